This is an optimization exercise on Yosys and OpenROAD, whose aim is small area, a short achievable clock period and few clock cycles per item, not a production implementation.
At most, simulation tests tie the RTL to the original design; equivalence was not proved.
Runs are listed by start time; runs that overlapped did not see each other's results, and the first one shown may already differ from the original design.
The series may have gaps, and a smaller design here may also do less where the tests do not look.
Only the layout flow was run in runs 2, 3, 5 to 13, 21, 29, 30, 41 and 42; the RTL was not checked for function there.
Power is estimated from default activity; no workload was simulated.

## design/flow/config.mk

```make
export PLATFORM = sky130hd
export DESIGN_NAME = cordic_multiply
export DESIGN_NICKNAME = cordic_multiply
export VERILOG_FILES = /design/flow/design.v
export SDC_FILE = /design/flow/constraint.sdc
export NUM_CORES = 4
export LEC_CHECK = 0
export CAP_MARGIN = 20
export CORE_MARGIN = 2
export CORE_UTILIZATION = 40
export SLEW_MARGIN = 20
```

## design/flow/constraint.sdc

```tcl
create_clock -name core_clock -period 7.0 [get_ports {clk}]
set_input_delay 1.4000 -clock core_clock [delete_from_list [all_inputs] [get_ports {clk}]]
set_output_delay 1.4000 -clock core_clock [all_outputs]
set_load 0.01 [all_outputs]
```

## design/flow/design.v

```verilog
module cordic_multiply #(
    parameter WL = 16,
    parameter FL = 14,
    parameter N_ITER = 15
)(
    input  wire                 clk,
    input  wire                 rst_n,
    input  wire                 start,
    input  wire signed [WL-1:0] in1,
    input  wire signed [WL-1:0] in2,
    output reg  signed [WL-1:0] out,
    output reg                  done
);
    wire [14:0] dir = {~in2[15], in2[14:1]};    
    wire signed [16:0] x = {in1[15], in1};
    reg  signed [16:0] y;
    integer k;
    always @(*) begin
        y = 17'sd0;
        for (k = 0; k < 15; k = k + 1)
            if (dir[14-k]) y = y + (x >>> k);
            else           y = y - (x >>> k);
    end
    always @(posedge clk)
        out <= y[16:1];
    always @(posedge clk or negedge rst_n)
        if (!rst_n) done <= 1'b0;
        else        done <= start;
endmodule
```

## design/flow/run.sh

```bash
#!/bin/bash
# synth_recipe.tcl (not shown) runs the flow's synth.tcl, then flattens the netlist and writes it again
# the make line also repeats each setting of config.mk as NAME=value (left out here)
make -C /OpenROAD-flow-scripts/flow DESIGN_CONFIG=/design/flow/config.mk WORK_HOME=/design/flow/orfs CLKGATE_MAP_FILE= SYNTH_SCRIPT=/design/flow/synth_recipe.tcl finish
```

==> run summary, run 1 <==
largest area contributor in the netlist ha_1; ANT cells 0; Worst-path clk slew 0.06 ns; share of cells above drive strength 1 42.3%; Critical Path AT 14.43 ns; Max Fclk 69.9 MHz; crit path time final 14.30 ns; Ports 52; Crit path max-delay family adder cells; number of flops mapped to enable cells by yosys 0; met1 Use GR 35.8%; Total GRT Usage 26.6%; CTS HTree Levels 1; worst min path class input pin to async pin; Area Overhead vs Synth 60.3%; GP Congestion 0.914; FILL cells 2,609; Max Cap Viol 0; synth unique cells 76; largest net degree at the start of global routing 41; Die ar. 0.0336 mm²; synthesized flop and latch total 17; type of destination of the critical path flip-flop; share of the synthesized area in the top cell type 25.5%; synthesized area 0.0129 mm²; Slew @ Worst Pin 0.623 ns; Post-CTS Hold Buffers 0; Root Buffer Master clkbuf_16; final WL 47,600 µm; Vias/cell 5.43; cell mode on critical path ha_1; Detailed Routing Iterations Pass 1 5; Worst Path Required 7.13 ns; WL/cell 17.2 µm; global-route wire length before repair 72,800 µm; Hold Fails Final Rpt 0; fin crit share 204%; dpl cell area 0.0181 mm²; mean post-synth cell area 7.45 µm²; Syn. warnings 1; Core ar. 0.0316 mm²; Nets 2,671; GR Util met3 2.22%; Num CTS Buffers 3; asr flop ratio synth 5.88%; clk buf depth 2; leading cell types by total area after synthesis ha_1 25%, xnor2_1 20%, a21oi_1 8.8%; CP peak stage delay 0.43 ns; main flop type after synthesis dfxtp_1; Slowest cell on crit path or4_4; # setup viols final 16; TritonCTS clock tree yes; Port Buffers 50; post-route cell area 0.0206 mm²; Detail Route Antenna Nets 0; Rel. slew slack 58.5%; DP HPWL 36,500 µm; number of DRC markers in iteration 0 918; initial antenna violation count 1; Clock Sinks 17; total number of vias 15,000; WP buf/inv 9; Final Worst Setup Slack -7.30 ns; RSZ-0062 raised after global routing true; run status finished with violations; synthesized instance count 1,729; SO Viols setup timing; critical path launch point type input pin; post-synthesis sequential area ratio 2.68%; Slew Viols, Final 0; Hold Slack 1.30 ns; die height 183 µm; die width 183 µm; initial core utilization 40.7%; met2 GRT Util 46.0%; critical path class input pin to flip-flop; floorplan row count 65; Post-route DRC 0; Top Usage Layer GRT met2; GR Overflow Total 0; Crit Path Max Fanout 5; vias in the first global route 14,800
cell usage after synthesis, drive strengths merged (4+ instances only):
master / instances
clkbuf: 31
a211oi: 14
mux2: 14
and3: 19
a311oi: 4
inv: 127
clkinv: 6
xnor2: 295
nand3: 33
a211o: 6
nor2: 143
o311ai: 5
fa: 14
o211ai: 4
or4: 4
a31oi: 34
buf: 14
nand2b: 7
o21ai: 63
nor2b: 14
or3: 5
dfxtp: 16
o21bai: 53
or2: 8
a31o: 9
a21o: 40
a311o: 5
a2111o: 6
o21a: 13
ha: 262
and2: 10
nand2: 73
a21boi: 4
nor4: 4
o31a: 6
a21oi: 228
xor2: 39
nor3: 26
nand4: 6
a2111oi: 7
o22ai: 6
o31ai: 21
registers in the layout (all words and copies together) (netlist names):
| register | cells |
|---|---|
| done | 1 |
| out | 16 |
cell type report:
type / count / area (µm²) / share of cell area (%)
inverter: 133 / 517 / 2.50
sequential: 17 / 345 / 1.67
tap: 402 / 503 / 2.44
timing repair buffer: 671 / 5260 / 25.5
multi-input combinational: 1534 / 13900 / 67.5
clock buffer: 4 / 78.8 / 0.382
cells in the final DEF (no fill, tap or decap), types with 9 or more instances in the layout:
master,Yosys,final
a21o_1,39,39
a21oi_1,226,142
a21oi_2,2,77
a21oi_4,0,9
a31o_2,9,9
a31oi_1,34,30
and3_1,18,18
buf_4,1,598
buf_6,0,22
clkdlybuf4s50_1,0,41
dfxtp_1,16,16
fa_2,0,10
ha_1,262,203
ha_2,0,20
ha_4,0,39
inv_1,124,111
inv_2,3,11
mux2_2,14,13
nand2_1,73,68
nand3_1,33,27
nor2_1,143,123
nor2_2,0,19
nor2b_1,14,12
nor3_1,26,18
o21a_1,13,12
o21ai_0,62,40
o21ai_1,1,16
o21bai_1,53,44
o31ai_1,20,9
xnor2_1,295,250
xnor2_2,0,37
xor2_1,39,34
layer usage:
metal / share of wire [%] / up-vias
met5: 0.027 / -
met4: 2.0 / 2
met3: 4.9 / 77
met2: 48 / 371
met1: 45 / 7105
li1: - / 7445
through the flow:
step | instances | setup TNS, ns | setup slack, ns | utilization (%)
2_1_floorplan | 1729 | -61.22 | -6.58 | -
3_3_place_gp | 2670 | -86.94 | -7.81 | 57.2
3_5_place_dp | 2670 | -89.60 | -8.11 | 57.2
4_1_cts | 2735 | -76.43 | -7.07 | 62.2
5_1_grt | 2761 | -85.04 | -7.90 | 65.2
6_report | 2761 | -78.03 | -7.30 | 65.2
cell families after synthesis:
family	synth area share, %
xor+xnor	23.4
buf+inv	5.26
compound gates	26.6
mux	1.46
simple gates	12.9
flops	2.68
fa+ha+maj	27.6
worst max path at each step:
stage / from / endpoint / slack, ns / cells after the start
after floorplan: in1[1] / out[15]$_DFF_P_ / -6.58 / 71
after global placement: in1[1] / out[15]$_DFF_P_ / -7.81 / 72
after detailed placement: in1[2] / out[15]$_DFF_P_ / -8.11 / 69
after CTS: in1[1] / out[15]$_DFF_P_ / -7.07 / 71
after global routing: in1[1] / out[15]$_DFF_P_ / -7.90 / 75
final: in1[1] / out[15]$_DFF_P_ / -7.30 / 73
what timing repair did:
| action | in CTS | in global routing |
|---|---|---|
| pin swaps | 169 | 110 |
| gates resized for setup | 231 | 126 |
| endpoints found under the setup margin | 16 | 16 |
| buffers inserted | 61 | 26 |
Testbench counts, summed over its fixed seeds: cycles 1,608, items 1,600.
Power of run 1 is not shown: default switching activity piles up to over one toggle a cycle in this logic, so the estimate is an artifact.
==> inputs of run 2 (changes only) <==
==> design/flow/design.v (replaced) <==
module cordic_multiply #(
    parameter WL = 16,
    parameter FL = 14,
    parameter N_ITER = 15
)(
    input  wire                 clk,
    input  wire                 rst_n,
    input  wire                 start,
    input  wire signed [WL-1:0] in1,
    input  wire signed [WL-1:0] in2,
    output reg  signed [WL-1:0] out,
    output reg                  done
);
    wire w1 = in2[15] & ~in1[0];
    wire w2 = in2[15] & ~in1[1];
    wire w3 = in2[15] & ~in1[2];
    wire w4 = in2[15] & ~in1[3];
    wire w5 = in2[15] & ~in1[4];
    wire w6 = in2[15] & ~in1[5];
    wire w7 = in2[15] & ~in1[6];
    wire w8 = in2[15] & ~in1[7];
    wire w9 = in2[15] & ~in1[8];
    wire w10 = in2[15] & ~in1[9];
    wire w11 = in2[15] & ~in1[10];
    wire w12 = in2[15] & ~in1[11];
    wire w13 = in2[15] & ~in1[12];
    wire w14 = in2[15] & ~in1[13];
    wire w15 = in2[15] & ~in1[14];
    wire w16 = in2[15] & ~in1[15];
    wire w17 = in2[14] & in1[1];
    wire w18 = in2[14] & in1[2];
    wire w19 = in2[14] & in1[3];
    wire w20 = in2[14] & in1[4];
    wire w21 = in2[14] & in1[5];
    wire w22 = in2[14] & in1[6];
    wire w23 = in2[14] & in1[7];
    wire w24 = in2[14] & in1[8];
    wire w25 = in2[14] & in1[9];
    wire w26 = in2[14] & in1[10];
    wire w27 = in2[14] & in1[11];
    wire w28 = in2[14] & in1[12];
    wire w29 = in2[14] & in1[13];
    wire w30 = in2[14] & in1[14];
    wire w31 = in2[14] & in1[15];
    wire w32 = in2[13] & in1[2];
    wire w33 = in2[13] & in1[3];
    wire w34 = in2[13] & in1[4];
    wire w35 = in2[13] & in1[5];
    wire w36 = in2[13] & in1[6];
    wire w37 = in2[13] & in1[7];
    wire w38 = in2[13] & in1[8];
    wire w39 = in2[13] & in1[9];
    wire w40 = in2[13] & in1[10];
    wire w41 = in2[13] & in1[11];
    wire w42 = in2[13] & in1[12];
    wire w43 = in2[13] & in1[13];
    wire w44 = in2[13] & in1[14];
    wire w45 = in2[13] & in1[15];
    wire w46 = in2[12] & in1[3];
    wire w47 = in2[12] & in1[4];
    wire w48 = in2[12] & in1[5];
    wire w49 = in2[12] & in1[6];
    wire w50 = in2[12] & in1[7];
    wire w51 = in2[12] & in1[8];
    wire w52 = in2[12] & in1[9];
    wire w53 = in2[12] & in1[10];
    wire w54 = in2[12] & in1[11];
    wire w55 = in2[12] & in1[12];
    wire w56 = in2[12] & in1[13];
    wire w57 = in2[12] & in1[14];
    wire w58 = in2[12] & in1[15];
    wire w59 = in2[11] & in1[4];
    wire w60 = in2[11] & in1[5];
    wire w61 = in2[11] & in1[6];
    wire w62 = in2[11] & in1[7];
    wire w63 = in2[11] & in1[8];
    wire w64 = in2[11] & in1[9];
    wire w65 = in2[11] & in1[10];
    wire w66 = in2[11] & in1[11];
    wire w67 = in2[11] & in1[12];
    wire w68 = in2[11] & in1[13];
    wire w69 = in2[11] & in1[14];
    wire w70 = in2[11] & in1[15];
    wire w71 = in2[10] & in1[5];
    wire w72 = in2[10] & in1[6];
    wire w73 = in2[10] & in1[7];
    wire w74 = in2[10] & in1[8];
    wire w75 = in2[10] & in1[9];
    wire w76 = in2[10] & in1[10];
    wire w77 = in2[10] & in1[11];
    wire w78 = in2[10] & in1[12];
    wire w79 = in2[10] & in1[13];
    wire w80 = in2[10] & in1[14];
    wire w81 = in2[10] & in1[15];
    wire w82 = in2[9] & in1[6];
    wire w83 = in2[9] & in1[7];
    wire w84 = in2[9] & in1[8];
    wire w85 = in2[9] & in1[9];
    wire w86 = in2[9] & in1[10];
    wire w87 = in2[9] & in1[11];
    wire w88 = in2[9] & in1[12];
    wire w89 = in2[9] & in1[13];
    wire w90 = in2[9] & in1[14];
    wire w91 = in2[9] & in1[15];
    wire w92 = in2[8] & in1[7];
    wire w93 = in2[8] & in1[8];
    wire w94 = in2[8] & in1[9];
    wire w95 = in2[8] & in1[10];
    wire w96 = in2[8] & in1[11];
    wire w97 = in2[8] & in1[12];
    wire w98 = in2[8] & in1[13];
    wire w99 = in2[8] & in1[14];
    wire w100 = in2[8] & in1[15];
    wire w101 = in2[7] & in1[8];
    wire w102 = in2[7] & in1[9];
    wire w103 = in2[7] & in1[10];
    wire w104 = in2[7] & in1[11];
    wire w105 = in2[7] & in1[12];
    wire w106 = in2[7] & in1[13];
    wire w107 = in2[7] & in1[14];
    wire w108 = in2[7] & in1[15];
    wire w109 = in2[6] & in1[9];
    wire w110 = in2[6] & in1[10];
    wire w111 = in2[6] & in1[11];
    wire w112 = in2[6] & in1[12];
    wire w113 = in2[6] & in1[13];
    wire w114 = in2[6] & in1[14];
    wire w115 = in2[6] & in1[15];
    wire w116 = in2[5] & in1[10];
    wire w117 = in2[5] & in1[11];
    wire w118 = in2[5] & in1[12];
    wire w119 = in2[5] & in1[13];
    wire w120 = in2[5] & in1[14];
    wire w121 = in2[5] & in1[15];
    wire w122 = in2[4] & in1[11];
    wire w123 = in2[4] & in1[12];
    wire w124 = in2[4] & in1[13];
    wire w125 = in2[4] & in1[14];
    wire w126 = in2[4] & in1[15];
    wire w127 = in2[3] & in1[12];
    wire w128 = in2[3] & in1[13];
    wire w129 = in2[3] & in1[14];
    wire w130 = in2[3] & in1[15];
    wire w131 = in2[2] & in1[13];
    wire w132 = in2[2] & in1[14];
    wire w133 = in2[2] & in1[15];
    wire w134 = in2[1] & in1[14];
    wire w135 = in2[1] & in1[15];
    wire s136 = in1[0] ^ in1[1] ^ in1[2];
    wire c136 = (in1[0] & in1[1]) | (in1[0] & in1[2]) | (in1[1] & in1[2]);
    wire s137 = ~in1[15] ^ in2[15] ^ 1'b1;
    wire c137 = (~in1[15] & in2[15]) | (~in1[15] & 1'b1) | (in2[15] & 1'b1);
    wire s138 = w1 ^ w17 ^ w32;
    wire c138 = (w1 & w17) | (w1 & w32) | (w17 & w32);
    wire s139 = w46 ^ w59 ^ w71;
    wire c139 = (w46 & w59) | (w46 & w71) | (w59 & w71);
    wire s140 = w2 ^ w18 ^ w33;
    wire c140 = (w2 & w18) | (w2 & w33) | (w18 & w33);
    wire s141 = w47 ^ w60 ^ w72;
    wire c141 = (w47 & w60) | (w47 & w72) | (w60 & w72);
    wire s142 = w83 ^ w93;
    wire c142 = w83 & w93;
    wire s143 = w3 ^ w19 ^ w34;
    wire c143 = (w3 & w19) | (w3 & w34) | (w19 & w34);
    wire s144 = w48 ^ w61 ^ w73;
    wire c144 = (w48 & w61) | (w48 & w73) | (w61 & w73);
    wire s145 = w4 ^ w20 ^ w35;
    wire c145 = (w4 & w20) | (w4 & w35) | (w20 & w35);
    wire s146 = in1[3] ^ in1[4] ^ in1[5];
    wire c146 = (in1[3] & in1[4]) | (in1[3] & in1[5]) | (in1[4] & in1[5]);
    wire s147 = in1[6] ^ in1[7] ^ in1[8];
    wire c147 = (in1[6] & in1[7]) | (in1[6] & in1[8]) | (in1[7] & in1[8]);
    wire s148 = w82 ^ w92 ^ w101;
    wire c148 = (w82 & w92) | (w82 & w101) | (w92 & w101);
    wire s149 = w109 ^ w116 ^ w122;
    wire c149 = (w109 & w116) | (w109 & w122) | (w116 & w122);
    wire s150 = w127 ^ w131 ^ w134;
    wire c150 = (w127 & w131) | (w127 & w134) | (w131 & w134);
    wire s151 = w102 ^ w110 ^ w117;
    wire c151 = (w102 & w110) | (w102 & w117) | (w110 & w117);
    wire s152 = w123 ^ w128 ^ w132;
    wire c152 = (w123 & w128) | (w123 & w132) | (w128 & w132);
    wire s153 = ~w135 ^ c137 ^ s142;
    wire c153 = (~w135 & c137) | (~w135 & s142) | (c137 & s142);
    wire s154 = s140 ^ s141;
    wire c154 = s140 & s141;
    wire s155 = w84 ^ w94 ^ w103;
    wire c155 = (w84 & w94) | (w84 & w103) | (w94 & w103);
    wire s156 = w111 ^ w118 ^ w124;
    wire c156 = (w111 & w118) | (w111 & w124) | (w118 & w124);
    wire s157 = w129 ^ ~w133 ^ c142;
    wire c157 = (w129 & ~w133) | (w129 & c142) | (~w133 & c142);
    wire s158 = s143 ^ s144 ^ c140;
    wire c158 = (s143 & s144) | (s143 & c140) | (s144 & c140);
    wire s159 = w49 ^ w62 ^ w74;
    wire c159 = (w49 & w62) | (w49 & w74) | (w62 & w74);
    wire s160 = w85 ^ w95 ^ w104;
    wire c160 = (w85 & w95) | (w85 & w104) | (w95 & w104);
    wire s161 = w112 ^ w119 ^ w125;
    wire c161 = (w112 & w119) | (w112 & w125) | (w119 & w125);
    wire s162 = ~w130 ^ s145 ^ c143;
    wire c162 = (~w130 & s145) | (~w130 & c143) | (s145 & c143);
    wire s163 = w5 ^ w21 ^ w36;
    wire c163 = (w5 & w21) | (w5 & w36) | (w21 & w36);
    wire s164 = w50 ^ w63 ^ w75;
    wire c164 = (w50 & w63) | (w50 & w75) | (w63 & w75);
    wire s165 = w86 ^ w96 ^ w105;
    wire c165 = (w86 & w96) | (w86 & w105) | (w96 & w105);
    wire s166 = w113 ^ w120 ^ ~w126;
    wire c166 = (w113 & w120) | (w113 & ~w126) | (w120 & ~w126);
    wire s167 = w6 ^ w22 ^ w37;
    wire c167 = (w6 & w22) | (w6 & w37) | (w22 & w37);
    wire s168 = w51 ^ w64 ^ w76;
    wire c168 = (w51 & w64) | (w51 & w76) | (w64 & w76);
    wire s169 = w87 ^ w97 ^ w106;
    wire c169 = (w87 & w97) | (w87 & w106) | (w97 & w106);
    wire s170 = w7 ^ w23 ^ w38;
    wire c170 = (w7 & w23) | (w7 & w38) | (w23 & w38);
    wire s171 = w52 ^ w65 ^ w77;
    wire c171 = (w52 & w65) | (w52 & w77) | (w65 & w77);
    wire s172 = w8 ^ w24 ^ w39;
    wire c172 = (w8 & w24) | (w8 & w39) | (w24 & w39);
    wire s173 = in1[9] ^ in1[10] ^ in1[11];
    wire c173 = (in1[9] & in1[10]) | (in1[9] & in1[11]) | (in1[10] & in1[11]);
    wire s174 = in1[12] ^ in1[13];
    wire c174 = in1[12] & in1[13];
    wire s175 = s137 ^ c136 ^ c146;
    wire c175 = (s137 & c136) | (s137 & c146) | (c136 & c146);
    wire s176 = c147 ^ s138 ^ s139;
    wire c176 = (c147 & s138) | (c147 & s139) | (s138 & s139);
    wire s177 = s148 ^ s149;
    wire c177 = s148 & s149;
    wire s178 = c138 ^ c139 ^ s151;
    wire c178 = (c138 & c139) | (c138 & s151) | (c139 & s151);
    wire s179 = s152 ^ c148 ^ c149;
    wire c179 = (s152 & c148) | (s152 & c149) | (c148 & c149);
    wire s180 = c150 ^ s153 ^ s154;
    wire c180 = (c150 & s153) | (c150 & s154) | (s153 & s154);
    wire s181 = c141 ^ s155 ^ s156;
    wire c181 = (c141 & s155) | (c141 & s156) | (s155 & s156);
    wire s182 = c151 ^ c152 ^ s157;
    wire c182 = (c151 & c152) | (c151 & s157) | (c152 & s157);
    wire s183 = c153 ^ c154 ^ s158;
    wire c183 = (c153 & c154) | (c153 & s158) | (c154 & s158);
    wire s184 = c144 ^ s159 ^ s160;
    wire c184 = (c144 & s159) | (c144 & s160) | (s159 & s160);
    wire s185 = s161 ^ c155 ^ c156;
    wire c185 = (s161 & c155) | (s161 & c156) | (c155 & c156);
    wire s186 = c157 ^ s162 ^ c158;
    wire c186 = (c157 & s162) | (c157 & c158) | (s162 & c158);
    wire s187 = c145 ^ s163 ^ s164;
    wire c187 = (c145 & s163) | (c145 & s164) | (s163 & s164);
    wire s188 = s165 ^ s166 ^ c159;
    wire c188 = (s165 & s166) | (s165 & c159) | (s166 & c159);
    wire s189 = c160 ^ c161 ^ c162;
    wire c189 = (c160 & c161) | (c160 & c162) | (c161 & c162);
    wire s190 = w114 ^ ~w121 ^ s167;
    wire c190 = (w114 & ~w121) | (w114 & s167) | (~w121 & s167);
    wire s191 = s168 ^ s169 ^ c163;
    wire c191 = (s168 & s169) | (s168 & c163) | (s169 & c163);
    wire s192 = c164 ^ c165 ^ c166;
    wire c192 = (c164 & c165) | (c164 & c166) | (c165 & c166);
    wire s193 = w88 ^ w98 ^ w107;
    wire c193 = (w88 & w98) | (w88 & w107) | (w98 & w107);
    wire s194 = ~w115 ^ s170 ^ s171;
    wire c194 = (~w115 & s170) | (~w115 & s171) | (s170 & s171);
    wire s195 = c167 ^ c168 ^ c169;
    wire c195 = (c167 & c168) | (c167 & c169) | (c168 & c169);
    wire s196 = w53 ^ w66 ^ w78;
    wire c196 = (w53 & w66) | (w53 & w78) | (w66 & w78);
    wire s197 = w89 ^ w99 ^ ~w108;
    wire c197 = (w89 & w99) | (w89 & ~w108) | (w99 & ~w108);
    wire s198 = s172 ^ c170 ^ c171;
    wire c198 = (s172 & c170) | (s172 & c171) | (c170 & c171);
    wire s199 = w9 ^ w25 ^ w40;
    wire c199 = (w9 & w25) | (w9 & w40) | (w25 & w40);
    wire s200 = w54 ^ w67 ^ w79;
    wire c200 = (w54 & w67) | (w54 & w79) | (w67 & w79);
    wire s201 = w90 ^ ~w100 ^ c172;
    wire c201 = (w90 & ~w100) | (w90 & c172) | (~w100 & c172);
    wire s202 = w10 ^ w26 ^ w41;
    wire c202 = (w10 & w26) | (w10 & w41) | (w26 & w41);
    wire s203 = w55 ^ w68 ^ w80;
    wire c203 = (w55 & w68) | (w55 & w80) | (w68 & w80);
    wire s204 = w11 ^ w27 ^ w42;
    wire c204 = (w11 & w27) | (w11 & w42) | (w27 & w42);
    wire s205 = in1[14] ^ s174 ^ s136;
    wire c205 = (in1[14] & s174) | (in1[14] & s136) | (s174 & s136);
    wire s206 = c174 ^ c173 ^ s150;
    wire c206 = (c174 & c173) | (c174 & s150) | (c173 & s150);
    wire s207 = s175 ^ s177;
    wire c207 = s175 & s177;
    wire s208 = c175 ^ c177 ^ s178;
    wire c208 = (c175 & c177) | (c175 & s178) | (c177 & s178);
    wire s209 = s179 ^ c176 ^ s180;
    wire c209 = (s179 & c176) | (s179 & s180) | (c176 & s180);
    wire s210 = s181 ^ c178 ^ c179;
    wire c210 = (s181 & c178) | (s181 & c179) | (c178 & c179);
    wire s211 = s182 ^ c180 ^ s183;
    wire c211 = (s182 & c180) | (s182 & s183) | (c180 & s183);
    wire s212 = s184 ^ s185 ^ c181;
    wire c212 = (s184 & s185) | (s184 & c181) | (s185 & c181);
    wire s213 = c182 ^ s186 ^ c183;
    wire c213 = (c182 & s186) | (c182 & c183) | (s186 & c183);
    wire s214 = s187 ^ s188 ^ c184;
    wire c214 = (s187 & s188) | (s187 & c184) | (s188 & c184);
    wire s215 = c185 ^ s189 ^ c186;
    wire c215 = (c185 & s189) | (c185 & c186) | (s189 & c186);
    wire s216 = s190 ^ s191 ^ s192;
    wire c216 = (s190 & s191) | (s190 & s192) | (s191 & s192);
    wire s217 = c187 ^ c188 ^ c189;
    wire c217 = (c187 & c188) | (c187 & c189) | (c188 & c189);
    wire s218 = s193 ^ s194 ^ s195;
    wire c218 = (s193 & s194) | (s193 & s195) | (s194 & s195);
    wire s219 = c190 ^ c191 ^ c192;
    wire c219 = (c190 & c191) | (c190 & c192) | (c191 & c192);
    wire s220 = s196 ^ s197 ^ c193;
    wire c220 = (s196 & s197) | (s196 & c193) | (s197 & c193);
    wire s221 = s198 ^ c194 ^ c195;
    wire c221 = (s198 & c194) | (s198 & c195) | (c194 & c195);
    wire s222 = s199 ^ s200 ^ c196;
    wire c222 = (s199 & s200) | (s199 & c196) | (s200 & c196);
    wire s223 = c197 ^ s201 ^ c198;
    wire c223 = (c197 & s201) | (c197 & c198) | (s201 & c198);
    wire s224 = ~w91 ^ s202 ^ s203;
    wire c224 = (~w91 & s202) | (~w91 & s203) | (s202 & s203);
    wire s225 = c199 ^ c200 ^ c201;
    wire c225 = (c199 & c200) | (c199 & c201) | (c200 & c201);
    wire s226 = w56 ^ w69 ^ ~w81;
    wire c226 = (w56 & w69) | (w56 & ~w81) | (w69 & ~w81);
    wire s227 = s204 ^ c202 ^ c203;
    wire c227 = (s204 & c202) | (s204 & c203) | (c202 & c203);
    wire s228 = w12 ^ w28 ^ w43;
    wire c228 = (w12 & w28) | (w12 & w43) | (w28 & w43);
    wire s229 = w57 ^ ~w70 ^ c204;
    wire c229 = (w57 & ~w70) | (w57 & c204) | (~w70 & c204);
    wire s230 = w13 ^ w29 ^ w44;
    wire c230 = (w13 & w29) | (w13 & w44) | (w29 & w44);
    wire s231 = s146 ^ s147;
    wire c231 = s146 & s147;
    wire s232 = c205 ^ s176 ^ s206;
    wire c232 = (c205 & s176) | (c205 & s206) | (s176 & s206);
    wire s233 = c206 ^ c207 ^ s208;
    wire c233 = (c206 & c207) | (c206 & s208) | (c207 & s208);
    wire s234 = s210 ^ c208 ^ c209;
    wire c234 = (s210 & c208) | (s210 & c209) | (c208 & c209);
    wire s235 = s212 ^ c210 ^ s213;
    wire c235 = (s212 & c210) | (s212 & s213) | (c210 & s213);
    wire s236 = s214 ^ c212 ^ s215;
    wire c236 = (s214 & c212) | (s214 & s215) | (c212 & s215);
    wire s237 = s216 ^ c214 ^ s217;
    wire c237 = (s216 & c214) | (s216 & s217) | (c214 & s217);
    wire s238 = s218 ^ s219 ^ c216;
    wire c238 = (s218 & s219) | (s218 & c216) | (s219 & c216);
    wire s239 = s220 ^ s221 ^ c218;
    wire c239 = (s220 & s221) | (s220 & c218) | (s221 & c218);
    wire s240 = s222 ^ c220 ^ s223;
    wire c240 = (s222 & c220) | (s222 & s223) | (c220 & s223);
    wire s241 = s224 ^ c222 ^ s225;
    wire c241 = (s224 & c222) | (s224 & s225) | (c222 & s225);
    wire s242 = s226 ^ s227 ^ c224;
    wire c242 = (s226 & s227) | (s226 & c224) | (s227 & c224);
    wire s243 = s228 ^ c226 ^ s229;
    wire c243 = (s228 & c226) | (s228 & s229) | (c226 & s229);
    wire s244 = ~w58 ^ s230 ^ c228;
    wire c244 = (~w58 & s230) | (~w58 & c228) | (s230 & c228);
    wire s245 = w14 ^ w30 ^ ~w45;
    wire c245 = (w14 & w30) | (w14 & ~w45) | (w30 & ~w45);
    wire s246 = s173 ^ s231;
    wire c246 = s173 & s231;
    wire s247 = c231 ^ s207 ^ s232;
    wire c247 = (c231 & s207) | (c231 & s232) | (s207 & s232);
    wire s248 = c232 ^ s209 ^ s233;
    wire c248 = (c232 & s209) | (c232 & s233) | (s209 & s233);
    wire s249 = s211 ^ c233 ^ s234;
    wire c249 = (s211 & c233) | (s211 & s234) | (c233 & s234);
    wire s250 = c211 ^ c234 ^ s235;
    wire c250 = (c211 & c234) | (c211 & s235) | (c234 & s235);
    wire s251 = c213 ^ s236 ^ c235;
    wire c251 = (c213 & s236) | (c213 & c235) | (s236 & c235);
    wire s252 = c215 ^ s237 ^ c236;
    wire c252 = (c215 & s237) | (c215 & c236) | (s237 & c236);
    wire s253 = c217 ^ s238 ^ c237;
    wire c253 = (c217 & s238) | (c217 & c237) | (s238 & c237);
    wire s254 = c219 ^ s239 ^ c238;
    wire c254 = (c219 & s239) | (c219 & c238) | (s239 & c238);
    wire s255 = c221 ^ s240 ^ c239;
    wire c255 = (c221 & s240) | (c221 & c239) | (s240 & c239);
    wire s256 = c223 ^ s241 ^ c240;
    wire c256 = (c223 & s241) | (c223 & c240) | (s241 & c240);
    wire s257 = c225 ^ s242 ^ c241;
    wire c257 = (c225 & s242) | (c225 & c241) | (s242 & c241);
    wire s258 = c227 ^ s243 ^ c242;
    wire c258 = (c227 & s243) | (c227 & c242) | (s243 & c242);
    wire s259 = c229 ^ s244 ^ c243;
    wire c259 = (c229 & s244) | (c229 & c243) | (s244 & c243);
    wire s260 = c230 ^ s245 ^ c244;
    wire c260 = (c230 & s245) | (c230 & c244) | (s245 & c244);
    wire s261 = w15 ^ ~w31 ^ c245;
    wire c261 = (w15 & ~w31) | (w15 & c245) | (~w31 & c245);
    wire s262 = 1'b1 ^ w16;
    wire c262 = 1'b1 & w16;
    wire [16:0] ya = {s262, s261, s260, s259, s258, s257, s256, s255, s254, s253, s252, s251, s250, s249, s248, s247, s205};
    wire [16:0] yb = {c261, c260, c259, c258, c257, c256, c255, c254, c253, c252, c251, c250, c249, c248, c247, c246, s246};
    wire [16:0] y = ya + yb;
    always @(posedge clk)
        out <= y[16:1];
    always @(posedge clk or negedge rst_n)
        if (!rst_n) done <= 1'b0;
        else        done <= start;
endmodule
==> run 2 against run 1 <==
- the run now finishes clean
- fmax is 120% higher
- global-route usage is 6.9 points lower
- setup slack better by 7.8 ns
- worst hold slack hardly changed
- area after synthesis is 62% lower
- flip-flop and latch count stayed put
==> run summary, run 2 <==
Slew Viols, Final 0 (unchanged); Max Cap Viol 0 (unchanged); synth unique cells 41 (-46%); Synth Area in XOR/XNOR 2.52% (-21 points); number of DRC markers in iteration 0 188 (-80%); Ports 52 (unchanged); CP peak stage delay 0.59 ns (+0.16 ns); Port Buffers 50 (unchanged); crit path time final 6.48 ns (-7.82 ns); GR Util met3 1.96% (-0.26 points); Critical Path AT 6.61 ns (-7.82 ns); RSZ-0062 raised after global routing false; # setup viols final 0 (-16); Hold Fails Final Rpt 0 (unchanged); Register Area 345 µm² (unchanged); Worst Path Required 7.13 ns (about the same); leading cell types by total area after synthesis fa_1 49%, and2_1 11%, inv_1 10%; initial core utilization 40.7% (about the same); number of flops mapped to enable cells by yosys 0 (unchanged); critical path class input pin to flip-flop; FILL cells 1,141 (-56%); area share of fa/ha/maj cells after synthesis 55.1% (+27 points); met2 GRT Util 33.8% (-12 points); Slowest cell on crit path fa_1; die width 114 µm (-38%); commonest non-fill, non-tap cell in the layout inv_1; largest area contributor in the netlist fa_1; type of destination of the critical path flip-flop; largest net degree at the start of global routing 15 (-63%); Root Buffer Master clkbuf_16; Area Overhead vs Synth 17.6%; global-route wire length before repair 19,800 µm (-73%); initial antenna violation count 0 (-1); GP Congestion 0.890 (-2.6%); floorplan row count 40 (-38%); multiplexer area fraction after synthesis 0% (-1.5 points); Clock Sinks 17 (unchanged); mean post-synth cell area 9.28 µm² (+25%); Crit Path Max Fanout 7 (+2); Num CTS Buffers 3 (unchanged); Detail Route Antenna Nets 0 (unchanged); Worst-path clk slew 0.05 ns (about the same); fin crit share 92.6% (-110 points); synthesized instance count 525 (-70%); Slew @ Worst Pin 0.472 ns (-0.151 ns); Vias/cell 4.88 (-10%); area of the multi-input gates 0.00397 mm² (-72%); Top Usage Layer GRT met2; share of cells above drive strength 1 5.47% (-37 points); Post-route DRC 0 (unchanged); number of flip-flops in the largest register 16 (unchanged); GR Overflow Total 0 (unchanged); asr flop ratio synth 5.88% (unchanged); commonest non-fill, non-tap cells in the layout 134 x inv_1, 119 x fa_1, 86 x and2_1; Nets 764 (-71%); critical path launch point type input pin; top-count cell post-synth inv_1; Max Fclk 154 MHz (+120%); synthesized flop and latch total 17 (unchanged); run status timing/DRC/antenna clean; Post-CTS Setup Inserts 0 (-100%); Compound-Gate Fraction of Synth Area 6.32% (-20 points); Detailed Routing Iterations Pass 1 4 (-1); top flop regs out (16), done (1); post-synthesis sequential area ratio 7.09% (+4.4 points); Core ar. 0.0120 mm² (-62%); CTS HTree Levels 1 (unchanged); cell mode on critical path fa_1; post-CTS sizing 0 (-100%); share of the synthesized area in the top cell type 48.9% (+23 points); Synth Area in Simple Gates 17.5% (+4.6 points); WL/cell 16.3 µm (-5.3%); worst min path class input pin to async pin; TritonCTS clock tree yes; Post-CTS Hold Buffers 0 (unchanged); vias in the first global route 3,852 (-74%); met1 Use GR 27.1% (-8.7 points); die height 114 µm (-38%); Rel. slew slack 68.4% (+9.9 points); synthesized area 0.00487 mm² (-62%); total number of vias 3,572 (-76%); final WL 12,000 µm (-75%); Largest Register out; Critical Path, Cell by Cell clkdlybuf4s50_1 -> and2_1 -> fa_1 -> fa_1 -> fa_1 -> inv_1 -> fa_1 -> inv_1 -> fa_1 -> fa_1 -> ha_1 -> and3_1 -> and3_1 -> a21oi_1 -> o21ai_1 -> xor2_1; clk buf depth 2 (unchanged); ANT cells 0 (unchanged); combinational family with the most area after synthesis adder cells; DP HPWL 10,400 µm (-72%); Die ar. 0.0131 mm² (-61%); Syn. warnings 1 (unchanged); Total GRT Usage 19.7% (-6.9 points); commonest cells in the netlist 134 x inv_1, 119 x fa_1, 86 x and2_1; setup TNS 0 ns (+78.03 ns); main flop type after synthesis dfxtp_1
-- run 2: cell count changes after synthesis, moves of 33 or more --
cell      delta
xor2_1      -34
nor2_1     -129
xnor2_1    -286
and2_1      +78
o21bai_1    -52
o21ai_0     -60
a21o_1      -34
a21oi_1    -211
nand2_1     -33
ha_1       -238
fa_1       +105
-- run 2: critical path: cells and delay by family --
family	cells	cell delay [ns]
buffers and inverters	3	0.65
and+or+nand+nor	3	0.65
adders and majority gates	7	3.42
xor gates and xnor gates	1	0.15
AOI/OAI and AO/OA	2	0.33
-- run 2: final timing paths --
kind | start | endpoint | slack [ns] | cells past startpoint
max | in2[13] | out[14]$_DFF_P_ | 0.52 | 16
min | rst_n | done$_DFF_PN0_ | 1.30 | 1
max in group asynchronous | rst_n | done$_DFF_PN0_ | 5.60 | 1
min in group core_clock | start | done$_DFF_PN0_ | 1.59 | 1
-- run 2: cells by family (layout without fill, tap and decap cells) --
group | Yosys count | after routing
adder cells (fa/ha/maj) | 143 | 143
buffers and inverters | 148 | 208
AO/OA/AOI/OAI | 45 | 45
AND/OR/NAND/NOR | 158 | 158
XOR/XNOR | 14 | 14
flip-flops | 17 | 17
-- run 2: area by class of cell --
class / count / share of cell area, %
Timing Repair Buffer: 70 / 11.4
Clock buffer: 3 / 1.31
Tap cell: 147 / 3.21
Multi-Input combinational cell: 360 / 69.2
Inverter: 134 / 8.78
Sequential cell: 17 / 6.03
Clock inverter: 1 / 0.0874
-- run 2: stage by stage --
stage / util [%] / cell area (µm²) / setup WS, ns / hold WS (ns) / std cells
after floorplan: - / 4870 / 0.954 / 1.10 / 525
after global placement: 47.2 / 5650 / 0.285 / 1.55 / 728
after detailed placement: 47.2 / 5650 / 0.261 / 1.55 / 728
after CTS: 47.9 / 5730 / 0.480 / 1.29 / 732
after global routing: 47.9 / 5730 / 0.262 / 1.30 / 732
final: 47.9 / 5730 / 0.520 / 1.30 / 732
-- run 2: routing by layer --
metal | vias up | part of all wire [%]
li1 | 1652 | -
met1 | 1786 | 44
met4 | 0 | 2.4
met5 | - | 0
met2 | 116 | 49
met3 | 18 | 5.3
Power of run 2 is not shown: the default activity estimate is doubtful for this run.
==> inputs of run 3 (changes only) <==
==> design/flow/design.v (replaced) <==
module cordic_multiply #(
    parameter WL = 16,
    parameter FL = 14,
    parameter N_ITER = 15
)(
    input  wire                 clk,
    input  wire                 rst_n,
    input  wire                 start,
    input  wire signed [WL-1:0] in1,
    input  wire signed [WL-1:0] in2,
    output reg  signed [WL-1:0] out,
    output reg                  done
);
    wire p1 = ~(in1[0]);
    wire p2 = ~(in1[1]);
    wire p3 = ~(in1[2]);
    wire p4 = ~(in1[3]);
    wire p5 = ~(in1[4]);
    wire p6 = ~(in1[5]);
    wire p7 = ~(in1[6]);
    wire p8 = ~(in1[7]);
    wire p9 = ~(in1[8]);
    wire p10 = ~(in1[9]);
    wire p11 = ~(in1[10]);
    wire p12 = ~(in1[11]);
    wire p13 = ~(in1[12]);
    wire p14 = ~(in1[13]);
    wire p15 = ~(in1[14]);
    wire p16 = ~(~(in1[15]));
    wire p17 = ~(in2[15] & ~in1[0]);
    wire p18 = ~(in2[15]);
    wire p19 = ~(in2[14] & in1[1]);
    wire p20 = ~(in2[13] & in1[2]);
    wire p21 = ~(in2[12] & in1[3]);
    wire p22 = ~(in2[11] & in1[4]);
    wire p23 = ~(in2[10] & in1[5]);
    wire p24 = ~(in2[9] & in1[6]);
    wire p25 = ~(in2[8] & in1[7]);
    wire p26 = ~(in2[7] & in1[8]);
    wire p27 = ~(in2[6] & in1[9]);
    wire p28 = ~(in2[5] & in1[10]);
    wire p29 = ~(in2[4] & in1[11]);
    wire p30 = ~(in2[3] & in1[12]);
    wire p31 = ~(in2[2] & in1[13]);
    wire p32 = ~(~(in2[1] & in1[14]));
    wire p33 = ~(in2[15] & ~in1[1]);
    wire p34 = ~(in2[14] & in1[2]);
    wire p35 = ~(in2[13] & in1[3]);
    wire p36 = ~(in2[12] & in1[4]);
    wire p37 = ~(in2[11] & in1[5]);
    wire p38 = ~(in2[10] & in1[6]);
    wire p39 = ~(in2[9] & in1[7]);
    wire p40 = ~(in2[8] & in1[8]);
    wire p41 = ~(in2[7] & in1[9]);
    wire p42 = ~(in2[6] & in1[10]);
    wire p43 = ~(in2[5] & in1[11]);
    wire p44 = ~(in2[4] & in1[12]);
    wire p45 = ~(in2[3] & in1[13]);
    wire p46 = ~(in2[2] & in1[14]);
    wire p47 = ~(~(in2[1] & in1[15]));
    wire p48 = ~(in2[1] & in1[14]);
    wire p49 = ~(in2[15] & ~in1[2]);
    wire p50 = ~(in2[14] & in1[3]);
    wire p51 = ~(in2[13] & in1[4]);
    wire p52 = ~(in2[12] & in1[5]);
    wire p53 = ~(in2[11] & in1[6]);
    wire p54 = ~(in2[10] & in1[7]);
    wire p55 = ~(in2[9] & in1[8]);
    wire p56 = ~(in2[8] & in1[9]);
    wire p57 = ~(in2[7] & in1[10]);
    wire p58 = ~(in2[6] & in1[11]);
    wire p59 = ~(in2[5] & in1[12]);
    wire p60 = ~(in2[4] & in1[13]);
    wire p61 = ~(in2[3] & in1[14]);
    wire p62 = ~(~(in2[2] & in1[15]));
    wire p63 = ~(in2[15] & ~in1[3]);
    wire p64 = ~(in2[14] & in1[4]);
    wire p65 = ~(in2[13] & in1[5]);
    wire p66 = ~(in2[12] & in1[6]);
    wire p67 = ~(in2[11] & in1[7]);
    wire p68 = ~(in2[10] & in1[8]);
    wire p69 = ~(in2[9] & in1[9]);
    wire p70 = ~(in2[8] & in1[10]);
    wire p71 = ~(in2[7] & in1[11]);
    wire p72 = ~(in2[6] & in1[12]);
    wire p73 = ~(in2[5] & in1[13]);
    wire p74 = ~(in2[4] & in1[14]);
    wire p75 = ~(~(in2[3] & in1[15]));
    wire p76 = ~(in2[15] & ~in1[4]);
    wire p77 = ~(in2[14] & in1[5]);
    wire p78 = ~(in2[13] & in1[6]);
    wire p79 = ~(in2[12] & in1[7]);
    wire p80 = ~(in2[11] & in1[8]);
    wire p81 = ~(in2[10] & in1[9]);
    wire p82 = ~(in2[9] & in1[10]);
    wire p83 = ~(in2[8] & in1[11]);
    wire p84 = ~(in2[7] & in1[12]);
    wire p85 = ~(in2[6] & in1[13]);
    wire p86 = ~(in2[5] & in1[14]);
    wire p87 = ~(~(in2[4] & in1[15]));
    wire p88 = ~(in2[15] & ~in1[5]);
    wire p89 = ~(in2[14] & in1[6]);
    wire p90 = ~(in2[13] & in1[7]);
    wire p91 = ~(in2[12] & in1[8]);
    wire p92 = ~(in2[11] & in1[9]);
    wire p93 = ~(in2[10] & in1[10]);
    wire p94 = ~(in2[9] & in1[11]);
    wire p95 = ~(in2[8] & in1[12]);
    wire p96 = ~(in2[7] & in1[13]);
    wire p97 = ~(in2[6] & in1[14]);
    wire p98 = ~(~(in2[5] & in1[15]));
    wire p99 = ~(in2[15] & ~in1[6]);
    wire p100 = ~(in2[14] & in1[7]);
    wire p101 = ~(in2[13] & in1[8]);
    wire p102 = ~(in2[12] & in1[9]);
    wire p103 = ~(in2[11] & in1[10]);
    wire p104 = ~(in2[10] & in1[11]);
    wire p105 = ~(in2[9] & in1[12]);
    wire p106 = ~(in2[8] & in1[13]);
    wire p107 = ~(in2[7] & in1[14]);
    wire p108 = ~(~(in2[6] & in1[15]));
    wire p109 = ~(in2[15] & ~in1[7]);
    wire p110 = ~(in2[14] & in1[8]);
    wire p111 = ~(in2[13] & in1[9]);
    wire p112 = ~(in2[12] & in1[10]);
    wire p113 = ~(in2[11] & in1[11]);
    wire p114 = ~(in2[10] & in1[12]);
    wire p115 = ~(in2[9] & in1[13]);
    wire p116 = ~(in2[8] & in1[14]);
    wire p117 = ~(~(in2[7] & in1[15]));
    wire p118 = ~(in2[15] & ~in1[8]);
    wire p119 = ~(in2[14] & in1[9]);
    wire p120 = ~(in2[13] & in1[10]);
    wire p121 = ~(in2[12] & in1[11]);
    wire p122 = ~(in2[11] & in1[12]);
    wire p123 = ~(in2[10] & in1[13]);
    wire p124 = ~(in2[9] & in1[14]);
    wire p125 = ~(~(in2[8] & in1[15]));
    wire p126 = ~(in2[15] & ~in1[9]);
    wire p127 = ~(in2[14] & in1[10]);
    wire p128 = ~(in2[13] & in1[11]);
    wire p129 = ~(in2[12] & in1[12]);
    wire p130 = ~(in2[11] & in1[13]);
    wire p131 = ~(in2[10] & in1[14]);
    wire p132 = ~(~(in2[9] & in1[15]));
    wire p133 = ~(in2[15] & ~in1[10]);
    wire p134 = ~(in2[14] & in1[11]);
    wire p135 = ~(in2[13] & in1[12]);
    wire p136 = ~(in2[12] & in1[13]);
    wire p137 = ~(in2[11] & in1[14]);
    wire p138 = ~(~(in2[10] & in1[15]));
    wire p139 = ~(in2[15] & ~in1[11]);
    wire p140 = ~(in2[14] & in1[12]);
    wire p141 = ~(in2[13] & in1[13]);
    wire p142 = ~(in2[12] & in1[14]);
    wire p143 = ~(~(in2[11] & in1[15]));
    wire p144 = ~(in2[15] & ~in1[12]);
    wire p145 = ~(in2[14] & in1[13]);
    wire p146 = ~(in2[13] & in1[14]);
    wire p147 = ~(~(in2[12] & in1[15]));
    wire p148 = ~(in2[15] & ~in1[13]);
    wire p149 = ~(in2[14] & in1[14]);
    wire p150 = ~(~(in2[13] & in1[15]));
    wire p151 = ~(in2[15] & ~in1[14]);
    wire p152 = ~(~(in2[14] & in1[15]));
    wire p153 = ~(in2[15] & ~in1[15]);
    wire p154 = ~(1'b1);
    wire s155, c156;
    cm_fa us155 (.a(p1), .b(p2), .ci(p3), .s(s155), .co(c156));
    wire s157, c158;
    cm_fa us157 (.a(p16), .b(p17), .ci(p18), .s(s157), .co(c158));
    wire s159, c160;
    cm_fa us159 (.a(p19), .b(p20), .ci(p21), .s(s159), .co(c160));
    wire s161, c162;
    cm_han us161 (.a(p22), .b(p23), .s(s161), .co(c162));
    wire s163, c164;
    cm_fa us163 (.a(p33), .b(p34), .ci(p35), .s(s163), .co(c164));
    wire s165, c166;
    cm_fa us165 (.a(p36), .b(p37), .ci(p38), .s(s165), .co(c166));
    wire s167, c168;
    cm_fa us167 (.a(p39), .b(p40), .ci(p41), .s(s167), .co(c168));
    wire s169, c170;
    cm_fa us169 (.a(p49), .b(p50), .ci(p51), .s(s169), .co(c170));
    wire s171, c172;
    cm_fa us171 (.a(p52), .b(p53), .ci(p54), .s(s171), .co(c172));
    wire s173, c174;
    cm_fa us173 (.a(p63), .b(p64), .ci(p65), .s(s173), .co(c174));
    wire s175, c176;
    cm_fa us175 (.a(p4), .b(p5), .ci(p6), .s(s175), .co(c176));
    wire s177, c178;
    cm_fa us177 (.a(p7), .b(p8), .ci(p9), .s(s177), .co(c178));
    wire s179, c180;
    cm_fa us179 (.a(p24), .b(p25), .ci(p26), .s(s179), .co(c180));
    wire s181, c182;
    cm_fa us181 (.a(p27), .b(p28), .ci(p29), .s(s181), .co(c182));
    wire s183, c184;
    cm_fa us183 (.a(p30), .b(p31), .ci(p32), .s(s183), .co(c184));
    wire s185, c186;
    cm_fa us185 (.a(p42), .b(p43), .ci(p44), .s(s185), .co(c186));
    wire s187, c188;
    cm_fa us187 (.a(p45), .b(p46), .ci(p47), .s(s187), .co(c188));
    wire s189, c190;
    cm_fa us189 (.a(p48), .b(c162), .ci(s163), .s(s189), .co(c190));
    wire s191, c192;
    cm_han us191 (.a(s165), .b(s167), .s(s191), .co(c192));
    wire s193, c194;
    cm_fa us193 (.a(p55), .b(p56), .ci(p57), .s(s193), .co(c194));
    wire s195, c196;
    cm_fa us195 (.a(p58), .b(p59), .ci(p60), .s(s195), .co(c196));
    wire s197, c198;
    cm_fa us197 (.a(p61), .b(p62), .ci(s169), .s(s197), .co(c198));
    wire s199, c200;
    cm_fa us199 (.a(s171), .b(c164), .ci(c166), .s(s199), .co(c200));
    wire s201, c202;
    cm_fa us201 (.a(p66), .b(p67), .ci(p68), .s(s201), .co(c202));
    wire s203, c204;
    cm_fa us203 (.a(p69), .b(p70), .ci(p71), .s(s203), .co(c204));
    wire s205, c206;
    cm_fa us205 (.a(p72), .b(p73), .ci(p74), .s(s205), .co(c206));
    wire s207, c208;
    cm_fa us207 (.a(p75), .b(s173), .ci(c170), .s(s207), .co(c208));
    wire s209, c210;
    cm_fa us209 (.a(p76), .b(p77), .ci(p78), .s(s209), .co(c210));
    wire s211, c212;
    cm_fa us211 (.a(p79), .b(p80), .ci(p81), .s(s211), .co(c212));
    wire s213, c214;
    cm_fa us213 (.a(p82), .b(p83), .ci(p84), .s(s213), .co(c214));
    wire s215, c216;
    cm_fa us215 (.a(p85), .b(p86), .ci(p87), .s(s215), .co(c216));
    wire s217, c218;
    cm_fa us217 (.a(p88), .b(p89), .ci(p90), .s(s217), .co(c218));
    wire s219, c220;
    cm_fa us219 (.a(p91), .b(p92), .ci(p93), .s(s219), .co(c220));
    wire s221, c222;
    cm_fa us221 (.a(p94), .b(p95), .ci(p96), .s(s221), .co(c222));
    wire s223, c224;
    cm_fa us223 (.a(p99), .b(p100), .ci(p101), .s(s223), .co(c224));
    wire s225, c226;
    cm_fa us225 (.a(p102), .b(p103), .ci(p104), .s(s225), .co(c226));
    wire s227, c228;
    cm_fa us227 (.a(p109), .b(p110), .ci(p111), .s(s227), .co(c228));
    wire s229, c230;
    cm_fa us229 (.a(p10), .b(p11), .ci(p12), .s(s229), .co(c230));
    wire s231, c232;
    cm_han us231 (.a(p13), .b(p14), .s(s231), .co(c232));
    wire s233, c234;
    cm_fa us233 (.a(c156), .b(c176), .ci(c178), .s(s233), .co(c234));
    wire s235, c236;
    cm_fa us235 (.a(s161), .b(s157), .ci(s159), .s(s235), .co(c236));
    wire s237, c238;
    cm_han us237 (.a(s179), .b(s181), .s(s237), .co(c238));
    wire s239, c240;
    cm_fa us239 (.a(c158), .b(c160), .ci(s185), .s(s239), .co(c240));
    wire s241, c242;
    cm_fa us241 (.a(s187), .b(c180), .ci(c182), .s(s241), .co(c242));
    wire s243, c244;
    cm_fa us243 (.a(c184), .b(s191), .ci(s189), .s(s243), .co(c244));
    wire s245, c246;
    cm_fa us245 (.a(c168), .b(s193), .ci(s195), .s(s245), .co(c246));
    wire s247, c248;
    cm_fa us247 (.a(c186), .b(c188), .ci(c192), .s(s247), .co(c248));
    wire s249, c250;
    cm_fa us249 (.a(s197), .b(s199), .ci(c190), .s(s249), .co(c250));
    wire s251, c252;
    cm_fa us251 (.a(c172), .b(s201), .ci(s203), .s(s251), .co(c252));
    wire s253, c254;
    cm_fa us253 (.a(s205), .b(c194), .ci(c196), .s(s253), .co(c254));
    wire s255, c256;
    cm_fa us255 (.a(s207), .b(c198), .ci(c200), .s(s255), .co(c256));
    wire s257, c258;
    cm_fa us257 (.a(c174), .b(s209), .ci(s211), .s(s257), .co(c258));
    wire s259, c260;
    cm_fa us259 (.a(s213), .b(s215), .ci(c202), .s(s259), .co(c260));
    wire s261, c262;
    cm_fa us261 (.a(c204), .b(c206), .ci(c208), .s(s261), .co(c262));
    wire s263, c264;
    cm_fa us263 (.a(p97), .b(p98), .ci(s217), .s(s263), .co(c264));
    wire s265, c266;
    cm_fa us265 (.a(s219), .b(s221), .ci(c210), .s(s265), .co(c266));
    wire s267, c268;
    cm_fa us267 (.a(c212), .b(c214), .ci(c216), .s(s267), .co(c268));
    wire s269, c270;
    cm_fa us269 (.a(p105), .b(p106), .ci(p107), .s(s269), .co(c270));
    wire s271, c272;
    cm_fa us271 (.a(p108), .b(s223), .ci(s225), .s(s271), .co(c272));
    wire s273, c274;
    cm_fa us273 (.a(c218), .b(c220), .ci(c222), .s(s273), .co(c274));
    wire s275, c276;
    cm_fa us275 (.a(p112), .b(p113), .ci(p114), .s(s275), .co(c276));
    wire s277, c278;
    cm_fa us277 (.a(p115), .b(p116), .ci(p117), .s(s277), .co(c278));
    wire s279, c280;
    cm_fa us279 (.a(s227), .b(c224), .ci(c226), .s(s279), .co(c280));
    wire s281, c282;
    cm_fa us281 (.a(p118), .b(p119), .ci(p120), .s(s281), .co(c282));
    wire s283, c284;
    cm_fa us283 (.a(p121), .b(p122), .ci(p123), .s(s283), .co(c284));
    wire s285, c286;
    cm_fa us285 (.a(p124), .b(p125), .ci(c228), .s(s285), .co(c286));
    wire s287, c288;
    cm_fa us287 (.a(p126), .b(p127), .ci(p128), .s(s287), .co(c288));
    wire s289, c290;
    cm_fa us289 (.a(p129), .b(p130), .ci(p131), .s(s289), .co(c290));
    wire s291, c292;
    cm_fa us291 (.a(p133), .b(p134), .ci(p135), .s(s291), .co(c292));
    wire s293, c294;
    cm_fa us293 (.a(p15), .b(s231), .ci(s155), .s(s293), .co(c294));
    wire s295, c296;
    cm_fa us295 (.a(c232), .b(c230), .ci(s183), .s(s295), .co(c296));
    wire s297, c298;
    cm_han us297 (.a(s233), .b(s237), .s(s297), .co(c298));
    wire s299, c300;
    cm_fa us299 (.a(c234), .b(c238), .ci(s239), .s(s299), .co(c300));
    wire s301, c302;
    cm_fa us301 (.a(s241), .b(c236), .ci(s243), .s(s301), .co(c302));
    wire s303, c304;
    cm_fa us303 (.a(s245), .b(c240), .ci(c242), .s(s303), .co(c304));
    wire s305, c306;
    cm_fa us305 (.a(s247), .b(s249), .ci(c244), .s(s305), .co(c306));
    wire s307, c308;
    cm_fa us307 (.a(s251), .b(s253), .ci(c246), .s(s307), .co(c308));
    wire s309, c310;
    cm_fa us309 (.a(c248), .b(s255), .ci(c250), .s(s309), .co(c310));
    wire s311, c312;
    cm_fa us311 (.a(s257), .b(s259), .ci(c252), .s(s311), .co(c312));
    wire s313, c314;
    cm_fa us313 (.a(c254), .b(s261), .ci(c256), .s(s313), .co(c314));
    wire s315, c316;
    cm_fa us315 (.a(s263), .b(s265), .ci(s267), .s(s315), .co(c316));
    wire s317, c318;
    cm_fa us317 (.a(c258), .b(c260), .ci(c262), .s(s317), .co(c318));
    wire s319, c320;
    cm_fa us319 (.a(s269), .b(s271), .ci(s273), .s(s319), .co(c320));
    wire s321, c322;
    cm_fa us321 (.a(c264), .b(c266), .ci(c268), .s(s321), .co(c322));
    wire s323, c324;
    cm_fa us323 (.a(s275), .b(s277), .ci(c270), .s(s323), .co(c324));
    wire s325, c326;
    cm_fa us325 (.a(s279), .b(c272), .ci(c274), .s(s325), .co(c326));
    wire s327, c328;
    cm_fa us327 (.a(s281), .b(s283), .ci(c276), .s(s327), .co(c328));
    wire s329, c330;
    cm_fa us329 (.a(c278), .b(s285), .ci(c280), .s(s329), .co(c330));
    wire s331, c332;
    cm_fa us331 (.a(p132), .b(s287), .ci(s289), .s(s331), .co(c332));
    wire s333, c334;
    cm_fa us333 (.a(c282), .b(c284), .ci(c286), .s(s333), .co(c334));
    wire s335, c336;
    cm_fa us335 (.a(p136), .b(p137), .ci(p138), .s(s335), .co(c336));
    wire s337, c338;
    cm_fa us337 (.a(s291), .b(c288), .ci(c290), .s(s337), .co(c338));
    wire s339, c340;
    cm_fa us339 (.a(p139), .b(p140), .ci(p141), .s(s339), .co(c340));
    wire s341, c342;
    cm_fa us341 (.a(p142), .b(p143), .ci(c292), .s(s341), .co(c342));
    wire s343, c344;
    cm_fa us343 (.a(p144), .b(p145), .ci(p146), .s(s343), .co(c344));
    wire s345, c346;
    cm_han us345 (.a(s175), .b(s177), .s(s345), .co(c346));
    wire s347, c348;
    cm_fa us347 (.a(c294), .b(s235), .ci(s295), .s(s347), .co(c348));
    wire s349, c350;
    cm_fa us349 (.a(c296), .b(c298), .ci(s299), .s(s349), .co(c350));
    wire s351, c352;
    cm_fa us351 (.a(s303), .b(c300), .ci(s305), .s(s351), .co(c352));
    wire s353, c354;
    cm_fa us353 (.a(s307), .b(c304), .ci(s309), .s(s353), .co(c354));
    wire s355, c356;
    cm_fa us355 (.a(s311), .b(c308), .ci(s313), .s(s355), .co(c356));
    wire s357, c358;
    cm_fa us357 (.a(s315), .b(c312), .ci(s317), .s(s357), .co(c358));
    wire s359, c360;
    cm_fa us359 (.a(s319), .b(s321), .ci(c316), .s(s359), .co(c360));
    wire s361, c362;
    cm_fa us361 (.a(s323), .b(s325), .ci(c320), .s(s361), .co(c362));
    wire s363, c364;
    cm_fa us363 (.a(s327), .b(c324), .ci(s329), .s(s363), .co(c364));
    wire s365, c366;
    cm_fa us365 (.a(s331), .b(c328), .ci(s333), .s(s365), .co(c366));
    wire s367, c368;
    cm_fa us367 (.a(s335), .b(s337), .ci(c332), .s(s367), .co(c368));
    wire s369, c370;
    cm_fa us369 (.a(s339), .b(c336), .ci(s341), .s(s369), .co(c370));
    wire s371, c372;
    cm_fa us371 (.a(p147), .b(s343), .ci(c340), .s(s371), .co(c372));
    wire s373, c374;
    cm_fa us373 (.a(p148), .b(p149), .ci(p150), .s(s373), .co(c374));
    wire s375, c376;
    cm_han us375 (.a(s229), .b(s345), .s(s375), .co(c376));
    wire s377, c378;
    cm_fa us377 (.a(c346), .b(s297), .ci(s347), .s(s377), .co(c378));
    wire s379, c380;
    cm_fa us379 (.a(c348), .b(s301), .ci(s349), .s(s379), .co(c380));
    wire s381, c382;
    cm_fa us381 (.a(c302), .b(c350), .ci(s351), .s(s381), .co(c382));
    wire s383, c384;
    cm_fa us383 (.a(c306), .b(s353), .ci(c352), .s(s383), .co(c384));
    wire s385, c386;
    cm_fa us385 (.a(c310), .b(s355), .ci(c354), .s(s385), .co(c386));
    wire s387, c388;
    cm_fa us387 (.a(c314), .b(s357), .ci(c356), .s(s387), .co(c388));
    wire s389, c390;
    cm_fa us389 (.a(c318), .b(s359), .ci(c358), .s(s389), .co(c390));
    wire s391, c392;
    cm_fa us391 (.a(c322), .b(s361), .ci(c360), .s(s391), .co(c392));
    wire s393, c394;
    cm_fa us393 (.a(c326), .b(s363), .ci(c362), .s(s393), .co(c394));
    wire s395, c396;
    cm_fa us395 (.a(c330), .b(s365), .ci(c364), .s(s395), .co(c396));
    wire s397, c398;
    cm_fa us397 (.a(c334), .b(s367), .ci(c366), .s(s397), .co(c398));
    wire s399, c400;
    cm_fa us399 (.a(c338), .b(s369), .ci(c368), .s(s399), .co(c400));
    wire s401, c402;
    cm_fa us401 (.a(c342), .b(s371), .ci(c370), .s(s401), .co(c402));
    wire s403, c404;
    cm_fa us403 (.a(c344), .b(s373), .ci(c372), .s(s403), .co(c404));
    wire s405, c406;
    cm_fa us405 (.a(p151), .b(p152), .ci(c374), .s(s405), .co(c406));
    wire s407, c408;
    cm_han us407 (.a(p153), .b(p154), .s(s407), .co(c408));
    wire [16:0] ya = {s407, s405, s403, s401, s399, s397, s395, s393, s391, s389, s387, s385, s383, s381, s379, s377, s293};
    wire [16:0] yb = {c406, c404, c402, c400, c398, c396, c394, c392, c390, c388, c386, c384, c382, c380, c378, c376, s375};
    wire [16:0] yn = ya + yb + 17'd1;
    wire [16:0] y = ~yn;
    always @(posedge clk)
        out <= y[16:1];
    always @(posedge clk or negedge rst_n)
        if (!rst_n) done <= 1'b0;
        else        done <= start;
endmodule
module cm_han (
    input  wire a,
    input  wire b,
    output wire s,
    output wire co
);
    assign s  = ~(a ^ b);
    assign co = a | b;
endmodule
module cm_fa (
    input  wire a,
    input  wire b,
    input  wire ci,
    output wire s,
    output wire co
);
    assign s  = a ^ b ^ ci;
    assign co = (a & b) | (a & ci) | (b & ci);
endmodule
--- a/design/flow/config.mk
+++ b/design/flow/config.mk
@@ -8,4 +8,7 @@
 export CAP_MARGIN = 20
 export CORE_MARGIN = 2
 export CORE_UTILIZATION = 40
+export CTS_BUF_LIST = sky130_fd_sc_hd__clkbuf_4
 export SLEW_MARGIN = 20
+export SYNTH_HIERARCHICAL = 1
+export SYNTH_MINIMUM_KEEP_SIZE = 0
==> run 3 against run 2 <==
- sequential share of layout area rose by 0.66 points
- still clean
- setup slack got worse by 0.031 ns
- global-route usage up 0.65 points
- critical path depth down 1
- count of clock-buffer cells in the layout increased by 1
- cell area down 9.8%
- core utilization hardly changed
- non-clock buffer count decreased by 3
- final cell count decreased by 12%
- first-iteration DRC count down 31%
- flip-flop and latch count unchanged
==> run summary, run 3 <==
Critical Path AT 6.69 ns (+0.08 ns); Post-CTS Setup Inserts 0 (unchanged); initial core utilization 40.6% (-0.077 points); total number of vias 3,200 (-10%); Post-CTS Hold Buffers 0 (unchanged); dpl cell area 0.00513 mm² (-9.1%); largest net degree at the start of global routing 18 (+3); Max Fclk 154 MHz (-0.48%); worst min path class input pin to async pin; Rel. slew slack 66.1% (-2.3 points); Detail Route Antenna Nets 0 (unchanged); Detailed Routing Iterations Pass 1 5 (+1); initial antenna violation count 0 (unchanged); Vias/cell 4.97 (+1.8%); final WL 10,600 µm (-12%); setup TNS 0 ns (unchanged); commonest non-fill, non-tap cell in the layout nand2_1; fin crit share 93.0% (+0.44 points); Crit Path Max Fanout 17 (+10); CTS HTree Levels 1 (unchanged); DP HPWL 9290 µm (-11%); Ports 52 (unchanged); synthesized area 0.00439 mm² (-9.9%); Die ar. 0.0118 mm² (-9.6%); Syn. warnings 7 (+6); GP Congestion 0.860 (-3.4%); type of destination of the critical path flip-flop; critical path launch point type input pin; Clock Sinks 17 (unchanged); Largest Register out; Max Cap Viol 0 (unchanged); die height 109 µm (-4.9%); clk buf depth 2 (unchanged); Finished Layout Cells 644 (-12%); run status timing/DRC/antenna clean; Nets 683 (-11%); Root Buffer Master clkbuf_4; GR Overflow Total 0 (unchanged); floorplan row count 38 (-5.0%); post-route cell area 0.00516 mm² (-9.8%); ANT cells 0 (unchanged); top flop regs out (16), done (1); number of flip-flops in the largest register 16 (unchanged); Slew Viols, Final 0 (unchanged); commonest non-fill, non-tap cells in the layout 130 x nand2_1, 120 x fa_1, 56 x inv_1; crit path time final 6.51 ns (+0.0311 ns); Area Overhead vs Synth 17.7%; # setup viols final 0 (unchanged); Slew @ Worst Pin 0.507 ns (+0.0346 ns); global-route wire length before repair 18,300 µm (-7.3%); post-CTS sizing 0 (unchanged); critical path class input pin to flip-flop; number of DRC markers in iteration 0 130 (-31%); Cells after DPL 640 (-12%); vias in the first global route 3,632 (-5.7%); Worst-path clk slew 0.09 ns (+0.04 ns); share of cells above drive strength 1 5.36% (-0.11 points); Worst Path Required 7.17 ns (+0.04 ns); TritonCTS clock tree yes; Hold Fails Final Rpt 0 (unchanged); Total GRT Usage 20.3% (+0.65 points); Post-route DRC 0 (unchanged); mean post-synth cell area 9.73 µm² (+4.8%); Num CTS Buffers 3 (unchanged); RSZ-0062 raised after global routing false; die width 109 µm (-4.9%); Core ar. 0.0108 mm² (-9.8%); Port Buffers 50 (unchanged); WL/cell 16.4 µm (+0.51%); synthesized instance count 451 (-14%)
## run 3: changes by cell type in the layout (fill, tap and decap cells not counted), moves of 4 or more
cell      before  now
and2_1        86   14
buf_4         20   16
o21ai_1        6    0
clkbuf_4       0    4
nor2_1        14    4
a21o_1         5    1
o21ai_0        2    6
inv_1        134   56
nand2_1       40  130
## run 3: through the flow
stage          util [%]  setup slack (ns)  hold WS, ns
4_1_cts            47.9             0.471         1.23
5_1_grt            47.9             0.242         1.22
3_5_place_dp       47.6             0.167         1.55
3_3_place_gp       47.6             0.173         1.55
2_1_floorplan         -             0.747         1.10
6_report           47.9             0.489         1.24
## run 3: area by class of cell
cell class                      count  area, µm²
Fill cell                        1021       5630
Multi-Input combinational cell    360       3760
Timing Repair Buffer               67        641
Sequential cell                    17        345
Inverter                           56        210
Tap cell                          140        175
Clock buffer                        4       30.0
## run 3: worst max-delay path, cell delays in order
cell	delay, ns
clkdlybuf4s50_1	0.51
buf_12	0.15
nand2_1	0.09
fa_1	0.56
fa_1	0.44
fa_1	0.52
fa_1	0.54
fa_1	0.44
fa_1	0.41
ha_1	0.40
and4_4	0.23
a21boi_4	0.15
o31ai_1	0.47
o211ai_1	0.21
xnor2_1	0.17
## run 3: worst max-delay path by stage
stage,to,slack [ns],from
after detailed placement,out[15]$_DFF_P_,0.17,in2[15]
final,out[15]$_DFF_P_,0.49,in2[15]
after CTS,out[15]$_DFF_P_,0.47,in2[15]
after global placement,out[15]$_DFF_P_,0.17,in2[15]
after floorplan,out[9]$_DFF_P_,0.75,in2[14]
after global routing,out[15]$_DFF_P_,0.24,in2[15]
## run 3: metal layers
layer  global-route usage, %  wire, µm
met1                    28.4      4770
met2                    34.5      5240
met3                    2.57       360
met4                    3.66       199
met5                       0         0
Power of run 3 is not shown: the default activity estimate is doubtful for this run.
==> inputs of run 4 (changes only) <==
--- a/design/flow/design.v
+++ b/design/flow/design.v
@@ -172,7 +172,7 @@
     wire s159, c160;
     cm_fa us159 (.a(p19), .b(p20), .ci(p21), .s(s159), .co(c160));
     wire s161, c162;
-    cm_han us161 (.a(p22), .b(p23), .s(s161), .co(c162));
+    cm_fa us161 (.a(p22), .b(p23), .ci(p24), .s(s161), .co(c162));
     wire s163, c164;
     cm_fa us163 (.a(p33), .b(p34), .ci(p35), .s(s163), .co(c164));
     wire s165, c166;
@@ -190,19 +190,19 @@
     wire s177, c178;
     cm_fa us177 (.a(p7), .b(p8), .ci(p9), .s(s177), .co(c178));
     wire s179, c180;
-    cm_fa us179 (.a(p24), .b(p25), .ci(p26), .s(s179), .co(c180));
+    cm_fa us179 (.a(p25), .b(p26), .ci(p27), .s(s179), .co(c180));
     wire s181, c182;
-    cm_fa us181 (.a(p27), .b(p28), .ci(p29), .s(s181), .co(c182));
+    cm_fa us181 (.a(p28), .b(p29), .ci(p30), .s(s181), .co(c182));
     wire s183, c184;
-    cm_fa us183 (.a(p30), .b(p31), .ci(p32), .s(s183), .co(c184));
+    cm_fa us183 (.a(p31), .b(p32), .ci(c156), .s(s183), .co(c184));
     wire s185, c186;
     cm_fa us185 (.a(p42), .b(p43), .ci(p44), .s(s185), .co(c186));
     wire s187, c188;
     cm_fa us187 (.a(p45), .b(p46), .ci(p47), .s(s187), .co(c188));
     wire s189, c190;
-    cm_fa us189 (.a(p48), .b(c162), .ci(s163), .s(s189), .co(c190));
+    cm_fa us189 (.a(p48), .b(s163), .ci(s165), .s(s189), .co(c190));
     wire s191, c192;
-    cm_han us191 (.a(s165), .b(s167), .s(s191), .co(c192));
+    cm_fa us191 (.a(s167), .b(c158), .ci(c160), .s(s191), .co(c192));
     wire s193, c194;
     cm_fa us193 (.a(p55), .b(p56), .ci(p57), .s(s193), .co(c194));
     wire s195, c196;
@@ -242,185 +242,177 @@
     wire s229, c230;
     cm_fa us229 (.a(p10), .b(p11), .ci(p12), .s(s229), .co(c230));
     wire s231, c232;
-    cm_han us231 (.a(p13), .b(p14), .s(s231), .co(c232));
+    cm_fa us231 (.a(p13), .b(p14), .ci(p15), .s(s231), .co(c232));
     wire s233, c234;
-    cm_fa us233 (.a(c156), .b(c176), .ci(c178), .s(s233), .co(c234));
+    cm_fa us233 (.a(c176), .b(c178), .ci(s157), .s(s233), .co(c234));
     wire s235, c236;
-    cm_fa us235 (.a(s161), .b(s157), .ci(s159), .s(s235), .co(c236));
+    cm_fa us235 (.a(s159), .b(s161), .ci(s179), .s(s235), .co(c236));
     wire s237, c238;
-    cm_han us237 (.a(s179), .b(s181), .s(s237), .co(c238));
+    cm_fa us237 (.a(c162), .b(s185), .ci(s187), .s(s237), .co(c238));
     wire s239, c240;
-    cm_fa us239 (.a(c158), .b(c160), .ci(s185), .s(s239), .co(c240));
+    cm_fa us239 (.a(c180), .b(c182), .ci(c184), .s(s239), .co(c240));
     wire s241, c242;
-    cm_fa us241 (.a(s187), .b(c180), .ci(c182), .s(s241), .co(c242));
+    cm_fa us241 (.a(c168), .b(s193), .ci(s195), .s(s241), .co(c242));
     wire s243, c244;
-    cm_fa us243 (.a(c184), .b(s191), .ci(s189), .s(s243), .co(c244));
+    cm_fa us243 (.a(c186), .b(c188), .ci(s197), .s(s243), .co(c244));
     wire s245, c246;
-    cm_fa us245 (.a(c168), .b(s193), .ci(s195), .s(s245), .co(c246));
+    cm_fa us245 (.a(s199), .b(c190), .ci(c192), .s(s245), .co(c246));
     wire s247, c248;
-    cm_fa us247 (.a(c186), .b(c188), .ci(c192), .s(s247), .co(c248));
+    cm_fa us247 (.a(c172), .b(s201), .ci(s203), .s(s247), .co(c248));
     wire s249, c250;
-    cm_fa us249 (.a(s197), .b(s199), .ci(c190), .s(s249), .co(c250));
+    cm_fa us249 (.a(s205), .b(c194), .ci(c196), .s(s249), .co(c250));
     wire s251, c252;
-    cm_fa us251 (.a(c172), .b(s201), .ci(s203), .s(s251), .co(c252));
+    cm_fa us251 (.a(s207), .b(c198), .ci(c200), .s(s251), .co(c252));
     wire s253, c254;
-    cm_fa us253 (.a(s205), .b(c194), .ci(c196), .s(s253), .co(c254));
+    cm_fa us253 (.a(c174), .b(s209), .ci(s211), .s(s253), .co(c254));
     wire s255, c256;
-    cm_fa us255 (.a(s207), .b(c198), .ci(c200), .s(s255), .co(c256));
+    cm_fa us255 (.a(s213), .b(s215), .ci(c202), .s(s255), .co(c256));
     wire s257, c258;
-    cm_fa us257 (.a(c174), .b(s209), .ci(s211), .s(s257), .co(c258));
+    cm_fa us257 (.a(c204), .b(c206), .ci(c208), .s(s257), .co(c258));
     wire s259, c260;
-    cm_fa us259 (.a(s213), .b(s215), .ci(c202), .s(s259), .co(c260));
+    cm_fa us259 (.a(p97), .b(p98), .ci(s217), .s(s259), .co(c260));
     wire s261, c262;
-    cm_fa us261 (.a(c204), .b(c206), .ci(c208), .s(s261), .co(c262));
+    cm_fa us261 (.a(s219), .b(s221), .ci(c210), .s(s261), .co(c262));
     wire s263, c264;
-    cm_fa us263 (.a(p97), .b(p98), .ci(s217), .s(s263), .co(c264));
+    cm_fa us263 (.a(c212), .b(c214), .ci(c216), .s(s263), .co(c264));
     wire s265, c266;
-    cm_fa us265 (.a(s219), .b(s221), .ci(c210), .s(s265), .co(c266));
+    cm_fa us265 (.a(p105), .b(p106), .ci(p107), .s(s265), .co(c266));
     wire s267, c268;
-    cm_fa us267 (.a(c212), .b(c214), .ci(c216), .s(s267), .co(c268));
+    cm_fa us267 (.a(p108), .b(s223), .ci(s225), .s(s267), .co(c268));
     wire s269, c270;
-    cm_fa us269 (.a(p105), .b(p106), .ci(p107), .s(s269), .co(c270));
+    cm_fa us269 (.a(c218), .b(c220), .ci(c222), .s(s269), .co(c270));
     wire s271, c272;
-    cm_fa us271 (.a(p108), .b(s223), .ci(s225), .s(s271), .co(c272));
+    cm_fa us271 (.a(p112), .b(p113), .ci(p114), .s(s271), .co(c272));
     wire s273, c274;
-    cm_fa us273 (.a(c218), .b(c220), .ci(c222), .s(s273), .co(c274));
+    cm_fa us273 (.a(p115), .b(p116), .ci(p117), .s(s273), .co(c274));
     wire s275, c276;
-    cm_fa us275 (.a(p112), .b(p113), .ci(p114), .s(s275), .co(c276));
+    cm_fa us275 (.a(s227), .b(c224), .ci(c226), .s(s275), .co(c276));
     wire s277, c278;
-    cm_fa us277 (.a(p115), .b(p116), .ci(p117), .s(s277), .co(c278));
+    cm_fa us277 (.a(p118), .b(p119), .ci(p120), .s(s277), .co(c278));
     wire s279, c280;
-    cm_fa us279 (.a(s227), .b(c224), .ci(c226), .s(s279), .co(c280));
+    cm_fa us279 (.a(p121), .b(p122), .ci(p123), .s(s279), .co(c280));
     wire s281, c282;
-    cm_fa us281 (.a(p118), .b(p119), .ci(p120), .s(s281), .co(c282));
+    cm_fa us281 (.a(p124), .b(p125), .ci(c228), .s(s281), .co(c282));
     wire s283, c284;
-    cm_fa us283 (.a(p121), .b(p122), .ci(p123), .s(s283), .co(c284));
+    cm_fa us283 (.a(p126), .b(p127), .ci(p128), .s(s283), .co(c284));
     wire s285, c286;
-    cm_fa us285 (.a(p124), .b(p125), .ci(c228), .s(s285), .co(c286));
+    cm_fa us285 (.a(p129), .b(p130), .ci(p131), .s(s285), .co(c286));
     wire s287, c288;
-    cm_fa us287 (.a(p126), .b(p127), .ci(p128), .s(s287), .co(c288));
+    cm_fa us287 (.a(p133), .b(p134), .ci(p135), .s(s287), .co(c288));
     wire s289, c290;
-    cm_fa us289 (.a(p129), .b(p130), .ci(p131), .s(s289), .co(c290));
+    cm_fa us289 (.a(s155), .b(s175), .ci(s177), .s(s289), .co(c290));
     wire s291, c292;
-    cm_fa us291 (.a(p133), .b(p134), .ci(p135), .s(s291), .co(c292));
+    cm_fa us291 (.a(c230), .b(c232), .ci(s181), .s(s291), .co(c292));
     wire s293, c294;
-    cm_fa us293 (.a(p15), .b(s231), .ci(s155), .s(s293), .co(c294));
+    cm_fa us293 (.a(s183), .b(s233), .ci(s235), .s(s293), .co(c294));
     wire s295, c296;
-    cm_fa us295 (.a(c232), .b(c230), .ci(s183), .s(s295), .co(c296));
+    cm_fa us295 (.a(s189), .b(s191), .ci(s237), .s(s295), .co(c296));
     wire s297, c298;
-    cm_han us297 (.a(s233), .b(s237), .s(s297), .co(c298));
+    cm_fa us297 (.a(c234), .b(c236), .ci(s239), .s(s297), .co(c298));
     wire s299, c300;
-    cm_fa us299 (.a(c234), .b(c238), .ci(s239), .s(s299), .co(c300));
+    cm_fa us299 (.a(s241), .b(c238), .ci(c240), .s(s299), .co(c300));
     wire s301, c302;
-    cm_fa us301 (.a(s241), .b(c236), .ci(s243), .s(s301), .co(c302));
+    cm_han us301 (.a(s243), .b(s245), .s(s301), .co(c302));
     wire s303, c304;
-    cm_fa us303 (.a(s245), .b(c240), .ci(c242), .s(s303), .co(c304));
+    cm_fa us303 (.a(s247), .b(s249), .ci(c242), .s(s303), .co(c304));
     wire s305, c306;
-    cm_fa us305 (.a(s247), .b(s249), .ci(c244), .s(s305), .co(c306));
+    cm_fa us305 (.a(s251), .b(c244), .ci(c246), .s(s305), .co(c306));
     wire s307, c308;
-    cm_fa us307 (.a(s251), .b(s253), .ci(c246), .s(s307), .co(c308));
+    cm_fa us307 (.a(s253), .b(s255), .ci(c248), .s(s307), .co(c308));
     wire s309, c310;
-    cm_fa us309 (.a(c248), .b(s255), .ci(c250), .s(s309), .co(c310));
+    cm_fa us309 (.a(c250), .b(s257), .ci(c252), .s(s309), .co(c310));
     wire s311, c312;
-    cm_fa us311 (.a(s257), .b(s259), .ci(c252), .s(s311), .co(c312));
+    cm_fa us311 (.a(s259), .b(s261), .ci(s263), .s(s311), .co(c312));
     wire s313, c314;
-    cm_fa us313 (.a(c254), .b(s261), .ci(c256), .s(s313), .co(c314));
+    cm_fa us313 (.a(c254), .b(c256), .ci(c258), .s(s313), .co(c314));
     wire s315, c316;
-    cm_fa us315 (.a(s263), .b(s265), .ci(s267), .s(s315), .co(c316));
+    cm_fa us315 (.a(s265), .b(s267), .ci(s269), .s(s315), .co(c316));
     wire s317, c318;
-    cm_fa us317 (.a(c258), .b(c260), .ci(c262), .s(s317), .co(c318));
+    cm_fa us317 (.a(c260), .b(c262), .ci(c264), .s(s317), .co(c318));
     wire s319, c320;
-    cm_fa us319 (.a(s269), .b(s271), .ci(s273), .s(s319), .co(c320));
+    cm_fa us319 (.a(s271), .b(s273), .ci(c266), .s(s319), .co(c320));
     wire s321, c322;
-    cm_fa us321 (.a(c264), .b(c266), .ci(c268), .s(s321), .co(c322));
+    cm_fa us321 (.a(s275), .b(c268), .ci(c270), .s(s321), .co(c322));
     wire s323, c324;
-    cm_fa us323 (.a(s275), .b(s277), .ci(c270), .s(s323), .co(c324));
+    cm_fa us323 (.a(s277), .b(s279), .ci(c272), .s(s323), .co(c324));
     wire s325, c326;
-    cm_fa us325 (.a(s279), .b(c272), .ci(c274), .s(s325), .co(c326));
+    cm_fa us325 (.a(c274), .b(s281), .ci(c276), .s(s325), .co(c326));
     wire s327, c328;
-    cm_fa us327 (.a(s281), .b(s283), .ci(c276), .s(s327), .co(c328));
+    cm_fa us327 (.a(p132), .b(s283), .ci(s285), .s(s327), .co(c328));
     wire s329, c330;
-    cm_fa us329 (.a(c278), .b(s285), .ci(c280), .s(s329), .co(c330));
+    cm_fa us329 (.a(c278), .b(c280), .ci(c282), .s(s329), .co(c330));
     wire s331, c332;
-    cm_fa us331 (.a(p132), .b(s287), .ci(s289), .s(s331), .co(c332));
+    cm_fa us331 (.a(p136), .b(p137), .ci(p138), .s(s331), .co(c332));
     wire s333, c334;
-    cm_fa us333 (.a(c282), .b(c284), .ci(c286), .s(s333), .co(c334));
+    cm_fa us333 (.a(s287), .b(c284), .ci(c286), .s(s333), .co(c334));
     wire s335, c336;
-    cm_fa us335 (.a(p136), .b(p137), .ci(p138), .s(s335), .co(c336));
+    cm_fa us335 (.a(p139), .b(p140), .ci(p141), .s(s335), .co(c336));
     wire s337, c338;
-    cm_fa us337 (.a(s291), .b(c288), .ci(c290), .s(s337), .co(c338));
+    cm_fa us337 (.a(p142), .b(p143), .ci(c288), .s(s337), .co(c338));
     wire s339, c340;
-    cm_fa us339 (.a(p139), .b(p140), .ci(p141), .s(s339), .co(c340));
+    cm_fa us339 (.a(p144), .b(p145), .ci(p146), .s(s339), .co(c340));
     wire s341, c342;
-    cm_fa us341 (.a(p142), .b(p143), .ci(c292), .s(s341), .co(c342));
+    cm_fa us341 (.a(c292), .b(s295), .ci(c294), .s(s341), .co(c342));
     wire s343, c344;
-    cm_fa us343 (.a(p144), .b(p145), .ci(p146), .s(s343), .co(c344));
+    cm_fa us343 (.a(c296), .b(s299), .ci(c298), .s(s343), .co(c344));
     wire s345, c346;
-    cm_han us345 (.a(s175), .b(s177), .s(s345), .co(c346));
+    cm_fa us345 (.a(s303), .b(c300), .ci(c302), .s(s345), .co(c346));
     wire s347, c348;
-    cm_fa us347 (.a(c294), .b(s235), .ci(s295), .s(s347), .co(c348));
+    cm_fa us347 (.a(s307), .b(c304), .ci(s309), .s(s347), .co(c348));
     wire s349, c350;
-    cm_fa us349 (.a(c296), .b(c298), .ci(s299), .s(s349), .co(c350));
+    cm_fa us349 (.a(s311), .b(c308), .ci(s313), .s(s349), .co(c350));
     wire s351, c352;
-    cm_fa us351 (.a(s303), .b(c300), .ci(s305), .s(s351), .co(c352));
+    cm_fa us351 (.a(s315), .b(s317), .ci(c312), .s(s351), .co(c352));
     wire s353, c354;
-    cm_fa us353 (.a(s307), .b(c304), .ci(s309), .s(s353), .co(c354));
+    cm_fa us353 (.a(s319), .b(s321), .ci(c316), .s(s353), .co(c354));
     wire s355, c356;
-    cm_fa us355 (.a(s311), .b(c308), .ci(s313), .s(s355), .co(c356));
+    cm_fa us355 (.a(s323), .b(c320), .ci(s325), .s(s355), .co(c356));
     wire s357, c358;
-    cm_fa us357 (.a(s315), .b(c312), .ci(s317), .s(s357), .co(c358));
+    cm_fa us357 (.a(s327), .b(c324), .ci(s329), .s(s357), .co(c358));
     wire s359, c360;
-    cm_fa us359 (.a(s319), .b(s321), .ci(c316), .s(s359), .co(c360));
+    cm_fa us359 (.a(s331), .b(s333), .ci(c328), .s(s359), .co(c360));
     wire s361, c362;
-    cm_fa us361 (.a(s323), .b(s325), .ci(c320), .s(s361), .co(c362));
+    cm_fa us361 (.a(s335), .b(c332), .ci(s337), .s(s361), .co(c362));
     wire s363, c364;
-    cm_fa us363 (.a(s327), .b(c324), .ci(s329), .s(s363), .co(c364));
+    cm_fa us363 (.a(p147), .b(s339), .ci(c336), .s(s363), .co(c364));
     wire s365, c366;
-    cm_fa us365 (.a(s331), .b(c328), .ci(s333), .s(s365), .co(c366));
+    cm_fa us365 (.a(p148), .b(p149), .ci(p150), .s(s365), .co(c366));
     wire s367, c368;
-    cm_fa us367 (.a(s335), .b(s337), .ci(c332), .s(s367), .co(c368));
+    cm_fa us367 (.a(s229), .b(s231), .ci(s289), .s(s367), .co(c368));
     wire s369, c370;
-    cm_fa us369 (.a(s339), .b(c336), .ci(s341), .s(s369), .co(c370));
+    cm_fa us369 (.a(c290), .b(s291), .ci(s293), .s(s369), .co(c370));
     wire s371, c372;
-    cm_fa us371 (.a(p147), .b(s343), .ci(c340), .s(s371), .co(c372));
+    cm_han us371 (.a(s297), .b(s341), .s(s371), .co(c372));
     wire s373, c374;
-    cm_fa us373 (.a(p148), .b(p149), .ci(p150), .s(s373), .co(c374));
+    cm_fa us373 (.a(s301), .b(c342), .ci(s343), .s(s373), .co(c374));
     wire s375, c376;
-    cm_han us375 (.a(s229), .b(s345), .s(s375), .co(c376));
+    cm_fa us375 (.a(s305), .b(c344), .ci(s345), .s(s375), .co(c376));
     wire s377, c378;
-    cm_fa us377 (.a(c346), .b(s297), .ci(s347), .s(s377), .co(c378));
+    cm_fa us377 (.a(c306), .b(c346), .ci(s347), .s(s377), .co(c378));
     wire s379, c380;
-    cm_fa us379 (.a(c348), .b(s301), .ci(s349), .s(s379), .co(c380));
+    cm_fa us379 (.a(c310), .b(s349), .ci(c348), .s(s379), .co(c380));
     wire s381, c382;
-    cm_fa us381 (.a(c302), .b(c350), .ci(s351), .s(s381), .co(c382));
+    cm_fa us381 (.a(c314), .b(s351), .ci(c350), .s(s381), .co(c382));
     wire s383, c384;
-    cm_fa us383 (.a(c306), .b(s353), .ci(c352), .s(s383), .co(c384));
+    cm_fa us383 (.a(c318), .b(s353), .ci(c352), .s(s383), .co(c384));
     wire s385, c386;
-    cm_fa us385 (.a(c310), .b(s355), .ci(c354), .s(s385), .co(c386));
+    cm_fa us385 (.a(c322), .b(s355), .ci(c354), .s(s385), .co(c386));
     wire s387, c388;
-    cm_fa us387 (.a(c314), .b(s357), .ci(c356), .s(s387), .co(c388));
+    cm_fa us387 (.a(c326), .b(s357), .ci(c356), .s(s387), .co(c388));
     wire s389, c390;
-    cm_fa us389 (.a(c318), .b(s359), .ci(c358), .s(s389), .co(c390));
+    cm_fa us389 (.a(c330), .b(s359), .ci(c358), .s(s389), .co(c390));
     wire s391, c392;
-    cm_fa us391 (.a(c322), .b(s361), .ci(c360), .s(s391), .co(c392));
+    cm_fa us391 (.a(c334), .b(s361), .ci(c360), .s(s391), .co(c392));
     wire s393, c394;
-    cm_fa us393 (.a(c326), .b(s363), .ci(c362), .s(s393), .co(c394));
+    cm_fa us393 (.a(c338), .b(s363), .ci(c362), .s(s393), .co(c394));
     wire s395, c396;
-    cm_fa us395 (.a(c330), .b(s365), .ci(c364), .s(s395), .co(c396));
+    cm_fa us395 (.a(c340), .b(s365), .ci(c364), .s(s395), .co(c396));
     wire s397, c398;
-    cm_fa us397 (.a(c334), .b(s367), .ci(c366), .s(s397), .co(c398));
+    cm_fa us397 (.a(p151), .b(p152), .ci(c366), .s(s397), .co(c398));
     wire s399, c400;
-    cm_fa us399 (.a(c338), .b(s369), .ci(c368), .s(s399), .co(c400));
-    wire s401, c402;
-    cm_fa us401 (.a(c342), .b(s371), .ci(c370), .s(s401), .co(c402));
-    wire s403, c404;
-    cm_fa us403 (.a(c344), .b(s373), .ci(c372), .s(s403), .co(c404));
-    wire s405, c406;
-    cm_fa us405 (.a(p151), .b(p152), .ci(c374), .s(s405), .co(c406));
-    wire s407, c408;
-    cm_han us407 (.a(p153), .b(p154), .s(s407), .co(c408));
-    wire [16:0] ya = {s407, s405, s403, s401, s399, s397, s395, s393, s391, s389, s387, s385, s383, s381, s379, s377, s293};
-    wire [16:0] yb = {c406, c404, c402, c400, c398, c396, c394, c392, c390, c388, c386, c384, c382, c380, c378, c376, s375};
+    cm_han us399 (.a(p153), .b(p154), .s(s399), .co(c400));
+    wire [16:0] ya = {s399, s397, s395, s393, s391, s389, s387, s385, s383, s381, s379, s377, s375, s373, s371, s369, s367};
+    wire [16:0] yb = {c398, c396, c394, c392, c390, c388, c386, c384, c382, c380, c378, c376, c374, c372, c370, c368, 1'b1};
     wire [16:0] yn = ya + yb + 17'd1;
     wire [16:0] y = ~yn;
     always @(posedge clk)
==> design/flow/flow/run.sh (new file) <==
#!/bin/bash
# Layout flow: the standard flow (standard.sh, unchanged synthesis and
# steps), except that the port buffers are the platform's smallest buffer
# (buf_1) instead of the default pick; repair_design still resizes them where
# a load needs it.  The full output goes to standard.log in this folder.
set -euo pipefail
export BUFFER_PORTS_ARGS="-buffer_cell sky130_fd_sc_hd__buf_1"
bash standard.sh > standard.log 2>&1
==> design/flow/standard.sh (new file) <==
#!/bin/bash
# synth_recipe.tcl (not shown) runs the flow's synth.tcl, then flattens the netlist and writes it again
# the make line also repeats each setting of config.mk as NAME=value (left out here)
make -C /OpenROAD-flow-scripts/flow DESIGN_CONFIG=/design/flow/config.mk WORK_HOME=/design/flow/orfs CLKGATE_MAP_FILE= SYNTH_SCRIPT=/design/flow/synth_recipe.tcl "${@:-finish}"
removed: design/flow/run.sh
==> run 4 against run 3 <==
- routed wire length decreased by 5.2%
- sequential share of layout area grew 0.62 points
- still clean
- global-route usage decreased by 1.6 points
==> run summary, run 4 <==
DP HPWL 9030 µm (-2.8%); post-CTS sizing 0 (unchanged); Detail Route Antenna Nets 0 (unchanged); Register Area 345 µm² (unchanged); WL/cell 16.4 µm (-0.36%); Final Worst Setup Slack 0.845 ns (+0.356 ns); number of DRC markers in iteration 0 144 (+11%); Slowest cell on crit path fa_1; die height 108 µm (-0.68%); Placement Setup Slack 0.520 ns (+0.353 ns); Area Overhead vs Synth 9.23%; RSZ-0062 raised after global routing false; die width 108 µm (-0.68%); Largest Register out; synthesized area 0.00433 mm² (-1.4%); initial core utilization 41.5% (+0.88 points); GP Congestion 0.849 (-1.3%); Critical Path, Cell by Cell buf_1 -> nand2_1 -> fa_1 -> fa_1 -> fa_1 -> fa_1 -> fa_1 -> fa_1 -> ha_1 -> a21o_1 -> a221oi_2 -> o22ai_2 -> a221oi_2 -> xor2_1; Total GRT Usage 18.7% (-1.6 points); critical path launch point type input pin; Num CTS Buffers 3 (unchanged); Core ar. 0.0104 mm² (-3.5%); setup TNS 0 ns (unchanged); share of cells above drive strength 1 4.82% (-0.54 points); worst min path class input pin to async pin; GR Overflow Total 0 (unchanged); Syn. warnings 7 (unchanged); mean post-synth cell area 10.0 µm² (+3.2%); largest net degree at the start of global routing 13 (-5); Vias/cell 5.15 (+3.6%); type of destination of the critical path flip-flop; WP buf/inv 1 (-1); commonest non-fill, non-tap cells in the layout 128 x nand2_1, 121 x fa_1, 50 x buf_1; Max Fclk 162 MHz (+5.8%); crit path time final 6.15 ns (-0.356 ns); Detailed Routing Iterations Pass 1 5 (unchanged); run status timing/DRC/antenna clean; cell mode on critical path fa_1; global-route wire length before repair 16,700 µm (-8.9%); Post-CTS Setup Inserts 0 (unchanged); Critical Path AT 6.38 ns (-0.31 ns); ANT cells 0 (unchanged); FILL cells 1,036 (+1.5%); Slew @ Worst Pin 0.602 ns (+0.0952 ns); area of the multi-input gates 0.00376 mm² (about the same); Nets 653 (-4.4%); # setup viols final 0 (unchanged); TritonCTS clock tree yes; CTS HTree Levels 1 (unchanged); Max Cap Viol 0 (unchanged); Worst Path Required 7.22 ns (+0.05 ns); Rel. slew slack 59.9% (-6.2 points); Post-CTS Hold Buffers 0 (unchanged); Root Buffer Master clkbuf_4; clk buf depth 2 (unchanged); top flop regs out (16), done (1); total number of vias 3,156 (-1.4%); Ports 52 (unchanged); Port Buffers 50 (unchanged); Post-route DRC 0 (unchanged); initial antenna violation count 0 (unchanged); commonest non-fill, non-tap cell in the layout nand2_1; floorplan row count 37 (-2.6%); synthesized instance count 431 (-4.4%); CP peak stage delay 0.58 ns (+0.02 ns); number of cells on the critical path 14 (-1); Crit path max-delay family adder cells; Finished Layout Cells 613 (-4.8%); Worst-path clk slew 0.10 ns (about the same); final WL 10,000 µm (-5.2%); Slew Viols, Final 0 (unchanged); Crit Path Max Fanout 6 (-11); vias in the first global route 3,373 (-7.1%); Clock Sinks 17 (unchanged); number of flip-flops in the largest register 16 (unchanged); Die ar. 0.0117 mm² (-1.3%); Cells after DPL 609 (-4.8%); fin crit share 87.9% (-5.1 points); Hold Fails Final Rpt 0 (unchanged); critical path class input pin to flip-flop
[run 4: cell type report]
cell class,instances,share of cell area [%]
clock buffers,4,0.636
inverters,35,2.78
multi-input cells,358,79.6
flip-flops and latches,17,7.31
well taps,136,3.60
repair buffers,63,6.04
[run 4: final timing paths]
path                         start               to  slack [ns]
max                        in2[15]  out[14]$_DFF_P_        0.85
min                          rst_n   done$_DFF_PN0_        0.86
max in group asynchronous    rst_n   done$_DFF_PN0_        6.04
min in group core_clock      start   done$_DFF_PN0_        1.21
[run 4: stage by stage]
stage / util (%) / cell area [µm²] / hold WS, ns
floorplan: - / 4330 / 1.10
global placement: 45.1 / 4690 / 1.16
detailed placement: 45.1 / 4690 / 1.17
CTS: 45.4 / 4720 / 0.851
global route: 45.4 / 4720 / 0.840
finish: 45.4 / 4720 / 0.863
[run 4: per-layer routing]
metal  wire length, µm  vias to the layer above  GRT usage [%]
li1                  -                     1430              -
met1              4360                     1636           26.0
met2              4920                       76           31.1
met3               527                       14           2.95
met4               221                        0           4.03
met5                 0                        -              0
Testbench counts for the RTL of run 4, summed over its fixed seeds: cycles 1,608, items 1,600.
Power of run 4 is not shown: the default activity estimate is doubtful for this run.
==> inputs of run 5 (changes only) <==
--- a/design/flow/design.v
+++ b/design/flow/design.v
@@ -8,9 +8,10 @@
     input  wire                 start,
     input  wire signed [WL-1:0] in1,
     input  wire signed [WL-1:0] in2,
-    output reg  signed [WL-1:0] out,
+    output wire signed [WL-1:0] out,
     output reg                  done
 );
+    reg  [16:0] ya_r, yb_r;
     wire p1 = ~(in1[0]);
     wire p2 = ~(in1[1]);
     wire p3 = ~(in1[2]);
@@ -413,10 +414,12 @@
     cm_han us399 (.a(p153), .b(p154), .s(s399), .co(c400));
     wire [16:0] ya = {s399, s397, s395, s393, s391, s389, s387, s385, s383, s381, s379, s377, s375, s373, s371, s369, s367};
     wire [16:0] yb = {c398, c396, c394, c392, c390, c388, c386, c384, c382, c380, c378, c376, c374, c372, c370, c368, 1'b1};
-    wire [16:0] yn = ya + yb + 17'd1;
-    wire [16:0] y = ~yn;
-    always @(posedge clk)
-        out <= y[16:1];
+    always @(posedge clk) begin
+        ya_r <= ya;
+        yb_r <= yb;
+    end
+    wire [16:0] yn = ya_r + yb_r + 17'd1;
+    assign out = ~yn[16:1];
     always @(posedge clk or negedge rst_n)
         if (!rst_n) done <= 1'b0;
         else        done <= start;
==> run 5 against run 4 <==
- die area grew 7.1%
- critical path depth decreased by 6
- final cell count grew 2.4%
- routed wire length is 9.0% higher
- still clean
- first-iteration DRC count shrank 10%
- critical path type unchanged
- highest routed layer unchanged
- flip-flop and latch count is 16 higher
- via count rose by 1.5%
- global-route usage down 0.072 points
==> run summary, run 5 <==
clk buf depth 2 (unchanged); vias in the first global route 3,607 (+6.9%); Post-route DRC 0 (unchanged); global-route wire length before repair 18,300 µm (+9.5%); Vias/cell 5.10 (-0.97%); Worst Path Required 7.20 ns (-0.02 ns); critical path class input pin to flip-flop; largest net degree at the start of global routing 18 (+5); Crit Path Max Fanout 15 (+9); top flop regs ya_r (16), yb_r (16), done (1); Detailed Routing Iterations Pass 1 4 (-1); Slew @ Worst Pin 0.867 ns (+0.265 ns); Util after Layout 44.1% (-1.3 points); dpl cell area 0.00493 mm² (+5.1%); total number of vias 3,202 (+1.5%); Total GRT Usage 18.6% (-0.072 points); run status timing/DRC/antenna clean; Detail Route Antenna Nets 0 (unchanged); WL/cell 17.4 µm (+6.4%); GR Overflow Total 0 (unchanged); ANT cells 0 (unchanged); Clock Sinks 33 (+16); PD cells 402 mW/mm²; setup TNS 0 ns (unchanged); CTS HTree Levels 2 (+1); post-CTS sizing 0 (unchanged); synthesized area 0.00465 mm² (+7.4%); TritonCTS clock tree yes; Hold Fails Final Rpt 0 (unchanged); fin crit share 69.5% (-18 points); Worst-path clk slew 0.09 ns (about the same); Slew Viols, Final 0 (unchanged); Max Fclk 206 MHz (+27%); crit path time final 4.86 ns (-1.29 ns); Root Buffer Master clkbuf_4; Post-CTS Hold Buffers 0 (unchanged); Syn. warnings 7 (unchanged); Core ar. 0.0114 mm² (+9.2%); Die ar. 0.0125 mm² (+7.1%); share of cells above drive strength 1 2.89% (-1.9 points); commonest non-fill, non-tap cell in the layout nand2_1; GR Util met3 1.20% (-1.8 points); DP HPWL 8990 µm (-0.41%); # setup viols final 0 (unchanged); Port Buffers 50 (unchanged); Ports 52 (unchanged); Post-CTS Setup Inserts 0 (unchanged); type of destination of the critical path flip-flop; critical path launch point type input pin; synthesized instance count 447 (+3.7%); post-route cell area 0.00501 mm² (+6.1%); floorplan row count 39 (+5.4%); met2 GRT Util 30.1% (-0.99 points); Area Overhead vs Synth 7.89%; mean post-synth cell area 10.4 µm² (+3.6%); initial core utilization 40.9% (-0.66 points); Rel. slew slack 42.2% (-18 points); met1 Use GR 27.2% (+1.2 points); Num CTS Buffers 5 (+2); final WL 10,900 µm (+9.0%); RSZ-0062 raised after global routing false; GP Congestion 0.849 (about the same); Hold Slack 0.823 ns (-0.0405 ns); worst min path class input pin to async pin; die height 112 µm (+3.5%); Finished Layout Cells 628 (+2.4%); Max Cap Viol 0 (unchanged); Top Usage Layer GRT met2; die width 112 µm (+3.5%); commonest non-fill, non-tap cells in the layout 128 x nand2_1, 121 x fa_1, 50 x buf_1; Cells after DPL 620 (+1.8%); Nets 659 (+0.92%); Leak 1.95 nW; Critical Path AT 5.06 ns (-1.32 ns); initial antenna violation count 0 (unchanged); peak supply drop 0.355 mV; number of DRC markers in iteration 0 129 (-10%)
## run 5: changes by cell type in the layout (fill, tap and decap cells not counted)
cell       before  now
buf_4          13    1
bufinv_16       0    1
clkinv_1        0    1
dfxtp_1        16   32
clkbuf_4        4    6
## run 5: path summary, 6_finish.rpt
check | slack [ns] | from | depth (start not counted) | end
setup / recovery | 2.14 | in2[14] | 8 | ya_r[5]$_DFF_P_
hold / removal | 0.82 | rst_n | 1 | done$_DFF_PN0_
max in group asynchronous | 6.08 | rst_n | 1 | done$_DFF_PN0_
min in group core_clock | 1.17 | start | 1 | done$_DFF_PN0_
## run 5: metrics by stage
stage | total power, mW | setup WS (ns)
after floorplan | 1.43 | 2.36
after CTS | 2.03 | 2.13
final | 2.01 | 2.14
after detailed placement | 1.89 | 1.77
after global placement | 1.85 | 1.82
after global routing | 2.24 | 2.02
## run 5: worst max-delay path: stages
cell,delay [ns]
buf_1,0.57
nand2_1,0.16
fa_1,0.59
fa_1,0.45
fa_1,0.45
fa_1,0.46
fa_1,0.55
fa_1,0.42
## run 5: layout make-up
cell class,instances,area [µm²]
Fill cell,1119,6360
Multi-Input combinational cell,358,3760
Sequential cell,33,666
Timing Repair Buffer,51,195
Tap cell,143,179
Inverter,35,131
Clock buffer,6,45.0
Clock inverter,2,33.8
## run 5: routing by layer
| layer | wire length, µm | vias up |
|---|---|---|
| li1 | - | 1456 |
| met1 | 4900 | 1615 |
| met2 | 5170 | 123 |
| met3 | 728 | 8 |
| met4 | 133 | 0 |
| met5 | 0 | - |
## run 5: where the power goes
group	total, mW	internal [mW]	switching, mW
logic	1.56	0.667	0.894
clock network	0.134	0.0782	0.0555
registers	0.318	0.288	0.0303
total	2.01	1.03	0.979
==> inputs of run 6 (changes only) <==
--- a/design/flow/flow/run.sh
+++ b/design/flow/flow/run.sh
@@ -4,5 +4,5 @@
 # (buf_1) instead of the default pick; repair_design still resizes them where
 # a load needs it.  The full output goes to standard.log in this folder.
 set -euo pipefail
-export BUFFER_PORTS_ARGS="-buffer_cell sky130_fd_sc_hd__buf_1"
+export BUFFER_PORTS_ARGS="-buffer_cell sky130_fd_sc_hd__buf_2"
 bash standard.sh > standard.log 2>&1
==> run 6 against run 5 <==
- core utilization rose by 0.48 points
- clock power is 3% higher
- power rose by 2.4%
- global-route usage increased by 0.37 points
- first-iteration DRC count is 85% higher
- via count up 1.5%
- critical path type unchanged
- cell area up 1.1%
- highest routed layer unchanged
- still clean
- worst hold slack better by 0.0010 ns
- count of clock-buffer cells in the layout unchanged
==> run summary, run 6 <==
WL/cell 17.8 µm (+2.4%); initial core utilization 40.9% (unchanged); total number of vias 3,249 (+1.5%); CTS HTree Levels 2 (unchanged); Post-CTS Setup Inserts 0 (unchanged); total power 2.06 mW (+2.4%); Util after Layout 44.6% (+0.48 points); fin crit share 65.1% (-4.4 points); share of cells above drive strength 1 13.0% (+10 points); Critical Path AT 4.76 ns (-0.30 ns); peak supply drop 0.320 mV (-9.7%); commonest non-fill, non-tap cells in the layout 128 x nand2_1, 121 x fa_1, 50 x buf_2; critical path launch point type input pin; Root Buffer Master clkbuf_4; Worst Path Required 7.21 ns (about the same); Core ar. 0.0114 mm² (unchanged); clk buf depth 2 (unchanged); dpl cell area 0.00499 mm² (+1.1%); vias in the first global route 3,612 (+0.14%); synthesized area 0.00465 mm² (unchanged); Nets 658 (-0.15%); largest net degree at the start of global routing 18 (unchanged); Post-CTS Hold Buffers 0 (unchanged); die height 112 µm (unchanged); Placement Setup Slack 2.09 ns (+0.319 ns); Hold Fails Final Rpt 0 (unchanged); post-route cell area 0.00507 mm² (+1.1%); Final Worst Setup Slack 2.45 ns (+0.308 ns); Total GRT Usage 19.0% (+0.37 points); Area Overhead vs Synth 9.08%; Leak 2.09 nW (+6.8%); crit path time final 4.55 ns (-0.308 ns); setup TNS 0 ns (unchanged); DP HPWL 9080 µm (+0.91%); TritonCTS clock tree yes; GP Congestion 0.859 (+1.1%); GR Overflow Total 0 (unchanged); critical path class input pin to flip-flop; RSZ-0062 raised after global routing false; Hold Slack 0.824 ns (+0.00105 ns); Max Cap Viol 0 (unchanged); Clock Sinks 33 (unchanged); Post-route DRC 0 (unchanged); # setup viols final 0 (unchanged); Worst-path clk slew 0.09 ns (about the same); Port Buffers 50 (unchanged); type of destination of the critical path flip-flop; Cells after DPL 619 (-0.16%); Detail Route Antenna Nets 0 (unchanged); Slew Viols, Final 0 (unchanged); post-CTS sizing 0 (unchanged); number of DRC markers in iteration 0 239 (+85%); Die ar. 0.0125 mm² (unchanged); worst min path class input pin to async pin; mean post-synth cell area 10.4 µm² (unchanged); top flop regs ya_r (16), yb_r (16), done (1); PD cells 407 mW/mm² (+1.3%); global-route wire length before repair 18,600 µm (+1.9%); Syn. warnings 7 (unchanged); commonest non-fill, non-tap cell in the layout nand2_1; Vias/cell 5.18 (+1.6%); run status timing/DRC/antenna clean; initial antenna violation count 0 (unchanged); final WL 11,200 µm (+2.2%); synthesized instance count 447 (unchanged); Num CTS Buffers 5 (unchanged); ANT cells 0 (unchanged); Detailed Routing Iterations Pass 1 4 (unchanged); Crit Path Max Fanout 17 (+2); floorplan row count 39 (unchanged); Max Fclk 220 MHz (+6.8%); die width 112 µm (unchanged); Ports 52 (unchanged); Finished Layout Cells 627 (-0.16%)
==> run 6: worst max-delay path, stage by stage <==
cell and delay (ns):
buf_2 0.29, nand2_1 0.14, fa_1 0.59, fa_1 0.46
fa_1 0.45, fa_1 0.45, fa_1 0.55, fa_1 0.43
==> run 6: worst paths after layout <==
check	cells past startpoint	start	slack [ns]	endpoint
max in group asynchronous	1	rst_n	6.09	done$_DFF_PN0_
worst min-delay path	1	rst_n	0.82	done$_DFF_PN0_
worst max-delay path	8	in2[15]	2.45	ya_r[5]$_DFF_P_
min in group core_clock	1	start	1.17	done$_DFF_PN0_
==> run 6: area by class of cell <==
| type | instances | area [µm²] |
|---|---|---|
| Clock buffer | 6 | 45.0 |
| Clock inverter | 2 | 33.8 |
| Fill cell | 1094 | 6300 |
| Inverter | 35 | 131 |
| Multi-Input combinational cell | 358 | 3760 |
| Sequential cell | 33 | 666 |
| Tap cell | 143 | 179 |
| Timing Repair Buffer | 50 | 250 |
==> run 6: where the power goes <==
group	leakage (nW)	total [mW]	internal (mW)	switching [mW]
registers	0.281	0.321	0.288	0.0328
logic	1.76	1.60	0.713	0.890
clock network	0.0433	0.138	0.0782	0.0599
==> run 6: per-layer routing <==
layer | up-vias | wire length [µm] | global-route usage [%]
li1 | 1460 | - | -
met2 | 123 | 5300 | 30.9
met5 | - | 0 | 0
met3 | 15 | 672 | 3.10
met1 | 1651 | 5030 | 26.6
met4 | 0 | 162 | 5.27
==> inputs of run 7 (changes only) <==
--- a/design/flow/flow/run.sh
+++ b/design/flow/flow/run.sh
@@ -4,5 +4,5 @@
 # (buf_1) instead of the default pick; repair_design still resizes them where
 # a load needs it.  The full output goes to standard.log in this folder.
 set -euo pipefail
-export BUFFER_PORTS_ARGS="-buffer_cell sky130_fd_sc_hd__buf_2"
+export BUFFER_PORTS_ARGS="-buffer_cell sky130_fd_sc_hd__buf_1"
 bash standard.sh > standard.log 2>&1
--- a/design/flow/config.mk
+++ b/design/flow/config.mk
@@ -9,6 +9,7 @@
 export CORE_MARGIN = 2
 export CORE_UTILIZATION = 40
 export CTS_BUF_LIST = sky130_fd_sc_hd__clkbuf_4
+export SETUP_SLACK_MARGIN = 2.5
 export SLEW_MARGIN = 20
 export SYNTH_HIERARCHICAL = 1
 export SYNTH_MINIMUM_KEEP_SIZE = 0
==> run 7 against run 6 <==
- synthesized cell count is the same
- first-iteration DRC count shrank 14%
- via count shrank 0.15%
==> run summary, run 7 <==
mean post-synth cell area 10.4 µm² (unchanged); commonest non-fill, non-tap cell in the layout nand2_1; Detailed Routing Iterations Pass 1 4 (unchanged); Hold Slack 0.823 ns (-0.000679 ns); worst min path class input pin to async pin; initial antenna violation count 0 (unchanged); critical path launch point type input pin; total number of vias 3,244 (-0.15%); Root Buffer Master clkbuf_4; Worst Path Required 7.21 ns (about the same); global-route wire length before repair 18,600 µm (-0.26%); Detail Route Antenna Nets 0 (unchanged); type of destination of the critical path flip-flop; peak supply drop 0.302 mV (-5.6%); number of DRC markers in iteration 0 206 (-14%); Port Buffers 50 (unchanged); synthesized instance count 447 (unchanged); Area Overhead vs Synth 8.30%; Post-CTS Hold Buffers 0 (unchanged); total power 2.01 mW (-2.4%); Die ar. 0.0125 mm² (unchanged); GR Overflow Total 0 (unchanged); die width 112 µm (unchanged); GP Congestion 0.849 (-1.1%); WL/cell 17.6 µm (-1.3%); ANT cells 0 (unchanged); Nets 658 (unchanged); Vias/cell 5.17 (-0.15%); Clock Sinks 33 (unchanged); Ports 52 (unchanged); share of cells above drive strength 1 5.17% (-7.9 points); Max Fclk 225 MHz (+2.4%); CTS HTree Levels 2 (unchanged); floorplan row count 39 (unchanged); critical path class input pin to flip-flop; Worst-path clk slew 0.09 ns (about the same); RSZ-0062 raised after global routing true; PD cells 400 mW/mm² (-1.7%); Crit Path Max Fanout 5 (-12); Post-CTS Setup Inserts 0 (unchanged); Rel. slew slack 63.5%; Hold Fails Final Rpt 0 (unchanged); Setup crit start in1[4]; Post-route DRC 0 (unchanged); # setup viols final 0 (unchanged); commonest non-fill, non-tap cells in the layout 128 x nand2_1, 121 x fa_1, 38 x buf_1; FILL cells 1,112 (+1.6%); TritonCTS clock tree yes; initial core utilization 40.9% (unchanged); synthesized area 0.00465 mm² (unchanged); final WL 11,000 µm (-1.3%); Critical Path AT 4.65 ns (-0.11 ns); largest net degree at the start of global routing 18 (unchanged); setup TNS 0 ns (unchanged); Core ar. 0.0114 mm² (unchanged); Total GRT Usage 18.9% (-0.072 points); fin crit share 63.5% (-1.5 points); run status timing/DRC/antenna clean; Num CTS Buffers 5 (unchanged); vias in the first global route 3,606 (-0.17%); clk buf depth 2 (unchanged); die height 112 µm (unchanged); top flop regs ya_r (16), yb_r (16), done (1); Max Cap Viol 0 (unchanged); Syn. warnings 7 (unchanged); DP HPWL 9010 µm (-0.77%); Slew Viols, Final 0 (unchanged); Slew @ Worst Pin 0.548 ns; crit path time final 4.45 ns (-0.106 ns); Leak 1.98 nW (-4.9%)
run 7: where the power goes:
part / total [mW] / leakage, nW / internal (mW) / switching (mW)
logic: 1.56 / 1.66 / 0.667 / 0.893
clock network: 0.135 / 0.0433 / 0.0782 / 0.0568
registers: 0.317 / 0.281 / 0.288 / 0.0293
run 7: what timing repair did:
item / in CTS / in global routing
endpoints found under the hold margin: 0 / 0
pin swaps: 0 / 0
gates resized for setup: 11 / 4
endpoints found under the setup margin: 10 / 6
run 7: final cells by class:
type | count | area, µm² | area share (%)
clock inverters | 2 | 33.8 | 0.671
clock buffers | 6 | 45.0 | 0.895
multi-input cells | 358 | 3760 | 74.8
inverters | 35 | 131 | 2.61
repair buffers | 50 | 214 | 4.25
well taps | 143 | 179 | 3.56
flip-flops and latches | 33 | 666 | 13.2
run 7: per-stage QoR:
stage	utilization, %	cell area, µm²	worst slack [ns]	cells
floorplan	-	4650	2.47	447
global placement	43.3	4930	1.85	619
detailed placement	43.3	4930	1.76	619
CTS	44.2	5020	2.48	627
global route	44.3	5030	2.47	627
finish	44.3	5030	2.55	627
run 7: path summary, 6_finish.rpt:
path / endpoint / slack (ns) / cells past startpoint
setup / recovery: ya_r[5]$_DFF_P_ / 2.55 / 8
hold / removal: done$_DFF_PN0_ / 0.82 / 1
max in group asynchronous: done$_DFF_PN0_ / 6.08 / 1
min in group core_clock: done$_DFF_PN0_ / 1.17 / 1
run 7: critical path, stage by stage:
cell	delay [ns]
buf_1	0.27
nand2_1	0.13
fa_1	0.53
fa_1	0.44
fa_1	0.45
fa_1	0.46
fa_1	0.54
fa_1	0.42
run 7: layer usage:
layer	vias to the layer above	wire length, µm	part of all wire [%]	global-route usage, %
met5	-	0	0	0
met4	0	138	1.3	5.27
met3	13	669	6.1	2.67
met2	101	5190	47	30.6
met1	1671	5020	46	27.0
li1	1459	-	-	-
==> inputs of run 8 (changes only) <==
--- a/design/flow/config.mk
+++ b/design/flow/config.mk
@@ -7,9 +7,8 @@
 export LEC_CHECK = 0
 export CAP_MARGIN = 20
 export CORE_MARGIN = 2
-export CORE_UTILIZATION = 40
+export CORE_UTILIZATION = 65
 export CTS_BUF_LIST = sky130_fd_sc_hd__clkbuf_4
-export SETUP_SLACK_MARGIN = 2.5
 export SLEW_MARGIN = 20
 export SYNTH_HIERARCHICAL = 1
 export SYNTH_MINIMUM_KEEP_SIZE = 0
==> run 8 against run 7 <==
- die area down 37%
- combinational power about the same
- area after synthesis unchanged
- fmax down 9.1%
- power down 0.17%
- setup slack worse by 0.44 ns
- count of clock-buffer cells in the layout unchanged
- clock power about the same
==> run summary, run 8 <==
Clock Sinks 33 (unchanged); Slowest cell on crit path fa_1; share of cells above drive strength 1 2.69% (-2.5 points); # setup viols final 0 (unchanged); TritonCTS clock tree yes; met2 GRT Util 49.8% (+19 points); synthesized instance count 447 (unchanged); critical path class input pin to flip-flop; Post-route DRC 0 (unchanged); RSZ-0062 raised after global routing false; post-CTS sizing 0 (-11); Ports 52 (unchanged); ANT cells 0 (unchanged); Num CTS Buffers 5 (unchanged); Detailed Routing Iterations Pass 1 4 (unchanged); synthesized area 0.00465 mm² (unchanged); GR Overflow Total 0 (unchanged); Top Usage Layer GRT met2; mean post-synth cell area 10.4 µm² (unchanged); Max Fclk 204 MHz (-9.1%); Crit path max-delay family adder cells; number of DRC markers in iteration 0 131 (-36%); Max Cap Viol 0 (unchanged); type of destination of the critical path flip-flop; PD cells 406 mW/mm² (+1.5%); Syn. warnings 7 (unchanged); clk buf depth 2 (unchanged); Critical Path AT 5.08 ns (+0.43 ns); Hold Fails Final Rpt 0 (unchanged); Crit Path Max Fanout 17 (+12); Worst Path Required 7.19 ns (-0.02 ns); WL/cell 17.7 µm (+0.94%); dpl cell area 0.00487 mm² (-1.2%); run status timing/DRC/antenna clean; CTS HTree Levels 2 (unchanged); Nets 658 (unchanged); initial antenna violation count 0 (unchanged); Worst-path clk slew 0.10 ns (about the same); Gate power share 77.3% (-0.2 points); top flop regs ya_r (16), yb_r (16), done (1); Slew Viols, Final 0 (unchanged); die width 88.5 µm (-21%); internal power 1.04 mW (+0.16%); critical path launch point type input pin; post-route cell area 0.00495 mm² (-1.7%); CP peak stage delay 0.62 ns (+0.08 ns); WP buf/inv 1 (unchanged); setup TNS 0 ns (unchanged); Slew @ Worst Pin 0.841 ns (+0.293 ns); peak supply drop 0.178 mV (-41%); GR Util met3 3.64% (+0.97 points); total number of vias 3,230 (-0.43%); commonest non-fill, non-tap cell in the layout nand2_1; largest net degree at the start of global routing 18 (unchanged); Post-CTS Hold Buffers 0 (unchanged); Die ar. 0.00784 mm² (-37%); Critical Path, Cell by Cell buf_1 -> nand2_1 -> fa_1 -> fa_1 -> fa_1 -> fa_1 -> fa_1 -> fa_1; Rel. slew slack 43.9% (-20 points); Vias/cell 5.57 (+7.6%); Total GRT Usage 29.3% (+10 points); global-route wire length before repair 16,800 µm (-9.7%); P_sw 0.974 mW (-0.52%); met1 Use GR 40.3% (+13 points); die height 88.5 µm (-21%); worst min path class input pin to async pin; DP HPWL 8230 µm (-8.7%); commonest non-fill, non-tap cells in the layout 128 x nand2_1, 121 x fa_1, 50 x buf_1; initial core utilization 67.6% (+27 points); cell mode on critical path fa_1; floorplan row count 30 (-23%); vias in the first global route 3,461 (-4.0%); total power 2.01 mW (-0.17%); Leak 1.95 nW (-1.8%); final WL 10,300 µm (-6.6%); Detail Route Antenna Nets 0 (unchanged); GP Congestion 0.911 (+7.2%); sequential share of power 15.9% (about the same); fin crit share 69.9% (+6.3 points); Root Buffer Master clkbuf_4; crit path time final 4.89 ns (+0.443 ns); Sw Ratio 48.5% (-0.17 points); Clk pwr share 6.8% (about the same); Port Buffers 50 (unchanged); Post-CTS Setup Inserts 0 (unchanged); Core ar. 0.00687 mm² (-40%); Area Overhead vs Synth 6.46%
==> run 8: cell type report <==
cell class / count / area [µm²]
Clock buffer: 6 / 45.0
Clock inverter: 2 / 33.8
Fill cell: 550 / 1920
Inverter: 35 / 131
Multi-Input combinational cell: 358 / 3760
Sequential cell: 33 / 666
Tap cell: 96 / 120
Timing Repair Buffer: 50 / 188
==> run 8: worst max path at each step <==
stage	from	endpoint	slack, ns	cells after the start
4_1_cts	in2[15]	ya_r[5]$_DFF_P_	2.13	8
5_1_grt	in2[15]	ya_r[5]$_DFF_P_	1.98	8
3_5_place_dp	in2[15]	ya_r[5]$_DFF_P_	1.79	8
3_3_place_gp	in2[15]	ya_r[5]$_DFF_P_	1.84	8
6_report	in2[15]	ya_r[5]$_DFF_P_	2.11	8
2_1_floorplan	in2[14]	ya_r[5]$_DFF_P_	2.36	8
==> run 8: per-stage QoR <==
step / util, % / instances / hold WS (ns) / worst slack [ns]
2_1_floorplan: - / 447 / 1.10 / 2.36
5_1_grt: 72.0 / 580 / 0.802 / 1.98
3_5_place_dp: 70.9 / 572 / 1.17 / 1.79
3_3_place_gp: 70.9 / 572 / 1.16 / 1.84
4_1_cts: 72.0 / 580 / 0.804 / 2.13
6_report: 72.0 / 580 / 0.814 / 2.11
==> run 8: power by group through the flow <==
stage	logic, mW	registers [mW]	clock network, mW
global placement	1.49	0.321	0
finish	1.55	0.319	0.137
detailed placement	1.55	0.324	0
global route	1.77	0.327	0.147
CTS	1.57	0.320	0.141
floorplan	1.11	0.314	0
==> run 8: metal layers <==
layer	share of wire, %	wire [µm]
met5	0	0
met4	2.1	213
met3	7.0	720
met2	49	5050
met1	42	4300
==> inputs of run 9 (changes only) <==
--- a/design/flow/config.mk
+++ b/design/flow/config.mk
@@ -7,8 +7,9 @@
 export LEC_CHECK = 0
 export CAP_MARGIN = 20
 export CORE_MARGIN = 2
-export CORE_UTILIZATION = 65
+export CORE_UTILIZATION = 40
 export CTS_BUF_LIST = sky130_fd_sc_hd__clkbuf_4
+export SETUP_SLACK_MARGIN = 4.0
 export SLEW_MARGIN = 20
 export SYNTH_HIERARCHICAL = 1
 export SYNTH_MINIMUM_KEEP_SIZE = 0
==> run 9 against run 8 <==
- final cell count is 13% higher
- largest cell class unchanged
- core utilization shrank 19 points
- critical path type unchanged
- die area grew 59%
==> run summary, run 9 <==
run status timing/DRC/antenna clean; Util after Layout 53.1% (-19 points); Max Fclk 239 MHz (+17%); Critical Path AT 4.39 ns (-0.69 ns); global-route wire length before repair 19,300 µm (+15%); commonest non-fill, non-tap cells in the layout 102 x nand2_1, 66 x fa_1, 55 x fa_2; Ports 52 (unchanged); type of destination of the critical path flip-flop; Setup crit start in1[4]; Slowest cell on crit path fa_1; commonest non-fill, non-tap cell in the layout nand2_1; total power 2.49 mW (+24%); Syn. warnings 7 (unchanged); GR Overflow Total 0 (unchanged); initial antenna violation count 0 (unchanged); critical path class input pin to flip-flop; vias in the first global route 3,853 (+11%); Core ar. 0.0114 mm² (+66%); worst min path class input pin to async pin; Hold Fails Final Rpt 0 (unchanged); Vias/cell 5.14 (-7.7%); WL/cell 17.8 µm (+0.47%); Cells after DPL 620 (+8.4%); floorplan row count 39 (+30%); TritonCTS clock tree yes; Post-route DRC 0 (unchanged); setup TNS 0 ns (unchanged); Leak 2.36 nW (+21%); number of DRC markers in iteration 0 212 (+62%); WP buf/inv 3 (+2); Crit path max-delay family adder cells; Port Buffers 50 (unchanged); Critical Path, Cell by Cell buf_8 -> buf_6 -> inv_1 -> nand2_1 -> fa_2 -> fa_1 -> fa_2 -> fa_1 -> fa_1; Total GRT Usage 19.7% (-9.7 points); Slew Viols, Final 0 (unchanged); crit path time final 4.19 ns (-0.699 ns); final WL 11,700 µm (+14%); die width 112 µm (+26%); initial core utilization 40.9% (-27 points); Worst Path Required 7.20 ns (about the same); PD cells 414 mW/mm² (+1.8%); Die ar. 0.0125 mm² (+59%); critical path launch point type input pin; RSZ-0062 raised after global routing true; GP Congestion 0.829 (-9.0%); CTS HTree Levels 2 (unchanged); Area Overhead vs Synth 29.8%; synthesized area 0.00465 mm² (unchanged); die height 112 µm (+26%); CP peak stage delay 0.60 ns (-0.02 ns); Detailed Routing Iterations Pass 1 4 (unchanged); ANT cells 0 (unchanged); Nets 689 (+4.7%); cell mode on critical path fa_1; fin crit share 59.9% (-10 points); synthesized instance count 447 (unchanged); Worst-path clk slew 0.09 ns (about the same); peak supply drop 0.427 mV (+140%); share of cells above drive strength 1 40.8% (+38 points); Clock Sinks 33 (unchanged); top flop regs ya_r (16), yb_r (16), done (1); # setup viols final 0 (unchanged); Crit Path Max Fanout 4 (-13); mean post-synth cell area 10.4 µm² (unchanged); DP HPWL 9140 µm (+11%); Num CTS Buffers 5 (unchanged); Detail Route Antenna Nets 0 (unchanged); Max Cap Viol 0 (unchanged); Root Buffer Master clkbuf_4; Finished Layout Cells 658 (+13%); total number of vias 3,381 (+4.7%); clk buf depth 2 (unchanged); largest net degree at the start of global routing 18 (unchanged)
==> run 9: metal layers <==
metal | track usage, % | wire, µm | vias to the layer above
met1 | 28.0 | 5290 | 1730
met2 | 32.1 | 5700 | 112
met5 | 0 | 0 | -
met4 | 6.01 | 209 | 0
met3 | 2.01 | 525 | 16
li1 | - | - | 1523
==> run 9: worst max-delay path by stage <==
stage	slack (ns)	endpoint	depth (start not counted)
after global routing	2.75	ya_r[5]$_DFF_P_	9
after global placement	1.92	ya_r[6]$_DFF_P_	8
after floorplan	2.64	ya_r[5]$_DFF_P_	8
after CTS	2.75	ya_r[5]$_DFF_P_	9
after detailed placement	1.85	ya_r[6]$_DFF_P_	8
final	2.81	ya_r[5]$_DFF_P_	9
==> run 9: layout make-up <==
class / instances / area [µm²]
fill: 1016 / 5340
clock buffer: 6 / 45.0
tap: 143 / 179
sequential: 33 / 671
multi-input combinational: 358 / 4230
inverter: 35 / 141
timing repair buffer: 81 / 756
clock inverter: 2 / 10.0
==> run 9: repair_timing <==
item / CTS / global route
buffers inserted: 22 / 8
hold endpoints to repair: 0 / 0
pin swaps: 40 / 39
hold buffers: 0 / 0
resized for setup: 156 / 55
setup endpoints to repair: 42 / 42
==> run 9: metrics by stage <==
step	hold WS [ns]	cell area (µm²)	setup WS, ns
after floorplan	1.10	5080	2.64
after global placement	1.16	5140	1.92
after detailed placement	1.16	5140	1.85
after CTS	0.809	5780	2.75
after global routing	0.807	6030	2.75
final	0.827	6030	2.81
==> run 9: report_power, final <==
group          internal (mW)  switching (mW)  leakage [nW]
registers              0.291          0.0420         0.281
logic                   1.01            1.05          2.04
clock network         0.0421          0.0561        0.0354
==> inputs of run 10 (changes only) <==
--- a/design/flow/config.mk
+++ b/design/flow/config.mk
@@ -9,7 +9,7 @@
 export CORE_MARGIN = 2
 export CORE_UTILIZATION = 40
 export CTS_BUF_LIST = sky130_fd_sc_hd__clkbuf_4
-export SETUP_SLACK_MARGIN = 4.0
+export SETUP_SLACK_MARGIN = 3.0
 export SLEW_MARGIN = 20
 export SYNTH_HIERARCHICAL = 1
 export SYNTH_MINIMUM_KEEP_SIZE = 0
==> run 10 against run 9 <==
- clock power is 37% higher
- critical path depth stayed put
- combinational power shrank 17%
- synthesized cell count is the same
- sequential power shrank 4%
- area after synthesis did not move
- largest cell class unchanged
- cell area down 8.2%
- final cell count shrank 2.0%
- power shrank 13%
- still clean on timing, DRC and antenna
==> run summary, run 10 <==
Leak 2.18 nW (-7.7%); initial core utilization 40.9% (unchanged); total number of vias 3,270 (-3.3%); Area Overhead vs Synth 19.2%; peak supply drop 0.330 mV (-23%); Worst-path clk slew 0.09 ns (about the same); PD cells 393 mW/mm² (-4.9%); Port Buffers 50 (unchanged); Hold Slack 0.825 ns (-0.00273 ns); CTS HTree Levels 2 (unchanged); commonest non-fill, non-tap cell in the layout nand2_1; commonest non-fill, non-tap cells in the layout 116 x nand2_1, 90 x fa_1, 31 x fa_2; GP Congestion 0.862 (+4.0%); critical path launch point type input pin; initial antenna violation count 0 (unchanged); number of DRC markers in iteration 0 222 (+4.7%); Slew Viols, Final 0 (unchanged); FILL cells 1,075 (+5.8%); critical path class input pin to flip-flop; fin crit share 59.7% (-0.18 points); vias in the first global route 3,680 (-4.5%); Hold Fails Final Rpt 0 (unchanged); Clock Sinks 33 (unchanged); RSZ-0062 raised after global routing true; die height 112 µm (unchanged); WL/cell 17.6 µm (-1.1%); Critical Path AT 4.38 ns (about the same); mean post-synth cell area 10.4 µm² (unchanged); ANT cells 0 (unchanged); global-route wire length before repair 18,700 µm (-3.0%); clk buf depth 2 (unchanged); GR Overflow Total 0 (unchanged); Ports 52 (unchanged); Syn. warnings 7 (unchanged); Die ar. 0.0125 mm² (unchanged); Post-route DRC 0 (unchanged); setup TNS 0 ns (unchanged); Worst Path Required 7.20 ns (about the same); Core ar. 0.0114 mm² (unchanged); final WL 11,400 µm (-3.1%); dpl cell area 0.00500 mm² (-2.8%); Post-CTS Hold Buffers 0 (unchanged); floorplan row count 39 (unchanged); share of cells above drive strength 1 22.7% (-18 points); Total GRT Usage 19.3% (-0.41 points); synthesized instance count 447 (unchanged); worst min path class input pin to async pin; Detailed Routing Iterations Pass 1 4 (unchanged); Nets 676 (-1.9%); Root Buffer Master clkbuf_4; Crit Path Max Fanout 3 (-1); Vias/cell 5.07 (-1.3%); run status timing/DRC/antenna clean; Max Cap Viol 0 (unchanged); die width 112 µm (unchanged); Max Fclk 239 MHz (+0.30%); TritonCTS clock tree yes; type of destination of the critical path flip-flop; largest net degree at the start of global routing 17 (-1); Detail Route Antenna Nets 0 (unchanged); synthesized area 0.00465 mm² (unchanged); # setup viols final 0 (unchanged); top flop regs ya_r (16), yb_r (16), done (1); crit path time final 4.18 ns (-0.0126 ns); DP HPWL 9200 µm (+0.56%); Num CTS Buffers 5 (unchanged); post-route cell area 0.00554 mm² (-8.2%)
run 10: area by class of cell:
cell class                      instances  area, µm²  area share, %
Clock inverter                          2       33.8          0.610
Clock buffer                            6       45.0          0.813
Inverter                               35        134           2.42
Multi-Input combinational cell        358       3950           71.2
Tap cell                              143        179           3.23
Timing Repair Buffer                   68        533           9.62
Sequential cell                        33        668           12.1
run 10: per-layer routing:
| metal | track usage (%) | part of all wire [%] | up-vias |
|---|---|---|---|
| met5 | 0 | 0 | - |
| met4 | 6.17 | 1.5 | 0 |
| met3 | 2.01 | 5.5 | 10 |
| met2 | 31.9 | 50 | 102 |
| met1 | 26.8 | 43 | 1668 |
| li1 | - | - | 1490 |
run 10: through the flow:
stage | total power, mW | cells | worst slack (ns) | util, %
after floorplan | 1.45 | 447 | 2.64 | -
after detailed placement | 1.91 | 619 | 1.84 | 44.0
after global placement | 1.86 | 619 | 1.89 | 44.0
final | 2.18 | 645 | 2.82 | 48.7
after global routing | 2.42 | 645 | 2.80 | 48.7
after CTS | 2.13 | 641 | 2.81 | 47.7
run 10: worst max path at each step:
stage / to / cells past startpoint / slack (ns) / from
detailed placement: ya_r[5]$_DFF_P_ / 8 / 1.84 / in2[15]
floorplan: ya_r[5]$_DFF_P_ / 8 / 2.64 / in2[15]
CTS: ya_r[5]$_DFF_P_ / 9 / 2.81 / in1[3]
global route: ya_r[5]$_DFF_P_ / 9 / 2.80 / in1[3]
finish: ya_r[5]$_DFF_P_ / 9 / 2.82 / in1[3]
global placement: ya_r[5]$_DFF_P_ / 8 / 1.89 / in2[15]
run 10: worst max-delay path: stages:
cell and delay (ns):
buf_8 0.11, inv_4 0.04, nand2_2 0.04, fa_1 0.48
fa_2 0.37, fa_1 0.52, fa_1 0.44, fa_2 0.56
fa_2 0.43
run 10: timing repair:
action                                 CTS  global route
gates resized for setup                 96            24
buffers inserted                        14             4
endpoints found under the hold margin    0             0
pin swaps                               20            16
setup endpoints to repair               23            18
run 10: power breakdown:
group | internal (mW) | switching (mW)
Clock | 0.0782 | 0.0565
Combinational | 0.770 | 0.954
Sequential | 0.289 | 0.0303
==> inputs of run 11 (changes only) <==
--- a/design/flow/design.v
+++ b/design/flow/design.v
@@ -11,7 +11,8 @@
     output wire signed [WL-1:0] out,
     output reg                  done
 );
-    reg  [16:0] ya_r, yb_r;
+    reg  [15:1] ya_r, yb_r;
+    reg         c0_r, p16_r;
     wire p1 = ~(in1[0]);
     wire p2 = ~(in1[1]);
     wire p3 = ~(in1[2]);
@@ -313,7 +314,7 @@
     wire s299, c300;
     cm_fa us299 (.a(s241), .b(c238), .ci(c240), .s(s299), .co(c300));
     wire s301, c302;
-    cm_han us301 (.a(s243), .b(s245), .s(s301), .co(c302));
+    cm_fa us301 (.a(s243), .b(s245), .ci(1'b1), .s(s301), .co(c302));
     wire s303, c304;
     cm_fa us303 (.a(s247), .b(s249), .ci(c242), .s(s303), .co(c304));
     wire s305, c306;
@@ -383,7 +384,7 @@
     wire s369, c370;
     cm_fa us369 (.a(c290), .b(s291), .ci(s293), .s(s369), .co(c370));
     wire s371, c372;
-    cm_han us371 (.a(s297), .b(s341), .s(s371), .co(c372));
+    cm_fa us371 (.a(s297), .b(s341), .ci(1'b1), .s(s371), .co(c372));
     wire s373, c374;
     cm_fa us373 (.a(s301), .b(c342), .ci(s343), .s(s373), .co(c374));
     wire s375, c376;
@@ -411,15 +412,19 @@
     wire s397, c398;
     cm_fa us397 (.a(p151), .b(p152), .ci(c366), .s(s397), .co(c398));
     wire s399, c400;
-    cm_han us399 (.a(p153), .b(p154), .s(s399), .co(c400));
+    cm_fa us399 (.a(p153), .b(p154), .ci(1'b1), .s(s399), .co(c400));
     wire [16:0] ya = {s399, s397, s395, s393, s391, s389, s387, s385, s383, s381, s379, s377, s375, s373, s371, s369, s367};
     wire [16:0] yb = {c398, c396, c394, c392, c390, c388, c386, c384, c382, c380, c378, c376, c374, c372, c370, c368, 1'b1};
+    wire        cy0 = ya[0] | yb[0];        
+    wire        sx16 = ~(ya[16] ^ yb[16]);  
     always @(posedge clk) begin
-        ya_r <= ya;
-        yb_r <= yb;
+        ya_r  <= ya[15:1];
+        yb_r  <= yb[15:1];
+        c0_r  <= cy0;
+        p16_r <= sx16;
     end
-    wire [16:0] yn = ya_r + yb_r + 17'd1;
-    assign out = ~yn[16:1];
+    wire [16:0] sum = {p16_r, ya_r, 1'b1} + {1'b1, yb_r, c0_r};
+    assign out = ~sum[16:1];
     always @(posedge clk or negedge rst_n)
         if (!rst_n) done <= 1'b0;
         else        done <= start;
--- a/design/flow/flow/run.sh
+++ b/design/flow/flow/run.sh
@@ -4,5 +4,5 @@
 # (buf_1) instead of the default pick; repair_design still resizes them where
 # a load needs it.  The full output goes to standard.log in this folder.
 set -euo pipefail
-export BUFFER_PORTS_ARGS="-buffer_cell sky130_fd_sc_hd__buf_1"
+export BUFFER_PORTS_ARGS="-buffer_cell sky130_fd_sc_hd__buf_2"
 bash standard.sh > standard.log 2>&1
--- a/design/flow/config.mk
+++ b/design/flow/config.mk
@@ -9,7 +9,7 @@
 export CORE_MARGIN = 2
 export CORE_UTILIZATION = 40
 export CTS_BUF_LIST = sky130_fd_sc_hd__clkbuf_4
-export SETUP_SLACK_MARGIN = 3.0
+export SETUP_SLACK_MARGIN = 2.5
 export SLEW_MARGIN = 20
 export SYNTH_HIERARCHICAL = 1
 export SYNTH_MINIMUM_KEEP_SIZE = 0
==> run 11 against run 10 <==
- still clean on timing, DRC and antenna
- power down 4.1%
- sequential power down 1%
- area after synthesis is 0.46% lower
- count of clock-buffer cells in the layout is 1 higher
- global-route usage fell by 0.38 points
- flip-flop and latch count shrank 1
- routed wire length down 3.7%
- critical path type unchanged
- largest cell class unchanged
- largest power group unchanged
==> run summary, run 11 <==
setup TNS 0 ns (unchanged); synthesized instance count 436 (-2.5%); Max Cap Viol 0 (unchanged); Slew Viols, Final 0 (unchanged); dpl cell area 0.00498 mm² (-0.45%); Port Buffers 50 (unchanged); leading cell types by total area after synthesis fa_1 54%, dfxtp_1 13%, nand2_1 10%; TritonCTS clock tree yes; fin crit share 63.1% (+3.4 points); Vias/cell 5.21 (+2.7%); largest net degree at the start of global routing 18 (+1); run status timing/DRC/antenna clean; die height 112 µm (-0.22%); Worst-path clk slew 0.09 ns (about the same); # setup viols final 0 (unchanged); Detail Route Antenna Nets 0 (unchanged); vias in the first global route 3,568 (-3.0%); initial antenna violation count 0 (unchanged); Num CTS Buffers 5 (unchanged); FILL cells 1,109 (+3.2%); Slowest cell on crit path fa_1; worst min path class input pin to async pin; Root Buffer Master clkbuf_4; Total GRT Usage 18.9% (-0.38 points); mean post-synth cell area 10.6 µm² (+2.1%); commonest cells in the netlist 128 x nand2_1, 124 x fa_1, 31 x dfxtp_1; CTS HTree Levels 2 (unchanged); post-route cell area 0.00504 mm² (-9.0%); Post-CTS Setup Inserts 0 (-14); total power 2.09 mW (-4.1%); top-count cell post-synth nand2_1; Hold Fails Final Rpt 0 (unchanged); die width 112 µm (-0.22%); commonest non-fill, non-tap cell in the layout nand2_1; cell mode on critical path fa_1; total number of vias 3,212 (-1.8%); GR Overflow Total 0 (unchanged); WL/cell 17.8 µm (+0.72%); Die ar. 0.0124 mm² (-0.45%); DP HPWL 9090 µm (-1.1%); Detailed Routing Iterations Pass 1 5 (+1); Crit Path Max Fanout 17 (+14); CP peak stage delay 0.58 ns (+0.02 ns); Crit path max-delay family adder cells; top flop regs ya_r (15), yb_r (15); Ports 52 (unchanged); WP buf/inv 1 (-1); Nets 648 (-4.1%); GP Congestion 0.819 (-5.0%); synthesized flop and latch total 32; Clock Sinks 32 (-3.0%); Worst Path Required 7.20 ns (about the same); Leak 2.03 nW (-6.7%); PD cells 414 mW/mm² (+5.4%); number of flops mapped to enable cells by yosys 0; main flop type after synthesis dfxtp_1; synthesized area 0.00462 mm² (-0.46%); final WL 11,000 µm (-3.7%); global-route wire length before repair 18,300 µm (-2.2%); type of destination of the critical path flip-flop; post-synthesis sequential area ratio 14.0%; Area Overhead vs Synth 9.01%; RSZ-0062 raised after global routing false; floorplan row count 39 (unchanged); largest area contributor in the netlist fa_1; ANT cells 0 (unchanged); asr flop ratio synth 3.13%; synth unique cells 39; Core ar. 0.0114 mm² (unchanged); Critical Path AT 4.62 ns (+0.24 ns); clk buf depth 2 (unchanged); critical path class input pin to flip-flop; commonest non-fill, non-tap cells in the layout 128 x nand2_1, 121 x fa_1, 47 x buf_2; Max Fclk 227 MHz (-5.3%); share of the synthesized area in the top cell type 53.7%; crit path time final 4.41 ns (+0.235 ns); initial core utilization 40.7% (-0.19 points); peak supply drop 0.341 mV (+3.3%); Critical Path, Cell by Cell clkbuf_4 -> nand2_1 -> fa_1 -> fa_1 -> fa_2 -> fa_1 -> fa_1 -> fa_1; Syn. warnings 7 (unchanged); Post-CTS Hold Buffers 0 (unchanged); number of DRC markers in iteration 0 249 (+12%); critical path launch point type input pin; Post-route DRC 0 (unchanged); share of cells above drive strength 1 14.1% (-8.6 points)
==> run 11: worst max-delay path by stage <==
stage	cells after the start	slack, ns	start	to
3_3_place_gp	8	2.22	in2[15]	ya_r[6]$_DFF_P_
3_5_place_dp	8	2.18	in2[15]	ya_r[5]$_DFF_P_
5_1_grt	9	2.51	in1[3]	ya_r[5]$_DFF_P_
6_report	8	2.59	in2[15]	ya_r[5]$_DFF_P_
4_1_cts	8	2.54	in2[15]	ya_r[4]$_DFF_P_
2_1_floorplan	8	2.49	in2[15]	ya_r[4]$_DFF_P_
==> run 11: layout make-up <==
class                           count  area [µm²]  share of cell area, %
Multi-Input combinational cell    363        3820                   75.8
Sequential cell                    32         646                   12.8
Timing Repair Buffer               50         258                   5.11
Tap cell                          143         179                   3.55
Inverter                           21        78.8                   1.56
Clock buffer                        7        52.6                   1.04
Clock inverter                      1        5.00                 0.0993
==> run 11: power breakdown <==
part / switching, mW / internal, mW
Sequential: 0.0314 / 0.284
Combinational: 0.932 / 0.741
Clock: 0.0539 / 0.0468
Total: 1.02 / 1.07
==> run 11: layer usage <==
layer / part of all wire [%] / vias up / track usage, %
li1: - / 1430 / -
met1: 47 / 1653 / 28.1
met5: 0 / - / 0
met4: 1.5 / 0 / 5.19
met2: 46 / 116 / 29.3
met3: 5.0 / 13 / 2.61
==> run 11: through the flow <==
stage | utilization, % | setup WS (ns) | hold WS [ns] | instances
floorplan | - | 2.49 | 1.10 | 438
global placement | 43.8 | 2.22 | 1.17 | 609
detailed placement | 43.8 | 2.18 | 1.17 | 609
CTS | 44.3 | 2.54 | 0.807 | 617
global route | 44.3 | 2.51 | 0.796 | 617
finish | 44.3 | 2.59 | 0.833 | 617
==> run 11: kinds of logic (layout without fill, tap and decap cells) <==
family / Yosys count / count (layout) / synth area share, %
and+or+nand+nor: 165 / 165 / 15.0
AOI/OAI and AO/OA: 40 / 40 / 6.55
xor gates and xnor gates: 14 / 14 / 2.65
DFF: 32 / 32 / 14.0
buffers and inverters: 43 / 79 / 3.71
other: 2 / 4 / 0.162
adders and majority gates: 140 / 140 / 58.0
==> run 11: per-module statistics from Yosys (local to each module, per instance) <==
| module | flops+latches | copies in the design |
|---|---|---|
| cordic_multiply | 32 | 1 |
| cm_fa | 0 | 123 |
==> run 11: repair_timing <==
item	in CTS	in global routing
endpoints found under the setup margin	0	5
endpoints found under the hold margin	0	0
resized for setup	0	3
==> inputs of run 12 (changes only) <==
--- a/design/flow/flow/run.sh
+++ b/design/flow/flow/run.sh
@@ -4,5 +4,5 @@
 # (buf_1) instead of the default pick; repair_design still resizes them where
 # a load needs it.  The full output goes to standard.log in this folder.
 set -euo pipefail
-export BUFFER_PORTS_ARGS="-buffer_cell sky130_fd_sc_hd__buf_2"
+export BUFFER_PORTS_ARGS="-buffer_cell sky130_fd_sc_hd__buf_1"
 bash standard.sh > standard.log 2>&1
==> run 12 against run 11 <==
- final cell count unchanged
- largest power group unchanged
- area after synthesis unchanged
- sequential share of layout area up 0.13 points
- flip-flop and latch count unchanged
- routed wire length up 0.10%
- synthesized cell count unchanged
- worst hold slack worse by 0.011 ns
- die area unchanged
- critical path type unchanged
- fmax down 0.56%
==> run summary, run 12 <==
commonest non-fill, non-tap cell in the layout nand2_1; worst min path class input pin to async pin; commonest non-fill, non-tap cells in the layout 128 x nand2_1, 121 x fa_1, 33 x buf_1; dpl cell area 0.00491 mm² (-1.3%); final WL 11,000 µm (+0.10%); Gate power share 79.9% (-0.2 points); ANT cells 0 (unchanged); Nets 648 (unchanged); Crit Path Max Fanout 15 (-2); post-synthesis sequential area ratio 14.0% (unchanged); Final Worst Setup Slack 2.56 ns (-0.0248 ns); vias in the first global route 3,574 (+0.17%); Area Overhead vs Synth 7.95%; share of cells above drive strength 1 6.75% (-7.4 points); critical path launch point type input pin; number of DRC markers in iteration 0 286 (+15%); Slew Viols, Final 0 (unchanged); GP Congestion 0.829 (+1.2%); main flop type after synthesis dfxtp_1; initial core utilization 40.7% (unchanged); Total GRT Usage 18.8% (-0.022 points); Max Cap Viol 0 (unchanged); CTS HTree Levels 2 (unchanged); asr flop ratio synth 3.13% (unchanged); Port Buffers 50 (unchanged); Placement Setup Slack 1.87 ns (-0.310 ns); Detail Route Antenna Nets 0 (unchanged); DP HPWL 9030 µm (-0.75%); Worst-path clk slew 0.09 ns (about the same); # setup viols final 0 (unchanged); setup TNS 0 ns (unchanged); Vias/cell 5.25 (+0.84%); sequential share of power 15.5% (+0.4 points); TritonCTS clock tree yes; Detailed Routing Iterations Pass 1 4 (-1); Hold Fails Final Rpt 0 (unchanged); clk buf depth 2 (unchanged); share of the synthesized area in the top cell type 53.7% (unchanged); GR Overflow Total 0 (unchanged); PD cells 406 mW/mm² (-2.1%); Hold Slack 0.822 ns (-0.0111 ns); synthesized area 0.00462 mm² (unchanged); global-route wire length before repair 18,600 µm (+1.4%); Post-route DRC 0 (unchanged); Clk pwr share 4.7% (about the same); synthesized instance count 436 (unchanged); floorplan row count 39 (unchanged); top-count cell post-synth nand2_1; Syn. warnings 7 (unchanged); Max Fclk 225 MHz (-0.56%); Die ar. 0.0124 mm² (unchanged); number of flops mapped to enable cells by yosys 0 (unchanged); Leak 1.94 nW (-4.7%); run status timing/DRC/antenna clean; Num CTS Buffers 5 (unchanged); Core ar. 0.0114 mm² (unchanged); post-route cell area 0.00499 mm² (-0.97%); total number of vias 3,239 (+0.84%); Clock Sinks 32 (unchanged); fin crit share 63.4% (+0.35 points); Ports 52 (unchanged); WL/cell 17.8 µm (+0.10%); initial antenna violation count 0 (unchanged); Critical Path AT 4.63 ns (about the same); commonest cells in the netlist 128 x nand2_1, 124 x fa_1, 31 x dfxtp_1; Sw Ratio 49.9% (+1.2 points); P_sw 1.01 mW (-0.62%); synth unique cells 39 (unchanged); type of destination of the critical path flip-flop; Root Buffer Master clkbuf_4; die height 112 µm (unchanged); peak supply drop 0.330 mV (-3.2%); mean post-synth cell area 10.6 µm² (unchanged); largest net degree at the start of global routing 18 (unchanged); crit path time final 4.44 ns (+0.0248 ns); leading cell types by total area after synthesis fa_1 54%, dfxtp_1 13%, nand2_1 10%; top flop regs ya_r (15), yb_r (15); critical path class input pin to flip-flop; RSZ-0062 raised after global routing false; internal power 1.01 mW (-5.4%); die width 112 µm (unchanged); Worst Path Required 7.19 ns (about the same); Setup crit start in2[14]; largest area contributor in the netlist fa_1; synthesized flop and latch total 32 (unchanged)
## run 12: changes by cell type in the layout (fill, tap and decap cells not counted)
| cell | previous run | this run |
|---|---|---|
| clkinv_1 | 0 | 2 |
| clkbuf_4 | 10 | 8 |
| clkinv_2 | 1 | 0 |
| clkbuf_2 | 0 | 5 |
| buf_2 | 47 | 10 |
| buf_1 | 0 | 33 |
## run 12: Yosys stat by module, one instance, submodules excluded
module	cells	flip-flops and latches
cm_fa	1	0
cordic_multiply	313	32
## run 12: timing repair
item                       CTS  global route
resized for setup           12             7
setup endpoints to repair   10             8
buffers inserted             0             0
hold buffers                 0             0
## run 12: power by group through the flow
stage / Combinational [mW] / Clock [mW] / Sequential (mW)
after floorplan: 1.15 / 0 / 0.310
after global placement: 1.57 / 0 / 0.319
after detailed placement: 1.61 / 0 / 0.319
after CTS: 1.62 / 0.100 / 0.315
after global routing: 1.82 / 0.104 / 0.323
final: 1.62 / 0.0943 / 0.314
## run 12: routing by layer
layer	wire [µm]	global-route usage [%]	vias up
li1	-	-	1424
met1	5050	28.0	1655
met2	5030	28.8	141
met3	667	2.99	19
met4	217	5.68	0
met5	0	0	-
## run 12: path summary, 6_finish.rpt
path	end
min in group core_clock	done$_DFF_PN0_
max	ya_r[4]$_DFF_P_
min	done$_DFF_PN0_
max in group asynchronous	done$_DFF_PN0_
## run 12: layout make-up
class	instances	area, µm²
inverter	21	78.8
sequential	32	646
clock buffer	6	45.0
fill	1113	6380
tap	143	179
timing repair buffer	50	214
multi-input combinational	363	3820
clock inverter	2	7.51
## run 12: logic make-up (layout without fill, tap and decap cells)
family                     after synthesis  after routing  share of synthesized area, %
buffers and inverters                   43             79                          3.71
other                                    2              4                         0.162
adders and majority gates              140            140                          58.0
and+or+nand+nor                        165            165                          15.0
AOI/OAI and AO/OA                       40             40                          6.55
DFF                                     32             32                          14.0
xor gates and xnor gates                14             14                          2.65
## run 12: worst max-delay path, stage by stage
cell and delay (ns):
buf_2 0.28, nand2_1 0.12, fa_1 0.55, fa_1 0.44, fa_1 0.51, fa_2 0.40, fa_1 0.50, fa_1 0.43
## run 12: stage by stage
stage / util (%) / cells / power [mW]
2_1_floorplan: - / 438 / 1.46
3_3_place_gp: 43.2 / 609 / 1.89
3_5_place_dp: 43.2 / 609 / 1.93
4_1_cts: 43.8 / 617 / 2.03
5_1_grt: 43.9 / 617 / 2.25
6_report: 43.9 / 617 / 2.02
==> inputs of run 13 (changes only) <==
--- a/design/flow/config.mk
+++ b/design/flow/config.mk
@@ -9,7 +9,7 @@
 export CORE_MARGIN = 2
 export CORE_UTILIZATION = 40
 export CTS_BUF_LIST = sky130_fd_sc_hd__clkbuf_4
-export SETUP_SLACK_MARGIN = 2.5
+export SETUP_SLACK_MARGIN = 2.8
 export SLEW_MARGIN = 20
 export SYNTH_HIERARCHICAL = 1
 export SYNTH_MINIMUM_KEEP_SIZE = 0
==> run 13 against run 12 <==
- core utilization rose by 2.3 points
- sequential power barely moved
- final cell count rose by 1.9%
- non-clock buffer count up 11
- combinational power is essentially flat
- fmax rose by 3.7%
- global-route usage is 0.15 points higher
- count of clock-buffer cells in the layout down 1
- critical path type unchanged
==> run summary, run 13 <==
Die ar. 0.0124 mm² (unchanged); peak supply drop 0.311 mV (-5.9%); GP Congestion 0.867 (+4.6%); commonest non-fill, non-tap cell in the layout nand2_1; Port Buffers 50 (unchanged); dpl cell area 0.00494 mm² (+0.46%); internal power 1.06 mW (+4.6%); vias in the first global route 3,603 (+0.81%); Slew Viols, Final 0 (unchanged); synthesized flop and latch total 32 (unchanged); Critical Path, Cell by Cell buf_4 -> nand2_1 -> fa_1 -> fa_2 -> fa_1 -> fa_2 -> fa_1 -> fa_1; Hold Fails Final Rpt 0 (unchanged); setup TNS 0 ns (unchanged); Crit Path Max Fanout 8 (-7); Syn. warnings 7 (unchanged); post-synthesis sequential area ratio 14.0% (unchanged); total number of vias 3,239 (unchanged); synthesized area 0.00462 mm² (unchanged); # setup viols final 0 (unchanged); top flop regs ya_r (15), yb_r (15); type of destination of the critical path flip-flop; run status timing/DRC/antenna clean; Worst Path Required 7.21 ns (+0.02 ns); Leak 2.06 nW (+6.3%); Max Fclk 234 MHz (+3.7%); sequential share of power 15.2% (-0.3 points); Core ar. 0.0114 mm² (unchanged); Detailed Routing Iterations Pass 1 4 (unchanged); critical path launch point type input pin; WL/cell 17.9 µm (+0.52%); synthesized instance count 436 (unchanged); Critical Path AT 4.49 ns (-0.14 ns); Area Overhead vs Synth 13.7%; floorplan row count 39 (unchanged); share of the synthesized area in the top cell type 53.7% (unchanged); Total GRT Usage 19.0% (+0.15 points); final WL 11,200 µm (+2.5%); Ports 52 (unchanged); Worst-path clk slew 0.10 ns (about the same); Util after Layout 46.3% (+2.3 points); initial core utilization 40.7% (unchanged); RSZ-0062 raised after global routing true; mean post-synth cell area 10.6 µm² (unchanged); Post-route DRC 0 (unchanged); Max Cap Viol 0 (unchanged); post-route cell area 0.00526 mm² (+5.3%); Clk pwr share 6.3% (+1.6 points); commonest cells in the netlist 128 x nand2_1, 124 x fa_1, 31 x dfxtp_1; number of DRC markers in iteration 0 238 (-17%); Nets 659 (+1.7%); cell mode on critical path fa_1; initial antenna violation count 1 (+1); PD cells 394 mW/mm² (-2.9%); Root Buffer Master clkbuf_4; Vias/cell 5.15 (-1.9%); number of flops mapped to enable cells by yosys 0 (unchanged); global-route wire length before repair 18,500 µm (-0.55%); main flop type after synthesis dfxtp_1; largest area contributor in the netlist fa_1; die width 112 µm (unchanged); worst min path class input pin to async pin; leading cell types by total area after synthesis fa_1 54%, dfxtp_1 13%, nand2_1 10%; commonest non-fill, non-tap cells in the layout 124 x nand2_1, 113 x fa_1, 31 x dfxtp_1; largest net degree at the start of global routing 17 (-1); P_sw 1.01 mW (about the same); critical path class input pin to flip-flop; synth unique cells 39 (unchanged); Clock Sinks 32 (unchanged); DP HPWL 9140 µm (+1.2%); share of cells above drive strength 1 13.0% (+6.2 points); top-count cell post-synth nand2_1; fin crit share 61.2% (-2.3 points); Sw Ratio 48.8% (-1.1 points); CTS HTree Levels 2 (unchanged); crit path time final 4.28 ns (-0.158 ns); Num CTS Buffers 5 (unchanged); clk buf depth 2 (unchanged); die height 112 µm (unchanged); Gate power share 78.5% (-1.4 points); TritonCTS clock tree yes; GR Overflow Total 0 (unchanged); asr flop ratio synth 3.13% (unchanged); CP peak stage delay 0.56 ns (about the same); Slowest cell on crit path fa_2; Detail Route Antenna Nets 0 (unchanged)
## run 13: cell counts after synthesis
Identical to the previous run, type by type.
## run 13: final cells by class
| class | count | area (µm²) |
|---|---|---|
| Antenna cell | 1 | 2.50 |
| Multi-Input combinational cell | 363 | 3860 |
| Fill cell | 1069 | 6110 |
| Sequential cell | 32 | 646 |
| Clock buffer | 5 | 37.5 |
| Inverter | 21 | 81.3 |
| Timing Repair Buffer | 61 | 413 |
| Clock inverter | 3 | 37.5 |
| Tap cell | 143 | 179 |
## run 13: metrics by stage
| stage | hold WS (ns) | total power [mW] | worst slack (ns) | cells |
|---|---|---|---|---|
| 2_1_floorplan | 1.10 | 1.46 | 2.60 | 438 |
| 3_3_place_gp | 1.16 | 1.90 | 1.76 | 609 |
| 3_5_place_dp | 1.17 | 1.93 | 1.70 | 609 |
| 4_1_cts | 0.813 | 2.09 | 2.70 | 628 |
| 5_1_grt | 0.814 | 2.31 | 2.68 | 629 |
| 6_report | 0.830 | 2.07 | 2.72 | 629 |
## run 13: worst paths after layout
check                       start         endpoint  slack, ns  depth (start not counted)
max in group asynchronous   rst_n   done$_DFF_PN0_       6.07                          1
worst min-delay path        rst_n   done$_DFF_PN0_       0.83                          1
min in group core_clock     start   done$_DFF_PN0_       1.18                          1
worst max-delay path       in1[7]  ya_r[4]$_DFF_P_       2.72                          8
## run 13: power by group through the flow
stage / sequential, mW / combinational, mW / clock [mW]
after global routing: 0.326 / 1.84 / 0.145
after global placement: 0.319 / 1.59 / 0
after CTS: 0.317 / 1.63 / 0.134
after detailed placement: 0.321 / 1.61 / 0
final: 0.315 / 1.63 / 0.130
after floorplan: 0.310 / 1.15 / 0
## run 13: cell families after synthesis
kind of cell / synth area share, %
adders and majority gates: 58.0
AOI/OAI and AO/OA: 6.55
other: 0.162
and+or+nand+nor: 15.0
xor gates and xnor gates: 2.65
buffers and inverters: 3.71
DFF: 14.0
## run 13: modules after synthesis (local to each module, per instance)
module           cells inside  copies in the design  flip-flops and latches  area (µm²)
cordic_multiply           313                     1                      32        2160
cm_fa                       1                   123                       0        20.0
## run 13: critical path: cells and delay by family
kind,cells,cell delay (ns)
adders and majority gates,6,2.86
buffers and inverters,1,0.15
and+or+nand+nor,1,0.09
## run 13: timing repair
item,4_1_cts,5_1_grt
setup buffers,11,0
endpoints found under the hold margin,0,0
hold buffers,0,0
resized for setup,68,8
endpoints found under the setup margin,19,5
pin swaps,10,3
## run 13: layer usage
metal | vias to the layer above | GRT usage, % | share of wire, %
met4 | 0 | 6.58 | 2.3
met2 | 128 | 31.6 | 48
met1 | 1639 | 26.6 | 43
li1 | 1456 | - | -
met5 | - | 0 | 0
met3 | 16 | 1.52 | 5.9
==> run 14: too many edits to list; what changed since run 13 <==
design/flow/design.v: 450 -> 450 lines; modules unchanged: 2
  cordic_multiply: edited, 431 -> 431 lines, shown in part
==> module cordic_multiply, changes in run 14, first 35 of 376 lines <==
@@ -170,251 +170,251 @@
     wire s155, c156;
     cm_fa us155 (.a(p1), .b(p2), .ci(p3), .s(s155), .co(c156));
     wire s157, c158;
-    cm_fa us157 (.a(p16), .b(p17), .ci(p18), .s(s157), .co(c158));
+    cm_fa us157 (.a(p4), .b(p5), .ci(p6), .s(s157), .co(c158));
     wire s159, c160;
-    cm_fa us159 (.a(p19), .b(p20), .ci(p21), .s(s159), .co(c160));
+    cm_fa us159 (.a(p7), .b(p8), .ci(p9), .s(s159), .co(c160));
     wire s161, c162;
-    cm_fa us161 (.a(p22), .b(p23), .ci(p24), .s(s161), .co(c162));
+    cm_fa us161 (.a(p10), .b(p11), .ci(p12), .s(s161), .co(c162));
     wire s163, c164;
-    cm_fa us163 (.a(p33), .b(p34), .ci(p35), .s(s163), .co(c164));
+    cm_fa us163 (.a(p13), .b(p14), .ci(p15), .s(s163), .co(c164));
     wire s165, c166;
-    cm_fa us165 (.a(p36), .b(p37), .ci(p38), .s(s165), .co(c166));
+    cm_fa us165 (.a(s155), .b(s157), .ci(s159), .s(s165), .co(c166));
     wire s167, c168;
-    cm_fa us167 (.a(p39), .b(p40), .ci(p41), .s(s167), .co(c168));
+    cm_fa us167 (.a(s161), .b(s163), .ci(s165), .s(s167), .co(c168));
     wire s169, c170;
-    cm_fa us169 (.a(p49), .b(p50), .ci(p51), .s(s169), .co(c170));
+    cm_fa us169 (.a(p16), .b(p17), .ci(p18), .s(s169), .co(c170));
     wire s171, c172;
-    cm_fa us171 (.a(p52), .b(p53), .ci(p54), .s(s171), .co(c172));
+    cm_fa us171 (.a(p19), .b(p20), .ci(p21), .s(s171), .co(c172));
     wire s173, c174;
-    cm_fa us173 (.a(p63), .b(p64), .ci(p65), .s(s173), .co(c174));
+    cm_fa us173 (.a(p22), .b(p23), .ci(p24), .s(s173), .co(c174));
     wire s175, c176;
-    cm_fa us175 (.a(p4), .b(p5), .ci(p6), .s(s175), .co(c176));
+    cm_fa us175 (.a(p25), .b(p26), .ci(p27), .s(s175), .co(c176));
     wire s177, c178;
-    cm_fa us177 (.a(p7), .b(p8), .ci(p9), .s(s177), .co(c178));
--- a/design/flow/config.mk
+++ b/design/flow/config.mk
@@ -9,7 +9,7 @@
 export CORE_MARGIN = 2
 export CORE_UTILIZATION = 40
 export CTS_BUF_LIST = sky130_fd_sc_hd__clkbuf_4
-export SETUP_SLACK_MARGIN = 2.8
+export SETUP_SLACK_MARGIN = 2.5
 export SLEW_MARGIN = 20
 export SYNTH_HIERARCHICAL = 1
 export SYNTH_MINIMUM_KEEP_SIZE = 0
==> run 14 against run 13 <==
- largest power group unchanged
- cell area down 7.3%
- critical endpoint is now yb_r[6]$_DFF_P_
- first-iteration DRC count down 22%
- worst hold slack better by 0.0024 ns
- final cell count down 3.8%
- core utilization down 1.5 points
- synthesized cell count down 3.4%
- non-clock buffer count down 7
- via count down 2.0%
- fmax down 2.9%
- critical path type unchanged
==> run summary, run 14 <==
asr flop ratio synth 3.33% (+0.21 points); share of the synthesized area in the top cell type 55.1% (+1.4 points); Ports 52 (unchanged); Area Overhead vs Synth 9.13%; number of DRC markers in iteration 0 186 (-22%); peak supply drop 0.368 mV (+18%); GR Overflow Total 0 (unchanged); Clk pwr share 5.1% (-1.2 points); TritonCTS clock tree yes; CP peak stage delay 0.51 ns (-0.05 ns); Post-CTS Setup Inserts 0 (-11); die width 110 µm (-1.6%); critical path launch point type input pin; Compound-Gate Fraction of Synth Area 5.29% (-1.3 points); multiplexer area fraction after synthesis 0.224% (+0.22 points); type of destination of the critical path flip-flop; Post-route DRC 0 (unchanged); top flop regs ya_r (15), yb_r (13); setup TNS 0 ns (unchanged); final WL 11,200 µm (-0.53%); Port Buffers 50 (unchanged); Largest Register ya_r; area share of fa/ha/maj cells after synthesis 59.0% (+1.0 points); crit path time final 4.41 ns (+0.127 ns); post-synthesis sequential area ratio 13.6% (-0.41 points); top-count cell post-synth nand2_1; Critical Path, Cell by Cell buf_1 -> buf_4 -> nand2_1 -> fa_1 -> fa_1 -> fa_1 -> fa_1 -> fa_1 -> fa_1; Root Buffer Master clkbuf_4; RSZ-0062 raised after global routing false; P_sw 0.931 mW (-7.8%); synth unique cells 41 (+5.1%); Sw Ratio 50.1% (+1.3 points); commonest cells in the netlist 125 x nand2_1, 123 x fa_1, 29 x dfxtp_1; Detailed Routing Iterations Pass 1 5 (+1); Synth Area in Simple Gates 16.5% (+1.5 points); Critical Path AT 4.58 ns (+0.09 ns); internal power 0.927 mW (-13%); synthesized area 0.00447 mm² (-3.4%); PD cells 381 mW/mm² (-3.3%); Crit Path Max Fanout 13 (+5); Max Cap Viol 0 (unchanged); die height 110 µm (-1.6%); FILL cells 1,026 (-4.0%); Worst Path Required 7.17 ns (-0.04 ns); number of flops mapped to enable cells by yosys 0 (unchanged); cell mode on critical path fa_1; Max Fclk 227 MHz (-2.9%); WL/cell 18.5 µm (+3.4%); synthesized flop and latch total 30 (-6.3%); # setup viols final 0 (unchanged); Core ar. 0.0109 mm² (-4.2%); commonest non-fill, non-tap cell in the layout nand2_1; Gate power share 78.9% (+0.4 points); Slowest cell on crit path fa_1; Nets 636 (-3.5%); Clock Sinks 30 (-6.3%); Slew Viols, Final 0 (unchanged); Total GRT Usage 20.5% (+1.5 points); Die ar. 0.0120 mm² (-3.3%); CTS HTree Levels 2 (unchanged); mean post-synth cell area 10.6 µm² (about the same); total power 1.86 mW (-10%); ANT cells 0 (-1); Detail Route Antenna Nets 0 (unchanged); number of flip-flops in the largest register 15; critical path class input pin to flip-flop; share of cells above drive strength 1 6.88% (-6.1 points); run status timing/DRC/antenna clean; Syn. warnings 7 (unchanged); GP Congestion 0.878 (+1.2%); vias in the first global route 3,529 (-2.1%); fin crit share 63.0% (+1.8 points); combinational family with the most area after synthesis adder cells; global-route wire length before repair 18,400 µm (-0.45%); Crit path max-delay family adder cells; main flop type after synthesis dfxtp_1; Num CTS Buffers 5 (unchanged); clk buf depth 2 (unchanged); Synth Area in XOR/XNOR 1.96% (-0.69 points); DP HPWL 9020 µm (-1.3%); largest net degree at the start of global routing 18 (+1); WP buf/inv 2 (+1); total number of vias 3,175 (-2.0%); Worst-path clk slew 0.09 ns (about the same); worst min path class input pin to async pin; sequential share of power 16.0% (+0.8 points); floorplan row count 38 (-2.6%); commonest non-fill, non-tap cells in the layout 125 x nand2_1, 122 x fa_1, 34 x buf_1; largest area contributor in the netlist fa_1; Vias/cell 5.25 (+1.9%); initial antenna violation count 0 (-1); synthesized instance count 421 (-3.4%); Register Area 606 µm² (-6.2%); initial core utilization 41.0% (+0.36 points); area of the multi-input gates 0.00371 mm² (-3.8%); Leak 1.88 nW (-8.7%); leading cell types by total area after synthesis fa_1 55%, dfxtp_1 13%, nand2_1 11%; Hold Fails Final Rpt 0 (unchanged)
[run 14: per-stage QoR]
step | utilization [%] | hold slack (ns) | std cells | setup WS (ns) | area, µm²
after floorplan | - | 1.10 | 421 | 2.50 | 4500
after global placement | 44.0 | 1.16 | 597 | 1.95 | 4800
after detailed placement | 44.0 | 1.17 | 597 | 1.91 | 4800
after CTS | 44.7 | 0.815 | 605 | 2.51 | 4860
after global routing | 44.8 | 0.806 | 605 | 2.50 | 4880
final | 44.8 | 0.832 | 605 | 2.59 | 4880
[run 14: per-layer routing]
| layer | GRT usage (%) | up-vias | share of wire [%] |
|---|---|---|---|
| li1 | - | 1405 | - |
| met1 | 27.9 | 1631 | 44 |
| met2 | 34.4 | 115 | 48 |
| met3 | 2.73 | 24 | 5.5 |
| met4 | 5.97 | 0 | 2.6 |
| met5 | 0 | - | 0 |
[run 14: worst paths after layout]
| kind | from | end | slack, ns | cells past startpoint |
|---|---|---|---|---|
| hold / removal | rst_n | done$_DFF_PN0_ | 0.83 | 1 |
| max in group asynchronous | rst_n | done$_DFF_PN0_ | 6.07 | 1 |
| setup / recovery | in2[12] | yb_r[6]$_DFF_P_ | 2.59 | 9 |
| min in group core_clock | start | done$_DFF_PN0_ | 1.19 | 1 |
[run 14: kinds of logic after synthesis]
logic type / after synthesis
adders and majority gates: 137
AOI/OAI and AO/OA: 34
DFF: 30
buffers and inverters: 40
and+or+nand+nor: 168
muxes: 1
other: 1
xor gates and xnor gates: 10
[run 14: area by class of cell]
cell class,instances,area share [%]
inverters,22,1.69
clock buffers,6,0.924
well taps,140,3.59
repair buffers,54,5.00
clock inverters,2,0.180
multi-input cells,351,76.2
flip-flops and latches,30,12.4
[run 14: per-module statistics from Yosys (local to each module, per instance)]
module           cells inside  copies in the design
cm_fa                       1                   123
cordic_multiply           298                     1
[run 14: repair_timing]
item                                    4_1_cts  5_1_grt
gates resized for setup                      11        7
endpoints found under the setup margin       10       10
hold buffers                                  0        0
[run 14: power groups by stage]
stage                     combinational [mW]  clock, mW  sequential, mW
final                                   1.46     0.0950           0.298
after floorplan                         1.01          0           0.293
after detailed placement                1.46          0           0.302
after global placement                  1.43          0           0.300
after CTS                               1.46     0.0992           0.299
after global routing                    1.66      0.105           0.306
Testbench counts for the RTL of run 14, summed over its fixed seeds: cycles 1,608, items 1,600.
==> inputs of run 15 (changes only) <==
==> design/flow/flow/run.sh (replaced) <==
#!/bin/bash
# Layout flow: the standard flow (standard.sh, unchanged synthesis and
# steps), except that
#  - the port buffers are the platform's smallest buffer (buf_1) instead of
#    the default pick; repair_design still resizes them where a load needs it;
#  - clock tree synthesis clusters all sinks under one leaf level and adds no
#    dummy loads.
# The full output goes to standard.log in this folder.
set -euo pipefail
export BUFFER_PORTS_ARGS="-buffer_cell sky130_fd_sc_hd__buf_1"
export CTS_ARGS="-sink_clustering_enable -repair_clock_nets -buf_list sky130_fd_sc_hd__clkbuf_4 -sink_clustering_size 16 -dont_use_dummy_load"
bash standard.sh > standard.log 2>&1
==> run 15 against run 14 <==
- still clean on timing, DRC and antenna
- die area is the same
- flip-flop and latch count stayed put
- combinational power barely moved
- final cell count decreased by 0.50%
- core utilization shrank 0.15 points
- critical path depth unchanged
- clock power fell by 15%
- non-clock buffer count unchanged
==> run summary, run 15 <==
run status timing/DRC/antenna clean; largest area contributor in the netlist fa_1; TritonCTS clock tree yes; number of DRC markers in iteration 0 195 (+4.8%); internal power 0.918 mW (-0.93%); WP buf/inv 2 (unchanged); Post-route DRC 0 (unchanged); setup TNS 0 ns (unchanged); top flop regs ya_r (15), yb_r (13); vias in the first global route 3,527 (-0.057%); Slew Viols, Final 0 (unchanged); Final Worst Setup Slack 2.55 ns (-0.0371 ns); GR Overflow Total 0 (unchanged); Sw Ratio 50.2% (about the same); post-synthesis sequential area ratio 13.6% (unchanged); Crit Path Max Fanout 13 (unchanged); Die ar. 0.0120 mm² (unchanged); Leak 1.87 nW (-0.54%); Worst-path clk slew 0.08 ns (about the same); Area Overhead vs Synth 8.77%; Post-CTS Setup Inserts 0 (unchanged); CTS HTree Levels 2 (unchanged); cell mode on critical path fa_1; die width 110 µm (unchanged); Post-CTS Hold Buffers 0 (unchanged); commonest cells in the netlist 125 x nand2_1, 123 x fa_1, 29 x dfxtp_1; synthesized flop and latch total 30 (unchanged); Critical Path AT 4.61 ns (+0.03 ns); P_sw 0.924 mW (-0.78%); PD cells 379 mW/mm² (-0.53%); sequential share of power 16.2% (+0.2 points); Clock Sinks 30 (unchanged); type of destination of the critical path flip-flop; fin crit share 63.5% (+0.53 points); GP Congestion 0.878 (unchanged); Largest Register ya_r; leading cell types by total area after synthesis fa_1 55%, dfxtp_1 13%, nand2_1 11%; critical path launch point type input pin; Critical Path, Cell by Cell buf_1 -> buf_4 -> nand2_1 -> fa_1 -> fa_1 -> fa_1 -> fa_1 -> fa_1 -> fa_1; initial antenna violation count 0 (unchanged); top-count cell post-synth nand2_1; synth unique cells 41 (unchanged); asr flop ratio synth 3.33% (unchanged); Slowest cell on crit path fa_1; number of flip-flops in the largest register 15 (unchanged); RSZ-0062 raised after global routing true; synthesized instance count 421 (unchanged); peak supply drop 0.366 mV (-0.36%); Placement Setup Slack 1.91 ns (unchanged); global-route wire length before repair 18,300 µm (-0.30%); share of the synthesized area in the top cell type 55.1% (unchanged); Hold Fails Final Rpt 0 (unchanged); Ports 52 (unchanged); Detail Route Antenna Nets 0 (unchanged); critical path class input pin to flip-flop; Gate power share 79.5% (+0.6 points); clk buf depth 2 (unchanged); Vias/cell 5.28 (+0.62%); Root Buffer Master clkbuf_4; Nets 636 (unchanged); Total GRT Usage 20.4% (-0.079 points); number of flops mapped to enable cells by yosys 0 (unchanged); largest net degree at the start of global routing 18 (unchanged); CP peak stage delay 0.54 ns (+0.03 ns); commonest non-fill, non-tap cell in the layout nand2_1; Clk pwr share 4.4% (-0.7 points); Max Cap Viol 0 (unchanged); final WL 11,100 µm (-0.68%); main flop type after synthesis dfxtp_1; Num CTS Buffers 5 (unchanged); Detailed Routing Iterations Pass 1 4 (-1); Crit path max-delay family adder cells; total number of vias 3,179 (+0.13%); synthesized area 0.00447 mm² (unchanged); ANT cells 0 (unchanged); Syn. warnings 7 (unchanged); crit path time final 4.45 ns (+0.0371 ns); die height 110 µm (unchanged); share of cells above drive strength 1 6.49% (-0.39 points); initial core utilization 41.0% (unchanged); commonest non-fill, non-tap cells in the layout 125 x nand2_1, 122 x fa_1, 34 x buf_1; Worst Path Required 7.17 ns (about the same); mean post-synth cell area 10.6 µm² (unchanged); # setup viols final 0 (unchanged); Port Buffers 50 (unchanged); floorplan row count 38 (unchanged); DP HPWL 9020 µm (unchanged); Core ar. 0.0109 mm² (unchanged); Max Fclk 225 MHz (-0.84%); worst min path class input pin to async pin; WL/cell 18.4 µm (-0.19%)
run 15: cell types whose count changed in the layout (fill, tap and decap cells not counted):
cell / change
clkinv_2: -1
clkinv_1: -1
clkbuf_4: -1
run 15: layout make-up:
class / count / area (µm²)
clock buffer: 5 / 37.5
fill: 1027 / 6030
inverter: 22 / 82.6
multi-input combinational: 351 / 3710
sequential: 30 / 606
tap: 140 / 175
timing repair buffer: 54 / 244
run 15: metal layers:
metal	GRT usage (%)	wire length [µm]	vias to the layer above
li1	-	-	1400
met1	27.9	4980	1634
met2	34.1	5300	121
met3	2.73	542	24
met4	5.97	279	0
met5	0	0	-
run 15: per-module statistics from Yosys, one instance, submodules excluded:
module           copies in the design  flops+latches  cell area (µm²)
cm_fa                             123              0             20.0
cordic_multiply                     1             30             2010
run 15: final timing paths:
path,slack [ns],start,end,cells after the start
max,2.55,in2[12],yb_r[5]$_DFF_P_,9
min,0.84,rst_n,done$_DFF_PN0_,1
max in group asynchronous,6.06,rst_n,done$_DFF_PN0_,1
min in group core_clock,1.19,start,done$_DFF_PN0_,1
run 15: cells by family (layout without fill, tap and decap cells):
logic type               after synthesis  after routing  synth area share (%)
XOR/XNOR                              10             10                  1.96
buffers and inverters                 40             81                  3.36
flip-flops                            30             30                  13.6
multiplexers                           1              1                 0.224
other                                  1              1                0.0839
AO/OA/AOI/OAI                         34             34                  5.29
adder cells (fa/ha/maj)              137            137                  59.0
AND/OR/NAND/NOR                      168            168                  16.5
run 15: repair_timing:
action,in CTS,in global routing
pin swaps,0,0
setup endpoints to repair,10,10
gates resized for setup,11,7
run 15: power groups by stage:
stage	registers [mW]	logic, mW	clock network, mW
after detailed placement	0.302	1.46	0
after CTS	0.298	1.46	0.0855
after global routing	0.306	1.66	0.0918
after floorplan	0.293	1.01	0
final	0.298	1.46	0.0807
after global placement	0.300	1.43	0
run 15: stage by stage:
step                util, %  instances  hold slack (ns)  area [µm²]  power (mW)
floorplan                 -        421             1.10        4500        1.31
finish                 44.6        602            0.839        4860        1.84
CTS                    44.5        602            0.822        4850        1.85
global route           44.6        602            0.815        4860        2.06
detailed placement     44.0        597             1.17        4800        1.76
global placement       44.0        597             1.16        4800        1.73
==> inputs of run 16 (changes only) <==
--- a/design/flow/design.v
+++ b/design/flow/design.v
@@ -13,6 +13,7 @@
 );
     reg  [15:1] ya_r, yb_r;
     reg         c0_r, p16_r;
+    reg  [8:3] yc_r;
     wire p1 = ~(in1[0]);
     wire p2 = ~(in1[1]);
     wire p3 = ~(in1[2]);
@@ -254,167 +255,155 @@
     wire s239, c240;
     cm_fa us239 (.a(s233), .b(s235), .ci(c214), .s(s239), .co(c240));
     wire s241, c242;
-    cm_fa us241 (.a(s237), .b(c216), .ci(s239), .s(s241), .co(c242));
+    cm_fa us241 (.a(p63), .b(p64), .ci(p65), .s(s241), .co(c242));
     wire s243, c244;
-    cm_fa us243 (.a(p63), .b(p64), .ci(p65), .s(s243), .co(c244));
+    cm_fa us243 (.a(p66), .b(p67), .ci(p68), .s(s243), .co(c244));
     wire s245, c246;
-    cm_fa us245 (.a(p66), .b(p67), .ci(p68), .s(s245), .co(c246));
+    cm_fa us245 (.a(p69), .b(p70), .ci(p71), .s(s245), .co(c246));
     wire s247, c248;
-    cm_fa us247 (.a(p69), .b(p70), .ci(p71), .s(s247), .co(c248));
+    cm_fa us247 (.a(p72), .b(p73), .ci(p74), .s(s247), .co(c248));
     wire s249, c250;
-    cm_fa us249 (.a(p72), .b(p73), .ci(p74), .s(s249), .co(c250));
+    cm_fa us249 (.a(p75), .b(c218), .ci(c220), .s(s249), .co(c250));
     wire s251, c252;
-    cm_fa us251 (.a(p75), .b(c218), .ci(c220), .s(s251), .co(c252));
+    cm_fa us251 (.a(c222), .b(c224), .ci(s241), .s(s251), .co(c252));
     wire s253, c254;
-    cm_fa us253 (.a(c222), .b(c224), .ci(s243), .s(s253), .co(c254));
+    cm_fa us253 (.a(s243), .b(s245), .ci(s247), .s(s253), .co(c254));
     wire s255, c256;
-    cm_fa us255 (.a(s245), .b(s247), .ci(s249), .s(s255), .co(c256));
+    cm_fa us255 (.a(c226), .b(c228), .ci(c230), .s(s255), .co(c256));
     wire s257, c258;
-    cm_fa us257 (.a(c226), .b(c228), .ci(c230), .s(s257), .co(c258));
+    cm_fa us257 (.a(s249), .b(s251), .ci(s253), .s(s257), .co(c258));
     wire s259, c260;
-    cm_fa us259 (.a(s251), .b(s253), .ci(s255), .s(s259), .co(c260));
+    cm_fa us259 (.a(c232), .b(c234), .ci(s255), .s(s259), .co(c260));
     wire s261, c262;
-    cm_fa us261 (.a(c232), .b(c234), .ci(s257), .s(s261), .co(c262));
+    cm_fa us261 (.a(s257), .b(c236), .ci(c238), .s(s261), .co(c262));
     wire s263, c264;
-    cm_fa us263 (.a(c236), .b(s259), .ci(c238), .s(s263), .co(c264));
+    cm_fa us263 (.a(p76), .b(p77), .ci(p78), .s(s263), .co(c264));
     wire s265, c266;
-    cm_fa us265 (.a(s261), .b(c240), .ci(s263), .s(s265), .co(c266));
+    cm_fa us265 (.a(p79), .b(p80), .ci(p81), .s(s265), .co(c266));
     wire s267, c268;
-    cm_fa us267 (.a(p76), .b(p77), .ci(p78), .s(s267), .co(c268));
+    cm_fa us267 (.a(p82), .b(p83), .ci(p84), .s(s267), .co(c268));
     wire s269, c270;
-    cm_fa us269 (.a(p79), .b(p80), .ci(p81), .s(s269), .co(c270));
+    cm_fa us269 (.a(p85), .b(p86), .ci(p87), .s(s269), .co(c270));
     wire s271, c272;
-    cm_fa us271 (.a(p82), .b(p83), .ci(p84), .s(s271), .co(c272));
+    cm_fa us271 (.a(c242), .b(c244), .ci(c246), .s(s271), .co(c272));
     wire s273, c274;
-    cm_fa us273 (.a(p85), .b(p86), .ci(p87), .s(s273), .co(c274));
+    cm_fa us273 (.a(c248), .b(s263), .ci(s265), .s(s273), .co(c274));
     wire s275, c276;
-    cm_fa us275 (.a(c244), .b(c246), .ci(c248), .s(s275), .co(c276));
+    cm_fa us275 (.a(s267), .b(s269), .ci(c250), .s(s275), .co(c276));
     wire s277, c278;
-    cm_fa us277 (.a(c250), .b(s267), .ci(s269), .s(s277), .co(c278));
+    cm_fa us277 (.a(c252), .b(c254), .ci(s271), .s(s277), .co(c278));
     wire s279, c280;
-    cm_fa us279 (.a(s271), .b(s273), .ci(c252), .s(s279), .co(c280));
+    cm_fa us279 (.a(s273), .b(c256), .ci(s275), .s(s279), .co(c280));
     wire s281, c282;
-    cm_fa us281 (.a(c254), .b(c256), .ci(s275), .s(s281), .co(c282));
+    cm_fa us281 (.a(c258), .b(s277), .ci(c260), .s(s281), .co(c282));
     wire s283, c284;
-    cm_fa us283 (.a(s277), .b(c258), .ci(s279), .s(s283), .co(c284));
+    cm_fa us283 (.a(p88), .b(p89), .ci(p90), .s(s283), .co(c284));
     wire s285, c286;
-    cm_fa us285 (.a(c260), .b(s281), .ci(c262), .s(s285), .co(c286));
+    cm_fa us285 (.a(p91), .b(p92), .ci(p93), .s(s285), .co(c286));
     wire s287, c288;
-    cm_fa us287 (.a(s283), .b(c264), .ci(s285), .s(s287), .co(c288));
+    cm_fa us287 (.a(p94), .b(p95), .ci(p96), .s(s287), .co(c288));
     wire s289, c290;
-    cm_fa us289 (.a(p88), .b(p89), .ci(p90), .s(s289), .co(c290));
+    cm_fa us289 (.a(p97), .b(p98), .ci(c264), .s(s289), .co(c290));
     wire s291, c292;
-    cm_fa us291 (.a(p91), .b(p92), .ci(p93), .s(s291), .co(c292));
+    cm_fa us291 (.a(c266), .b(c268), .ci(c270), .s(s291), .co(c292));
     wire s293, c294;
-    cm_fa us293 (.a(p94), .b(p95), .ci(p96), .s(s293), .co(c294));
+    cm_fa us293 (.a(s283), .b(s285), .ci(s287), .s(s293), .co(c294));
     wire s295, c296;
-    cm_fa us295 (.a(p97), .b(p98), .ci(c268), .s(s295), .co(c296));
+    cm_fa us295 (.a(c272), .b(c274), .ci(s289), .s(s295), .co(c296));
     wire s297, c298;
-    cm_fa us297 (.a(c270), .b(c272), .ci(c274), .s(s297), .co(c298));
+    cm_fa us297 (.a(s291), .b(s293), .ci(c276), .s(s297), .co(c298));
     wire s299, c300;
-    cm_fa us299 (.a(s289), .b(s291), .ci(s293), .s(s299), .co(c300));
+    cm_fa us299 (.a(c278), .b(s295), .ci(c280), .s(s299), .co(c300));
     wire s301, c302;
-    cm_fa us301 (.a(c276), .b(c278), .ci(s295), .s(s301), .co(c302));
+    cm_fa us301 (.a(p99), .b(p100), .ci(p101), .s(s301), .co(c302));
     wire s303, c304;
-    cm_fa us303 (.a(s297), .b(s299), .ci(c280), .s(s303), .co(c304));
+    cm_fa us303 (.a(p102), .b(p103), .ci(p104), .s(s303), .co(c304));
     wire s305, c306;
-    cm_fa us305 (.a(c282), .b(s301), .ci(c284), .s(s305), .co(c306));
+    cm_fa us305 (.a(p105), .b(p106), .ci(p107), .s(s305), .co(c306));
     wire s307, c308;
-    cm_fa us307 (.a(s303), .b(c286), .ci(s305), .s(s307), .co(c308));
+    cm_fa us307 (.a(p108), .b(c284), .ci(c286), .s(s307), .co(c308));
     wire s309, c310;
-    cm_fa us309 (.a(p99), .b(p100), .ci(p101), .s(s309), .co(c310));
+    cm_fa us309 (.a(c288), .b(s301), .ci(s303), .s(s309), .co(c310));
     wire s311, c312;
-    cm_fa us311 (.a(p102), .b(p103), .ci(p104), .s(s311), .co(c312));
+    cm_fa us311 (.a(s305), .b(c290), .ci(c292), .s(s311), .co(c312));
     wire s313, c314;
-    cm_fa us313 (.a(p105), .b(p106), .ci(p107), .s(s313), .co(c314));
+    cm_fa us313 (.a(c294), .b(s307), .ci(s309), .s(s313), .co(c314));
     wire s315, c316;
-    cm_fa us315 (.a(p108), .b(c290), .ci(c292), .s(s315), .co(c316));
+    cm_fa us315 (.a(c296), .b(s311), .ci(s313), .s(s315), .co(c316));
     wire s317, c318;
-    cm_fa us317 (.a(c294), .b(s309), .ci(s311), .s(s317), .co(c318));
+    cm_fa us317 (.a(p109), .b(p110), .ci(p111), .s(s317), .co(c318));
     wire s319, c320;
-    cm_fa us319 (.a(s313), .b(c296), .ci(c298), .s(s319), .co(c320));
+    cm_fa us319 (.a(p112), .b(p113), .ci(p114), .s(s319), .co(c320));
     wire s321, c322;
-    cm_fa us321 (.a(c300), .b(s315), .ci(s317), .s(s321), .co(c322));
+    cm_fa us321 (.a(p115), .b(p116), .ci(p117), .s(s321), .co(c322));
     wire s323, c324;
-    cm_fa us323 (.a(c302), .b(s319), .ci(s321), .s(s323), .co(c324));
+    cm_fa us323 (.a(c302), .b(c304), .ci(c306), .s(s323), .co(c324));
     wire s325, c326;
-    cm_fa us325 (.a(c304), .b(s323), .ci(c306), .s(s325), .co(c326));
+    cm_fa us325 (.a(s317), .b(s319), .ci(s321), .s(s325), .co(c326));
     wire s327, c328;
-    cm_fa us327 (.a(p109), .b(p110), .ci(p111), .s(s327), .co(c328));
+    cm_fa us327 (.a(c308), .b(c310), .ci(s323), .s(s327), .co(c328));
     wire s329, c330;
-    cm_fa us329 (.a(p112), .b(p113), .ci(p114), .s(s329), .co(c330));
+    cm_fa us329 (.a(s325), .b(c312), .ci(c314), .s(s329), .co(c330));
     wire s331, c332;
-    cm_fa us331 (.a(p115), .b(p116), .ci(p117), .s(s331), .co(c332));
+    cm_fa us331 (.a(p118), .b(p119), .ci(p120), .s(s331), .co(c332));
     wire s333, c334;
-    cm_fa us333 (.a(c310), .b(c312), .ci(c314), .s(s333), .co(c334));
+    cm_fa us333 (.a(p121), .b(p122), .ci(p123), .s(s333), .co(c334));
     wire s335, c336;
-    cm_fa us335 (.a(s327), .b(s329), .ci(s331), .s(s335), .co(c336));
+    cm_fa us335 (.a(p124), .b(p125), .ci(c318), .s(s335), .co(c336));
     wire s337, c338;
-    cm_fa us337 (.a(c316), .b(c318), .ci(s333), .s(s337), .co(c338));
+    cm_fa us337 (.a(c320), .b(c322), .ci(s331), .s(s337), .co(c338));
     wire s339, c340;
-    cm_fa us339 (.a(s335), .b(c320), .ci(c322), .s(s339), .co(c340));
+    cm_fa us339 (.a(s333), .b(c324), .ci(c326), .s(s339), .co(c340));
     wire s341, c342;
-    cm_fa us341 (.a(s337), .b(c324), .ci(s339), .s(s341), .co(c342));
+    cm_fa us341 (.a(s335), .b(s337), .ci(c328), .s(s341), .co(c342));
     wire s343, c344;
-    cm_fa us343 (.a(p118), .b(p119), .ci(p120), .s(s343), .co(c344));
+    cm_fa us343 (.a(s339), .b(c330), .ci(s341), .s(s343), .co(c344));
     wire s345, c346;
-    cm_fa us345 (.a(p121), .b(p122), .ci(p123), .s(s345), .co(c346));
+    cm_fa us345 (.a(p126), .b(p127), .ci(p128), .s(s345), .co(c346));
     wire s347, c348;
-    cm_fa us347 (.a(p124), .b(p125), .ci(c328), .s(s347), .co(c348));
+    cm_fa us347 (.a(p129), .b(p130), .ci(p131), .s(s347), .co(c348));
     wire s349, c350;
-    cm_fa us349 (.a(c330), .b(c332), .ci(s343), .s(s349), .co(c350));
+    cm_fa us349 (.a(p132), .b(c332), .ci(c334), .s(s349), .co(c350));
     wire s351, c352;
-    cm_fa us351 (.a(s345), .b(c334), .ci(c336), .s(s351), .co(c352));
+    cm_fa us351 (.a(s345), .b(s347), .ci(c336), .s(s351), .co(c352));
     wire s353, c354;
-    cm_fa us353 (.a(s347), .b(s349), .ci(c338), .s(s353), .co(c354));
+    cm_fa us353 (.a(c338), .b(s349), .ci(c340), .s(s353), .co(c354));
     wire s355, c356;
-    cm_fa us355 (.a(s351), .b(c340), .ci(s353), .s(s355), .co(c356));
+    cm_fa us355 (.a(s351), .b(c342), .ci(s353), .s(s355), .co(c356));
     wire s357, c358;
-    cm_fa us357 (.a(p126), .b(p127), .ci(p128), .s(s357), .co(c358));
+    cm_fa us357 (.a(p133), .b(p134), .ci(p135), .s(s357), .co(c358));
     wire s359, c360;
-    cm_fa us359 (.a(p129), .b(p130), .ci(p131), .s(s359), .co(c360));
+    cm_fa us359 (.a(p136), .b(p137), .ci(p138), .s(s359), .co(c360));
     wire s361, c362;
-    cm_fa us361 (.a(p132), .b(c344), .ci(c346), .s(s361), .co(c362));
+    cm_fa us361 (.a(c346), .b(c348), .ci(s357), .s(s361), .co(c362));
     wire s363, c364;
-    cm_fa us363 (.a(s357), .b(s359), .ci(c348), .s(s363), .co(c364));
+    cm_fa us363 (.a(s359), .b(c350), .ci(s361), .s(s363), .co(c364));
     wire s365, c366;
-    cm_fa us365 (.a(c350), .b(s361), .ci(c352), .s(s365), .co(c366));
+    cm_fa us365 (.a(c352), .b(s363), .ci(c354), .s(s365), .co(c366));
     wire s367, c368;
-    cm_fa us367 (.a(s363), .b(c354), .ci(s365), .s(s367), .co(c368));
+    cm_fa us367 (.a(p139), .b(p140), .ci(p141), .s(s367), .co(c368));
     wire s369, c370;
-    cm_fa us369 (.a(p133), .b(p134), .ci(p135), .s(s369), .co(c370));
+    cm_fa us369 (.a(p142), .b(p143), .ci(c358), .s(s369), .co(c370));
     wire s371, c372;
-    cm_fa us371 (.a(p136), .b(p137), .ci(p138), .s(s371), .co(c372));
+    cm_fa us371 (.a(c360), .b(s367), .ci(c362), .s(s371), .co(c372));
     wire s373, c374;
-    cm_fa us373 (.a(c358), .b(c360), .ci(s369), .s(s373), .co(c374));
+    cm_fa us373 (.a(s369), .b(c364), .ci(s371), .s(s373), .co(c374));
     wire s375, c376;
-    cm_fa us375 (.a(s371), .b(c362), .ci(s373), .s(s375), .co(c376));
+    cm_fa us375 (.a(p144), .b(p145), .ci(p146), .s(s375), .co(c376));
     wire s377, c378;
-    cm_fa us377 (.a(c364), .b(s375), .ci(c366), .s(s377), .co(c378));
+    cm_fa us377 (.a(p147), .b(c368), .ci(s375), .s(s377), .co(c378));
     wire s379, c380;
-    cm_fa us379 (.a(p139), .b(p140), .ci(p141), .s(s379), .co(c380));
+    cm_fa us379 (.a(c370), .b(s377), .ci(c372), .s(s379), .co(c380));
     wire s381, c382;
-    cm_fa us381 (.a(p142), .b(p143), .ci(c370), .s(s381), .co(c382));
+    cm_fa us381 (.a(p148), .b(p149), .ci(p150), .s(s381), .co(c382));
     wire s383, c384;
-    cm_fa us383 (.a(c372), .b(s379), .ci(c374), .s(s383), .co(c384));
+    cm_fa us383 (.a(c376), .b(s381), .ci(c378), .s(s383), .co(c384));
     wire s385, c386;
-    cm_fa us385 (.a(s381), .b(c376), .ci(s383), .s(s385), .co(c386));
+    cm_fa us385 (.a(p151), .b(p152), .ci(c382), .s(s385), .co(c386));
     wire s387, c388;
-    cm_fa us387 (.a(p144), .b(p145), .ci(p146), .s(s387), .co(c388));
-    wire s389, c390;
-    cm_fa us389 (.a(p147), .b(c380), .ci(s387), .s(s389), .co(c390));
-    wire s391, c392;
-    cm_fa us391 (.a(c382), .b(s389), .ci(c384), .s(s391), .co(c392));
-    wire s393, c394;
-    cm_fa us393 (.a(p148), .b(p149), .ci(p150), .s(s393), .co(c394));
-    wire s395, c396;
-    cm_fa us395 (.a(c388), .b(s393), .ci(c390), .s(s395), .co(c396));
-    wire s397, c398;
-    cm_fa us397 (.a(p151), .b(p152), .ci(c394), .s(s397), .co(c398));
-    wire s399, c400;
-    cm_fa us399 (.a(p153), .b(p154), .ci(c398), .s(s399), .co(c400));
-    wire [16:0] ya = {s399, c396, c392, c386, c378, c368, c356, c342, c326, c308, c288, c266, c242, s241, s215, s187, s167};
-    wire [16:0] yb = {1'b1, s397, s395, s391, s385, s377, s367, s355, s341, s325, s307, s287, s265, 1'b1, 1'b1, s189, 1'b1};
+    cm_fa us387 (.a(p153), .b(p154), .ci(c386), .s(s387), .co(c388));
+    wire [16:0] ya = {s387, c384, c380, c374, c366, c356, c344, s343, s327, c298, s297, s279, s259, s237, s215, s187, s167};
+    wire [16:0] yb = {1'b1, s385, s383, s379, s373, s365, s355, 1'b1, c316, c300, c282, c262, c240, c216, 1'b1, s189, 1'b1};
     wire        cy0 = ya[0] | yb[0];        
     wire        sx16 = ~(ya[16] ^ yb[16]);  
     always @(posedge clk) begin
@@ -423,7 +412,46 @@
         c0_r  <= cy0;
         p16_r <= sx16;
     end
-    wire [16:0] sum = {p16_r, ya_r, 1'b1} + {1'b1, yb_r, c0_r};
+    always @(posedge clk)
+        yc_r <= {s329, s315, s299, s281, s261, s239};
+    wire [15:1] ya2, yb2;
+    wire yk9;
+    wire yk8;
+    wire yk7;
+    wire yk6;
+    wire yk5;
+    wire yk4;
+    cm_fa ur3 (.a(ya_r[3]), .b(yb_r[3]), .ci(yc_r[3]), .s(ya2[3]), .co(yk4));
+    cm_fa ur4 (.a(ya_r[4]), .b(yb_r[4]), .ci(yc_r[4]), .s(ya2[4]), .co(yk5));
+    cm_fa ur5 (.a(ya_r[5]), .b(yb_r[5]), .ci(yc_r[5]), .s(ya2[5]), .co(yk6));
+    cm_fa ur6 (.a(ya_r[6]), .b(yb_r[6]), .ci(yc_r[6]), .s(ya2[6]), .co(yk7));
+    cm_fa ur7 (.a(ya_r[7]), .b(yb_r[7]), .ci(yc_r[7]), .s(ya2[7]), .co(yk8));
+    cm_fa ur8 (.a(ya_r[8]), .b(yb_r[8]), .ci(yc_r[8]), .s(ya2[8]), .co(yk9));
+    assign ya2[1] = ya_r[1];
+    assign yb2[1] = yb_r[1];
+    assign ya2[2] = ya_r[2];
+    assign yb2[2] = yb_r[2];
+    assign yb2[3] = 1'b1;
+    assign yb2[4] = yk4;
+    assign yb2[5] = yk5;
+    assign yb2[6] = yk6;
+    assign yb2[7] = yk7;
+    assign yb2[8] = yk8;
+    assign ya2[9] = ya_r[9];
+    assign yb2[9] = yk9;
+    assign ya2[10] = ya_r[10];
+    assign yb2[10] = yb_r[10];
+    assign ya2[11] = ya_r[11];
+    assign yb2[11] = yb_r[11];
+    assign ya2[12] = ya_r[12];
+    assign yb2[12] = yb_r[12];
+    assign ya2[13] = ya_r[13];
+    assign yb2[13] = yb_r[13];
+    assign ya2[14] = ya_r[14];
+    assign yb2[14] = yb_r[14];
+    assign ya2[15] = ya_r[15];
+    assign yb2[15] = yb_r[15];
+    wire [16:0] sum = {p16_r, ya2, 1'b1} + {1'b1, yb2, c0_r};
     assign out = ~sum[16:1];
     always @(posedge clk or negedge rst_n)
         if (!rst_n) done <= 1'b0;
==> design/flow/flow/run.sh (replaced) <==
#!/bin/bash
# Layout flow: the standard flow (standard.sh, unchanged synthesis and
# steps), except that the port buffers are the platform's smallest buffer
# (buf_1) instead of the default pick; repair_design still resizes them where
# a load needs it.  The full output goes to standard.log in this folder.
set -euo pipefail
export BUFFER_PORTS_ARGS="-buffer_cell sky130_fd_sc_hd__buf_1"
bash standard.sh > standard.log 2>&1
==> run 16 against run 15 <==
- global-route usage down 1.5 points
- critical path depth down 2
- via count down 0.91%
- critical path type unchanged
- synthesized cell count up 2.6%
- core utilization down 0.57 points
==> run summary, run 16 <==
top flop regs ya_r (15), yb_r (13), yc_r (6); Max Cap Viol 0 (unchanged); Post-route DRC 0 (unchanged); cell mode on critical path fa_1; synth unique cells 39 (-4.9%); global-route wire length before repair 18,100 µm (-1.2%); post-synthesis sequential area ratio 15.8% (+2.2 points); commonest non-fill, non-tap cells in the layout 127 x nand2_1, 123 x fa_1, 50 x buf_1; post-CTS sizing 0 (-11); number of flops mapped to enable cells by yosys 0 (unchanged); critical path class input pin to flip-flop; CP peak stage delay 0.65 ns (+0.11 ns); Vias/cell 5.11 (-3.2%); die width 111 µm (+1.4%); Detail Route Antenna Nets 0 (unchanged); TritonCTS clock tree yes; Die ar. 0.0124 mm² (+2.8%); Util after Layout 44.1% (-0.57 points); Worst-path clk slew 0.10 ns (+0.02 ns); mean post-synth cell area 10.6 µm² (+0.29%); initial antenna violation count 0 (unchanged); CTS HTree Levels 2 (unchanged); asr flop ratio synth 2.78% (-0.56 points); Nets 644 (+1.3%); Post-CTS Hold Buffers 0 (unchanged); commonest cells in the netlist 127 x nand2_1, 123 x fa_1, 35 x dfxtp_1; floorplan row count 39 (+2.6%); largest net degree at the start of global routing 18 (unchanged); Finished Layout Cells 616 (+2.3%); post-route cell area 0.00499 mm² (+2.7%); number of flip-flops in the largest register 15 (unchanged); die height 111 µm (+1.4%); crit path time final 4.40 ns (-0.0479 ns); type of destination of the critical path flip-flop; DP HPWL 9130 µm (+1.3%); share of the synthesized area in the top cell type 53.6% (-1.6 points); Num CTS Buffers 5 (unchanged); Max Fclk 227 MHz (+1.1%); Clock Sinks 36 (+20%); synthesized instance count 432 (+2.6%); synthesized flop and latch total 36 (+20%); Ports 52 (unchanged); Post-CTS Setup Inserts 0 (unchanged); Port Buffers 50 (unchanged); Critical Path AT 4.62 ns (about the same); worst min path class input pin to async pin; setup TNS 0 ns (unchanged); final WL 11,300 µm (+1.5%); Area Overhead vs Synth 8.49%; Largest Register ya_r; clk buf depth 2 (unchanged); Critical Path, Cell by Cell buf_1 -> nand2_1 -> fa_1 -> fa_1 -> fa_1 -> fa_1 -> fa_1; RSZ-0062 raised after global routing false; initial core utilization 40.6% (-0.42 points); critical path launch point type input pin; vias in the first global route 3,426 (-2.9%); GP Congestion 0.862 (-1.9%); top-count cell post-synth nand2_1; synthesized area 0.00460 mm² (+2.9%); Slew @ Worst Pin 0.886 ns; WL/cell 18.3 µm (-0.81%); Worst Path Required 7.22 ns (+0.05 ns); routed metal-1 wire length 5110 µm (+2.5%); run status timing/DRC/antenna clean; # setup viols final 0 (unchanged); Crit Path Max Fanout 15 (+2); Total GRT Usage 18.9% (-1.5 points); main flop type after synthesis dfxtp_1; Slew Viols, Final 0 (unchanged); Cells after DPL 608 (+1.8%); met2 routed WL 5350 µm (+0.98%); dpl cell area 0.00491 mm² (+2.3%); Core ar. 0.0113 mm² (+4.0%); share of cells above drive strength 1 2.96% (-3.5 points); total number of vias 3,150 (-0.91%); number of DRC markers in iteration 0 247 (+27%); largest area contributor in the netlist fa_1; Max Used Layer met4; met3 WL post-DR 686 µm (+27%); commonest non-fill, non-tap cell in the layout nand2_1; Syn. warnings 7 (unchanged); GR Overflow Total 0 (unchanged); Rel. slew slack 40.9%; Slowest cell on crit path buf_1; ANT cells 0 (unchanged); Root Buffer Master clkbuf_4; Hold Fails Final Rpt 0 (unchanged); Detailed Routing Iterations Pass 1 5 (+1); fin crit share 62.8% (-0.68 points); leading cell types by total area after synthesis fa_1 54%, dfxtp_1 15%, nand2_1 10%
-- run 16: changes by cell type after synthesis, sizes merged, moves of 2 or more --
cell   change
nor2       +2
dfxtp      +6
a21o       -2
nand2      +2
a21oi      +2
-- run 16: cell families (layout without fill, tap and decap cells) --
| kind of cell | count (synthesis) | in the layout | synth area share, % |
|---|---|---|---|
| simple gates | 170 | 170 | 15.9 |
| fa+ha+maj | 137 | 137 | 57.4 |
| buf+inv | 42 | 83 | 3.43 |
| compound gates | 36 | 36 | 5.58 |
| flops | 36 | 36 | 15.8 |
| xor+xnor | 10 | 10 | 1.90 |
| other cells | 1 | 1 | 0.0816 |
-- run 16: routing by layer --
metal / up-vias / global-route usage [%]
li1: 1422 / -
met1: 1597 / 26.8
met2: 121 / 31.1
met3: 10 / 2.52
met4: 0 / 4.77
met5: - / 0
-- run 16: final timing paths --
check | startpoint | end | slack, ns
worst min-delay path | rst_n | done$_DFF_PN0_ | 0.80
max in group asynchronous | rst_n | done$_DFF_PN0_ | 6.10
min in group core_clock | start | done$_DFF_PN0_ | 1.17
worst max-delay path | in2[14] | ya_r[2]$_DFF_P_ | 2.60
-- run 16: metrics by stage --
stage               hold WS (ns)  setup WS (ns)
CTS                        0.782           2.61
detailed placement          1.17           2.23
finish                     0.805           2.60
floorplan                   1.10           2.63
global placement            1.16           2.27
global route               0.783           2.50
-- run 16: per-module statistics from Yosys, one instance, submodules excluded --
module	times used	flops+latches
cm_fa	123	0
cordic_multiply	1	36
-- run 16: area by class of cell --
| type | count | area [µm²] |
|---|---|---|
| Clock buffer | 6 | 45.0 |
| Clock inverter | 2 | 35.0 |
| Fill cell | 1098 | 6330 |
| Inverter | 23 | 86.3 |
| Multi-Input combinational cell | 354 | 3710 |
| Sequential cell | 36 | 726 |
| Tap cell | 143 | 179 |
| Timing Repair Buffer | 52 | 203 |
-- run 16: worst max-delay path: cells and delay by family --
family                   cells  cell delay (ns)
adder cells (fa/ha/maj)      5             2.39
buffers and inverters        1             0.65
AND/OR/NAND/NOR              1             0.18
Testbench counts for the RTL of run 16, summed over its fixed seeds: cycles 1,608, items 1,600.
Power of run 16 is not shown: the default activity estimate is doubtful for this run.
==> inputs of run 17 (changes only) <==
--- a/design/flow/config.mk
+++ b/design/flow/config.mk
@@ -9,7 +9,7 @@
 export CORE_MARGIN = 2
 export CORE_UTILIZATION = 40
 export CTS_BUF_LIST = sky130_fd_sc_hd__clkbuf_4
-export SETUP_SLACK_MARGIN = 2.5
+export SETUP_SLACK_MARGIN = 2.8
 export SLEW_MARGIN = 20
 export SYNTH_HIERARCHICAL = 1
 export SYNTH_MINIMUM_KEEP_SIZE = 0
==> run 17 against run 16 <==
- routed wire length down 0.16%
- final cell count fell by 0.16%
- cell area grew 0.10%
- worst hold slack better by 0.0049 ns
- global-route usage is 0.62 points higher
- area after synthesis unchanged
- die area is the same
- via count increased by 2.0%
==> run summary, run 17 <==
run status timing/DRC/antenna clean; floorplan row count 39 (unchanged); share of the synthesized area in the top cell type 53.6% (unchanged); asr flop ratio synth 2.78% (unchanged); vias in the first global route 3,586 (+4.7%); Clock Sinks 36 (unchanged); # setup viols final 0 (unchanged); Post-CTS Setup Inserts 0 (unchanged); synthesized area 0.00460 mm² (unchanged); Detail Route Antenna Nets 0 (unchanged); die height 111 µm (unchanged); Post-CTS Hold Buffers 0 (unchanged); critical path class input pin to flip-flop; area share of fa/ha/maj cells after synthesis 57.4% (unchanged); FILL cells 1,095 (-0.27%); Synth Area in Simple Gates 15.9% (unchanged); top-count cell post-synth nand2_1; ANT cells 0 (unchanged); GR Overflow Total 0 (unchanged); clk buf depth 2 (unchanged); Root Buffer Master clkbuf_4; Largest Register ya_r; Worst Path Required 7.19 ns (-0.03 ns); cell mode on critical path fa_1; commonest non-fill, non-tap cell in the layout nand2_1; initial core utilization 40.6% (unchanged); area of the multi-input gates 0.00373 mm² (+0.44%); synthesized flop and latch total 36 (unchanged); Max Cap Viol 0 (unchanged); crit path time final 4.16 ns (-0.236 ns); fin crit share 59.4% (-3.4 points); synthesized instance count 432 (unchanged); largest net degree at the start of global routing 18 (unchanged); Synth Area in XOR/XNOR 1.90% (unchanged); top flop regs ya_r (15), yb_r (13), yc_r (6); Port Buffers 50 (unchanged); Vias/cell 5.22 (+2.1%); main flop type after synthesis dfxtp_1; Crit path max-delay family adder cells; Die ar. 0.0124 mm² (unchanged); Max Fclk 240 MHz (+5.7%); largest area contributor in the netlist fa_1; Hold Fails Final Rpt 0 (unchanged); Core ar. 0.0113 mm² (unchanged); synth unique cells 39 (unchanged); Post-route DRC 0 (unchanged); Slew @ Worst Pin 0.614 ns (-0.273 ns); Worst-path clk slew 0.11 ns (about the same); die width 111 µm (unchanged); Num CTS Buffers 5 (unchanged); mean post-synth cell area 10.6 µm² (unchanged); final WL 11,200 µm (-0.16%); setup TNS 0 ns (unchanged); DP HPWL 9140 µm (about the same); multiplexer area fraction after synthesis 0% (unchanged); CP peak stage delay 0.51 ns (-0.14 ns); CTS HTree Levels 2 (unchanged); number of DRC markers in iteration 0 250 (+1.2%); combinational family with the most area after synthesis adder cells; number of flops mapped to enable cells by yosys 0 (unchanged); Util after Layout 44.1% (+0.044 points); number of flip-flops in the largest register 15 (unchanged); Critical Path AT 4.36 ns (-0.26 ns); GP Congestion 0.869 (+0.87%); Crit Path Max Fanout 10 (-5); Nets 643 (-0.16%); Compound-Gate Fraction of Synth Area 5.58% (unchanged); Ports 52 (unchanged); TritonCTS clock tree yes; Slew Viols, Final 0 (unchanged); commonest non-fill, non-tap cells in the layout 127 x nand2_1, 123 x fa_1, 36 x buf_1; Total GRT Usage 19.5% (+0.62 points); initial antenna violation count 0 (unchanged); share of cells above drive strength 1 6.14% (+3.2 points); RSZ-0062 raised after global routing true; Syn. warnings 7 (unchanged); WL/cell 18.3 µm (about the same); Rel. slew slack 59.1% (+18 points); Critical Path, Cell by Cell buf_1 -> nand2_1 -> fa_1 -> fa_1 -> fa_1 -> fa_1 -> fa_1; post-synthesis sequential area ratio 15.8% (unchanged); Register Area 726 µm² (unchanged); total number of vias 3,212 (+2.0%); type of destination of the critical path flip-flop; WP buf/inv 1 (unchanged); critical path launch point type input pin; Area Overhead vs Synth 8.60%; leading cell types by total area after synthesis fa_1 54%, dfxtp_1 15%, nand2_1 10%; Detailed Routing Iterations Pass 1 4 (-1); global-route wire length before repair 18,900 µm (+4.3%); worst min path class input pin to async pin; commonest cells in the netlist 127 x nand2_1, 123 x fa_1, 35 x dfxtp_1; Slowest cell on crit path fa_1
==> run 17: worst paths after layout <==
path,depth (start not counted),endpoint,from,slack (ns)
worst min-delay path,1,done$_DFF_PN0_,rst_n,0.81
worst max-delay path,7,ya_r[9]$_DFF_P_,in2[9],2.84
max in group asynchronous,1,done$_DFF_PN0_,rst_n,6.10
min in group core_clock,1,done$_DFF_PN0_,start,1.17
==> run 17: stage by stage <==
step,instance area (µm²),hold WS [ns],instances,worst slack [ns]
after global placement,4900,1.16,607,2.29
after floorplan,4600,1.10,432,2.82
after CTS,4980,0.787,615,2.82
after global routing,4990,0.789,615,2.75
final,4990,0.809,615,2.84
after detailed placement,4900,1.16,607,2.27
==> run 17: final cells by class <==
type	count	area share, %
Multi-Input combinational cell	354	74.7
Sequential cell	36	14.5
Timing Repair Buffer	51	4.38
Tap cell	143	3.58
Inverter	23	1.73
Clock buffer	6	0.902
Clock inverter	2	0.150
==> run 17: timing repair <==
item                       CTS  global route
pin swaps                    0             2
cloned                       0             0
resized for setup           11            10
setup endpoints to repair   18            14
==> run 17: kinds of logic (layout without fill, tap and decap cells) <==
family	Yosys count	after routing
AND/OR/NAND/NOR	170	170
adder cells (fa/ha/maj)	137	137
buffers and inverters	42	82
AO/OA/AOI/OAI	36	36
flip-flops	36	36
XOR/XNOR	10	10
other	1	1
==> run 17: Yosys stat by module, one instance, submodules excluded <==
module | times used | area [µm²] | flops+latches | cells
cordic_multiply | 1 | 2140 | 36 | 309
cm_fa | 123 | 20.0 | 0 | 1
==> run 17: metal layers <==
metal  vias to the layer above  share of wire [%]  global-route usage (%)  wire length, µm
met1                      1641                 47                    28.9             5270
li1                       1418                  -                       -                -
met5                         -                  0                       0                0
met3                        20                5.8                    1.69              650
met2                       133                 45                    31.0             5080
met4                         0                2.2                    5.68              243
Power of run 17 is not shown: the default activity estimate is doubtful for this run.
==> inputs of run 18 (changes only) <==
--- a/design/flow/config.mk
+++ b/design/flow/config.mk
@@ -9,7 +9,7 @@
 export CORE_MARGIN = 2
 export CORE_UTILIZATION = 40
 export CTS_BUF_LIST = sky130_fd_sc_hd__clkbuf_4
-export SETUP_SLACK_MARGIN = 2.8
+export SETUP_SLACK_MARGIN = 3.5
 export SLEW_MARGIN = 20
 export SYNTH_HIERARCHICAL = 1
 export SYNTH_MINIMUM_KEEP_SIZE = 0
==> run 18 against run 17 <==
- flip-flop and latch count did not move
- worst hold slack improved by 0.0022 ns
- critical path type is now flip-flop to primary output
- die area did not move
- via count rose by 4.9%
- fmax rose by 6.0%
- non-clock buffer count rose by 25
- final cell count rose by 4.1%
- sequential share of layout area fell by 1.9 points
- synthesized cell count did not move
- routed wire length rose by 9.2%
- global-route usage rose by 1.4 points
- core utilization rose by 7.0 points
==> run summary, run 18 <==
WP buf/inv 1 (unchanged); vias in the first global route 3,753 (+4.7%); Critical Path, Cell by Cell fa_2 -> ha_4 -> a21o_1 -> a221o_1 -> a311oi_2 -> o21bai_1 -> xnor2_1 -> buf_2; post-synthesis sequential area ratio 15.8% (unchanged); commonest non-fill, non-tap cell in the layout nand2_1; Critical Path AT 2.52 ns (-1.84 ns); CTS HTree Levels 2 (unchanged); floorplan row count 39 (unchanged); Clock Sinks 36 (unchanged); Detail Route Antenna Nets 0 (unchanged); Port Buffers 50 (unchanged); Synth Area in XOR/XNOR 1.90% (unchanged); Synth Area in Simple Gates 15.9% (unchanged); FILL cells 1,012 (-7.6%); mean post-synth cell area 10.6 µm² (unchanged); Root Buffer Master clkbuf_4; number of flops mapped to enable cells by yosys 0 (unchanged); area of the multi-input gates 0.00415 mm² (+11%); Hold Fails Final Rpt 0 (unchanged); initial core utilization 40.6% (unchanged); Max Cap Viol 0 (unchanged); final WL 12,300 µm (+9.2%); main flop type after synthesis dfxtp_1; multiplexer area fraction after synthesis 0% (unchanged); Area Overhead vs Synth 25.8%; combinational family with the most area after synthesis adder cells; initial antenna violation count 0 (unchanged); Final Worst Setup Slack 3.08 ns (+0.237 ns); Placement Setup Slack 2.27 ns (+0.00801 ns); setup TNS 0 ns (unchanged); top-count cell post-synth nand2_1; Worst-path clk slew 0.10 ns (about the same); asr flop ratio synth 2.78% (unchanged); critical path launch point type flip-flop; worst min path class input pin to async pin; number of DRC markers in iteration 0 241 (-3.6%); share of the synthesized area in the top cell type 53.6% (unchanged); synth unique cells 39 (unchanged); Worst Path Required 5.60 ns (-1.59 ns); leading cell types by total area after synthesis fa_1 54%, dfxtp_1 15%, nand2_1 10%; synthesized area 0.00460 mm² (unchanged); crit path time final 3.92 ns (-0.237 ns); die width 111 µm (unchanged); Core ar. 0.0113 mm² (unchanged); share of cells above drive strength 1 37.6% (+31 points); Compound-Gate Fraction of Synth Area 5.58% (unchanged); commonest cells in the netlist 127 x nand2_1, 123 x fa_1, 35 x dfxtp_1; Syn. warnings 7 (unchanged); Slew Viols, Final 0 (unchanged); GP Congestion 0.840 (-3.3%); largest net degree at the start of global routing 18 (unchanged); Vias/cell 5.27 (+0.82%); clk buf depth 2 (unchanged); area share of fa/ha/maj cells after synthesis 57.4% (unchanged); RSZ-0062 raised after global routing true; Largest Register ya_r; DP HPWL 9380 µm (+2.6%); Register Area 732 µm² (+0.86%); die height 111 µm (unchanged); Cells after DPL 609 (+0.33%); Die ar. 0.0124 mm² (unchanged); ANT cells 0 (unchanged); total number of vias 3,370 (+4.9%); largest area contributor in the netlist fa_1; TritonCTS clock tree yes; # setup viols final 0 (unchanged); synthesized instance count 432 (unchanged); Slowest cell on crit path fa_2; CP peak stage delay 0.48 ns (-0.03 ns); Total GRT Usage 20.9% (+1.4 points); global-route wire length before repair 20,100 µm (+6.6%); Post-route DRC 0 (unchanged); number of flip-flops in the largest register 15 (unchanged); Crit Path Max Fanout 3 (-7); Nets 668 (+3.9%); run status timing/DRC/antenna clean; critical path class flip-flop to primary output; top flop regs ya_r (15), yb_r (13), yc_r (6); fin crit share 56.1% (-3.4 points); Ports 52 (unchanged); WL/cell 19.2 µm (+5.0%); Finished Layout Cells 640 (+4.1%); synthesized flop and latch total 36 (unchanged); GR Overflow Total 0 (unchanged); type of destination of the critical path primary output; Max Fclk 255 MHz (+6.0%); Detailed Routing Iterations Pass 1 4 (unchanged); commonest non-fill, non-tap cells in the layout 113 x nand2_1, 70 x fa_2, 53 x fa_1; Crit path max-delay family compound AO/OA/AOI/OAI gates; Num CTS Buffers 5 (unchanged)
-- run 18: cell types whose count changed in the layout (fill, tap and decap cells not counted), sizes merged --
cell,previous run,this run
clkbuf,11,8
buf,45,74
clkdlybuf4s15,1,0
-- run 18: worst paths after layout --
path                                  from             end  slack, ns  cells after the start
setup / recovery           yb_r[8]$_DFF_P_         out[13]       3.08                      8
min in group core_clock              start  done$_DFF_PN0_       1.17                      1
max in group asynchronous            rst_n  done$_DFF_PN0_       6.09                      1
hold / removal                       rst_n  done$_DFF_PN0_       0.81                      1
-- run 18: logic make-up after synthesis --
family | Yosys count
xor gates and xnor gates | 10
DFF | 36
and+or+nand+nor | 170
buffers and inverters | 42
AOI/OAI and AO/OA | 36
other | 1
adders and majority gates | 137
-- run 18: Yosys stat by module (local to each module, per instance) --
module | flip-flops and latches | cells inside
cordic_multiply | 36 | 309
cm_fa | 0 | 1
-- run 18: through the flow --
step	hold WS [ns]	area [µm²]	utilization, %
after global placement	1.16	5050	44.6
after CTS	0.798	5620	49.6
after global routing	0.796	5780	51.1
after detailed placement	1.17	5050	44.6
after floorplan	1.10	4870	-
final	0.812	5780	51.1
-- run 18: metal layers --
layer | GRT usage [%] | up-vias | routed length, µm
li1 | - | 1481 | -
met1 | 29.8 | 1741 | 5340
met2 | 35.2 | 134 | 6020
met3 | 0.984 | 14 | 767
met4 | 5.84 | 0 | 160
met5 | 0 | - | 0
-- run 18: what timing repair did --
item,CTS,global route
pin swaps,43,20
endpoints found under the hold margin,0,0
buffers inserted,17,6
setup endpoints to repair,41,30
resized for setup,137,39
hold buffers,0,0
cloned,0,0
-- run 18: layout make-up --
class | count | share of cell area [%]
clock inverters | 2 | 0.130
inverters | 23 | 1.58
flip-flops and latches | 36 | 12.7
multi-input cells | 354 | 71.7
clock buffers | 6 | 0.779
repair buffers | 76 | 10.1
well taps | 143 | 3.09
Power of run 18 is not shown: the default activity estimate is doubtful for this run.
==> inputs of run 19 (changes only) <==
--- a/design/flow/config.mk
+++ b/design/flow/config.mk
@@ -9,7 +9,7 @@
 export CORE_MARGIN = 2
 export CORE_UTILIZATION = 40
 export CTS_BUF_LIST = sky130_fd_sc_hd__clkbuf_4
-export SETUP_SLACK_MARGIN = 3.5
+export SETUP_SLACK_MARGIN = 3.3
 export SLEW_MARGIN = 20
 export SYNTH_HIERARCHICAL = 1
 export SYNTH_MINIMUM_KEEP_SIZE = 0
==> run 19 against run 18 <==
- still clean
- worst hold slack got worse by 0.0046 ns
- first-iteration DRC count fell by 27%
- flip-flop and latch count unchanged
- area after synthesis is the same
- die area did not move
- setup slack worse by 0.051 ns
- critical path depth is the same
- count of clock-buffer cells in the layout down 1
==> run summary, run 19 <==
leading cell types by total area after synthesis fa_1 54%, dfxtp_1 15%, nand2_1 10%; largest net degree at the start of global routing 18 (unchanged); initial core utilization 40.6% (unchanged); Die ar. 0.0124 mm² (unchanged); Total GRT Usage 19.7% (-1.2 points); final WL 11,600 µm (-5.8%); CP peak stage delay 0.50 ns (+0.02 ns); critical path class flip-flop to primary output; Core ar. 0.0113 mm² (unchanged); fin crit share 56.8% (+0.74 points); number of DRC markers in iteration 0 175 (-27%); post-synthesis sequential area ratio 15.8% (unchanged); Clock Sinks 36 (unchanged); met2 routed WL 5430 µm (-9.8%); commonest cells in the netlist 127 x nand2_1, 123 x fa_1, 35 x dfxtp_1; routed metal-1 wire length 5160 µm (-3.4%); total number of vias 3,291 (-2.3%); number of flip-flops in the largest register 15 (unchanged); Crit Path Max Fanout 3 (unchanged); synth unique cells 39 (unchanged); Worst Path Required 5.60 ns (about the same); Detailed Routing Iterations Pass 1 4 (unchanged); type of destination of the critical path primary output; mean post-synth cell area 10.6 µm² (unchanged); Worst-path clk slew 0.10 ns (about the same); Num CTS Buffers 5 (unchanged); WL/cell 18.3 µm (-4.7%); die height 111 µm (unchanged); Slowest cell on crit path fa_2; Largest Register ya_r; commonest non-fill, non-tap cell in the layout nand2_1; CTS HTree Levels 2 (unchanged); Max Cap Viol 0 (unchanged); TritonCTS clock tree yes; initial antenna violation count 0 (unchanged); clk buf depth 2 (unchanged); share of the synthesized area in the top cell type 53.6% (unchanged); top flop regs ya_r (15), yb_r (13), yc_r (6); synthesized instance count 432 (unchanged); Post-route DRC 0 (unchanged); Syn. warnings 7 (unchanged); worst min path class input pin to async pin; GR Overflow Total 0 (unchanged); Area Overhead vs Synth 20.4%; vias in the first global route 3,686 (-1.8%); setup TNS 0 ns (unchanged); run status timing/DRC/antenna clean; Root Buffer Master clkbuf_4; Slew Viols, Final 0 (unchanged); # setup viols final 0 (unchanged); Critical Path, Cell by Cell fa_2 -> ha_4 -> a21o_1 -> a221o_1 -> a311oi_2 -> o21bai_1 -> xnor2_1 -> buf_2; Max Fclk 252 MHz (-1.3%); Max Used Layer met4; Nets 660 (-1.2%); number of flops mapped to enable cells by yosys 0 (unchanged); die width 111 µm (unchanged); Ports 52 (unchanged); Hold Fails Final Rpt 0 (unchanged); synthesized area 0.00460 mm² (unchanged); GP Congestion 0.868 (+3.3%); Finished Layout Cells 632 (-1.3%); global-route wire length before repair 19,000 µm (-5.8%); critical path launch point type flip-flop; Cells after DPL 608 (-0.16%); commonest non-fill, non-tap cells in the layout 124 x nand2_1, 78 x fa_1, 45 x fa_2; top-count cell post-synth nand2_1; floorplan row count 39 (unchanged); DP HPWL 9100 µm (-3.0%); synthesized flop and latch total 36 (unchanged); ANT cells 0 (unchanged); largest area contributor in the netlist fa_1; Vias/cell 5.21 (-1.1%); RSZ-0062 raised after global routing true; met3 WL post-DR 788 µm (+2.7%); Critical Path AT 2.58 ns (+0.06 ns); Port Buffers 50 (unchanged); asr flop ratio synth 2.78% (unchanged); Detail Route Antenna Nets 0 (unchanged); main flop type after synthesis dfxtp_1; share of cells above drive strength 1 27.4% (-10 points); crit path time final 3.98 ns (+0.0514 ns)
## run 19: changes by cell type in the layout (fill, tap and decap cells not counted), sizes merged
cell,change
clkbuf,-2
inv,+1
buf,-7
clkinv,-1
clkinvlp,+1
## run 19: final cells by class
cell class,instances,area [µm²]
flip-flops and latches,36,729
multi-input cells,354,4000
clock inverters,3,21.3
repair buffers,68,483
clock buffers,5,37.5
fillers,1032,5790
inverters,23,86.3
well taps,143,179
## run 19: final timing paths
check                           startpoint        endpoint  slack [ns]  depth (start not counted)
max in group asynchronous            rst_n  done$_DFF_PN0_        6.10                          1
min in group core_clock              start  done$_DFF_PN0_        1.17                          1
setup / recovery           yb_r[8]$_DFF_P_         out[13]        3.02                          8
hold / removal                       rst_n  done$_DFF_PN0_        0.81                          1
## run 19: cells by family (layout without fill, tap and decap cells)
logic type | after synthesis | after routing | synth area share (%)
compound gates | 36 | 36 | 5.58
xor+xnor | 10 | 10 | 1.90
fa+ha+maj | 137 | 137 | 57.4
buf+inv | 42 | 99 | 3.43
flops | 36 | 36 | 15.8
other cells | 1 | 1 | 0.0816
simple gates | 170 | 170 | 15.9
## run 19: modules after synthesis (local to each module, per instance)
module / flip-flops and latches / times used / cells inside
cm_fa: 0 / 123 / 1
cordic_multiply: 36 / 1 / 309
## run 19: repair_timing
action | in CTS | in global routing
endpoints found under the setup margin | 36 | 13
buffers inserted | 11 | 5
hold buffers | 0 | 0
resized for setup | 100 | 17
pin swaps | 23 | 8
## run 19: through the flow
step                hold WS [ns]  area (µm²)  worst slack, ns  utilization, %
CTS                        0.794        5460             3.01            48.3
detailed placement          1.16        5000             2.31            44.2
finish                     0.807        5540             3.02            48.9
global route               0.794        5540             2.89            48.9
global placement            1.16        5000             2.34            44.2
floorplan                   1.10        4790             3.01               -
## run 19: critical path, delay by kind of cell (launching register included)
kind | cells | cell delay, ns
flops | 1 | 0.34
buf+inv | 1 | 0.15
xor+xnor | 1 | 0.15
compound gates | 4 | 0.92
fa+ha+maj | 2 | 0.69
## run 19: metal layers
layer / up-vias / track usage [%]
li1: 1458 / -
met5: - / 0
met4: 0 / 4.77
met1: 1675 / 28.3
met3: 17 / 2.46
met2: 141 / 32.3
Power of run 19 is not shown: the default activity estimate is doubtful for this run.
==> inputs of run 20 (changes only) <==
--- a/design/flow/config.mk
+++ b/design/flow/config.mk
@@ -9,7 +9,7 @@
 export CORE_MARGIN = 2
 export CORE_UTILIZATION = 40
 export CTS_BUF_LIST = sky130_fd_sc_hd__clkbuf_4
-export SETUP_SLACK_MARGIN = 3.3
+export SETUP_SLACK_MARGIN = 3.1
 export SLEW_MARGIN = 20
 export SYNTH_HIERARCHICAL = 1
 export SYNTH_MINIMUM_KEEP_SIZE = 0
==> run 20 against run 19 <==
- critical path type unchanged
- routed wire length is 0.39% lower
- fmax up 1.2%
- non-clock buffer count decreased by 7
- setup slack better by 0.049 ns
- sequential share of layout area up 0.63 points
- cell area decreased by 4.7%
- final cell count is 1.1% lower
- synthesized cell count unchanged
==> run summary, run 20 <==
critical path class flip-flop to primary output; post-synthesis sequential area ratio 15.8% (unchanged); Vias/cell 5.27 (+1.2%); met1 Use GR 28.3% (about the same); synthesized instance count 432 (unchanged); GR Util met3 1.97% (-0.49 points); met2 GRT Util 31.9% (-0.37 points); commonest cells in the netlist 127 x nand2_1, 123 x fa_1, 35 x dfxtp_1; commonest non-fill, non-tap cell in the layout nand2_1; Num CTS Buffers 5 (unchanged); Max Fclk 255 MHz (+1.2%); WP buf/inv 1 (unchanged); largest area contributor in the netlist fa_1; CP peak stage delay 0.48 ns (-0.02 ns); Max Cap Viol 0 (unchanged); asr flop ratio synth 2.78% (unchanged); GP Congestion 0.852 (-1.8%); critical path launch point type flip-flop; Post-route DRC 0 (unchanged); Critical Path End out[13]; Largest Register ya_r; Nets 653 (-1.1%); Critical Path, Cell by Cell fa_1 -> ha_2 -> nor4b_4 -> o21bai_2 -> a311oi_2 -> o21bai_1 -> xnor2_1 -> buf_2; run status timing/DRC/antenna clean; GR Overflow Total 0 (unchanged); type of destination of the critical path primary output; Crit path max-delay family adder cells; vias in the first global route 3,693 (+0.19%); setup TNS 0 ns (unchanged); clk buf depth 2 (unchanged); initial core utilization 40.6% (unchanged); Slowest cell on crit path fa_1; Slew Viols, Final 0 (unchanged); final WL 11,500 µm (-0.39%); RSZ-0062 raised after global routing true; synthesized flop and latch total 36 (unchanged); share of cells above drive strength 1 18.5% (-8.9 points); Total GRT Usage 19.5% (-0.20 points); number of flops mapped to enable cells by yosys 0 (unchanged); number of flip-flops in the largest register 15 (unchanged); Area Overhead vs Synth 14.7%; CTS HTree Levels 2 (unchanged); Top Usage Layer GRT met2; main flop type after synthesis dfxtp_1; Hold Fails Final Rpt 0 (unchanged); total number of vias 3,293 (+0.061%); ANT cells 0 (unchanged); top-count cell post-synth nand2_1; Detailed Routing Iterations Pass 1 4 (unchanged); Root Buffer Master clkbuf_4; die width 111 µm (unchanged); Crit Path Max Fanout 3 (unchanged); number of DRC markers in iteration 0 176 (+0.57%); top flop regs ya_r (15), yb_r (13), yc_r (6); Port Buffers 50 (unchanged); Die ar. 0.0124 mm² (unchanged); Core ar. 0.0113 mm² (unchanged); fin crit share 56.1% (-0.70 points); DP HPWL 9160 µm (+0.68%); Critical Path AT 2.53 ns (-0.05 ns); synthesized area 0.00460 mm² (unchanged); global-route wire length before repair 19,000 µm (+0.22%); # setup viols final 0 (unchanged); synth unique cells 39 (unchanged); Worst Path Required 5.60 ns (about the same); share of the synthesized area in the top cell type 53.6% (unchanged); largest net degree at the start of global routing 18 (unchanged); crit path time final 3.93 ns (-0.0491 ns); WL/cell 18.4 µm (+0.73%); commonest non-fill, non-tap cells in the layout 126 x nand2_1, 102 x fa_1, 33 x dfxtp_1; Setup crit start ya_r[4]$_DFF_P_; die height 111 µm (unchanged); floorplan row count 39 (unchanged); number of cells on the critical path 8 (unchanged); Ports 52 (unchanged); Worst-path clk slew 0.11 ns (about the same); initial antenna violation count 0 (unchanged); Syn. warnings 7 (unchanged); TritonCTS clock tree yes; Detail Route Antenna Nets 0 (unchanged); worst min path class input pin to async pin; Clock Sinks 36 (unchanged); mean post-synth cell area 10.6 µm² (unchanged); leading cell types by total area after synthesis fa_1 54%, dfxtp_1 15%, nand2_1 10%
## run 20: cell counts after synthesis
No cell type changed its count.
## run 20: final cells by class
type                            instances  area (µm²)
Fill cell                            1076        6050
Clock inverter                          2        7.51
Clock buffer                            6        45.0
Tap cell                              143         179
Inverter                               23        86.3
Multi-Input combinational cell        354        3890
Sequential cell                        36         728
Timing Repair Buffer                   61         334
## run 20: what timing repair did
action                                  CTS  global route
hold buffers                              0             0
resized for setup                        48            24
endpoints found under the setup margin   28            20
setup buffers                             6             4
pin swaps                                10             4
## run 20: kinds of logic after synthesis
| family | after synthesis | synth area share (%) |
|---|---|---|
| other | 1 | 0.0816 |
| DFF | 36 | 15.8 |
| xor gates and xnor gates | 10 | 1.90 |
| buffers and inverters | 42 | 3.43 |
| AOI/OAI and AO/OA | 36 | 5.58 |
| and+or+nand+nor | 170 | 15.9 |
| adders and majority gates | 137 | 57.4 |
## run 20: worst min-delay path by stage
stage | to | slack [ns] | cells past startpoint
3_3_place_gp | done$_DFF_PN0_ | 1.16 | 1
3_5_place_dp | done$_DFF_PN0_ | 1.16 | 1
4_1_cts | done$_DFF_PN0_ | 0.78 | 1
6_report | done$_DFF_PN0_ | 0.81 | 1
5_1_grt | done$_DFF_PN0_ | 0.78 | 1
2_1_floorplan | done$_DFF_PN0_ | 1.10 | 0
## run 20: through the flow
step	util, %	hold WS, ns	worst slack (ns)	cells	cell area (µm²)
2_1_floorplan	-	1.10	3.01	432	4710
3_3_place_gp	43.7	1.16	2.33	607	4950
3_5_place_dp	43.7	1.16	2.30	607	4950
4_1_cts	45.6	0.777	3.02	621	5160
5_1_grt	46.6	0.780	2.91	625	5270
6_report	46.6	0.806	3.07	625	5270
## run 20: Yosys stat by module, one instance, submodules excluded
module / cell area, µm² / cells inside
cm_fa: 20.0 / 1
cordic_multiply: 2140 / 309
## run 20: layer usage
metal  vias up  wire (µm)
li1       1444          -
met1      1699       5190
met2       134       5400
met3        16        740
met4         0        189
met5         -          0
Power of run 20 is not shown: the default activity estimate is doubtful for this run.
==> inputs of run 21 (changes only) <==
--- a/design/flow/design.v
+++ b/design/flow/design.v
@@ -13,7 +13,7 @@
 );
     reg  [15:1] ya_r, yb_r;
     reg         c0_r, p16_r;
-    reg  [8:3] yc_r;
+    reg  [8:2] yc_r;
     wire p1 = ~(in1[0]);
     wire p2 = ~(in1[1]);
     wire p3 = ~(in1[2]);
@@ -229,181 +229,179 @@
     wire s213, c214;
     cm_fa us213 (.a(c188), .b(s207), .ci(s209), .s(s213), .co(c214));
     wire s215, c216;
-    cm_fa us215 (.a(s211), .b(c190), .ci(s213), .s(s215), .co(c216));
+    cm_fa us215 (.a(p49), .b(p50), .ci(p51), .s(s215), .co(c216));
     wire s217, c218;
-    cm_fa us217 (.a(p49), .b(p50), .ci(p51), .s(s217), .co(c218));
+    cm_fa us217 (.a(p52), .b(p53), .ci(p54), .s(s217), .co(c218));
     wire s219, c220;
-    cm_fa us219 (.a(p52), .b(p53), .ci(p54), .s(s219), .co(c220));
+    cm_fa us219 (.a(p55), .b(p56), .ci(p57), .s(s219), .co(c220));
     wire s221, c222;
-    cm_fa us221 (.a(p55), .b(p56), .ci(p57), .s(s221), .co(c222));
+    cm_fa us221 (.a(p58), .b(p59), .ci(p60), .s(s221), .co(c222));
     wire s223, c224;
-    cm_fa us223 (.a(p58), .b(p59), .ci(p60), .s(s223), .co(c224));
+    cm_fa us223 (.a(p61), .b(p62), .ci(c192), .s(s223), .co(c224));
     wire s225, c226;
-    cm_fa us225 (.a(p61), .b(p62), .ci(c192), .s(s225), .co(c226));
+    cm_fa us225 (.a(c194), .b(c196), .ci(c198), .s(s225), .co(c226));
     wire s227, c228;
-    cm_fa us227 (.a(c194), .b(c196), .ci(c198), .s(s227), .co(c228));
+    cm_fa us227 (.a(c200), .b(s215), .ci(s217), .s(s227), .co(c228));
     wire s229, c230;
-    cm_fa us229 (.a(c200), .b(s217), .ci(s219), .s(s229), .co(c230));
+    cm_fa us229 (.a(s219), .b(s221), .ci(c202), .s(s229), .co(c230));
     wire s231, c232;
-    cm_fa us231 (.a(s221), .b(s223), .ci(c202), .s(s231), .co(c232));
+    cm_fa us231 (.a(c204), .b(c206), .ci(s223), .s(s231), .co(c232));
     wire s233, c234;
-    cm_fa us233 (.a(c204), .b(c206), .ci(s225), .s(s233), .co(c234));
+    cm_fa us233 (.a(s225), .b(s227), .ci(c208), .s(s233), .co(c234));
     wire s235, c236;
-    cm_fa us235 (.a(s227), .b(s229), .ci(c208), .s(s235), .co(c236));
+    cm_fa us235 (.a(c210), .b(s229), .ci(c212), .s(s235), .co(c236));
     wire s237, c238;
-    cm_fa us237 (.a(c210), .b(s231), .ci(c212), .s(s237), .co(c238));
+    cm_fa us237 (.a(s231), .b(s233), .ci(c214), .s(s237), .co(c238));
     wire s239, c240;
-    cm_fa us239 (.a(s233), .b(s235), .ci(c214), .s(s239), .co(c240));
+    cm_fa us239 (.a(p63), .b(p64), .ci(p65), .s(s239), .co(c240));
     wire s241, c242;
-    cm_fa us241 (.a(p63), .b(p64), .ci(p65), .s(s241), .co(c242));
+    cm_fa us241 (.a(p66), .b(p67), .ci(p68), .s(s241), .co(c242));
     wire s243, c244;
-    cm_fa us243 (.a(p66), .b(p67), .ci(p68), .s(s243), .co(c244));
+    cm_fa us243 (.a(p69), .b(p70), .ci(p71), .s(s243), .co(c244));
     wire s245, c246;
-    cm_fa us245 (.a(p69), .b(p70), .ci(p71), .s(s245), .co(c246));
+    cm_fa us245 (.a(p72), .b(p73), .ci(p74), .s(s245), .co(c246));
     wire s247, c248;
-    cm_fa us247 (.a(p72), .b(p73), .ci(p74), .s(s247), .co(c248));
+    cm_fa us247 (.a(p75), .b(c216), .ci(c218), .s(s247), .co(c248));
     wire s249, c250;
-    cm_fa us249 (.a(p75), .b(c218), .ci(c220), .s(s249), .co(c250));
+    cm_fa us249 (.a(c220), .b(c222), .ci(s239), .s(s249), .co(c250));
     wire s251, c252;
-    cm_fa us251 (.a(c222), .b(c224), .ci(s241), .s(s251), .co(c252));
+    cm_fa us251 (.a(s241), .b(s243), .ci(s245), .s(s251), .co(c252));
     wire s253, c254;
-    cm_fa us253 (.a(s243), .b(s245), .ci(s247), .s(s253), .co(c254));
+    cm_fa us253 (.a(c224), .b(c226), .ci(c228), .s(s253), .co(c254));
     wire s255, c256;
-    cm_fa us255 (.a(c226), .b(c228), .ci(c230), .s(s255), .co(c256));
+    cm_fa us255 (.a(s247), .b(s249), .ci(s251), .s(s255), .co(c256));
     wire s257, c258;
-    cm_fa us257 (.a(s249), .b(s251), .ci(s253), .s(s257), .co(c258));
+    cm_fa us257 (.a(c230), .b(c232), .ci(s253), .s(s257), .co(c258));
     wire s259, c260;
-    cm_fa us259 (.a(c232), .b(c234), .ci(s255), .s(s259), .co(c260));
+    cm_fa us259 (.a(s255), .b(c234), .ci(c236), .s(s259), .co(c260));
     wire s261, c262;
-    cm_fa us261 (.a(s257), .b(c236), .ci(c238), .s(s261), .co(c262));
+    cm_fa us261 (.a(p76), .b(p77), .ci(p78), .s(s261), .co(c262));
     wire s263, c264;
-    cm_fa us263 (.a(p76), .b(p77), .ci(p78), .s(s263), .co(c264));
+    cm_fa us263 (.a(p79), .b(p80), .ci(p81), .s(s263), .co(c264));
     wire s265, c266;
-    cm_fa us265 (.a(p79), .b(p80), .ci(p81), .s(s265), .co(c266));
+    cm_fa us265 (.a(p82), .b(p83), .ci(p84), .s(s265), .co(c266));
     wire s267, c268;
-    cm_fa us267 (.a(p82), .b(p83), .ci(p84), .s(s267), .co(c268));
+    cm_fa us267 (.a(p85), .b(p86), .ci(p87), .s(s267), .co(c268));
     wire s269, c270;
-    cm_fa us269 (.a(p85), .b(p86), .ci(p87), .s(s269), .co(c270));
+    cm_fa us269 (.a(c240), .b(c242), .ci(c244), .s(s269), .co(c270));
     wire s271, c272;
-    cm_fa us271 (.a(c242), .b(c244), .ci(c246), .s(s271), .co(c272));
+    cm_fa us271 (.a(c246), .b(s261), .ci(s263), .s(s271), .co(c272));
     wire s273, c274;
-    cm_fa us273 (.a(c248), .b(s263), .ci(s265), .s(s273), .co(c274));
+    cm_fa us273 (.a(s265), .b(s267), .ci(c248), .s(s273), .co(c274));
     wire s275, c276;
-    cm_fa us275 (.a(s267), .b(s269), .ci(c250), .s(s275), .co(c276));
+    cm_fa us275 (.a(c250), .b(c252), .ci(s269), .s(s275), .co(c276));
     wire s277, c278;
-    cm_fa us277 (.a(c252), .b(c254), .ci(s271), .s(s277), .co(c278));
+    cm_fa us277 (.a(s271), .b(c254), .ci(s273), .s(s277), .co(c278));
     wire s279, c280;
-    cm_fa us279 (.a(s273), .b(c256), .ci(s275), .s(s279), .co(c280));
+    cm_fa us279 (.a(c256), .b(s275), .ci(c258), .s(s279), .co(c280));
     wire s281, c282;
-    cm_fa us281 (.a(c258), .b(s277), .ci(c260), .s(s281), .co(c282));
+    cm_fa us281 (.a(p88), .b(p89), .ci(p90), .s(s281), .co(c282));
     wire s283, c284;
-    cm_fa us283 (.a(p88), .b(p89), .ci(p90), .s(s283), .co(c284));
+    cm_fa us283 (.a(p91), .b(p92), .ci(p93), .s(s283), .co(c284));
     wire s285, c286;
-    cm_fa us285 (.a(p91), .b(p92), .ci(p93), .s(s285), .co(c286));
+    cm_fa us285 (.a(p94), .b(p95), .ci(p96), .s(s285), .co(c286));
     wire s287, c288;
-    cm_fa us287 (.a(p94), .b(p95), .ci(p96), .s(s287), .co(c288));
+    cm_fa us287 (.a(p97), .b(p98), .ci(c262), .s(s287), .co(c288));
     wire s289, c290;
-    cm_fa us289 (.a(p97), .b(p98), .ci(c264), .s(s289), .co(c290));
+    cm_fa us289 (.a(c264), .b(c266), .ci(c268), .s(s289), .co(c290));
     wire s291, c292;
-    cm_fa us291 (.a(c266), .b(c268), .ci(c270), .s(s291), .co(c292));
+    cm_fa us291 (.a(s281), .b(s283), .ci(s285), .s(s291), .co(c292));
     wire s293, c294;
-    cm_fa us293 (.a(s283), .b(s285), .ci(s287), .s(s293), .co(c294));
+    cm_fa us293 (.a(c270), .b(c272), .ci(s287), .s(s293), .co(c294));
     wire s295, c296;
-    cm_fa us295 (.a(c272), .b(c274), .ci(s289), .s(s295), .co(c296));
+    cm_fa us295 (.a(s289), .b(s291), .ci(c274), .s(s295), .co(c296));
     wire s297, c298;
-    cm_fa us297 (.a(s291), .b(s293), .ci(c276), .s(s297), .co(c298));
+    cm_fa us297 (.a(c276), .b(s293), .ci(c278), .s(s297), .co(c298));
     wire s299, c300;
-    cm_fa us299 (.a(c278), .b(s295), .ci(c280), .s(s299), .co(c300));
+    cm_fa us299 (.a(p99), .b(p100), .ci(p101), .s(s299), .co(c300));
     wire s301, c302;
-    cm_fa us301 (.a(p99), .b(p100), .ci(p101), .s(s301), .co(c302));
+    cm_fa us301 (.a(p102), .b(p103), .ci(p104), .s(s301), .co(c302));
     wire s303, c304;
-    cm_fa us303 (.a(p102), .b(p103), .ci(p104), .s(s303), .co(c304));
+    cm_fa us303 (.a(p105), .b(p106), .ci(p107), .s(s303), .co(c304));
     wire s305, c306;
-    cm_fa us305 (.a(p105), .b(p106), .ci(p107), .s(s305), .co(c306));
+    cm_fa us305 (.a(p108), .b(c282), .ci(c284), .s(s305), .co(c306));
     wire s307, c308;
-    cm_fa us307 (.a(p108), .b(c284), .ci(c286), .s(s307), .co(c308));
+    cm_fa us307 (.a(c286), .b(s299), .ci(s301), .s(s307), .co(c308));
     wire s309, c310;
-    cm_fa us309 (.a(c288), .b(s301), .ci(s303), .s(s309), .co(c310));
+    cm_fa us309 (.a(s303), .b(c288), .ci(c290), .s(s309), .co(c310));
     wire s311, c312;
-    cm_fa us311 (.a(s305), .b(c290), .ci(c292), .s(s311), .co(c312));
+    cm_fa us311 (.a(c292), .b(s305), .ci(s307), .s(s311), .co(c312));
     wire s313, c314;
-    cm_fa us313 (.a(c294), .b(s307), .ci(s309), .s(s313), .co(c314));
+    cm_fa us313 (.a(c294), .b(s309), .ci(s311), .s(s313), .co(c314));
     wire s315, c316;
-    cm_fa us315 (.a(c296), .b(s311), .ci(s313), .s(s315), .co(c316));
+    cm_fa us315 (.a(p109), .b(p110), .ci(p111), .s(s315), .co(c316));
     wire s317, c318;
-    cm_fa us317 (.a(p109), .b(p110), .ci(p111), .s(s317), .co(c318));
+    cm_fa us317 (.a(p112), .b(p113), .ci(p114), .s(s317), .co(c318));
     wire s319, c320;
-    cm_fa us319 (.a(p112), .b(p113), .ci(p114), .s(s319), .co(c320));
+    cm_fa us319 (.a(p115), .b(p116), .ci(p117), .s(s319), .co(c320));
     wire s321, c322;
-    cm_fa us321 (.a(p115), .b(p116), .ci(p117), .s(s321), .co(c322));
+    cm_fa us321 (.a(c300), .b(c302), .ci(c304), .s(s321), .co(c322));
     wire s323, c324;
-    cm_fa us323 (.a(c302), .b(c304), .ci(c306), .s(s323), .co(c324));
+    cm_fa us323 (.a(s315), .b(s317), .ci(s319), .s(s323), .co(c324));
     wire s325, c326;
-    cm_fa us325 (.a(s317), .b(s319), .ci(s321), .s(s325), .co(c326));
+    cm_fa us325 (.a(c306), .b(c308), .ci(s321), .s(s325), .co(c326));
     wire s327, c328;
-    cm_fa us327 (.a(c308), .b(c310), .ci(s323), .s(s327), .co(c328));
+    cm_fa us327 (.a(s323), .b(c310), .ci(c312), .s(s327), .co(c328));
     wire s329, c330;
-    cm_fa us329 (.a(s325), .b(c312), .ci(c314), .s(s329), .co(c330));
+    cm_fa us329 (.a(p118), .b(p119), .ci(p120), .s(s329), .co(c330));
     wire s331, c332;
-    cm_fa us331 (.a(p118), .b(p119), .ci(p120), .s(s331), .co(c332));
+    cm_fa us331 (.a(p121), .b(p122), .ci(p123), .s(s331), .co(c332));
     wire s333, c334;
-    cm_fa us333 (.a(p121), .b(p122), .ci(p123), .s(s333), .co(c334));
+    cm_fa us333 (.a(p124), .b(p125), .ci(c316), .s(s333), .co(c334));
     wire s335, c336;
-    cm_fa us335 (.a(p124), .b(p125), .ci(c318), .s(s335), .co(c336));
+    cm_fa us335 (.a(c318), .b(c320), .ci(s329), .s(s335), .co(c336));
     wire s337, c338;
-    cm_fa us337 (.a(c320), .b(c322), .ci(s331), .s(s337), .co(c338));
+    cm_fa us337 (.a(s331), .b(c322), .ci(c324), .s(s337), .co(c338));
     wire s339, c340;
-    cm_fa us339 (.a(s333), .b(c324), .ci(c326), .s(s339), .co(c340));
+    cm_fa us339 (.a(s333), .b(s335), .ci(c326), .s(s339), .co(c340));
     wire s341, c342;
-    cm_fa us341 (.a(s335), .b(s337), .ci(c328), .s(s341), .co(c342));
+    cm_fa us341 (.a(s337), .b(c328), .ci(s339), .s(s341), .co(c342));
     wire s343, c344;
-    cm_fa us343 (.a(s339), .b(c330), .ci(s341), .s(s343), .co(c344));
+    cm_fa us343 (.a(p126), .b(p127), .ci(p128), .s(s343), .co(c344));
     wire s345, c346;
-    cm_fa us345 (.a(p126), .b(p127), .ci(p128), .s(s345), .co(c346));
+    cm_fa us345 (.a(p129), .b(p130), .ci(p131), .s(s345), .co(c346));
     wire s347, c348;
-    cm_fa us347 (.a(p129), .b(p130), .ci(p131), .s(s347), .co(c348));
+    cm_fa us347 (.a(p132), .b(c330), .ci(c332), .s(s347), .co(c348));
     wire s349, c350;
-    cm_fa us349 (.a(p132), .b(c332), .ci(c334), .s(s349), .co(c350));
+    cm_fa us349 (.a(s343), .b(s345), .ci(c334), .s(s349), .co(c350));
     wire s351, c352;
-    cm_fa us351 (.a(s345), .b(s347), .ci(c336), .s(s351), .co(c352));
+    cm_fa us351 (.a(c336), .b(s347), .ci(c338), .s(s351), .co(c352));
     wire s353, c354;
-    cm_fa us353 (.a(c338), .b(s349), .ci(c340), .s(s353), .co(c354));
+    cm_fa us353 (.a(s349), .b(c340), .ci(s351), .s(s353), .co(c354));
     wire s355, c356;
-    cm_fa us355 (.a(s351), .b(c342), .ci(s353), .s(s355), .co(c356));
+    cm_fa us355 (.a(p133), .b(p134), .ci(p135), .s(s355), .co(c356));
     wire s357, c358;
-    cm_fa us357 (.a(p133), .b(p134), .ci(p135), .s(s357), .co(c358));
+    cm_fa us357 (.a(p136), .b(p137), .ci(p138), .s(s357), .co(c358));
     wire s359, c360;
-    cm_fa us359 (.a(p136), .b(p137), .ci(p138), .s(s359), .co(c360));
+    cm_fa us359 (.a(c344), .b(c346), .ci(s355), .s(s359), .co(c360));
     wire s361, c362;
-    cm_fa us361 (.a(c346), .b(c348), .ci(s357), .s(s361), .co(c362));
+    cm_fa us361 (.a(s357), .b(c348), .ci(s359), .s(s361), .co(c362));
     wire s363, c364;
-    cm_fa us363 (.a(s359), .b(c350), .ci(s361), .s(s363), .co(c364));
+    cm_fa us363 (.a(c350), .b(s361), .ci(c352), .s(s363), .co(c364));
     wire s365, c366;
-    cm_fa us365 (.a(c352), .b(s363), .ci(c354), .s(s365), .co(c366));
+    cm_fa us365 (.a(p139), .b(p140), .ci(p141), .s(s365), .co(c366));
     wire s367, c368;
-    cm_fa us367 (.a(p139), .b(p140), .ci(p141), .s(s367), .co(c368));
+    cm_fa us367 (.a(p142), .b(p143), .ci(c356), .s(s367), .co(c368));
     wire s369, c370;
-    cm_fa us369 (.a(p142), .b(p143), .ci(c358), .s(s369), .co(c370));
+    cm_fa us369 (.a(c358), .b(s365), .ci(c360), .s(s369), .co(c370));
     wire s371, c372;
-    cm_fa us371 (.a(c360), .b(s367), .ci(c362), .s(s371), .co(c372));
+    cm_fa us371 (.a(s367), .b(c362), .ci(s369), .s(s371), .co(c372));
     wire s373, c374;
-    cm_fa us373 (.a(s369), .b(c364), .ci(s371), .s(s373), .co(c374));
+    cm_fa us373 (.a(p144), .b(p145), .ci(p146), .s(s373), .co(c374));
     wire s375, c376;
-    cm_fa us375 (.a(p144), .b(p145), .ci(p146), .s(s375), .co(c376));
+    cm_fa us375 (.a(p147), .b(c366), .ci(s373), .s(s375), .co(c376));
     wire s377, c378;
-    cm_fa us377 (.a(p147), .b(c368), .ci(s375), .s(s377), .co(c378));
+    cm_fa us377 (.a(c368), .b(s375), .ci(c370), .s(s377), .co(c378));
     wire s379, c380;
-    cm_fa us379 (.a(c370), .b(s377), .ci(c372), .s(s379), .co(c380));
+    cm_fa us379 (.a(p148), .b(p149), .ci(p150), .s(s379), .co(c380));
     wire s381, c382;
-    cm_fa us381 (.a(p148), .b(p149), .ci(p150), .s(s381), .co(c382));
+    cm_fa us381 (.a(c374), .b(s379), .ci(c376), .s(s381), .co(c382));
     wire s383, c384;
-    cm_fa us383 (.a(c376), .b(s381), .ci(c378), .s(s383), .co(c384));
+    cm_fa us383 (.a(p151), .b(p152), .ci(c380), .s(s383), .co(c384));
     wire s385, c386;
-    cm_fa us385 (.a(p151), .b(p152), .ci(c382), .s(s385), .co(c386));
-    wire s387, c388;
-    cm_fa us387 (.a(p153), .b(p154), .ci(c386), .s(s387), .co(c388));
-    wire [16:0] ya = {s387, c384, c380, c374, c366, c356, c344, s343, s327, c298, s297, s279, s259, s237, s215, s187, s167};
-    wire [16:0] yb = {1'b1, s385, s383, s379, s373, s365, s355, 1'b1, c316, c300, c282, c262, c240, c216, 1'b1, s189, 1'b1};
+    cm_fa us385 (.a(p153), .b(p154), .ci(c384), .s(s385), .co(c386));
+    wire [16:0] ya = {s385, c382, c378, c372, c364, c354, c342, s341, s325, c296, s295, s277, s257, s235, s211, s187, s167};
+    wire [16:0] yb = {1'b1, s383, s381, s377, s371, s363, s353, 1'b1, c314, c298, c280, c260, c238, s237, c190, s189, 1'b1};
     wire        cy0 = ya[0] | yb[0];        
     wire        sx16 = ~(ya[16] ^ yb[16]);  
     always @(posedge clk) begin
@@ -413,32 +411,40 @@
         p16_r <= sx16;
     end
     always @(posedge clk)
-        yc_r <= {s329, s315, s299, s281, s261, s239};
+        yc_r <= {s327, s313, s297, s279, s259, 1'b1, s213};
+    wire ys2_0, yk3_2;
+    cm_fa urys2_0 (.a(ya_r[2]), .b(yb_r[2]), .ci(yc_r[2]), .s(ys2_0), .co(yk3_2));
+    wire ys3_0, yk4_3;
+    cm_fa urys3_0 (.a(ya_r[3]), .b(yb_r[3]), .ci(yk3_2), .s(ys3_0), .co(yk4_3));
+    wire ys4_1, yk5_3;
+    cm_fa urys4_1 (.a(ya_r[4]), .b(yb_r[4]), .ci(yc_r[4]), .s(ys4_1), .co(yk5_3));
+    wire ys5_1, yk6_3;
+    cm_fa urys5_1 (.a(ya_r[5]), .b(yb_r[5]), .ci(yc_r[5]), .s(ys5_1), .co(yk6_3));
+    wire ys6_1, yk7_3;
+    cm_fa urys6_1 (.a(ya_r[6]), .b(yb_r[6]), .ci(yc_r[6]), .s(ys6_1), .co(yk7_3));
+    wire ys7_1, yk8_3;
+    cm_fa urys7_1 (.a(ya_r[7]), .b(yb_r[7]), .ci(yc_r[7]), .s(ys7_1), .co(yk8_3));
+    wire ys8_1, yk9_1;
+    cm_fa urys8_1 (.a(ya_r[8]), .b(yb_r[8]), .ci(yc_r[8]), .s(ys8_1), .co(yk9_1));
     wire [15:1] ya2, yb2;
-    wire yk9;
-    wire yk8;
-    wire yk7;
-    wire yk6;
-    wire yk5;
-    wire yk4;
-    cm_fa ur3 (.a(ya_r[3]), .b(yb_r[3]), .ci(yc_r[3]), .s(ya2[3]), .co(yk4));
-    cm_fa ur4 (.a(ya_r[4]), .b(yb_r[4]), .ci(yc_r[4]), .s(ya2[4]), .co(yk5));
-    cm_fa ur5 (.a(ya_r[5]), .b(yb_r[5]), .ci(yc_r[5]), .s(ya2[5]), .co(yk6));
-    cm_fa ur6 (.a(ya_r[6]), .b(yb_r[6]), .ci(yc_r[6]), .s(ya2[6]), .co(yk7));
-    cm_fa ur7 (.a(ya_r[7]), .b(yb_r[7]), .ci(yc_r[7]), .s(ya2[7]), .co(yk8));
-    cm_fa ur8 (.a(ya_r[8]), .b(yb_r[8]), .ci(yc_r[8]), .s(ya2[8]), .co(yk9));
     assign ya2[1] = ya_r[1];
     assign yb2[1] = yb_r[1];
-    assign ya2[2] = ya_r[2];
-    assign yb2[2] = yb_r[2];
+    assign ya2[2] = ys2_0;
+    assign yb2[2] = 1'b1;
+    assign ya2[3] = ys3_0;
     assign yb2[3] = 1'b1;
-    assign yb2[4] = yk4;
-    assign yb2[5] = yk5;
-    assign yb2[6] = yk6;
-    assign yb2[7] = yk7;
-    assign yb2[8] = yk8;
+    assign ya2[4] = yk4_3;
+    assign yb2[4] = ys4_1;
+    assign ya2[5] = yk5_3;
+    assign yb2[5] = ys5_1;
+    assign ya2[6] = yk6_3;
+    assign yb2[6] = ys6_1;
+    assign ya2[7] = yk7_3;
+    assign yb2[7] = ys7_1;
+    assign ya2[8] = yk8_3;
+    assign yb2[8] = ys8_1;
     assign ya2[9] = ya_r[9];
-    assign yb2[9] = yk9;
+    assign yb2[9] = yk9_1;
     assign ya2[10] = ya_r[10];
     assign yb2[10] = yb_r[10];
     assign ya2[11] = ya_r[11];
==> run 21 against run 20 <==
- global-route usage decreased by 0.46 points
- setup slack got worse by 0.16 ns
- non-clock buffer count decreased by 3
- still clean on timing, DRC and antenna
==> run summary, run 21 <==
commonest non-fill, non-tap cells in the layout 124 x nand2_1, 102 x fa_1, 35 x dfxtp_1; top-count cell post-synth nand2_1; Clock Sinks 37 (+2.8%); synthesized flop and latch total 37 (+2.8%); FILL cells 1,081 (+0.46%); share of cells above drive strength 1 17.0% (-1.4 points); vias in the first global route 3,633 (-1.6%); asr flop ratio synth 2.70% (-0.075 points); RSZ-0062 raised after global routing true; global-route wire length before repair 18,600 µm (-2.1%); Ports 52 (unchanged); Detail Route Antenna Nets 0 (unchanged); number of DRC markers in iteration 0 175 (-0.57%); Syn. warnings 7 (unchanged); Critical Path AT 2.68 ns (+0.15 ns); TritonCTS clock tree yes; largest area contributor in the netlist fa_1; top flop regs ya_r (15), yb_r (14), yc_r (6); Critical Path End out[15]; number of flops mapped to enable cells by yosys 0 (unchanged); Post-route DRC 0 (unchanged); Hold Fails Final Rpt 0 (unchanged); Max Fclk 245 MHz (-3.9%); leading cell types by total area after synthesis fa_1 53%, dfxtp_1 16%, nand2_1 10%; Vias/cell 5.19 (-1.4%); crit path time final 4.08 ns (+0.157 ns); total number of vias 3,215 (-2.4%); CTS HTree Levels 2 (unchanged); dpl cell area 0.00496 mm² (+0.28%); Root Buffer Master clkbuf_4; Slew Viols, Final 0 (unchanged); Total GRT Usage 19.1% (-0.46 points); Worst-path clk slew 0.11 ns (about the same); synthesized instance count 428 (-0.93%); post-route cell area 0.00525 mm² (-0.45%); Post-CTS Hold Buffers 0 (unchanged); commonest non-fill, non-tap cell in the layout nand2_1; Setup crit start yc_r[2]$_DFF_P_; floorplan row count 39 (unchanged); ANT cells 0 (unchanged); Core ar. 0.0113 mm² (unchanged); initial antenna violation count 0 (unchanged); Register Area 747 µm² (+2.6%); GR Overflow Total 0 (unchanged); commonest cells in the netlist 125 x nand2_1, 123 x fa_1, 36 x dfxtp_1; die height 111 µm (+0.11%); critical path class flip-flop to primary output; type of destination of the critical path primary output; mean post-synth cell area 10.8 µm² (+1.2%); initial core utilization 40.7% (+0.088 points); run status timing/DRC/antenna clean; WL/cell 18.2 µm (-1.2%); largest net degree at the start of global routing 18 (unchanged); Num CTS Buffers 5 (unchanged); area of the multi-input gates 0.00385 mm² (-1.0%); Detailed Routing Iterations Pass 1 5 (+1); Port Buffers 50 (unchanged); number of flip-flops in the largest register 15 (unchanged); final WL 11,300 µm (-2.2%); main flop type after synthesis dfxtp_1; # setup viols final 0 (unchanged); fin crit share 58.4% (+2.2 points); die width 111 µm (+0.11%); Die ar. 0.0124 mm² (+0.22%); Nets 647 (-0.92%); Max Cap Viol 0 (unchanged); share of the synthesized area in the top cell type 53.4% (-0.12 points); Crit Path Max Fanout 4 (+1); Largest Register ya_r; GP Congestion 0.854 (+0.25%); Area Overhead vs Synth 13.9%; synthesized area 0.00461 mm² (+0.22%); Worst Path Required 5.60 ns (about the same); synth unique cells 41 (+5.1%); setup TNS 0 ns (unchanged); clk buf depth 2 (unchanged); Finished Layout Cells 619 (-0.96%); DP HPWL 9170 µm (about the same); worst min path class input pin to async pin; critical path launch point type flip-flop; post-synthesis sequential area ratio 16.2% (+0.40 points); Cells after DPL 604 (-0.49%)
-- run 21: cell count changes after synthesis, sizes merged, moves of 2 or more --
| cell | previous run | this run |
|---|---|---|
| a21o | 2 | 4 |
| a21oi | 11 | 9 |
| nand2 | 127 | 125 |
| nor2 | 6 | 4 |
-- run 21: layer usage --
layer	wire length (µm)	GRT usage (%)	vias to the layer above
met4	229	5.93	0
met3	594	1.74	18
met1	5260	28.0	1646
li1	-	-	1428
met2	5190	30.4	123
met5	0	0	-
-- run 21: cells by family after synthesis --
| family | share of synthesized area [%] |
|---|---|
| AND/OR/NAND/NOR | 16.0 |
| other | 0.0814 |
| AO/OA/AOI/OAI | 5.13 |
| adder cells (fa/ha/maj) | 57.2 |
| buffers and inverters | 3.26 |
| multiplexers | 0.217 |
| flip-flops | 16.2 |
| XOR/XNOR | 1.90 |
-- run 21: final cells by class --
type,instances,area share [%]
Clock inverter,2,0.644
Inverter,22,1.57
Timing Repair Buffer,58,5.86
Tap cell,143,3.41
Multi-Input combinational cell,351,73.4
Sequential cell,37,14.2
Clock buffer,6,0.858
-- run 21: worst max-delay path, cell delays in order, from the launching register on --
cell	delay, ns
dfxtp_2	0.34
fa_2	0.39
fa_2	0.39
ha_4	0.31
o21ai_2	0.07
o21ai_2	0.23
nand4_1	0.15
a211o_1	0.28
nand3_1	0.07
buf_2	0.13
-- run 21: what timing repair did --
| action | in CTS | in global routing |
|---|---|---|
| gates resized for setup | 47 | 12 |
| endpoints found under the hold margin | 0 | 0 |
| setup buffers | 6 | 1 |
| pin swaps | 13 | 3 |
| endpoints found under the setup margin | 31 | 20 |
-- run 21: metrics by stage --
stage	setup WS [ns]	hold WS, ns	util [%]
after floorplan	3.02	1.10	-
after global placement	2.34	1.16	43.9
after detailed placement	2.33	1.16	43.9
after CTS	2.88	0.781	46.0
after global routing	2.79	0.782	46.4
final	2.92	0.798	46.4
-- run 21: Yosys stat by module, one instance, submodules excluded --
module,cells inside,copies in the design,flip-flops and latches,area (µm²)
cm_fa,1,123,0,20.0
cordic_multiply,305,1,37,2150
-- run 21: worst min path at each step --
stage,from,end,slack [ns],cells after the start
6_report,rst_n,done$_DFF_PN0_,0.80,1
5_1_grt,rst_n,done$_DFF_PN0_,0.78,1
4_1_cts,rst_n,done$_DFF_PN0_,0.78,1
3_5_place_dp,rst_n,done$_DFF_PN0_,1.16,1
3_3_place_gp,rst_n,done$_DFF_PN0_,1.16,1
2_1_floorplan,rst_n,done$_DFF_PN0_,1.10,0
Power of run 21 is not shown: the default activity estimate is doubtful for this run.
==> inputs of run 22 (changes only) <==
==> design/flow/design.v: back to that of run 16 <==
--- a/design/flow/config.mk
+++ b/design/flow/config.mk
@@ -9,7 +9,7 @@
 export CORE_MARGIN = 2
 export CORE_UTILIZATION = 40
 export CTS_BUF_LIST = sky130_fd_sc_hd__clkbuf_4
-export SETUP_SLACK_MARGIN = 3.1
+export SETUP_SLACK_MARGIN = 3.2
 export SLEW_MARGIN = 20
 export SYNTH_HIERARCHICAL = 1
 export SYNTH_MINIMUM_KEEP_SIZE = 0
==> run 22 against run 21 <==
- setup slack improved by 0.13 ns
- via count rose by 2.7%
- non-clock buffer count rose by 5
- flip-flop and latch count fell by 1
- area after synthesis fell by 0.22%
- fmax rose by 3.2%
- synthesized cell count rose by 0.93%
- cell area rose by 3.5%
- core utilization rose by 1.6 points
- first-iteration DRC count rose by 12%
- count of clock-buffer cells in the layout rose by 1
- sequential share of layout area fell by 0.80 points
- largest cell class unchanged
- highest routed layer unchanged
==> run summary, run 22 <==
run status timing/DRC/antenna clean; Nets 655 (+1.2%); Slew Viols, Final 0 (unchanged); CP peak stage delay 0.49 ns (+0.10 ns); Root Buffer Master clkbuf_4; GR Overflow Total 0 (unchanged); die height 111 µm (-0.11%); Detail Route Antenna Nets 0 (unchanged); Vias/cell 5.26 (+1.4%); Critical Path AT 2.56 ns (-0.12 ns); WL/cell 18.7 µm (+2.6%); floorplan row count 39 (unchanged); post-route cell area 0.00543 mm² (+3.5%); global-route wire length before repair 19,200 µm (+3.2%); number of DRC markers in iteration 0 196 (+12%); clk buf depth 2 (unchanged); Die ar. 0.0124 mm² (-0.22%); share of the synthesized area in the top cell type 53.6% (+0.12 points); Max Fclk 253 MHz (+3.2%); final WL 11,700 µm (+3.9%); CTS HTree Levels 2 (unchanged); dpl cell area 0.00499 mm² (+0.48%); Crit Path Max Fanout 3 (-1); TritonCTS clock tree yes; RSZ-0062 raised after global routing true; Total GRT Usage 19.8% (+0.74 points); FILL cells 1,051 (-2.8%); vias in the first global route 3,656 (+0.63%); Num CTS Buffers 5 (unchanged); initial core utilization 40.6% (-0.088 points); Syn. warnings 7 (unchanged); commonest non-fill, non-tap cells in the layout 124 x nand2_1, 83 x fa_1, 40 x fa_2; Port Buffers 50 (unchanged); Register Area 729 µm² (-2.3%); crit path time final 3.96 ns (-0.127 ns); Worst Path Required 5.60 ns (about the same); initial antenna violation count 0 (unchanged); die width 111 µm (-0.11%); Area Overhead vs Synth 18.1%; main flop type after synthesis dfxtp_1; type of destination of the critical path primary output; WP buf/inv 1 (unchanged); top-count cell post-synth nand2_1; synthesized instance count 432 (+0.93%); critical path class flip-flop to primary output; commonest non-fill, non-tap cell in the layout nand2_1; number of flip-flops in the largest register 15 (unchanged); Largest Register ya_r; number of flops mapped to enable cells by yosys 0 (unchanged); asr flop ratio synth 2.78% (+0.075 points); DP HPWL 9180 µm (+0.13%); Crit path max-delay family compound AO/OA/AOI/OAI gates; Detailed Routing Iterations Pass 1 4 (-1); Slowest cell on crit path fa_2; Core ar. 0.0113 mm² (unchanged); Hold Fails Final Rpt 0 (unchanged); total number of vias 3,301 (+2.7%); post-synthesis sequential area ratio 15.8% (-0.40 points); GP Congestion 0.864 (+1.1%); fin crit share 56.5% (-1.8 points); area of the multi-input gates 0.00398 mm² (+3.1%); worst min path class input pin to async pin; Critical Path, Cell by Cell fa_2 -> ha_4 -> a21o_1 -> a221o_1 -> a311oi_2 -> o21bai_1 -> xnor2_1 -> buf_2; Setup crit start yb_r[8]$_DFF_P_; largest net degree at the start of global routing 18 (unchanged); synthesized flop and latch total 36 (-2.7%); Max Cap Viol 0 (unchanged); Ports 52 (unchanged); largest area contributor in the netlist fa_1; # setup viols final 0 (unchanged); synth unique cells 39 (-4.9%); mean post-synth cell area 10.6 µm² (-1.1%); share of cells above drive strength 1 25.0% (+8.0 points); critical path launch point type flip-flop; ANT cells 0 (unchanged); Post-route DRC 0 (unchanged); leading cell types by total area after synthesis fa_1 54%, dfxtp_1 15%, nand2_1 10%; Worst-path clk slew 0.11 ns (about the same); Clock Sinks 36 (-2.7%); commonest cells in the netlist 127 x nand2_1, 123 x fa_1, 35 x dfxtp_1; setup TNS 0 ns (unchanged); top flop regs ya_r (15), yb_r (13), yc_r (6); synthesized area 0.00460 mm² (-0.22%)
[run 22: modules after synthesis, one instance, submodules excluded]
module	times used	cell area [µm²]	flops+latches	cells inside
cm_fa	123	20.0	0	1
cordic_multiply	1	2140	36	309
[run 22: metal layers]
layer / part of all wire [%] / up-vias / global-route usage (%) / wire, µm
met4: 0.87 / 0 / 4.12 / 102
li1: - / 1450 / - / -
met2: 48 / 144 / 32.9 / 5670
met1: 45 / 1695 / 28.3 / 5270
met5: 0 / - / 0 / 0
met3: 5.8 / 12 / 2.30 / 680
[run 22: area by class of cell]
class	instances	area share [%]
well taps	143	3.29
multi-input cells	354	73.2
flip-flops and latches	36	13.4
repair buffers	63	7.46
inverters	23	1.59
clock inverters	1	0.0921
clock buffers	7	0.967
[run 22: worst max-delay path by stage]
stage	to	slack (ns)	cells after the start
after floorplan	ya_r[2]$_DFF_P_	3.01	8
after global placement	yb_r[10]$_DFF_P_	2.34	7
after detailed placement	yb_r[10]$_DFF_P_	2.34	7
after CTS	out[13]	2.99	8
after global routing	out[13]	2.94	8
final	out[13]	3.04	8
[run 22: cell families (layout without fill, tap and decap cells)]
logic type	after synthesis	after routing	synth area share [%]
simple gates	170	170	15.9
fa+ha+maj	137	137	57.4
buf+inv	42	94	3.43
compound gates	36	36	5.58
flops	36	36	15.8
xor+xnor	10	10	1.90
other cells	1	1	0.0816
[run 22: repair_timing]
| item | in CTS | in global routing |
|---|---|---|
| pin swaps | 17 | 22 |
| cloned | 0 | 0 |
| hold buffers | 0 | 0 |
| gates resized for setup | 65 | 32 |
| setup endpoints to repair | 34 | 15 |
| buffers inserted | 10 | 1 |
[run 22: stage by stage]
| stage | hold slack [ns] | utilization, % | setup slack [ns] | std cells |
|---|---|---|---|---|
| 2_1_floorplan | 1.10 | - | 3.01 | 432 |
| 3_5_place_dp | 1.17 | 44.1 | 2.34 | 608 |
| 6_report | 0.804 | 48.0 | 3.04 | 627 |
| 4_1_cts | 0.786 | 46.9 | 2.99 | 626 |
| 3_3_place_gp | 1.16 | 44.1 | 2.34 | 608 |
| 5_1_grt | 0.784 | 48.0 | 2.94 | 627 |
Testbench counts for the RTL of run 22, summed over its fixed seeds: cycles 1,608, items 1,600.
Power of run 22 is not shown: the default activity estimate is doubtful for this run.
==> inputs of run 23 (changes only) <==
--- a/design/flow/config.mk
+++ b/design/flow/config.mk
@@ -9,7 +9,7 @@
 export CORE_MARGIN = 2
 export CORE_UTILIZATION = 40
 export CTS_BUF_LIST = sky130_fd_sc_hd__clkbuf_4
-export SETUP_SLACK_MARGIN = 3.2
+export SETUP_SLACK_MARGIN = 2.85
 export SLEW_MARGIN = 20
 export SYNTH_HIERARCHICAL = 1
 export SYNTH_MINIMUM_KEEP_SIZE = 0
==> run 23 against run 22 <==
- routed wire length down 4.8%
- worst hold slack better by 0.0017 ns
- critical path depth down 1
- cell area down 7.0%
- critical path type is now input pin to flip-flop
==> run summary, run 23 <==
TritonCTS clock tree yes; Hold Fails Final Rpt 0 (unchanged); Hold Slack 0.806 ns (+0.00174 ns); ANT cells 0 (unchanged); commonest non-fill, non-tap cell in the layout nand2_1; clk buf depth 2 (unchanged); floorplan row count 39 (unchanged); synth unique cells 39 (unchanged); number of flops mapped to enable cells by yosys 0 (unchanged); leading cell types by total area after synthesis fa_1 54%, dfxtp_1 15%, nand2_1 10%; GP Congestion 0.859 (-0.60%); Critical Path AT 4.30 ns (+1.74 ns); Post-CTS Setup Inserts 0 (-10); fin crit share 58.2% (+1.7 points); CP peak stage delay 0.52 ns (+0.03 ns); Crit path max-delay family adder cells; type of destination of the critical path flip-flop; initial antenna violation count 0 (unchanged); Slew @ Worst Pin 0.513 ns; GR Overflow Total 0 (unchanged); Clock Sinks 36 (unchanged); Port Buffers 50 (unchanged); Core ar. 0.0113 mm² (unchanged); Post-CTS Hold Buffers 0 (unchanged); CTS HTree Levels 2 (unchanged); critical path launch point type input pin; run status timing/DRC/antenna clean; cell mode on critical path fa_1; initial core utilization 40.6% (unchanged); critical path class input pin to flip-flop; worst min path class input pin to async pin; Largest Register ya_r; main flop type after synthesis dfxtp_1; asr flop ratio synth 2.78% (unchanged); total number of vias 3,246 (-1.7%); final WL 11,200 µm (-4.8%); die width 111 µm (unchanged); Crit Path Max Fanout 9 (+6); global-route wire length before repair 18,400 µm (-4.3%); Rel. slew slack 65.8%; Max Cap Viol 0 (unchanged); Slowest cell on crit path fa_1; largest area contributor in the netlist fa_1; Worst-path clk slew 0.11 ns (about the same); Nets 643 (-1.8%); Slew Viols, Final 0 (unchanged); Total GRT Usage 18.9% (-0.86 points); synthesized area 0.00460 mm² (unchanged); WP buf/inv 1 (unchanged); die height 111 µm (unchanged); Worst Path Required 7.22 ns (+1.62 ns); Ports 52 (unchanged); number of DRC markers in iteration 0 149 (-24%); mean post-synth cell area 10.6 µm² (unchanged); crit path time final 4.08 ns (+0.118 ns); share of cells above drive strength 1 7.84% (-17 points); area of the multi-input gates 0.00376 mm² (-5.3%); synthesized flop and latch total 36 (unchanged); setup TNS 0 ns (unchanged); # setup viols final 0 (unchanged); Detailed Routing Iterations Pass 1 4 (unchanged); top flop regs ya_r (15), yb_r (13), yc_r (6); Die ar. 0.0124 mm² (unchanged); share of the synthesized area in the top cell type 53.6% (unchanged); Root Buffer Master clkbuf_4; Detail Route Antenna Nets 0 (unchanged); Num CTS Buffers 5 (unchanged); commonest cells in the netlist 127 x nand2_1, 123 x fa_1, 35 x dfxtp_1; Max Fclk 245 MHz (-2.9%); WL/cell 18.1 µm (-2.9%); DP HPWL 9060 µm (-1.3%); RSZ-0062 raised after global routing false; top-count cell post-synth nand2_1; Syn. warnings 7 (unchanged); synthesized instance count 432 (unchanged); FILL cells 1,106 (+5.2%); number of flip-flops in the largest register 15 (unchanged); Critical Path, Cell by Cell buf_1 -> nand2_1 -> fa_1 -> fa_1 -> fa_1 -> fa_1 -> fa_1; commonest non-fill, non-tap cells in the layout 127 x nand2_1, 122 x fa_1, 34 x buf_1, 34 x dfxtp_1, 23 x inv_1; largest net degree at the start of global routing 18 (unchanged); Area Overhead vs Synth 9.88%; vias in the first global route 3,582 (-2.0%); Vias/cell 5.28 (+0.25%); post-synthesis sequential area ratio 15.8% (unchanged); Register Area 727 µm² (-0.34%); Post-route DRC 0 (unchanged)
==> run 23: final timing paths <==
check / startpoint / to / slack, ns / cells past startpoint
setup / recovery: in2[8] / ya_r[2]$_DFF_P_ / 2.92 / 7
hold / removal: rst_n / done$_DFF_PN0_ / 0.81 / 1
max in group asynchronous: rst_n / done$_DFF_PN0_ / 6.10 / 1
min in group core_clock: start / done$_DFF_PN0_ / 1.16 / 1
==> run 23: logic make-up (layout without fill, tap and decap cells) <==
group | Yosys count | in the layout | share of synthesized area, %
XOR/XNOR | 10 | 10 | 1.90
buffers and inverters | 42 | 82 | 3.43
adder cells (fa/ha/maj) | 137 | 137 | 57.4
flip-flops | 36 | 36 | 15.8
other | 1 | 1 | 0.0816
AND/OR/NAND/NOR | 170 | 170 | 15.9
AO/OA/AOI/OAI | 36 | 36 | 5.58
==> run 23: what timing repair did <==
item	CTS	global route
pin swaps	1	2
setup endpoints to repair	19	13
resized for setup	15	16
==> run 23: final cells by class <==
class                           instances  share of cell area [%]
Clock inverter                          2                   0.693
Clock buffer                            6                   0.892
Timing Repair Buffer                   51                    4.26
Tap cell                              143                    3.54
Sequential cell                        36                    14.4
Inverter                               23                    1.71
Multi-Input combinational cell        354                    74.5
==> run 23: layer usage <==
metal | track usage, % | part of all wire (%) | vias to the layer above
met5 | 0 | 0 | -
met4 | 5.51 | 2.1 | 0
met3 | 4.21 | 9.5 | 16
met2 | 29.6 | 45 | 153
met1 | 26.8 | 43 | 1659
li1 | - | - | 1418
==> run 23: through the flow <==
step                      instances  area (µm²)  utilization [%]  worst slack [ns]
final                           615        5050             44.6              2.92
after global routing            615        5050             44.6              2.86
after CTS                       615        5010             44.3              2.84
after detailed placement        607        4900             43.3              2.19
after global placement          607        4900             43.3              2.27
after floorplan                 432        4610                -              2.85
==> run 23: Yosys stat by module, one instance, submodules excluded <==
module | times used | area, µm² | cells inside
cordic_multiply | 1 | 2140 | 309
cm_fa | 123 | 20.0 | 1
Power of run 23 is not shown: the default activity estimate is doubtful for this run.
==> inputs of run 24 (changes only) <==
--- a/design/flow/config.mk
+++ b/design/flow/config.mk
@@ -9,7 +9,7 @@
 export CORE_MARGIN = 2
 export CORE_UTILIZATION = 40
 export CTS_BUF_LIST = sky130_fd_sc_hd__clkbuf_4
-export SETUP_SLACK_MARGIN = 2.85
+export SETUP_SLACK_MARGIN = 3.0
 export SLEW_MARGIN = 20
 export SYNTH_HIERARCHICAL = 1
 export SYNTH_MINIMUM_KEEP_SIZE = 0
==> run 24 against run 23 <==
- flip-flop and latch count unchanged
- die area unchanged
- still clean
- critical endpoint is now out[15]
- first-iteration DRC count increased by 46%
- largest cell class unchanged
==> run summary, run 24 <==
run status timing/DRC/antenna clean; total number of vias 3,294 (+1.5%); mean post-synth cell area 10.6 µm² (unchanged); crit path time final 4.03 ns (-0.0501 ns); DP HPWL 9010 µm (-0.49%); number of flip-flops in the largest register 15 (unchanged); top flop regs ya_r (15), yb_r (13), yc_r (6); ANT cells 0 (unchanged); synth unique cells 39 (unchanged); fin crit share 57.5% (-0.72 points); leading cell types by total area after synthesis fa_1 54%, dfxtp_1 15%, nand2_1 10%; Root Buffer Master clkbuf_4; synthesized flop and latch total 36 (unchanged); Register Area 728 µm² (+0.17%); FILL cells 1,091 (-1.4%); global-route wire length before repair 18,400 µm (about the same); Clock Sinks 36 (unchanged); WL/cell 18.3 µm (+1.1%); Detail Route Antenna Nets 0 (unchanged); share of cells above drive strength 1 15.1% (+7.2 points); die width 111 µm (unchanged); critical path launch point type flip-flop; initial antenna violation count 0 (unchanged); synthesized area 0.00460 mm² (unchanged); floorplan row count 39 (unchanged); type of destination of the critical path primary output; share of the synthesized area in the top cell type 53.6% (unchanged); commonest cells in the netlist 127 x nand2_1, 123 x fa_1, 35 x dfxtp_1; Port Buffers 50 (unchanged); post-synthesis sequential area ratio 15.8% (unchanged); largest net degree at the start of global routing 18 (unchanged); final WL 11,400 µm (+2.1%); commonest non-fill, non-tap cell in the layout nand2_1; Max Fclk 248 MHz (+1.2%); top-count cell post-synth nand2_1; Crit Path Max Fanout 3 (-6); Nets 649 (+0.93%); CTS HTree Levels 2 (unchanged); Die ar. 0.0124 mm² (unchanged); initial core utilization 40.6% (unchanged); Core ar. 0.0113 mm² (unchanged); Max Cap Viol 0 (unchanged); Vias/cell 5.30 (+0.50%); # setup viols final 0 (unchanged); GR Overflow Total 0 (unchanged); number of DRC markers in iteration 0 217 (+46%); die height 111 µm (unchanged); Area Overhead vs Synth 12.9%; Num CTS Buffers 5 (unchanged); Post-CTS Hold Buffers 0 (unchanged); worst min path class input pin to async pin; Largest Register ya_r; Post-route DRC 0 (unchanged); number of flops mapped to enable cells by yosys 0 (unchanged); vias in the first global route 3,557 (-0.70%); Hold Fails Final Rpt 0 (unchanged); Worst-path clk slew 0.10 ns (about the same); synthesized instance count 432 (unchanged); TritonCTS clock tree yes; area of the multi-input gates 0.00387 mm² (+2.8%); critical path class flip-flop to primary output; Ports 52 (unchanged); main flop type after synthesis dfxtp_1; Total GRT Usage 18.9% (-0.050 points); GP Congestion 0.869 (+1.2%); RSZ-0062 raised after global routing true; Detailed Routing Iterations Pass 1 4 (unchanged); asr flop ratio synth 2.78% (unchanged); largest area contributor in the netlist fa_1; setup TNS 0 ns (unchanged); Slew Viols, Final 0 (unchanged); commonest non-fill, non-tap cells in the layout 125 x nand2_1, 111 x fa_1, 33 x dfxtp_1; Syn. warnings 7 (unchanged); Critical Path AT 2.63 ns (-1.67 ns); clk buf depth 2 (unchanged); Worst Path Required 5.60 ns (-1.62 ns)
## run 24: routing by layer
layer	GRT usage [%]	vias up	share of wire, %
met5	0	-	0
met4	5.93	0	2.1
met3	1.69	19	4.3
met2	30.0	117	46
met1	27.7	1718	47
li1	-	1440	-
## run 24: area by class of cell
cell class                      instances  share of cell area (%)
Multi-Input combinational cell        354                    74.5
Inverter                               23                    1.66
Clock inverter                          1                  0.0964
Timing Repair Buffer                   57                    5.21
Sequential cell                        36                    14.0
Clock buffer                            7                    1.01
Tap cell                              143                    3.45
## run 24: worst max-delay path: stages (launching register included)
cell and delay (ns):
dfxtp_2 0.33, fa_2 0.41, ha_4 0.24, a21o_1 0.20, a221o_1 0.36, a21oi_2 0.20
buf_4 0.14, a211o_1 0.15, o311ai_4 0.11, buf_2 0.16
## run 24: cell families after synthesis
| family | share of synthesized area, % |
|---|---|
| buffers and inverters | 3.43 |
| AO/OA/AOI/OAI | 5.58 |
| AND/OR/NAND/NOR | 15.9 |
| flip-flops | 15.8 |
| XOR/XNOR | 1.90 |
| other | 0.0816 |
| adder cells (fa/ha/maj) | 57.4 |
## run 24: metrics by stage
stage / util [%] / std cells / setup slack [ns] / cell area (µm²) / hold WS (ns)
after floorplan: - / 432 / 2.97 / 4660 / 1.10
after global placement: 43.5 / 607 / 2.33 / 4930 / 1.16
after detailed placement: 43.5 / 607 / 2.32 / 4930 / 1.17
after CTS: 44.8 / 616 / 2.98 / 5070 / 0.790
after global routing: 45.9 / 621 / 2.90 / 5190 / 0.785
final: 45.9 / 621 / 2.97 / 5190 / 0.811
## run 24: timing repair
action / 4_1_cts / 5_1_grt
setup endpoints to repair: 21 / 16
pin swaps: 3 / 12
buffers inserted: 1 / 5
resized for setup: 31 / 22
## run 24: final timing paths
path | from | to | slack [ns]
min in group core_clock | start | done$_DFF_PN0_ | 1.18
worst max-delay path | ya_r[8]$_DFF_P_ | out[15] | 2.97
worst min-delay path | rst_n | done$_DFF_PN0_ | 0.81
max in group asynchronous | rst_n | done$_DFF_PN0_ | 6.09
## run 24: per-module statistics from Yosys, one instance, submodules excluded
module / cells / flip-flops and latches / times used / cell area [µm²]
cm_fa: 1 / 0 / 123 / 20.0
cordic_multiply: 309 / 36 / 1 / 2140
Power of run 24 is not shown: the default activity estimate is doubtful for this run.
==> inputs of run 25 (changes only) <==
--- a/design/flow/config.mk
+++ b/design/flow/config.mk
@@ -7,9 +7,9 @@
 export LEC_CHECK = 0
 export CAP_MARGIN = 20
 export CORE_MARGIN = 2
-export CORE_UTILIZATION = 40
+export CORE_UTILIZATION = 50
 export CTS_BUF_LIST = sky130_fd_sc_hd__clkbuf_4
-export SETUP_SLACK_MARGIN = 3.0
+export SETUP_SLACK_MARGIN = 2.9
 export SLEW_MARGIN = 20
 export SYNTH_HIERARCHICAL = 1
 export SYNTH_MINIMUM_KEEP_SIZE = 0
==> run 25 against run 24 <==
- die area fell by 19%
- global-route usage grew 5.8 points
- highest routed layer unchanged
- cell area decreased by 3.1%
- count of clock-buffer cells in the layout decreased by 1
- first-iteration DRC count shrank 50%
- largest cell class unchanged
- fmax grew 0.10%
- non-clock buffer count is 5 lower
==> run summary, run 25 <==
Slew Viols, Final 0 (unchanged); commonest non-fill, non-tap cells in the layout 127 x nand2_1, 117 x fa_1, 35 x dfxtp_1; Syn. warnings 7 (unchanged); final WL 11,000 µm (-3.3%); Detailed Routing Iterations Pass 1 4 (unchanged); Register Area 726 µm² (-0.34%); combinational family with the most area after synthesis adder cells; critical path class input pin to flip-flop; Vias/cell 5.48 (+3.2%); synth unique cells 39 (unchanged); die width 99.9 µm (-10%); type of destination of the critical path flip-flop; Synth Area in Simple Gates 15.9% (unchanged); multiplexer area fraction after synthesis 0% (unchanged); Core ar. 0.00881 mm² (-22%); setup TNS 0 ns (unchanged); Port Buffers 50 (unchanged); Critical Path AT 4.24 ns (+1.61 ns); share of cells above drive strength 1 10.4% (-4.7 points); share of the synthesized area in the top cell type 53.6% (unchanged); global-route wire length before repair 18,800 µm (+2.3%); asr flop ratio synth 2.78% (unchanged); Die ar. 0.00998 mm² (-19%); crit path time final 4.02 ns (-0.00420 ns); Final Worst Setup Slack 2.98 ns (+0.00420 ns); largest net degree at the start of global routing 18 (unchanged); Worst Path Required 7.22 ns (+1.62 ns); ANT cells 0 (unchanged); RSZ-0062 raised after global routing true; area share of fa/ha/maj cells after synthesis 57.4% (unchanged); largest area contributor in the netlist fa_1; synthesized instance count 432 (unchanged); main flop type after synthesis dfxtp_1; critical path launch point type input pin; GP Congestion 0.895 (+2.9%); WL/cell 19.0 µm (+3.6%); initial core utilization 52.2% (+12 points); GR Overflow Total 0 (unchanged); synthesized area 0.00460 mm² (unchanged); die height 99.9 µm (-10%); area of the multi-input gates 0.00381 mm² (-1.6%); Compound-Gate Fraction of Synth Area 5.58% (unchanged); Area Overhead vs Synth 9.42%; Worst-path clk slew 0.10 ns (about the same); FILL cells 783 (-28%); leading cell types by total area after synthesis fa_1 54%, dfxtp_1 15%, nand2_1 10%; Setup crit start in1[6]; run status timing/DRC/antenna clean; mean post-synth cell area 10.6 µm² (unchanged); TritonCTS clock tree yes; Num CTS Buffers 5 (unchanged); post-synthesis sequential area ratio 15.8% (unchanged); Hold Fails Final Rpt 0 (unchanged); DP HPWL 8920 µm (-1.0%); number of flip-flops in the largest register 15 (unchanged); Max Cap Viol 0 (unchanged); Detail Route Antenna Nets 0 (unchanged); # setup viols final 0 (unchanged); initial antenna violation count 0 (unchanged); clk buf depth 2 (unchanged); number of DRC markers in iteration 0 109 (-50%); Total GRT Usage 24.7% (+5.8 points); Largest Register ya_r; top-count cell post-synth nand2_1; Root Buffer Master clkbuf_4; synthesized flop and latch total 36 (unchanged); commonest cells in the netlist 127 x nand2_1, 123 x fa_1, 35 x dfxtp_1; floorplan row count 34 (-13%); commonest non-fill, non-tap cell in the layout nand2_1; Synth Area in XOR/XNOR 1.90% (unchanged); Ports 52 (unchanged); top flop regs ya_r (15), yb_r (13), yc_r (6); Max Fclk 249 MHz (+0.10%); fin crit share 57.5% (-0.060 points); worst min path class input pin to async pin; Nets 644 (-0.77%); total number of vias 3,176 (-3.6%); Clock Sinks 36 (unchanged); CTS HTree Levels 2 (unchanged); Post-route DRC 0 (unchanged); Placement Setup Slack 2.30 ns (-0.0265 ns); vias in the first global route 3,592 (+0.98%); Crit Path Max Fanout 7 (+4); number of flops mapped to enable cells by yosys 0 (unchanged)
==> run 25: layout make-up <==
cell class,count,share of cell area [%]
Multi-Input combinational cell,354,75.7
Timing Repair Buffer,52,4.53
Clock inverter,1,0.0995
Tap cell,108,2.69
Clock buffer,6,0.895
Sequential cell,36,14.4
Inverter,23,1.72
==> run 25: layer usage <==
layer  part of all wire (%)  GRT usage, %  wire, µm
met3                    7.7          5.22       850
met5                      0             0         0
met4                    1.0          5.69       113
met2                     47          39.3      5140
met1                     45          35.5      4910
==> run 25: Yosys stat by module, one instance, submodules excluded <==
| module | cells | flip-flops and latches | cell area [µm²] |
|---|---|---|---|
| cordic_multiply | 309 | 36 | 2140 |
| cm_fa | 1 | 0 | 20.0 |
==> run 25: worst max path at each step <==
stage,end,slack [ns],cells past startpoint
detailed placement,ya_r[2]$_DFF_P_,2.30,7
global route,out[14],2.88,8
CTS,ya_r[2]$_DFF_P_,2.89,7
floorplan,ya_r[2]$_DFF_P_,2.91,7
global placement,ya_r[9]$_DFF_P_,2.26,7
finish,ya_r[2]$_DFF_P_,2.98,7
==> run 25: cells by family after synthesis <==
group / Yosys count
AOI/OAI and AO/OA: 36
DFF: 36
and+or+nand+nor: 170
adders and majority gates: 137
other: 1
buffers and inverters: 42
xor gates and xnor gates: 10
==> run 25: repair_timing <==
| item | 4_1_cts | 5_1_grt |
|---|---|---|
| resized for setup | 19 | 19 |
| setup buffers | 0 | 1 |
| hold buffers | 0 | 0 |
| endpoints found under the setup margin | 19 | 17 |
| pin swaps | 0 | 5 |
==> run 25: per-stage QoR <==
stage / utilization [%] / area [µm²] / instances / hold slack [ns]
after floorplan: - / 4640 / 432 / 1.10
after global routing: 57.1 / 5030 / 580 / 0.794
after global placement: 55.3 / 4870 / 572 / 1.16
after detailed placement: 55.3 / 4870 / 572 / 1.18
after CTS: 56.3 / 4960 / 579 / 0.808
final: 57.1 / 5030 / 580 / 0.821
==> run 25: critical path, cell delays in order <==
cell and delay (ns):
buf_1 0.30, inv_1 0.15, fa_1 0.52, fa_1 0.41, fa_1 0.49, fa_1 0.57, fa_1 0.40
Power of run 25 is not shown: the default activity estimate is doubtful for this run.
==> inputs of run 26 (changes only) <==
--- a/design/flow/config.mk
+++ b/design/flow/config.mk
@@ -7,8 +7,8 @@
 export LEC_CHECK = 0
 export CAP_MARGIN = 20
 export CORE_MARGIN = 2
-export CORE_UTILIZATION = 50
-export CTS_BUF_LIST = sky130_fd_sc_hd__clkbuf_4
+export CORE_UTILIZATION = 40
+export CTS_BUF_LIST = sky130_fd_sc_hd__clkbuf_8
 export SETUP_SLACK_MARGIN = 2.9
 export SLEW_MARGIN = 20
 export SYNTH_HIERARCHICAL = 1
==> run 26 against run 25 <==
- still clean
- worst hold slack improved by 0.043 ns
- flip-flop and latch count did not move
- fmax fell by 0.39%
- critical endpoint is now out[13]
==> run summary, run 26 <==
Root Buffer Master clkbuf_8; Crit path max-delay family compound AO/OA/AOI/OAI gates; largest net degree at the start of global routing 18 (unchanged); setup TNS 0 ns (unchanged); initial antenna violation count 0 (unchanged); Max Used Layer met4; synthesized instance count 432 (unchanged); Synth Area in XOR/XNOR 1.90% (unchanged); Critical Path AT 2.64 ns (-1.60 ns); floorplan row count 39 (+15%); Hold Fails Final Rpt 0 (unchanged); Max Cap Viol 0 (unchanged); run status timing/DRC/antenna clean; CTS HTree Levels 2 (unchanged); Util after Layout 44.9% (-12 points); post-route cell area 0.00509 mm² (+1.1%); Cells after DPL 607 (+6.1%); dpl cell area 0.00491 mm² (+0.90%); Leak 1.94 nW; FILL cells 1,108 (+42%); PD cells 475 mW/mm²; ANT cells 0 (unchanged); commonest cells in the netlist 127 x nand2_1, 123 x fa_1, 35 x dfxtp_1; commonest non-fill, non-tap cells in the layout 127 x nand2_1, 117 x fa_1, 35 x dfxtp_1; GP Congestion 0.855 (-4.5%); Worst-path clk slew 0.07 ns (-0.03 ns); Compound-Gate Fraction of Synth Area 5.58% (unchanged); Max Fclk 248 MHz (-0.39%); combinational family with the most area after synthesis adder cells; largest area contributor in the netlist fa_1; synthesized flop and latch total 36 (unchanged); met3 WL post-DR 700 µm (-18%); synth unique cells 39 (unchanged); crit path time final 4.04 ns (+0.0159 ns); WL/cell 18.5 µm (-2.5%); asr flop ratio synth 2.78% (unchanged); vias in the first global route 3,704 (+3.1%); clk buf depth 2 (unchanged); Post-CTS Hold Buffers 0 (unchanged); Num CTS Buffers 5 (unchanged); commonest non-fill, non-tap cell in the layout nand2_1; CP peak stage delay 0.48 ns (-0.09 ns); area share of fa/ha/maj cells after synthesis 57.4% (unchanged); leading cell types by total area after synthesis fa_1 54%, dfxtp_1 15%, nand2_1 10%; Post-CTS Setup Inserts 0 (unchanged); number of flops mapped to enable cells by yosys 0 (unchanged); share of cells above drive strength 1 8.69% (-1.7 points); Syn. warnings 7 (unchanged); number of flip-flops in the largest register 15 (unchanged); initial core utilization 40.6% (-12 points); multiplexer area fraction after synthesis 0% (unchanged); Register Area 726 µm² (unchanged); top flop regs ya_r (15), yb_r (13), yc_r (6); met2 routed WL 5420 µm (+5.5%); GR Overflow Total 0 (unchanged); Worst Path Required 5.60 ns (-1.62 ns); die width 111 µm (+11%); area of the multi-input gates 0.00376 mm² (-1.2%); Total GRT Usage 19.5% (-5.3 points); critical path class flip-flop to primary output; Clock Sinks 36 (unchanged); Finished Layout Cells 615 (+6.0%); Nets 643 (-0.16%); critical path launch point type flip-flop; Synth Area in Simple Gates 15.9% (unchanged); fin crit share 57.7% (+0.23 points); Placement Setup Slack 2.28 ns (-0.0174 ns); # setup viols final 0 (unchanged); Critical Path, Cell by Cell fa_1 -> ha_1 -> o21ai_0 -> o21bai_2 -> a311oi_2 -> o21bai_1 -> xnor2_1 -> clkbuf_2; worst min path class input pin to async pin; routed metal-1 wire length 5100 µm (+3.9%); Crit Path Max Fanout 3 (-4); post-synthesis sequential area ratio 15.8% (unchanged); peak supply drop 0.711 mV; Slowest cell on crit path fa_1; Ports 52 (unchanged); RSZ-0062 raised after global routing true; Core ar. 0.0113 mm² (+29%); final WL 11,400 µm (+3.4%); Die ar. 0.0124 mm² (+24%); mean post-synth cell area 10.6 µm² (unchanged); global-route wire length before repair 18,900 µm (+0.77%); Port Buffers 50 (unchanged); DP HPWL 9250 µm (+3.7%); synthesized area 0.00460 mm² (unchanged); main flop type after synthesis dfxtp_1; Hold Slack 0.864 ns (+0.0431 ns); type of destination of the critical path primary output; Detail Route Antenna Nets 0 (unchanged); Slew Viols, Final 0 (unchanged); Final Worst Setup Slack 2.96 ns (-0.0159 ns); Area Overhead vs Synth 10.6%; total number of vias 3,215 (+1.2%); die height 111 µm (+11%); Detailed Routing Iterations Pass 1 4 (unchanged); Post-route DRC 0 (unchanged); top-count cell post-synth nand2_1; total power 2.42 mW; number of DRC markers in iteration 0 214 (+96%); share of the synthesized area in the top cell type 53.6% (unchanged); TritonCTS clock tree yes; WP buf/inv 1 (-1); Vias/cell 5.23 (-4.5%); Largest Register ya_r
run 26: modules after synthesis (local to each module, per instance):
module           copies in the design  flops+latches  cells  cell area [µm²]
cm_fa                             123              0      1             20.0
cordic_multiply                     1             36    309             2140
run 26: logic make-up after synthesis:
family          after synthesis
simple gates                170
xor+xnor                     10
flops                        36
compound gates               36
other cells                   1
buf+inv                      42
fa+ha+maj                   137
run 26: worst paths after layout:
| path | slack, ns | startpoint | endpoint | depth (start not counted) |
|---|---|---|---|---|
| max | 2.96 | ya_r[4]$_DFF_P_ | out[13] | 8 |
| min | 0.86 | rst_n | done$_DFF_PN0_ | 1 |
| max in group asynchronous | 6.04 | rst_n | done$_DFF_PN0_ | 1 |
| min in group core_clock | 1.21 | start | done$_DFF_PN0_ | 1 |
run 26: cell type report:
type,count,area share (%)
Timing Repair Buffer,51,4.45
Inverter,23,1.70
Multi-Input combinational cell,354,74.0
Clock inverter,3,0.762
Sequential cell,36,14.3
Tap cell,143,3.52
Clock buffer,5,1.35
run 26: repair_timing:
item                                    CTS  global route
gates resized for setup                  22            10
endpoints found under the hold margin     0             0
endpoints found under the setup margin   19            14
pin swaps                                 1             1
run 26: report_power, final:
part,switching [mW],internal (mW),total (mW)
Combinational,1.10,0.788,1.89
Sequential,0.0451,0.312,0.357
Clock,0.0683,0.104,0.172
run 26: routing by layer:
metal,up-vias,GRT usage [%]
li1,1419,-
met1,1651,27.7
met2,132,31.6
met3,13,2.41
met4,0,5.76
met5,-,0
==> inputs of run 27 (changes only) <==
--- a/design/flow/config.mk
+++ b/design/flow/config.mk
@@ -8,7 +8,7 @@
 export CAP_MARGIN = 20
 export CORE_MARGIN = 2
 export CORE_UTILIZATION = 40
-export CTS_BUF_LIST = sky130_fd_sc_hd__clkbuf_8
+export CTS_BUF_LIST = sky130_fd_sc_hd__clkbuf_4
 export SETUP_SLACK_MARGIN = 2.9
 export SLEW_MARGIN = 20
 export SYNTH_HIERARCHICAL = 1
==> run 27 against run 26 <==
- still clean on timing, DRC and antenna
- setup slack improved by 0.046 ns
- fmax increased by 1.1%
- flip-flop and latch count unchanged
- count of clock-buffer cells in the layout up 1
- via count grew 1.3%
- critical path type is now input pin to flip-flop
==> run summary, run 27 <==
Slew Viols, Final 0 (unchanged); Detailed Routing Iterations Pass 1 5 (+1); GR Overflow Total 0 (unchanged); type of destination of the critical path flip-flop; mean post-synth cell area 10.6 µm² (unchanged); TritonCTS clock tree yes; critical path launch point type input pin; initial core utilization 40.6% (unchanged); WL/cell 18.5 µm (about the same); largest area contributor in the netlist fa_1; Root Buffer Master clkbuf_4; fin crit share 57.0% (-0.65 points); Num CTS Buffers 5 (unchanged); synthesized flop and latch total 36 (unchanged); # setup viols final 0 (unchanged); DP HPWL 9250 µm (unchanged); met2 routed WL 5390 µm (-0.63%); commonest cells in the netlist 127 x nand2_1, 123 x fa_1, 35 x dfxtp_1; Area Overhead vs Synth 11.0%; floorplan row count 39 (unchanged); Max Fclk 250 MHz (+1.1%); die width 111 µm (unchanged); Register Area 729 µm² (+0.52%); GP Congestion 0.855 (unchanged); share of the synthesized area in the top cell type 53.6% (unchanged); critical path class input pin to flip-flop; top flop regs ya_r (15), yb_r (13), yc_r (6); Core ar. 0.0113 mm² (unchanged); number of flops mapped to enable cells by yosys 0 (unchanged); synthesized area 0.00460 mm² (unchanged); Placement Setup Slack 2.28 ns (unchanged); ANT cells 0 (unchanged); FILL cells 1,112 (+0.36%); clk buf depth 2 (unchanged); Crit Path Max Fanout 14 (+11); synth unique cells 39 (unchanged); run status timing/DRC/antenna clean; final WL 11,400 µm (+0.32%); area of the multi-input gates 0.00379 mm² (+0.83%); commonest non-fill, non-tap cells in the layout 127 x nand2_1, 117 x fa_1, 32 x dfxtp_1; Worst-path clk slew 0.11 ns (+0.04 ns); Vias/cell 5.28 (+0.95%); post-synthesis sequential area ratio 15.8% (unchanged); Max Cap Viol 0 (unchanged); largest net degree at the start of global routing 18 (unchanged); Total GRT Usage 19.5% (+0.059 points); met3 WL post-DR 658 µm (-6.0%); top-count cell post-synth nand2_1; Post-CTS Hold Buffers 0 (unchanged); Worst Path Required 7.20 ns (+1.60 ns); dpl cell area 0.00491 mm² (unchanged); global-route wire length before repair 18,900 µm (unchanged); worst min path class input pin to async pin; Max Used Layer met4; vias in the first global route 3,712 (+0.22%); asr flop ratio synth 2.78% (unchanged); die height 111 µm (unchanged); Util after Layout 45.1% (+0.15 points); synthesized instance count 432 (unchanged); crit path time final 3.99 ns (-0.0458 ns); Ports 52 (unchanged); share of cells above drive strength 1 11.2% (+2.5 points); number of DRC markers in iteration 0 180 (-16%); Port Buffers 50 (unchanged); routed metal-1 wire length 5150 µm (+0.92%); total number of vias 3,256 (+1.3%); Clock Sinks 36 (unchanged); initial antenna violation count 0 (unchanged); Post-route DRC 0 (unchanged); number of flip-flops in the largest register 15 (unchanged); CTS HTree Levels 2 (unchanged); Hold Fails Final Rpt 0 (unchanged); Critical Path AT 4.19 ns (+1.55 ns); main flop type after synthesis dfxtp_1; leading cell types by total area after synthesis fa_1 54%, dfxtp_1 15%, nand2_1 10%; Die ar. 0.0124 mm² (unchanged); Nets 645 (+0.31%); RSZ-0062 raised after global routing true; setup TNS 0 ns (unchanged); Detail Route Antenna Nets 0 (unchanged); Final Worst Setup Slack 3.01 ns (+0.0458 ns); Syn. warnings 7 (unchanged); post-route cell area 0.00510 mm² (+0.34%); commonest non-fill, non-tap cell in the layout nand2_1; Largest Register ya_r
## run 27: what timing repair did
action	CTS	global route
endpoints found under the hold margin	0	0
setup endpoints to repair	20	14
gates resized for setup	21	20
pin swaps	2	3
buffers inserted	0	2
## run 27: layout make-up
type                       count  share of cell area [%]
clock buffer                   6                   0.882
inverter                      23                    1.69
timing repair buffer          53                    4.63
tap                          143                    3.50
multi-input combinational    354                    74.3
clock inverter                 2                   0.686
sequential                    36                    14.3
## run 27: per-layer routing
metal  vias to the layer above  GRT usage, %
li1                       1425             -
met1                      1668          27.6
met2                       147          31.7
met3                        16          2.08
met4                         0          6.75
met5                         -             0
## run 27: kinds of logic after synthesis
family                   synth area share (%)
AND/OR/NAND/NOR                          15.9
adder cells (fa/ha/maj)                  57.4
XOR/XNOR                                 1.90
other                                  0.0816
AO/OA/AOI/OAI                            5.58
buffers and inverters                    3.43
flip-flops                               15.8
## run 27: through the flow
| step | hold slack [ns] | cells |
|---|---|---|
| final | 0.798 | 617 |
| after detailed placement | 1.16 | 607 |
| after floorplan | 1.10 | 432 |
| after global routing | 0.784 | 617 |
| after global placement | 1.16 | 607 |
| after CTS | 0.784 | 615 |
## run 27: critical path, stage by stage
cell and delay [ns]:
buf_2 0.31, nand2_1 0.13, fa_1 0.51, fa_1 0.46
fa_1 0.39, fa_1 0.54, fa_1 0.45
## run 27: modules after synthesis, one instance, submodules excluded
module,flops+latches,cells inside
cordic_multiply,36,309
cm_fa,0,1
## run 27: worst max-delay path by stage
| stage | from | end | slack, ns | cells past startpoint |
|---|---|---|---|---|
| global placement | in2[15] | ya_r[9]$_DFF_P_ | 2.32 | 7 |
| global route | ya_r[4]$_DFF_P_ | out[13] | 2.86 | 8 |
| detailed placement | in2[15] | yc_r[6]$_DFF_P_ | 2.28 | 7 |
| finish | in2[13] | yb_r[10]$_DFF_P_ | 3.01 | 7 |
| floorplan | in1[8] | ya_r[2]$_DFF_P_ | 2.91 | 7 |
| CTS | ya_r[8]$_DFF_P_ | out[13] | 2.89 | 8 |
Power of run 27 is not shown: the default activity estimate is doubtful for this run.
==> inputs of run 28 (changes only) <==
--- a/design/flow/config.mk
+++ b/design/flow/config.mk
@@ -5,11 +5,11 @@
 export SDC_FILE = /design/flow/constraint.sdc
 export NUM_CORES = 4
 export LEC_CHECK = 0
-export CAP_MARGIN = 20
+export CAP_MARGIN = 0
 export CORE_MARGIN = 2
 export CORE_UTILIZATION = 40
 export CTS_BUF_LIST = sky130_fd_sc_hd__clkbuf_4
 export SETUP_SLACK_MARGIN = 2.9
-export SLEW_MARGIN = 20
+export SLEW_MARGIN = 0
 export SYNTH_HIERARCHICAL = 1
 export SYNTH_MINIMUM_KEEP_SIZE = 0
==> run 28 against run 27 <==
- still clean on timing, DRC and antenna
- die area unchanged
- flip-flop and latch count unchanged
- area after synthesis unchanged
- non-clock buffer count unchanged
- critical path depth unchanged
- setup slack unchanged
- count of clock-buffer cells in the layout unchanged
==> run summary, run 28 <==
largest net degree at the start of global routing 18 (unchanged); Syn. warnings 7 (unchanged); CP peak stage delay 0.54 ns (about the same); Max Fclk 250 MHz (unchanged); synthesized area 0.00460 mm² (unchanged); asr flop ratio synth 2.78% (unchanged); top flop regs ya_r (15), yb_r (13), yc_r (6); run status timing/DRC/antenna clean; post-synthesis sequential area ratio 15.8% (unchanged); Nets 645 (unchanged); vias in the first global route 3,712 (unchanged); Critical Path, Cell by Cell buf_2 -> nand2_1 -> fa_1 -> fa_1 -> fa_1 -> fa_1 -> fa_1; Crit Path Max Fanout 14 (unchanged); synth unique cells 39 (unchanged); Setup crit start in2[13]; floorplan row count 39 (unchanged); Largest Register ya_r; largest area contributor in the netlist fa_1; Post-CTS Hold Buffers 0 (unchanged); Post-route DRC 0 (unchanged); Root Buffer Master clkbuf_4; commonest non-fill, non-tap cells in the layout 127 x nand2_1, 117 x fa_1, 32 x dfxtp_1; crit path time final 3.99 ns (unchanged); worst min path class input pin to async pin; WL/cell 18.5 µm (unchanged); RSZ-0062 raised after global routing true; Finished Layout Cells 617 (unchanged); die width 111 µm (unchanged); Slowest cell on crit path fa_1; type of destination of the critical path flip-flop; Worst-path clk slew 0.11 ns (about the same); Worst Path Required 7.20 ns (about the same); GP Congestion 0.855 (unchanged); ANT cells 0 (unchanged); Die ar. 0.0124 mm² (unchanged); final WL 11,400 µm (unchanged); initial antenna violation count 0 (unchanged); main flop type after synthesis dfxtp_1; number of DRC markers in iteration 0 180 (unchanged); Detail Route Antenna Nets 0 (unchanged); CTS HTree Levels 2 (unchanged); Detailed Routing Iterations Pass 1 5 (unchanged); Total GRT Usage 19.5% (unchanged); Final Worst Setup Slack 3.01 ns (unchanged); share of the synthesized area in the top cell type 53.6% (unchanged); global-route wire length before repair 18,900 µm (unchanged); commonest non-fill, non-tap cell in the layout nand2_1; Critical Path End yb_r[10]$_DFF_P_; Clock Sinks 36 (unchanged); synthesized flop and latch total 36 (unchanged); FILL cells 1,112 (unchanged); TritonCTS clock tree yes; share of cells above drive strength 1 11.2% (unchanged); synthesized instance count 432 (unchanged); Num CTS Buffers 5 (unchanged); Cells after DPL 607 (unchanged); Vias/cell 5.28 (unchanged); total number of vias 3,256 (unchanged); top-count cell post-synth nand2_1; fin crit share 57.0% (unchanged); commonest cells in the netlist 127 x nand2_1, 123 x fa_1, 35 x dfxtp_1; number of flops mapped to enable cells by yosys 0 (unchanged); Port Buffers 50 (unchanged); Critical Path AT 4.19 ns (about the same); Hold Fails Final Rpt 0 (unchanged); clk buf depth 2 (unchanged); number of flip-flops in the largest register 15 (unchanged); die height 111 µm (unchanged); cell mode on critical path fa_1; critical path launch point type input pin; DP HPWL 9250 µm (unchanged); Area Overhead vs Synth 11.0% (unchanged); setup TNS 0 ns (unchanged); GR Overflow Total 0 (unchanged); initial core utilization 40.6% (unchanged); Core ar. 0.0113 mm² (unchanged); leading cell types by total area after synthesis fa_1 54%, dfxtp_1 15%, nand2_1 10%; Placement Setup Slack 2.28 ns (unchanged); Slew Viols, Final 0 (unchanged); Ports 52 (unchanged); critical path class input pin to flip-flop; Max Cap Viol 0 (unchanged); # setup viols final 0 (unchanged); mean post-synth cell area 10.6 µm² (unchanged)
[run 28: cell counts after synthesis]
No cell type changed its count.
[run 28: worst min-delay path by stage]
stage,endpoint,slack (ns),cells after the start
4_1_cts,done$_DFF_PN0_,0.78,1
3_5_place_dp,done$_DFF_PN0_,1.16,1
5_1_grt,done$_DFF_PN0_,0.78,1
2_1_floorplan,done$_DFF_PN0_,1.10,0
3_3_place_gp,done$_DFF_PN0_,1.16,1
6_report,done$_DFF_PN0_,0.80,1
[run 28: modules after synthesis (local to each module, per instance)]
module / area [µm²] / cells inside
cm_fa: 20.0 / 1
cordic_multiply: 2140 / 309
[run 28: final cells by class]
cell class                 instances  area, µm²  area share [%]
sequential                        36        729            14.3
clock buffer                       6       45.0           0.882
tap                              143        179            3.50
inverter                          23       86.3            1.69
timing repair buffer              53        236            4.63
clock inverter                     2       35.0           0.686
multi-input combinational        354       3790            74.3
[run 28: worst max-delay path: cells and delay by family]
family / cells / cell delay [ns]
buffers and inverters: 1 / 0.31
AND/OR/NAND/NOR: 1 / 0.13
adder cells (fa/ha/maj): 5 / 2.35
[run 28: routing by layer]
| layer | track usage (%) | vias up | part of all wire, % |
|---|---|---|---|
| li1 | - | 1425 | - |
| met1 | 27.6 | 1668 | 45 |
| met2 | 31.7 | 147 | 47 |
| met3 | 2.08 | 16 | 5.8 |
| met4 | 6.75 | 0 | 2.0 |
| met5 | 0 | - | 0 |
[run 28: per-stage QoR]
stage | utilization (%) | hold WS [ns] | cell area [µm²]
finish | 45.1 | 0.798 | 5100
global route | 45.1 | 0.784 | 5100
CTS | 44.5 | 0.784 | 5040
detailed placement | 43.4 | 1.16 | 4910
global placement | 43.4 | 1.16 | 4910
floorplan | - | 1.10 | 4640
[run 28: kinds of logic (layout without fill, tap and decap cells)]
kind of cell / Yosys count / after routing / synth area share, %
and+or+nand+nor: 170 / 170 / 15.9
adders and majority gates: 137 / 137 / 57.4
buffers and inverters: 42 / 84 / 3.43
AOI/OAI and AO/OA: 36 / 36 / 5.58
DFF: 36 / 36 / 15.8
xor gates and xnor gates: 10 / 10 / 1.90
other: 1 / 1 / 0.0816
[run 28: repair_timing]
item	CTS	global route
buffers inserted	0	2
endpoints found under the hold margin	0	0
resized for setup	21	20
pin swaps	2	3
endpoints found under the setup margin	20	14
Power of run 28 is not shown: the default activity estimate is doubtful for this run.
--- run 29: outline of the changes from run 28 ---
design/flow/design.v: 478 -> 484 lines; modules unchanged: 2
  cordic_multiply: edited, 459 -> 465 lines, shown in part
==> module cordic_multiply, changes in run 29, first 40 of 351 lines <==
@@ -13,7 +13,7 @@
 );
     reg  [15:1] ya_r, yb_r;
     reg         c0_r, p16_r;
-    reg  [8:3] yc_r;
+    reg  [10:2] yc_r;
     wire p1 = ~(in1[0]);
     wire p2 = ~(in1[1]);
     wire p3 = ~(in1[2]);
@@ -229,181 +229,175 @@
     wire s213, c214;
     cm_fa us213 (.a(c188), .b(s207), .ci(s209), .s(s213), .co(c214));
     wire s215, c216;
-    cm_fa us215 (.a(s211), .b(c190), .ci(s213), .s(s215), .co(c216));
+    cm_fa us215 (.a(p49), .b(p50), .ci(p51), .s(s215), .co(c216));
     wire s217, c218;
-    cm_fa us217 (.a(p49), .b(p50), .ci(p51), .s(s217), .co(c218));
+    cm_fa us217 (.a(p52), .b(p53), .ci(p54), .s(s217), .co(c218));
     wire s219, c220;
-    cm_fa us219 (.a(p52), .b(p53), .ci(p54), .s(s219), .co(c220));
+    cm_fa us219 (.a(p55), .b(p56), .ci(p57), .s(s219), .co(c220));
     wire s221, c222;
-    cm_fa us221 (.a(p55), .b(p56), .ci(p57), .s(s221), .co(c222));
+    cm_fa us221 (.a(p58), .b(p59), .ci(p60), .s(s221), .co(c222));
     wire s223, c224;
-    cm_fa us223 (.a(p58), .b(p59), .ci(p60), .s(s223), .co(c224));
+    cm_fa us223 (.a(p61), .b(p62), .ci(c192), .s(s223), .co(c224));
     wire s225, c226;
-    cm_fa us225 (.a(p61), .b(p62), .ci(c192), .s(s225), .co(c226));
+    cm_fa us225 (.a(c194), .b(c196), .ci(c198), .s(s225), .co(c226));
     wire s227, c228;
-    cm_fa us227 (.a(c194), .b(c196), .ci(c198), .s(s227), .co(c228));
+    cm_fa us227 (.a(c200), .b(s215), .ci(s217), .s(s227), .co(c228));
     wire s229, c230;
-    cm_fa us229 (.a(c200), .b(s217), .ci(s219), .s(s229), .co(c230));
+    cm_fa us229 (.a(s219), .b(s221), .ci(c202), .s(s229), .co(c230));
     wire s231, c232;
-    cm_fa us231 (.a(s221), .b(s223), .ci(c202), .s(s231), .co(c232));
+    cm_fa us231 (.a(c204), .b(c206), .ci(s223), .s(s231), .co(c232));
     wire s233, c234;
==> design/flow/config.mk (replaced) <==
export PLATFORM = sky130hd
export DESIGN_NAME = cordic_multiply
export DESIGN_NICKNAME = cordic_multiply
export VERILOG_FILES = /design/flow/design.v
export SDC_FILE = /design/flow/constraint.sdc
export NUM_CORES = 4
export LEC_CHECK = 0
export CAP_MARGIN = 20
export CORE_MARGIN = 2
export CORE_UTILIZATION = 40
export CTS_BUF_LIST = sky130_fd_sc_hd__clkbuf_4
export SETUP_SLACK_MARGIN = 3.1
export SLEW_MARGIN = 20
export SYNTH_HIERARCHICAL = 1
export SYNTH_MINIMUM_KEEP_SIZE = 0
==> run 29 against run 28 <==
- routed wire length is 4.5% higher
- flip-flop and latch count grew 3
- via count is 1.5% higher
- setup slack worse by 0.18 ns
- non-clock buffer count up 11
- first-iteration DRC count shrank 19%
- critical path type is now flip-flop to primary output
- largest cell class unchanged
- highest routed layer unchanged
==> run summary, run 29 <==
combinational family with the most area after synthesis adder cells; Worst-path clk slew 0.11 ns (about the same); Synth Area in Simple Gates 15.9% (about the same); setup TNS 0 ns (unchanged); worst min path class input pin to async pin; die width 112 µm (+0.53%); CP peak stage delay 0.61 ns (+0.07 ns); largest net degree at the start of global routing 18 (unchanged); Synth Area in XOR/XNOR 1.88% (-0.021 points); share of the synthesized area in the top cell type 53.0% (-0.58 points); floorplan row count 39 (unchanged); largest area contributor in the netlist fa_1; Core ar. 0.0114 mm² (+0.43%); synth unique cells 41 (+5.1%); Detailed Routing Iterations Pass 1 4 (-1); area share of fa/ha/maj cells after synthesis 56.7% (-0.62 points); number of DRC markers in iteration 0 146 (-19%); number of flip-flops in the largest register 15 (unchanged); Nets 655 (+1.6%); Detail Route Antenna Nets 0 (unchanged); vias in the first global route 3,721 (+0.24%); Max Fclk 240 MHz (-4.3%); share of cells above drive strength 1 20.0% (+8.9 points); RSZ-0062 raised after global routing true; Critical Path, Cell by Cell fa_2 -> ha_4 -> a21o_1 -> a221o_1 -> a311oi_2 -> o21bai_1 -> xnor2_1 -> buf_2; die height 112 µm (+0.53%); # setup viols final 0 (unchanged); GP Congestion 0.871 (+1.9%); Hold Fails Final Rpt 0 (unchanged); clk buf depth 2 (unchanged); mean post-synth cell area 10.8 µm² (+1.6%); final WL 11,900 µm (+4.5%); leading cell types by total area after synthesis fa_1 53%, dfxtp_1 16%, nand2_1 10%; Max Used Layer met4; top flop regs ya_r (15), yb_r (14), yc_r (8); Crit Path Max Fanout 3 (-11); Critical Path AT 2.77 ns (-1.42 ns); total number of vias 3,304 (+1.5%); commonest cells in the netlist 125 x nand2_1, 123 x fa_1, 38 x dfxtp_1; routed metal-1 wire length 4900 µm (-4.9%); met3 WL post-DR 957 µm (+45%); top-count cell post-synth nand2_1; multiplexer area fraction after synthesis 0.215% (+0.22 points); main flop type after synthesis dfxtp_1; Slew Viols, Final 0 (unchanged); type of destination of the critical path primary output; synthesized area 0.00465 mm² (+1.1%); synthesized instance count 430 (-0.46%); commonest non-fill, non-tap cells in the layout 125 x nand2_1, 105 x fa_1, 35 x dfxtp_1; critical path launch point type flip-flop; GR Overflow Total 0 (unchanged); Clock Sinks 39 (+8.3%); number of flops mapped to enable cells by yosys 0 (unchanged); met2 routed WL 5840 µm (+8.3%); Compound-Gate Fraction of Synth Area 5.09% (-0.49 points); initial core utilization 40.9% (+0.27 points); Post-route DRC 0 (unchanged); critical path class flip-flop to primary output; Die ar. 0.0125 mm² (+1.1%); DP HPWL 9350 µm (+1.1%); fin crit share 59.6% (+2.6 points); crit path time final 4.17 ns (+0.179 ns); asr flop ratio synth 2.56% (-0.21 points); Max Cap Viol 0 (unchanged); Worst Path Required 5.60 ns (-1.60 ns); Root Buffer Master clkbuf_4; Ports 52 (unchanged); WL/cell 19.0 µm (+2.7%); TritonCTS clock tree yes; Syn. warnings 7 (unchanged); commonest non-fill, non-tap cell in the layout nand2_1; Area Overhead vs Synth 16.5%; Total GRT Usage 19.8% (+0.29 points); Slowest cell on crit path fa_2; CTS HTree Levels 2 (unchanged); post-synthesis sequential area ratio 16.9% (+1.1 points); Port Buffers 50 (unchanged); synthesized flop and latch total 39 (+8.3%); run status timing/DRC/antenna clean; Vias/cell 5.26 (-0.30%); Num CTS Buffers 5 (unchanged); Largest Register ya_r; initial antenna violation count 1 (+1); global-route wire length before repair 19,200 µm (+1.3%); Post-CTS Hold Buffers 0 (unchanged)
-- run 29: cell count changes after synthesis, sizes merged, moves of 2 or more --
cell,change
nor2,-2
a21oi,-2
nand2,-2
a21o,+2
dfxtp,+3
-- run 29: repair_timing --
action,in CTS,in global routing
pin swaps,28,14
setup buffers,9,3
setup endpoints to repair,24,15
gates resized for setup,57,22
-- run 29: per-layer routing --
metal	up-vias	GRT usage (%)
met1	1673	27.4
li1	1450	-
met5	-	0
met2	157	33.0
met4	0	6.09
met3	24	2.45
-- run 29: metrics by stage --
| step | setup slack (ns) | utilization [%] | hold slack, ns | std cells | instance area, µm² |
|---|---|---|---|---|---|
| floorplan | 3.12 | - | 1.10 | 430 | 4740 |
| global placement | 2.42 | 44.0 | 1.16 | 607 | 5000 |
| detailed placement | 2.36 | 44.0 | 1.16 | 607 | 5000 |
| CTS | 2.81 | 46.8 | 0.780 | 624 | 5320 |
| global route | 2.68 | 47.6 | 0.778 | 628 | 5420 |
| finish | 2.83 | 47.6 | 0.789 | 628 | 5420 |
-- run 29: logic make-up (layout without fill, tap and decap cells) --
family,count (synthesis),in the layout
adders and majority gates,137,137
other,1,2
DFF,39,39
xor gates and xnor gates,10,10
and+or+nand+nor,168,168
muxes,1,1
buffers and inverters,40,94
AOI/OAI and AO/OA,34,34
-- run 29: modules after synthesis, one instance, submodules excluded --
module	times used	cell area (µm²)
cordic_multiply	1	2190
cm_fa	123	20.0
-- run 29: layout make-up --
type | instances | area, µm²
antenna | 1 | 2.50
clock buffer | 5 | 37.5
clock inverter | 3 | 38.8
fill | 1062 | 5950
inverter | 22 | 82.6
multi-input combinational | 351 | 3930
sequential | 39 | 790
tap | 143 | 179
timing repair buffer | 64 | 360
-- run 29: critical path: cells and delay by family, from the launching register on --
family,cells,cell delay [ns]
buf+inv,1,0.15
flops,1,0.34
fa+ha+maj,2,0.83
xor+xnor,1,0.15
compound gates,4,0.97
-- run 29: path summary, 6_finish.rpt --
kind / endpoint / depth (start not counted) / from
worst min-delay path: done$_DFF_PN0_ / 1 / rst_n
max in group asynchronous: done$_DFF_PN0_ / 1 / rst_n
min in group core_clock: done$_DFF_PN0_ / 1 / start
worst max-delay path: out[13] / 8 / yc_r[9]$_DFF_P_
Power of run 29 is not shown: the default activity estimate is doubtful for this run.
==> inputs of run 30 (changes only) <==
--- a/design/flow/config.mk
+++ b/design/flow/config.mk
@@ -9,7 +9,7 @@
 export CORE_MARGIN = 2
 export CORE_UTILIZATION = 40
 export CTS_BUF_LIST = sky130_fd_sc_hd__clkbuf_4
-export SETUP_SLACK_MARGIN = 3.1
+export SETUP_SLACK_MARGIN = 2.9
 export SLEW_MARGIN = 20
 export SYNTH_HIERARCHICAL = 1
 export SYNTH_MINIMUM_KEEP_SIZE = 0
==> run 30 against run 29 <==
- final cell count decreased by 0.96%
- fmax increased by 1.0%
- count of clock-buffer cells in the layout unchanged
- non-clock buffer count decreased by 5
- global-route usage decreased by 0.43 points
- core utilization decreased by 1.2 points
- area after synthesis unchanged
- setup slack improved by 0.043 ns
- largest cell class unchanged
- via count decreased by 1.5%
- first-iteration DRC count increased by 14%
- cell area decreased by 2.6%
==> run summary, run 30 <==
run status timing/DRC/antenna clean; Rel. slew slack 66.3%; vias in the first global route 3,691 (-0.81%); Vias/cell 5.23 (-0.50%); worst min path class input pin to async pin; Max Fclk 242 MHz (+1.0%); main flop type after synthesis dfxtp_1; critical path class flip-flop to primary output; Post-CTS Hold Buffers 0 (unchanged); Critical Path End out[15]; top flop regs ya_r (15), yb_r (14), yc_r (8); Core ar. 0.0114 mm² (unchanged); Max Cap Viol 0 (unchanged); Largest Register ya_r; Num CTS Buffers 5 (unchanged); Die ar. 0.0125 mm² (unchanged); synthesized instance count 430 (unchanged); Hold Fails Final Rpt 0 (unchanged); Port Buffers 50 (unchanged); Area Overhead vs Synth 13.5%; asr flop ratio synth 2.56% (unchanged); Crit Path Max Fanout 4 (+1); initial core utilization 40.9% (unchanged); die width 112 µm (unchanged); Setup crit start yc_r[2]$_DFF_P_; share of the synthesized area in the top cell type 53.0% (unchanged); setup TNS 0 ns (unchanged); # setup viols final 0 (unchanged); Util after Layout 46.4% (-1.2 points); commonest non-fill, non-tap cells in the layout 125 x nand2_1, 120 x fa_1, 35 x dfxtp_1; GP Congestion 0.890 (+2.2%); ANT cells 0 (-1); commonest non-fill, non-tap cell in the layout nand2_1; Nets 650 (-0.76%); total number of vias 3,256 (-1.5%); commonest cells in the netlist 125 x nand2_1, 123 x fa_1, 38 x dfxtp_1; RSZ-0062 raised after global routing true; number of flops mapped to enable cells by yosys 0 (unchanged); TritonCTS clock tree yes; DP HPWL 9240 µm (-1.2%); CP peak stage delay 0.60 ns (about the same); largest net degree at the start of global routing 18 (unchanged); Critical Path AT 2.73 ns (-0.04 ns); Slowest cell on crit path fa_2; final WL 11,500 µm (-3.7%); initial antenna violation count 0 (-1); largest area contributor in the netlist fa_1; Critical Path, Cell by Cell fa_2 -> fa_2 -> nor4b_4 -> buf_4 -> o21ai_4 -> nand4_1 -> a211o_1 -> nand3_1 -> buf_2; CTS HTree Levels 2 (unchanged); Worst-path clk slew 0.11 ns (about the same); Detailed Routing Iterations Pass 1 4 (unchanged); GR Overflow Total 0 (unchanged); global-route wire length before repair 18,900 µm (-1.7%); synthesized area 0.00465 mm² (unchanged); mean post-synth cell area 10.8 µm² (unchanged); die height 112 µm (unchanged); number of DRC markers in iteration 0 167 (+14%); leading cell types by total area after synthesis fa_1 53%, dfxtp_1 16%, nand2_1 10%; Clock Sinks 39 (unchanged); Root Buffer Master clkbuf_4; synth unique cells 41 (unchanged); number of flip-flops in the largest register 15 (unchanged); top-count cell post-synth nand2_1; type of destination of the critical path primary output; synthesized flop and latch total 39 (unchanged); floorplan row count 39 (unchanged); clk buf depth 2 (unchanged); cell mode on critical path fa_2; Worst Path Required 5.60 ns (about the same); Total GRT Usage 19.4% (-0.43 points); crit path time final 4.13 ns (-0.0426 ns); Slew Viols, Final 0 (unchanged); Hold Slack 0.806 ns (+0.0171 ns); post-synthesis sequential area ratio 16.9% (unchanged); Post-route DRC 0 (unchanged); fin crit share 59.0% (-0.61 points); FILL cells 1,083 (+2.0%); Syn. warnings 7 (unchanged); WL/cell 18.5 µm (-2.7%); Ports 52 (unchanged); Detail Route Antenna Nets 0 (unchanged); Slew @ Worst Pin 0.506 ns; share of cells above drive strength 1 12.7% (-7.3 points); critical path launch point type flip-flop
==> run 30: cell counts after synthesis <==
No cell type changed its count.
==> run 30: through the flow <==
stage          std cells  setup slack [ns]  cell area, µm²
2_1_floorplan        430              2.91            4650
5_1_grt              622              2.73            5280
4_1_cts              619              2.84            5210
6_report             622              2.87            5280
3_5_place_dp         605              2.30            4950
3_3_place_gp         605              2.35            4950
==> run 30: worst min path at each step <==
stage / start / end
after detailed placement: rst_n / done$_DFF_PN0_
after global routing: rst_n / done$_DFF_PN0_
after global placement: rst_n / done$_DFF_PN0_
after CTS: rst_n / done$_DFF_PN0_
after floorplan: rst_n / done$_DFF_PN0_
final: rst_n / done$_DFF_PN0_
==> run 30: worst max-delay path: cells and delay by family (launching register included) <==
family	cells	cell delay, ns
buf+inv	2	0.27
flops	1	0.34
fa+ha+maj	2	1.00
simple gates	3	0.30
compound gates	2	0.48
==> run 30: Yosys stat by module, one instance, submodules excluded <==
module,times used,flip-flops and latches,area [µm²],cells
cordic_multiply,1,39,2190,307
cm_fa,123,0,20.0,1
==> run 30: kinds of logic after synthesis <==
logic type      share of synthesized area [%]
buf+inv                                  3.23
xor+xnor                                 1.88
fa+ha+maj                                56.7
mux                                     0.215
compound gates                           5.09
flops                                    16.9
simple gates                             15.9
other cells                            0.0807
==> run 30: cell type report <==
cell class	count	area, µm²	share of cell area (%)
clock buffers	5	37.5	0.711
clock inverters	3	38.8	0.735
inverters	22	82.6	1.56
multi-input cells	351	3860	73.2
flip-flops and latches	39	790	15.0
well taps	143	179	3.39
repair buffers	59	287	5.43
==> run 30: timing repair <==
item,in CTS,in global routing
setup buffers,6,3
gates resized for setup,38,14
pin swaps,13,14
setup endpoints to repair,19,14
gates cloned,0,0
==> run 30: routing by layer <==
layer | track usage [%] | vias up | routed length (µm)
met4 | 5.19 | 0 | 189
met5 | 0 | - | 0
met1 | 26.7 | 1678 | 5090
li1 | - | 1436 | -
met2 | 33.0 | 127 | 5540
met3 | 2.23 | 15 | 676
Power of run 30 is not shown: the default activity estimate is doubtful for this run.
==> inputs of run 31 (changes only) <==
==> design/flow/design.v: back to that of run 16 <==
--- a/design/flow/config.mk
+++ b/design/flow/config.mk
@@ -9,6 +9,7 @@
 export CORE_MARGIN = 2
 export CORE_UTILIZATION = 40
 export CTS_BUF_LIST = sky130_fd_sc_hd__clkbuf_4
+export PLACE_DENSITY = 0.65
 export SETUP_SLACK_MARGIN = 2.9
 export SLEW_MARGIN = 20
 export SYNTH_HIERARCHICAL = 1
==> run 31 against run 30 <==
- cell area down 3.6%
- via count is 1.4% higher
- area after synthesis fell by 1.1%
- flip-flop and latch count is 3 lower
- non-clock buffer count shrank 8
- count of clock-buffer cells in the layout unchanged
- final cell count down 1.1%
- first-iteration DRC count increased by 17%
- routed wire length grew 0.25%
==> run summary, run 31 <==
run status timing/DRC/antenna clean; Setup crit start in1[6]; final WL 11,500 µm (+0.25%); top flop regs ya_r (15), yb_r (13), yc_r (6); Worst Path Required 7.23 ns (+1.63 ns); Post-route DRC 0 (unchanged); largest net degree at the start of global routing 18 (unchanged); mean post-synth cell area 10.6 µm² (-1.5%); Hold Fails Final Rpt 0 (unchanged); die height 111 µm (-0.52%); Port Buffers 50 (unchanged); Clock Sinks 36 (-7.7%); Crit Path Max Fanout 7 (+3); crit path time final 4.05 ns (-0.0803 ns); Nets 643 (-1.1%); number of flops mapped to enable cells by yosys 0 (unchanged); synthesized area 0.00460 mm² (-1.1%); share of the synthesized area in the top cell type 53.6% (+0.58 points); main flop type after synthesis dfxtp_1; TritonCTS clock tree yes; initial core utilization 40.6% (-0.27 points); Max Fclk 247 MHz (+2.0%); Critical Path AT 4.28 ns (+1.55 ns); type of destination of the critical path flip-flop; Root Buffer Master clkbuf_4; number of DRC markers in iteration 0 196 (+17%); vias in the first global route 3,659 (-0.87%); GP Congestion 0.897 (+0.83%); global-route wire length before repair 19,100 µm (+1.2%); Finished Layout Cells 615 (-1.1%); Area Overhead vs Synth 10.7%; Slew Viols, Final 0 (unchanged); share of cells above drive strength 1 10.4% (-2.4 points); CTS HTree Levels 2 (unchanged); synthesized instance count 432 (+0.47%); asr flop ratio synth 2.78% (+0.21 points); synth unique cells 39 (-4.9%); # setup viols final 0 (unchanged); DP HPWL 8990 µm (-2.7%); fin crit share 57.8% (-1.1 points); synthesized flop and latch total 36 (-7.7%); Core ar. 0.0113 mm² (-0.43%); Syn. warnings 7 (unchanged); Total GRT Usage 19.5% (+0.15 points); Die ar. 0.0124 mm² (-1.0%); Largest Register ya_r; setup TNS 0 ns (unchanged); Worst-path clk slew 0.11 ns (about the same); clk buf depth 2 (unchanged); Rel. slew slack 64.7% (-1.5 points); die width 111 µm (-0.52%); Slew @ Worst Pin 0.529 ns (+0.0230 ns); Vias/cell 5.37 (+2.6%); WL/cell 18.8 µm (+1.4%); Critical Path End ya_r[2]$_DFF_P_; Detail Route Antenna Nets 0 (unchanged); largest area contributor in the netlist fa_1; top-count cell post-synth nand2_1; Detailed Routing Iterations Pass 1 5 (+1); commonest non-fill, non-tap cell in the layout nand2_1; number of flip-flops in the largest register 15 (unchanged); ANT cells 0 (unchanged); post-synthesis sequential area ratio 15.8% (-1.1 points); total number of vias 3,303 (+1.4%); critical path launch point type input pin; Ports 52 (unchanged); worst min path class input pin to async pin; floorplan row count 39 (unchanged); critical path class input pin to flip-flop; Cells after DPL 606 (+0.17%); initial antenna violation count 0 (unchanged); commonest cells in the netlist 127 x nand2_1, 123 x fa_1, 35 x dfxtp_1; GR Overflow Total 0 (unchanged); commonest non-fill, non-tap cells in the layout 127 x nand2_1, 117 x fa_1, 35 x dfxtp_1; Max Cap Viol 0 (unchanged); Num CTS Buffers 5 (unchanged); RSZ-0062 raised after global routing true; leading cell types by total area after synthesis fa_1 54%, dfxtp_1 15%, nand2_1 10%; Post-CTS Hold Buffers 0 (unchanged)
run 31: cell types whose count changed after synthesis, sizes merged, moves of 2 or more:
cell,change
dfxtp,-3
a21o,-2
a21oi,+2
nand2,+2
nor2,+2
run 31: cells by family after synthesis:
kind of cell / synth area share, %
other: 0.0816
adder cells (fa/ha/maj): 57.4
AO/OA/AOI/OAI: 5.58
flip-flops: 15.8
buffers and inverters: 3.43
AND/OR/NAND/NOR: 15.9
XOR/XNOR: 1.90
run 31: worst max-delay path, cell delays in order:
cell and delay [ns]:
buf_1 0.33, inv_1 0.15, fa_1 0.56, fa_1 0.41, fa_1 0.46, fa_1 0.57, fa_1 0.41
run 31: area by class of cell:
type / instances / area, µm²
Timing Repair Buffer: 51 / 224
Inverter: 23 / 86.3
Clock buffer: 5 / 37.5
Multi-Input combinational cell: 354 / 3790
Clock inverter: 3 / 42.5
Sequential cell: 36 / 726
Fill cell: 1097 / 6230
Tap cell: 143 / 179
run 31: per-stage QoR:
stage | setup slack, ns | cell area [µm²] | util (%) | hold WS [ns]
3_3_place_gp | 2.31 | 4910 | 43.3 | 1.16
2_1_floorplan | 2.91 | 4640 | - | 1.10
4_1_cts | 2.90 | 5060 | 44.7 | 0.758
6_report | 2.95 | 5090 | 45.0 | 0.790
5_1_grt | 2.85 | 5090 | 45.0 | 0.750
3_5_place_dp | 2.29 | 4910 | 43.3 | 1.16
run 31: per-module statistics from Yosys, one instance, submodules excluded:
module / flip-flops and latches / area, µm²
cm_fa: 0 / 20.0
cordic_multiply: 36 / 2140
run 31: per-layer routing:
metal	vias up	wire length [µm]	global-route usage, %
met4	0	98	4.36
met2	142	5580	32.5
met1	1730	5030	27.5
met3	8	828	2.73
met5	-	0	0
li1	1423	-	-
run 31: timing repair:
action / 4_1_cts / 5_1_grt
endpoints found under the hold margin: 0 / 0
endpoints found under the setup margin: 20 / 16
setup buffers: 1 / 0
resized for setup: 23 / 20
pin swaps: 1 / 2
run 31: how the worst min path moves through the flow:
| stage | cells after the start | endpoint | slack, ns |
|---|---|---|---|
| floorplan | 0 | done$_DFF_PN0_ | 1.10 |
| global placement | 1 | done$_DFF_PN0_ | 1.16 |
| detailed placement | 1 | done$_DFF_PN0_ | 1.16 |
| CTS | 1 | done$_DFF_PN0_ | 0.76 |
| global route | 1 | done$_DFF_PN0_ | 0.75 |
| finish | 1 | done$_DFF_PN0_ | 0.79 |
Testbench counts for the RTL of run 31, summed over its fixed seeds: cycles 1,608, items 1,600.
Power of run 31 is not shown: the default activity estimate is doubtful for this run.
==> inputs of run 32 (changes only) <==
--- a/design/flow/config.mk
+++ b/design/flow/config.mk
@@ -9,7 +9,7 @@
 export CORE_MARGIN = 2
 export CORE_UTILIZATION = 40
 export CTS_BUF_LIST = sky130_fd_sc_hd__clkbuf_4
-export PLACE_DENSITY = 0.65
+export PLACE_DENSITY = 0.85
 export SETUP_SLACK_MARGIN = 2.9
 export SLEW_MARGIN = 20
 export SYNTH_HIERARCHICAL = 1
==> run 32 against run 31 <==
- fmax rose by 0.60%
- area after synthesis did not move
- die area unchanged
- flip-flop and latch count is the same
- final cell count increased by 0.81%
- worst hold slack better by 0.0041 ns
- non-clock buffer count is 5 higher
- via count grew 0.97%
- cell area up 0.54%
- critical path depth did not move
- highest routed layer unchanged
- synthesized cell count did not move
==> run summary, run 32 <==
run status timing/DRC/antenna clean; commonest cells in the netlist 127 x nand2_1, 123 x fa_1, 35 x dfxtp_1; Max Cap Viol 0 (unchanged); critical path class flip-flop to primary output; number of flops mapped to enable cells by yosys 0 (unchanged); Port Buffers 50 (unchanged); Setup crit start ya_r[6]$_DFF_P_; Critical Path, Cell by Cell fa_1 -> ha_1 -> o21ai_0 -> nand2b_1 -> a41oi_1 -> xor2_1 -> clkbuf_2; TritonCTS clock tree yes; leading cell types by total area after synthesis fa_1 54%, dfxtp_1 15%, nand2_1 10%; main flop type after synthesis dfxtp_1; share of the synthesized area in the top cell type 53.6% (unchanged); Detail Route Antenna Nets 0 (unchanged); Crit path max-delay family adder cells; GR Util met3 3.61% (+0.87 points); initial antenna violation count 0 (unchanged); Largest Register ya_r; top flop regs ya_r (15), yb_r (13), yc_r (6); total number of vias 3,335 (+0.97%); met2 GRT Util 31.2% (-1.3 points); global-route wire length before repair 17,700 µm (-6.9%); WP buf/inv 1 (-1); crit path time final 4.02 ns (-0.0240 ns); Critical Path AT 2.62 ns (-1.66 ns); Top Usage Layer GRT met2; Syn. warnings 7 (unchanged); number of flip-flops in the largest register 15 (unchanged); number of cells on the critical path 7 (unchanged); # setup viols final 0 (unchanged); synthesized area 0.00460 mm² (unchanged); share of cells above drive strength 1 11.7% (+1.4 points); number of DRC markers in iteration 0 304 (+55%); critical path launch point type flip-flop; die height 111 µm (unchanged); post-synthesis sequential area ratio 15.8% (unchanged); worst min path class input pin to async pin; Worst-path clk slew 0.11 ns (about the same); Core ar. 0.0113 mm² (unchanged); Crit Path Max Fanout 5 (-2); setup TNS 0 ns (unchanged); Worst Path Required 5.60 ns (-1.63 ns); GP Congestion 0.952 (+6.1%); Clock Sinks 36 (unchanged); largest area contributor in the netlist fa_1; Hold Fails Final Rpt 0 (unchanged); ANT cells 0 (unchanged); Max Fclk 248 MHz (+0.60%); DP HPWL 9000 µm (about the same); GR Overflow Total 0 (unchanged); vias in the first global route 3,704 (+1.2%); synth unique cells 39 (unchanged); Die ar. 0.0124 mm² (unchanged); RSZ-0062 raised after global routing true; FILL cells 1,035 (-5.7%); final WL 11,000 µm (-4.4%); Slowest cell on crit path fa_1; type of destination of the critical path primary output; largest net degree at the start of global routing 18 (unchanged); commonest non-fill, non-tap cell in the layout nand2_1; synthesized instance count 432 (unchanged); Root Buffer Master clkbuf_4; die width 111 µm (unchanged); Vias/cell 5.38 (+0.15%); mean post-synth cell area 10.6 µm² (unchanged); Ports 52 (unchanged); Nets 648 (+0.78%); CTS HTree Levels 2 (unchanged); Cells after DPL 606 (unchanged); CP peak stage delay 0.47 ns (-0.10 ns); top-count cell post-synth nand2_1; Critical Path End out[9]; Slew Viols, Final 0 (unchanged); Finished Layout Cells 620 (+0.81%); fin crit share 57.5% (-0.34 points); synthesized flop and latch total 36 (unchanged); Area Overhead vs Synth 11.3%; initial core utilization 40.6% (unchanged); Detailed Routing Iterations Pass 1 4 (-1); met1 Use GR 22.3% (-5.2 points); Total GRT Usage 18.0% (-1.5 points); floorplan row count 39 (unchanged); clk buf depth 2 (unchanged); Num CTS Buffers 5 (unchanged); Post-route DRC 0 (unchanged); asr flop ratio synth 2.78% (unchanged); WL/cell 17.8 µm (-5.2%); commonest non-fill, non-tap cells in the layout 127 x nand2_1, 117 x fa_1, 33 x dfxtp_1
run 32: cell counts after synthesis:
Identical to the previous run, type by type.
run 32: per-module statistics from Yosys (local to each module, per instance):
module,cell area [µm²],flip-flops and latches
cm_fa,20.0,0
cordic_multiply,2140,36
run 32: worst min-delay path by stage:
| stage | end | from | cells after the start | slack [ns] |
|---|---|---|---|---|
| floorplan | done$_DFF_PN0_ | rst_n | 0 | 1.10 |
| global placement | done$_DFF_PN0_ | rst_n | 1 | 1.16 |
| detailed placement | done$_DFF_PN0_ | rst_n | 1 | 1.16 |
| CTS | done$_DFF_PN0_ | rst_n | 1 | 0.77 |
| global route | done$_DFF_PN0_ | rst_n | 1 | 0.77 |
| finish | done$_DFF_PN0_ | rst_n | 1 | 0.79 |
run 32: what timing repair did:
| action | CTS | global route |
|---|---|---|
| setup endpoints to repair | 19 | 12 |
| resized for setup | 17 | 22 |
| setup buffers | 0 | 6 |
| pin swaps | 1 | 13 |
| hold buffers | 0 | 0 |
run 32: cell families (layout without fill, tap and decap cells):
| kind of cell | count (synthesis) | in the layout | synth area share (%) |
|---|---|---|---|
| buf+inv | 42 | 87 | 3.43 |
| simple gates | 170 | 170 | 15.9 |
| fa+ha+maj | 137 | 137 | 57.4 |
| compound gates | 36 | 36 | 5.58 |
| xor+xnor | 10 | 10 | 1.90 |
| other cells | 1 | 1 | 0.0816 |
| flops | 36 | 36 | 15.8 |
run 32: routing by layer:
metal  vias to the layer above  part of all wire (%)
met5                         -                     0
met4                         0                   3.0
met3                        31                   9.2
met2                       192                    50
met1                      1679                    38
li1                       1433                     -
run 32: area by class of cell:
cell class              instances  area [µm²]  area share [%]
clock buffers                   5        37.5           0.733
clock inverters                 3        13.8           0.269
inverters                      23        86.3            1.69
multi-input cells             354        3810            74.5
flip-flops and latches         36         728            14.2
well taps                     143         179            3.50
repair buffers                 56         258            5.04
run 32: stage by stage:
step / instance area [µm²] / utilization (%) / setup slack [ns] / hold slack (ns)
6_report: 5120 / 45.2 / 2.98 / 0.794
5_1_grt: 5120 / 45.2 / 2.84 / 0.774
2_1_floorplan: 4640 / - / 2.91 / 1.10
3_5_place_dp: 4910 / 43.3 / 2.34 / 1.16
4_1_cts: 5000 / 44.2 / 2.88 / 0.774
3_3_place_gp: 4910 / 43.3 / 2.42 / 1.16
Power of run 32 is not shown: the default activity estimate is doubtful for this run.
==> inputs of run 33 (changes only) <==
--- a/design/flow/config.mk
+++ b/design/flow/config.mk
@@ -9,7 +9,7 @@
 export CORE_MARGIN = 2
 export CORE_UTILIZATION = 40
 export CTS_BUF_LIST = sky130_fd_sc_hd__clkbuf_4
-export PLACE_DENSITY = 0.85
+export PLACE_DENSITY = 0.75
 export SETUP_SLACK_MARGIN = 2.9
 export SLEW_MARGIN = 20
 export SYNTH_HIERARCHICAL = 1
==> run 33 against run 32 <==
- flip-flop and latch count stayed put
- first-iteration DRC count is 43% lower
- worst hold slack better by 0.020 ns
- sequential share of layout area is 0.22 points higher
- area after synthesis stayed put
- cell area is 1.8% lower
- routed wire length is 3.9% lower
- highest routed layer unchanged
- die area stayed put
- largest cell class unchanged
==> run summary, run 33 <==
Die ar. 0.0124 mm² (unchanged); number of flops mapped to enable cells by yosys 0 (unchanged); Clock Sinks 36 (unchanged); crit path time final 4.03 ns (+0.00794 ns); Port Buffers 50 (unchanged); leading cell types by total area after synthesis fa_1 54%, dfxtp_1 15%, nand2_1 10%; vias in the first global route 3,606 (-2.6%); top flop regs ya_r (15), yb_r (13), yc_r (6); dpl cell area 0.00491 mm² (unchanged); Root Buffer Master clkbuf_4; Crit Path Max Fanout 7 (+2); total number of vias 3,188 (-4.4%); Post-route DRC 0 (unchanged); fin crit share 57.6% (+0.11 points); Area Overhead vs Synth 9.25%; Critical Path AT 4.24 ns (+1.62 ns); main flop type after synthesis dfxtp_1; critical path launch point type input pin; commonest non-fill, non-tap cells in the layout 127 x nand2_1, 118 x fa_1, 35 x dfxtp_1; Max Cap Viol 0 (unchanged); Core ar. 0.0113 mm² (unchanged); Ports 52 (unchanged); floorplan row count 39 (unchanged); synthesized flop and latch total 36 (unchanged); die width 111 µm (unchanged); clk buf depth 2 (unchanged); # setup viols final 0 (unchanged); ANT cells 0 (unchanged); CTS HTree Levels 2 (unchanged); Detailed Routing Iterations Pass 1 4 (unchanged); Syn. warnings 7 (unchanged); WL/cell 17.3 µm (-2.9%); initial core utilization 40.6% (unchanged); global-route wire length before repair 17,800 µm (about the same); largest area contributor in the netlist fa_1; die height 111 µm (unchanged); Hold Fails Final Rpt 0 (unchanged); post-route cell area 0.00502 mm² (-1.8%); Slew Viols, Final 0 (unchanged); Max Fclk 248 MHz (-0.20%); final WL 10,600 µm (-3.9%); initial antenna violation count 0 (unchanged); worst min path class input pin to async pin; Worst Path Required 7.21 ns (+1.61 ns); run status timing/DRC/antenna clean; mean post-synth cell area 10.6 µm² (unchanged); Num CTS Buffers 5 (unchanged); GP Congestion 0.897 (-5.8%); FILL cells 1,076 (+4.0%); Vias/cell 5.19 (-3.5%); Placement Setup Slack 2.36 ns (+0.0141 ns); number of DRC markers in iteration 0 173 (-43%); Total GRT Usage 18.1% (+0.055 points); commonest cells in the netlist 127 x nand2_1, 123 x fa_1, 35 x dfxtp_1; TritonCTS clock tree yes; asr flop ratio synth 2.78% (unchanged); Final Worst Setup Slack 2.97 ns (-0.00794 ns); Post-CTS Hold Buffers 0 (unchanged); GR Overflow Total 0 (unchanged); Nets 642 (-0.93%); commonest non-fill, non-tap cell in the layout nand2_1; Detail Route Antenna Nets 0 (unchanged); critical path class input pin to flip-flop; synthesized area 0.00460 mm² (unchanged); synthesized instance count 432 (unchanged); setup TNS 0 ns (unchanged); share of cells above drive strength 1 8.49% (-3.2 points); largest net degree at the start of global routing 18 (unchanged); type of destination of the critical path flip-flop; DP HPWL 8940 µm (-0.62%); share of the synthesized area in the top cell type 53.6% (unchanged); Worst-path clk slew 0.10 ns (about the same); top-count cell post-synth nand2_1; synth unique cells 39 (unchanged); Largest Register ya_r; number of flip-flops in the largest register 15 (unchanged); post-synthesis sequential area ratio 15.8% (unchanged); RSZ-0062 raised after global routing true
-- run 33: cell counts after synthesis --
Identical to the previous run, type by type.
-- run 33: cell families after synthesis --
logic type	synth area share, %
compound gates	5.58
other cells	0.0816
simple gates	15.9
xor+xnor	1.90
flops	15.8
buf+inv	3.43
fa+ha+maj	57.4
-- run 33: critical path, cell delays in order --
cell	delay (ns)
buf_1	0.32
inv_1	0.15
fa_1	0.52
fa_1	0.41
fa_1	0.46
fa_1	0.57
fa_1	0.41
-- run 33: final cells by class --
class,count,area (µm²),share of cell area (%)
Multi-Input combinational cell,354,3770,75.0
Sequential cell,36,726,14.4
Timing Repair Buffer,50,210,4.18
Tap cell,143,179,3.56
Inverter,23,86.3,1.72
Clock buffer,6,45.0,0.897
Clock inverter,2,7.51,0.149
-- run 33: what timing repair did --
| item | CTS | global route |
|---|---|---|
| setup buffers | 0 | 0 |
| gates cloned | 0 | 0 |
| setup endpoints to repair | 19 | 9 |
| resized for setup | 16 | 12 |
| pin swaps | 0 | 2 |
-- run 33: Yosys stat by module, one instance, submodules excluded --
module           times used  cells
cm_fa                   123      1
cordic_multiply           1    309
-- run 33: routing by layer --
layer / global-route usage (%) / wire (µm)
met5: 0 / 0
met4: 5.84 / 206
met3: 3.39 / 742
met2: 30.1 / 5240
met1: 24.1 / 4410
-- run 33: path summary, 6_finish.rpt --
kind | start | endpoint
min in group core_clock | start | done$_DFF_PN0_
max in group asynchronous | rst_n | done$_DFF_PN0_
min | rst_n | done$_DFF_PN0_
max | in1[6] | ya_r[2]$_DFF_P_
-- run 33: per-stage QoR --
stage | util (%) | hold slack [ns] | std cells
after detailed placement | 43.3 | 1.17 | 606
after CTS | 44.1 | 0.795 | 614
final | 44.4 | 0.815 | 614
after global routing | 44.4 | 0.783 | 614
after global placement | 43.3 | 1.16 | 606
after floorplan | - | 1.10 | 432
Power of run 33 is not shown: the default activity estimate is doubtful for this run.
==> inputs of run 34 (changes only) <==
--- a/design/flow/config.mk
+++ b/design/flow/config.mk
@@ -10,7 +10,7 @@
 export CORE_UTILIZATION = 40
 export CTS_BUF_LIST = sky130_fd_sc_hd__clkbuf_4
 export PLACE_DENSITY = 0.75
-export SETUP_SLACK_MARGIN = 2.9
+export SETUP_SLACK_MARGIN = 2.8
 export SLEW_MARGIN = 20
 export SYNTH_HIERARCHICAL = 1
 export SYNTH_MINIMUM_KEEP_SIZE = 0
==> run 34 against run 33 <==
- routed wire length grew 2.9%
- synthesized cell count stayed put
- flip-flop and latch count stayed put
- critical path depth did not move
- core utilization decreased by 0.099 points
- die area did not move
- final cell count unchanged
- non-clock buffer count did not move
- area after synthesis did not move
==> run summary, run 34 <==
vias in the first global route 3,693 (+2.4%); largest net degree at the start of global routing 18 (unchanged); WL/cell 17.8 µm (+2.9%); peak supply drop 0.469 mV; Area Overhead vs Synth 9.01%; critical path launch point type input pin; Finished Layout Cells 614 (unchanged); number of flip-flops in the largest register 15 (unchanged); Post-CTS Hold Buffers 0 (unchanged); mean post-synth cell area 10.6 µm² (unchanged); top-count cell post-synth nand2_1; setup TNS 0 ns (unchanged); GR Overflow Total 0 (unchanged); Cells after DPL 606 (unchanged); Slew @ Worst Pin 0.563 ns; total power 2.33 mW; leading cell types by total area after synthesis fa_1 54%, dfxtp_1 15%, nand2_1 10%; synthesized instance count 432 (unchanged); Die ar. 0.0124 mm² (unchanged); post-synthesis sequential area ratio 15.8% (unchanged); Post-route DRC 0 (unchanged); number of flops mapped to enable cells by yosys 0 (unchanged); TritonCTS clock tree yes; # setup viols final 0 (unchanged); Root Buffer Master clkbuf_4; Num CTS Buffers 5 (unchanged); worst min path class input pin to async pin; Clock Sinks 36 (unchanged); GP Congestion 0.908 (+1.2%); clk buf depth 2 (unchanged); Ports 52 (unchanged); die height 111 µm (unchanged); Slowest cell on crit path fa_1; dpl cell area 0.00489 mm² (-0.26%); Worst Path Required 7.21 ns (about the same); Core ar. 0.0113 mm² (unchanged); Crit Path Max Fanout 11 (+4); post-route cell area 0.00501 mm² (-0.22%); Critical Path AT 4.38 ns (+0.14 ns); commonest non-fill, non-tap cells in the layout 127 x nand2_1, 123 x fa_1, 39 x buf_1; Slew Viols, Final 0 (unchanged); top flop regs ya_r (15), yb_r (13), yc_r (6); Max Cap Viol 0 (unchanged); Hold Fails Final Rpt 0 (unchanged); synthesized flop and latch total 36 (unchanged); initial antenna violation count 0 (unchanged); fin crit share 59.6% (+2.0 points); Top Usage Layer GRT met2; cell mode on critical path fa_1; Max Fclk 240 MHz (-3.4%); Rel. slew slack 62.5%; RSZ-0062 raised after global routing false; Vias/cell 5.32 (+2.4%); share of cells above drive strength 1 5.73% (-2.8 points); PD cells 466 mW/mm²; type of destination of the critical path flip-flop; Leak 1.90 nW; ANT cells 0 (unchanged); commonest non-fill, non-tap cell in the layout nand2_1; Worst-path clk slew 0.10 ns (about the same); crit path time final 4.17 ns (+0.142 ns); met1 Use GR 23.1% (-0.99 points); Placement Setup Slack 2.27 ns (-0.0937 ns); initial core utilization 40.6% (unchanged); CP peak stage delay 0.52 ns (-0.05 ns); Critical Path, Cell by Cell buf_1 -> nand2_1 -> fa_1 -> fa_1 -> fa_1 -> fa_1 -> fa_1; critical path class input pin to flip-flop; run status timing/DRC/antenna clean; Detailed Routing Iterations Pass 1 5 (+1); share of the synthesized area in the top cell type 53.6% (unchanged); DP HPWL 9140 µm (+2.2%); commonest cells in the netlist 127 x nand2_1, 123 x fa_1, 35 x dfxtp_1; Nets 642 (unchanged); CTS HTree Levels 2 (unchanged); global-route wire length before repair 18,300 µm (+2.8%); largest area contributor in the netlist fa_1; Largest Register ya_r; Hold Slack 0.817 ns (+0.00286 ns); synthesized area 0.00460 mm² (unchanged); die width 111 µm (unchanged); Detail Route Antenna Nets 0 (unchanged); GR Util met3 4.32% (+0.93 points); final WL 10,900 µm (+2.9%); asr flop ratio synth 2.78% (unchanged); number of DRC markers in iteration 0 172 (-0.58%); Syn. warnings 7 (unchanged); synth unique cells 39 (unchanged); main flop type after synthesis dfxtp_1; Final Worst Setup Slack 2.83 ns (-0.142 ns); floorplan row count 39 (unchanged); Total GRT Usage 18.6% (+0.52 points); met2 GRT Util 31.4% (+1.3 points); Util after Layout 44.3% (-0.099 points); Port Buffers 50 (unchanged); total number of vias 3,265 (+2.4%)
## run 34: what timing repair did
action | in CTS | in global routing
setup endpoints to repair | 17 | 16
pin swaps | 0 | 1
buffers inserted | 0 | 0
gates resized for setup | 9 | 8
## run 34: metal layers
layer,vias up,wire (µm)
li1,1423,-
met1,1632,4280
met2,175,5260
met4,0,424
met5,-,0
met3,35,940
## run 34: final timing paths
check                        start  slack, ns         endpoint  cells after the start
max                        in2[10]       2.83  ya_r[2]$_DFF_P_                      7
min                          rst_n       0.82   done$_DFF_PN0_                      1
max in group asynchronous    rst_n       6.08   done$_DFF_PN0_                      1
min in group core_clock      start       1.17   done$_DFF_PN0_                      1
## run 34: kinds of logic after synthesis
family	after synthesis	share of synthesized area, %
adder cells (fa/ha/maj)	137	57.4
XOR/XNOR	10	1.90
other	1	0.0816
AO/OA/AOI/OAI	36	5.58
buffers and inverters	42	3.43
flip-flops	36	15.8
AND/OR/NAND/NOR	170	15.9
## run 34: cell type report
cell class              count  area (µm²)
fillers                  1067        6310
multi-input cells         354        3740
flip-flops and latches     36         726
repair buffers             50         201
well taps                 143         179
inverters                  23        86.3
clock buffers               6        45.0
clock inverters             2        35.0
## run 34: report_power, final
group,leakage (nW),internal [mW],switching (mW)
clock network,0.0456,0.0788,0.0616
logic,1.55,0.756,1.08
registers,0.307,0.311,0.0461
## run 34: modules after synthesis, one instance, submodules excluded
| module | flops+latches | times used |
|---|---|---|
| cordic_multiply | 36 | 1 |
| cm_fa | 0 | 123 |
## run 34: worst max-delay path, delay by kind of cell
kind                       cells  cell delay, ns
and+or+nand+nor                1            0.17
adders and majority gates      5            2.39
buffers and inverters          1            0.42
==> inputs of run 35 (changes only) <==
--- a/design/flow/config.mk
+++ b/design/flow/config.mk
@@ -10,7 +10,7 @@
 export CORE_UTILIZATION = 40
 export CTS_BUF_LIST = sky130_fd_sc_hd__clkbuf_4
 export PLACE_DENSITY = 0.75
-export SETUP_SLACK_MARGIN = 2.8
+export SETUP_SLACK_MARGIN = 3.0
 export SLEW_MARGIN = 20
 export SYNTH_HIERARCHICAL = 1
 export SYNTH_MINIMUM_KEEP_SIZE = 0
==> run 35 against run 34 <==
- still clean on timing, DRC and antenna
- worst hold slack worse by 0.019 ns
- fmax is 4.5% higher
- setup slack better by 0.18 ns
- core utilization is 1.1 points higher
- global-route usage is 0.80 points higher
- critical path type is now flip-flop to primary output
==> run summary, run 35 <==
Port Buffers 50 (unchanged); Vias/cell 5.43 (+2.1%); type of destination of the critical path primary output; clk buf depth 2 (unchanged); ANT cells 0 (unchanged); TritonCTS clock tree yes; Top Usage Layer GRT met2; synthesized flop and latch total 36 (unchanged); asr flop ratio synth 2.78% (unchanged); worst min path class input pin to async pin; floorplan row count 39 (unchanged); global-route wire length before repair 19,100 µm (+4.7%); main flop type after synthesis dfxtp_1; Core ar. 0.0113 mm² (unchanged); Slowest cell on crit path fa_1; total number of vias 3,344 (+2.4%); top flop regs ya_r (15), yb_r (13), yc_r (6); commonest cells in the netlist 127 x nand2_1, 123 x fa_1, 35 x dfxtp_1; GP Congestion 0.905 (-0.32%); crit path time final 3.99 ns (-0.182 ns); GR Util met3 3.88% (-0.44 points); area share of fa/ha/maj cells after synthesis 57.4% (unchanged); Num CTS Buffers 5 (unchanged); Critical Path AT 2.59 ns (-1.79 ns); Syn. warnings 7 (unchanged); Placement Setup Slack 2.34 ns (+0.0725 ns); Synth Area in Simple Gates 15.9% (unchanged); Nets 644 (+0.31%); setup TNS 0 ns (unchanged); CP peak stage delay 0.52 ns (about the same); share of cells above drive strength 1 13.3% (+7.6 points); Crit Path Max Fanout 3 (-8); number of DRC markers in iteration 0 279 (+62%); Total GRT Usage 19.4% (+0.80 points); die width 111 µm (unchanged); post-synthesis sequential area ratio 15.8% (unchanged); mean post-synth cell area 10.6 µm² (unchanged); die height 111 µm (unchanged); CTS HTree Levels 2 (unchanged); cell mode on critical path o21ai_2; synth unique cells 39 (unchanged); initial antenna violation count 0 (unchanged); RSZ-0062 raised after global routing true; share of the synthesized area in the top cell type 53.6% (unchanged); Worst-path clk slew 0.10 ns (about the same); Finished Layout Cells 616 (+0.33%); Max Cap Viol 0 (unchanged); critical path class flip-flop to primary output; multiplexer area fraction after synthesis 0% (unchanged); Post-CTS Hold Buffers 0 (unchanged); Hold Fails Final Rpt 0 (unchanged); Clock Sinks 36 (unchanged); combinational family with the most area after synthesis adder cells; Final Worst Setup Slack 3.01 ns (+0.182 ns); run status timing/DRC/antenna clean; largest area contributor in the netlist fa_1; synthesized area 0.00460 mm² (unchanged); Worst Path Required 5.60 ns (-1.61 ns); top-count cell post-synth nand2_1; met2 GRT Util 33.5% (+2.1 points); synthesized instance count 432 (unchanged); GR Overflow Total 0 (unchanged); Detail Route Antenna Nets 0 (unchanged); # setup viols final 0 (unchanged); largest net degree at the start of global routing 18 (unchanged); critical path launch point type flip-flop; Largest Register ya_r; DP HPWL 9130 µm (-0.14%); final WL 11,300 µm (+4.1%); Root Buffer Master clkbuf_4; vias in the first global route 3,906 (+5.8%); Area Overhead vs Synth 11.6%; Setup crit start yc_r[4]$_DFF_P_; Slew Viols, Final 0 (unchanged); Detailed Routing Iterations Pass 1 4 (-1); Max Fclk 250 MHz (+4.5%); fin crit share 57.0% (-2.6 points); Ports 52 (unchanged); Post-route DRC 0 (unchanged); commonest non-fill, non-tap cells in the layout 127 x nand2_1, 111 x fa_1, 32 x dfxtp_1; leading cell types by total area after synthesis fa_1 54%, dfxtp_1 15%, nand2_1 10%; commonest non-fill, non-tap cell in the layout nand2_1; WL/cell 18.4 µm (+3.7%); initial core utilization 40.6% (unchanged); Critical Path, Cell by Cell fa_1 -> ha_4 -> o21ai_2 -> o21ai_2 -> nand3_1 -> a211o_1 -> o311ai_2 -> buf_2; number of flip-flops in the largest register 15 (unchanged); Cells after DPL 606 (unchanged); Die ar. 0.0124 mm² (unchanged); met1 Use GR 23.5% (+0.41 points); number of flops mapped to enable cells by yosys 0 (unchanged); Compound-Gate Fraction of Synth Area 5.58% (unchanged); Synth Area in XOR/XNOR 1.90% (unchanged)
-- run 35: cell counts after synthesis --
No cell type changed its count.
-- run 35: logic make-up after synthesis --
| group | count (synthesis) |
|---|---|
| buffers and inverters | 42 |
| xor gates and xnor gates | 10 |
| adders and majority gates | 137 |
| other | 1 |
| AOI/OAI and AO/OA | 36 |
| and+or+nand+nor | 170 |
| DFF | 36 |
-- run 35: modules after synthesis, one instance, submodules excluded --
module | cell area [µm²] | flip-flops and latches | cells | copies in the design
cm_fa | 20.0 | 0 | 1 | 123
cordic_multiply | 2140 | 36 | 309 | 1
-- run 35: per-layer routing --
| metal | part of all wire, % | vias to the layer above | wire length (µm) |
|---|---|---|---|
| met1 | 38 | 1700 | 4330 |
| li1 | - | 1423 | - |
| met3 | 8.8 | 34 | 1000 |
| met5 | 0 | - | 0 |
| met2 | 50 | 187 | 5640 |
| met4 | 3.3 | 0 | 371 |
-- run 35: layout make-up --
type	instances	area, µm²
multi-input combinational	354	3820
fill	1062	6190
inverter	23	86.3
clock buffer	6	45.0
tap	143	179
timing repair buffer	52	234
clock inverter	2	35.0
sequential	36	729
-- run 35: path summary, 6_finish.rpt --
path                                   to  depth (start not counted)
worst max-delay path              out[15]                          8
worst min-delay path       done$_DFF_PN0_                          1
max in group asynchronous  done$_DFF_PN0_                          1
min in group core_clock    done$_DFF_PN0_                          1
-- run 35: per-stage QoR --
stage / hold WS, ns / area (µm²) / utilization (%)
final: 0.799 / 5130 / 45.3
after CTS: 0.782 / 5100 / 45.0
after floorplan: 1.10 / 4660 / -
after global routing: 0.766 / 5130 / 45.3
after global placement: 1.16 / 4920 / 43.5
after detailed placement: 1.16 / 4920 / 43.5
-- run 35: repair_timing --
action                                  in CTS  in global routing
endpoints found under the setup margin      21                  7
pin swaps                                    9                  6
resized for setup                           33                 14
setup buffers                                2                  0
-- run 35: critical path: cells and delay by family (launching register included) --
| kind | cells | cell delay (ns) |
|---|---|---|
| AO/OA/AOI/OAI | 4 | 0.74 |
| adder cells (fa/ha/maj) | 2 | 0.84 |
| buffers and inverters | 1 | 0.19 |
| flip-flops | 1 | 0.33 |
| AND/OR/NAND/NOR | 1 | 0.16 |
Power of run 35 is not shown: the default activity estimate is doubtful for this run.
==> inputs of run 36 (changes only) <==
==> design/flow/design.v: back to that of run 14 <==
--- a/design/flow/config.mk
+++ b/design/flow/config.mk
@@ -10,7 +10,7 @@
 export CORE_UTILIZATION = 40
 export CTS_BUF_LIST = sky130_fd_sc_hd__clkbuf_4
 export PLACE_DENSITY = 0.75
-export SETUP_SLACK_MARGIN = 3.0
+export SETUP_SLACK_MARGIN = 2.9
 export SLEW_MARGIN = 20
 export SYNTH_HIERARCHICAL = 1
 export SYNTH_MINIMUM_KEEP_SIZE = 0
==> run 36 against run 35 <==
- still clean on timing, DRC and antenna
- core utilization up 3.4 points
- setup slack worse by 0.15 ns
- routed wire length down 0.40%
- fmax down 3.5%
- largest cell class unchanged
- highest routed layer unchanged
==> run summary, run 36 <==
run status timing/DRC/antenna clean; Syn. warnings 7 (unchanged); Root Buffer Master clkbuf_4; post-route cell area 0.00531 mm² (+3.4%); commonest cells in the netlist 125 x nand2_1, 123 x fa_1, 29 x dfxtp_1; RSZ-0062 raised after global routing true; Port Buffers 50 (unchanged); Detail Route Antenna Nets 0 (unchanged); Slew Viols, Final 0 (unchanged); critical path launch point type input pin; Leak 2.01 nW; synthesized instance count 421 (-2.5%); synthesized area 0.00447 mm² (-2.8%); Worst-path clk slew 0.09 ns (about the same); critical path class input pin to flip-flop; Num CTS Buffers 5 (unchanged); P_sw 0.935 mW; top flop regs ya_r (15), yb_r (13); Crit path max-delay family adder cells; asr flop ratio synth 3.33% (+0.56 points); synth unique cells 41 (+5.1%); Ports 52 (unchanged); number of DRC markers in iteration 0 293 (+5.0%); Post-CTS Hold Buffers 0 (unchanged); PD cells 360 mW/mm²; Area Overhead vs Synth 18.8%; fin crit share 59.1% (+2.1 points); combinational family with the most area after synthesis adder cells; Worst Path Required 7.19 ns (+1.59 ns); GP Congestion 0.888 (-1.8%); sequential share of power 15.5%; clk buf depth 2 (unchanged); WP buf/inv 1 (unchanged); floorplan row count 38 (-2.6%); commonest non-fill, non-tap cells in the layout 110 x nand2_1, 76 x fa_1, 47 x fa_2; share of the synthesized area in the top cell type 55.1% (+1.6 points); Total GRT Usage 20.6% (+1.2 points); Gate power share 79.6%; post-synthesis sequential area ratio 13.6% (-2.2 points); leading cell types by total area after synthesis fa_1 55%, dfxtp_1 13%, nand2_1 11%; Compound-Gate Fraction of Synth Area 5.29% (-0.29 points); Util after Layout 48.8% (+3.4 points); Clock Sinks 30 (-17%); WL/cell 18.4 µm (about the same); Hold Fails Final Rpt 0 (unchanged); Finished Layout Cells 613 (-0.49%); TritonCTS clock tree yes; largest net degree at the start of global routing 18 (unchanged); commonest non-fill, non-tap cell in the layout nand2_1; CP peak stage delay 0.55 ns (+0.03 ns); initial antenna violation count 0 (unchanged); synthesized flop and latch total 30 (-17%); Slowest cell on crit path fa_2; main flop type after synthesis dfxtp_1; crit path time final 4.14 ns (+0.146 ns); DP HPWL 9000 µm (-1.4%); number of flops mapped to enable cells by yosys 0 (unchanged); peak supply drop 0.376 mV; type of destination of the critical path flip-flop; met2 routed WL 5610 µm (-0.62%); share of cells above drive strength 1 24.3% (+11 points); number of flip-flops in the largest register 15 (unchanged); top-count cell post-synth nand2_1; CTS HTree Levels 2 (unchanged); initial core utilization 41.0% (+0.42 points); Cells after DPL 595 (-1.8%); setup TNS 0 ns (unchanged); total power 1.91 mW; Post-route DRC 0 (unchanged); ANT cells 0 (unchanged); Vias/cell 5.40 (-0.50%); Sw Ratio 48.9%; Die ar. 0.0120 mm² (-2.7%); Critical Path AT 4.33 ns (+1.74 ns); Critical Path, Cell by Cell buf_4 -> nand2_1 -> fa_2 -> fa_2 -> fa_2 -> fa_2 -> fa_2 -> fa_1; area share of fa/ha/maj cells after synthesis 59.0% (+1.7 points); Largest Register ya_r; Nets 644 (unchanged); Crit Path Max Fanout 9 (+6); cell mode on critical path fa_2; Synth Area in XOR/XNOR 1.96% (+0.055 points); dpl cell area 0.00487 mm² (-1.1%); Detailed Routing Iterations Pass 1 4 (unchanged); routed metal-1 wire length 4530 µm (+4.8%); final WL 11,300 µm (-0.40%); worst min path class input pin to async pin; Clk pwr share 4.9%; internal power 0.978 mW; Max Cap Viol 0 (unchanged); largest area contributor in the netlist fa_1; mean post-synth cell area 10.6 µm² (-0.29%); # setup viols final 0 (unchanged); GR Overflow Total 0 (unchanged); die width 110 µm (-1.4%); vias in the first global route 3,599 (-7.9%); global-route wire length before repair 18,600 µm (-2.9%); Synth Area in Simple Gates 16.5% (+0.63 points); met3 WL post-DR 856 µm (-15%); total number of vias 3,311 (-0.99%); Core ar. 0.0109 mm² (-3.8%); Max Used Layer met4; die height 110 µm (-1.4%); multiplexer area fraction after synthesis 0.224% (+0.22 points); Max Fclk 242 MHz (-3.5%)
==> run 36: changes by cell type after synthesis, sizes merged, moves of 2 or more <==
| cell | before | now |
|---|---|---|
| nand2 | 127 | 125 |
| nor2 | 6 | 4 |
| a21oi | 11 | 9 |
| dfxtp | 35 | 29 |
| a21o | 2 | 4 |
==> run 36: kinds of logic (layout without fill, tap and decap cells) <==
kind of cell,after synthesis,in the layout
AO/OA/AOI/OAI,34,34
flip-flops,30,30
buffers and inverters,40,92
multiplexers,1,1
XOR/XNOR,10,10
AND/OR/NAND/NOR,168,168
other,1,1
adder cells (fa/ha/maj),137,137
==> run 36: stage by stage <==
stage	worst slack, ns	hold WS [ns]
5_1_grt	2.83	0.806
3_5_place_dp	1.94	1.17
6_report	2.86	0.835
2_1_floorplan	2.62	1.10
4_1_cts	2.88	0.819
3_3_place_gp	1.97	1.16
==> run 36: power groups by stage <==
stage,clock network [mW],registers [mW],logic [mW]
after floorplan,0,0.293,1.05
after global placement,0,0.300,1.43
after detailed placement,0,0.301,1.48
after CTS,0.0962,0.298,1.50
after global routing,0.105,0.304,1.71
final,0.0931,0.297,1.52
==> run 36: final timing paths <==
check                      cells past startpoint         endpoint  slack [ns]   start
worst min-delay path                           1   done$_DFF_PN0_        0.83   rst_n
min in group core_clock                        1   done$_DFF_PN0_        1.18   start
worst max-delay path                           8  yb_r[4]$_DFF_P_        2.86  in2[8]
max in group asynchronous                      1   done$_DFF_PN0_        6.07   rst_n
==> run 36: metal layers <==
| layer | track usage (%) | vias up |
|---|---|---|
| li1 | - | 1414 |
| met2 | 35.5 | 169 |
| met5 | 0 | - |
| met1 | 27.2 | 1700 |
| met4 | 5.97 | 0 |
| met3 | 2.79 | 28 |
==> run 36: repair_timing <==
item / in CTS / in global routing
setup endpoints to repair: 19 / 8
pin swaps: 9 / 28
buffers inserted: 4 / 6
gates resized for setup: 68 / 49
==> run 36: layout make-up <==
type | count | area [µm²]
fill | 1017 | 5580
multi-input combinational | 351 | 3880
sequential | 30 | 606
timing repair buffer | 62 | 510
tap | 140 | 175
inverter | 22 | 85.1
clock buffer | 6 | 45.0
clock inverter | 2 | 8.76
==> run 36: Yosys stat by module, one instance, submodules excluded <==
module           cell area (µm²)  copies in the design  flip-flops and latches  cells
cordic_multiply             2010                     1                      30    298
cm_fa                       20.0                   123                       0      1
Testbench counts for the RTL of run 36, summed over its fixed seeds: cycles 1,608, items 1,600.
==> inputs of run 37 (changes only) <==
==> design/flow/design.v: back to that of run 16 <==
--- a/design/flow/config.mk
+++ b/design/flow/config.mk
@@ -9,7 +9,7 @@
 export CORE_MARGIN = 2
 export CORE_UTILIZATION = 40
 export CTS_BUF_LIST = sky130_fd_sc_hd__clkbuf_4
-export PLACE_DENSITY = 0.75
+export PLACE_DENSITY = 0.7
 export SETUP_SLACK_MARGIN = 2.9
 export SLEW_MARGIN = 20
 export SYNTH_HIERARCHICAL = 1
==> run 37 against run 36 <==
- synthesized cell count up 2.6%
- via count up 0.45%
- worst hold slack worse by 0.037 ns
- cell area down 3.9%
- area after synthesis up 2.9%
- critical path depth down 1
- final cell count up 0.49%
- largest cell class unchanged
==> run summary, run 37 <==
run status timing/DRC/antenna clean; Detailed Routing Iterations Pass 1 5 (+1); Nets 644 (unchanged); mean post-synth cell area 10.6 µm² (+0.29%); Post-route DRC 0 (unchanged); share of the synthesized area in the top cell type 53.6% (-1.6 points); commonest cells in the netlist 127 x nand2_1, 123 x fa_1, 35 x dfxtp_1; Port Buffers 50 (unchanged); leading cell types by total area after synthesis fa_1 54%, dfxtp_1 15%, nand2_1 10%; worst min path class input pin to async pin; Max Fclk 247 MHz (+2.3%); Die ar. 0.0124 mm² (+2.8%); Clock Sinks 36 (+20%); synthesized area 0.00460 mm² (+2.9%); Num CTS Buffers 5 (unchanged); die width 111 µm (+1.4%); DP HPWL 8980 µm (-0.20%); crit path time final 4.05 ns (-0.0926 ns); Post-CTS Hold Buffers 0 (unchanged); floorplan row count 39 (+2.6%); GP Congestion 0.895 (+0.71%); Largest Register ya_r; number of flops mapped to enable cells by yosys 0 (unchanged); Area Overhead vs Synth 11.0%; post-synthesis sequential area ratio 15.8% (+2.2 points); initial core utilization 40.6% (-0.42 points); Worst-path clk slew 0.10 ns (about the same); Root Buffer Master clkbuf_4; Max Cap Viol 0 (unchanged); # setup viols final 0 (unchanged); share of cells above drive strength 1 10.4% (-14 points); Vias/cell 5.40 (about the same); critical path class input pin to flip-flop; GR Overflow Total 0 (unchanged); number of DRC markers in iteration 0 262 (-11%); clk buf depth 2 (unchanged); Total GRT Usage 19.1% (-1.5 points); die height 111 µm (+1.4%); Util after Layout 45.1% (-3.7 points); top flop regs ya_r (15), yb_r (13), yc_r (6); final WL 11,100 µm (-1.5%); TritonCTS clock tree yes; commonest non-fill, non-tap cells in the layout 127 x nand2_1, 118 x fa_1, 34 x dfxtp_1; largest net degree at the start of global routing 18 (unchanged); Worst Path Required 7.21 ns (+0.02 ns); top-count cell post-synth nand2_1; setup TNS 0 ns (unchanged); FILL cells 1,076 (+5.8%); Crit Path Max Fanout 16 (+7); CTS HTree Levels 2 (unchanged); Core ar. 0.0113 mm² (+4.0%); Syn. warnings 7 (unchanged); Ports 52 (unchanged); Slew Viols, Final 0 (unchanged); Critical Path AT 4.26 ns (-0.07 ns); commonest non-fill, non-tap cell in the layout nand2_1; RSZ-0062 raised after global routing true; main flop type after synthesis dfxtp_1; synthesized instance count 432 (+2.6%); total number of vias 3,326 (+0.45%); critical path launch point type input pin; Detail Route Antenna Nets 0 (unchanged); fin crit share 57.8% (-1.3 points); number of flip-flops in the largest register 15 (unchanged); global-route wire length before repair 18,600 µm (+0.30%); ANT cells 0 (unchanged); synthesized flop and latch total 36 (+20%); type of destination of the critical path flip-flop; initial antenna violation count 0 (unchanged); Hold Fails Final Rpt 0 (unchanged); WL/cell 18.1 µm (-2.0%); vias in the first global route 3,784 (+5.1%); synth unique cells 39 (-4.9%); largest area contributor in the netlist fa_1; asr flop ratio synth 2.78% (-0.56 points)
## run 37: cell count changes in the layout (fill, tap and decap cells not counted), moves of 3 or more
| cell | delta |
|---|---|
| fa_1 | +42 |
| fa_2 | -42 |
| nand2_1 | +17 |
| buf_6 | -14 |
| nand2_2 | -13 |
| buf_2 | +12 |
| buf_4 | -10 |
| buf_1 | +7 |
| buf_12 | -6 |
| dfxtp_1 | +5 |
| inv_1 | +4 |
| clkbuf_2 | +3 |
| ha_1 | -3 |
## run 37: through the flow
| step | std cells | instance area (µm²) | hold WS (ns) | setup WS, ns |
|---|---|---|---|---|
| 2_1_floorplan | 432 | 4640 | 1.10 | 2.91 |
| 6_report | 616 | 5100 | 0.797 | 2.95 |
| 3_5_place_dp | 606 | 4910 | 1.17 | 2.30 |
| 4_1_cts | 614 | 5030 | 0.780 | 2.89 |
| 5_1_grt | 616 | 5100 | 0.779 | 2.86 |
| 3_3_place_gp | 606 | 4910 | 1.16 | 2.36 |
## run 37: cell type report
class | instances | area (µm²) | share of cell area (%)
Clock buffer | 6 | 45.0 | 0.883
Clock inverter | 2 | 35.0 | 0.686
Inverter | 23 | 86.3 | 1.69
Multi-Input combinational cell | 354 | 3800 | 74.4
Sequential cell | 36 | 727 | 14.2
Tap cell | 143 | 179 | 3.51
Timing Repair Buffer | 52 | 233 | 4.56
## run 37: logic make-up (layout without fill, tap and decap cells)
| family | Yosys count | in the layout | share of synthesized area (%) |
|---|---|---|---|
| adders and majority gates | 137 | 137 | 57.4 |
| DFF | 36 | 36 | 15.8 |
| AOI/OAI and AO/OA | 36 | 36 | 5.58 |
| xor gates and xnor gates | 10 | 10 | 1.90 |
| and+or+nand+nor | 170 | 170 | 15.9 |
| other | 1 | 1 | 0.0816 |
| buffers and inverters | 42 | 83 | 3.43 |
## run 37: per-module statistics from Yosys, one instance, submodules excluded
module           flops+latches  cell area (µm²)  copies in the design
cm_fa                        0             20.0                   123
cordic_multiply             36             2140                     1
## run 37: worst max-delay path, stage by stage
cell,delay [ns]
clkdlybuf4s15_2,0.43
and2_1,0.23
fa_1,0.44
fa_1,0.39
fa_1,0.39
fa_1,0.54
fa_1,0.43
## run 37: worst max-delay path by stage
stage / from / to / slack [ns] / depth (start not counted)
final: in1[15] / yb_r[10]$_DFF_P_ / 2.95 / 7
after global routing: yc_r[4]$_DFF_P_ / out[13] / 2.86 / 8
after CTS: ya_r[8]$_DFF_P_ / out[13] / 2.89 / 8
after detailed placement: in1[12] / ya_r[2]$_DFF_P_ / 2.30 / 7
after global placement: in1[12] / ya_r[2]$_DFF_P_ / 2.36 / 7
after floorplan: in1[8] / ya_r[2]$_DFF_P_ / 2.91 / 7
## run 37: what timing repair did
item,CTS,global route
setup buffers,0,2
pin swaps,0,7
gates resized for setup,21,15
setup endpoints to repair,19,11
## run 37: routing by layer
metal  share of wire, %  track usage, %  up-vias
met4                4.0            9.14        0
li1                   -               -     1428
met5                  0               0        -
met1                 40            24.0     1691
met3                8.4            3.50       37
met2                 47            31.9      170
Testbench counts for the RTL of run 37, summed over its fixed seeds: cycles 1,608, items 1,600.
Power of run 37 is not shown: the default activity estimate is doubtful for this run.
==> inputs of run 38 (changes only) <==
--- a/design/flow/config.mk
+++ b/design/flow/config.mk
@@ -7,9 +7,9 @@
 export LEC_CHECK = 0
 export CAP_MARGIN = 20
 export CORE_MARGIN = 2
-export CORE_UTILIZATION = 40
+export CORE_UTILIZATION = 50
 export CTS_BUF_LIST = sky130_fd_sc_hd__clkbuf_4
-export PLACE_DENSITY = 0.7
+export PLACE_DENSITY = 0.75
 export SETUP_SLACK_MARGIN = 2.9
 export SLEW_MARGIN = 20
 export SYNTH_HIERARCHICAL = 1
==> run 38 against run 37 <==
- first-iteration DRC count is 11% lower
- worst hold slack improved by 0.0083 ns
- sequential share of layout area up 0.23 points
- setup slack worse by 0.033 ns
- count of clock-buffer cells in the layout up 1
- core utilization up 12 points
- flip-flop and latch count unchanged
- routed wire length is 1.4% lower
- global-route usage is 4.7 points higher
- synthesized cell count unchanged
- final cell count fell by 5.8%
==> run summary, run 38 <==
Syn. warnings 7 (unchanged); largest area contributor in the netlist fa_1; crit path time final 4.08 ns (+0.0326 ns); GP Congestion 0.926 (+3.5%); top flop regs ya_r (15), yb_r (13), yc_r (6); floorplan row count 34 (-13%); synthesized flop and latch total 36 (unchanged); RSZ-0062 raised after global routing true; top-count cell post-synth nand2_1; Post-CTS Hold Buffers 0 (unchanged); Num CTS Buffers 5 (unchanged); clk buf depth 2 (unchanged); Largest Register ya_r; # setup viols final 0 (unchanged); final WL 11,000 µm (-1.4%); asr flop ratio synth 2.78% (unchanged); Root Buffer Master clkbuf_4; largest net degree at the start of global routing 18 (unchanged); critical path launch point type input pin; initial antenna violation count 0 (unchanged); Max Fclk 245 MHz (-0.80%); synthesized area 0.00460 mm² (unchanged); Nets 643 (-0.16%); synth unique cells 39 (unchanged); Hold Fails Final Rpt 0 (unchanged); share of cells above drive strength 1 9.96% (-0.40 points); Detail Route Antenna Nets 0 (unchanged); Area Overhead vs Synth 9.03%; Port Buffers 50 (unchanged); Worst-path clk slew 0.10 ns (about the same); GR Overflow Total 0 (unchanged); WL/cell 18.9 µm (+4.7%); Total GRT Usage 23.8% (+4.7 points); commonest non-fill, non-tap cell in the layout nand2_1; Rel. slew slack 66.6%; Critical Path AT 4.30 ns (+0.04 ns); Ports 52 (unchanged); Clock Sinks 36 (unchanged); Vias/cell 5.75 (+6.5%); CTS HTree Levels 2 (unchanged); total number of vias 3,335 (+0.27%); ANT cells 0 (unchanged); Core ar. 0.00881 mm² (-22%); leading cell types by total area after synthesis fa_1 54%, dfxtp_1 15%, nand2_1 10%; commonest non-fill, non-tap cells in the layout 127 x nand2_1, 117 x fa_1, 35 x dfxtp_1; global-route wire length before repair 18,200 µm (-2.4%); die height 99.9 µm (-10%); Crit Path Max Fanout 7 (-9); mean post-synth cell area 10.6 µm² (unchanged); number of flip-flops in the largest register 15 (unchanged); Post-route DRC 0 (unchanged); Slew Viols, Final 0 (unchanged); main flop type after synthesis dfxtp_1; vias in the first global route 3,632 (-4.0%); critical path class input pin to flip-flop; number of flops mapped to enable cells by yosys 0 (unchanged); die width 99.9 µm (-10%); commonest cells in the netlist 127 x nand2_1, 123 x fa_1, 35 x dfxtp_1; Worst Path Required 7.22 ns (about the same); setup TNS 0 ns (unchanged); fin crit share 58.3% (+0.47 points); Slew @ Worst Pin 0.501 ns; Detailed Routing Iterations Pass 1 5 (unchanged); TritonCTS clock tree yes; DP HPWL 8810 µm (-1.9%); worst min path class input pin to async pin; type of destination of the critical path flip-flop; Max Cap Viol 0 (unchanged); initial core utilization 52.2% (+12 points); synthesized instance count 432 (unchanged); share of the synthesized area in the top cell type 53.6% (unchanged); post-synthesis sequential area ratio 15.8% (unchanged); number of DRC markers in iteration 0 234 (-11%); run status timing/DRC/antenna clean; Die ar. 0.00998 mm² (-19%)
run 38: cell type report:
class | count | area, µm²
inverter | 23 | 86.3
timing repair buffer | 51 | 219
clock inverter | 1 | 3.75
fill | 755 | 3790
sequential | 36 | 726
clock buffer | 7 | 52.6
multi-input combinational | 354 | 3790
tap | 108 | 135
run 38: metrics by stage:
step | cell area, µm² | utilization, % | instances | hold WS [ns] | setup WS, ns
global route | 5010 | 56.9 | 580 | 0.788 | 2.82
CTS | 4940 | 56.2 | 579 | 0.781 | 2.86
floorplan | 4640 | - | 432 | 1.10 | 2.91
global placement | 4860 | 55.2 | 571 | 1.16 | 2.37
finish | 5010 | 56.9 | 580 | 0.806 | 2.92
detailed placement | 4860 | 55.2 | 571 | 1.16 | 2.34
run 38: worst max-delay path, stage by stage:
cell   delay [ns]
buf_1        0.35
inv_1        0.15
fa_1         0.54
fa_1         0.42
fa_1         0.47
fa_1         0.56
fa_1         0.41
run 38: timing repair:
item                       CTS  global route
setup buffers                0             1
pin swaps                    1             6
setup endpoints to repair   19            19
gates resized for setup     14            20
run 38: per-layer routing:
| metal | global-route usage (%) | up-vias | wire length (µm) |
|---|---|---|---|
| met5 | 0 | - | 0 |
| met4 | 7.27 | 0 | 169 |
| met3 | 3.83 | 16 | 1080 |
| met2 | 38.0 | 199 | 5200 |
| met1 | 33.9 | 1696 | 4520 |
| li1 | - | 1424 | - |
run 38: final timing paths:
| check | startpoint | endpoint | slack [ns] | cells after the start |
|---|---|---|---|---|
| min in group core_clock | start | done$_DFF_PN0_ | 1.16 | 1 |
| max in group asynchronous | rst_n | done$_DFF_PN0_ | 6.10 | 1 |
| worst min-delay path | rst_n | done$_DFF_PN0_ | 0.81 | 1 |
| worst max-delay path | in1[6] | ya_r[2]$_DFF_P_ | 2.92 | 7 |
run 38: logic make-up after synthesis:
family	Yosys count	synth area share, %
simple gates	170	15.9
fa+ha+maj	137	57.4
buf+inv	42	3.43
compound gates	36	5.58
flops	36	15.8
xor+xnor	10	1.90
other cells	1	0.0816
run 38: modules after synthesis, one instance, submodules excluded:
module	cells inside	times used
cordic_multiply	309	1
cm_fa	1	123
Power of run 38 is not shown: the default activity estimate is doubtful for this run.
==> inputs of run 39 (changes only) <==
--- a/design/flow/config.mk
+++ b/design/flow/config.mk
@@ -5,9 +5,10 @@
 export SDC_FILE = /design/flow/constraint.sdc
 export NUM_CORES = 4
 export LEC_CHECK = 0
+export ABC_CLOCK_PERIOD_IN_PS = 1500
 export CAP_MARGIN = 20
 export CORE_MARGIN = 2
-export CORE_UTILIZATION = 50
+export CORE_UTILIZATION = 40
 export CTS_BUF_LIST = sky130_fd_sc_hd__clkbuf_4
 export PLACE_DENSITY = 0.75
 export SETUP_SLACK_MARGIN = 2.9
==> run 39 against run 38 <==
- still clean on timing, DRC and antenna
- die area increased by 24%
- fmax increased by 1.2%
- core utilization decreased by 13 points
- count of clock-buffer cells in the layout decreased by 1
- final cell count increased by 5.9%
- non-clock buffer count decreased by 1
- first-iteration DRC count decreased by 26%
- synthesized cell count unchanged
- cell area increased by 0.20%
- routed wire length decreased by 3.4%
- critical path type unchanged
- highest routed layer unchanged
==> run summary, run 39 <==
Syn. warnings 7 (unchanged); RSZ-0062 raised after global routing true; worst min path class input pin to async pin; synth unique cells 39 (unchanged); DP HPWL 8940 µm (+1.5%); Clock Sinks 36 (unchanged); Detailed Routing Iterations Pass 1 4 (-1); largest area contributor in the netlist fa_1; critical path class input pin to flip-flop; Post-CTS Hold Buffers 0 (unchanged); GP Congestion 0.897 (-3.2%); Ports 52 (unchanged); Total GRT Usage 18.1% (-5.7 points); floorplan row count 39 (+15%); vias in the first global route 3,606 (-0.72%); share of cells above drive strength 1 8.49% (-1.5 points); Util after Layout 44.4% (-13 points); commonest cells in the netlist 127 x nand2_1, 123 x fa_1, 35 x dfxtp_1; Critical Path, Cell by Cell buf_1 -> inv_1 -> fa_1 -> fa_1 -> fa_1 -> fa_1 -> fa_1; initial core utilization 40.6% (-12 points); Root Buffer Master clkbuf_4; post-synthesis sequential area ratio 15.8% (unchanged); run status timing/DRC/antenna clean; TritonCTS clock tree yes; global-route wire length before repair 17,800 µm (-2.3%); Die ar. 0.0124 mm² (+24%); top flop regs ya_r (15), yb_r (13), yc_r (6); WP buf/inv 2 (unchanged); CP peak stage delay 0.57 ns (about the same); Area Overhead vs Synth 9.25%; Cells after DPL 606 (+6.1%); Vias/cell 5.19 (-9.7%); critical path launch point type input pin; final WL 10,600 µm (-3.4%); Max Fclk 248 MHz (+1.2%); Critical Path AT 4.24 ns (-0.06 ns); type of destination of the critical path flip-flop; total number of vias 3,188 (-4.4%); fin crit share 57.6% (-0.66 points); number of flip-flops in the largest register 15 (unchanged); main flop type after synthesis dfxtp_1; synthesized flop and latch total 36 (unchanged); setup TNS 0 ns (unchanged); WL/cell 17.3 µm (-8.8%); GR Overflow Total 0 (unchanged); commonest non-fill, non-tap cells in the layout 127 x nand2_1, 118 x fa_1, 35 x dfxtp_1; asr flop ratio synth 2.78% (unchanged); die height 111 µm (+11%); Slew Viols, Final 0 (unchanged); CTS HTree Levels 2 (unchanged); Max Cap Viol 0 (unchanged); mean post-synth cell area 10.6 µm² (unchanged); Slowest cell on crit path fa_1; Post-route DRC 0 (unchanged); Worst Path Required 7.21 ns (about the same); Nets 642 (-0.16%); number of flops mapped to enable cells by yosys 0 (unchanged); initial antenna violation count 0 (unchanged); Detail Route Antenna Nets 0 (unchanged); cell mode on critical path fa_1; top-count cell post-synth nand2_1; Finished Layout Cells 614 (+5.9%); crit path time final 4.03 ns (-0.0464 ns); leading cell types by total area after synthesis fa_1 54%, dfxtp_1 15%, nand2_1 10%; largest net degree at the start of global routing 18 (unchanged); Num CTS Buffers 5 (unchanged); Hold Fails Final Rpt 0 (unchanged); clk buf depth 2 (unchanged); synthesized instance count 432 (unchanged); Port Buffers 50 (unchanged); # setup viols final 0 (unchanged); number of DRC markers in iteration 0 173 (-26%); Crit path max-delay family adder cells; Largest Register ya_r; die width 111 µm (+11%); ANT cells 0 (unchanged); commonest non-fill, non-tap cell in the layout nand2_1; Worst-path clk slew 0.10 ns (about the same); Crit Path Max Fanout 7 (unchanged); Hold Slack 0.815 ns (+0.00886 ns); share of the synthesized area in the top cell type 53.6% (unchanged); synthesized area 0.00460 mm² (unchanged); Core ar. 0.0113 mm² (+29%)
==> run 39: cell types whose count changed in the layout (fill, tap and decap cells not counted), sizes merged <==
cell / change
buf: +2
clkbuf: -4
clkinv: +1
==> run 39: what timing repair did <==
| action | CTS | global route |
|---|---|---|
| pin swaps | 0 | 2 |
| buffers inserted | 0 | 0 |
| gates resized for setup | 16 | 12 |
| setup endpoints to repair | 19 | 9 |
==> run 39: cell families after synthesis <==
group,synth area share (%)
and+or+nand+nor,15.9
adders and majority gates,57.4
buffers and inverters,3.43
AOI/OAI and AO/OA,5.58
DFF,15.8
xor gates and xnor gates,1.90
other,0.0816
==> run 39: per-module statistics from Yosys, one instance, submodules excluded <==
module	copies in the design	area (µm²)	flops+latches	cells
cordic_multiply	1	2140	36	309
cm_fa	123	20.0	0	1
==> run 39: final cells by class <==
cell class	count	area, µm²
timing repair buffer	50	210
fill	1076	6300
clock buffer	6	45.0
sequential	36	726
inverter	23	86.3
clock inverter	2	7.51
multi-input combinational	354	3770
tap	143	179
==> run 39: through the flow <==
step	worst slack [ns]	cell area [µm²]
after floorplan	2.91	4640
after detailed placement	2.36	4910
after CTS	2.92	4990
final	2.97	5020
after global placement	2.41	4910
after global routing	2.87	5020
==> run 39: worst max-delay path by stage <==
stage                                 end       startpoint  depth (start not counted)  slack, ns
after global routing              out[13]  ya_r[8]$_DFF_P_                          8       2.87
after floorplan           ya_r[2]$_DFF_P_           in1[8]                          7       2.91
after global placement    ya_r[2]$_DFF_P_          in1[12]                          7       2.41
after CTS                         out[15]  ya_r[8]$_DFF_P_                          8       2.92
final                     ya_r[2]$_DFF_P_           in1[6]                          7       2.97
after detailed placement  ya_r[2]$_DFF_P_          in1[13]                          7       2.36
==> run 39: routing by layer <==
metal	global-route usage [%]	vias to the layer above	routed length [µm]
li1	-	1418	-
met1	24.1	1615	4410
met2	30.1	135	5240
met3	3.39	20	742
met4	5.84	0	206
met5	0	-	0
Power of run 39 is not shown: the default activity estimate is doubtful for this run.
==> inputs of run 40 (changes only) <==
--- a/design/flow/config.mk
+++ b/design/flow/config.mk
@@ -5,7 +5,7 @@
 export SDC_FILE = /design/flow/constraint.sdc
 export NUM_CORES = 4
 export LEC_CHECK = 0
-export ABC_CLOCK_PERIOD_IN_PS = 1500
+export ABC_CLOCK_PERIOD_IN_PS = 3000
 export CAP_MARGIN = 20
 export CORE_MARGIN = 2
 export CORE_UTILIZATION = 40
==> run 40 against run 39 <==
- critical path depth is the same
- global-route usage stayed put
- area after synthesis stayed put
- first-iteration DRC count unchanged
- die area unchanged
- core utilization is the same
- routed wire length unchanged
- final cell count stayed put
- via count stayed put
- count of clock-buffer cells in the layout did not move
- fmax stayed put
==> run summary, run 40 <==
largest net degree at the start of global routing 18 (unchanged); Port Buffers 50 (unchanged); Root Buffer Master clkbuf_4; CP peak stage delay 0.57 ns (about the same); Detail Route Antenna Nets 0 (unchanged); worst min path class input pin to async pin; Critical Path, Cell by Cell buf_1 -> inv_1 -> fa_1 -> fa_1 -> fa_1 -> fa_1 -> fa_1; Slowest cell on crit path fa_1; number of flops mapped to enable cells by yosys 0 (unchanged); commonest cells in the netlist 127 x nand2_1, 123 x fa_1, 35 x dfxtp_1; Worst-path clk slew 0.10 ns (about the same); Crit Path Max Fanout 7 (unchanged); floorplan row count 39 (unchanged); Nets 642 (unchanged); largest area contributor in the netlist fa_1; TritonCTS clock tree yes; Post-CTS Hold Buffers 0 (unchanged); asr flop ratio synth 2.78% (unchanged); Post-route DRC 0 (unchanged); die height 111 µm (unchanged); clk buf depth 2 (unchanged); initial antenna violation count 0 (unchanged); top-count cell post-synth nand2_1; commonest non-fill, non-tap cells in the layout 127 x nand2_1, 118 x fa_1, 35 x dfxtp_1; Util after Layout 44.4% (unchanged); main flop type after synthesis dfxtp_1; top flop regs ya_r (15), yb_r (13), yc_r (6); synthesized area 0.00460 mm² (unchanged); Max Fclk 248 MHz (unchanged); Core ar. 0.0113 mm² (unchanged); type of destination of the critical path flip-flop; cell mode on critical path fa_1; critical path class input pin to flip-flop; DP HPWL 8940 µm (unchanged); fin crit share 57.6% (unchanged); Max Cap Viol 0 (unchanged); ANT cells 0 (unchanged); Critical Path AT 4.24 ns (about the same); synthesized instance count 432 (unchanged); final WL 10,600 µm (unchanged); setup TNS 0 ns (unchanged); Worst Path Required 7.21 ns (about the same); synth unique cells 39 (unchanged); number of DRC markers in iteration 0 173 (unchanged); Vias/cell 5.19 (unchanged); # setup viols final 0 (unchanged); crit path time final 4.03 ns (unchanged); Detailed Routing Iterations Pass 1 4 (unchanged); vias in the first global route 3,606 (unchanged); Largest Register ya_r; number of flip-flops in the largest register 15 (unchanged); Area Overhead vs Synth 9.25% (unchanged); Cells after DPL 606 (unchanged); Num CTS Buffers 5 (unchanged); FILL cells 1,076 (unchanged); GR Overflow Total 0 (unchanged); commonest non-fill, non-tap cell in the layout nand2_1; Total GRT Usage 18.1% (unchanged); GP Congestion 0.897 (unchanged); share of the synthesized area in the top cell type 53.6% (unchanged); Slew Viols, Final 0 (unchanged); critical path launch point type input pin; mean post-synth cell area 10.6 µm² (unchanged); Post-CTS Setup Inserts 0 (unchanged); run status timing/DRC/antenna clean; Ports 52 (unchanged); Die ar. 0.0124 mm² (unchanged); global-route wire length before repair 17,800 µm (unchanged); CTS HTree Levels 2 (unchanged); RSZ-0062 raised after global routing true; Clock Sinks 36 (unchanged); share of cells above drive strength 1 8.49% (unchanged); Finished Layout Cells 614 (unchanged); Hold Fails Final Rpt 0 (unchanged); Syn. warnings 7 (unchanged); die width 111 µm (unchanged); WL/cell 17.3 µm (unchanged); total number of vias 3,188 (unchanged); initial core utilization 40.6% (unchanged); leading cell types by total area after synthesis fa_1 54%, dfxtp_1 15%, nand2_1 10%; synthesized flop and latch total 36 (unchanged); post-synthesis sequential area ratio 15.8% (unchanged)
run 40: cell counts after synthesis:
Identical to the previous run, type by type.
run 40: cell type report:
cell class                 instances  area (µm²)  area share [%]
clock buffer                       6        45.0           0.897
clock inverter                     2        7.51           0.149
inverter                          23        86.3            1.72
multi-input combinational        354        3770            75.0
sequential                        36         726            14.4
tap                              143         179            3.56
timing repair buffer              50         210            4.18
run 40: path summary, 6_finish.rpt:
path / slack (ns) / depth (start not counted) / startpoint / to
worst max-delay path: 2.97 / 7 / in1[6] / ya_r[2]$_DFF_P_
worst min-delay path: 0.81 / 1 / rst_n / done$_DFF_PN0_
max in group asynchronous: 6.09 / 1 / rst_n / done$_DFF_PN0_
min in group core_clock: 1.17 / 1 / start / done$_DFF_PN0_
run 40: Yosys stat by module, one instance, submodules excluded:
module	cells	area (µm²)	flip-flops and latches	copies in the design
cordic_multiply	309	2140	36	1
cm_fa	1	20.0	0	123
run 40: cell families after synthesis:
kind of cell               synth area share (%)
AOI/OAI and AO/OA                          5.58
buffers and inverters                      3.43
DFF                                        15.8
and+or+nand+nor                            15.9
xor gates and xnor gates                   1.90
other                                    0.0816
adders and majority gates                  57.4
run 40: worst max-delay path: cells and delay by family:
family     cells  cell delay (ns)
fa+ha+maj      5             2.37
buf+inv        2             0.47
run 40: stage by stage:
stage	hold WS (ns)	setup slack (ns)	instance area, µm²
after detailed placement	1.17	2.36	4910
after global placement	1.16	2.41	4910
after CTS	0.795	2.92	4990
after floorplan	1.10	2.91	4640
after global routing	0.783	2.87	5020
final	0.815	2.97	5020
run 40: metal layers:
metal  GRT usage, %  up-vias  part of all wire, %
met5              0        -                    0
met4           5.84        0                  1.9
met3           3.39       20                  7.0
met2           30.1      135                   49
met1           24.1     1615                   42
li1               -     1418                    -
run 40: timing repair:
action                     CTS  global route
setup endpoints to repair   19             9
pin swaps                    0             2
resized for setup           16            12
Power of run 40 is not shown: the default activity estimate is doubtful for this run.
==> inputs of run 41 (changes only) <==
--- a/design/flow/design.v
+++ b/design/flow/design.v
@@ -275,7 +275,7 @@
     wire s259, c260;
     cm_fa us259 (.a(c232), .b(c234), .ci(s255), .s(s259), .co(c260));
     wire s261, c262;
-    cm_fa us261 (.a(s257), .b(c236), .ci(c238), .s(s261), .co(c262));
+    cm_fa us261 (.a(c236), .b(s257), .ci(c238), .s(s261), .co(c262));
     wire s263, c264;
     cm_fa us263 (.a(p76), .b(p77), .ci(p78), .s(s263), .co(c264));
     wire s265, c266;
--- a/design/flow/config.mk
+++ b/design/flow/config.mk
@@ -5,7 +5,6 @@
 export SDC_FILE = /design/flow/constraint.sdc
 export NUM_CORES = 4
 export LEC_CHECK = 0
-export ABC_CLOCK_PERIOD_IN_PS = 3000
 export CAP_MARGIN = 20
 export CORE_MARGIN = 2
 export CORE_UTILIZATION = 40
==> run 41 against run 40 <==
- setup slack got worse by 0.012 ns
- first-iteration DRC count increased by 43%
- flip-flop and latch count did not move
- sequential share of layout area fell by 0.16 points
- cell area up 1.1%
- worst hold slack lost 0.0053 ns
- largest cell class unchanged
==> run summary, run 41 <==
run status timing/DRC/antenna clean; CTS HTree Levels 2 (unchanged); type of destination of the critical path flip-flop; setup TNS 0 ns (unchanged); Largest Register ya_r; # setup viols final 0 (unchanged); global-route wire length before repair 18,200 µm (+2.4%); Syn. warnings 7 (unchanged); Detailed Routing Iterations Pass 1 5 (+1); leading cell types by total area after synthesis fa_1 54%, dfxtp_1 15%, nand2_1 10%; Core ar. 0.0113 mm² (unchanged); share of cells above drive strength 1 10.2% (+1.7 points); critical path launch point type input pin; number of flip-flops in the largest register 15 (unchanged); Num CTS Buffers 5 (unchanged); DP HPWL 8860 µm (-0.89%); Cells after DPL 606 (unchanged); vias in the first global route 3,736 (+3.6%); asr flop ratio synth 2.78% (unchanged); Vias/cell 5.34 (+2.8%); RSZ-0062 raised after global routing true; top flop regs ya_r (15), yb_r (13), yc_r (6); mean post-synth cell area 10.6 µm² (unchanged); Ports 52 (unchanged); Post-CTS Hold Buffers 0 (unchanged); number of flops mapped to enable cells by yosys 0 (unchanged); number of DRC markers in iteration 0 248 (+43%); GP Congestion 0.916 (+2.2%); cell mode on critical path fa_1; Worst-path clk slew 0.10 ns (about the same); initial antenna violation count 0 (unchanged); initial core utilization 40.6% (unchanged); Crit Path Max Fanout 7 (unchanged); Slowest cell on crit path fa_1; TritonCTS clock tree yes; Slew Viols, Final 0 (unchanged); Area Overhead vs Synth 10.5%; Final Worst Setup Slack 2.96 ns (-0.0118 ns); Max Cap Viol 0 (unchanged); Die ar. 0.0124 mm² (unchanged); largest area contributor in the netlist fa_1; share of the synthesized area in the top cell type 53.6% (unchanged); CP peak stage delay 0.58 ns (about the same); Root Buffer Master clkbuf_4; final WL 10,900 µm (+3.2%); Max Fclk 247 MHz (-0.29%); commonest non-fill, non-tap cell in the layout nand2_1; synth unique cells 39 (unchanged); WL/cell 17.8 µm (+3.0%); synthesized area 0.00460 mm² (unchanged); Detail Route Antenna Nets 0 (unchanged); Port Buffers 50 (unchanged); ANT cells 0 (unchanged); synthesized instance count 432 (unchanged); Placement Setup Slack 2.30 ns (-0.0597 ns); post-synthesis sequential area ratio 15.8% (unchanged); Nets 643 (+0.16%); Total GRT Usage 18.4% (+0.30 points); GR Overflow Total 0 (unchanged); Critical Path AT 4.26 ns (+0.02 ns); Clock Sinks 36 (unchanged); floorplan row count 39 (unchanged); commonest cells in the netlist 127 x nand2_1, 123 x fa_1, 35 x dfxtp_1; die height 111 µm (unchanged); fin crit share 57.8% (+0.17 points); Finished Layout Cells 615 (+0.16%); clk buf depth 2 (unchanged); synthesized flop and latch total 36 (unchanged); die width 111 µm (unchanged); main flop type after synthesis dfxtp_1; largest net degree at the start of global routing 18 (unchanged); commonest non-fill, non-tap cells in the layout 127 x nand2_1, 118 x fa_1, 35 x dfxtp_1; Hold Fails Final Rpt 0 (unchanged); worst min path class input pin to async pin; Util after Layout 44.9% (+0.50 points); Critical Path, Cell by Cell buf_1 -> inv_1 -> fa_1 -> fa_1 -> fa_1 -> fa_1 -> fa_1; top-count cell post-synth nand2_1; critical path class input pin to flip-flop; crit path time final 4.04 ns (+0.0118 ns); Post-route DRC 0 (unchanged); Worst Path Required 7.21 ns (about the same); total number of vias 3,284 (+3.0%)
==> run 41: cells by family after synthesis <==
family	share of synthesized area, %
flip-flops	15.8
XOR/XNOR	1.90
AO/OA/AOI/OAI	5.58
adder cells (fa/ha/maj)	57.4
buffers and inverters	3.43
other	0.0816
AND/OR/NAND/NOR	15.9
==> run 41: per-stage QoR <==
step / hold WS [ns] / area (µm²)
finish: 0.809 / 5080
CTS: 0.791 / 5020
global placement: 1.16 / 4910
global route: 0.792 / 5080
detailed placement: 1.16 / 4910
floorplan: 1.10 / 4640
==> run 41: layer usage <==
metal	vias up	global-route usage, %	share of wire, %
li1	1422	-	-
met3	30	3.77	7.4
met1	1666	23.1	40
met5	-	0	0
met2	166	30.7	49
met4	0	8.48	3.7
==> run 41: repair_timing <==
action | 4_1_cts | 5_1_grt
resized for setup | 16 | 18
setup endpoints to repair | 19 | 19
buffers inserted | 0 | 1
pin swaps | 0 | 5
==> run 41: cell type report <==
cell class,instances,area [µm²]
flip-flops and latches,36,726
repair buffers,51,220
well taps,143,179
clock buffers,6,45.0
fillers,1068,6240
multi-input cells,354,3790
clock inverters,2,35.0
inverters,23,86.3
==> run 41: how the worst max path moves through the flow <==
stage | slack [ns] | cells after the start | to | start
2_1_floorplan | 2.91 | 7 | ya_r[2]$_DFF_P_ | in1[8]
3_3_place_gp | 2.36 | 7 | ya_r[2]$_DFF_P_ | in1[12]
6_report | 2.96 | 7 | ya_r[2]$_DFF_P_ | in1[6]
5_1_grt | 2.86 | 8 | out[13] | ya_r[8]$_DFF_P_
3_5_place_dp | 2.30 | 7 | ya_r[2]$_DFF_P_ | in1[13]
4_1_cts | 2.84 | 7 | ya_r[2]$_DFF_P_ | in2[10]
==> run 41: worst max-delay path: cells and delay by family <==
| kind | cells | cell delay, ns |
|---|---|---|
| buffers and inverters | 2 | 0.47 |
| adder cells (fa/ha/maj) | 5 | 2.39 |
==> run 41: Yosys stat by module, one instance, submodules excluded <==
| module | cell area, µm² | times used |
|---|---|---|
| cordic_multiply | 2140 | 1 |
| cm_fa | 20.0 | 123 |
Power of run 41 is not shown: the default activity estimate is doubtful for this run.
==> inputs of run 42 (changes only) <==
--- a/design/flow/design.v
+++ b/design/flow/design.v
@@ -227,7 +227,7 @@
     wire s211, c212;
     cm_fa us211 (.a(s201), .b(s203), .ci(s205), .s(s211), .co(c212));
     wire s213, c214;
-    cm_fa us213 (.a(c188), .b(s207), .ci(s209), .s(s213), .co(c214));
+    cm_fa us213 (.a(s207), .b(c188), .ci(s209), .s(s213), .co(c214));
     wire s215, c216;
     cm_fa us215 (.a(s211), .b(c190), .ci(s213), .s(s215), .co(c216));
     wire s217, c218;
@@ -275,7 +275,7 @@
     wire s259, c260;
     cm_fa us259 (.a(c232), .b(c234), .ci(s255), .s(s259), .co(c260));
     wire s261, c262;
-    cm_fa us261 (.a(c236), .b(s257), .ci(c238), .s(s261), .co(c262));
+    cm_fa us261 (.a(s257), .b(c236), .ci(c238), .s(s261), .co(c262));
     wire s263, c264;
     cm_fa us263 (.a(p76), .b(p77), .ci(p78), .s(s263), .co(c264));
     wire s265, c266;
==> run 42 against run 41 <==
- sequential share of layout area barely moved
- die area did not move
- flip-flop and latch count unchanged
- cell area grew 0.12%
- worst hold slack got worse by 0.011 ns
- non-clock buffer count unchanged
- setup slack improved by 0.040 ns
- critical path depth unchanged
- still clean
- core utilization grew 0.055 points
- final cell count stayed put
==> run summary, run 42 <==
Root Buffer Master clkbuf_4; Critical Path, Cell by Cell buf_1 -> inv_1 -> fa_1 -> fa_1 -> fa_1 -> fa_1 -> fa_1; Synth Area in XOR/XNOR 1.90% (unchanged); area share of fa/ha/maj cells after synthesis 57.4% (unchanged); GR Util met3 3.12% (-0.66 points); Final Worst Setup Slack 3.00 ns (+0.0402 ns); post-synthesis sequential area ratio 15.8% (unchanged); RSZ-0062 raised after global routing true; Compound-Gate Fraction of Synth Area 5.58% (unchanged); Worst Path Required 7.23 ns (+0.02 ns); Post-route DRC 0 (unchanged); main flop type after synthesis dfxtp_1; crit path time final 4.00 ns (-0.0402 ns); clk buf depth 2 (unchanged); fin crit share 57.2% (-0.57 points); commonest cells in the netlist 127 x nand2_1, 123 x fa_1, 35 x dfxtp_1; CP peak stage delay 0.58 ns (about the same); die width 111 µm (unchanged); FILL cells 1,059 (-0.84%); number of DRC markers in iteration 0 273 (+10%); Vias/cell 5.38 (+0.73%); synth unique cells 39 (unchanged); Core ar. 0.0113 mm² (unchanged); share of the synthesized area in the top cell type 53.6% (unchanged); initial antenna violation count 0 (unchanged); Syn. warnings 7 (unchanged); largest net degree at the start of global routing 18 (unchanged); multiplexer area fraction after synthesis 0% (unchanged); met2 GRT Util 33.9% (+3.3 points); Hold Fails Final Rpt 0 (unchanged); vias in the first global route 3,811 (+2.0%); met1 Use GR 23.8% (+0.72 points); combinational family with the most area after synthesis adder cells; DP HPWL 9120 µm (+2.9%); Hold Slack 0.799 ns (-0.0107 ns); critical path launch point type input pin; die height 111 µm (unchanged); commonest non-fill, non-tap cells in the layout 127 x nand2_1, 118 x fa_1, 35 x dfxtp_1; mean post-synth cell area 10.6 µm² (unchanged); worst min path class input pin to async pin; WP buf/inv 2 (unchanged); Critical Path AT 4.23 ns (-0.03 ns); type of destination of the critical path flip-flop; Crit Path Max Fanout 7 (unchanged); Slew Viols, Final 0 (unchanged); Detailed Routing Iterations Pass 1 5 (unchanged); run status timing/DRC/antenna clean; Total GRT Usage 19.1% (+0.68 points); total number of vias 3,308 (+0.73%); floorplan row count 39 (unchanged); Die ar. 0.0124 mm² (unchanged); Worst-path clk slew 0.10 ns (about the same); Post-CTS Hold Buffers 0 (unchanged); Largest Register ya_r; GP Congestion 0.907 (-0.98%); synthesized area 0.00460 mm² (unchanged); Crit path max-delay family adder cells; setup TNS 0 ns (unchanged); ANT cells 0 (unchanged); Finished Layout Cells 615 (unchanged); largest area contributor in the netlist fa_1; commonest non-fill, non-tap cell in the layout nand2_1; top flop regs ya_r (15), yb_r (13), yc_r (6); CTS HTree Levels 2 (unchanged); top-count cell post-synth nand2_1; Ports 52 (unchanged); final WL 11,100 µm (+1.6%); asr flop ratio synth 2.78% (unchanged); WL/cell 18.1 µm (+1.6%); number of flip-flops in the largest register 15 (unchanged); Max Fclk 250 MHz (+1.0%); # setup viols final 0 (unchanged); TritonCTS clock tree yes; Cells after DPL 606 (unchanged); GR Overflow Total 0 (unchanged); initial core utilization 40.6% (unchanged); Detail Route Antenna Nets 0 (unchanged); Max Cap Viol 0 (unchanged); leading cell types by total area after synthesis fa_1 54%, dfxtp_1 15%, nand2_1 10%; Slowest cell on crit path fa_1; Area Overhead vs Synth 10.6%; global-route wire length before repair 18,600 µm (+2.6%); Nets 643 (unchanged); share of cells above drive strength 1 9.96% (-0.21 points); Top Usage Layer GRT met2; Num CTS Buffers 5 (unchanged); Clock Sinks 36 (unchanged); Port Buffers 50 (unchanged); synthesized instance count 432 (unchanged); synthesized flop and latch total 36 (unchanged); cell mode on critical path fa_1; Synth Area in Simple Gates 15.9% (unchanged); Placement Setup Slack 2.32 ns (+0.0193 ns); critical path class input pin to flip-flop; number of flops mapped to enable cells by yosys 0 (unchanged)
run 42: logic make-up (layout without fill, tap and decap cells):
kind of cell,count (synthesis),after routing
compound gates,36,36
fa+ha+maj,137,137
xor+xnor,10,10
buf+inv,42,82
other cells,1,1
simple gates,170,170
flops,36,36
run 42: per-module statistics from Yosys, one instance, submodules excluded:
module / flip-flops and latches / copies in the design
cordic_multiply: 36 / 1
cm_fa: 0 / 123
run 42: worst paths after layout:
kind / start / endpoint / slack, ns / depth (start not counted)
worst max-delay path: in1[6] / ya_r[2]$_DFF_P_ / 3.00 / 7
worst min-delay path: rst_n / done$_DFF_PN0_ / 0.80 / 1
max in group asynchronous: rst_n / done$_DFF_PN0_ / 6.11 / 1
min in group core_clock: start / done$_DFF_PN0_ / 1.17 / 1
run 42: cell type report:
type	count	area (µm²)	area share, %
Clock buffer	5	37.5	0.738
Tap cell	143	179	3.52
Sequential cell	36	726	14.3
Clock inverter	3	37.5	0.738
Inverter	23	86.3	1.70
Timing Repair Buffer	51	221	4.35
Multi-Input combinational cell	354	3800	74.7
run 42: layer usage:
metal  wire (µm)  vias to the layer above
met1        4360                     1678
met4         227                        0
met2        5570                      176
li1            -                     1426
met3         950                       28
met5           0                        -
run 42: through the flow:
step	cell area (µm²)	util [%]
2_1_floorplan	4630	-
3_3_place_gp	4910	43.3
3_5_place_dp	4910	43.3
4_1_cts	5010	44.3
5_1_grt	5090	44.9
6_report	5090	44.9
run 42: repair_timing:
| item | CTS | global route |
|---|---|---|
| cloned | 0 | 0 |
| setup buffers | 0 | 1 |
| gates resized for setup | 17 | 20 |
| pin swaps | 0 | 6 |
| endpoints found under the setup margin | 19 | 13 |
Power of run 42 is not shown: the default activity estimate is doubtful for this run.

## afterwards: timing with drivers on the ports
Ports are ideal in the flow. The routed layouts listed here were re-timed in OpenROAD.
Step 1, drivers: a clkbuf_16 drives clk and a buf_2 each remaining input, both assumed.
Step 2 times the ports against the registers' clock, not the clock port: input delays grow and output delays shrink by t, the midpoint of the rising clock arrivals with the driver on.
a / b / c = ideal / step 1 / step 2; a / b = the first two.
run	t (ns)	setup slack, ns	worst setup path after step 2	latest minus earliest clock arrival (ns)
run 1	0.279	-7.304 / -7.340 / -7.620	input to register	0.012 / 0.013
run 2	0.269	0.520 / 0.503 / 0.234	input to register	0.004 / 0.004
run 3	0.308	0.489 / 0.486 / 0.178	input to register	0.004 / 0.004
run 4	0.307	0.845 / 0.824 / 0.516	input to register	0.011 / 0.011
run 5	0.336	2.138 / 2.134 / 1.798	input to register	0.011 / 0.010
run 6	0.352	2.446 / 2.413 / 2.061	input to register	0.004 / 0.004
run 7	0.340	2.552 / 2.544 / 2.204	input to register	0.011 / 0.010
run 8	0.338	2.109 / 2.110 / 1.772	input to register	0.017 / 0.017
run 9	0.333	2.808 / 2.744 / 2.411	input to register	0.003 / 0.003
run 10	0.333	2.820 / 2.771 / 2.438	input to register	0.008 / 0.007
run 11	0.338	2.585 / 2.559 / 2.222	input to register	0.012 / 0.011
run 12	0.335	2.560 / 2.531 / 2.196	input to register	0.014 / 0.014
run 13	0.344	2.719 / 2.714 / 2.370	input to register	0.013 / 0.013
run 14	0.331	2.592 / 2.593 / 2.262	input to register	0.008 / 0.007
run 15	0.323	2.555 / 2.556 / 2.233	input to register	0.019 / 0.020
run 16	0.355	2.602 / 2.603 / 2.248	input to register	0.009 / 0.008
run 17	0.344	2.839 / 2.837 / 2.493	input to register	0.014 / 0.014
run 18	0.344	3.075 / 3.051 / 2.833	input to register	0.016 / 0.016
run 19	0.358	3.024 / 2.997 / 2.895	input to register	0.011 / 0.011
run 20	0.350	3.073 / 3.047 / 2.784	input to register	0.012 / 0.012
run 21	0.356	2.915 / 2.888 / 2.794	input to register	0.012 / 0.011
run 22	0.351	3.042 / 3.015 / 2.858	input to register	0.016 / 0.016
run 23	0.344	2.924 / 2.924 / 2.580	input to register	0.016 / 0.016
run 24	0.348	2.974 / 2.948 / 2.686	input to register	0.009 / 0.009
run 25	0.347	2.978 / 2.981 / 2.634	input to register	0.009 / 0.008
run 26	0.306	2.962 / 2.933 / 2.680	input to register	0.007 / 0.007
run 27	0.352	3.008 / 2.991 / 2.659	input to register	0.016 / 0.017
run 28	0.352	3.008 / 2.991 / 2.659	input to register	0.016 / 0.017
run 29	0.369	2.829 / 2.801 / 2.783	input to register	0.008 / 0.008
run 30	0.356	2.871 / 2.844 / 2.606	input to register	0.007 / 0.007
run 31	0.364	2.952 / 2.953 / 2.589	input to register	0.007 / 0.008
run 32	0.352	2.976 / 2.954 / 2.610	input to register	0.017 / 0.017
run 33	0.338	2.968 / 2.966 / 2.628	input to register	0.012 / 0.012
run 34	0.341	2.826 / 2.826 / 2.485	input to register	0.007 / 0.007
run 35	0.353	3.008 / 2.984 / 2.701	input to register	0.013 / 0.014
run 36	0.329	2.861 / 2.828 / 2.499	input to register	0.006 / 0.005
run 37	0.357	2.954 / 2.956 / 2.599	input to register	0.010 / 0.010
run 38	0.351	2.921 / 2.927 / 2.576	input to register	0.011 / 0.010
run 39	0.338	2.968 / 2.966 / 2.628	input to register	0.012 / 0.012
run 40	0.338	2.968 / 2.966 / 2.628	input to register	0.012 / 0.012
run 41	0.347	2.956 / 2.960 / 2.613	input to register	0.008 / 0.008
run 42	0.353	2.996 / 2.988 / 2.635	input to register	0.013 / 0.013
For run 9, which loses most, drivers alone change the setup slack by -0.064 ns; drivers and shift together by -0.397 ns.
